Context: an optimization exercise on an open-source flow, tuned for small area. The choices shown serve that exercise and are no tape-out recipe. RTL that was checked went through simulation tests only; none was proved equivalent to the original. Order is by start time. A run may have started before the one above it ended, and the first run may already hold edits. Not every run is shown, and edits may drop behaviour that the tests do not exercise. For runs 8, 9, 11, 17, 18, 21 to 23, 29, 32, 33, 36, 39 and 40, only the layout was checked, not whether the RTL still works. Power and IR drop assume default switching activity.

File: design/flow/config.mk
export PLATFORM = sky130hd
export DESIGN_NAME = ALU_wrapper
export DESIGN_NICKNAME = ALU_wrapper
export VERILOG_FILES = /design/flow/design.v
export SDC_FILE = /design/flow/constraint.sdc
export NUM_CORES = 4
export LEC_CHECK = 0
export CAP_MARGIN = 20
export CORE_MARGIN = 2
export CORE_UTILIZATION = 40
export SLEW_MARGIN = 20
File: design/flow/constraint.sdc
create_clock -name core_clock -period 6.0 [get_ports {clk}]
set_input_delay 1.2000 -clock core_clock [delete_from_list [all_inputs] [get_ports {clk}]]
set_output_delay 1.2000 -clock core_clock [all_outputs]
set_load 0.01 [all_outputs]
File: design/flow/design.v
module ALU( op, shr, AI, BI, CI, CO, BCD, OUT, V, Z, N, HC);
	input shr;
	input [3:0] op;		 
	input [7:0] AI;
	input [7:0] BI;
	input CI;
	input BCD;		 
	output [7:0] OUT;
	output CO;
	output V;
	output Z;
	output N;
	output HC;
wire [7:0] OUT;
wire CO;
wire V;
wire Z;
wire N;
wire HC;
wire AI7;
wire BI7;
reg [8:0] temp_logic;
reg [7:0] temp_BI;
reg [4:0] temp_l;
reg [4:0] temp_h;
wire [8:0] temp = { temp_h, temp_l[3:0] };
wire adder_CI = (shr | (op[3:2] == 2'b11)) ? 0 : CI;
always @*  begin
	case( op[1:0] )
	    2'b00: temp_logic = {1'b0, AI | BI};
	    2'b01: temp_logic = {1'b0, AI & BI};
	    2'b10: temp_logic = {1'b0, AI ^ BI};
	    2'b11: temp_logic = {1'b0, AI};
	endcase
	if( shr )
	    temp_logic = { AI[0], CI, AI[7:1] };
end
always @* begin
	case( op[3:2] )
	    2'b00: temp_BI = BI;	 
	    2'b01: temp_BI = ~BI;	 
	    2'b10: temp_BI = temp_logic[7:0];	 
	    2'b11: temp_BI = 0;		 
	endcase	
end
wire HC9 = BCD & (temp_l[3:1] >= 3'd5);
wire CO9 = BCD & (temp_h[3:1] >= 3'd5);
wire temp_HC = temp_l[4] | HC9;
always @* begin
/*verilator lint_off WIDTHEXPAND*/
	temp_l = temp_logic[3:0] + temp_BI[3:0] + adder_CI;
	temp_h = temp_logic[8:4] + temp_BI[7:4] + temp_HC;
/*verilator lint_on WIDTHEXPAND*/
end
assign AI7 = AI[7];
assign BI7 = temp_BI[7];
assign OUT = temp[7:0];
assign CO  = temp[8] | CO9;
assign N   = temp[7];
assign HC  = temp_HC;
assign V   = AI7 ^ BI7 ^ CO ^ N;
assign Z   = ~|OUT;
endmodule
module ALU_wrapper( clk, reset, ABCmd_i, LoadA_i, LoadB_i, LoadCmd_i, ACC_o, Done_o);
	input clk;
	input reset;
    input LoadA_i;
    input LoadB_i;
    input LoadCmd_i;
    input [7:0] ABCmd_i;
    output [7:0] ACC_o;
    output Done_o;
    reg [7:0] rA, rB, ACC_o;
    reg Done_o;
    wire [7:0] AI = rA;
    wire [7:0] BI = rB;
    wire [7:0] ACC;
    wire [7:0] rCmd = ABCmd_i;  
    wire [3:0] alu_op = rCmd[3:0];
    wire CI  = rCmd[4];
    wire shr = rCmd[5];
    wire BCD = rCmd[6];
    wire MUL = rCmd[7];
    wire CO, AV, AZ, AN, HC;
    wire [15:0] mult_out;
    parameter sReady   = 3'b001;
    parameter sLoadA   = 3'b010;
    parameter sLoadB   = 3'b011;
    parameter sLoadCmd = 3'b100;
    parameter sOutFlag = 3'b110;
    reg [2:0] state;
    reg LoadA, LoadB, LoadCmd, OutFlag;
    always@(posedge clk or posedge reset)
    begin : FSM_STATE
        if(reset) begin
            state <= sReady;
        end
        else begin
            case(state)
                sReady:
                    if (LoadCmd_i)      state <= sLoadCmd;
                    else if (LoadB_i)   state <= sLoadB;
                    else if (LoadA_i)   state <= sLoadA;
                    else                state <= sReady;
                sLoadA:
                    if (LoadB_i)        state <= sLoadB;
                    else if (LoadCmd_i) state <= sLoadCmd;
                    else                state <= sLoadA;
                sLoadB:
                    if (LoadA_i)        state <= sLoadA;
                    else if (LoadCmd_i) state <= sLoadCmd;
                    else                state <= sLoadB;
                sLoadCmd:
                    if (LoadA_i)        state <= sLoadA;
                    else if (LoadB_i)   state <= sLoadB;
                    else                state <= sOutFlag;
                sOutFlag:
                    if (LoadCmd_i)      state <= sLoadCmd;
                    else if (LoadB_i)   state <= sLoadB;
                    else if (LoadA_i)   state <= sLoadA;
                    else                state <= sReady;
                default:                state <= sReady;
            endcase
        end
    end
    always @*
    begin : FSM_OUT
        LoadA = 0;
        LoadB = 0;
        LoadCmd = 0;
        OutFlag = 0;
        Done_o = 0;
        case(state)
            sLoadA:
                LoadA = 1;
            sLoadB:
                LoadB = 1;
            sLoadCmd:
                LoadCmd = 1;
            sOutFlag: begin
                OutFlag = 1;
                Done_o = 1;
            end
            default: begin
                        LoadA = 0;
                        LoadB = 0;
                        LoadCmd = 0;
                        OutFlag = 0;
                        Done_o = 0;
            end
        endcase
    end
    always @(posedge clk or posedge reset)
    begin : LOAD_REGS
        if (reset) begin
            rA <= 0;
            rB <= 0;
        end
        else begin
            if (LoadA)      rA <= ABCmd_i;
            if (LoadB)      rB <= ABCmd_i;
        end
    end
    ALU u_ALU(
         .op(alu_op),
         .shr(shr),
         .AI(AI),
         .BI(BI),
         .CI(CI),
         .BCD(BCD),
         .CO(CO),
         .OUT(ACC),
         .V(AV),
         .Z(AZ),
         .N(AN),
         .HC(HC) );
    assign mult_out = AI * BI;
    always @(posedge clk or posedge reset)
    begin : EXECUTE
        if (reset) begin
            ACC_o <= 0;
        end
        else begin
            if (LoadCmd) begin
                if (MUL)
                    ACC_o <= mult_out[7:0];
                else
                    ACC_o <= ACC;
            end
            else if (OutFlag) begin
                if (MUL)
                    ACC_o <= mult_out[15:8];
                else
                    ACC_o <= { 3'b000, CO, AV, AZ, AN, HC};
            end
        end
    end
endmodule
File: design/flow/run.sh
#!/bin/bash
# synth_recipe.tcl (not shown) runs the flow's synth.tcl, then flattens the netlist and writes it again
# the make line also repeats each setting of config.mk as NAME=value (left out here)
make -C /OpenROAD-flow-scripts/flow DESIGN_CONFIG=/design/flow/config.mk WORK_HOME=/design/flow/orfs CLKGATE_MAP_FILE= SYNTH_SCRIPT=/design/flow/synth_recipe.tcl finish
==> impl_results.md, run 1 <==
* Status: complete, no violations
* Drt first-iter violations at about 200
* Total Routing Usage GR at between 20% and 30%
* Actual slew at the worst max-slew pin at 697.6 ps
* Worst Path Arrival at 5860 ps
* Pre-antenna DRT Iters at 5
* Critical path type: input pin to register
* Syn Area/Cell at ~8.4 µm²
* CTS buffer count at 3
* Startpoint Class: input pin
* GPL Wtd Cong at 0.8789
* Detailed-route DRC error count at 0
* First-pass GRT wire length at about 19000 µm
* Max cap viols at 0
* Die width at about 110 µm
* Synth area leader: fa_1
* Share of cells above drive strength 1 at 9.290%
* Die height at 108.3 µm
* Synthesized flop and latch total at 27
* RSZ-0062 raised after global routing: false
* Setup Skew at about 9 ps
* Crit Path Max Fanout at 3
* TritonCTS clock tree: built
* Starting Density at 40.50%
* Antenna fix cells at 0
* Post-layout util at 45.55%
* Total Nets Final at around 660
* Cell area after layout at 0.004895 mm²
* Synth cell types at 55
* Most frequent cell after synthesis: inv_1
* Buffers on Ports at 21
* Largest family of logic cells by synthesized area: adder cells
* Post-Synth Simple-Gate Area at 14.35%
* Vias in the first global route at 3808
* Main area contributors after synthesis: fa_1 (18%), ha_1 (17%), dfrtp_1 (15%), inv_1 (7.2%), nand2_1 (5.5%)
* Clock sink count at 27
* Fmax achieved at 177.5 MHz
* Most frequent cells after synthesis: inv_1 (84), nand2_1 (64), ha_1 (58)
* Io pins at 22
* Cell area after synthesis at 0.004352 mm²
* Setup TNS at 0 ps
* Min Tclk post-route at 5632 ps
* Post-detail-place hpwl at ~9600 µm
* Placement-stage worst setup slack at -317.4 ps
* DR vias/cell at between 5 and 6
* Core Footprint at 0.01075 mm²
* Post-synthesis mux area share at 8.568%
* Initial antenna violation count at 0
* Period utilisation layout at 93.87%
* Worst-Skew Late Latency at 290 ps
* FP Rows at 38
* Filler cells at 1113
* Hold Vio Cnt, Final at 0
* XOR/XNOR Fraction of Synth Area at 2.616%
* FFs w/ async S/R, synth at between 90% and 100%
* Final ANT Viol Nets at 0
* Adder-Cell Fraction of Synth Area at 35.08%
* GRT Residual Overflow at 0
* Setup ws final at 367.6 ps
* Wirelength per Cell at between 15 and 20 µm
* Register area share after synthesis at 15.55%
* Clock tree buffer depth at 2
* H-tree depth at 1
* Vias at 3636
* Synthesis Warnings at 2
* Buffer count from post-CTS setup fixing at 0
* Final setup violation count at 0
* Synth Area in Compound Gates at 14.46%
* Clock-pin slew on the worst setup and hold paths at 110 ps
* EDFF count, synth at 0
* Pin count of the biggest net entering global routing at 25
* Die ar. at 0.01173 mm²
* Layout area overhead at 12.48%
* Mapped Cells at 520
* Most frequently used flop master after synthesis: dfrtp_1
* Routed WL at 11440 µm
* Rel. slew slack at 53.49%
* CP Capture Type: register
* Worst min path class: register to register
* Placed instance area at approximately 0.0048 mm²
* CTS root buf: clkbuf_8
* Worst Path Required at approximately 6200 ps
* Final slew viol count at 0
* Post-synth top area share at 18.40%
==> layout by cell type, fill, tap and decap left out, drive strengths merged, types with 2 or more instances in the layout <==
| cell type | instances |
|---|---|
| a211oi | 6 |
| a21boi | 3 |
| a21o | 6 |
| a21oi | 23 |
| a22oi | 2 |
| a31oi | 7 |
| and3 | 2 |
| buf | 20 |
| clkbuf | 3 |
| clkdlybuf4s50 | 20 |
| clkinv | 6 |
| dfrtp | 26 |
| fa | 40 |
| ha | 58 |
| inv | 86 |
| mux2 | 16 |
| mux2i | 5 |
| mux4 | 6 |
| nand2 | 64 |
| nand2b | 5 |
| nand3 | 11 |
| nor2 | 46 |
| nor2b | 3 |
| nor3 | 3 |
| nor3b | 4 |
| o21a | 4 |
| o21ai | 35 |
| o22ai | 3 |
| o31ai | 3 |
| or4 | 2 |
| xnor2 | 11 |
| xor2 | 2 |
==> metrics by stage <==
step	instances	hold WS [ps]
finish	689	520.7
global placement	684	493.7
global route	689	565.9
CTS	689	525.1
floorplan	520	522.9
detailed placement	685	499.4
==> routing by layer <==
layer	part of all wire, %	vias to the layer above	GRT usage, %
li1	-	1785	-
met1	45	1726	30.13
met2	47	108	34.64
met3	6.2	17	3.074
met5	0	-	0
met4	1.6	0	4.579
==> cell type report <==
cell class | instances | area [µm²] | area share, %
clock inverters | 1 | 5.005 | 0.1022
well taps | 140 | 175.2 | 3.579
clock buffers | 3 | 41.29 | 0.8436
flip-flops and latches | 27 | 676.9 | 13.83
multi-input cells | 386 | 3284 | 67.10
repair buffers | 41 | 370.4 | 7.566
inverters | 91 | 341.6 | 6.979
==> final timing paths <==
path,to,slack [ps],cells after the start,start
max in group asynchronous,rA[2],4250,3,reset
min in group asynchronous,ACC_o[0],1240,2,reset
hold reg to reg,ACC_o[0],520,2,ACC_o[0]
setup reg to reg,ACC_o[2],640,18,rA[0]
setup / recovery,ACC_o[2],370,16,ABCmd_i[0]
hold / removal,ACC_o[0],520,2,ACC_o[0]
==> logic make-up (layout without fill, tap and decap cells) <==
logic type | after synthesis | count (layout)
buf+inv | 107 | 136
flops | 27 | 27
xor+xnor | 13 | 13
compound gates | 103 | 103
mux | 27 | 27
simple gates | 145 | 145
fa+ha+maj | 98 | 98
==> worst max-delay path: stages <==
cell,delay (ps)
clkdlybuf4s50_1,480
buf_4,130
mux4_1,530
mux2_2,300
o21ai_1,130
nand2_1,70
ha_1,340
xor2_2,170
nand2_1,100
a311o_1,390
fa_1,420
fa_1,490
or4_1,540
o32ai_1,340
a31oi_1,80
o21ai_1,140
==> state kept, by name, indices dropped and copies added (netlist names) <==
register  flops
rA            8
state         3
rB            8
ACC_o         8
==> repair_timing <==
item,CTS,global route
pin swaps,0,2
gates resized for setup,1,5
cloned,0,0
hold buffers,0,0
setup endpoints to repair,1,5
Power of run 1 is not shown: default switching activity piles up to over one toggle a cycle in this logic, so the estimate is an artifact.
==> run 2, diff against run 1 <==
==> design/flow/design.v (replaced) <==
module FA(a, b, c, s, co);
	input a, b, c;
	output s, co;
	assign s  = a ^ b ^ c;
	assign co = (a & b) | (a & c) | (b & c);
endmodule
module HA(a, b, s, co);
	input a, b;
	output s, co;
	assign s  = a ^ b;
	assign co = a & b;
endmodule
module ALU_wrapper( clk, reset, ABCmd_i, LoadA_i, LoadB_i, LoadCmd_i, ACC_o, Done_o);
	input clk;
	input reset;
	input LoadA_i;
	input LoadB_i;
	input LoadCmd_i;
	input [7:0] ABCmd_i;
	output [7:0] ACC_o;
	output Done_o;
	reg [7:0] rA, rB, ACC_o;
	wire [3:0] op  = ABCmd_i[3:0];
	wire       CI  = ABCmd_i[4];
	wire       shr = ABCmd_i[5];
	wire       BCD = ABCmd_i[6];
	wire       MUL = ABCmd_i[7];
	reg [2:0] state;
	wire RO      = ~state[2] & ~state[1];
	wire LoadA   = ~state[2] &  state[1];
	wire LoadB   =  state[2] & ~state[1];
	wire LoadCmd =  state[2] &  state[1];
	assign Done_o = state[0];
	wire nA = (RO & ~LoadCmd_i & ~LoadB_i & LoadA_i) | (LoadA & ~LoadB_i & ~LoadCmd_i) |
	          (LoadB & LoadA_i) | (LoadCmd & LoadA_i);
	wire nB = (RO & ~LoadCmd_i & LoadB_i) | (LoadA & LoadB_i) |
	          (LoadB & ~LoadA_i & ~LoadCmd_i) | (LoadCmd & ~LoadA_i & LoadB_i);
	wire nC = (RO & LoadCmd_i) | (LoadA & ~LoadB_i & LoadCmd_i) | (LoadB & ~LoadA_i & LoadCmd_i);
	wire nO = LoadCmd & ~LoadA_i & ~LoadB_i;
	always @(posedge clk or posedge reset)
		if (reset)
			state <= 3'b000;
		else
			state <= {nB | nC, nA | nC, nO};
	always @(posedge clk or posedge reset)
		if (reset) begin
			rA <= 0;
			rB <= 0;
		end else begin
			if (LoadA) rA <= ABCmd_i;
			if (LoadB) rB <= ABCmd_i;
		end
	reg  [7:0] lg;
	wire       lg8 = shr & rA[0];
	reg  [7:0] op2;
	wire       cin = CI & ~shr & ~(op[3] & op[2]);
	always @* begin
		case (op[1:0])
		    2'b00: lg = rA | rB;
		    2'b01: lg = rA & rB;
		    2'b10: lg = rA ^ rB;
		    2'b11: lg = rA;
		endcase
		if (shr)
		    lg = {CI, rA[7:1]};
		case (op[3:2])
		    2'b00: op2 = rB;
		    2'b01: op2 = ~rB;
		    2'b10: op2 = lg;
		    2'b11: op2 = 8'd0;
		endcase
	end
	wire [7:0] s;
	wire c1, c2, c3, c4, c5, c6, c7, c8;
	FA u_a0(.a(lg[0]), .b(op2[0]), .c(cin), .s(s[0]), .co(c1));
	FA u_a1(.a(lg[1]), .b(op2[1]), .c(c1),  .s(s[1]), .co(c2));
	FA u_a2(.a(lg[2]), .b(op2[2]), .c(c2),  .s(s[2]), .co(c3));
	FA u_a3(.a(lg[3]), .b(op2[3]), .c(c3),  .s(s[3]), .co(c4));
	wire HC = c4 | (BCD & s[3] & (s[2] | s[1]));
	FA u_a4(.a(lg[4]), .b(op2[4]), .c(HC),  .s(s[4]), .co(c5));
	FA u_a5(.a(lg[5]), .b(op2[5]), .c(c5),  .s(s[5]), .co(c6));
	FA u_a6(.a(lg[6]), .b(op2[6]), .c(c6),  .s(s[6]), .co(c7));
	FA u_a7(.a(lg[7]), .b(op2[7]), .c(c7),  .s(s[7]), .co(c8));
	wire CO = (lg8 ^ c8) | (BCD & s[7] & (s[6] | s[5]));
	wire AN = s[7];
	wire AZ = ~|s;
	wire AV = rA[7] ^ op2[7] ^ CO ^ AN;
	reg mc_hi;
	wire pp0_0 = ~(rA[0] & rB[0]);
	wire pp0_1 = ~(rA[1] & rB[0]);
	wire pp0_2 = ~(rA[2] & rB[0]);
	wire pp0_3 = ~(rA[3] & rB[0]);
	wire pp0_4 = ~(rA[4] & rB[0]);
	wire pp0_5 = ~(rA[5] & rB[0]);
	wire pp0_6 = ~(rA[6] & rB[0]);
	wire pp0_7 = ~(rA[7] & rB[0]);
	wire pp1_0 = ~(rA[0] & rB[1]);
	wire pp1_1 = ~(rA[1] & rB[1]);
	wire pp1_2 = ~(rA[2] & rB[1]);
	wire pp1_3 = ~(rA[3] & rB[1]);
	wire pp1_4 = ~(rA[4] & rB[1]);
	wire pp1_5 = ~(rA[5] & rB[1]);
	wire pp1_6 = ~(rA[6] & rB[1]);
	wire pp1_7 = ~(rA[7] & rB[1]);
	wire pp2_0 = ~(rA[0] & rB[2]);
	wire pp2_1 = ~(rA[1] & rB[2]);
	wire pp2_2 = ~(rA[2] & rB[2]);
	wire pp2_3 = ~(rA[3] & rB[2]);
	wire pp2_4 = ~(rA[4] & rB[2]);
	wire pp2_5 = ~(rA[5] & rB[2]);
	wire pp2_6 = ~(rA[6] & rB[2]);
	wire pp2_7 = ~(rA[7] & rB[2]);
	wire pp3_0 = ~(rA[0] & rB[3]);
	wire pp3_1 = ~(rA[1] & rB[3]);
	wire pp3_2 = ~(rA[2] & rB[3]);
	wire pp3_3 = ~(rA[3] & rB[3]);
	wire pp3_4 = ~(rA[4] & rB[3]);
	wire pp3_5 = ~(rA[5] & rB[3]);
	wire pp3_6 = ~(rA[6] & rB[3]);
	wire pp3_7 = ~(rA[7] & rB[3]);
	wire pp4_0 = ~(rA[0] & rB[4]);
	wire pp4_1 = ~(rA[1] & rB[4]);
	wire pp4_2 = ~(rA[2] & rB[4]);
	wire pp4_3 = ~(rA[3] & rB[4]);
	wire pp4_4 = ~(rA[4] & rB[4]);
	wire pp4_5 = ~(rA[5] & rB[4]);
	wire pp4_6 = ~(rA[6] & rB[4]);
	wire pp4_7 = ~(rA[7] & rB[4]);
	wire pp5_0 = ~(rA[0] & rB[5]);
	wire pp5_1 = ~(rA[1] & rB[5]);
	wire pp5_2 = ~(rA[2] & rB[5]);
	wire pp5_3 = ~(rA[3] & rB[5]);
	wire pp5_4 = ~(rA[4] & rB[5]);
	wire pp5_5 = ~(rA[5] & rB[5]);
	wire pp5_6 = ~(rA[6] & rB[5]);
	wire pp5_7 = ~(rA[7] & rB[5]);
	wire pp6_0 = ~(rA[0] & rB[6]);
	wire pp6_1 = ~(rA[1] & rB[6]);
	wire pp6_2 = ~(rA[2] & rB[6]);
	wire pp6_3 = ~(rA[3] & rB[6]);
	wire pp6_4 = ~(rA[4] & rB[6]);
	wire pp6_5 = ~(rA[5] & rB[6]);
	wire pp6_6 = ~(rA[6] & rB[6]);
	wire pp6_7 = ~(rA[7] & rB[6]);
	wire pp7_0 = ~(rA[0] & rB[7]);
	wire pp7_1 = ~(rA[1] & rB[7]);
	wire pp7_2 = ~(rA[2] & rB[7]);
	wire pp7_3 = ~(rA[3] & rB[7]);
	wire pp7_4 = ~(rA[4] & rB[7]);
	wire pp7_5 = ~(rA[5] & rB[7]);
	wire pp7_6 = ~(rA[6] & rB[7]);
	wire pp7_7 = ~(rA[7] & rB[7]);
	wire ms0, mc0;
	FA u_m0(.a(pp0_6), .b(pp1_5), .c(1'b1), .s(ms0), .co(mc0));
	wire ms1, mc1;
	FA u_m1(.a(pp0_7), .b(pp1_6), .c(pp2_5), .s(ms1), .co(mc1));
	wire ms2, mc2;
	FA u_m2(.a(pp3_4), .b(pp4_3), .c(1'b1), .s(ms2), .co(mc2));
	wire ms3, mc3;
	FA u_m3(.a(pp1_7), .b(pp2_6), .c(pp3_5), .s(ms3), .co(mc3));
	wire ms4, mc4;
	FA u_m4(.a(pp4_4), .b(pp5_3), .c(1'b1), .s(ms4), .co(mc4));
	wire ms5, mc5;
	FA u_m5(.a(pp2_7), .b(pp3_6), .c(pp4_5), .s(ms5), .co(mc5));
	wire ms6, mc6;
	FA u_m6(.a(pp0_4), .b(pp1_3), .c(1'b1), .s(ms6), .co(mc6));
	wire ms7, mc7;
	FA u_m7(.a(pp0_5), .b(pp1_4), .c(pp2_3), .s(ms7), .co(mc7));
	wire ms8, mc8;
	FA u_m8(.a(pp3_2), .b(pp4_1), .c(1'b1), .s(ms8), .co(mc8));
	wire ms9, mc9;
	FA u_m9(.a(ms0), .b(pp2_4), .c(pp3_3), .s(ms9), .co(mc9));
	wire ms10, mc10;
	FA u_m10(.a(pp4_2), .b(pp5_1), .c(pp6_0), .s(ms10), .co(mc10));
	wire ms11, mc11;
	FA u_m11(.a(mc0), .b(ms1), .c(ms2), .s(ms11), .co(mc11));
	wire ms12, mc12;
	FA u_m12(.a(pp5_2), .b(pp6_1), .c(pp7_0), .s(ms12), .co(mc12));
	wire ms13, mc13;
	FA u_m13(.a(mc1), .b(mc2), .c(ms3), .s(ms13), .co(mc13));
	wire ms14, mc14;
	FA u_m14(.a(ms4), .b(pp6_2), .c(pp7_1), .s(ms14), .co(mc14));
	wire ms15, mc15;
	FA u_m15(.a(mc3), .b(mc4), .c(ms5), .s(ms15), .co(mc15));
	wire ms16, mc16;
	FA u_m16(.a(pp5_4), .b(pp6_3), .c(pp7_2), .s(ms16), .co(mc16));
	wire ms17, mc17;
	FA u_m17(.a(mc5), .b(pp3_7), .c(pp4_6), .s(ms17), .co(mc17));
	wire ms18, mc18;
	FA u_m18(.a(pp5_5), .b(pp6_4), .c(pp7_3), .s(ms18), .co(mc18));
	wire ms19, mc19;
	FA u_m19(.a(pp4_7), .b(pp5_6), .c(pp6_5), .s(ms19), .co(mc19));
	wire ms20, mc20;
	FA u_m20(.a(pp0_3), .b(pp1_2), .c(1'b1), .s(ms20), .co(mc20));
	wire ms21, mc21;
	FA u_m21(.a(ms6), .b(pp2_2), .c(pp3_1), .s(ms21), .co(mc21));
	wire ms22, mc22;
	FA u_m22(.a(mc6), .b(ms7), .c(ms8), .s(ms22), .co(mc22));
	wire ms23, mc23;
	FA u_m23(.a(mc7), .b(mc8), .c(ms9), .s(ms23), .co(mc23));
	wire ms24, mc24;
	FA u_m24(.a(mc9), .b(mc10), .c(ms11), .s(ms24), .co(mc24));
	wire ms25, mc25;
	FA u_m25(.a(mc11), .b(mc12), .c(ms13), .s(ms25), .co(mc25));
	wire ms26, mc26;
	FA u_m26(.a(mc13), .b(mc14), .c(ms15), .s(ms26), .co(mc26));
	wire ms27, mc27;
	FA u_m27(.a(mc15), .b(mc16), .c(ms17), .s(ms27), .co(mc27));
	wire ms28, mc28;
	FA u_m28(.a(mc17), .b(mc18), .c(ms19), .s(ms28), .co(mc28));
	wire ms29, mc29;
	FA u_m29(.a(mc19), .b(pp5_7), .c(pp6_6), .s(ms29), .co(mc29));
	wire ms30, mc30;
	FA u_m30(.a(pp0_2), .b(pp1_1), .c(1'b1), .s(ms30), .co(mc30));
	wire ms31, mc31;
	FA u_m31(.a(ms20), .b(pp2_1), .c(pp3_0), .s(ms31), .co(mc31));
	wire ms32, mc32;
	FA u_m32(.a(mc20), .b(ms21), .c(pp4_0), .s(ms32), .co(mc32));
	wire ms33, mc33;
	FA u_m33(.a(mc21), .b(ms22), .c(pp5_0), .s(ms33), .co(mc33));
	wire ms34, mc34;
	FA u_m34(.a(mc22), .b(ms23), .c(ms10), .s(ms34), .co(mc34));
	wire ms35, mc35;
	FA u_m35(.a(mc23), .b(ms24), .c(ms12), .s(ms35), .co(mc35));
	wire ms36, mc36;
	FA u_m36(.a(mc24), .b(ms25), .c(ms14), .s(ms36), .co(mc36));
	wire ms37, mc37;
	FA u_m37(.a(mc25), .b(ms26), .c(ms16), .s(ms37), .co(mc37));
	wire ms38, mc38;
	FA u_m38(.a(mc26), .b(ms27), .c(ms18), .s(ms38), .co(mc38));
	wire ms39, mc39;
	FA u_m39(.a(mc27), .b(ms28), .c(pp7_4), .s(ms39), .co(mc39));
	wire ms40, mc40;
	FA u_m40(.a(mc28), .b(ms29), .c(pp7_5), .s(ms40), .co(mc40));
	wire ms41, mc41;
	FA u_m41(.a(mc29), .b(pp6_7), .c(pp7_6), .s(ms41), .co(mc41));
	wire ms42, mc42;
	FA u_m42(.a(pp0_1), .b(pp1_0), .c(1'b1), .s(ms42), .co(mc42));
	wire ms43, mc43;
	FA u_m43(.a(ms30), .b(pp2_0), .c(mc42), .s(ms43), .co(mc43));
	wire ms44, mc44;
	FA u_m44(.a(mc30), .b(ms31), .c(mc43), .s(ms44), .co(mc44));
	wire ms45, mc45;
	FA u_m45(.a(mc31), .b(ms32), .c(mc44), .s(ms45), .co(mc45));
	wire ms46, mc46;
	FA u_m46(.a(mc32), .b(ms33), .c(mc45), .s(ms46), .co(mc46));
	wire ms47, mc47;
	FA u_m47(.a(mc33), .b(ms34), .c(mc46), .s(ms47), .co(mc47));
	wire ms48, mc48;
	FA u_m48(.a(mc34), .b(ms35), .c(mc47), .s(ms48), .co(mc48));
	wire mc_lo = mc48;
	wire ms49, mc49;
	FA u_m49(.a(mc35), .b(ms36), .c(mc_hi), .s(ms49), .co(mc49));
	wire ms50, mc50;
	FA u_m50(.a(mc36), .b(ms37), .c(mc49), .s(ms50), .co(mc50));
	wire ms51, mc51;
	FA u_m51(.a(mc37), .b(ms38), .c(mc50), .s(ms51), .co(mc51));
	wire ms52, mc52;
	FA u_m52(.a(mc38), .b(ms39), .c(mc51), .s(ms52), .co(mc52));
	wire ms53, mc53;
	FA u_m53(.a(mc39), .b(ms40), .c(mc52), .s(ms53), .co(mc53));
	wire ms54, mc54;
	FA u_m54(.a(mc40), .b(ms41), .c(mc53), .s(ms54), .co(mc54));
	wire ms55, mc55;
	FA u_m55(.a(mc41), .b(pp7_7), .c(mc54), .s(ms55), .co(mc55));
	wire [15:0] mult_out = ~{mc55, ms55, ms54, ms53, ms52, ms51, ms50, ms49, ms48, ms47, ms46, ms45, ms44, ms43, ms42, pp0_0};
	always @(posedge clk)
		mc_hi <= mc_lo;
	always @(posedge clk or posedge reset)
		if (reset)
			ACC_o <= 0;
		else if (LoadCmd)
			ACC_o <= MUL ? mult_out[7:0] : s;
		else if (Done_o)
			ACC_o <= MUL ? mult_out[15:8] : {3'b000, CO, AV, AZ, AN, HC};
endmodule
==> design/flow/flow/run.sh (new file) <==
#!/bin/bash
# Own layout flow: the standard ORFS flow, except that
#  - synthesis maps the design's FA/HA adder modules straight onto the
#    sky130 fa_1/ha_1 cells (flow/my_synth.tcl), and
#  - port buffers are the smallest buffer (buf_1).
# Each tool's output goes to a log file of its own in this folder.
set -euo pipefail
W=$(pwd)
F=$W/flow
# same make call as standard.sh, with our synthesis script
sed "s#SYNTH_SCRIPT=[^ ]*#SYNTH_SCRIPT=$F/my_synth.tcl#" standard.sh > my_standard.sh
grep -q "SYNTH_SCRIPT=$F/my_synth.tcl" my_standard.sh
# my_synth.tcl = synth_recipe.tcl with our own synth wrapper in place of its first line
{ echo "source $F/synth_pre.tcl"; tail -n +2 synth_recipe.tcl; } > $F/my_synth.tcl
export MY_FLOW_DIR=$F
if [[ -f $F/env.sh ]]; then source $F/env.sh; fi
bash my_standard.sh synth > synth.log 2>&1
bash my_standard.sh > layout.log 2>&1
==> design/flow/flow/abc3.script (new file) <==
strash
ifraig
dc2
dch -f
map -a
mfs2
strash
dch -f
map -a
topo
==> design/flow/flow/adder_map.v (new file) <==
module FA(a, b, c, s, co);
	input a, b, c;
	output s, co;
	sky130_fd_sc_hd__fa_1 _TECHMAP_REPLACE_ (.A(a), .B(b), .CIN(c), .SUM(s), .COUT(co));
endmodule

module HA(a, b, s, co);
	input a, b;
	output s, co;
	sky130_fd_sc_hd__ha_1 _TECHMAP_REPLACE_ (.A(a), .B(b), .SUM(s), .COUT(co));
endmodule
==> design/flow/flow/env.sh (new file) <==
export BUFFER_PORTS_ARGS="-buffer_cell sky130_fd_sc_hd__buf_1"
export MY_NO_EXTRACT_FA=1
export MY_ABC_SCRIPT=abc3.script
==> design/flow/flow/synth_pre.tcl (new file) <==
# Replaces the first line of synth_recipe.tcl (which wraps synth in -nofsm -noshare).
# Before the first synth call, the FA/HA adder modules of the design are mapped
# straight onto the platform's full/half adder cells, and ABC is given an
# area-oriented script.
proc synth {args} {
  if { ![info exists ::my_adders_mapped] } {
    set ::my_adders_mapped 1
    yosys proc
    yosys techmap -map $::env(MY_FLOW_DIR)/adder_map.v
    if { [info exists ::env(MY_NO_EXTRACT_FA)] } {
      unset ::env(ADDER_MAP_FILE)
    }
    if { [info exists ::env(MY_ABC_SCRIPT)] } {
      set i [lsearch -exact $::abc_args -script]
      lset ::abc_args [expr {$i + 1}] $::env(MY_FLOW_DIR)/$::env(MY_ABC_SCRIPT)
    }
  }
  yosys synth -nofsm -noshare {*}$args
}
==> design/flow/standard.sh (new file) <==
#!/bin/bash
# synth_recipe.tcl (not shown) runs the flow's synth.tcl, then flattens the netlist and writes it again
# the make line also repeats each setting of config.mk as NAME=value (left out here)
make -C /OpenROAD-flow-scripts/flow DESIGN_CONFIG=/design/flow/config.mk WORK_HOME=/design/flow/orfs CLKGATE_MAP_FILE= SYNTH_SCRIPT=/design/flow/synth_recipe.tcl "${@:-finish}"
removed: design/flow/run.sh
==> impl_results.md, run 2 <==
* Syn Area/Cell at 8.735 µm²
* Synth cell types at 22
* RSZ-0062 raised after global routing: true
* Cells on Worst Hold Path at 2
* Post-detail-place hpwl at 7839 µm
* Hold_buf cts at 0
* Io pins at 22
* Layout area overhead at 21.70%
* Post-synth top area share at 39.97%
* CP Capture Type: register
* Pin count of the biggest net entering global routing at 28
* Total Routing Usage GR at between 20% and 30%
* Critical path type: input pin to register
* Wirelength per Cell at 17.46 µm
* Detailed-route DRC error count at 0
* Startpoint Class: input pin
* First-pass GRT wire length at around 15000 µm
* Routed WL at 9497 µm
* Pre-antenna DRT Iters at 5
* Most common cell after layout, fill and taps aside: nand2_1
* Initial antenna violation count at 0
* GPL Wtd Cong at 0.9439
* Buffers on Ports at 21
* Vias in the first global route at roughly 3k
* Clock sink count at 28
* DR vias/cell at 5.393
* Die width at just over 90 µm
* Period utilisation layout at 98.87%
* Vias at just under 3k
* Post-layout util at between 50% and 60%
* Final ANT Viol Nets at 0
* Crit Path Max Fanout at 4
* Commonest non-fill, non-tap cells in the layout: nand2_1 (111), fa_1 (54), o21ai_0 (48)
* Filler cells at roughly 740
* EDFF count, synth at 0
* Worst Path Required at between 6000 and 7000 ps
* H-tree depth at 1
* Register area share after synthesis at 21.70%
* Clock-pin slew on the worst setup and hold paths at 110 ps
* Status: complete, no violations
* FP Rows at 32
* Max cap viols at 0
* Most frequent cells after synthesis: nand2_1 (112), fa_1 (64), o21ai_0 (52)
* CTS buffer count at 3
* Biggest regs: ACC_o: 8 flops, rA: 8 flops, rB: 8 flops
* Antenna fix cells at 0
* Final slew viol count at 0
* Synthesis Warnings at 1
* TritonCTS clock tree: built
* Final setup violation count at 0
* Most frequently used flop master after synthesis: dfrtp_1
* Setup Skew at 10.92 ps
* Worst-Skew Late Latency at 280 ps
* Actual slew at the worst max-slew pin at 966.5 ps
* Fmax achieved at 168.6 MHz
* Synthesized flop and latch total at 28
* Mapped Cells at 367
* Min Tclk post-route at 5932 ps
* Synth area leader: fa_1
* Die ar. at ~0.0087 mm²
* Rel. slew slack at 35.33%
* Total Nets Final at 520
* Clock tree buffer depth at 2
* FFs w/ async S/R, synth at approximately 96%
* Share of cells above drive strength 1 at roughly 17%
* Placed instance area at 0.003750 mm²
* Die height at 93.52 µm
* Starting Density at 41.48%
* GRT Residual Overflow at 0
* Worst min path class: register to register
* Worst hold margin at 494.6 ps
* Hold Vio Cnt, Final at 0
* Worst Path Arrival at 6150 ps
* CTS root buf: clkbuf_8
* Cell area after layout at 0.003901 mm²
* Drt first-iter violations at 192
* Main area contributors after synthesis: fa_1 (40%), dfrtp_1 (21%), nand2_1 (13%), o21ai_0 (8.1%), clkinv_1 (3.4%)
* R2R cell count at 15
* Core Footprint at a little under 0.008 mm²
* Cell area after synthesis at ~0.0032 mm²
* Most frequent cell after synthesis: nand2_1
run 2: metrics by stage:
stage | worst slack (ps) | TNS (ps) | instances
after detailed placement | -410.6 | -1495 | 536
after global routing | -133.0 | -201.3 | 544
after global placement | -204.4 | -613.5 | 536
after floorplan | 8.622 | 0 | 374
after CTS | 20.53 | 0 | 540
final | 67.54 | 0 | 544
run 2: kinds of logic after synthesis:
kind of cell | after synthesis | share of synthesized area, %
simple gates | 149 | 17.80
compound gates | 94 | 16.47
fa+ha+maj | 64 | 39.97
buf+inv | 29 | 3.396
flops | 28 | 21.70
xor+xnor | 2 | 0.5465
other cells | 1 | 0.1170
run 2: layout make-up:
cell class / instances / area, µm² / share of cell area (%)
Multi-Input combinational cell: 317 / 2506 / 64.24
Tap cell: 102 / 127.6 / 3.271
Inverter: 29 / 111.4 / 2.854
Clock buffer: 4 / 55.05 / 1.411
Sequential cell: 28 / 698.2 / 17.90
Timing Repair Buffer: 64 / 402.9 / 10.33
run 2: final timing paths:
path / slack (ps) / from / endpoint
worst min-delay path: 490 / ACC_o[7] / ACC_o[7]
max in group asynchronous: 4580 / reset / rA[5]
worst max register to register: 250 / rB[1] / ACC_o[6]
worst max-delay path: 70 / ABCmd_i[0] / ACC_o[3]
min in group asynchronous: 970 / reset / rA[1]
worst min register to register: 490 / ACC_o[7] / ACC_o[7]
run 2: worst max-delay path: stages:
cell and delay [ps]:
clkbuf_2 130, nor2_2 120, nand2_1 70, a22oi_2 140
o22ai_2 90, nand2_1 90, o21ai_2 80, fa_2 400
fa_2 350, fa_2 350, fa_1 500, nand2_1 100
o21bai_2 90, fa_2 360, fa_2 340, fa_2 350
fa_2 590, nand3_2 90, nand3_2 120, xor2_2 160
a21oi_1 80, o21ai_1 120, nand2_1 90, a21oi_2 130
run 2: layer usage:
| metal | global-route usage, % | vias to the layer above | part of all wire, % |
|---|---|---|---|
| met5 | 0 | - | 0 |
| met4 | 4.534 | 0 | 2.0 |
| met3 | 2.981 | 12 | 7.0 |
| met2 | 38.07 | 135 | 49 |
| met1 | 32.19 | 1431 | 42 |
| li1 | - | 1356 | - |
run 2: repair_timing:
action,CTS,global route
endpoints found under the setup margin,3,5
setup buffers,0,3
resized for setup,2,23
pin swaps,1,8
Power of run 2 is not shown: the default activity estimate is doubtful for this run.
==> run 3, diff against run 2 <==
==> design/flow/flow/my_synth.tcl (new file) <==
source /design/flow/flow/synth_pre.tcl
source $::env(SCRIPTS_DIR)/synth.tcl
# left out here: clear keep_hierarchy, flatten, clean up, hide names made inside functions, write 1_2_yosys.v
--- a/design/flow/config.mk
+++ b/design/flow/config.mk
@@ -9,3 +9,4 @@
 export CORE_MARGIN = 2
 export CORE_UTILIZATION = 40
+export GPL_TIMING_DRIVEN = 0
 export SLEW_MARGIN = 20
==> impl_results.md, run 3 <==
* Status: complete, no violations
* Total Routing Usage GR at between 20% and 30%
* Detailed-route DRC error count at 0
* Hold Vio Cnt, Final at 0
* Pin count of the biggest net entering global routing at 28
* Placed cell count at 497
* Vias at 2832
* Crit Path Max Fanout at 8
* CTS buffer count at 3
* Most frequent cell after synthesis: nand2_1
* Cell mode on critical path: fa_2
* Cell Chain, Critical Path: clkbuf_4 > clkinv_4 > nand2_8 > a22oi_2 > o22ai_2 > nand2_1 > o21ai_2 > fa_2 > fa_2 > fa_2 > fa_1 > nand2_1 > o21bai_2 > fa_2 > fa_2 > fa_2 > fa_2 > nand3_1 > nand3_2 > xor2_2 > a21oi_1 > o21ai_1 > nand2_1 > a21oi_2
* Synth cell types at 22
* Worst min path class: register to register
* Setup Skew at 3.827 ps
* EDFF count, synth at 0
* CTS root buf: clkbuf_8
* Synthesis Warnings at 1
* Biggest regs: ACC_o: 8 flops, rA: 8 flops, rB: 8 flops
* DR vias/cell at 5.415
* Slowest stage cell, crit path: fa_2
* Total Nets Final at 499
* GPL Wtd Cong at approximately 0.87
* RSZ-0062 raised after global routing: true
* Actual slew at the worst max-slew pin at 1001 ps
* Startpoint Class: input pin
* Pre-antenna DRT Iters at 5
* Worst path buffer plus inverter count at 2
* Crit-path max cell delay at about 580 ps
* Clock sink count at 28
* Filler cells at 737
* FFs w/ async S/R, synth at between 90% and 100%
* Synthesized flop and latch total at 28
* Clock-pin slew on the worst setup and hold paths at 100 ps
* Post-Layout Cell Count at 523
* Worst Path Required at 6220 ps
* Worst-Skew Late Latency at 290 ps
* Share of cells above drive strength 1 at ~15%
* Worst Path Arrival at 6110 ps
* H-tree depth at 1
* FP Rows at 32
* Cell area after layout at between 0.003 and 0.004 mm²
* Antenna fix cells at 0
* Period utilisation layout at 98.15%
* Synth area leader: fa_1
* Starting Density at around two fifths
* CP Capture Type: register
* Multi-input logic area at between 0.002 and 0.003 mm²
* Commonest non-fill, non-tap cells in the layout: nand2_1 (111), fa_1 (54), o21ai_0 (49)
* Vias in the first global route at ~2.8k
* Cell area after synthesis at 0.003206 mm²
* Fmax achieved at 169.8 MHz
* Critical path type: input pin to register
* Syn Area/Cell at 8.735 µm²
* Placed instance area at between 0.003 and 0.004 mm²
* Min Tclk post-route at 5889 ps
* Final setup violation count at 0
* Max cap viols at 0
* Most frequent cells after synthesis: nand2_1 (112), fa_1 (64), o21ai_0 (52)
* Routed WL at between 8000 and 9000 µm
* Initial antenna violation count at 0
* Most common cell after layout, fill and taps aside: nand2_1
* CP delay by family, top: adder cells
* Post-synth top area share at about two fifths
* Die ar. at about 0.0087 mm²
* TritonCTS clock tree: built
* Drt first-iter violations at 138
* Register area at 708.2 µm²
* Rel. slew slack at 33.00%
* First-pass GRT wire length at 14260 µm
* Die width at 93.52 µm
* Die height at 93.52 µm
* Io pins at 22
* Layout area overhead at 18.46%
* Core Footprint at approximately 0.0077 mm²
* Buffers on Ports at 21
* Register area share after synthesis at 21.70%
* Wirelength per Cell at 16.22 µm
* Main area contributors after synthesis: fa_1 (40%), dfrtp_1 (21%), nand2_1 (13%), o21ai_0 (8.1%), clkinv_1 (3.4%)
* GRT Residual Overflow at 0
* Final slew viol count at 0
* Clock tree buffer depth at 2
* Mapped Cells at between 300 and 400
* Most frequently used flop master after synthesis: dfrtp_1
* Final ANT Viol Nets at 0
* Post-detail-place hpwl at between 6000 and 7000 µm
==> run 3: cell counts after synthesis <==
No cell type changed its count.
==> run 3: per-layer routing <==
metal / vias up / global-route usage (%) / share of wire, %
met3: 9 / 2.579 / 5.2
met2: 77 / 35.55 / 50
met4: 0 / 1.838 / 2.0
li1: 1321 / - / -
met5: - / 0 / 0
met1: 1425 / 29.61 / 43
==> run 3: path summary, 6_finish.rpt <==
check | end | slack [ps] | startpoint | cells after the start
min | ACC_o[7] | 490 | ACC_o[7] | 2
max in group asynchronous | rB[0] | 4620 | reset | 2
min reg2reg | ACC_o[7] | 490 | ACC_o[7] | 2
max | ACC_o[3] | 110 | ABCmd_i[1] | 24
min in group asynchronous | rA[5] | 950 | reset | 2
max reg2reg | ACC_o[6] | 160 | rB[1] | 15
==> run 3: timing repair <==
| item | 4_1_cts | 5_1_grt |
|---|---|---|
| gates resized for setup | 24 | 19 |
| pin swaps | 2 | 4 |
| endpoints found under the setup margin | 6 | 4 |
| setup buffers | 2 | 20 |
| hold buffers | 0 | 0 |
==> run 3: final cells by class <==
cell class                      instances  area share (%)
Multi-Input combinational cell        317           66.36
Inverter                               29           3.163
Timing Repair Buffer                   43           6.590
Clock inverter                          1          0.7908
Clock buffer                            3           1.087
Tap cell                              102           3.361
Sequential cell                        28           18.65
==> run 3: logic make-up (layout without fill, tap and decap cells) <==
kind of cell | after synthesis | count (layout) | share of synthesized area, %
AO/OA/AOI/OAI | 94 | 94 | 16.47
XOR/XNOR | 2 | 2 | 0.5465
adder cells (fa/ha/maj) | 64 | 64 | 39.97
AND/OR/NAND/NOR | 149 | 149 | 17.80
flip-flops | 28 | 28 | 21.70
buffers and inverters | 29 | 76 | 3.396
other | 1 | 8 | 0.1170
==> run 3: worst reg2reg max path: stages (launching register included) <==
cell and delay [ps]:
dfrtp_2 470, nand2_1 110, fa_1 560, fa_1 440, fa_1 510, fa_1 440, fa_1 420, fa_1 380
fa_1 390, fa_1 380, fa_1 390, fa_1 410, fa_1 480, nor3_2 190, a21oi_2 60, o21ai_0 160
==> run 3: per-stage QoR <==
stage	setup TNS (ps)	hold slack, ps	util [%]	setup slack, ps
floorplan	0	515.7	-	8.622
global placement	-3497	464.5	44.74	-870.0
detailed placement	-3831	466.3	44.74	-928.3
CTS	0	493.0	46.42	17.26
global route	-144.8	523.7	49.14	-110.9
finish	0	486.6	49.14	110.8
Power of run 3 is not shown: the default activity estimate is doubtful for this run.
==> run 4, diff against run 3 <==
--- a/design/flow/design.v
+++ b/design/flow/design.v
@@ -72,18 +72,30 @@
 	end
 	wire [7:0] s;
-	wire c1, c2, c3, c4, c5, c6, c7, c8;
+	wire c1, c2, c3, c5, c6, c7;
 	FA u_a0(.a(lg[0]), .b(op2[0]), .c(cin), .s(s[0]), .co(c1));
 	FA u_a1(.a(lg[1]), .b(op2[1]), .c(c1),  .s(s[1]), .co(c2));
 	FA u_a2(.a(lg[2]), .b(op2[2]), .c(c2),  .s(s[2]), .co(c3));
-	FA u_a3(.a(lg[3]), .b(op2[3]), .c(c3),  .s(s[3]), .co(c4));
-	wire HC = c4 | (BCD & s[3] & (s[2] | s[1]));
+	wire t3  = lg[3] ^ op2[3];
+	wire g3  = lg[3] & op2[3];
+	assign s[3] = t3 ^ c3;
+	wire s21 = s[2] | s[1];
+	wire HC0 = g3 | (BCD & t3 & s21);
+	wire HC1 = g3 | t3 | (BCD & ~t3 & s21);
+	wire HC  = c3 ? HC1 : HC0;
 	FA u_a4(.a(lg[4]), .b(op2[4]), .c(HC),  .s(s[4]), .co(c5));
 	FA u_a5(.a(lg[5]), .b(op2[5]), .c(c5),  .s(s[5]), .co(c6));
 	FA u_a6(.a(lg[6]), .b(op2[6]), .c(c6),  .s(s[6]), .co(c7));
-	FA u_a7(.a(lg[7]), .b(op2[7]), .c(c7),  .s(s[7]), .co(c8));
-	wire CO = (lg8 ^ c8) | (BCD & s[7] & (s[6] | s[5]));
-	wire AN = s[7];
-	wire AZ = ~|s;
-	wire AV = rA[7] ^ op2[7] ^ CO ^ AN;
+	wire t7  = lg[7] ^ op2[7];
+	wire g7  = lg[7] & op2[7];
+	assign s[7] = t7 ^ c7;
+	wire s65 = s[6] | s[5];
+	wire CO0 = (lg8 ^ g7) | (BCD & t7 & s65);
+	wire CO1 = (lg8 ^ (g7 | t7)) | (BCD & ~t7 & s65);
+	wire CO  = c7 ? CO1 : CO0;
+	wire V0  = rA[7] ^ op2[7] ^ CO0 ^ t7;
+	wire V1  = rA[7] ^ op2[7] ^ CO1 ^ ~t7;
+	wire AV  = c7 ? V1 : V0;
+	wire AN  = s[7];
+	wire AZ  = ~|s;
 	reg mc_hi;
 	wire pp0_0 = ~(rA[0] & rB[0]);
@@ -151,22 +163,22 @@
 	wire pp7_6 = ~(rA[6] & rB[7]);
 	wire pp7_7 = ~(rA[7] & rB[7]);
-	wire ms0, mc0;
-	FA u_m0(.a(pp0_6), .b(pp1_5), .c(1'b1), .s(ms0), .co(mc0));
+	wire ms0 = ~(pp0_6 ^ pp1_5);
+	wire mc0 = pp0_6 | pp1_5;
 	wire ms1, mc1;
 	FA u_m1(.a(pp0_7), .b(pp1_6), .c(pp2_5), .s(ms1), .co(mc1));
-	wire ms2, mc2;
-	FA u_m2(.a(pp3_4), .b(pp4_3), .c(1'b1), .s(ms2), .co(mc2));
+	wire ms2 = ~(pp3_4 ^ pp4_3);
+	wire mc2 = pp3_4 | pp4_3;
 	wire ms3, mc3;
 	FA u_m3(.a(pp1_7), .b(pp2_6), .c(pp3_5), .s(ms3), .co(mc3));
-	wire ms4, mc4;
-	FA u_m4(.a(pp4_4), .b(pp5_3), .c(1'b1), .s(ms4), .co(mc4));
+	wire ms4 = ~(pp4_4 ^ pp5_3);
+	wire mc4 = pp4_4 | pp5_3;
 	wire ms5, mc5;
 	FA u_m5(.a(pp2_7), .b(pp3_6), .c(pp4_5), .s(ms5), .co(mc5));
-	wire ms6, mc6;
-	FA u_m6(.a(pp0_4), .b(pp1_3), .c(1'b1), .s(ms6), .co(mc6));
+	wire ms6 = ~(pp0_4 ^ pp1_3);
+	wire mc6 = pp0_4 | pp1_3;
 	wire ms7, mc7;
 	FA u_m7(.a(pp0_5), .b(pp1_4), .c(pp2_3), .s(ms7), .co(mc7));
-	wire ms8, mc8;
-	FA u_m8(.a(pp3_2), .b(pp4_1), .c(1'b1), .s(ms8), .co(mc8));
+	wire ms8 = ~(pp3_2 ^ pp4_1);
+	wire mc8 = pp3_2 | pp4_1;
 	wire ms9, mc9;
 	FA u_m9(.a(ms0), .b(pp2_4), .c(pp3_3), .s(ms9), .co(mc9));
@@ -191,6 +203,6 @@
 	wire ms19, mc19;
 	FA u_m19(.a(pp4_7), .b(pp5_6), .c(pp6_5), .s(ms19), .co(mc19));
-	wire ms20, mc20;
-	FA u_m20(.a(pp0_3), .b(pp1_2), .c(1'b1), .s(ms20), .co(mc20));
+	wire ms20 = ~(pp0_3 ^ pp1_2);
+	wire mc20 = pp0_3 | pp1_2;
 	wire ms21, mc21;
 	FA u_m21(.a(ms6), .b(pp2_2), .c(pp3_1), .s(ms21), .co(mc21));
@@ -211,6 +223,6 @@
 	wire ms29, mc29;
 	FA u_m29(.a(mc19), .b(pp5_7), .c(pp6_6), .s(ms29), .co(mc29));
-	wire ms30, mc30;
-	FA u_m30(.a(pp0_2), .b(pp1_1), .c(1'b1), .s(ms30), .co(mc30));
+	wire ms30 = ~(pp0_2 ^ pp1_1);
+	wire mc30 = pp0_2 | pp1_1;
 	wire ms31, mc31;
 	FA u_m31(.a(ms20), .b(pp2_1), .c(pp3_0), .s(ms31), .co(mc31));
@@ -235,6 +247,6 @@
 	wire ms41, mc41;
 	FA u_m41(.a(mc29), .b(pp6_7), .c(pp7_6), .s(ms41), .co(mc41));
-	wire ms42, mc42;
-	FA u_m42(.a(pp0_1), .b(pp1_0), .c(1'b1), .s(ms42), .co(mc42));
+	wire ms42 = ~(pp0_1 ^ pp1_0);
+	wire mc42 = pp0_1 | pp1_0;
 	wire ms43, mc43;
 	FA u_m43(.a(ms30), .b(pp2_0), .c(mc42), .s(ms43), .co(mc43));
@@ -256,6 +268,7 @@
 	wire ms51, mc51;
 	FA u_m51(.a(mc37), .b(ms38), .c(mc50), .s(ms51), .co(mc51));
+	wire mc_la = ~((~(mc37 | ms38)) | ((~(mc37 & ms38)) & (~(mc36 | ms37))) | ((~(mc37 & ms38)) & (~(mc36 & ms37)) & (~(mc35 | ms36))) | ((~(mc37 & ms38)) & (~(mc36 & ms37)) & (~(mc35 & ms36)) & ~mc_hi));
 	wire ms52, mc52;
-	FA u_m52(.a(mc38), .b(ms39), .c(mc51), .s(ms52), .co(mc52));
+	FA u_m52(.a(mc38), .b(ms39), .c(mc_la), .s(ms52), .co(mc52));
 	wire ms53, mc53;
 	FA u_m53(.a(mc39), .b(ms40), .c(mc52), .s(ms53), .co(mc53));
==> impl_results.md, run 4 <==
* Status: complete, no violations
* Cell area after synthesis at 0.003199 mm²
* Clock-pin slew on the worst setup and hold paths at 110 ps
* Main area contributors after synthesis: fa_1 (34%), dfrtp_1 (21%), nand2_1 (12%), o21ai_0 (8.1%), nor2_1 (5.3%)
* Filler cells at 781
* Antenna fix cells at 0
* Setup Skew at 13.21 ps
* CTS root buf: clkbuf_8
* Core Footprint at slightly below 0.008 mm²
* Drt first-iter violations at between 150 and 200
* Initial antenna violation count at 0
* Post-Layout Cell Count at 521
* First-pass GRT wire length at 14770 µm
* Total Routing Usage GR at 21.90%
* Min Tclk post-route at between 5000 and 6000 ps
* Max cap viols at 0
* Slowest stage cell, crit path: dfrtp_1
* Worst hold margin at 496.4 ps
* GRT Residual Overflow at 0
* Most common cell after layout, fill and taps aside: nand2_1
* Startpoint Class: register
* Clock sink count at 28
* Crit Path Max Fanout at 11
* Hold Vio Cnt, Final at 0
* Actual slew at the worst max-slew pin at 1046 ps
* Vias in the first global route at between 2k and 3k
* FFs w/ async S/R, synth at between 90% and 100%
* Final slew viol count at 0
* CTS buffer count at 3
* Routed WL at 8876 µm
* Pin count of the biggest net entering global routing at 28
* Register area share after synthesis at 21.74%
* Detailed-route DRC error count at 0
* Starting Density at 41.40%
* Clock tree buffer depth at 2
* Layout area overhead at 10.13%
* Die ar. at 0.008730 mm²
* GPL Wtd Cong at 0.9167
* TritonCTS clock tree: built
* Fmax achieved at around 170 MHz
* Total Nets Final at around 500
* Most frequent cells after synthesis: nand2_1 (104), fa_1 (54), o21ai_0 (52)
* Most frequently used flop master after synthesis: dfrtp_1
* Cell Chain, Critical Path: nand2_1 > fa_1 > fa_1 > fa_1 > fa_1 > maj3_1 > maj3_1 > maj3_1 > fa_1 > fa_1 > fa_1 > fa_1 > nor2_1 > a21oi_1 > o21ai_0
* Worst-Skew Late Latency at 290 ps
* Worst min path class: register to register
* Die height at 93.44 µm
* Final ANT Viol Nets at 0
* Pre-antenna DRT Iters at 5
* Die width at 93.44 µm
* CP Capture Type: register
* Io pins at 22
* Period utilisation layout at 96.36%
* Placed cell count at 515
* Final setup violation count at 0
* Crit-path max cell delay at 610 ps
* Most frequent cell after synthesis: nand2_1
* Post-layout util at 45.60%
* Synthesis Warnings at 1
* Vias at a little under 3k
* Rel. slew slack at 29.98%
* H-tree depth at 1
* Worst Path Required at roughly 6200 ps
* Biggest regs: ACC_o: 8 flops, rA: 8 flops, rB: 8 flops
* Setup TNS at 0 ps
* DR vias/cell at approximately 5.6
* Mapped Cells at 392
* Share of cells above drive strength 1 at 7.399%
* Synth area leader: fa_1
* Commonest non-fill, non-tap cells in the layout: nand2_1 (104), fa_1 (53), o21ai_0 (50)
* Wirelength per Cell at 17.04 µm
* Post-detail-place hpwl at 7076 µm
* Critical path type: register to register
* FP Rows at 32
* Synth cell types at 23
* EDFF count, synth at 0
* Hold_buf cts at 0
* Buffers on Ports at 21
* Worst Path Arrival at 5950 ps
* Synthesized flop and latch total at 28
* Post-synth top area share at 33.79%
* Cell mode on critical path: fa_1
* Syn Area/Cell at 8.162 µm²
[run 4: changes by cell type in the layout (fill, tap and decap cells not counted), sizes merged, moves of 8 or more]
| cell | delta |
|---|---|
| nor2 | +16 |
| nand2 | -8 |
| conb | -8 |
| buf | -17 |
| nand4 | +8 |
| fa | -10 |
[run 4: final timing paths]
kind	endpoint	cells past startpoint	slack, ps	startpoint
min in group asynchronous	state[1]	2	940	reset
setup / recovery	ACC_o[6]	15	220	rA[5]
hold reg to reg	ACC_o[6]	2	500	ACC_o[6]
max in group asynchronous	rA[7]	2	4630	reset
hold / removal	ACC_o[6]	2	500	ACC_o[6]
setup reg to reg	ACC_o[6]	15	220	rA[5]
[run 4: worst max-delay path: cells and delay by family, from the launching register on]
| kind | cells | cell delay [ps] |
|---|---|---|
| DFF | 1 | 610 |
| AOI/OAI and AO/OA | 2 | 200 |
| and+or+nand+nor | 2 | 170 |
| adders and majority gates | 11 | 4670 |
[run 4: final cells by class]
cell class	count	area, µm²	area share, %
well taps	102	127.6	3.622
flip-flops and latches	28	704.4	19.99
repair buffers	23	101.3	2.876
multi-input cells	330	2396	68.00
inverters	34	148.9	4.226
clock buffers	4	45.04	1.278
[run 4: stage by stage]
step           setup slack [ps]  instance area (µm²)
5_1_grt                  -9.008                 3523
2_1_floorplan             284.5                 3199
3_5_place_dp             -665.4                 3406
4_1_cts                   14.11                 3465
6_report                  218.4                 3523
3_3_place_gp             -551.0                 3406
[run 4: logic make-up after synthesis]
group,share of synthesized area [%]
XOR/XNOR,1.095
buffers and inverters,3.989
flip-flops,21.74
AND/OR/NAND/NOR,20.88
adder cells (fa/ha/maj),34.73
AO/OA/AOI/OAI,17.56
[run 4: repair_timing]
| action | CTS | global route |
|---|---|---|
| gates cloned | 0 | 0 |
| setup endpoints to repair | 2 | 4 |
| pin swaps | 0 | 1 |
| buffers inserted | 0 | 2 |
| gates resized for setup | 8 | 20 |
[run 4: routing by layer]
metal / global-route usage, % / up-vias / part of all wire [%]
met1: 30.61 / 1417 / 45
li1: - / 1384 / -
met2: 35.37 / 86 / 47
met5: 0 / - / 0
met4: 5.760 / 0 / 1.3
met3: 3.787 / 10 / 6.9
Power of run 4 is not shown: the default activity estimate is doubtful for this run.
==> run 5, diff against run 4 <==
--- a/design/flow/config.mk
+++ b/design/flow/config.mk
@@ -9,4 +9,3 @@
 export CORE_MARGIN = 2
 export CORE_UTILIZATION = 40
-export GPL_TIMING_DRIVEN = 0
 export SLEW_MARGIN = 20
==> impl_results.md, run 5 <==
* Register area share after synthesis at 21.74%
* Slowest stage cell, crit path: dfrtp_1
* CP endpoint: ACC_o[6]
* Synthesis Warnings at 1
* Crit-path max cell delay at 560 ps
* Actual slew at the worst max-slew pin at 1071 ps
* Wirelength per Cell at 17.51 µm
* Initial antenna violation count at 0
* Source of the critical timing path: rA[5]
* Routed WL at between 9000 and 10000 µm
* Most frequent cell after synthesis: nand2_1
* Die height at between 90 and 100 µm
* Hold_buf cts at 0
* Worst path buffer plus inverter count at 0
* R2R Setup Slk at 330 ps
* Min Tclk post-route at 5674 ps
* Clock sink count at 28
* Main area contributors after synthesis: fa_1 (34%), dfrtp_1 (21%), nand2_1 (12%), o21ai_0 (8.1%), nor2_1 (5.3%)
* Post-synth top area share at around 34%
* CTS root buf: clkbuf_8
* Mapped Cells at 392
* RSZ-0062 raised after global routing: false
* Biggest regs: ACC_o: 8 flops, rA: 8 flops, rB: 8 flops
* Final ANT Viol Nets at 0
* Worst-Skew Late Latency at about 270 ps
* Cell area after synthesis at 0.003199 mm²
* Post-detail-place hpwl at 7936 µm
* Pin count of the biggest net entering global routing at 28
* CP delay by family, top: adder cells
* Max cap viols at 0
* Fmax achieved at between 150 and 200 MHz
* Crit Path Max Fanout at 11
* Synth cell types at 23
* Die ar. at 0.008730 mm²
* GRT Residual Overflow at 0
* Clock tree buffer depth at 2
* FF-to-FF End: ACC_o[6]
* DR vias/cell at approximately 5.6
* Worst min path class: register to register
* EDFF count, synth at 0
* R2R Path Start: rA[5]
* Worst Path Required at 6140 ps
* Antenna fix cells at 0
* Setup Skew at 3.490 ps
* Total Nets Final at approximately 520
* Core Footprint at 0.007727 mm²
* R2R cell count at 15
* Io pins at 22
* Filler cells at 770
* Total Routing Usage GR at 23.51%
* CTS buffer count at 3
* Multi-input logic area at 0.002376 mm²
* Final slew viol count at 0
* Rel. slew slack at 28.33%
* Pre-antenna DRT Iters at 6
* First-pass GRT wire length at 15790 µm
* Worst Path Arrival at 5820 ps
* Critical path type: register to register
* Cell mode on critical path: fa_1
* Most frequently used flop master after synthesis: dfrtp_1
* Most common cell after layout, fill and taps aside: nand2_1
* Status: complete, no violations
* Buffer count from post-CTS setup fixing at 0
* FFs w/ async S/R, synth at about 96%
* Cell Chain, Critical Path: nand2_1 > fa_1 > fa_1 > fa_1 > fa_1 > maj3_1 > maj3_1 > maj3_1 > fa_1 > fa_1 > fa_1 > fa_1 > nor2_1 > a21oi_1 > o21ai_0
* Startpoint Class: register
* Layout area overhead at 15.72%
* FP Rows at 32
* Register area at approximately 700 µm²
* CP Capture Type: register
* Commonest non-fill, non-tap cells in the layout: nand2_1 (104), fa_1 (54), o21ai_0 (50)
* Setup TNS at 0 ps
* Die width at 93.44 µm
* Detailed-route DRC error count at 0
* Starting Density at 41.40%
* Hold Vio Cnt, Final at 0
* Syn Area/Cell at 8.162 µm²
* Final setup violation count at 0
* Buffers on Ports at 21
* Drt first-iter violations at 257
* Clock-pin slew on the worst setup and hold paths at 90 ps
* Worst hold margin at 509.5 ps
* Share of cells above drive strength 1 at 9.131%
* GPL Wtd Cong at approximately 1
* Most frequent cells after synthesis: nand2_1 (104), fa_1 (54), o21ai_0 (52)
* Synthesized flop and latch total at 28
* Crit path depth at 15
* Period utilisation layout at 94.56%
* H-tree depth at 1
* TritonCTS clock tree: built
* Synth area leader: fa_1
* Vias at just over 3k
* Vias in the first global route at 3084
[run 5: changes by cell type in the layout (fill, tap and decap cells not counted), moves of 3 or more]
cell / change
buf_4: +29
dfrtp_1: +6
dfrtp_2: -6
clkinv_1: +5
buf_1: +4
buf_2: -3
clkinvlp_4: -3
[run 5: per-stage QoR]
step | cell area [µm²] | instances | utilization, % | setup slack, ps
2_1_floorplan | 3199 | 392 | - | 284.5
3_3_place_gp | 3646 | 547 | 47.18 | 203.5
3_5_place_dp | 3646 | 547 | 47.18 | 55.71
4_1_cts | 3701 | 551 | 47.90 | 264.5
5_1_grt | 3702 | 551 | 47.91 | 28.52
6_report | 3702 | 551 | 47.91 | 326.1
[run 5: cells by family (layout without fill, tap and decap cells)]
| logic type | Yosys count | count (layout) | share of synthesized area (%) |
|---|---|---|---|
| xor+xnor | 4 | 4 | 1.095 |
| compound gates | 101 | 101 | 17.56 |
| flops | 28 | 28 | 21.74 |
| fa+ha+maj | 57 | 57 | 34.73 |
| buf+inv | 34 | 91 | 3.989 |
| simple gates | 168 | 168 | 20.88 |
[run 5: worst min path at each step]
stage                  start  endpoint  cells past startpoint
floorplan           ACC_o[1]  ACC_o[1]                      2
detailed placement  ACC_o[6]  ACC_o[6]                      2
global placement    ACC_o[1]  ACC_o[1]                      2
global route        ACC_o[1]  ACC_o[1]                      2
CTS                 ACC_o[6]  ACC_o[6]                      2
finish              ACC_o[1]  ACC_o[1]                      2
[run 5: final cells by class]
| cell class | instances | share of cell area [%] |
|---|---|---|
| tap | 102 | 3.447 |
| inverter | 34 | 3.447 |
| multi-input combinational | 330 | 64.18 |
| sequential | 28 | 18.82 |
| timing repair buffer | 53 | 8.618 |
| clock buffer | 4 | 1.487 |
[run 5: worst reg2reg max path, cell delays in order (launching register included)]
cell and delay (ps):
dfrtp_1 560, nand2_1 130, fa_1 520, fa_1 440, fa_1 530, fa_1 440, maj3_1 360, maj3_1 330
maj3_1 340, fa_1 380, fa_1 390, fa_1 390, fa_1 500, nor2_1 50, a21oi_1 100, o21ai_0 80
[run 5: what timing repair did]
item	4_1_cts	5_1_grt
resized for setup	0	3
hold endpoints to repair	0	0
endpoints found under the setup margin	0	2
[run 5: metal layers]
metal	global-route usage (%)	wire length [µm]
met1	33.94	4301
met2	37.65	4314
met3	2.498	731
met4	6.618	302
met5	0	0
Power of run 5 is not shown: the default activity estimate is doubtful for this run.
==> run 6, diff against run 5 <==
--- a/design/flow/config.mk
+++ b/design/flow/config.mk
@@ -9,3 +9,4 @@
 export CORE_MARGIN = 2
 export CORE_UTILIZATION = 40
+export GPL_TIMING_DRIVEN = 0
 export SLEW_MARGIN = 20
removed: design/flow/flow/my_synth.tcl
==> impl_results.md, run 6 <==
* Status: complete, no violations
* Worst Path Required at 6170 ps
* FP Rows at 32
* Cell area after synthesis at 0.003199 mm²
* Most common cell after layout, fill and taps aside: nand2_1
* Worst Path Arrival at roughly 6000 ps
* R2R cell count at 15
* Post-Synth Simple-Gate Area at 20.88%
* Cells on Worst Hold Path at 2
* Critical path type: register to register
* Final ANT Viol Nets at 0
* GRT Residual Overflow at 0
* Buffers on Ports at 21
* Post-synthesis mux area share at 0%
* Register area share after synthesis at 21.74%
* Die width at roughly 93 µm
* CTS buffer count at 3
* Core Footprint at slightly below 0.008 mm²
* EDFF count, synth at 0
* Max cap viols at 0
* Final setup violation count at 0
* Min Tclk post-route at 5782 ps
* Syn Area/Cell at 8.162 µm²
* Drt first-iter violations at 188
* Hold_sp: ACC_o[6]
* Clock sink count at 28
* Fmax achieved at 173.0 MHz
* Synthesis Warnings at 1
* Total Routing Usage GR at 21.90%
* Clock-pin slew on the worst setup and hold paths at 110 ps
* Largest family of logic cells by synthesized area: adder cells
* Total Nets Final at around 490
* DR vias/cell at 5.560
* Biggest regs: ACC_o: 8 flops, rA: 8 flops, rB: 8 flops
* Pre-antenna DRT Iters at 5
* Most frequently used flop master after synthesis: dfrtp_1
* Antenna fix cells at 0
* Detailed-route DRC error count at 0
* Vias at slightly below 3k
* TritonCTS clock tree: built
* Setup Skew at 13.21 ps
* Period utilisation layout at a little over nine tenths
* Final slew viol count at 0
* GPL Wtd Cong at approximately 0.9
* R2R Path Start: rA[5]
* Initial antenna violation count at 0
* Worst min path class: register to register
* Die height at 93.44 µm
* Most frequent cells after synthesis: nand2_1 (104), fa_1 (54), o21ai_0 (52)
* First-pass GRT wire length at 14770 µm
* CTS root buf: clkbuf_8
* Adder-Cell Fraction of Synth Area at 34.73%
* Starting Density at 41.40%
* Worst-Skew Late Latency at 290 ps
* CP Capture Type: register
* Synth cell types at 23
* Post-synth top area share at 33.79%
* H-tree depth at 1
* Synth Area in Compound Gates at 17.56%
* Post-layout util at between 40% and 50%
* Rel. slew slack at 29.98%
* Hold Vio Cnt, Final at 0
* Clock tree buffer depth at 2
* Crit Path Max Fanout at 11
* Setup TNS at 0 ps
* Most frequent cell after synthesis: nand2_1
* R2R Setup Slk at 220 ps
* Actual slew at the worst max-slew pin at 1046 ps
* Hold worst-path end: ACC_o[6]
* Routed WL at 8876 µm
* Wirelength per Cell at 17.04 µm
* Synthesized flop and latch total at 28
* Io pins at 22
* Startpoint Class: register
* Pin count of the biggest net entering global routing at 28
* Cell area after layout at 0.003523 mm²
* Vias in the first global route at 2918
* Share of cells above drive strength 1 at 7.399%
* FF-to-FF End: ACC_o[6]
* Post-detail-place hpwl at 7076 µm
* FFs w/ async S/R, synth at between 90% and 100%
* Commonest non-fill, non-tap cells in the layout: nand2_1 (104), fa_1 (53), o21ai_0 (50)
* XOR/XNOR Fraction of Synth Area at under 10%
* Mapped Cells at 392
* Main area contributors after synthesis: fa_1 (34%), dfrtp_1 (21%), nand2_1 (12%), o21ai_0 (8.1%), nor2_1 (5.3%)
* Die ar. at about 0.0087 mm²
* Layout area overhead at 10.13%
* Placed instance area at approximately 0.0034 mm²
* Synth area leader: fa_1
==> run 6: cell types whose count changed in the layout (fill, tap and decap cells not counted), sizes merged <==
cell / previous run / this run
clkinvlp: 0 / 3
clkinv: 33 / 30
buf: 53 / 23
==> run 6: layout make-up <==
type | instances | area (µm²)
well taps | 102 | 127.6
repair buffers | 23 | 101.3
flip-flops and latches | 28 | 704.4
multi-input cells | 330 | 2396
fillers | 781 | 4204
clock buffers | 4 | 45.04
inverters | 34 | 148.9
==> run 6: logic make-up (layout without fill, tap and decap cells) <==
group / Yosys count / count (layout)
AOI/OAI and AO/OA: 101 / 101
xor gates and xnor gates: 4 / 4
adders and majority gates: 57 / 57
buffers and inverters: 34 / 61
DFF: 28 / 28
and+or+nand+nor: 168 / 168
==> run 6: worst max path at each step <==
stage	start	endpoint	slack, ps	cells after the start
2_1_floorplan	ABCmd_i[5]	ACC_o[3]	280	22
3_3_place_gp	ABCmd_i[0]	ACC_o[3]	-550	23
3_5_place_dp	ABCmd_i[0]	ACC_o[3]	-670	23
4_1_cts	rB[1]	ACC_o[6]	10	16
5_1_grt	ABCmd_i[0]	ACC_o[3]	-9	24
6_report	rA[5]	ACC_o[6]	220	15
==> run 6: routing by layer <==
metal | global-route usage [%] | up-vias | wire length, µm
met5 | 0 | - | 0
met2 | 35.37 | 86 | 4159
met3 | 3.787 | 10 | 612
met4 | 5.760 | 0 | 116
li1 | - | 1384 | -
met1 | 30.61 | 1417 | 3988
==> run 6: through the flow <==
step                      cells  setup slack [ps]  hold slack [ps]
after global placement      515            -551.0            464.8
after global routing        521            -9.008            524.7
after CTS                   519             14.11            502.8
after detailed placement    515            -665.4            476.8
final                       521             218.4            496.4
after floorplan             392             284.5            518.7
==> run 6: what timing repair did <==
item | CTS | global route
endpoints found under the setup margin | 2 | 4
pin swaps | 0 | 1
gates resized for setup | 8 | 20
buffers inserted | 0 | 2
hold buffers | 0 | 0
==> run 6: critical path: stages, from the launching register on <==
cell     delay [ps]
dfrtp_1         610
nand2_1         120
fa_1            470
fa_1            440
fa_1            570
fa_1            480
maj3_1          380
maj3_1          330
maj3_1          350
fa_1            380
fa_1            390
fa_1            380
fa_1            500
nor2_1           50
a21oi_1         120
o21ai_0          80
Power of run 6 is not shown: the default activity estimate is doubtful for this run.
==> run 7, diff against run 6 <==
==> design/flow/flow/my_synth.tcl (new file) <==
source /design/flow/flow/synth_pre.tcl
source $::env(SCRIPTS_DIR)/synth.tcl
# left out here: clear keep_hierarchy, flatten, clean up, hide names made inside functions, write 1_2_yosys.v
--- a/design/flow/config.mk
+++ b/design/flow/config.mk
@@ -9,4 +9,6 @@
 export CORE_MARGIN = 2
 export CORE_UTILIZATION = 40
+export CTS_CLUSTER_DIAMETER = 500
+export CTS_CLUSTER_SIZE = 32
 export GPL_TIMING_DRIVEN = 0
 export SLEW_MARGIN = 20
==> impl_results.md, run 7 <==
* Status: complete, no violations
* Hold Vio Cnt, Final at 0
* Most common cell after layout, fill and taps aside: nand2_1
* Layout area overhead at 10.13%
* Cell area after layout at between 0.003 and 0.004 mm²
* First-pass GRT wire length at 14770 µm
* Die ar. at 0.008730 mm²
* Main area contributors after synthesis: fa_1 (34%), dfrtp_1 (21%), nand2_1 (12%), o21ai_0 (8.1%), nor2_1 (5.3%)
* Worst min path class: register to register
* Buffers on Ports at 21
* Pin count of the biggest net entering global routing at 28
* Final setup violation count at 0
* GPL Wtd Cong at 0.9167
* Placed instance area at about 0.0034 mm²
* Vias at 2897
* Final ANT Viol Nets at 0
* H-tree depth at 1
* Mapped Cells at 392
* Min Tclk post-route at 5782 ps
* Clock-pin slew on the worst setup and hold paths at 110 ps
* Detailed-route DRC error count at 0
* Post-synth top area share at 33.79%
* TritonCTS clock tree: built
* Max cap viols at 0
* Setup Skew at between 10 and 15 ps
* Period utilisation layout at about 96%
* Cell Chain, Critical Path: nand2_1 > fa_1 > fa_1 > fa_1 > fa_1 > maj3_1 > maj3_1 > maj3_1 > fa_1 > fa_1 > fa_1 > fa_1 > nor2_1 > a21oi_1 > o21ai_0
* Crit-path max cell delay at 610 ps
* DR vias/cell at 5.560
* Starting Density at 41.40%
* Filler cells at roughly 780
* GRT Residual Overflow at 0
* Cell mode on critical path: fa_1
* Cell area after synthesis at 0.003199 mm²
* Commonest non-fill, non-tap cells in the layout: nand2_1 (104), fa_1 (53), o21ai_0 (50)
* Post-detail-place hpwl at 7076 µm
* Post-layout util at 45.60%
* Syn Area/Cell at around 8.2 µm²
* CP delay by family, top: adder cells
* Synth cell types at 23
* Final slew viol count at 0
* Total Nets Final at slightly below 500
* Die height at around 93 µm
* Setup TNS at 0 ps
* Register area share after synthesis at 21.74%
* Drt first-iter violations at 188
* Placed cell count at 515
* Worst Path Required at 6170 ps
* CP Capture Type: register
* FP Rows at 32
* Worst path buffer plus inverter count at 0
* Clock tree buffer depth at 2
* Hold_buf cts at 0
* Core Footprint at 0.007727 mm²
* CTS root buf: clkbuf_8
* Synth area leader: fa_1
* Most frequent cells after synthesis: nand2_1 (104), fa_1 (54), o21ai_0 (52)
* Slowest stage cell, crit path: dfrtp_1
* FFs w/ async S/R, synth at 96.43%
* Total Routing Usage GR at about 22%
* EDFF count, synth at 0
* Crit Path Max Fanout at 11
* Most frequently used flop master after synthesis: dfrtp_1
* Worst-Skew Late Latency at just under 300 ps
* Fmax achieved at 173.0 MHz
* Io pins at 22
* Post-Layout Cell Count at 521
* Pre-antenna DRT Iters at 5
* Routed WL at 8876 µm
* Rel. slew slack at roughly 30%
* Biggest regs: ACC_o: 8 flops, rA: 8 flops, rB: 8 flops
* Die width at 93.44 µm
* Antenna fix cells at 0
* Critical path type: register to register
* CTS buffer count at 3
* Most frequent cell after synthesis: nand2_1
* Clock sink count at 28
* Synthesis Warnings at 1
* Initial antenna violation count at 0
* Wirelength per Cell at between 15 and 20 µm
* Startpoint Class: register
* Share of cells above drive strength 1 at 7.399%
* Worst Path Arrival at 5950 ps
* Actual slew at the worst max-slew pin at 1046 ps
* Synthesized flop and latch total at 28
* Vias in the first global route at 2918
==> run 7: cell counts after synthesis <==
Identical to the previous run, type by type.
==> run 7: worst paths after layout <==
check                         start       end  slack, ps  depth (start not counted)
setup / recovery              rA[5]  ACC_o[6]        220                         15
hold / removal             ACC_o[6]  ACC_o[6]        500                          2
setup reg to reg              rA[5]  ACC_o[6]        220                         15
hold reg to reg            ACC_o[6]  ACC_o[6]        500                          2
max in group asynchronous     reset     rA[7]       4630                          2
min in group asynchronous     reset  state[1]        940                          2
==> run 7: layer usage <==
layer	vias to the layer above	GRT usage (%)	routed length [µm]
li1	1384	-	-
met1	1417	30.61	3988
met2	86	35.37	4159
met3	10	3.787	612
met4	0	5.760	116
met5	-	0	0
==> run 7: final cells by class <==
class | instances | area (µm²) | area share (%)
clock buffer | 4 | 45.04 | 1.278
sequential | 28 | 704.4 | 19.99
multi-input combinational | 330 | 2396 | 68.00
timing repair buffer | 23 | 101.3 | 2.876
inverter | 34 | 148.9 | 4.226
tap | 102 | 127.6 | 3.622
==> run 7: logic make-up after synthesis <==
| logic type | Yosys count | synth area share (%) |
|---|---|---|
| XOR/XNOR | 4 | 1.095 |
| adder cells (fa/ha/maj) | 57 | 34.73 |
| AND/OR/NAND/NOR | 168 | 20.88 |
| AO/OA/AOI/OAI | 101 | 17.56 |
| flip-flops | 28 | 21.74 |
| buffers and inverters | 34 | 3.989 |
==> run 7: repair_timing <==
action / CTS / global route
setup endpoints to repair: 2 / 4
pin swaps: 0 / 1
gates resized for setup: 8 / 20
setup buffers: 0 / 2
gates cloned: 0 / 0
==> run 7: worst reg2reg max path, stage by stage (launching register included) <==
cell and delay (ps):
dfrtp_1 610, nand2_1 120, fa_1 470, fa_1 440
fa_1 570, fa_1 480, maj3_1 380, maj3_1 330
maj3_1 350, fa_1 380, fa_1 390, fa_1 390
fa_1 500, nor2_1 50, a21oi_1 120, o21ai_0 90
==> run 7: per-stage QoR <==
step	setup slack [ps]	hold slack, ps
finish	218.4	496.4
global route	-9.008	524.7
CTS	14.11	502.8
detailed placement	-665.4	476.8
global placement	-551.0	464.8
floorplan	284.5	518.7
Power of run 7 is not shown: the default activity estimate is doubtful for this run.
==> run 8, diff against run 7 <==
==> design/flow/design.v (replaced) <==
module FA(a, b, c, s, co);
	input a, b, c;
	output s, co;
	assign s  = a ^ b ^ c;
	assign co = (a & b) | (a & c) | (b & c);
endmodule
module HA(a, b, s, co);
	input a, b;
	output s, co;
	assign s  = a ^ b;
	assign co = a & b;
endmodule
module ALU_wrapper( clk, reset, ABCmd_i, LoadA_i, LoadB_i, LoadCmd_i, ACC_o, Done_o);
	input clk;
	input reset;
	input LoadA_i;
	input LoadB_i;
	input LoadCmd_i;
	input [7:0] ABCmd_i;
	output [7:0] ACC_o;
	output Done_o;
	reg [7:0] rA, rB, ACC_o;
	wire [3:0] op  = ABCmd_i[3:0];
	wire       CI  = ABCmd_i[4];
	wire       shr = ABCmd_i[5];
	wire       BCD = ABCmd_i[6];
	wire       MUL = ABCmd_i[7];
	reg [2:0] state;
	wire RO      = ~state[2] & ~state[1];
	wire LoadA   = ~state[2] &  state[1];
	wire LoadB   =  state[2] & ~state[1];
	wire LoadCmd =  state[2] &  state[1];
	assign Done_o = state[0];
	wire nA = (RO & ~LoadCmd_i & ~LoadB_i & LoadA_i) | (LoadA & ~LoadB_i & ~LoadCmd_i) |
	          (LoadB & LoadA_i) | (LoadCmd & LoadA_i);
	wire nB = (RO & ~LoadCmd_i & LoadB_i) | (LoadA & LoadB_i) |
	          (LoadB & ~LoadA_i & ~LoadCmd_i) | (LoadCmd & ~LoadA_i & LoadB_i);
	wire nC = (RO & LoadCmd_i) | (LoadA & ~LoadB_i & LoadCmd_i) | (LoadB & ~LoadA_i & LoadCmd_i);
	wire nO = LoadCmd & ~LoadA_i & ~LoadB_i;
	always @(posedge clk or posedge reset)
		if (reset)
			state <= 3'b000;
		else
			state <= {nB | nC, nA | nC, nO};
	always @(posedge clk or posedge reset)
		if (reset) begin
			rA <= 0;
			rB <= 0;
		end else begin
			if (LoadA) rA <= ABCmd_i;
			if (LoadB) rB <= ABCmd_i;
		end
	reg  [7:0] lg;
	wire       lg8 = shr & rA[0];
	reg  [7:0] op2;
	wire       cin = CI & ~shr & ~(op[3] & op[2]);
	always @* begin
		case (op[1:0])
		    2'b00: lg = rA | rB;
		    2'b01: lg = rA & rB;
		    2'b10: lg = rA ^ rB;
		    2'b11: lg = rA;
		endcase
		if (shr)
		    lg = {CI, rA[7:1]};
		case (op[3:2])
		    2'b00: op2 = rB;
		    2'b01: op2 = ~rB;
		    2'b10: op2 = lg;
		    2'b11: op2 = 8'd0;
		endcase
	end
	wire pp0_0 = ~(rA[0] & rB[0]);
	wire pp0_1 = ~(rA[1] & rB[0]);
	wire pp0_2 = ~(rA[2] & rB[0]);
	wire pp0_3 = ~(rA[3] & rB[0]);
	wire pp0_4 = ~(rA[4] & rB[0]);
	wire pp0_5 = ~(rA[5] & rB[0]);
	wire pp0_6 = ~(rA[6] & rB[0]);
	wire pp0_7 = ~(rA[7] & rB[0]);
	wire pp1_0 = ~(rA[0] & rB[1]);
	wire pp1_1 = ~(rA[1] & rB[1]);
	wire pp1_2 = ~(rA[2] & rB[1]);
	wire pp1_3 = ~(rA[3] & rB[1]);
	wire pp1_4 = ~(rA[4] & rB[1]);
	wire pp1_5 = ~(rA[5] & rB[1]);
	wire pp1_6 = ~(rA[6] & rB[1]);
	wire pp1_7 = ~(rA[7] & rB[1]);
	wire pp2_0 = ~(rA[0] & rB[2]);
	wire pp2_1 = ~(rA[1] & rB[2]);
	wire pp2_2 = ~(rA[2] & rB[2]);
	wire pp2_3 = ~(rA[3] & rB[2]);
	wire pp2_4 = ~(rA[4] & rB[2]);
	wire pp2_5 = ~(rA[5] & rB[2]);
	wire pp2_6 = ~(rA[6] & rB[2]);
	wire pp2_7 = ~(rA[7] & rB[2]);
	wire pp3_0 = ~(rA[0] & rB[3]);
	wire pp3_1 = ~(rA[1] & rB[3]);
	wire pp3_2 = ~(rA[2] & rB[3]);
	wire pp3_3 = ~(rA[3] & rB[3]);
	wire pp3_4 = ~(rA[4] & rB[3]);
	wire pp3_5 = ~(rA[5] & rB[3]);
	wire pp3_6 = ~(rA[6] & rB[3]);
	wire pp3_7 = ~(rA[7] & rB[3]);
	wire pp4_0 = ~(rA[0] & rB[4]);
	wire pp4_1 = ~(rA[1] & rB[4]);
	wire pp4_2 = ~(rA[2] & rB[4]);
	wire pp4_3 = ~(rA[3] & rB[4]);
	wire pp4_4 = ~(rA[4] & rB[4]);
	wire pp4_5 = ~(rA[5] & rB[4]);
	wire pp4_6 = ~(rA[6] & rB[4]);
	wire pp4_7 = ~(rA[7] & rB[4]);
	wire pp5_0 = ~(rA[0] & rB[5]);
	wire pp5_1 = ~(rA[1] & rB[5]);
	wire pp5_2 = ~(rA[2] & rB[5]);
	wire pp5_3 = ~(rA[3] & rB[5]);
	wire pp5_4 = ~(rA[4] & rB[5]);
	wire pp5_5 = ~(rA[5] & rB[5]);
	wire pp5_6 = ~(rA[6] & rB[5]);
	wire pp5_7 = ~(rA[7] & rB[5]);
	wire pp6_0 = ~(rA[0] & rB[6]);
	wire pp6_1 = ~(rA[1] & rB[6]);
	wire pp6_2 = ~(rA[2] & rB[6]);
	wire pp6_3 = ~(rA[3] & rB[6]);
	wire pp6_4 = ~(rA[4] & rB[6]);
	wire pp6_5 = ~(rA[5] & rB[6]);
	wire pp6_6 = ~(rA[6] & rB[6]);
	wire pp6_7 = ~(rA[7] & rB[6]);
	wire pp7_0 = ~(rA[0] & rB[7]);
	wire pp7_1 = ~(rA[1] & rB[7]);
	wire pp7_2 = ~(rA[2] & rB[7]);
	wire pp7_3 = ~(rA[3] & rB[7]);
	wire pp7_4 = ~(rA[4] & rB[7]);
	wire pp7_5 = ~(rA[5] & rB[7]);
	wire pp7_6 = ~(rA[6] & rB[7]);
	wire pp7_7 = ~(rA[7] & rB[7]);
	wire ms0 = ~(pp0_1 ^ pp1_0);
	wire mc0 = pp0_1 | pp1_0;
	wire ms1, mc1;
	FA u_m1(.a(pp0_2), .b(pp1_1), .c(pp2_0), .s(ms1), .co(mc1));
	wire ms2 = ~(mc0 ^ ms1);
	wire mc2 = mc0 | ms1;
	wire ms3, mc3;
	FA u_m3(.a(pp0_3), .b(pp1_2), .c(pp2_1), .s(ms3), .co(mc3));
	wire ms4, mc4;
	FA u_m4(.a(pp3_0), .b(mc1), .c(ms3), .s(ms4), .co(mc4));
	wire ms5 = ~(mc2 ^ ms4);
	wire mc5 = mc2 | ms4;
	wire ms6, mc6;
	FA u_m6(.a(pp0_4), .b(pp1_3), .c(pp2_2), .s(ms6), .co(mc6));
	wire ms7, mc7;
	FA u_m7(.a(pp3_1), .b(pp4_0), .c(mc3), .s(ms7), .co(mc7));
	wire ms8, mc8;
	FA u_m8(.a(ms6), .b(mc4), .c(ms7), .s(ms8), .co(mc8));
	wire ms9 = ~(mc5 ^ ms8);
	wire mc9 = mc5 | ms8;
	wire ms10, mc10;
	FA u_m10(.a(pp0_5), .b(pp1_4), .c(pp2_3), .s(ms10), .co(mc10));
	wire ms11, mc11;
	FA u_m11(.a(pp3_2), .b(pp4_1), .c(pp5_0), .s(ms11), .co(mc11));
	wire ms12, mc12;
	FA u_m12(.a(mc6), .b(ms10), .c(ms11), .s(ms12), .co(mc12));
	wire ms13, mc13;
	FA u_m13(.a(mc7), .b(ms12), .c(mc8), .s(ms13), .co(mc13));
	wire ms14 = ~(mc9 ^ ms13);
	wire mc14 = mc9 | ms13;
	wire ms15, mc15;
	FA u_m15(.a(pp0_6), .b(pp1_5), .c(pp2_4), .s(ms15), .co(mc15));
	wire ms16, mc16;
	FA u_m16(.a(pp3_3), .b(pp4_2), .c(pp5_1), .s(ms16), .co(mc16));
	wire ms17, mc17;
	FA u_m17(.a(pp6_0), .b(mc10), .c(mc11), .s(ms17), .co(mc17));
	wire ms18, mc18;
	FA u_m18(.a(ms15), .b(ms16), .c(mc12), .s(ms18), .co(mc18));
	wire ms19, mc19;
	FA u_m19(.a(ms17), .b(ms18), .c(mc13), .s(ms19), .co(mc19));
	wire ms20 = ~(mc14 ^ ms19);
	wire mc20 = mc14 | ms19;
	wire ms21, mc21;
	FA u_m21(.a(pp0_7), .b(pp1_6), .c(pp2_5), .s(ms21), .co(mc21));
	wire ms22, mc22;
	FA u_m22(.a(pp3_4), .b(pp4_3), .c(pp5_2), .s(ms22), .co(mc22));
	wire ms23, mc23;
	FA u_m23(.a(pp6_1), .b(pp7_0), .c(mc15), .s(ms23), .co(mc23));
	wire ms24, mc24;
	FA u_m24(.a(mc16), .b(ms21), .c(ms22), .s(ms24), .co(mc24));
	wire ms25, mc25;
	FA u_m25(.a(mc17), .b(ms23), .c(ms24), .s(ms25), .co(mc25));
	wire ms26, mc26;
	FA u_m26(.a(mc18), .b(ms25), .c(mc19), .s(ms26), .co(mc26));
	wire ms27 = ~(mc20 ^ ms26);
	wire mc27 = mc20 | ms26;
	wire ms28, mc28;
	FA u_m28(.a(pp1_7), .b(pp2_6), .c(pp3_5), .s(ms28), .co(mc28));
	wire ms29, mc29;
	FA u_m29(.a(pp4_4), .b(pp5_3), .c(pp6_2), .s(ms29), .co(mc29));
	wire ms30, mc30;
	FA u_m30(.a(pp7_1), .b(mc21), .c(mc22), .s(ms30), .co(mc30));
	wire ms31, mc31;
	FA u_m31(.a(ms28), .b(ms29), .c(mc23), .s(ms31), .co(mc31));
	wire ms32, mc32;
	FA u_m32(.a(mc24), .b(ms30), .c(ms31), .s(ms32), .co(mc32));
	wire ms33, mc33;
	FA u_m33(.a(mc25), .b(ms32), .c(mc26), .s(ms33), .co(mc33));
	wire ms34, mc34;
	FA u_m34(.a(pp2_7), .b(pp3_6), .c(pp4_5), .s(ms34), .co(mc34));
	wire ms35, mc35;
	FA u_m35(.a(pp5_4), .b(pp6_3), .c(pp7_2), .s(ms35), .co(mc35));
	wire ms36, mc36;
	FA u_m36(.a(mc28), .b(mc29), .c(ms34), .s(ms36), .co(mc36));
	wire ms37, mc37;
	FA u_m37(.a(ms35), .b(mc30), .c(ms36), .s(ms37), .co(mc37));
	wire ms38, mc38;
	FA u_m38(.a(mc31), .b(ms37), .c(mc32), .s(ms38), .co(mc38));
	wire ms39, mc39;
	FA u_m39(.a(pp3_7), .b(pp4_6), .c(pp5_5), .s(ms39), .co(mc39));
	wire ms40, mc40;
	FA u_m40(.a(pp6_4), .b(pp7_3), .c(mc34), .s(ms40), .co(mc40));
	wire ms41, mc41;
	FA u_m41(.a(mc35), .b(ms39), .c(mc36), .s(ms41), .co(mc41));
	wire ms42, mc42;
	FA u_m42(.a(ms40), .b(mc37), .c(ms41), .s(ms42), .co(mc42));
	wire ms43, mc43;
	FA u_m43(.a(pp4_7), .b(pp5_6), .c(pp6_5), .s(ms43), .co(mc43));
	wire ms44, mc44;
	FA u_m44(.a(pp7_4), .b(mc39), .c(ms43), .s(ms44), .co(mc44));
	wire ms45, mc45;
	FA u_m45(.a(mc40), .b(ms44), .c(mc41), .s(ms45), .co(mc45));
	wire ms46, mc46;
	FA u_m46(.a(pp5_7), .b(pp6_6), .c(pp7_5), .s(ms46), .co(mc46));
	wire ms47, mc47;
	FA u_m47(.a(mc43), .b(ms46), .c(mc44), .s(ms47), .co(mc47));
	wire ms48, mc48;
	FA u_m48(.a(pp6_7), .b(pp7_6), .c(mc46), .s(ms48), .co(mc48));
	wire [7:0] mlo = ~{ms27, ms20, ms14, ms9, ms5, ms2, ms0, pp0_0};
	wire [7:0] mha = ~{1'b1, pp7_7, ms48, ms47, mc42, ms42, ms38, mc27};
	wire [7:0] mhb = ~{1'b1, mc48, mc47, mc45, ms45, mc38, mc33, ms33};
	wire [7:0] x  = MUL ? mha : lg;
	wire [7:0] y  = MUL ? mhb : op2;
	wire       c0 = ~MUL & cin;
	wire       BCDa = ~MUL & BCD;
	wire [7:0] s;
	wire c1, c2, c5, c6;
	FA u_a0(.a(x[0]), .b(y[0]), .c(c0), .s(s[0]), .co(c1));
	FA u_a1(.a(x[1]), .b(y[1]), .c(c1), .s(s[1]), .co(c2));
	wire c2x;
	FA u_a2(.a(x[2]), .b(y[2]), .c(c2), .s(s[2]), .co(c2x));
	wire [7:0] g = x & y;
	wire [7:0] p = x | y;
	wire c3 = g[2] | (p[2] & g[1]) | (p[2] & p[1] & g[0]) | (p[2] & p[1] & p[0] & c0);
	wire t3  = x[3] ^ y[3];
	assign s[3] = t3 ^ c3;
	wire s21 = s[2] | s[1];
	wire HC0 = g[3] | (BCDa & t3 & s21);
	wire HC1 = g[3] | t3 | (BCDa & ~t3 & s21);
	wire HC  = c3 ? HC1 : HC0;
	FA u_a4(.a(x[4]), .b(y[4]), .c(HC), .s(s[4]), .co(c5));
	FA u_a5(.a(x[5]), .b(y[5]), .c(c5), .s(s[5]), .co(c6));
	wire c6x;
	FA u_a6(.a(x[6]), .b(y[6]), .c(c6), .s(s[6]), .co(c6x));
	wire c7 = g[6] | (p[6] & g[5]) | (p[6] & p[5] & g[4]) | (p[6] & p[5] & p[4] & HC);
	wire t7  = x[7] ^ y[7];
	assign s[7] = t7 ^ c7;
	wire s65 = s[6] | s[5];
	wire CO0 = (lg8 ^ g[7]) | (BCD & t7 & s65);
	wire CO1 = (lg8 ^ (g[7] | t7)) | (BCD & ~t7 & s65);
	wire CO  = c7 ? CO1 : CO0;
	wire V0  = rA[7] ^ op2[7] ^ CO0 ^ t7;
	wire V1  = rA[7] ^ op2[7] ^ CO1 ^ ~t7;
	wire AV  = c7 ? V1 : V0;
	wire AN  = s[7];
	wire AZ  = ~|s;
	wire eL = LoadCmd & MUL;
	wire eS = (LoadCmd & ~MUL) | (Done_o & MUL);
	wire eF = Done_o & ~MUL;
	wire eH = ~LoadCmd & ~Done_o;
	wire [7:0] acc_d = ({8{eL}} & mlo) | ({8{eS}} & s) | ({8{eF}} & {3'b000, CO, AV, AZ, AN, HC}) | ({8{eH}} & ACC_o);
	always @(posedge clk or posedge reset)
		if (reset)
			ACC_o <= 0;
		else
			ACC_o <= acc_d;
endmodule
--- a/design/flow/config.mk
+++ b/design/flow/config.mk
@@ -9,6 +9,4 @@
 export CORE_MARGIN = 2
 export CORE_UTILIZATION = 40
-export CTS_CLUSTER_DIAMETER = 500
-export CTS_CLUSTER_SIZE = 32
 export GPL_TIMING_DRIVEN = 0
 export SLEW_MARGIN = 20
==> impl_results.md, run 8 <==
* Final slew viol count at 0
* Cell area after synthesis at 0.003178 mm²
* Met2 Resource Use GR at 40.64%
* Antenna fix cells at 0
* Fmax achieved at 132.7 MHz
* RSZ-0062 raised after global routing: true
* Commonest non-fill, non-tap cells in the layout: nand2_1 (117), clkinv_1 (45), o21ai_0 (35), fa_1 (35)
* Synthesized flop and latch total at 27
* Layout area overhead at 21.61%
* Synth cell types at 27
* Max cap viols at 0
* Post-synth top area share at just over 30%
* H-tree depth at 1
* Vias at 3174
* Detailed-route DRC error count at 0
* Placed cell count at 528
* Startpoint Class: register
* CTS root buf: clkbuf_8
* Final ANT Viol Nets at 0
* Post-Layout Cell Count at 568
* Crit-path max cell delay at 600 ps
* Routed WL at 9927 µm
* TritonCTS clock tree: built
* Post-detail-place hpwl at ~7000 µm
* Total Routing Usage GR at 24.21%
* Total Nets Final at 528
* Buffers on Ports at 21
* Die width at 93.14 µm
* Hold_buf cts at 0
* Crit Path Max Fanout at 3
* Register area share after synthesis at 21.26%
* Mapped Cells at 405
* Share of cells above drive strength 1 at 19.31%
* Biggest regs: ACC_o: 8 flops, rA: 8 flops, rB: 8 flops
* FF-to-FF End: ACC_o[3]
* GRT Residual Overflow at 0
* Rel. slew slack at around a quarter
* FP Rows at 32
* Final setup violation count at 7
* First-pass GRT wire length at 16350 µm
* Most Used Layer, Global Route: met2
* Most common cell after layout, fill and taps aside: nand2_1
* FFs w/ async S/R, synth at 100.0%
* Source of the critical timing path: rA[3]
* Clock sink count at 27
* CTS buffer count at 3
* R2R cell count at 29
* Setup ws final at -1536 ps
* Met3 usage at 3.304%
* Drt first-iter violations at 262
* Clock tree buffer depth at 2
* Min Tclk post-route at around 7500 ps
* Hold_sp: ACC_o[6]
* Die ar. at 0.008674 mm²
* Worst Path Arrival at 7760 ps
* Setup Skew at 9.614 ps
* Main area contributors after synthesis: fa_1 (30%), dfrtp_1 (21%), nand2_1 (14%), o21ai_0 (6.0%), clkinv_1 (5.6%)
* GPL Wtd Cong at a little under 0.9
* Actual slew at the worst max-slew pin at 1091 ps
* Layout check faults: setup timing
* Worst min path class: register to register
* Vias in the first global route at 3237
* CP Capture Type: register
* Status: finished with violations
* DR vias/cell at 5.588
* R2R Setup Slk at -1540 ps
* Most frequently used flop master after synthesis: dfrtp_1
* Worst Path Required at ~6200 ps
* Synth area leader: fa_1
* Slowest stage cell, crit path: fa_2
* M1 GR Usage at 33.49%
* Die height at slightly above 90 µm
* Wirelength per Cell at 17.48 µm
* Filler cells at 743
* Critical path type: register to register
* Pre-antenna DRT Iters at 4
* Pin count of the biggest net entering global routing at 28
* Worst-Skew Late Latency at 280 ps
* Most frequent cells after synthesis: nand2_1 (121), fa_1 (48), clkinv_1 (47)
* Starting Density at 41.13%
* Io pins at 22
* Clock-pin slew on the worst setup and hold paths at 100 ps
* Initial antenna violation count at 0
* Hold Vio Cnt, Final at 0
* R2R Path Start: rA[3]
* Core Footprint at approximately 0.0077 mm²
* Synthesis Warnings at 1
* Most frequent cell after synthesis: nand2_1
* CP endpoint: ACC_o[3]
* Period utilisation layout at 125.6%
* Cell mode on critical path: fa_2
* Syn Area/Cell at between 7 and 8 µm²
* EDFF count, synth at 0
==> run 8: cell types whose count changed after synthesis, sizes merged, moves of 3 or more <==
cell	delta
a22oi	+15
clkinv	+13
fa	-6
maj3	-3
nand2	+17
nand3	+7
nand4	-7
nor2	-10
o21ai	-14
o22ai	-12
o31ai	+3
==> run 8: what timing repair did <==
| action | CTS | global route |
|---|---|---|
| gates resized for setup | 12 | 17 |
| setup buffers | 27 | 8 |
| endpoints found under the setup margin | 7 | 8 |
| pin swaps | 10 | 7 |
==> run 8: routing by layer <==
metal  vias to the layer above  wire, µm
met5                         -         0
met4                         0       145
met3                        14       502
met2                       107      4855
met1                      1586      4423
li1                       1467         -
==> run 8: logic make-up after synthesis <==
group,synth area share (%)
XOR/XNOR,1.378
flip-flops,21.26
buffers and inverters,5.551
adder cells (fa/ha/maj),30.24
AND/OR/NAND/NOR,21.73
multiplexers,0.6299
AO/OA/AOI/OAI,19.21
==> run 8: worst min path at each step <==
stage          endpoint  cells after the start
3_3_place_gp   ACC_o[7]                      2
5_1_grt        ACC_o[6]                      1
3_5_place_dp   ACC_o[7]                      2
6_report       ACC_o[6]                      1
2_1_floorplan  state[2]                      1
4_1_cts        ACC_o[7]                      2
==> run 8: per-stage QoR <==
stage	setup TNS (ps)	setup WS [ps]	instance area, µm²	hold WS, ps	util (%)
floorplan	-3505	-997.5	3239	521.9	-
finish	-6582	-1536	3865	528.9	50.02
detailed placement	-7825	-1741	3446	508.9	44.59
global placement	-7292	-1655	3446	498.4	44.59
CTS	-5930	-1423	3731	532.8	48.28
global route	-8207	-1762	3865	567.8	50.02
==> run 8: final cells by class <==
class,count,area [µm²],share of cell area (%)
inverter,47,176.4,4.565
tap,102,127.6,3.302
sequential,27,691.9,17.90
clock inverter,1,5.005,0.1295
multi-input combinational,331,2462,63.71
clock buffer,3,41.29,1.068
timing repair buffer,57,360.3,9.323
==> run 8: critical path, delay by kind of cell (launching register included) <==
kind,cells,cell delay [ps]
adders and majority gates,13,5340
AOI/OAI and AO/OA,7,870
and+or+nand+nor,8,730
DFF,1,420
buffers and inverters,1,130
Power of run 8 is not shown: the default activity estimate is doubtful for this run.
==> run 9, diff against run 8 <==
==> design/flow/design.v (replaced) <==
module FA(a, b, c, s, co);
	input a, b, c;
	output s, co;
	assign s  = a ^ b ^ c;
	assign co = (a & b) | (a & c) | (b & c);
endmodule
module HA(a, b, s, co);
	input a, b;
	output s, co;
	assign s  = a ^ b;
	assign co = a & b;
endmodule
module ALU_wrapper( clk, reset, ABCmd_i, LoadA_i, LoadB_i, LoadCmd_i, ACC_o, Done_o);
	input clk;
	input reset;
	input LoadA_i;
	input LoadB_i;
	input LoadCmd_i;
	input [7:0] ABCmd_i;
	output [7:0] ACC_o;
	output Done_o;
	reg [7:0] rA, rB, ACC_o;
	wire [3:0] op  = ABCmd_i[3:0];
	wire       CI  = ABCmd_i[4];
	wire       shr = ABCmd_i[5];
	wire       BCD = ABCmd_i[6];
	wire       MUL = ABCmd_i[7];
	reg [2:0] state;
	wire RO      = ~state[2] & ~state[1];
	wire LoadA   = ~state[2] &  state[1];
	wire LoadB   =  state[2] & ~state[1];
	wire LoadCmd =  state[2] &  state[1];
	assign Done_o = state[0];
	wire nA = (RO & ~LoadCmd_i & ~LoadB_i & LoadA_i) | (LoadA & ~LoadB_i & ~LoadCmd_i) |
	          (LoadB & LoadA_i) | (LoadCmd & LoadA_i);
	wire nB = (RO & ~LoadCmd_i & LoadB_i) | (LoadA & LoadB_i) |
	          (LoadB & ~LoadA_i & ~LoadCmd_i) | (LoadCmd & ~LoadA_i & LoadB_i);
	wire nC = (RO & LoadCmd_i) | (LoadA & ~LoadB_i & LoadCmd_i) | (LoadB & ~LoadA_i & LoadCmd_i);
	wire nO = LoadCmd & ~LoadA_i & ~LoadB_i;
	always @(posedge clk or posedge reset)
		if (reset)
			state <= 3'b000;
		else
			state <= {nB | nC, nA | nC, nO};
	always @(posedge clk or posedge reset)
		if (reset) begin
			rA <= 0;
			rB <= 0;
		end else begin
			if (LoadA) rA <= ABCmd_i;
			if (LoadB) rB <= ABCmd_i;
		end
	reg  [7:0] lg;
	wire       lg8 = shr & rA[0];
	reg  [7:0] op2;
	wire       cin = CI & ~shr & ~(op[3] & op[2]);
	always @* begin
		case (op[1:0])
		    2'b00: lg = rA | rB;
		    2'b01: lg = rA & rB;
		    2'b10: lg = rA ^ rB;
		    2'b11: lg = rA;
		endcase
		if (shr)
		    lg = {CI, rA[7:1]};
		case (op[3:2])
		    2'b00: op2 = rB;
		    2'b01: op2 = ~rB;
		    2'b10: op2 = lg;
		    2'b11: op2 = 8'd0;
		endcase
	end
	wire [7:0] s;
	wire c1, c2, c3, c5, c6, c7;
	FA u_a0(.a(lg[0]), .b(op2[0]), .c(cin), .s(s[0]), .co(c1));
	FA u_a1(.a(lg[1]), .b(op2[1]), .c(c1),  .s(s[1]), .co(c2));
	FA u_a2(.a(lg[2]), .b(op2[2]), .c(c2),  .s(s[2]), .co(c3));
	wire t3  = lg[3] ^ op2[3];
	wire g3  = lg[3] & op2[3];
	assign s[3] = t3 ^ c3;
	wire s21 = s[2] | s[1];
	wire HC0 = g3 | (BCD & t3 & s21);
	wire HC1 = g3 | t3 | (BCD & ~t3 & s21);
	wire HC  = c3 ? HC1 : HC0;
	FA u_a4(.a(lg[4]), .b(op2[4]), .c(HC),  .s(s[4]), .co(c5));
	FA u_a5(.a(lg[5]), .b(op2[5]), .c(c5),  .s(s[5]), .co(c6));
	FA u_a6(.a(lg[6]), .b(op2[6]), .c(c6),  .s(s[6]), .co(c7));
	wire t7  = lg[7] ^ op2[7];
	wire g7  = lg[7] & op2[7];
	assign s[7] = t7 ^ c7;
	wire s65 = s[6] | s[5];
	wire CO0 = (lg8 ^ g7) | (BCD & t7 & s65);
	wire CO1 = (lg8 ^ (g7 | t7)) | (BCD & ~t7 & s65);
	wire CO  = c7 ? CO1 : CO0;
	wire V0  = rA[7] ^ op2[7] ^ CO0 ^ t7;
	wire V1  = rA[7] ^ op2[7] ^ CO1 ^ ~t7;
	wire AV  = c7 ? V1 : V0;
	wire AN  = s[7];
	wire AZ  = ~|s;
	reg mc_hi;
	wire pp0_0 = ~(rA[0] & rB[0]);
	wire pp0_1 = ~(rA[1] & rB[0]);
	wire pp0_2 = ~(rA[2] & rB[0]);
	wire pp0_3 = ~(rA[3] & rB[0]);
	wire pp0_4 = ~(rA[4] & rB[0]);
	wire pp0_5 = ~(rA[5] & rB[0]);
	wire pp0_6 = ~(rA[6] & rB[0]);
	wire pp0_7 = ~(rA[7] & rB[0]);
	wire pp1_0 = ~(rA[0] & rB[1]);
	wire pp1_1 = ~(rA[1] & rB[1]);
	wire pp1_2 = ~(rA[2] & rB[1]);
	wire pp1_3 = ~(rA[3] & rB[1]);
	wire pp1_4 = ~(rA[4] & rB[1]);
	wire pp1_5 = ~(rA[5] & rB[1]);
	wire pp1_6 = ~(rA[6] & rB[1]);
	wire pp1_7 = ~(rA[7] & rB[1]);
	wire pp2_0 = ~(rA[0] & rB[2]);
	wire pp2_1 = ~(rA[1] & rB[2]);
	wire pp2_2 = ~(rA[2] & rB[2]);
	wire pp2_3 = ~(rA[3] & rB[2]);
	wire pp2_4 = ~(rA[4] & rB[2]);
	wire pp2_5 = ~(rA[5] & rB[2]);
	wire pp2_6 = ~(rA[6] & rB[2]);
	wire pp2_7 = ~(rA[7] & rB[2]);
	wire pp3_0 = ~(rA[0] & rB[3]);
	wire pp3_1 = ~(rA[1] & rB[3]);
	wire pp3_2 = ~(rA[2] & rB[3]);
	wire pp3_3 = ~(rA[3] & rB[3]);
	wire pp3_4 = ~(rA[4] & rB[3]);
	wire pp3_5 = ~(rA[5] & rB[3]);
	wire pp3_6 = ~(rA[6] & rB[3]);
	wire pp3_7 = ~(rA[7] & rB[3]);
	wire pp4_0 = ~(rA[0] & rB[4]);
	wire pp4_1 = ~(rA[1] & rB[4]);
	wire pp4_2 = ~(rA[2] & rB[4]);
	wire pp4_3 = ~(rA[3] & rB[4]);
	wire pp4_4 = ~(rA[4] & rB[4]);
	wire pp4_5 = ~(rA[5] & rB[4]);
	wire pp4_6 = ~(rA[6] & rB[4]);
	wire pp4_7 = ~(rA[7] & rB[4]);
	wire pp5_0 = ~(rA[0] & rB[5]);
	wire pp5_1 = ~(rA[1] & rB[5]);
	wire pp5_2 = ~(rA[2] & rB[5]);
	wire pp5_3 = ~(rA[3] & rB[5]);
	wire pp5_4 = ~(rA[4] & rB[5]);
	wire pp5_5 = ~(rA[5] & rB[5]);
	wire pp5_6 = ~(rA[6] & rB[5]);
	wire pp5_7 = ~(rA[7] & rB[5]);
	wire pp6_0 = ~(rA[0] & rB[6]);
	wire pp6_1 = ~(rA[1] & rB[6]);
	wire pp6_2 = ~(rA[2] & rB[6]);
	wire pp6_3 = ~(rA[3] & rB[6]);
	wire pp6_4 = ~(rA[4] & rB[6]);
	wire pp6_5 = ~(rA[5] & rB[6]);
	wire pp6_6 = ~(rA[6] & rB[6]);
	wire pp6_7 = ~(rA[7] & rB[6]);
	wire pp7_0 = ~(rA[0] & rB[7]);
	wire pp7_1 = ~(rA[1] & rB[7]);
	wire pp7_2 = ~(rA[2] & rB[7]);
	wire pp7_3 = ~(rA[3] & rB[7]);
	wire pp7_4 = ~(rA[4] & rB[7]);
	wire pp7_5 = ~(rA[5] & rB[7]);
	wire pp7_6 = ~(rA[6] & rB[7]);
	wire pp7_7 = ~(rA[7] & rB[7]);
	wire ms0 = ~(pp0_6 ^ pp1_5);
	wire mc0 = pp0_6 | pp1_5;
	wire ms1, mc1;
	FA u_m1(.a(pp0_7), .b(pp1_6), .c(pp2_5), .s(ms1), .co(mc1));
	wire ms2 = ~(pp3_4 ^ pp4_3);
	wire mc2 = pp3_4 | pp4_3;
	wire ms3, mc3;
	FA u_m3(.a(pp1_7), .b(pp2_6), .c(pp3_5), .s(ms3), .co(mc3));
	wire ms4 = ~(pp4_4 ^ pp5_3);
	wire mc4 = pp4_4 | pp5_3;
	wire ms5, mc5;
	FA u_m5(.a(pp2_7), .b(pp3_6), .c(pp4_5), .s(ms5), .co(mc5));
	wire ms6 = ~(pp0_4 ^ pp1_3);
	wire mc6 = pp0_4 | pp1_3;
	wire ms7, mc7;
	FA u_m7(.a(pp0_5), .b(pp1_4), .c(pp2_3), .s(ms7), .co(mc7));
	wire ms8 = ~(pp3_2 ^ pp4_1);
	wire mc8 = pp3_2 | pp4_1;
	wire ms9, mc9;
	FA u_m9(.a(ms0), .b(pp2_4), .c(pp3_3), .s(ms9), .co(mc9));
	wire ms10, mc10;
	FA u_m10(.a(pp4_2), .b(pp5_1), .c(pp6_0), .s(ms10), .co(mc10));
	wire ms11, mc11;
	FA u_m11(.a(mc0), .b(ms1), .c(ms2), .s(ms11), .co(mc11));
	wire ms12, mc12;
	FA u_m12(.a(pp5_2), .b(pp6_1), .c(pp7_0), .s(ms12), .co(mc12));
	wire ms13, mc13;
	FA u_m13(.a(mc1), .b(mc2), .c(ms3), .s(ms13), .co(mc13));
	wire ms14, mc14;
	FA u_m14(.a(ms4), .b(pp6_2), .c(pp7_1), .s(ms14), .co(mc14));
	wire ms15, mc15;
	FA u_m15(.a(mc3), .b(mc4), .c(ms5), .s(ms15), .co(mc15));
	wire ms16, mc16;
	FA u_m16(.a(pp5_4), .b(pp6_3), .c(pp7_2), .s(ms16), .co(mc16));
	wire ms17, mc17;
	FA u_m17(.a(mc5), .b(pp3_7), .c(pp4_6), .s(ms17), .co(mc17));
	wire ms18, mc18;
	FA u_m18(.a(pp5_5), .b(pp6_4), .c(pp7_3), .s(ms18), .co(mc18));
	wire ms19, mc19;
	FA u_m19(.a(pp4_7), .b(pp5_6), .c(pp6_5), .s(ms19), .co(mc19));
	wire ms20 = ~(pp0_3 ^ pp1_2);
	wire mc20 = pp0_3 | pp1_2;
	wire ms21, mc21;
	FA u_m21(.a(ms6), .b(pp2_2), .c(pp3_1), .s(ms21), .co(mc21));
	wire ms22, mc22;
	FA u_m22(.a(mc6), .b(ms7), .c(ms8), .s(ms22), .co(mc22));
	wire ms23, mc23;
	FA u_m23(.a(mc7), .b(mc8), .c(ms9), .s(ms23), .co(mc23));
	wire ms24, mc24;
	FA u_m24(.a(mc9), .b(mc10), .c(ms11), .s(ms24), .co(mc24));
	wire ms25, mc25;
	FA u_m25(.a(mc11), .b(mc12), .c(ms13), .s(ms25), .co(mc25));
	wire ms26, mc26;
	FA u_m26(.a(mc13), .b(mc14), .c(ms15), .s(ms26), .co(mc26));
	wire ms27, mc27;
	FA u_m27(.a(mc15), .b(mc16), .c(ms17), .s(ms27), .co(mc27));
	wire ms28, mc28;
	FA u_m28(.a(mc17), .b(mc18), .c(ms19), .s(ms28), .co(mc28));
	wire ms29, mc29;
	FA u_m29(.a(mc19), .b(pp5_7), .c(pp6_6), .s(ms29), .co(mc29));
	wire ms30 = ~(pp0_2 ^ pp1_1);
	wire mc30 = pp0_2 | pp1_1;
	wire ms31, mc31;
	FA u_m31(.a(ms20), .b(pp2_1), .c(pp3_0), .s(ms31), .co(mc31));
	wire ms32, mc32;
	FA u_m32(.a(mc20), .b(ms21), .c(pp4_0), .s(ms32), .co(mc32));
	wire ms33, mc33;
	FA u_m33(.a(mc21), .b(ms22), .c(pp5_0), .s(ms33), .co(mc33));
	wire ms34, mc34;
	FA u_m34(.a(mc22), .b(ms23), .c(ms10), .s(ms34), .co(mc34));
	wire ms35, mc35;
	FA u_m35(.a(mc23), .b(ms24), .c(ms12), .s(ms35), .co(mc35));
	wire ms36, mc36;
	FA u_m36(.a(mc24), .b(ms25), .c(ms14), .s(ms36), .co(mc36));
	wire ms37, mc37;
	FA u_m37(.a(mc25), .b(ms26), .c(ms16), .s(ms37), .co(mc37));
	wire ms38, mc38;
	FA u_m38(.a(mc26), .b(ms27), .c(ms18), .s(ms38), .co(mc38));
	wire ms39, mc39;
	FA u_m39(.a(mc27), .b(ms28), .c(pp7_4), .s(ms39), .co(mc39));
	wire ms40, mc40;
	FA u_m40(.a(mc28), .b(ms29), .c(pp7_5), .s(ms40), .co(mc40));
	wire ms41, mc41;
	FA u_m41(.a(mc29), .b(pp6_7), .c(pp7_6), .s(ms41), .co(mc41));
	wire ms42 = ~(pp0_1 ^ pp1_0);
	wire mc42 = pp0_1 | pp1_0;
	wire ms43, mc43;
	FA u_m43(.a(ms30), .b(pp2_0), .c(mc42), .s(ms43), .co(mc43));
	wire ms44, mc44;
	FA u_m44(.a(mc30), .b(ms31), .c(mc43), .s(ms44), .co(mc44));
	wire ms45, mc45;
	FA u_m45(.a(mc31), .b(ms32), .c(mc44), .s(ms45), .co(mc45));
	wire ms46, mc46;
	FA u_m46(.a(mc32), .b(ms33), .c(mc45), .s(ms46), .co(mc46));
	wire ms47, mc47;
	FA u_m47(.a(mc33), .b(ms34), .c(mc46), .s(ms47), .co(mc47));
	wire ms48, mc48;
	FA u_m48(.a(mc34), .b(ms35), .c(mc47), .s(ms48), .co(mc48));
	wire mc_lo = mc48;
	wire ms49, mc49;
	FA u_m49(.a(mc35), .b(ms36), .c(mc_hi), .s(ms49), .co(mc49));
	wire ms50, mc50;
	FA u_m50(.a(mc36), .b(ms37), .c(mc49), .s(ms50), .co(mc50));
	wire ms51, mc51;
	FA u_m51(.a(mc37), .b(ms38), .c(mc50), .s(ms51), .co(mc51));
	wire mc_la = ~((~(mc37 | ms38)) | ((~(mc37 & ms38)) & (~(mc36 | ms37))) | ((~(mc37 & ms38)) & (~(mc36 & ms37)) & (~(mc35 | ms36))) | ((~(mc37 & ms38)) & (~(mc36 & ms37)) & (~(mc35 & ms36)) & ~mc_hi));
	wire ms52, mc52;
	FA u_m52(.a(mc38), .b(ms39), .c(mc_la), .s(ms52), .co(mc52));
	wire ms53, mc53;
	FA u_m53(.a(mc39), .b(ms40), .c(mc52), .s(ms53), .co(mc53));
	wire ms54, mc54;
	FA u_m54(.a(mc40), .b(ms41), .c(mc53), .s(ms54), .co(mc54));
	wire ms55, mc55;
	FA u_m55(.a(mc41), .b(pp7_7), .c(mc54), .s(ms55), .co(mc55));
	wire [15:0] mult_out = ~{mc55, ms55, ms54, ms53, ms52, ms51, ms50, ms49, ms48, ms47, ms46, ms45, ms44, ms43, ms42, pp0_0};
	always @(posedge clk)
		mc_hi <= mc_lo;
	wire eL = LoadCmd & MUL;
	wire eH8 = Done_o & MUL;
	wire eS = LoadCmd & ~MUL;
	wire eF = Done_o & ~MUL;
	wire eH = ~LoadCmd & ~Done_o;
	wire [7:0] acc_d = ({8{eL}} & mult_out[7:0]) | ({8{eH8}} & mult_out[15:8]) | ({8{eS}} & s) |
	                   ({8{eF}} & {3'b000, CO, AV, AZ, AN, HC}) | ({8{eH}} & ACC_o);
	always @(posedge clk or posedge reset)
		if (reset)
			ACC_o <= 0;
		else
			ACC_o <= acc_d;
endmodule
==> impl_results.md, run 9 <==
* Fmax achieved at 172.5 MHz
* FFs w/ async S/R, synth at 96.43%
* Starting Density at 41.00%
* Cell Chain, Critical Path: buf_6 > nor2_4 > a21oi_1 > nor2_1 > o22ai_2 > a22oi_1 > nand2_1 > fa_2 > fa_2 > fa_2 > nor2_4 > o21bai_4 > fa_2 > fa_2 > fa_2 > o21a_1 > or4_2 > o21ai_2 > a21oi_1 > xnor2_1 > o221ai_1
* R2R Path Start: rB[0]
* Rel. slew slack at 35.59%
* Pin count of the biggest net entering global routing at 28
* Syn Area/Cell at between 8 and 9 µm²
* Hold Vio Cnt, Final at 0
* Biggest regs: ACC_o: 8 flops, rA: 8 flops, rB: 8 flops
* FP Rows at 32
* Most frequently used flop master after synthesis: dfrtp_1
* Critical path type: input pin to register
* Commonest non-fill, non-tap cells in the layout: nand2_1 (105), fa_1 (48), o21ai_0 (38)
* Routed WL at 8699 µm
* Synthesized flop and latch total at 28
* Setup Skew at 6.054 ps
* Main area contributors after synthesis: fa_1 (34%), dfrtp_1 (21%), nand2_1 (13%), o21ai_0 (6.4%), clkinv_1 (4.3%)
* GPL Wtd Cong at 0.8938
* Vias in the first global route at 2702
* Drt first-iter violations at 204
* Total Nets Final at ~470
* Source of the critical timing path: ABCmd_i[0]
* Worst-Skew Late Latency at between 200 and 300 ps
* Initial antenna violation count at 0
* Cell mode on critical path: fa_2
* CTS buffer count at 3
* Total Routing Usage GR at ~21%
* Register area at 696.9 µm²
* Die width at 92.77 µm
* Final slew viol count at 0
* CTS root buf: clkbuf_8
* Status: complete, no violations
* Post-detail-place hpwl at approximately 6800 µm
* Antenna fix cells at 0
* Min Tclk post-route at a little under 6000 ps
* FF-to-FF End: ACC_o[3]
* R2R cell count at 21
* Synth cell types at 25
* Filler cells at 783
* Most frequent cell after synthesis: nand2_1
* Final setup violation count at 0
* First-pass GRT wire length at approximately 14000 µm
* Hold_buf cts at 0
* GRT Residual Overflow at 0
* Setup TNS at 0 ps
* Cells on Worst Hold Path at 1
* Die height at 92.77 µm
* Layout area overhead at 12.23%
* CP Capture Type: register
* Vias at 2838
* Buffers on Ports at 21
* Slowest stage cell, crit path: or4_2
* Core Footprint at 0.007687 mm²
* Startpoint Class: input pin
* Most frequent cells after synthesis: nand2_1 (105), fa_1 (54), o21ai_0 (40)
* Synth area leader: fa_1
* Register area share after synthesis at 22.07%
* Clock-pin slew on the worst setup and hold paths at ~100 ps
* Crit Path Max Fanout at 17
* Mapped Cells at 375
* Synthesis Warnings at 1
* Worst min path class: register to register
* Actual slew at the worst max-slew pin at 962.7 ps
* RSZ-0062 raised after global routing: false
* R2R Setup Slk at 390 ps
* Crit-path max cell delay at 620 ps
* Final ANT Viol Nets at 0
* Wirelength per Cell at 17.12 µm
* Clock sink count at 28
* Worst Path Arrival at 5960 ps
* Die ar. at 0.008605 mm²
* Share of cells above drive strength 1 at between 8 and 9%
* Post-layout util at 46.01%
* Most common cell after layout, fill and taps aside: nand2_1
* Detailed-route DRC error count at 0
* Max cap viols at 0
* Clock tree buffer depth at 2
* Cell area after synthesis at 0.003152 mm²
* Period utilisation layout at 96.64%
* DR vias/cell at 5.587
* EDFF count, synth at 0
* CP endpoint: ACC_o[3]
* Post-synth top area share at approximately 34%
* TritonCTS clock tree: built
* Worst Path Required at 6160 ps
* H-tree depth at 1
* Io pins at 22
* Multi-input logic area at 0.002375 mm²
* Pre-antenna DRT Iters at 5
## run 9: cell types whose count changed in the layout (fill, tap and decap cells not counted), sizes merged, moves of 3 or more
cell,previous run,this run
o2111ai,0,3
nand2,121,105
o22ai,3,14
a22oi,16,12
buf,57,27
fa,48,54
a21oi,22,19
nand4,1,4
o31ai,3,0
o211ai,5,2
clkinv,46,35
nand3,13,7
## run 9: stage by stage
| stage | instance area (µm²) | instances | hold WS [ps] | worst slack (ps) |
|---|---|---|---|---|
| finish | 3537 | 508 | 534.0 | 201.5 |
| global placement | 3358 | 498 | 502.1 | -841.4 |
| floorplan | 3152 | 375 | 521.9 | 33.09 |
| detailed placement | 3358 | 498 | 518.1 | -827.7 |
| global route | 3537 | 508 | 551.9 | 3.734 |
| CTS | 3448 | 503 | 543.9 | 20.14 |
## run 9: per-layer routing
metal  share of wire [%]  vias to the layer above  global-route usage, %
met5                   0                        -                      0
met4                 2.0                        0                  4.167
met3                 4.4                       12                  2.522
met2                  45                       96                  32.91
met1                  49                     1394                  32.77
li1                    -                     1336                      -
## run 9: critical path: cells and delay by family
kind,cells,cell delay (ps)
AOI/OAI and AO/OA,8,890
xor gates and xnor gates,1,180
adders and majority gates,6,2430
buffers and inverters,1,140
and+or+nand+nor,5,1130
## run 9: how the worst min path moves through the flow
stage,to,start,slack [ps]
after floorplan,state[2],state[1],520
after global placement,ACC_o[7],ACC_o[7],500
after detailed placement,ACC_o[2],ACC_o[2],520
after CTS,ACC_o[7],ACC_o[7],540
after global routing,ACC_o[7],ACC_o[7],550
final,ACC_o[7],ACC_o[7],530
## run 9: layout make-up
class,instances,area share [%]
Inverter,36,4.103
Tap cell,102,3.608
Multi-Input combinational cell,311,67.14
Clock buffer,4,1.556
Sequential cell,28,19.70
Timing Repair Buffer,27,3.891
## run 9: logic make-up (layout without fill, tap and decap cells)
kind of cell	after synthesis	count (layout)	share of synthesized area, %
compound gates	100	100	19.13
xor+xnor	4	4	1.112
fa+ha+maj	54	54	34.30
buf+inv	36	67	4.287
flops	28	28	22.07
simple gates	153	153	19.09
## run 9: repair_timing
action | 4_1_cts | 5_1_grt
endpoints found under the setup margin | 2 | 2
pin swaps | 3 | 9
resized for setup | 13 | 16
buffers inserted | 1 | 5
gates cloned | 0 | 0
Power of run 9 is not shown: the default activity estimate is doubtful for this run.
==> run 10, diff against run 9 <==
--- a/design/flow/design.v
+++ b/design/flow/design.v
@@ -280,15 +280,10 @@
 	always @(posedge clk)
 		mc_hi <= mc_lo;
-	wire eL = LoadCmd & MUL;
-	wire eH8 = Done_o & MUL;
-	wire eS = LoadCmd & ~MUL;
-	wire eF = Done_o & ~MUL;
-	wire eH = ~LoadCmd & ~Done_o;
-	wire [7:0] acc_d = ({8{eL}} & mult_out[7:0]) | ({8{eH8}} & mult_out[15:8]) | ({8{eS}} & s) |
-	                   ({8{eF}} & {3'b000, CO, AV, AZ, AN, HC}) | ({8{eH}} & ACC_o);
 	always @(posedge clk or posedge reset)
 		if (reset)
 			ACC_o <= 0;
-		else
-			ACC_o <= acc_d;
+		else if (LoadCmd)
+			ACC_o <= MUL ? mult_out[7:0] : s;
+		else if (Done_o)
+			ACC_o <= MUL ? mult_out[15:8] : {3'b000, CO, AV, AZ, AN, HC};
 endmodule
==> design/flow/flow/env.sh (replaced) <==
export BUFFER_PORTS_ARGS="-buffer_cell sky130_fd_sc_hd__buf_1"
export MY_NO_EXTRACT_FA=1
export MY_ABC_SCRIPT=abc3.script
export RECOVER_POWER=100
==> impl_results.md, run 10 <==
* Status: complete, no violations
* First-pass GRT wire length at 14770 µm
* Cell area after layout at 0.003523 mm²
* R2R Setup Slk at 210 ps
* Final ANT Viol Nets at 0
* Startpoint Class: register
* Placement-stage worst setup slack at -665.4 ps
* R2R Path Start: rA[5]
* Most frequent cells after synthesis: nand2_1 (104), fa_1 (54), o21ai_0 (52)
* Actual slew at the worst max-slew pin at 1054 ps
* CP delay by family, top: adder cells
* Clock tree buffer depth at 2
* Crit Path Max Fanout at 11
* Cell Chain, Critical Path: nand2_1 > fa_1 > fa_1 > fa_1 > fa_1 > maj3_1 > maj3_1 > maj3_1 > fa_1 > fa_1 > fa_1 > fa_1 > nor2_1 > a21oi_1 > o21ai_0
* Biggest regs: ACC_o: 8 flops, rA: 8 flops, rB: 8 flops
* Hold worst-path end: ACC_o[6]
* FFs w/ async S/R, synth at 96.43%
* Min Tclk post-route at between 5000 and 6000 ps
* Clock sink count at 28
* R2R cell count at 15
* Synth cell types at 23
* Total Nets Final at a little under 500
* Post-synth top area share at between 30% and 40%
* Most common cell after layout, fill and taps aside: nand2_1
* Core Footprint at between 0.007 and 0.008 mm²
* Hold Vio Cnt, Final at 0
* EDFF count, synth at 0
* Commonest non-fill, non-tap cells in the layout: nand2_1 (104), fa_1 (53), o21ai_0 (50)
* Share of cells above drive strength 1 at 7.160%
* Period utilisation layout at between 90% and 100%
* Die ar. at 0.008730 mm²
* Hold_sp: ACC_o[6]
* Syn Area/Cell at 8.162 µm²
* Register area share after synthesis at between 20 and 25%
* Critical path type: register to register
* Worst min path class: register to register
* FP Rows at 32
* Drt first-iter violations at 200
* CP Capture Type: register
* Worst path buffer plus inverter count at 0
* Io pins at 22
* Cell mode on critical path: fa_1
* Slowest stage cell, crit path: dfrtp_1
* Wirelength per Cell at 17.10 µm
* Pin count of the biggest net entering global routing at 28
* Initial antenna violation count at 0
* Synthesized flop and latch total at 28
* GPL Wtd Cong at 0.9167
* Antenna fix cells at 0
* Mapped Cells at 392
* Clock-pin slew on the worst setup and hold paths at 110 ps
* Synth area leader: fa_1
* Filler cells at 781
* Fmax achieved at 172.8 MHz
* Routed WL at slightly below 9000 µm
* Final slew viol count at 0
* Vias at 2905
* Total Routing Usage GR at 21.90%
* Pre-antenna DRT Iters at 4
* Rel. slew slack at 29.49%
* Main area contributors after synthesis: fa_1 (34%), dfrtp_1 (21%), nand2_1 (12%), o21ai_0 (8.1%), nor2_1 (5.3%)
* Vias in the first global route at 2918
* Worst Path Required at a little over 6000 ps
* TritonCTS clock tree: built
* Most frequent cell after synthesis: nand2_1
* Die width at 93.44 µm
* Worst Path Arrival at between 5000 and 6000 ps
* Cell area after synthesis at around 0.0032 mm²
* Final setup violation count at 0
* Synthesis Warnings at 1
* Post-detail-place hpwl at 7076 µm
* Starting Density at 41.40%
* Layout area overhead at 10.13%
* Die height at 93.44 µm
* Buffers on Ports at 21
* Most frequently used flop master after synthesis: dfrtp_1
* Crit path depth at 15
* Max cap viols at 0
* Placed instance area at 0.003406 mm²
* Worst-Skew Late Latency at 290 ps
* Setup Skew at about 17 ps
* Cells on Worst Hold Path at 2
* FF-to-FF End: ACC_o[6]
* CTS root buf: clkbuf_8
* GRT Residual Overflow at 0
* Setup ws final at 212.7 ps
* H-tree depth at 1
* CTS buffer count at 3
* Detailed-route DRC error count at 0
* Crit-path max cell delay at 620 ps
* DR vias/cell at approximately 5.6
[run 10: worst max path at each step]
stage               start        to
5_1_grt        ABCmd_i[0]  ACC_o[3]
4_1_cts             rB[1]  ACC_o[6]
6_report            rA[5]  ACC_o[6]
3_3_place_gp   ABCmd_i[0]  ACC_o[3]
3_5_place_dp   ABCmd_i[0]  ACC_o[3]
2_1_floorplan  ABCmd_i[5]  ACC_o[3]
[run 10: metrics by stage]
stage / hold slack [ps] / std cells / utilization [%] / TNS [ps]
after floorplan: 518.7 / 392 / - / 0
after global placement: 464.8 / 515 / 44.07 / -1733
after detailed placement: 476.8 / 515 / 44.07 / -2045
after CTS: 502.8 / 519 / 44.83 / 0
after global routing: 524.7 / 521 / 45.60 / -9.008
final: 497.3 / 521 / 45.60 / 0
[run 10: per-layer routing]
layer | part of all wire, % | GRT usage [%] | routed length, µm
met1 | 45 | 30.61 | 3986
met2 | 47 | 35.37 | 4180
met3 | 7.0 | 3.787 | 626
met4 | 1.3 | 5.760 | 116
met5 | 0 | 0 | 0
[run 10: area by class of cell]
cell class | instances | area (µm²) | share of cell area [%]
Tap cell | 102 | 127.6 | 3.622
Clock buffer | 4 | 45.04 | 1.278
Inverter | 34 | 148.9 | 4.226
Timing Repair Buffer | 23 | 101.3 | 2.876
Sequential cell | 28 | 704.4 | 19.99
Multi-Input combinational cell | 330 | 2396 | 68.00
[run 10: repair_timing]
action,CTS,global route
hold endpoints to repair,0,0
pin swaps,0,1
resized for setup,8,20
hold buffers,0,0
buffers inserted,0,2
setup endpoints to repair,2,4
[run 10: kinds of logic after synthesis]
| group | Yosys count | share of synthesized area [%] |
|---|---|---|
| DFF | 28 | 21.74 |
| and+or+nand+nor | 168 | 20.88 |
| AOI/OAI and AO/OA | 101 | 17.56 |
| xor gates and xnor gates | 4 | 1.095 |
| buffers and inverters | 34 | 3.989 |
| adders and majority gates | 57 | 34.73 |
[run 10: worst reg2reg max path, stage by stage (launching register included)]
cell     delay [ps]
dfrtp_1         620
nand2_1         130
fa_1            470
fa_1            440
fa_1            570
fa_1            480
maj3_1          380
maj3_1          330
maj3_1          350
fa_1            380
fa_1            390
fa_1            390
fa_1            500
nor2_1           50
a21oi_1         120
o21ai_0          90
Power of run 10 is not shown: the default activity estimate is doubtful for this run.
==> run 11, diff against run 10 <==
--- a/design/flow/design.v
+++ b/design/flow/design.v
@@ -55,13 +55,9 @@
 	reg  [7:0] op2;
 	wire       cin = CI & ~shr & ~(op[3] & op[2]);
+	wire [7:0] u  = shr ? {CI, rA[7:1]} : rA;
+	wire [1:0] k  = shr ? 2'b11 : op[1:0];
+	wire       ke = ~(k[1] ^ k[0]);
 	always @* begin
-		case (op[1:0])
-		    2'b00: lg = rA | rB;
-		    2'b01: lg = rA & rB;
-		    2'b10: lg = rA ^ rB;
-		    2'b11: lg = rA;
-		endcase
-		if (shr)
-		    lg = {CI, rA[7:1]};
+		lg  = ({8{~k[0]}} & ~u & rB) | (u & ({8{ke}} | (rB ^ {8{k[1]}})));
 		case (op[3:2])
 		    2'b00: op2 = rB;
@@ -280,10 +276,15 @@
 	always @(posedge clk)
 		mc_hi <= mc_lo;
+	wire eL = LoadCmd & MUL;
+	wire eH8 = Done_o & MUL;
+	wire eS = LoadCmd & ~MUL;
+	wire eF = Done_o & ~MUL;
+	wire eH = ~LoadCmd & ~Done_o;
+	wire [7:0] acc_d = ({8{eL}} & mult_out[7:0]) | ({8{eH8}} & mult_out[15:8]) | ({8{eS}} & s) |
+	                   ({8{eF}} & {3'b000, CO, AV, AZ, AN, HC}) | ({8{eH}} & ACC_o);
 	always @(posedge clk or posedge reset)
 		if (reset)
 			ACC_o <= 0;
-		else if (LoadCmd)
-			ACC_o <= MUL ? mult_out[7:0] : s;
-		else if (Done_o)
-			ACC_o <= MUL ? mult_out[15:8] : {3'b000, CO, AV, AZ, AN, HC};
+		else
+			ACC_o <= acc_d;
 endmodule
==> impl_results.md, run 11 <==
* Share of cells above drive strength 1 at 9.828%
* Min Tclk post-route at just under 6000 ps
* EDFF count, synth at 0
* Setup Skew at 6.689 ps
* Rel. slew slack at between 30 and 40%
* Antenna fix cells at 0
* R2R Path Start: rB[0]
* Worst path buffer plus inverter count at 1
* Final setup violation count at 0
* Die ar. at 0.008553 mm²
* Final slew viol count at 0
* Initial antenna violation count at 0
* Total Nets Final at 475
* Slowest stage cell, crit path: fa_1
* GRT Residual Overflow at 0
* Cell area after synthesis at 0.003132 mm²
* Hold_sp: ACC_o[2]
* Crit-path max cell delay at 530 ps
* Syn Area/Cell at 8.510 µm²
* Vias at 2785
* Top sig layer: met4
* WL met1 at 3881 µm
* Post-detail-place hpwl at roughly 6700 µm
* Placement-stage worst setup slack at -985.6 ps
* Biggest regs: ACC_o: 8 flops, rA: 8 flops, rB: 8 flops
* Commonest non-fill, non-tap cells in the layout: nand2_1 (115), fa_1 (49), o21ai_0 (33)
* First-pass GRT wire length at 14230 µm
* Main area contributors after synthesis: fa_1 (35%), dfrtp_1 (22%), nand2_1 (14%), o21ai_0 (5.9%), clkinv_1 (3.8%)
* Fmax achieved at between 150 and 200 MHz
* CTS buffer count at 3
* Worst Path Required at 6170 ps
* Actual slew at the worst max-slew pin at 1048 ps
* Starting Density at 40.95%
* Period utilisation layout at 98.26%
* Most frequent cell after synthesis: nand2_1
* Synthesis Warnings at 1
* Most frequently used flop master after synthesis: dfrtp_1
* Pre-antenna DRT Iters at 4
* CP delay by family, top: adder cells
* Vias in the first global route at 2691
* FFs w/ async S/R, synth at 96.43%
* Met2 WL at 4085 µm
* Status: complete, no violations
* Worst min path class: register to register
* Core Footprint at 0.007647 mm²
* H-tree depth at 1
* FP Rows at 32
* Layout area overhead at 15.14%
* Synthesized flop and latch total at 28
* Post-layout util at 47.15%
* CP Capture Type: register
* Final ANT Viol Nets at 0
* Synth cell types at 27
* Drt first-iter violations at 192
* Pin count of the biggest net entering global routing at 28
* Worst-Skew Late Latency at 280 ps
* Clock sink count at 28
* Crit Path Max Fanout at 5
* Post-synth top area share at 34.52%
* Setup ws final at 104.6 ps
* Buffers on Ports at 21
* Register area share after synthesis at 22.21%
* Mapped Cells at 368
* TritonCTS clock tree: built
* Io pins at 22
* Die width at 92.49 µm
* Synth area leader: fa_1
* Source of the critical timing path: ABCmd_i[5]
* Cell Chain, Critical Path: buf_16 > nor3b_4 > nand2_1 > nand3_1 > nand2_2 > a22oi_2 > o21ai_2 > fa_2 > fa_2 > fa_2 > or2_4 > nand3_2 > o21ai_2 > fa_2 > fa_2 > fa_1 > nor2_2 > nor2_2 > o21ai_1 > o211ai_1 > o21ai_1 > xor2_1 > a221o_2
* Worst Path Arrival at 6060 ps
* CTS root buf: clkbuf_8
* Max cap viols at 0
* DR WL met3 at 555 µm
* RSZ-0062 raised after global routing: true
* Hold Vio Cnt, Final at 0
* DR vias/cell at 5.472
* Die height at 92.49 µm
* Critical path type: input pin to register
* Clock tree buffer depth at 2
* Wirelength per Cell at 16.84 µm
* Detailed-route DRC error count at 0
* Routed WL at between 8000 and 9000 µm
* Cell mode on critical path: fa_2
* Clock-pin slew on the worst setup and hold paths at 90 ps
* GPL Wtd Cong at 0.9471
* Total Routing Usage GR at between 20% and 30%
* Most frequent cells after synthesis: nand2_1 (117), fa_1 (54), o21ai_0 (37)
* Startpoint Class: input pin
* Most common cell after layout, fill and taps aside: nand2_1
run 11: cell type report:
type	count	area [µm²]
Timing Repair Buffer	35	232.7
Fill cell	756	4041
Sequential cell	28	695.7
Inverter	32	127.6
Multi-Input combinational cell	308	2377
Clock buffer	4	45.04
Tap cell	102	127.6
run 11: final timing paths:
path                       endpoint  cells after the start  slack, ps
max in group asynchronous     rB[7]                      2       4240
hold / removal             ACC_o[2]                      2        550
setup / recovery           ACC_o[3]                     23        100
setup reg to reg           ACC_o[3]                     22        510
hold reg to reg            ACC_o[2]                      2        550
min in group asynchronous  ACC_o[2]                      2       1140
run 11: timing repair:
item	CTS	global route
gates resized for setup	12	22
hold buffers	0	0
setup endpoints to repair	5	1
setup buffers	3	10
cloned	0	1
pin swaps	2	19
run 11: tightest hold or removal path, stage by stage (launching register included):
cell and delay, ps:
dfrtp_1 370, a221oi_1 80, o41ai_1 70
run 11: stage by stage:
step	area (µm²)	hold WS [ps]	setup TNS, ps	cells
after floorplan	3151	521.9	0	368
after global placement	3357	514.7	-3204	491
after detailed placement	3357	529.3	-3127	491
after CTS	3447	558.5	0	498
after global routing	3606	598.7	-57.96	509
final	3606	549.4	0	509
run 11: per-layer routing:
layer  up-vias  GRT usage (%)
li1       1329              -
met1      1361          29.45
met2        91          36.50
met4         0          3.358
met3         4          3.255
met5         -              0
run 11: cell families after synthesis:
kind of cell / count (synthesis) / share of synthesized area (%)
compound gates: 80 / 16.10
xor+xnor: 5 / 1.398
fa+ha+maj: 54 / 34.52
buf+inv: 32 / 3.836
flops: 28 / 22.21
simple gates: 169 / 21.93
Power of run 11 is not shown: the default activity estimate is doubtful for this run.
==> run 12, diff against run 11 <==
--- a/design/flow/design.v
+++ b/design/flow/design.v
@@ -55,9 +55,13 @@
 	reg  [7:0] op2;
 	wire       cin = CI & ~shr & ~(op[3] & op[2]);
-	wire [7:0] u  = shr ? {CI, rA[7:1]} : rA;
-	wire [1:0] k  = shr ? 2'b11 : op[1:0];
-	wire       ke = ~(k[1] ^ k[0]);
 	always @* begin
-		lg  = ({8{~k[0]}} & ~u & rB) | (u & ({8{ke}} | (rB ^ {8{k[1]}})));
+		case (op[1:0])
+		    2'b00: lg = rA | rB;
+		    2'b01: lg = rA & rB;
+		    2'b10: lg = rA ^ rB;
+		    2'b11: lg = rA;
+		endcase
+		if (shr)
+		    lg = {CI, rA[7:1]};
 		case (op[3:2])
 		    2'b00: op2 = rB;
@@ -276,15 +280,10 @@
 	always @(posedge clk)
 		mc_hi <= mc_lo;
-	wire eL = LoadCmd & MUL;
-	wire eH8 = Done_o & MUL;
-	wire eS = LoadCmd & ~MUL;
-	wire eF = Done_o & ~MUL;
-	wire eH = ~LoadCmd & ~Done_o;
-	wire [7:0] acc_d = ({8{eL}} & mult_out[7:0]) | ({8{eH8}} & mult_out[15:8]) | ({8{eS}} & s) |
-	                   ({8{eF}} & {3'b000, CO, AV, AZ, AN, HC}) | ({8{eH}} & ACC_o);
 	always @(posedge clk or posedge reset)
 		if (reset)
 			ACC_o <= 0;
-		else
-			ACC_o <= acc_d;
+		else if (LoadCmd)
+			ACC_o <= MUL ? mult_out[7:0] : s;
+		else if (Done_o)
+			ACC_o <= MUL ? mult_out[15:8] : {3'b000, CO, AV, AZ, AN, HC};
 endmodule
==> design/flow/flow/env.sh (replaced) <==
export BUFFER_PORTS_ARGS="-buffer_cell sky130_fd_sc_hd__buf_1"
export MY_NO_EXTRACT_FA=1
export MY_ABC_SCRIPT=abc3.script
--- a/design/flow/config.mk
+++ b/design/flow/config.mk
@@ -8,5 +8,5 @@
 export CAP_MARGIN = 20
 export CORE_MARGIN = 2
-export CORE_UTILIZATION = 40
+export CORE_UTILIZATION = 55
 export GPL_TIMING_DRIVEN = 0
 export SLEW_MARGIN = 20
==> impl_results.md, run 12 <==
* Status: complete, no violations
* Pin count of the biggest net entering global routing at 28
* R2R Setup Slk at 270 ps
* Die height at 80.27 µm
* Fmax achieved at 174.5 MHz
* GRT Residual Overflow at 0
* FFs w/ async S/R, synth at 96.43%
* Worst min path class: register to register
* FP Rows at 27
* Total Nets Final at 500
* Pre-antenna DRT Iters at 5
* Most frequent cells after synthesis: nand2_1 (104), fa_1 (54), o21ai_0 (52)
* CP delay by family, top: adder cells
* Slowest stage cell, crit path: fa_1
* Commonest non-fill, non-tap cells in the layout: nand2_1 (104), fa_1 (53), o21ai_0 (48)
* Cell area after synthesis at 0.003199 mm²
* Worst Path Required at between 6000 and 7000 ps
* Total Routing Usage GR at 29.86%
* Crit Path Max Fanout at 11
* Drt first-iter violations at 225
* Final setup violation count at 0
* Synthesized flop and latch total at 28
* Final slew viol count at 0
* Register area share after synthesis at roughly 22%
* Post-detail-place hpwl at 6689 µm
* RSZ-0062 raised after global routing: false
* FF-to-FF End: ACC_o[6]
* Filler cells at 502
* Rel. slew slack at 27.52%
* Hold Vio Cnt, Final at 0
* Clock-pin slew on the worst setup and hold paths at 110 ps
* Max cap viols at 0
* Post-Layout Cell Count at about 500
* Io pins at 22
* CTS buffer count at 3
* Cell Chain, Critical Path: clkinvlp_4 > o22ai_1 > nand2_1 > fa_1 > fa_1 > fa_1 > maj3_1 > maj3_1 > maj3_1 > fa_1 > fa_1 > fa_1 > fa_1 > nor2_1 > a21oi_1 > o21ai_1
* Synth cell types at 23
* Core Footprint at about 0.0056 mm²
* EDFF count, synth at 0
* Synth area leader: fa_1
* Starting Density at 57.40%
* Initial antenna violation count at 0
* Actual slew at the worst max-slew pin at 1083 ps
* Hold worst-path end: ACC_o[1]
* Final ANT Viol Nets at 0
* R2R Path Start: rA[3]
* Placed cell count at 485
* Period utilisation layout at a little over nine tenths
* Main area contributors after synthesis: fa_1 (34%), dfrtp_1 (21%), nand2_1 (12%), o21ai_0 (8.1%), nor2_1 (5.3%)
* Most frequently used flop master after synthesis: dfrtp_1
* Worst path buffer plus inverter count at 1
* Worst Path Arrival at 5900 ps
* First-pass GRT wire length at 14410 µm
* TritonCTS clock tree: built
* Syn Area/Cell at 8.162 µm²
* Worst hold margin at 494.4 ps
* Most frequent cell after synthesis: nand2_1
* Antenna fix cells at 0
* Clock sink count at 28
* Mapped Cells at roughly 400
* Die width at 80.27 µm
* Min Tclk post-route at approximately 5700 ps
* Cells on Worst Hold Path at 2
* Layout area overhead at 12.63%
* Most common cell after layout, fill and taps aside: nand2_1
* Critical path type: register to register
* Startpoint Class: register
* Hold_buf cts at 0
* Synthesis Warnings at 1
* Crit-path max cell delay at 570 ps
* R2R cell count at 16
* Wirelength per Cell at 17.51 µm
* Clock tree buffer depth at 2
* Setup Skew at 11.96 ps
* Share of cells above drive strength 1 at between 10% and 20%
* Buffers on Ports at 21
* Die ar. at 0.006443 mm²
* DR vias/cell at just under 6
* CP Capture Type: register
* Biggest regs: ACC_o: 8 flops, rA: 8 flops, rB: 8 flops
* Cell mode on critical path: fa_1
* GPL Wtd Cong at 0.9453
* Vias at ~3.0k
* CTS root buf: clkbuf_8
* Post-synth top area share at roughly 34%
* H-tree depth at 1
* Worst-Skew Late Latency at ~290 ps
* Routed WL at 8827 µm
* Hold_sp: ACC_o[1]
* Vias in the first global route at around 2.8k
* Detailed-route DRC error count at 0
==> run 12: worst reg2reg max path, cell delays in order, from the launching register on <==
cell and delay, ps:
dfrtp_2 550, clkinvlp_4 230, o22ai_1 230, nand2_1 90
fa_1 410, fa_1 570, fa_1 470, maj3_1 390
maj3_1 350, maj3_1 360, fa_1 410, fa_1 410
fa_1 400, fa_1 500, nor2_1 40, a21oi_1 130
o21ai_1 70
==> run 12: cell type report <==
type	count	area, µm²	area share [%]
Multi-Input combinational cell	330	2392	66.39
Inverter	34	156.4	4.340
Timing Repair Buffer	36	201.4	5.590
Sequential cell	28	708.2	19.65
Clock buffer	4	55.05	1.528
Tap cell	72	90.09	2.500
==> run 12: stage by stage <==
step                setup slack [ps]  util (%)  area (µm²)  TNS (ps)
global route                   6.765     64.65        3603         0
floorplan                      284.5         -        3199         0
finish                         269.6     64.65        3603         0
global placement              -489.8     60.43        3368     -1333
CTS                            27.84     61.62        3435         0
detailed placement            -603.3     60.43        3368     -1762
==> run 12: kinds of logic (layout without fill, tap and decap cells) <==
kind of cell | after synthesis | in the layout | share of synthesized area [%]
buffers and inverters | 34 | 74 | 3.989
XOR/XNOR | 4 | 4 | 1.095
AND/OR/NAND/NOR | 168 | 168 | 20.88
AO/OA/AOI/OAI | 101 | 101 | 17.56
adder cells (fa/ha/maj) | 57 | 57 | 34.73
flip-flops | 28 | 28 | 21.74
==> run 12: worst max-delay path by stage <==
stage	start	end	slack (ps)	depth (start not counted)
2_1_floorplan	ABCmd_i[5]	ACC_o[3]	280	22
3_3_place_gp	ABCmd_i[0]	ACC_o[3]	-490	23
4_1_cts	rB[0]	ACC_o[6]	30	16
5_1_grt	ABCmd_i[1]	ACC_o[3]	7	23
3_5_place_dp	ABCmd_i[0]	ACC_o[3]	-600	23
6_report	rA[3]	ACC_o[6]	270	16
==> run 12: repair_timing <==
action,4_1_cts,5_1_grt
setup endpoints to repair,3,5
gates resized for setup,8,29
cloned,0,0
setup buffers,0,15
==> run 12: per-layer routing <==
| metal | vias to the layer above | global-route usage [%] | part of all wire, % |
|---|---|---|---|
| li1 | 1405 | - | - |
| met1 | 1426 | 46.38 | 44 |
| met2 | 127 | 46.67 | 47 |
| met3 | 12 | 3.258 | 7.2 |
| met4 | 0 | 3.898 | 0.97 |
| met5 | - | 0 | 0 |
Power of run 12 is not shown: the default activity estimate is doubtful for this run.
==> run 13, diff against run 12 <==
==> design/flow/flow/abc10.script (new file) <==
&get -n
&st
&dch -f
&nf -R 1000
&put
topo
==> design/flow/flow/env.sh (replaced) <==
export BUFFER_PORTS_ARGS="-buffer_cell sky130_fd_sc_hd__buf_1"
export MY_NO_EXTRACT_FA=1
export MY_ABC_SCRIPT=abc10.script
--- a/design/flow/config.mk
+++ b/design/flow/config.mk
@@ -8,5 +8,5 @@
 export CAP_MARGIN = 20
 export CORE_MARGIN = 2
-export CORE_UTILIZATION = 55
+export CORE_UTILIZATION = 40
 export GPL_TIMING_DRIVEN = 0
 export SLEW_MARGIN = 20
removed: design/flow/flow/abc3.script
==> impl_results.md, run 13 <==
* Status: complete, no violations
* Min Tclk post-route at 5898 ps
* Filler cells at between 700 and 800
* Vias in the first global route at around 2.7k
* FP Rows at 32
* H-tree depth at 1
* Register area share after synthesis at 21.54%
* TritonCTS clock tree: built
* Wirelength per Cell at 17.12 µm
* Worst Path Arrival at 6110 ps
* Routed WL at 8318 µm
* Critical path type: input pin to register
* FFs w/ async S/R, synth at 96.43%
* DR vias/cell at 5.640
* Clock sink count at 28
* Most frequent cells after synthesis: nand2_1 (95), fa_1 (54), nor2_1 (28)
* GPL Wtd Cong at 0.8522
* Setup Skew at between 9 and 10 ps
* Clock-pin slew on the worst setup and hold paths at 110 ps
* Hold Vio Cnt, Final at 0
* Final setup violation count at 0
* Biggest regs: ACC_o: 8 flops, rA: 8 flops, rB: 8 flops
* Commonest non-fill, non-tap cells in the layout: nand2_1 (94), fa_1 (50), nor2_1 (28)
* Post-detail-place hpwl at 6310 µm
* Worst min path class: register to register
* Actual slew at the worst max-slew pin at 943.1 ps
* RSZ-0062 raised after global routing: true
* Placed cell count at 474
* Main area contributors after synthesis: fa_1 (33%), dfrtp_1 (21%), nand2_1 (11%), a21oi_1 (4.2%), mux2_1 (4.2%)
* Post-synth top area share at 33.48%
* Mapped Cells at 351
* Worst-Skew Late Latency at 280 ps
* CTS buffer count at 3
* Io pins at 22
* Drt first-iter violations at 126
* Die height at 93.85 µm
* Vias at 2741
* EDFF count, synth at 0
* Most frequent cell after synthesis: nand2_1
* Antenna fix cells at 0
* Fmax achieved at about 170 MHz
* Synth area leader: fa_1
* Die ar. at between 0.008 and 0.009 mm²
* Layout area overhead at 12.79%
* Initial antenna violation count at 0
* Share of cells above drive strength 1 at 7.292%
* Clock tree buffer depth at 2
* Most common cell after layout, fill and taps aside: nand2_1
* Cell Chain, Critical Path: buf_12 > nand2b_4 > a22oi_2 > o31ai_4 > a221o_1 > fa_2 > fa_2 > fa_1 > o21ai_2 > nor2_1 > nor3_1 > a31oi_1 > fa_2 > fa_2 > fa_1 > or2_1 > nand2_1 > o211ai_1 > o211a_1 > nor2_1 > xnor2_1 > o21ai_1 > a31oi_1
* Period utilisation layout at 98.30%
* Crit-path max cell delay at approximately 530 ps
* CTS root buf: clkbuf_8
* Final slew viol count at 0
* Post-layout util at 46.89%
* Startpoint Class: input pin
* Syn Area/Cell at just over 9 µm²
* Max cap viols at 0
* Cell area after synthesis at 0.003229 mm²
* Synthesized flop and latch total at 28
* Pre-antenna DRT Iters at 5
* Final ANT Viol Nets at 0
* First-pass GRT wire length at 14140 µm
* Starting Density at 41.58%
* Crit Path Max Fanout at 6
* Detailed-route DRC error count at 0
* Cell mode on critical path: fa_2
* CP Capture Type: register
* Core Footprint at between 0.007 and 0.008 mm²
* Total Nets Final at ~450
* Pin count of the biggest net entering global routing at 28
* Rel. slew slack at 36.99%
* Synthesis Warnings at 1
* GRT Residual Overflow at 0
* Die width at 93.85 µm
* Buffers on Ports at 21
* Slowest stage cell, crit path: fa_1
* Post-Layout Cell Count at 486
* Most frequently used flop master after synthesis: dfrtp_1
* Worst Path Required at 6220 ps
* Synth cell types at 32
* Total Routing Usage GR at 20.67%
## run 13: cell count changes after synthesis, sizes merged, moves of 6 or more
cell / change
o21ai: -34
a221o: +6
nand3: -6
a22o: +7
o22ai: -14
a22oi: +9
nor2: -17
mux2: +12
nand2: -9
a21oi: +7
o31ai: +7
clkinv: -27
## run 13: final timing paths
path,start,endpoint,slack (ps),cells after the start
max,ABCmd_i[1],ACC_o[3],100,23
min,ACC_o[1],ACC_o[1],500,2
max reg2reg,rB[0],ACC_o[3],370,22
min reg2reg,ACC_o[1],ACC_o[1],500,2
max in group asynchronous,reset,rA[4],4680,2
min in group asynchronous,reset,state[1],940,2
## run 13: cell families after synthesis
family	after synthesis	synth area share (%)
adders and majority gates	54	33.48
muxes	12	4.184
buffers and inverters	7	0.8138
DFF	28	21.54
and+or+nand+nor	152	19.68
xor gates and xnor gates	6	1.627
AOI/OAI and AO/OA	92	18.68
## run 13: final cells by class
class	instances	area, µm²	share of cell area, %
clock buffer	3	41.29	1.134
clock inverter	1	30.03	0.8245
inverter	7	31.28	0.8588
multi-input combinational	316	2555	70.15
sequential	28	695.7	19.10
tap	102	127.6	3.504
timing repair buffer	29	161.4	4.431
## run 13: per-stage QoR
step	TNS (ps)	setup WS, ps	area (µm²)	hold slack (ps)
floorplan	0	1.554	3233	516.2
global placement	-2627	-774.4	3440	464.0
detailed placement	-3140	-853.6	3440	475.4
CTS	0	5.938	3595	502.5
global route	-392.7	-211.1	3642	541.3
finish	0	102.1	3642	498.5
## run 13: worst max-delay path: cells and delay by family
| kind | cells | cell delay (ps) |
|---|---|---|
| compound gates | 9 | 1570 |
| simple gates | 6 | 630 |
| xor+xnor | 1 | 160 |
| fa+ha+maj | 6 | 2440 |
| buf+inv | 1 | 110 |
## run 13: per-layer routing
metal  up-vias  global-route usage, %  share of wire [%]
li1       1307                      -                  -
met1      1338                  30.99                 45
met2        86                  32.08                 46
met3        10                  2.648                7.1
met4         0                  4.589                1.8
met5         -                      0                  0
## run 13: what timing repair did
item,in CTS,in global routing
pin swaps,5,4
gates resized for setup,14,11
hold buffers,0,0
setup endpoints to repair,4,3
setup buffers,6,2
Power of run 13 is left out: the tool's default activity adds up to more than one toggle a clock period on the data nets, which glitch-free logic cannot reach.
==> run 14, diff against run 13 <==
==> design/flow/flow/abc3.script (new file) <==
strash
ifraig
dc2
dch -f
map -a
mfs2
strash
dch -f
map -a
topo
==> design/flow/flow/env.sh (replaced) <==
export BUFFER_PORTS_ARGS="-buffer_cell sky130_fd_sc_hd__buf_1"
export MY_NO_EXTRACT_FA=1
export MY_ABC_SCRIPT=abc3.script
--- a/design/flow/config.mk
+++ b/design/flow/config.mk
@@ -6,7 +6,7 @@
 export NUM_CORES = 4
 export LEC_CHECK = 0
-export CAP_MARGIN = 20
+export CAP_MARGIN = 0
 export CORE_MARGIN = 2
 export CORE_UTILIZATION = 40
 export GPL_TIMING_DRIVEN = 0
-export SLEW_MARGIN = 20
+export SLEW_MARGIN = 0
removed: design/flow/flow/abc10.script
==> impl_results.md, run 14 <==
* Vias in the first global route at 2918
* Final ANT Viol Nets at 0
* Total Nets Final at approximately 490
* TritonCTS clock tree: built
* Routed WL at 8876 µm
* Commonest non-fill, non-tap cells in the layout: nand2_1 (104), fa_1 (53), o21ai_0 (50)
* Pin count of the biggest net entering global routing at 28
* Most frequent cell after synthesis: nand2_1
* Startpoint Class: register
* Post-synth top area share at 33.79%
* Cell area after synthesis at 0.003199 mm²
* Clock sink count at 28
* Register area at 704.4 µm²
* Post-detail-place hpwl at just over 7000 µm
* Source of the critical timing path: rA[5]
* Filler cells at 781
* Die width at 93.44 µm
* Critical path type: register to register
* Status: complete, no violations
* Layout area overhead at 10.13%
* Hold_buf cts at 0
* Min Tclk post-route at between 5000 and 6000 ps
* Starting Density at roughly 41%
* CTS buffer count at 3
* Cells on Worst Hold Path at 2
* Clock-pin slew on the worst setup and hold paths at between 100 and 150 ps
* R2R Setup Slk at between 200 and 250 ps
* Final setup violation count at 0
* Wirelength per Cell at 17.04 µm
* DR vias/cell at 5.560
* Io pins at 22
* Hold_sp: ACC_o[6]
* FFs w/ async S/R, synth at 96.43%
* Worst min path class: register to register
* CTS root buf: clkbuf_8
* Final slew viol count at 0
* Rel. slew slack at 29.98%
* Synthesized flop and latch total at 28
* Fmax achieved at 173.0 MHz
* FF-to-FF End: ACC_o[6]
* Most frequently used flop master after synthesis: dfrtp_1
* Vias at roughly 2.9k
* GPL Wtd Cong at 0.9167
* Drt first-iter violations at 188
* Main area contributors after synthesis: fa_1 (34%), dfrtp_1 (21%), nand2_1 (12%), o21ai_0 (8.1%), nor2_1 (5.3%)
* R2R Path Start: rA[5]
* Mapped Cells at a little under 400
* Synth area leader: fa_1
* Die ar. at 0.008730 mm²
* Max cap viols at 0
* Register area share after synthesis at 21.74%
* Worst Path Required at 6170 ps
* Buffers on Ports at 21
* Setup Skew at 13.21 ps
* Detailed-route DRC error count at 0
* Synth cell types at 23
* Initial antenna violation count at 0
* Total Routing Usage GR at 21.90%
* Biggest regs: ACC_o: 8 flops, rA: 8 flops, rB: 8 flops
* Die height at 93.44 µm
* CP Capture Type: register
* Pre-antenna DRT Iters at 5
* FP Rows at 32
* First-pass GRT wire length at 14770 µm
* EDFF count, synth at 0
* Most frequent cells after synthesis: nand2_1 (104), fa_1 (54), o21ai_0 (52)
* CP endpoint: ACC_o[6]
* Synthesis Warnings at 1
* Worst Path Arrival at 5950 ps
* R2R cell count at 15
* Worst-Skew Late Latency at 290 ps
* Crit Path Max Fanout at 11
* Most common cell after layout, fill and taps aside: nand2_1
* Syn Area/Cell at a little over 8 µm²
* Setup TNS at 0 ps
* Period utilisation layout at 96.36%
* Share of cells above drive strength 1 at around 7%
* Core Footprint at 0.007727 mm²
* Actual slew at the worst max-slew pin at 1046 ps
* GRT Residual Overflow at 0
* Hold Vio Cnt, Final at 0
* Antenna fix cells at 0
* Clock tree buffer depth at 2
* H-tree depth at 1
* Multi-input logic area at 0.002396 mm²
run 14: kinds of logic after synthesis:
| kind of cell | share of synthesized area (%) |
|---|---|
| buf+inv | 3.989 |
| flops | 21.74 |
| fa+ha+maj | 34.73 |
| xor+xnor | 1.095 |
| simple gates | 20.88 |
| compound gates | 17.56 |
run 14: repair_timing:
| item | CTS | global route |
|---|---|---|
| gates resized for setup | 8 | 20 |
| endpoints found under the hold margin | 0 | 0 |
| setup endpoints to repair | 2 | 4 |
| pin swaps | 0 | 1 |
| gates cloned | 0 | 0 |
| buffers inserted | 0 | 2 |
run 14: through the flow:
step,utilization (%),instance area [µm²],cells,hold slack [ps],worst slack (ps)
after detailed placement,44.07,3406,515,476.8,-665.4
after CTS,44.83,3465,519,502.8,14.11
final,45.60,3523,521,496.4,218.4
after floorplan,-,3199,392,518.7,284.5
after global routing,45.60,3523,521,524.7,-9.008
after global placement,44.07,3406,515,464.8,-551.0
run 14: per-layer routing:
metal  vias to the layer above  track usage [%]  wire length (µm)
met5                         -                0                 0
met4                         0            5.760               116
met3                        10            3.787               612
met2                        86            35.37              4159
met1                      1417            30.61              3987
li1                       1384                -                 -
run 14: layout make-up:
class,instances,share of cell area [%]
inverters,34,4.226
well taps,102,3.622
repair buffers,23,2.876
multi-input cells,330,68.00
clock buffers,4,1.278
flip-flops and latches,28,19.99
run 14: worst min path at each step:
stage / to
2_1_floorplan: ACC_o[1]
3_3_place_gp: ACC_o[6]
3_5_place_dp: ACC_o[6]
4_1_cts: ACC_o[6]
5_1_grt: ACC_o[6]
6_report: ACC_o[6]
run 14: critical path, cell delays in order (launching register included):
cell and delay (ps):
dfrtp_1 610, nand2_1 120, fa_1 470, fa_1 440, fa_1 570, fa_1 480
maj3_1 380, maj3_1 330, maj3_1 350, fa_1 380, fa_1 390, fa_1 380
fa_1 500, nor2_1 50, a21oi_1 120, o21ai_0 80
Power of run 14 is not shown: the default activity estimate is doubtful for this run.
==> run 15, diff against run 14 <==
==> design/flow/flow/env.sh (replaced) <==
export BUFFER_PORTS_ARGS="-buffer_cell sky130_fd_sc_hd__buf_1"
export MY_NO_EXTRACT_FA=1
export MY_ABC_SCRIPT=abc3.script
export SETUP_MOVE_SEQUENCE="unbuffer,sizeup,swap"
--- a/design/flow/config.mk
+++ b/design/flow/config.mk
@@ -6,7 +6,7 @@
 export NUM_CORES = 4
 export LEC_CHECK = 0
-export CAP_MARGIN = 0
+export CAP_MARGIN = 20
 export CORE_MARGIN = 2
 export CORE_UTILIZATION = 40
 export GPL_TIMING_DRIVEN = 0
-export SLEW_MARGIN = 0
+export SLEW_MARGIN = 20
==> impl_results.md, run 15 <==
* Status: complete, no violations
* Share of cells above drive strength 1 at 7.194%
* Most frequently used flop master after synthesis: dfrtp_1
* Io pins at 22
* Pre-antenna DRT Iters at 4
* Vias at 2886
* Filler cells at around 780
* Routed WL at 8848 µm
* Rel. slew slack at between 20% and 30%
* Worst hold margin at 495.5 ps
* Worst min path class: register to register
* Period utilisation layout at 96.61%
* Startpoint Class: register
* Crit Path Max Fanout at 10
* Synth cell types at 23
* RSZ-0062 raised after global routing: false
* Worst Path Required at 6160 ps
* Hold Vio Cnt, Final at 0
* Antenna fix cells at 0
* Register area share after synthesis at 21.74%
* FFs w/ async S/R, synth at between 90% and 100%
* Critical path type: register to register
* Starting Density at 41.40%
* First-pass GRT wire length at roughly 15000 µm
* Most frequent cells after synthesis: nand2_1 (104), fa_1 (54), o21ai_0 (52)
* Die width at 93.44 µm
* Most common cell after layout, fill and taps aside: nand2_1
* GPL Wtd Cong at 0.9167
* Clock tree buffer depth at 2
* Post-synth top area share at 33.79%
* Die height at 93.44 µm
* Core Footprint at 0.007727 mm²
* Total Routing Usage GR at between 20% and 30%
* Clock sink count at 28
* TritonCTS clock tree: built
* Drt first-iter violations at 198
* Biggest regs: ACC_o: 8 flops, rA: 8 flops, rB: 8 flops
* Synthesis Warnings at 1
* Vias in the first global route at about 2.9k
* EDFF count, synth at 0
* Fmax achieved at 172.5 MHz
* Clock-pin slew on the worst setup and hold paths at 100 ps
* Actual slew at the worst max-slew pin at 1047 ps
* Min Tclk post-route at 5797 ps
* CTS root buf: clkbuf_8
* Syn Area/Cell at just over 8 µm²
* Final setup violation count at 0
* Detailed-route DRC error count at 0
* Synth area leader: fa_1
* Most frequent cell after synthesis: nand2_1
* FP Rows at 32
* Buffers on Ports at 21
* Hold_buf cts at 0
* Initial antenna violation count at 0
* H-tree depth at 1
* Total Nets Final at slightly below 500
* Die ar. at a little under 0.009 mm²
* Synthesized flop and latch total at 28
* Worst Path Arrival at between 5000 and 6000 ps
* Mapped Cells at 392
* Wirelength per Cell at 17.05 µm
* Final ANT Viol Nets at 0
* DR vias/cell at 5.561
* R2R Setup Slk at 200 ps
* CTS buffer count at 3
* CP Capture Type: register
* Worst-Skew Late Latency at between 200 and 300 ps
* Main area contributors after synthesis: fa_1 (34%), dfrtp_1 (21%), nand2_1 (12%), o21ai_0 (8.1%), nor2_1 (5.3%)
* Final slew viol count at 0
* Setup Skew at 8.789 ps
* Pin count of the biggest net entering global routing at 28
* Layout area overhead at 9.816%
* Cell area after synthesis at about 0.0032 mm²
* GRT Residual Overflow at 0
* Post-layout util at 45.47%
* Max cap viols at 0
* Post-detail-place hpwl at 7076 µm
* Commonest non-fill, non-tap cells in the layout: nand2_1 (104), fa_1 (53), o21ai_0 (49)
run 15: worst paths after layout:
kind,from,to,cells past startpoint
max,rB[2],ACC_o[6],15
min reg2reg,ACC_o[6],ACC_o[6],2
min,ACC_o[6],ACC_o[6],2
max reg2reg,rB[2],ACC_o[6],15
max in group asynchronous,reset,rA[7],2
min in group asynchronous,reset,state[1],2
run 15: timing repair:
item | in CTS | in global routing
setup buffers | 0 | 0
endpoints found under the setup margin | 2 | 4
pin swaps | 0 | 2
resized for setup | 8 | 23
cloned | 0 | 0
run 15: kinds of logic after synthesis:
| group | synth area share (%) |
|---|---|
| simple gates | 20.88 |
| compound gates | 17.56 |
| fa+ha+maj | 34.73 |
| buf+inv | 3.989 |
| flops | 21.74 |
| xor+xnor | 1.095 |
run 15: per-layer routing:
metal	global-route usage (%)	part of all wire, %	vias to the layer above
met1	30.61	44	1392
met5	0	0	-
met3	3.787	8.1	13
li1	-	-	1373
met2	35.37	46	108
met4	5.760	1.8	0
run 15: cell type report:
cell class / count / area, µm² / area share (%)
repair buffers: 21 / 88.84 / 2.528
flip-flops and latches: 28 / 704.4 / 20.05
well taps: 102 / 127.6 / 3.632
inverters: 34 / 148.9 / 4.238
multi-input cells: 330 / 2399 / 68.27
clock buffers: 4 / 45.04 / 1.282
run 15: metrics by stage:
step / TNS (ps) / cell area [µm²] / worst slack [ps] / std cells
floorplan: 0 / 3199 / 284.5 / 392
global placement: -1733 / 3406 / -551.0 / 515
detailed placement: -2045 / 3406 / -665.4 / 515
CTS: 0 / 3465 / 14.11 / 519
global route: 0 / 3513 / 1.285 / 519
finish: 0 / 3513 / 203.1 / 519
run 15: critical path, cell delays in order (launching register included):
cell	delay, ps
dfrtp_1	610
nand2_1	140
fa_1	480
fa_1	510
fa_1	430
fa_1	540
maj3_1	380
maj3_1	330
maj3_1	350
fa_1	380
fa_1	390
fa_1	380
fa_1	500
nor2_1	50
a21oi_1	120
o21ai_0	80
Power of run 15 is not shown: the default activity estimate is doubtful for this run.
==> run 16, diff against run 15 <==
removed: design/flow/flow/my_synth.tcl
==> impl_results.md, run 16 <==
* GPL Wtd Cong at 0.9167
* Io pins at 22
* Register area share after synthesis at 21.74%
* TritonCTS clock tree: built
* Worst path buffer plus inverter count at 0
* Worst hold margin at 495.5 ps
* Synth cell types at 23
* Post-detail-place hpwl at just over 7000 µm
* Die ar. at 0.008730 mm²
* DR vias/cell at 5.561
* Antenna fix cells at 0
* Detailed-route DRC error count at 0
* Wirelength per Cell at approximately 17 µm
* Critical path type: register to register
* Core Footprint at 0.007727 mm²
* Setup Skew at 8.789 ps
* FFs w/ async S/R, synth at 96.43%
* Cell Chain, Critical Path: nand2_1 > fa_1 > fa_1 > fa_1 > fa_1 > maj3_1 > maj3_1 > maj3_1 > fa_1 > fa_1 > fa_1 > fa_1 > nor2_1 > a21oi_1 > o21ai_0
* Period utilisation layout at 96.61%
* Most common cell after layout, fill and taps aside: nand2_1
* Crit-path max cell delay at 610 ps
* Initial antenna violation count at 0
* Buffers on Ports at 21
* Die height at 93.44 µm
* Multi-input logic area at 0.002399 mm²
* Rel. slew slack at 29.95%
* CTS buffer count at 3
* RSZ-0062 raised after global routing: false
* Worst-Skew Late Latency at roughly 290 ps
* CP Capture Type: register
* Starting Density at between 40% and 50%
* Synthesis Warnings at 1
* Most frequent cells after synthesis: nand2_1 (104), fa_1 (54), o21ai_0 (52)
* Final setup violation count at 0
* Source of the critical timing path: rB[2]
* Final ANT Viol Nets at 0
* Routed WL at between 8000 and 9000 µm
* Main area contributors after synthesis: fa_1 (34%), dfrtp_1 (21%), nand2_1 (12%), o21ai_0 (8.1%), nor2_1 (5.3%)
* Post-synth top area share at 33.79%
* Most Used Layer, Global Route: met2
* R2R Path Start: rB[2]
* Vias in the first global route at 2918
* Synthesized flop and latch total at 28
* Cell mode on critical path: fa_1
* Final slew viol count at 0
* H-tree depth at 1
* Fmax achieved at about 170 MHz
* Status: complete, no violations
* Share of cells above drive strength 1 at 7.194%
* Worst min path class: register to register
* First-pass GRT wire length at 14770 µm
* Most frequent cell after synthesis: nand2_1
* Most frequently used flop master after synthesis: dfrtp_1
* Total Routing Usage GR at 21.90%
* Max cap viols at 0
* Met3 usage at ~3.8%
* Mapped Cells at 392
* Min Tclk post-route at between 5000 and 6000 ps
* Worst Path Arrival at 5960 ps
* Die width at 93.44 µm
* Met2 Resource Use GR at 35.37%
* Pre-antenna DRT Iters at 4
* CP delay by family, top: adder cells
* Commonest non-fill, non-tap cells in the layout: nand2_1 (104), fa_1 (53), o21ai_0 (49)
* CTS root buf: clkbuf_8
* Cell area after layout at 0.003513 mm²
* M1 GR Usage at 30.61%
* FP Rows at 32
* Hold_sp: ACC_o[6]
* Buffer count from post-CTS setup fixing at 0
* Cell area after synthesis at between 0.003 and 0.004 mm²
* Biggest regs: ACC_o: 8 flops, rA: 8 flops, rB: 8 flops
* Drt first-iter violations at 198
* EDFF count, synth at 0
* Clock-pin slew on the worst setup and hold paths at roughly 100 ps
* Synth area leader: fa_1
* Register area at just over 700 µm²
* Pin count of the biggest net entering global routing at 28
* GRT Residual Overflow at 0
* Slowest stage cell, crit path: dfrtp_1
* Clock tree buffer depth at 2
* Total Nets Final at 485
* Syn Area/Cell at 8.162 µm²
* Hold Vio Cnt, Final at 0
* Actual slew at the worst max-slew pin at 1047 ps
* Startpoint Class: register
* Worst Path Required at 6160 ps
* Post-layout util at 45.47%
* Layout area overhead at 9.816%
* Filler cells at 784
* Vias at 2886
* Crit Path Max Fanout at 10
* Clock sink count at 28
* Placed instance area at 0.003406 mm²
run 16: cell counts in the layout (fill, tap and decap cells not counted):
Identical to the previous run, type by type.
run 16: final cells by class:
cell class                 instances  area share [%]
multi-input combinational        330           68.27
sequential                        28           20.05
inverter                          34           4.238
tap                              102           3.632
timing repair buffer              21           2.528
clock buffer                       4           1.282
run 16: worst paths after layout:
kind                       endpoint  slack, ps  cells past startpoint
max                        ACC_o[6]        200                     15
min                        ACC_o[6]        500                      2
max reg2reg                ACC_o[6]        200                     15
min reg2reg                ACC_o[6]        500                      2
max in group asynchronous     rA[7]       4650                      2
min in group asynchronous  state[1]        930                      2
run 16: what timing repair did:
action	4_1_cts	5_1_grt
pin swaps	0	2
cloned	0	0
hold buffers	0	0
setup endpoints to repair	2	4
resized for setup	8	23
run 16: metrics by stage:
step                std cells  setup slack, ps  setup TNS (ps)
finish                    519            203.1               0
global route              519            1.285               0
CTS                       519            14.11               0
detailed placement        515           -665.4           -2045
global placement          515           -551.0           -1733
floorplan                 392            284.5               0
run 16: metal layers:
layer / wire length [µm] / part of all wire, %
met1: 3914 / 44
met2: 4057 / 46
met3: 719 / 8.1
met4: 157 / 1.8
met5: 0 / 0
run 16: worst min-delay path, cell delays in order (launching register included):
cell	delay, ps
dfrtp_1	360
nand2_1	50
o21ai_0	60
run 16: kinds of logic after synthesis:
logic type                 Yosys count  share of synthesized area [%]
and+or+nand+nor                    168                          20.88
DFF                                 28                          21.74
buffers and inverters               34                          3.989
AOI/OAI and AO/OA                  101                          17.56
adders and majority gates           57                          34.73
xor gates and xnor gates             4                          1.095
Power of run 16 is not shown: the default activity estimate is doubtful for this run.
==> run 17, diff against run 16 <==
--- a/design/flow/design.v
+++ b/design/flow/design.v
@@ -26,10 +26,6 @@
 	wire       BCD = ABCmd_i[6];
 	wire       MUL = ABCmd_i[7];
-	reg [2:0] state;
-	wire RO      = ~state[2] & ~state[1];
-	wire LoadA   = ~state[2] &  state[1];
-	wire LoadB   =  state[2] & ~state[1];
-	wire LoadCmd =  state[2] &  state[1];
-	assign Done_o = state[0];
+	reg LoadA, LoadB, LoadCmd, Done_o;
+	wire RO = ~LoadA & ~LoadB & ~LoadCmd;
 	wire nA = (RO & ~LoadCmd_i & ~LoadB_i & LoadA_i) | (LoadA & ~LoadB_i & ~LoadCmd_i) |
 	          (LoadB & LoadA_i) | (LoadCmd & LoadA_i);
@@ -40,7 +36,7 @@
 	always @(posedge clk or posedge reset)
 		if (reset)
-			state <= 3'b000;
+			{LoadA, LoadB, LoadCmd, Done_o} <= 4'b0000;
 		else
-			state <= {nB | nC, nA | nC, nO};
+			{LoadA, LoadB, LoadCmd, Done_o} <= {nA, nB, nC, nO};
 	always @(posedge clk or posedge reset)
 		if (reset) begin
==> design/flow/flow/my_synth.tcl (new file) <==
source /design/flow/flow/synth_pre.tcl
source $::env(SCRIPTS_DIR)/synth.tcl
# left out here: clear keep_hierarchy, flatten, clean up, hide names made inside functions, write 1_2_yosys.v
==> impl_results.md, run 17 <==
* Status: complete, no violations
* Fmax achieved at between 150 and 200 MHz
* CP delay by family, top: adder cells
* Synth area leader: fa_1
* Die width at 93.70 µm
* Worst min path class: register to register
* Detailed-route DRC error count at 0
* Period utilisation layout at 96.23%
* CP Capture Type: register
* DR vias/cell at around 5.7
* M1 GR Usage at 33.79%
* Min Tclk post-route at ~5800 ps
* GPL Wtd Cong at 0.9550
* Pre-antenna DRT Iters at 5
* Setup Skew at 8.948 ps
* Rel. slew slack at 48.23%
* Share of cells above drive strength 1 at 7.488%
* Clock tree buffer depth at 2
* FP Rows at 32
* Critical path type: input pin to register
* Pin count of the biggest net entering global routing at 29
* Die ar. at 0.008779 mm²
* PwrDens at 501.5 mW/mm²
* Slowest stage cell, crit path: fa_1
* Final slew viol count at 0
* Total Nets Final at 480
* GRT Residual Overflow at 0
* Mapped Cells at 385
* Cells on Worst Hold Path at 2
* First-pass GRT wire length at around 15000 µm
* Most frequent cell after synthesis: nand2_1
* Antenna fix cells at 0
* Worst Path Arrival at between 5000 and 6000 ps
* Hold worst-path end: ACC_o[5]
* Buffer count from post-CTS setup fixing at 0
* Total Routing Usage GR at 21.82%
* EDFF count, synth at 0
* Vias at 2921
* Layout area overhead at 10.96%
* Routed WL at 9134 µm
* Cell area after layout at 0.003571 mm²
* Met3 usage at 3.692%
* Cell mode on critical path: fa_1
* Starting Density at slightly above 40%
* Wirelength per Cell at 17.70 µm
* Register area share after synthesis at approximately 22%
* Most frequent cells after synthesis: nand2_1 (101), fa_1 (54), o21ai_0 (44)
* Synthesized flop and latch total at 29
* Worst Path Required at 6170 ps
* Synth cell types at 25
* Filler cells at approximately 780
* Pwr Total at about 1.8 mW
* Final ANT Viol Nets at 0
* R2R Path Start: rA[7]
* Worst VDD drop at 0.0001626 V
* Most Used Layer, Global Route: met1
* Biggest regs: ACC_o: 8 flops, rA: 8 flops, rB: 8 flops
* Drt first-iter violations at 326
* R2R Setup Slk at 260 ps
* Initial antenna violation count at 0
* Io pins at 22
* Hold_buf cts at 0
* Core Footprint at 0.007767 mm²
* Met2 Resource Use GR at between 30% and 40%
* Clock-pin slew on the worst setup and hold paths at 70 ps
* Syn Area/Cell at 8.359 µm²
* Crit Path Max Fanout at 10
* Buffers on Ports at 21
* R2R cell count at 15
* Most common cell after layout, fill and taps aside: nand2_1
* Worst-Skew Late Latency at roughly 290 ps
* Cell Chain, Critical Path: clkbuf_2 > inv_4 > a21oi_1 > nor2_1 > o22ai_1 > a22oi_1 > nand2_1 > fa_1 > fa_1 > fa_2 > o221ai_1 > nand3_1 > fa_1 > fa_1 > fa_1 > o21ai_2 > nand3_1 > o21ai_0 > o22ai_1 > xor2_1 > o21ai_0 > a31oi_1
* Final setup violation count at 0
* Die height at 93.70 µm
* CTS buffer count at 5
* Actual slew at the worst max-slew pin at a little under 800 ps
* Cell area after synthesis at 0.003218 mm²
* Post-detail-place hpwl at roughly 6900 µm
* Post-synth top area share at 33.59%
* Register area at 734.5 µm²
* Hold_sp: ACC_o[5]
* Clock sink count at 29
* Synthesis Warnings at 1
* Startpoint Class: input pin
* CTS root buf: clkbuf_8
* TritonCTS clock tree: built
* Most frequently used flop master after synthesis: dfrtp_1
* Multi-input logic area at 0.002392 mm²
* Pleak at 1.180 nW
* Worst path buffer plus inverter count at 2
* FFs w/ async S/R, synth at 96.55%
* FF-to-FF End: ACC_o[6]
* H-tree depth at 2
* Commonest non-fill, non-tap cells in the layout: nand2_1 (99), fa_1 (51), o21ai_0 (42)
* Vias in the first global route at 2705
* Max cap viols at 0
* Main area contributors after synthesis: fa_1 (34%), dfrtp_1 (22%), nand2_1 (12%), o21ai_0 (6.8%), a21oi_1 (4.2%)
* Crit-path max cell delay at approximately 520 ps
* Placed instance area at roughly 0.0034 mm²
* Hold Vio Cnt, Final at 0
## run 17: changes by cell type in the layout (fill, tap and decap cells not counted), sizes merged, moves of 4 or more
| cell | before | now |
|---|---|---|
| clkbuf | 5 | 10 |
| nand3 | 6 | 10 |
| nor2 | 45 | 31 |
| a22oi | 1 | 8 |
| nand4 | 8 | 3 |
| o21ai | 52 | 44 |
| a21oi | 20 | 27 |
## run 17: power by group
part	switching [mW]	total, mW	internal, mW	leakage [nW]
clock	0.0771	0.171	0.0935	0.0455
sequential	0.153	0.415	0.262	0.340
combinational	0.692	1.20	0.513	0.794
## run 17: final cells by class
type | count | share of cell area [%]
inverters | 35 | 3.994
well taps | 102 | 3.574
multi-input cells | 321 | 66.99
repair buffers | 21 | 2.348
flip-flops and latches | 29 | 20.57
clock buffers | 8 | 2.523
## run 17: routing by layer
layer,wire [µm],up-vias
li1,-,1369
met1,4318,1418
met2,3963,118
met3,652,16
met4,199,0
met5,0,-
## run 17: what timing repair did
| action | CTS | global route |
|---|---|---|
| hold endpoints to repair | 0 | 0 |
| gates resized for setup | 5 | 26 |
| endpoints found under the setup margin | 2 | 4 |
| pin swaps | 0 | 2 |
## run 17: kinds of logic after synthesis
kind of cell | share of synthesized area (%)
AND/OR/NAND/NOR | 18.55
AO/OA/AOI/OAI | 19.09
adder cells (fa/ha/maj) | 34.53
buffers and inverters | 4.083
flip-flops | 22.39
XOR/XNOR | 1.361
## run 17: how the worst max path moves through the flow
stage | from | to | slack (ps) | cells past startpoint
finish | ABCmd_i[1] | ACC_o[3] | 230 | 22
detailed placement | ABCmd_i[0] | ACC_o[3] | -460 | 20
CTS | ABCmd_i[1] | ACC_o[3] | 50 | 21
floorplan | ABCmd_i[5] | ACC_o[3] | 350 | 20
global route | ABCmd_i[1] | ACC_o[3] | -7 | 22
global placement | ABCmd_i[0] | ACC_o[3] | -390 | 21
## run 17: worst min-delay path, delay by kind of cell (launching register included)
family | cells | cell delay, ps
compound gates | 1 | 70
flops | 1 | 350
simple gates | 1 | 50
## run 17: metrics by stage
stage | hold slack (ps) | utilization, % | setup slack, ps | setup TNS [ps] | std cells
5_1_grt | 543.4 | 45.97 | -7.363 | -7.363 | 516
2_1_floorplan | 518.7 | - | 346.9 | 0 | 385
4_1_cts | 499.7 | 45.34 | 48.57 | 0 | 516
3_5_place_dp | 483.5 | 44.09 | -458.7 | -919.6 | 508
6_report | 506.8 | 45.97 | 226.3 | 0 | 516
3_3_place_gp | 465.6 | 44.09 | -393.4 | -591.7 | 508
==> run 18, diff against run 17 <==
--- a/design/flow/design.v
+++ b/design/flow/design.v
@@ -26,6 +26,10 @@
 	wire       BCD = ABCmd_i[6];
 	wire       MUL = ABCmd_i[7];
-	reg LoadA, LoadB, LoadCmd, Done_o;
-	wire RO = ~LoadA & ~LoadB & ~LoadCmd;
+	reg [2:0] state;
+	wire RO      = ~state[2] & ~state[1];
+	wire LoadCmd =  state[2] &  state[1];
+	wire LoadA   =  state[2] & ~state[1];
+	wire LoadB   = ~state[2] &  state[1];
+	assign Done_o = state[0];
 	wire nA = (RO & ~LoadCmd_i & ~LoadB_i & LoadA_i) | (LoadA & ~LoadB_i & ~LoadCmd_i) |
 	          (LoadB & LoadA_i) | (LoadCmd & LoadA_i);
@@ -36,7 +40,7 @@
 	always @(posedge clk or posedge reset)
 		if (reset)
-			{LoadA, LoadB, LoadCmd, Done_o} <= 4'b0000;
+			state <= 3'b000;
 		else
-			{LoadA, LoadB, LoadCmd, Done_o} <= {nA, nB, nC, nO};
+			state <= {nA | nC, nB | nC, nO};
 	always @(posedge clk or posedge reset)
 		if (reset) begin
==> impl_results.md, run 18 <==
* Multi-input logic area at 0.002406 mm²
* DR WL met3 at 511 µm
* WL met1 at approximately 4400 µm
* Hold Vio Cnt, Final at 0
* Total Routing Usage GR at between 20% and 30%
* Buffer count from post-CTS setup fixing at 0
* XOR/XNOR Fraction of Synth Area at 1.365%
* Mapped Cells at 395
* First-pass GRT wire length at 15100 µm
* Worst min path class: register to register
* Layout area overhead at 11.08%
* Die width at 93.56 µm
* GRT Residual Overflow at 0
* FFs w/ async S/R, synth at roughly 96%
* Synth Area in Compound Gates at 17.59%
* Die height at between 90 and 100 µm
* Rel. slew slack at between 50% and 60%
* Final ANT Viol Nets at 0
* Antenna fix cells at 0
* Final setup violation count at 0
* Post-synthesis mux area share at 0%
* Status: complete, no violations
* FP Rows at 32
* Drt first-iter violations at 233
* Source of the critical timing path: rA[7]
* Cell mode on critical path: fa_1
* Final slew viol count at 0
* Startpoint Class: register
* Worst-Skew Late Latency at 280 ps
* Max cap viols at 0
* Io pins at 22
* Crit-path max cell delay at 600 ps
* Min Tclk post-route at 5838 ps
* Met2 WL at 3938 µm
* R2R cell count at 15
* CP Capture Type: register
* Pin count of the biggest net entering global routing at 28
* Vias at around 3.0k
* Crit Path Max Fanout at 12
* Die ar. at 0.008753 mm²
* Period utilisation layout at 97.30%
* FF-to-FF End: ACC_o[6]
* Most frequently used flop master after synthesis: dfrtp_1
* Pre-antenna DRT Iters at 5
* CTS root buf: clkbuf_8
* Synth cell types at 22
* CTS buffer count at 3
* Main area contributors after synthesis: fa_1 (34%), dfrtp_1 (21%), nand2_1 (12%), o21ai_0 (8.0%), nor2_1 (5.0%)
* CP endpoint: ACC_o[6]
* Clock-pin slew on the worst setup and hold paths at 100 ps
* R2R Setup Slk at ~160 ps
* Post-Synth Simple-Gate Area at roughly a fifth
* Vias in the first global route at 2917
* Routed WL at slightly above 9000 µm
* Setup ws final at 161.8 ps
* Starting Density at between 40 and 50%
* Post-synth top area share at 33.70%
* Cell area after synthesis at 0.003208 mm²
* Most frequent cells after synthesis: nand2_1 (101), fa_1 (54), o21ai_0 (51)
* Actual slew at the worst max-slew pin at a little under 700 ps
* TritonCTS clock tree: built
* Fmax achieved at between 150 and 200 MHz
* Critical path type: register to register
* Register area at 708.2 µm²
* Initial antenna violation count at 0
* Commonest non-fill, non-tap cells in the layout: nand2_1 (100), fa_1 (49), o21ai_0 (48)
* Wirelength per Cell at roughly 17 µm
* H-tree depth at 1
* Cell Chain, Critical Path: nand2_1 > fa_2 > fa_2 > fa_2 > fa_1 > maj3_1 > maj3_1 > maj3_1 > fa_1 > fa_1 > fa_1 > fa_1 > nor3_1 > a21oi_1 > o21ai_1
* Worst Path Required at between 6000 and 7000 ps
* Worst hold margin at 494.0 ps
* Setup Skew at 2.783 ps
* EDFF count, synth at 0
* Top sig layer: met4
* Buffers on Ports at 21
* DR vias/cell at 5.674
* Core Footprint at about 0.0078 mm²
* Adder-Cell Fraction of Synth Area at 34.63%
* GPL Wtd Cong at 0.9537
* Detailed-route DRC error count at 0
* Most frequent cell after synthesis: nand2_1
* Hold_buf cts at 0
* Slowest stage cell, crit path: dfrtp_2
* Filler cells at around 790
* Clock tree buffer depth at 2
* Synthesis Warnings at 1
* Post-detail-place hpwl at 6968 µm
* Cells on Worst Hold Path at 2
* Setup TNS at 0 ps
* Worst Path Arrival at 6050 ps
* Synth area leader: fa_1
* Largest family of logic cells by synthesized area: adder cells
* Most common cell after layout, fill and taps aside: nand2_1
* Share of cells above drive strength 1 at between 8 and 9%
* Biggest regs: ACC_o: 8 flops, rA: 8 flops, rB: 8 flops
* Clock sink count at 28
* Total Nets Final at 488
* Synthesized flop and latch total at 28
* RSZ-0062 raised after global routing: false
* R2R Path Start: rA[7]
* Syn Area/Cell at 8.122 µm²
* Placement-stage worst setup slack at -567.4 ps
* Register area share after synthesis at 21.68%
-- run 18: cell count changes after synthesis, moves of 3 or more --
cell	previous run	this run
clkinv_1	35	38
a21oi_1	27	24
nand4_1	3	8
nor2_1	31	43
o21ai_0	44	51
a22oi_1	8	2
-- run 18: metal layers --
metal	GRT usage, %	up-vias
li1	-	1381
met1	33.42	1450
met2	34.41	116
met3	2.740	15
met4	5.435	0
met5	0	-
-- run 18: area by class of cell --
class	instances	share of cell area, %
Inverter	38	4.600
Sequential cell	28	19.87
Tap cell	102	3.581
Clock inverter	1	0.8427
Timing Repair Buffer	21	2.423
Multi-Input combinational cell	329	67.52
Clock buffer	3	1.159
-- run 18: through the flow --
step | area [µm²] | std cells | util (%)
floorplan | 3208 | 395 | -
global placement | 3415 | 518 | 43.96
detailed placement | 3415 | 518 | 43.96
CTS | 3498 | 522 | 45.04
global route | 3563 | 522 | 45.88
finish | 3563 | 522 | 45.88
-- run 18: how the worst min path moves through the flow --
stage | from | endpoint
final | ACC_o[5] | ACC_o[5]
after global routing | ACC_o[6] | ACC_o[6]
after CTS | ACC_o[5] | ACC_o[5]
after detailed placement | ACC_o[5] | ACC_o[5]
after global placement | ACC_o[1] | ACC_o[1]
after floorplan | state[1] | state[1]
-- run 18: what timing repair did --
action | 4_1_cts | 5_1_grt
pin swaps | 0 | 2
gates resized for setup | 8 | 29
cloned | 0 | 0
setup endpoints to repair | 2 | 2
-- run 18: logic make-up (layout without fill, tap and decap cells) --
family,after synthesis,after routing
buffers and inverters,38,63
adder cells (fa/ha/maj),57,57
AND/OR/NAND/NOR,164,164
flip-flops,28,28
AO/OA/AOI/OAI,103,103
XOR/XNOR,5,5
-- run 18: critical path: cells and delay by family, from the launching register on --
kind	cells	cell delay [ps]
AOI/OAI and AO/OA	2	210
adders and majority gates	11	4640
DFF	1	600
and+or+nand+nor	2	320
Power of run 18 is not shown: the default activity estimate is doubtful for this run.
==> run 19, diff against run 18 <==
--- a/design/flow/design.v
+++ b/design/flow/design.v
@@ -27,9 +27,9 @@
 	wire       MUL = ABCmd_i[7];
 	reg [2:0] state;
-	wire RO      = ~state[2] & ~state[1];
+	wire RO      = ~state[1];
+	wire LoadA   = ~state[2] &  state[1] & ~state[0];
+	wire LoadB   =  state[0];
 	wire LoadCmd =  state[2] &  state[1];
-	wire LoadA   =  state[2] & ~state[1];
-	wire LoadB   = ~state[2] &  state[1];
-	assign Done_o = state[0];
+	assign Done_o = state[2] & ~state[1];
 	wire nA = (RO & ~LoadCmd_i & ~LoadB_i & LoadA_i) | (LoadA & ~LoadB_i & ~LoadCmd_i) |
 	          (LoadB & LoadA_i) | (LoadCmd & LoadA_i);
@@ -42,5 +42,5 @@
 			state <= 3'b000;
 		else
-			state <= {nA | nC, nB | nC, nO};
+			state <= {nC | nO, nA | nB | nC, nB};
 	always @(posedge clk or posedge reset)
 		if (reset) begin
==> impl_results.md, run 19 <==
* Placed instance area at 0.003398 mm²
* Most frequently used flop master after synthesis: dfrtp_1
* Largest family of logic cells by synthesized area: adder cells
* Final setup violation count at 0
* Actual slew at the worst max-slew pin at around 600 ps
* Worst min path class: register to register
* Cell area after layout at 0.003481 mm²
* Starting Density at slightly above 40%
* Main area contributors after synthesis: fa_1 (34%), dfrtp_1 (21%), nand2_1 (11%), o21ai_0 (7.9%), a21oi_1 (4.9%)
* Critical path type: register to register
* Rel. slew slack at ~60%
* Cell area after synthesis at 0.003179 mm²
* DR vias/cell at 5.627
* Routed WL at 8783 µm
* Biggest regs: ACC_o: 8 flops, rA: 8 flops, rB: 8 flops
* Mapped Cells at 384
* Die width at slightly above 90 µm
* Most frequent cells after synthesis: nand2_1 (94), fa_1 (54), o21ai_0 (50)
* Pin count of the biggest net entering global routing at 28
* Synth Area in Compound Gates at 19.01%
* First-pass GRT wire length at 14660 µm
* Filler cells at 773
* Status: complete, no violations
* Period utilisation layout at 96.46%
* CTS buffer count at 3
* GPL Wtd Cong at 0.9301
* Buffers on Ports at 21
* Initial antenna violation count at 0
* Min Tclk post-route at 5788 ps
* EDFF count, synth at 0
* Worst Path Arrival at 5950 ps
* GRT Residual Overflow at 0
* Antenna fix cells at 0
* H-tree depth at 1
* Post-detail-place hpwl at slightly below 7000 µm
* XOR/XNOR Fraction of Synth Area at 1.377%
* Most common cell after layout, fill and taps aside: nand2_1
* Wirelength per Cell at about 17 µm
* Die ar. at 0.008677 mm²
* Adder-Cell Fraction of Synth Area at between 30% and 40%
* Total Nets Final at about 480
* Vias at 2881
* Buffer count from post-CTS setup fixing at 0
* Synthesized flop and latch total at 28
* Syn Area/Cell at 8.279 µm²
* Synthesis Warnings at 1
* Commonest non-fill, non-tap cells in the layout: nand2_1 (94), fa_1 (53), o21ai_0 (50)
* FP Rows at 32
* Worst-Skew Late Latency at 280 ps
* CTS root buf: clkbuf_8
* Crit Path Max Fanout at 11
* Fmax achieved at 172.8 MHz
* Worst Path Required at 6170 ps
* Hold_buf cts at 0
* Clock sink count at 28
* Max cap viols at 0
* Drt first-iter violations at 228
* Startpoint Class: register
* Post-Synth Simple-Gate Area at between 10% and 20%
* Core Footprint at 0.007727 mm²
* Final slew viol count at 0
* Post-synth top area share at about a third
* Final ANT Viol Nets at 0
* Worst hold margin at 518.1 ps
* CP Capture Type: register
* Hold Vio Cnt, Final at 0
* Setup Skew at ~6.6 ps
* Share of cells above drive strength 1 at between 4 and 5%
* Register area share after synthesis at 21.88%
* Synth area leader: fa_1
* Clock-pin slew on the worst setup and hold paths at 100 ps
* Vias in the first global route at approximately 2.8k
* Layout area overhead at 9.485%
* Total Routing Usage GR at approximately 22%
* Synth cell types at 25
* Io pins at 22
* Die height at 93.15 µm
* Detailed-route DRC error count at 0
* Pre-antenna DRT Iters at 5
* TritonCTS clock tree: built
* FFs w/ async S/R, synth at 96.43%
* Clock tree buffer depth at 2
* Most frequent cell after synthesis: nand2_1
* RSZ-0062 raised after global routing: false
* Post-synthesis mux area share at 0%
[run 19: changes by cell type in the layout (fill, tap and decap cells not counted), sizes merged, moves of 3 or more]
| cell | delta |
|---|---|
| a21oi | +7 |
| nand2 | -7 |
| nand3 | -4 |
| nor2 | -4 |
| clkinv | -3 |
[run 19: layout make-up]
cell class / instances / area (µm²) / area share, %
multi-input cells: 320 / 2361 / 67.83
flip-flops and latches: 28 / 696.9 / 20.02
repair buffers: 22 / 92.59 / 2.660
well taps: 102 / 127.6 / 3.666
clock buffers: 4 / 55.05 / 1.582
inverters: 36 / 147.6 / 4.242
[run 19: cells by family (layout without fill, tap and decap cells)]
logic type      after synthesis  count (layout)
fa+ha+maj                    57              57
compound gates              109             109
flops                        28              28
xor+xnor                      5               5
simple gates                149             149
buf+inv                      36              62
[run 19: critical path, cell delays in order, from the launching register on]
cell and delay (ps):
dfrtp_1 620, clkinv_1 320, o22ai_1 310, nand2_1 100, fa_1 410, fa_1 580
fa_1 480, maj3_1 380, maj3_1 340, maj3_1 350, fa_1 390, fa_1 390
fa_1 390, fa_1 500, o211ai_1 100
[run 19: repair_timing]
action	CTS	global route
resized for setup	4	13
endpoints found under the setup margin	2	3
pin swaps	0	0
[run 19: worst paths after layout]
check,from,endpoint,slack (ps),cells past startpoint
setup / recovery,rA[3],ACC_o[6],210,14
hold / removal,ACC_o[5],ACC_o[5],520,2
setup reg to reg,rA[3],ACC_o[6],210,14
hold reg to reg,ACC_o[5],ACC_o[5],520,2
max in group asynchronous,reset,rB[1],4630,2
min in group asynchronous,reset,rA[0],950,2
[run 19: stage by stage]
stage / cells / utilization, % / setup TNS, ps / setup slack (ps)
2_1_floorplan: 384 / - / 0 / 304.7
3_3_place_gp: 507 / 43.81 / -718.4 / -427.0
3_5_place_dp: 508 / 43.98 / -967.1 / -507.8
4_1_cts: 512 / 44.75 / 0 / 63.35
5_1_grt: 512 / 45.05 / 0 / 0.7510
6_report: 512 / 45.05 / 0 / 212.3
[run 19: metal layers]
metal  GRT usage, %  vias up  wire (µm)
met3          4.271        8        545
met2          33.03      104       3903
met4          3.186        0         74
li1               -     1348          -
met1          32.95     1421       4261
met5              0        -          0
Power of run 19 is not shown: the default activity estimate is doubtful for this run.
==> run 20, diff against run 19 <==
removed: design/flow/flow/my_synth.tcl
==> impl_results.md, run 20 <==
* Status: complete, no violations
* Routed WL at 8783 µm
* Most frequently used flop master after synthesis: dfrtp_1
* Clock tree buffer depth at 2
* Final ANT Viol Nets at 0
* Post-detail-place hpwl at 6945 µm
* Rel. slew slack at 59.84%
* Post-synth top area share at 34.00%
* Final setup violation count at 0
* CTS root buf: clkbuf_8
* Cell area after synthesis at ~0.0032 mm²
* CP endpoint: ACC_o[6]
* Antenna fix cells at 0
* Synthesis Warnings at 1
* Worst Path Required at 6170 ps
* Period utilisation layout at 96.46%
* Most frequent cells after synthesis: nand2_1 (94), fa_1 (54), o21ai_0 (50)
* Die ar. at around 0.0087 mm²
* Hold Vio Cnt, Final at 0
* Placed cell count at a little over 500
* Vias at 2881
* FF-to-FF End: ACC_o[6]
* Cell area after layout at 0.003481 mm²
* Total Nets Final at 478
* Worst-Skew Late Latency at 280 ps
* DR vias/cell at 5.627
* Synth cell types at 25
* Worst Path Arrival at 5950 ps
* Clock sink count at 28
* R2R Setup Slk at 210 ps
* First-pass GRT wire length at roughly 15000 µm
* Cell Chain, Critical Path: clkinv_1 > o22ai_1 > nand2_1 > fa_1 > fa_1 > fa_1 > maj3_1 > maj3_1 > maj3_1 > fa_1 > fa_1 > fa_1 > fa_1 > o211ai_1
* Synthesized flop and latch total at 28
* Buffers on Ports at 21
* GPL Wtd Cong at 0.9301
* Setup Skew at 6.647 ps
* Critical path type: register to register
* Most frequent cell after synthesis: nand2_1
* Most common cell after layout, fill and taps aside: nand2_1
* Post-Layout Cell Count at 512
* Core Footprint at about 0.0077 mm²
* Final slew viol count at 0
* Pre-antenna DRT Iters at 5
* FFs w/ async S/R, synth at between 90% and 100%
* Source of the critical timing path: rA[3]
* Pin count of the biggest net entering global routing at 28
* Crit-path max cell delay at 620 ps
* Main area contributors after synthesis: fa_1 (34%), dfrtp_1 (21%), nand2_1 (11%), o21ai_0 (7.9%), a21oi_1 (4.9%)
* EDFF count, synth at 0
* CP delay by family, top: adder cells
* CP Capture Type: register
* Vias in the first global route at 2800
* Placed instance area at 0.003398 mm²
* CTS buffer count at 3
* Startpoint Class: register
* Actual slew at the worst max-slew pin at ~600 ps
* Commonest non-fill, non-tap cells in the layout: nand2_1 (94), fa_1 (53), o21ai_0 (50)
* Synth area leader: fa_1
* Crit path depth at 14
* Share of cells above drive strength 1 at 4.878%
* Hold_buf cts at 0
* Cell mode on critical path: fa_1
* Max cap viols at 0
* Slowest stage cell, crit path: dfrtp_1
* Worst min path class: register to register
* Syn Area/Cell at around 8.3 µm²
* Wirelength per Cell at between 15 and 20 µm
* Starting Density at around two fifths
* H-tree depth at 1
* RSZ-0062 raised after global routing: false
* Crit Path Max Fanout at 11
* Drt first-iter violations at about 230
* Total Routing Usage GR at 21.71%
* Mapped Cells at 384
* Filler cells at 773
* GRT Residual Overflow at 0
* TritonCTS clock tree: built
* Detailed-route DRC error count at 0
* Layout area overhead at 9.485%
* Min Tclk post-route at 5788 ps
* Io pins at 22
* Die height at 93.15 µm
* Biggest regs: ACC_o: 8 flops, rA: 8 flops, rB: 8 flops
* Worst path buffer plus inverter count at 1
* R2R Path Start: rA[3]
* Register area share after synthesis at 21.88%
* FP Rows at 32
* Clock-pin slew on the worst setup and hold paths at 100 ps
* Initial antenna violation count at 0
* R2R cell count at 14
* Fmax achieved at 172.8 MHz
* Die width at about 93 µm
-- run 20: cell counts after synthesis --
Identical to the previous run, type by type.
-- run 20: metal layers --
| metal | part of all wire (%) | global-route usage [%] | up-vias |
|---|---|---|---|
| met3 | 6.2 | 4.271 | 8 |
| met1 | 49 | 32.95 | 1421 |
| met5 | 0 | 0 | - |
| met2 | 44 | 33.03 | 104 |
| li1 | - | - | 1348 |
| met4 | 0.84 | 3.186 | 0 |
-- run 20: layout make-up --
cell class                      instances  area [µm²]  area share, %
Multi-Input combinational cell        320        2361          67.83
Sequential cell                        28       696.9          20.02
Inverter                               36       147.6          4.242
Tap cell                              102       127.6          3.666
Timing Repair Buffer                   22       92.59          2.660
Clock buffer                            4       55.05          1.582
-- run 20: timing repair --
item                       in CTS  in global routing
gates cloned                    0                  0
gates resized for setup         4                 13
buffers inserted                0                  0
setup endpoints to repair       2                  3
pin swaps                       0                  0
-- run 20: worst min path at each step --
stage,to,start,slack (ps),cells after the start
2_1_floorplan,ACC_o[5],ACC_o[5],540,2
3_3_place_gp,ACC_o[5],ACC_o[5],500,2
3_5_place_dp,ACC_o[5],ACC_o[5],500,2
4_1_cts,ACC_o[5],ACC_o[5],520,2
5_1_grt,ACC_o[2],ACC_o[2],550,2
6_report,ACC_o[5],ACC_o[5],520,2
-- run 20: worst register-to-register path: cells and delay by family, from the launching register on --
family | cells | cell delay, ps
compound gates | 2 | 420
fa+ha+maj | 10 | 4210
buf+inv | 1 | 320
flops | 1 | 620
simple gates | 1 | 100
-- run 20: kinds of logic (layout without fill, tap and decap cells) --
logic type,Yosys count,count (layout),synth area share [%]
buffers and inverters,36,62,4.250
flip-flops,28,28,21.88
XOR/XNOR,5,5,1.377
AO/OA/AOI/OAI,109,109,19.01
AND/OR/NAND/NOR,149,149,18.54
adder cells (fa/ha/maj),57,57,34.95
-- run 20: per-stage QoR --
step | setup WS, ps | util [%] | TNS (ps) | hold WS (ps)
after CTS | 63.35 | 44.75 | 0 | 523.2
final | 212.3 | 45.05 | 0 | 518.1
after global placement | -427.0 | 43.81 | -718.4 | 496.2
after detailed placement | -507.8 | 43.98 | -967.1 | 497.0
after floorplan | 304.7 | - | 0 | 536.5
after global routing | 0.7510 | 45.05 | 0 | 546.8
Power of run 20 is not shown: the default activity estimate is doubtful for this run.
==> run 21, diff against run 20 <==
--- a/design/flow/design.v
+++ b/design/flow/design.v
@@ -27,9 +27,9 @@
 	wire       MUL = ABCmd_i[7];
 	reg [2:0] state;
-	wire RO      = ~state[1];
-	wire LoadA   = ~state[2] &  state[1] & ~state[0];
-	wire LoadB   =  state[0];
-	wire LoadCmd =  state[2] &  state[1];
-	assign Done_o = state[2] & ~state[1];
+	wire RO      = ~state[2] & ~state[1];
+	wire LoadA   =  state[1] & ~state[0];
+	wire LoadB   =  state[1] &  state[0];
+	wire LoadCmd =  state[2];
+	assign Done_o = ~state[1] & state[0];
 	wire nA = (RO & ~LoadCmd_i & ~LoadB_i & LoadA_i) | (LoadA & ~LoadB_i & ~LoadCmd_i) |
 	          (LoadB & LoadA_i) | (LoadCmd & LoadA_i);
@@ -42,5 +42,5 @@
 			state <= 3'b000;
 		else
-			state <= {nC | nO, nA | nB | nC, nB};
+			state <= {nC, nA | nB, nB | nO};
 	always @(posedge clk or posedge reset)
 		if (reset) begin
==> design/flow/flow/my_synth.tcl (new file) <==
source /design/flow/flow/synth_pre.tcl
source $::env(SCRIPTS_DIR)/synth.tcl
# left out here: clear keep_hierarchy, flatten, clean up, hide names made inside functions, write 1_2_yosys.v
==> impl_results.md, run 21 <==
* Status: complete, no violations
* Most frequently used flop master after synthesis: dfrtp_1
* Clock tree buffer depth at 2
* WL met1 at 4342 µm
* Final setup violation count at 0
* RSZ-0062 raised after global routing: false
* Detailed-route DRC error count at 0
* Synthesized flop and latch total at 28
* Cell Chain, Critical Path: buf_4 > nor2_4 > nor2_1 > nor2_1 > o22ai_2 > nand2_1 > o21ai_1 > fa_2 > fa_2 > fa_1 > o21ai_1 > o211ai_1 > fa_2 > fa_2 > fa_2 > o21a_1 > clkinv_1 > o21ai_2 > clkinv_1 > o21ai_1 > a21boi_1 > o21ai_1 > a31oi_1
* Starting Density at 41.62%
* Mapped Cells at approximately 400
* GPL Wtd Cong at 0.9396
* Final ANT Viol Nets at 0
* Hold_buf cts at 0
* Biggest regs: ACC_o: 8 flops, rA: 8 flops, rB: 8 flops
* Most common cell after layout, fill and taps aside: nand2_1
* H-tree depth at 1
* Pre-antenna DRT Iters at 5
* Slowest stage cell, crit path: fa_2
* FP Rows at 32
* DR vias/cell at 5.682
* Worst min path class: register to register
* Vias at roughly 3.0k
* Total Routing Usage GR at 21.90%
* Pin count of the biggest net entering global routing at 28
* Synth area leader: fa_1
* Register area share after synthesis at 21.52%
* First-pass GRT wire length at 14940 µm
* Critical path type: input pin to register
* EDFF count, synth at 0
* Register area at between 600 and 700 µm²
* Commonest non-fill, non-tap cells in the layout: nand2_1 (94), o21ai_0 (55), nor2_1 (49), fa_1 (49), clkinv_1 (32)
* CP delay by family, top: adder cells
* Total Nets Final at 495
* Final slew viol count at 0
* Most frequent cell after synthesis: nand2_1
* GRT Residual Overflow at 0
* Worst path buffer plus inverter count at 3
* Crit Path Max Fanout at 10
* Buffers on Ports at 21
* TritonCTS clock tree: built
* Crit-path max cell delay at 620 ps
* Die width at about 94 µm
* Worst hold margin at approximately 500 ps
* Worst-Skew Late Latency at between 200 and 300 ps
* DR WL met3 at 531 µm
* Multi-input logic area at approximately 0.0024 mm²
* Clock sink count at 28
* Layout area overhead at 10.18%
* Drt first-iter violations at 240
* CP Capture Type: register
* Fmax achieved at 175.5 MHz
* Routed WL at roughly 9000 µm
* Met2 WL at between 3000 and 4000 µm
* Rel. slew slack at 47.02%
* Share of cells above drive strength 1 at 5.152%
* Die height at between 90 and 100 µm
* Die ar. at about 0.0088 mm²
* Max cap viols at 0
* Actual slew at the worst max-slew pin at 793.9 ps
* Worst Path Arrival at 5870 ps
* Min Tclk post-route at 5699 ps
* Cell area after synthesis at 0.003233 mm²
* Syn Area/Cell at 8.043 µm²
* Period utilisation layout at between 90% and 100%
* Antenna fix cells at 0
* Core Footprint at 0.007767 mm²
* Synthesis Warnings at 1
* Post-detail-place hpwl at 7035 µm
* Top sig layer: met4
* Initial antenna violation count at 0
* Cell mode on critical path: fa_2
* Worst Path Required at 6170 ps
* Io pins at 22
* Wirelength per Cell at 17.06 µm
* Clock-pin slew on the worst setup and hold paths at approximately 100 ps
* FFs w/ async S/R, synth at a little over nine tenths
* Most frequent cells after synthesis: nand2_1 (94), o21ai_0 (60), fa_1 (54)
* CTS buffer count at 3
* Filler cells at between 700 and 800
* Vias in the first global route at 2876
* Synth cell types at 22
* CTS root buf: clkbuf_8
* Hold Vio Cnt, Final at 0
* Startpoint Class: input pin
* Setup Skew at 6.359 ps
* Main area contributors after synthesis: fa_1 (33%), dfrtp_1 (21%), nand2_1 (11%), o21ai_0 (9.3%), nor2_1 (6.0%)
* Post-synth top area share at between 30% and 40%
[run 21: changes by cell type after synthesis, moves of 2 or more]
cell,before,now
o21a_1,0,2
nand4_1,7,9
o21ai_0,50,60
o22ai_1,13,16
o2111ai_1,2,0
maj3_1,3,0
nor2_1,39,52
nor3_1,4,8
a31oi_1,2,7
a21oi_1,31,17
[run 21: metal layers]
metal  GRT usage, %  vias to the layer above
li1               -                     1408
met1          33.14                     1447
met2          33.15                      128
met3          2.729                       23
met4          5.918                        0
met5              0                        -
[run 21: logic make-up (layout without fill, tap and decap cells)]
kind of cell               Yosys count  in the layout  share of synthesized area (%)
adders and majority gates           54             54                          33.44
and+or+nand+nor                    170            170                          21.09
AOI/OAI and AO/OA                  110            110                          18.69
buffers and inverters               36             61                          4.180
DFF                                 28             28                          21.52
xor gates and xnor gates             4              4                          1.083
[run 21: worst min-delay path, delay by kind of cell, from the launching register on]
family | cells | cell delay (ps)
DFF | 1 | 360
and+or+nand+nor | 1 | 50
AOI/OAI and AO/OA | 1 | 60
[run 21: stage by stage]
step / area (µm²) / util (%) / worst slack [ps] / instances / setup TNS [ps]
3_3_place_gp: 3440 / 44.28 / -891.7 / 525 / -2851
6_report: 3562 / 45.86 / 301.3 / 529 / 0
3_5_place_dp: 3442 / 44.31 / -963.8 / 525 / -3152
5_1_grt: 3562 / 45.86 / 10.67 / 529 / 0
2_1_floorplan: 3233 / - / 219.8 / 402 / 0
4_1_cts: 3528 / 45.43 / 8.445 / 529 / 0
[run 21: area by class of cell]
class / instances / share of cell area [%]
clock buffer: 3 / 1.159
clock inverter: 1 / 0.8430
inverter: 36 / 3.899
multi-input combinational: 338 / 68.42
sequential: 28 / 19.53
tap: 102 / 3.583
timing repair buffer: 21 / 2.564
[run 21: final timing paths]
path / start / to / slack, ps / depth (start not counted)
min in group asynchronous: reset / ACC_o[5] / 960 / 2
max in group asynchronous: reset / rA[2] / 4640 / 2
hold / removal: ACC_o[1] / ACC_o[1] / 500 / 2
hold reg to reg: ACC_o[1] / ACC_o[1] / 500 / 2
setup / recovery: ABCmd_i[1] / ACC_o[3] / 300 / 23
setup reg to reg: rB[0] / ACC_o[3] / 490 / 23
[run 21: repair_timing]
action / in CTS / in global routing
resized for setup: 8 / 18
pin swaps: 1 / 7
setup endpoints to repair: 5 / 2
buffers inserted: 0 / 0
Power of run 21 is not shown: the default activity estimate is doubtful for this run.
==> run 22, diff against run 21 <==
--- a/design/flow/design.v
+++ b/design/flow/design.v
@@ -27,9 +27,9 @@
 	wire       MUL = ABCmd_i[7];
 	reg [2:0] state;
-	wire RO      = ~state[2] & ~state[1];
-	wire LoadA   =  state[1] & ~state[0];
+	wire RO      = ~state[1] & ~state[0];
+	wire LoadA   = ~state[1] &  state[0];
 	wire LoadB   =  state[1] &  state[0];
-	wire LoadCmd =  state[2];
-	assign Done_o = ~state[1] & state[0];
+	wire LoadCmd =  state[2] &  state[1];
+	assign Done_o = state[2] & ~state[1];
 	wire nA = (RO & ~LoadCmd_i & ~LoadB_i & LoadA_i) | (LoadA & ~LoadB_i & ~LoadCmd_i) |
 	          (LoadB & LoadA_i) | (LoadCmd & LoadA_i);
@@ -42,5 +42,5 @@
 			state <= 3'b000;
 		else
-			state <= {nC, nA | nB, nB | nO};
+			state <= {nC | nO, nB | nC, nA | nB};
 	always @(posedge clk or posedge reset)
 		if (reset) begin
==> impl_results.md, run 22 <==
* Filler cells at 812
* Register area at 699.4 µm²
* Commonest non-fill, non-tap cells in the layout: nand2_1 (100), o21ai_0 (53), fa_1 (53)
* Hold_sp: ACC_o[5]
* CP Capture Type: register
* Worst min path class: register to register
* Drt first-iter violations at approximately 220
* Share of cells above drive strength 1 at under 10%
* R2R Path Start: rA[6]
* Total Routing Usage GR at 21.98%
* Die ar. at 0.008775 mm²
* Core Footprint at around 0.0078 mm²
* Crit Path Max Fanout at 11
* Setup Skew at 8.115 ps
* RSZ-0062 raised after global routing: false
* Final slew viol count at 0
* Initial antenna violation count at 0
* Cell Chain, Critical Path: nand2_1 > fa_1 > fa_1 > fa_1 > fa_1 > maj3_1 > maj3_1 > maj3_1 > fa_1 > fa_1 > fa_1 > fa_1 > o211ai_1
* FF-to-FF End: ACC_o[6]
* Multi-input logic area at roughly 0.0024 mm²
* Worst path buffer plus inverter count at 0
* Rel. slew slack at about 47%
* Period utilisation layout at between 90% and 100%
* Detailed-route DRC error count at 0
* Max cap viols at 0
* FFs w/ async S/R, synth at 96.43%
* Io pins at 22
* Synth cell types at 23
* Register area share after synthesis at between 20% and 30%
* GRT Residual Overflow at 0
* EDFF count, synth at 0
* Clock-pin slew on the worst setup and hold paths at 110 ps
* Post-layout util at between 40 and 50%
* Crit path depth at 13
* Vias at 2900
* Starting Density at 41.41%
* Worst hold margin at 517.0 ps
* Slowest stage cell, crit path: dfrtp_1
* Antenna fix cells at 0
* Synthesis Warnings at 1
* Most frequent cells after synthesis: nand2_1 (100), fa_1 (54), o21ai_0 (54)
* Final ANT Viol Nets at 0
* Status: complete, no violations
* Worst Path Required at just over 6000 ps
* Min Tclk post-route at 5718 ps
* Synth area leader: fa_1
* Critical path type: register to register
* R2R Setup Slk at 280 ps
* Post-synth top area share at 33.61%
* Most common cell after layout, fill and taps aside: nand2_1
* Cells on Worst Hold Path at 2
* CTS buffer count at 3
* H-tree depth at 1
* Hold_buf cts at 0
* Die width at roughly 94 µm
* Most frequently used flop master after synthesis: dfrtp_1
* Die height at approximately 94 µm
* Worst Path Arrival at slightly below 6000 ps
* Syn Area/Cell at 8.144 µm²
* Crit-path max cell delay at 660 ps
* CP delay by family, top: adder cells
* First-pass GRT wire length at 14950 µm
* Pre-antenna DRT Iters at 4
* Routed WL at 8873 µm
* Startpoint Class: register
* Mapped Cells at 395
* GPL Wtd Cong at 0.9923
* Actual slew at the worst max-slew pin at 790.9 ps
* Biggest regs: ACC_o: 8 flops, rA: 8 flops, rB: 8 flops
* DR vias/cell at 5.545
* Wirelength per Cell at 16.97 µm
* Post-detail-place hpwl at ~7000 µm
* Vias in the first global route at 2933
* Most frequent cell after synthesis: nand2_1
* Cell mode on critical path: fa_1
* FP Rows at 32
* Post-cts resize count at 5
* Hold Vio Cnt, Final at 0
* Worst-Skew Late Latency at approximately 290 ps
* Cell area after synthesis at 0.003217 mm²
* Final setup violation count at 0
* Synthesized flop and latch total at 28
* R2R cell count at 13
* Layout area overhead at 10.23%
* TritonCTS clock tree: built
* Buffer count from post-CTS setup fixing at 0
* Fmax achieved at 174.9 MHz
* Main area contributors after synthesis: fa_1 (34%), dfrtp_1 (21%), nand2_1 (12%), o21ai_0 (8.4%), nor2_1 (5.4%)
* Pin count of the biggest net entering global routing at 28
* Total Nets Final at 489
* Clock tree buffer depth at 2
* Buffers on Ports at 21
* CTS root buf: clkbuf_8
* Hold worst-path end: ACC_o[5]
* Clock sink count at 28
[run 22: stage by stage]
| stage | std cells | cell area [µm²] | worst slack [ps] | setup TNS, ps |
|---|---|---|---|---|
| after floorplan | 395 | 3217 | 311.2 | 0 |
| after global placement | 518 | 3423 | -517.9 | -736.9 |
| after detailed placement | 518 | 3426 | -616.6 | -963.0 |
| after CTS | 522 | 3503 | 23.76 | 0 |
| after global routing | 523 | 3546 | 19.85 | 0 |
| final | 523 | 3546 | 282.0 | 0 |
[run 22: worst register-to-register path: cells and delay by family, from the launching register on]
kind                     cells  cell delay (ps)
AO/OA/AOI/OAI                1               90
adder cells (fa/ha/maj)     11             4720
flip-flops                   1              660
AND/OR/NAND/NOR              1              140
[run 22: cell type report]
class | instances | share of cell area [%]
clock buffer | 3 | 1.164
sequential | 28 | 19.72
tap | 102 | 3.599
timing repair buffer | 22 | 2.682
multi-input combinational | 329 | 67.43
inverter | 38 | 4.552
clock inverter | 1 | 0.8469
[run 22: metal layers]
metal	vias up	wire (µm)	track usage (%)
li1	1386	-	-
met1	1415	4147	31.58
met2	91	4110	35.37
met3	8	504	3.371
met4	0	111	5.072
met5	-	0	0
[run 22: cell families (layout without fill, tap and decap cells)]
group / count (synthesis) / after routing / share of synthesized area (%)
flops: 28 / 28 / 21.63
xor+xnor: 4 / 4 / 1.089
buf+inv: 38 / 64 / 4.434
fa+ha+maj: 57 / 57 / 34.54
compound gates: 110 / 110 / 19.14
simple gates: 158 / 158 / 19.18
[run 22: how the worst max path moves through the flow]
stage                     from  endpoint  slack, ps
floorplan           ABCmd_i[5]  ACC_o[3]        310
global placement    ABCmd_i[0]  ACC_o[3]       -520
detailed placement  ABCmd_i[0]  ACC_o[3]       -620
CTS                 ABCmd_i[0]  ACC_o[3]         20
global route        ABCmd_i[0]  ACC_o[3]         20
finish                   rA[6]  ACC_o[6]        280
Power of run 22 is not shown: the default activity estimate is doubtful for this run.
==> run 23, diff against run 22 <==
--- a/design/flow/design.v
+++ b/design/flow/design.v
@@ -27,7 +27,7 @@
 	wire       MUL = ABCmd_i[7];
 	reg [2:0] state;
-	wire RO      = ~state[1] & ~state[0];
-	wire LoadA   = ~state[1] &  state[0];
-	wire LoadB   =  state[1] &  state[0];
+	wire RO      = ~state[1];
+	wire LoadA   = ~state[2] &  state[1] & ~state[0];
+	wire LoadB   =  state[0];
 	wire LoadCmd =  state[2] &  state[1];
 	assign Done_o = state[2] & ~state[1];
@@ -42,5 +42,5 @@
 			state <= 3'b000;
 		else
-			state <= {nC | nO, nB | nC, nA | nB};
+			state <= {nC | nO, nA | nB | nC, nB};
 	always @(posedge clk or posedge reset)
 		if (reset) begin
@@ -55,13 +55,9 @@
 	reg  [7:0] op2;
 	wire       cin = CI & ~shr & ~(op[3] & op[2]);
+	wire [7:0] u  = shr ? {CI, rA[7:1]} : rA;
+	wire [1:0] k  = shr ? 2'b11 : op[1:0];
+	wire       ke = ~(k[1] ^ k[0]);
 	always @* begin
-		case (op[1:0])
-		    2'b00: lg = rA | rB;
-		    2'b01: lg = rA & rB;
-		    2'b10: lg = rA ^ rB;
-		    2'b11: lg = rA;
-		endcase
-		if (shr)
-		    lg = {CI, rA[7:1]};
+		lg  = ({8{~k[0]}} & ~u & rB) | (u & ({8{ke}} | (rB ^ {8{k[1]}})));
 		case (op[3:2])
 		    2'b00: op2 = rB;
==> impl_results.md, run 23 <==
* Most frequent cells after synthesis: nand2_1 (117), o21ai_0 (61), fa_1 (54)
* Hold worst-path end: ACC_o[6]
* Register area share after synthesis at 21.65%
* Die width at approximately 94 µm
* Post-Layout Cell Count at 525
* Vias at 2930
* Io pins at 22
* Source of the critical timing path: ABCmd_i[1]
* Slowest stage cell, crit path: fa_2
* Antenna fix cells at 0
* Crit Path Max Fanout at 8
* Pre-antenna DRT Iters at 5
* Hold_sp: ACC_o[6]
* Register area at about 700 µm²
* Main area contributors after synthesis: fa_1 (34%), dfrtp_1 (21%), nand2_1 (14%), o21ai_0 (9.5%), clkinv_1 (4.4%)
* Total Routing Usage GR at roughly 22%
* Final setup violation count at 0
* CP Capture Type: register
* Buffers on Ports at 21
* Critical path type: input pin to register
* Min Tclk post-route at 5704 ps
* Hold Vio Cnt, Final at 0
* Cells on Worst Hold Path at 2
* Total Nets Final at 491
* XOR/XNOR Fraction of Synth Area at 1.090%
* Multi-input logic area at 0.002436 mm²
* Pin count of the biggest net entering global routing at 28
* Post-synth top area share at 33.64%
* Placed cell count at approximately 520
* CTS root buf: clkbuf_8
* Status: complete, no violations
* Most frequently used flop master after synthesis: dfrtp_1
* GRT Residual Overflow at 0
* Filler cells at 822
* Routed WL at ~9000 µm
* EDFF count, synth at 0
* Clock-pin slew on the worst setup and hold paths at 110 ps
* Worst Path Required at 6170 ps
* Synth area leader: fa_1
* Period utilisation layout at 95.07%
* Most frequent cell after synthesis: nand2_1
* Clock sink count at 28
* FP Rows at 32
* FF-to-FF End: ACC_o[6]
* Commonest non-fill, non-tap cells in the layout: nand2_1 (115), o21ai_0 (57), fa_1 (49)
* Die height at 93.63 µm
* Worst Path Arrival at just under 6000 ps
* Syn Area/Cell at 8.093 µm²
* DR vias/cell at 5.581
* Post-detail-place hpwl at 7101 µm
* First-pass GRT wire length at 14940 µm
* Buffer count from post-CTS setup fixing at 0
* Drt first-iter violations at 208
* Most common cell after layout, fill and taps aside: nand2_1
* Clock tree buffer depth at 2
* Post-synthesis mux area share at 0%
* Core Footprint at 0.007767 mm²
* Share of cells above drive strength 1 at 6.856%
* Starting Density at around 41%
* Rel. slew slack at 50.61%
* Adder-Cell Fraction of Synth Area at 33.64%
* Final ANT Viol Nets at 0
* GPL Wtd Cong at 0.8652
* Wirelength per Cell at 17.24 µm
* Post-Synth Simple-Gate Area at 20.60%
* Final slew viol count at 0
* Crit-path max cell delay at 570 ps
* CTS buffer count at 3
* Hold_buf cts at 0
* Actual slew at the worst max-slew pin at 740.8 ps
* FFs w/ async S/R, synth at 96.43%
* Cell area after synthesis at 0.003213 mm²
* Mapped Cells at 397
* Worst-Skew Late Latency at 290 ps
* R2R Setup Slk at 750 ps
* Biggest regs: ACC_o: 8 flops, rA: 8 flops, rB: 8 flops
* Die ar. at 0.008766 mm²
* R2R Path Start: rB[1]
* Layout area overhead at 10.63%
* H-tree depth at 1
* Setup Skew at between 15 and 20 ps
* Synthesis Warnings at 1
* Worst min path class: register to register
* R2R cell count at 15
* Synthesized flop and latch total at 28
* Initial antenna violation count at 0
* Fmax achieved at 175.3 MHz
* Largest family of logic cells by synthesized area: adder cells
* Synth cell types at 20
* TritonCTS clock tree: built
* Synth Area in Compound Gates at between 15 and 20%
* Vias in the first global route at 2841
* Cell mode on critical path: fa_2
* RSZ-0062 raised after global routing: false
* Max cap viols at 0
* Detailed-route DRC error count at 0
* Startpoint Class: input pin
[run 23: logic make-up (layout without fill, tap and decap cells)]
logic type,Yosys count,after routing
flip-flops,28,28
buffers and inverters,38,64
AO/OA/AOI/OAI,108,108
adder cells (fa/ha/maj),54,54
AND/OR/NAND/NOR,165,165
XOR/XNOR,4,4
[run 23: metrics by stage]
step | area, µm² | hold WS, ps | utilization (%) | setup slack, ps | setup TNS (ps)
floorplan | 3213 | 531.9 | - | 85.81 | 0
global placement | 3420 | 485.1 | 44.02 | -1108 | -3678
detailed placement | 3432 | 486.3 | 44.18 | -1163 | -3940
CTS | 3535 | 517.3 | 45.51 | 19.03 | 0
global route | 3555 | 528.6 | 45.76 | 34.71 | 0
finish | 3555 | 513.6 | 45.76 | 296.1 | 0
[run 23: cell type report]
cell class / instances / share of cell area (%)
well taps: 102 / 3.590
multi-input cells: 331 / 68.53
inverters: 38 / 4.083
flip-flops and latches: 28 / 19.57
repair buffers: 22 / 2.675
clock buffers: 4 / 1.549
[run 23: how the worst max path moves through the flow]
| stage | endpoint | slack [ps] | depth (start not counted) |
|---|---|---|---|
| finish | ACC_o[3] | 300 | 25 |
| global route | ACC_o[3] | 30 | 25 |
| CTS | ACC_o[3] | 20 | 25 |
| detailed placement | ACC_o[3] | -1160 | 25 |
| global placement | ACC_o[3] | -1110 | 25 |
| floorplan | ACC_o[3] | 90 | 24 |
[run 23: repair_timing]
item	CTS	global route
resized for setup	21	9
pin swaps	5	8
setup endpoints to repair	6	2
endpoints found under the hold margin	0	0
[run 23: worst max-delay path: cells and delay by family]
| family | cells | cell delay (ps) |
|---|---|---|
| fa+ha+maj | 6 | 2470 |
| simple gates | 7 | 810 |
| buf+inv | 3 | 310 |
| compound gates | 8 | 930 |
| xor+xnor | 1 | 160 |
[run 23: per-layer routing]
| layer | wire length (µm) | global-route usage (%) | vias to the layer above |
|---|---|---|---|
| met4 | 174 | 4.469 | 0 |
| li1 | - | - | 1393 |
| met3 | 536 | 2.659 | 11 |
| met2 | 4187 | 35.43 | 92 |
| met1 | 4151 | 32.39 | 1434 |
| met5 | 0 | 0 | - |
Power of run 23 is not shown: the default activity estimate is doubtful for this run.
==> run 24, diff against run 23 <==
--- a/design/flow/design.v
+++ b/design/flow/design.v
@@ -55,9 +55,13 @@
 	reg  [7:0] op2;
 	wire       cin = CI & ~shr & ~(op[3] & op[2]);
-	wire [7:0] u  = shr ? {CI, rA[7:1]} : rA;
-	wire [1:0] k  = shr ? 2'b11 : op[1:0];
-	wire       ke = ~(k[1] ^ k[0]);
 	always @* begin
-		lg  = ({8{~k[0]}} & ~u & rB) | (u & ({8{ke}} | (rB ^ {8{k[1]}})));
+		case (op[1:0])
+		    2'b00: lg = rA | rB;
+		    2'b01: lg = rA & rB;
+		    2'b10: lg = rA ^ rB;
+		    2'b11: lg = rA;
+		endcase
+		if (shr)
+		    lg = {CI, rA[7:1]};
 		case (op[3:2])
 		    2'b00: op2 = rB;
--- a/design/flow/flow/env.sh
+++ b/design/flow/flow/env.sh
@@ -3,2 +3,3 @@
 export MY_ABC_SCRIPT=abc3.script
 export SETUP_MOVE_SEQUENCE="unbuffer,sizeup,swap"
+export CTS_ARGS="-sink_clustering_enable -sink_clustering_size 30 -sink_clustering_max_diameter 300 -repair_clock_nets -dont_use_dummy_load -root_buf sky130_fd_sc_hd__clkbuf_8 -buf_list sky130_fd_sc_hd__clkbuf_8"
==> impl_results.md, run 24 <==
* Status: complete, no violations
* Crit Path Max Fanout at 10
* Fmax achieved at 172.7 MHz
* Placed instance area at 0.003398 mm²
* Final slew viol count at 0
* CP delay by family, top: adder cells
* Worst path buffer plus inverter count at 1
* Crit-path max cell delay at 630 ps
* Detailed-route DRC error count at 0
* M1 GR Usage at 33.11%
* FP Rows at 32
* R2R Setup Slk at 210 ps
* Buffers on Ports at 21
* Actual slew at the worst max-slew pin at about 610 ps
* Hold Vio Cnt, Final at 0
* Clock tree buffer depth at 2
* CP Capture Type: register
* Hold_sp: ACC_o[5]
* Placed cell count at 508
* Main area contributors after synthesis: fa_1 (34%), dfrtp_1 (21%), nand2_1 (11%), o21ai_0 (7.9%), a21oi_1 (4.9%)
* Layout area overhead at 9.130%
* Die width at 93.15 µm
* Cells on Worst Hold Path at 2
* Total Nets Final at 478
* Cell area after layout at 0.003470 mm²
* FF-to-FF End: ACC_o[6]
* Pre-antenna DRT Iters at 4
* Syn Area/Cell at 8.279 µm²
* Most frequently used flop master after synthesis: dfrtp_1
* Crit path depth at 14
* Worst Path Required at 6160 ps
* Cell mode on critical path: fa_1
* Placement-stage worst setup slack at -507.8 ps
* RSZ-0062 raised after global routing: false
* R2R cell count at 14
* Synthesis Warnings at 1
* Final ANT Viol Nets at 0
* Vias at 2876
* Cell Chain, Critical Path: clkinv_1 > o22ai_1 > nand2_1 > fa_1 > fa_1 > fa_1 > maj3_1 > maj3_1 > maj3_1 > fa_1 > fa_1 > fa_1 > fa_1 > o211ai_1
* Synthesized flop and latch total at 28
* Mapped Cells at roughly 380
* Critical path type: register to register
* CTS root buf: clkbuf_8
* Vias in the first global route at between 2k and 3k
* Share of cells above drive strength 1 at around 4.9%
* Clock sink count at 28
* Most Used Layer, Global Route: met1
* Buffer count from post-CTS setup fixing at 0
* Max cap viols at 0
* Die height at 93.15 µm
* Biggest regs: ACC_o: 8 flops, rA: 8 flops, rB: 8 flops
* Final setup violation count at 0
* GPL Wtd Cong at just over 0.9
* DR vias/cell at 5.628
* GRT Residual Overflow at 0
* Register area share after synthesis at 21.88%
* EDFF count, synth at 0
* Pin count of the biggest net entering global routing at 28
* Die ar. at 0.008677 mm²
* Worst-Skew Late Latency at 280 ps
* Drt first-iter violations at approximately 240
* Post-synth top area share at between 30% and 40%
* Synth area leader: fa_1
* Worst min path class: register to register
* R2R Path Start: rB[4]
* CTS buffer count at 3
* Post-Layout Cell Count at 511
* Min Tclk post-route at 5789 ps
* Total Routing Usage GR at 21.71%
* Initial antenna violation count at 0
* Post-detail-place hpwl at 6945 µm
* Setup ws final at approximately 210 ps
* Clock-pin slew on the worst setup and hold paths at 100 ps
* Setup Skew at approximately 11 ps
* Worst Path Arrival at 5950 ps
* Rel. slew slack at 59.44%
* Routed WL at 8775 µm
* Core Footprint at slightly below 0.008 mm²
* H-tree depth at 1
* Startpoint Class: register
* Most frequent cells after synthesis: nand2_1 (94), fa_1 (54), o21ai_0 (50)
* Commonest non-fill, non-tap cells in the layout: nand2_1 (94), fa_1 (53), o21ai_0 (50)
* Met3 usage at 4.271%
* FFs w/ async S/R, synth at 96.43%
* Worst hold margin at 518.0 ps
* Antenna fix cells at 0
* Wirelength per Cell at 17.17 µm
* Starting Density at approximately two fifths
* TritonCTS clock tree: built
* Slowest stage cell, crit path: dfrtp_1
* Hold worst-path end: ACC_o[5]
* Most frequent cell after synthesis: nand2_1
* First-pass GRT wire length at 14650 µm
* Io pins at 22
* Period utilisation layout at 96.48%
* Synth cell types at 25
* Cell area after synthesis at 0.003179 mm²
* Met2 Resource Use GR at 32.85%
* Most common cell after layout, fill and taps aside: nand2_1
[run 24: tightest hold or removal path, stage by stage, from the launching register on]
cell and delay (ps):
dfrtp_1 360, nand2_1 60, o211ai_1 70
[run 24: per-stage QoR]
step,TNS (ps),util (%)
global route,0,44.90
detailed placement,-967.1,43.98
global placement,-718.4,43.81
floorplan,0,-
finish,0,44.90
CTS,0,44.58
[run 24: metal layers]
| metal | up-vias | wire (µm) |
|---|---|---|
| li1 | 1350 | - |
| met1 | 1401 | 4252 |
| met2 | 113 | 3876 |
| met3 | 12 | 556 |
| met4 | 0 | 89 |
| met5 | - | 0 |
[run 24: kinds of logic after synthesis]
logic type	share of synthesized area (%)
xor gates and xnor gates	1.377
and+or+nand+nor	18.54
AOI/OAI and AO/OA	19.01
DFF	21.88
buffers and inverters	4.250
adders and majority gates	34.95
[run 24: timing repair]
action,4_1_cts,5_1_grt
pin swaps,0,0
gates cloned,0,0
endpoints found under the setup margin,2,3
resized for setup,4,14
hold buffers,0,0
[run 24: final cells by class]
cell class / count / area [µm²]
Clock buffer: 3 / 41.29
Fill cell: 774 / 4258
Inverter: 36 / 147.6
Tap cell: 102 / 127.6
Multi-Input combinational cell: 320 / 2364
Sequential cell: 28 / 696.9
Timing Repair Buffer: 22 / 92.59
[run 24: worst max-delay path by stage]
stage	startpoint	endpoint	slack, ps
final	rB[4]	ACC_o[6]	210
after global routing	ABCmd_i[1]	ACC_o[3]	5
after CTS	ABCmd_i[1]	ACC_o[3]	60
after detailed placement	ABCmd_i[0]	ACC_o[3]	-510
after global placement	ABCmd_i[0]	ACC_o[3]	-430
after floorplan	ABCmd_i[5]	ACC_o[3]	300
Power of run 24 is not shown: the default activity estimate is doubtful for this run.
==> run 25, diff against run 24 <==
==> design/flow/flow/env.sh (replaced) <==
export BUFFER_PORTS_ARGS="-buffer_cell sky130_fd_sc_hd__buf_1"
export MY_NO_EXTRACT_FA=1
export MY_ABC_SCRIPT=abc3.script
export SETUP_MOVE_SEQUENCE="unbuffer,sizeup,swap"
export CTS_ARGS="-sink_clustering_enable -repair_clock_nets -dont_use_dummy_load"
==> impl_results.md, run 25 <==
* Status: complete, no violations
* Cell area after synthesis at roughly 0.0032 mm²
* Rel. slew slack at 59.44%
* Setup Skew at roughly 11 ps
* Total Nets Final at 478
* Cell area after layout at around 0.0035 mm²
* Main area contributors after synthesis: fa_1 (34%), dfrtp_1 (21%), nand2_1 (11%), o21ai_0 (7.9%), a21oi_1 (4.9%)
* Starting Density at 41.14%
* Antenna fix cells at 0
* First-pass GRT wire length at 14650 µm
* Max cap viols at 0
* Critical path type: register to register
* Biggest regs: ACC_o: 8 flops, rA: 8 flops, rB: 8 flops
* Cell Chain, Critical Path: clkinv_1 > o22ai_1 > nand2_1 > fa_1 > fa_1 > fa_1 > maj3_1 > maj3_1 > maj3_1 > fa_1 > fa_1 > fa_1 > fa_1 > o211ai_1
* Pin count of the biggest net entering global routing at 28
* Most common cell after layout, fill and taps aside: nand2_1
* Buffers on Ports at 21
* Synthesis Warnings at 1
* Mapped Cells at 384
* Detailed-route DRC error count at 0
* Register area share after synthesis at between 20% and 30%
* FFs w/ async S/R, synth at 96.43%
* Placed instance area at 0.003398 mm²
* Layout area overhead at 9.130%
* Share of cells above drive strength 1 at a little under 5%
* Synth Area in Compound Gates at 19.01%
* Worst-Skew Late Latency at 280 ps
* Synth cell types at 25
* Most frequent cell after synthesis: nand2_1
* XOR/XNOR Fraction of Synth Area at between 1 and 1.5%
* Commonest non-fill, non-tap cells in the layout: nand2_1 (94), fa_1 (53), o21ai_0 (50)
* FP Rows at 32
* Crit Path Max Fanout at 10
* Total Routing Usage GR at between 20 and 25%
* Synth area leader: fa_1
* DR vias/cell at 5.628
* CTS root buf: clkbuf_8
* Slowest stage cell, crit path: dfrtp_1
* Filler cells at 774
* CP Capture Type: register
* Largest family of logic cells by synthesized area: adder cells
* Clock tree buffer depth at 2
* Vias in the first global route at 2792
* Most frequently used flop master after synthesis: dfrtp_1
* Cell mode on critical path: fa_1
* CTS buffer count at 3
* Die height at roughly 93 µm
* Final ANT Viol Nets at 0
* Worst Path Required at ~6200 ps
* Post-Synth Simple-Gate Area at around 19%
* Routed WL at 8775 µm
* Wirelength per Cell at 17.17 µm
* Worst min path class: register to register
* TritonCTS clock tree: built
* GRT Residual Overflow at 0
* EDFF count, synth at 0
* Post-synthesis mux area share at 0%
* Worst Path Arrival at a little under 6000 ps
* Clock sink count at 28
* RSZ-0062 raised after global routing: false
* R2R Setup Slk at ~210 ps
* Final setup violation count at 0
* Io pins at 22
* Synthesized flop and latch total at 28
* Actual slew at the worst max-slew pin at approximately 610 ps
* Crit-path max cell delay at between 600 and 700 ps
* Fmax achieved at 172.7 MHz
* Pre-antenna DRT Iters at 4
* Die width at 93.15 µm
* Startpoint Class: register
* Min Tclk post-route at 5789 ps
* Drt first-iter violations at 244
* Placement-stage worst setup slack at -507.8 ps
* Most frequent cells after synthesis: nand2_1 (94), fa_1 (54), o21ai_0 (50)
* Clock-pin slew on the worst setup and hold paths at 100 ps
* GPL Wtd Cong at 0.9301
* Worst hold margin at about 520 ps
* H-tree depth at 1
* Vias at 2876
* Setup ws final at 211.1 ps
* Die ar. at 0.008677 mm²
* Post-synth top area share at 34.00%
* Period utilisation layout at 96.48%
* Post-detail-place hpwl at 6945 µm
* Core Footprint at 0.007727 mm²
* Hold Vio Cnt, Final at 0
* Initial antenna violation count at 0
* Final slew viol count at 0
* Adder-Cell Fraction of Synth Area at 34.95%
* Syn Area/Cell at 8.279 µm²
==> run 25: worst paths after layout <==
path	startpoint	endpoint	cells after the start
max	rB[4]	ACC_o[6]	14
min	ACC_o[5]	ACC_o[5]	2
max reg2reg	rB[4]	ACC_o[6]	14
min reg2reg	ACC_o[5]	ACC_o[5]	2
max in group asynchronous	reset	rB[1]	2
min in group asynchronous	reset	rA[0]	2
==> run 25: cells by family after synthesis <==
logic type,after synthesis
AO/OA/AOI/OAI,109
buffers and inverters,36
XOR/XNOR,5
flip-flops,28
adder cells (fa/ha/maj),57
AND/OR/NAND/NOR,149
==> run 25: stage by stage <==
| step | util, % | setup TNS, ps | std cells |
|---|---|---|---|
| CTS | 44.58 | 0 | 511 |
| detailed placement | 43.98 | -967.1 | 508 |
| global placement | 43.81 | -718.4 | 507 |
| floorplan | - | 0 | 384 |
| finish | 44.90 | 0 | 511 |
| global route | 44.90 | 0 | 511 |
==> run 25: worst max-delay path: cells and delay by family (launching register included) <==
kind | cells | cell delay [ps]
AND/OR/NAND/NOR | 1 | 100
buffers and inverters | 1 | 330
adder cells (fa/ha/maj) | 10 | 4210
flip-flops | 1 | 630
AO/OA/AOI/OAI | 2 | 410
==> run 25: per-layer routing <==
layer | vias up | wire, µm | GRT usage (%)
li1 | 1350 | - | -
met1 | 1401 | 4252 | 33.11
met2 | 113 | 3876 | 32.85
met3 | 12 | 556 | 4.271
met4 | 0 | 89 | 3.186
met5 | - | 0 | 0
==> run 25: cell type report <==
cell class	count	area [µm²]	share of cell area [%]
timing repair buffer	22	92.59	2.669
sequential	28	696.9	20.09
multi-input combinational	320	2364	68.12
tap	102	127.6	3.678
inverter	36	147.6	4.255
clock buffer	3	41.29	1.190
==> run 25: repair_timing <==
item,in CTS,in global routing
hold buffers,0,0
buffers inserted,0,0
cloned,0,0
resized for setup,4,14
endpoints found under the setup margin,2,3
Power of run 25 is not shown: the default activity estimate is doubtful for this run.
==> run 26, diff against run 25 <==
==> design/flow/flow/env.sh (replaced) <==
export BUFFER_PORTS_ARGS="-buffer_cell sky130_fd_sc_hd__buf_1"
export MY_NO_EXTRACT_FA=1
export MY_ABC_SCRIPT=abc3.script
export SETUP_MOVE_SEQUENCE="unbuffer,sizeup,swap"
export CTS_ARGS="-sink_clustering_enable -repair_clock_nets -dont_use_dummy_load -sink_buffer_max_cap_derate 0.6 -buf_list sky130_fd_sc_hd__clkbuf_8 -root_buf sky130_fd_sc_hd__clkbuf_8 -sink_clustering_buffer sky130_fd_sc_hd__clkbuf_8"
==> impl_results.md, run 26 <==
* Core Footprint at 0.007727 mm²
* RSZ-0062 raised after global routing: false
* Min Tclk post-route at 5789 ps
* Die height at 93.15 µm
* Vias in the first global route at 2792
* CTS buffer count at 3
* Final slew viol count at 0
* Crit-path max cell delay at 630 ps
* Routed WL at just under 9000 µm
* Io pins at 22
* Most frequently used flop master after synthesis: dfrtp_1
* Cell mode on critical path: fa_1
* EDFF count, synth at 0
* Buffers on Ports at 21
* Actual slew at the worst max-slew pin at 608.4 ps
* Detailed-route DRC error count at 0
* Synthesis Warnings at 1
* Setup Skew at between 10 and 15 ps
* Multi-input logic area at 0.002364 mm²
* Worst path buffer plus inverter count at 1
* Main area contributors after synthesis: fa_1 (34%), dfrtp_1 (21%), nand2_1 (11%), o21ai_0 (7.9%), a21oi_1 (4.9%)
* Most common cell after layout, fill and taps aside: nand2_1
* Initial antenna violation count at 0
* GRT Residual Overflow at 0
* Antenna fix cells at 0
* Die width at slightly above 90 µm
* Critical path type: register to register
* Status: complete, no violations
* Pin count of the biggest net entering global routing at 28
* Most frequent cell after synthesis: nand2_1
* Share of cells above drive strength 1 at 4.890%
* Die ar. at 0.008677 mm²
* DR vias/cell at 5.628
* Cell area after synthesis at 0.003179 mm²
* FFs w/ async S/R, synth at between 90% and 100%
* Layout area overhead at 9.130%
* CP delay by family, top: adder cells
* Commonest non-fill, non-tap cells in the layout: nand2_1 (94), fa_1 (53), o21ai_0 (50)
* Register area share after synthesis at approximately 22%
* Syn Area/Cell at 8.279 µm²
* GPL Wtd Cong at about 0.93
* WL met1 at roughly 4300 µm
* Post-synth top area share at 34.00%
* Pre-antenna DRT Iters at 4
* FP Rows at 32
* CTS root buf: clkbuf_8
* Post-layout util at 44.90%
* Met2 WL at 3876 µm
* Starting Density at 41.14%
* Most frequent cells after synthesis: nand2_1 (94), fa_1 (54), o21ai_0 (50)
* Total Nets Final at roughly 480
* Period utilisation layout at 96.48%
* Mapped Cells at ~380
* CP Capture Type: register
* DR WL met3 at 556 µm
* Worst Path Arrival at 5950 ps
* Biggest regs: ACC_o: 8 flops, rA: 8 flops, rB: 8 flops
* Total Routing Usage GR at 21.71%
* Clock sink count at 28
* Hold Vio Cnt, Final at 0
* Top sig layer: met4
* Worst hold margin at 518.0 ps
* Vias at around 2.9k
* Final setup violation count at 0
* Synthesized flop and latch total at 28
* Startpoint Class: register
* Max cap viols at 0
* Synth cell types at 25
* Post-detail-place hpwl at 6945 µm
* Fmax achieved at 172.7 MHz
* Drt first-iter violations at 244
* Wirelength per Cell at 17.17 µm
* Register area at about 700 µm²
* Rel. slew slack at 59.44%
* Crit Path Max Fanout at 10
* Filler cells at a little under 800
* TritonCTS clock tree: built
* Synth area leader: fa_1
* Slowest stage cell, crit path: dfrtp_1
* First-pass GRT wire length at roughly 15000 µm
* Worst-Skew Late Latency at 280 ps
* Cell Chain, Critical Path: clkinv_1 > o22ai_1 > nand2_1 > fa_1 > fa_1 > fa_1 > maj3_1 > maj3_1 > maj3_1 > fa_1 > fa_1 > fa_1 > fa_1 > o211ai_1
* Final ANT Viol Nets at 0
* Worst Path Required at between 6000 and 7000 ps
* Clock-pin slew on the worst setup and hold paths at 100 ps
* H-tree depth at 1
* Clock tree buffer depth at 2
* Worst min path class: register to register
[run 26: worst min-delay path, cell delays in order, from the launching register on]
cell and delay [ps]:
dfrtp_1 360, nand2_1 60, o211ai_1 70
[run 26: cells by family after synthesis]
group / share of synthesized area [%]
buf+inv: 4.250
compound gates: 19.01
xor+xnor: 1.377
fa+ha+maj: 34.95
simple gates: 18.54
flops: 21.88
[run 26: per-stage QoR]
step / setup slack, ps / TNS (ps) / instances / cell area (µm²)
global route: 4.819 / 0 / 511 / 3470
finish: 211.1 / 0 / 511 / 3470
global placement: -427.0 / -718.4 / 507 / 3386
detailed placement: -507.8 / -967.1 / 508 / 3398
CTS: 63.34 / 0 / 511 / 3445
floorplan: 304.7 / 0 / 384 / 3179
[run 26: final cells by class]
cell class,instances,share of cell area [%]
clock buffers,3,1.190
inverters,36,4.255
multi-input cells,320,68.12
flip-flops and latches,28,20.09
well taps,102,3.678
repair buffers,22,2.669
[run 26: repair_timing]
action / CTS / global route
hold buffers: 0 / 0
setup endpoints to repair: 2 / 3
resized for setup: 4 / 14
buffers inserted: 0 / 0
cloned: 0 / 0
[run 26: path summary, 6_finish.rpt]
| path | slack [ps] | depth (start not counted) | startpoint | end |
|---|---|---|---|---|
| worst max-delay path | 210 | 14 | rB[4] | ACC_o[6] |
| worst min-delay path | 520 | 2 | ACC_o[5] | ACC_o[5] |
| worst max register to register | 210 | 14 | rB[4] | ACC_o[6] |
| worst min register to register | 520 | 2 | ACC_o[5] | ACC_o[5] |
| max in group asynchronous | 4630 | 2 | reset | rB[1] |
| min in group asynchronous | 940 | 2 | reset | rA[0] |
[run 26: metal layers]
metal  vias to the layer above  GRT usage [%]
met2                       113          32.85
met1                      1401          33.11
met4                         0          3.186
met5                         -              0
li1                       1350              -
met3                        12          4.271
Power of run 26 is not shown: the default activity estimate is doubtful for this run.
==> run 27, diff against run 26 <==
==> design/flow/flow/env.sh (replaced) <==
export BUFFER_PORTS_ARGS="-buffer_cell sky130_fd_sc_hd__buf_1"
export MY_NO_EXTRACT_FA=1
export MY_ABC_SCRIPT=abc3.script
export SETUP_MOVE_SEQUENCE="unbuffer,sizeup,swap"
export CTS_ARGS="-sink_clustering_enable -repair_clock_nets -dont_use_dummy_load -sink_buffer_max_cap_derate 0.3 -buf_list sky130_fd_sc_hd__clkbuf_8 -root_buf sky130_fd_sc_hd__clkbuf_8 -sink_clustering_buffer sky130_fd_sc_hd__clkbuf_8"
==> impl_results.md, run 27 <==
* Most frequent cell after synthesis: nand2_1
* R2R Path Start: rB[4]
* Initial antenna violation count at 0
* Final setup violation count at 0
* Main area contributors after synthesis: fa_1 (34%), dfrtp_1 (21%), nand2_1 (11%), o21ai_0 (7.9%), a21oi_1 (4.9%)
* Starting Density at 41.14%
* Cell area after synthesis at 0.003179 mm²
* DR vias/cell at 5.628
* EDFF count, synth at 0
* Biggest regs: ACC_o: 8 flops, rA: 8 flops, rB: 8 flops
* Status: complete, no violations
* Final slew viol count at 0
* Mapped Cells at roughly 380
* FFs w/ async S/R, synth at between 90% and 100%
* RSZ-0062 raised after global routing: false
* FP Rows at 32
* Buffer count from post-CTS setup fixing at 0
* Register area share after synthesis at approximately 22%
* Die width at ~93 µm
* Pre-antenna DRT Iters at 4
* XOR/XNOR Fraction of Synth Area at 1.377%
* Hold Vio Cnt, Final at 0
* Period utilisation layout at between 90 and 100%
* Worst min path class: register to register
* R2R cell count at 14
* Synthesized flop and latch total at 28
* Filler cells at slightly below 800
* Vias at 2876
* Post-layout util at 44.90%
* Detailed-route DRC error count at 0
* Syn Area/Cell at 8.279 µm²
* Io pins at 22
* Final ANT Viol Nets at 0
* Most common cell after layout, fill and taps aside: nand2_1
* CTS root buf: clkbuf_8
* Adder-Cell Fraction of Synth Area at 34.95%
* Antenna fix cells at 0
* First-pass GRT wire length at ~15000 µm
* GRT Residual Overflow at 0
* Fmax achieved at 172.7 MHz
* Hold worst-path end: ACC_o[5]
* Rel. slew slack at 59.44%
* Post-Synth Simple-Gate Area at 18.54%
* Wirelength per Cell at 17.17 µm
* Clock-pin slew on the worst setup and hold paths at 100 ps
* Synth Area in Compound Gates at 19.01%
* Share of cells above drive strength 1 at 4.890%
* Cell mode on critical path: fa_1
* Hold_buf cts at 0
* Die ar. at 0.008677 mm²
* Synth cell types at 25
* Total Nets Final at 478
* Most frequently used flop master after synthesis: dfrtp_1
* Most Used Layer, Global Route: met1
* Cell Chain, Critical Path: clkinv_1 > o22ai_1 > nand2_1 > fa_1 > fa_1 > fa_1 > maj3_1 > maj3_1 > maj3_1 > fa_1 > fa_1 > fa_1 > fa_1 > o211ai_1
* Buffers on Ports at 21
* Met3 usage at 4.271%
* Die height at around 93 µm
* Met2 Resource Use GR at 32.85%
* Total Routing Usage GR at around 22%
* Crit Path Max Fanout at 10
* GPL Wtd Cong at approximately 0.93
* Worst Path Required at around 6200 ps
* Worst path buffer plus inverter count at 1
* Synthesis Warnings at 1
* CP delay by family, top: adder cells
* Core Footprint at 0.007727 mm²
* Synth area leader: fa_1
* CP Capture Type: register
* Post-detail-place hpwl at around 6900 µm
* Worst-Skew Late Latency at 280 ps
* Clock tree buffer depth at 2
* FF-to-FF End: ACC_o[6]
* R2R Setup Slk at roughly 210 ps
* H-tree depth at 1
* CTS buffer count at 3
* TritonCTS clock tree: built
* Most frequent cells after synthesis: nand2_1 (94), fa_1 (54), o21ai_0 (50)
* Slowest stage cell, crit path: dfrtp_1
* Startpoint Class: register
* Routed WL at 8775 µm
* Layout area overhead at 9.130%
* M1 GR Usage at 33.11%
* Drt first-iter violations at 244
* Crit-path max cell delay at 630 ps
* Post-synth top area share at 34.00%
* Worst Path Arrival at 5950 ps
* Commonest non-fill, non-tap cells in the layout: nand2_1 (94), fa_1 (53), o21ai_0 (50)
* Min Tclk post-route at roughly 5800 ps
* Actual slew at the worst max-slew pin at 608.4 ps
* Cells on Worst Hold Path at 2
* Hold_sp: ACC_o[5]
* Post-synthesis mux area share at 0%
* Setup Skew at 11.19 ps
* Pin count of the biggest net entering global routing at 28
* Vias in the first global route at 2792
* Largest family of logic cells by synthesized area: adder cells
* Clock sink count at 28
* Critical path type: register to register
* Max cap viols at 0
[run 27: kinds of logic (layout without fill, tap and decap cells)]
kind of cell             count (synthesis)  in the layout
AO/OA/AOI/OAI                          109            109
XOR/XNOR                                 5              5
adder cells (fa/ha/maj)                 57             57
buffers and inverters                   36             61
flip-flops                              28             28
AND/OR/NAND/NOR                        149            149
[run 27: per-stage QoR]
step                      setup slack (ps)  TNS [ps]  cells  hold WS (ps)  cell area, µm²
after detailed placement            -507.8    -967.1    508         497.0            3398
after global routing                 4.819         0    511         546.8            3470
after global placement              -427.0    -718.4    507         496.2            3386
after floorplan                      304.7         0    384         536.5            3179
after CTS                            63.34         0    511         523.2            3445
final                                211.1         0    511         518.0            3470
[run 27: per-layer routing]
layer,routed length (µm),vias up
li1,-,1350
met3,556,12
met5,0,-
met4,89,0
met1,4252,1401
met2,3876,113
[run 27: worst max path at each step]
stage / startpoint / cells past startpoint / to / slack, ps
6_report: rB[4] / 14 / ACC_o[6] / 210
3_5_place_dp: ABCmd_i[0] / 23 / ACC_o[3] / -510
5_1_grt: ABCmd_i[1] / 24 / ACC_o[3] / 5
4_1_cts: ABCmd_i[1] / 23 / ACC_o[3] / 60
3_3_place_gp: ABCmd_i[0] / 23 / ACC_o[3] / -430
2_1_floorplan: ABCmd_i[5] / 22 / ACC_o[3] / 300
[run 27: final cells by class]
| cell class | instances | area (µm²) | share of cell area, % |
|---|---|---|---|
| timing repair buffer | 22 | 92.59 | 2.669 |
| tap | 102 | 127.6 | 3.678 |
| sequential | 28 | 696.9 | 20.09 |
| inverter | 36 | 147.6 | 4.255 |
| multi-input combinational | 320 | 2364 | 68.12 |
| clock buffer | 3 | 41.29 | 1.190 |
[run 27: worst register-to-register path, delay by kind of cell (launching register included)]
| kind | cells | cell delay [ps] |
|---|---|---|
| AO/OA/AOI/OAI | 2 | 410 |
| buffers and inverters | 1 | 330 |
| adder cells (fa/ha/maj) | 10 | 4210 |
| AND/OR/NAND/NOR | 1 | 100 |
| flip-flops | 1 | 630 |
[run 27: what timing repair did]
item / in CTS / in global routing
gates resized for setup: 4 / 14
setup endpoints to repair: 2 / 3
hold endpoints to repair: 0 / 0
Power of run 27 is not shown: the default activity estimate is doubtful for this run.
==> run 28, diff against run 27 <==
==> design/flow/flow/env.sh (replaced) <==
export BUFFER_PORTS_ARGS="-buffer_cell sky130_fd_sc_hd__buf_1"
export MY_NO_EXTRACT_FA=1
export MY_ABC_SCRIPT=abc3.script
export SETUP_MOVE_SEQUENCE="unbuffer,sizeup,swap"
export CTS_ARGS="-sink_clustering_enable -repair_clock_nets -dont_use_dummy_load"
removed: design/flow/flow/my_synth.tcl
==> impl_results.md, run 28 <==
* Vias at 2876
* Actual slew at the worst max-slew pin at ~600 ps
* Final setup violation count at 0
* TritonCTS clock tree: built
* Final slew viol count at 0
* EDFF count, synth at 0
* Post-cts resize count at 4
* Core Footprint at 0.007727 mm²
* Routed WL at 8775 µm
* Worst min path class: register to register
* Cell area after layout at 0.003470 mm²
* Antenna fix cells at 0
* Synth area leader: fa_1
* Worst Path Required at 6160 ps
* Post-Layout Cell Count at 511
* Worst Path Arrival at 5950 ps
* Setup Skew at 11.19 ps
* Biggest regs: ACC_o: 8 flops, rA: 8 flops, rB: 8 flops
* Post-detail-place hpwl at 6945 µm
* FFs w/ async S/R, synth at 96.43%
* Clock-pin slew on the worst setup and hold paths at 100 ps
* Register area share after synthesis at 21.88%
* Total Routing Usage GR at ~22%
* Slowest stage cell, crit path: dfrtp_1
* Placed instance area at 0.003398 mm²
* Pre-antenna DRT Iters at 4
* H-tree depth at 1
* Crit-path max cell delay at 630 ps
* Hold_buf cts at 0
* Filler cells at 774
* Crit Path Max Fanout at 10
* GRT Residual Overflow at 0
* Synthesized flop and latch total at 28
* Die ar. at ~0.0087 mm²
* Vias in the first global route at 2792
* Buffer count from post-CTS setup fixing at 0
* Critical path type: register to register
* Starting Density at 41.14%
* Cell Chain, Critical Path: clkinv_1 > o22ai_1 > nand2_1 > fa_1 > fa_1 > fa_1 > maj3_1 > maj3_1 > maj3_1 > fa_1 > fa_1 > fa_1 > fa_1 > o211ai_1
* Syn Area/Cell at roughly 8.3 µm²
* Synthesis Warnings at 1
* Placement-stage worst setup slack at -507.8 ps
* CP Capture Type: register
* Period utilisation layout at 96.48%
* Most frequently used flop master after synthesis: dfrtp_1
* Post-synth top area share at 34.00%
* Rel. slew slack at 59.44%
* Most common cell after layout, fill and taps aside: nand2_1
* Share of cells above drive strength 1 at approximately 4.9%
* First-pass GRT wire length at 14650 µm
* Detailed-route DRC error count at 0
* Mapped Cells at approximately 380
* Startpoint Class: register
* CP delay by family, top: adder cells
* Placed cell count at 508
* RSZ-0062 raised after global routing: false
* Total Nets Final at 478
* Cell mode on critical path: fa_1
* Buffers on Ports at 21
* DR vias/cell at 5.628
* Setup ws final at between 200 and 250 ps
* Clock sink count at 28
* Initial antenna violation count at 0
* Max cap viols at 0
* Drt first-iter violations at 244
* Synth cell types at 25
* Min Tclk post-route at between 5000 and 6000 ps
* Cell area after synthesis at 0.003179 mm²
* Wirelength per Cell at 17.17 µm
* Worst path buffer plus inverter count at 1
* Pin count of the biggest net entering global routing at 28
* CTS buffer count at 3
* Final ANT Viol Nets at 0
* Most frequent cells after synthesis: nand2_1 (94), fa_1 (54), o21ai_0 (50)
* Die width at 93.15 µm
* Hold Vio Cnt, Final at 0
* Status: complete, no violations
* Commonest non-fill, non-tap cells in the layout: nand2_1 (94), fa_1 (53), o21ai_0 (50)
* FP Rows at 32
* Layout area overhead at 9.130%
* Main area contributors after synthesis: fa_1 (34%), dfrtp_1 (21%), nand2_1 (11%), o21ai_0 (7.9%), a21oi_1 (4.9%)
* Clock tree buffer depth at 2
* Worst-Skew Late Latency at 280 ps
* Die height at 93.15 µm
* GPL Wtd Cong at about 0.93
* CTS root buf: clkbuf_8
* Most frequent cell after synthesis: nand2_1
* Fmax achieved at 172.7 MHz
* Io pins at 22
[run 28: stage by stage]
stage / util [%] / TNS [ps] / hold WS (ps)
6_report: 44.90 / 0 / 518.0
5_1_grt: 44.90 / 0 / 546.8
4_1_cts: 44.58 / 0 / 523.2
3_5_place_dp: 43.98 / -967.1 / 497.0
3_3_place_gp: 43.81 / -718.4 / 496.2
2_1_floorplan: - / 0 / 536.5
[run 28: final timing paths]
| check | depth (start not counted) | start | end | slack [ps] |
|---|---|---|---|---|
| worst max-delay path | 14 | rB[4] | ACC_o[6] | 210 |
| worst min-delay path | 2 | ACC_o[5] | ACC_o[5] | 520 |
| worst max register to register | 14 | rB[4] | ACC_o[6] | 210 |
| worst min register to register | 2 | ACC_o[5] | ACC_o[5] | 520 |
| max in group asynchronous | 2 | reset | rB[1] | 4630 |
| min in group asynchronous | 2 | reset | rA[0] | 940 |
[run 28: worst reg2reg max path: stages, from the launching register on]
cell and delay (ps):
dfrtp_1 630, clkinv_1 330, o22ai_1 310, nand2_1 100, fa_1 410, fa_1 580
fa_1 480, maj3_1 380, maj3_1 340, maj3_1 350, fa_1 390, fa_1 390
fa_1 390, fa_1 500, o211ai_1 100
[run 28: logic make-up (layout without fill, tap and decap cells)]
group / count (synthesis) / after routing / synth area share, %
xor+xnor: 5 / 5 / 1.377
simple gates: 149 / 149 / 18.54
buf+inv: 36 / 61 / 4.250
flops: 28 / 28 / 21.88
fa+ha+maj: 57 / 57 / 34.95
compound gates: 109 / 109 / 19.01
[run 28: cell type report]
type	instances	area [µm²]	area share [%]
Timing Repair Buffer	22	92.59	2.669
Inverter	36	147.6	4.255
Tap cell	102	127.6	3.678
Clock buffer	3	41.29	1.190
Sequential cell	28	696.9	20.09
Multi-Input combinational cell	320	2364	68.12
[run 28: per-layer routing]
metal  vias to the layer above  track usage [%]  wire length, µm
li1                       1350                -                -
met1                      1401            33.11             4252
met2                       113            32.85             3876
met3                        12            4.271              556
met4                         0            3.186               89
met5                         -                0                0
Power of run 28 is not shown: the default activity estimate is doubtful for this run.
==> run 29, diff against run 28 <==
--- a/design/flow/design.v
+++ b/design/flow/design.v
@@ -71,31 +71,4 @@
 		endcase
 	end
-	wire [7:0] s;
-	wire c1, c2, c3, c5, c6, c7;
-	FA u_a0(.a(lg[0]), .b(op2[0]), .c(cin), .s(s[0]), .co(c1));
-	FA u_a1(.a(lg[1]), .b(op2[1]), .c(c1),  .s(s[1]), .co(c2));
-	FA u_a2(.a(lg[2]), .b(op2[2]), .c(c2),  .s(s[2]), .co(c3));
-	wire t3  = lg[3] ^ op2[3];
-	wire g3  = lg[3] & op2[3];
-	assign s[3] = t3 ^ c3;
-	wire s21 = s[2] | s[1];
-	wire HC0 = g3 | (BCD & t3 & s21);
-	wire HC1 = g3 | t3 | (BCD & ~t3 & s21);
-	wire HC  = c3 ? HC1 : HC0;
-	FA u_a4(.a(lg[4]), .b(op2[4]), .c(HC),  .s(s[4]), .co(c5));
-	FA u_a5(.a(lg[5]), .b(op2[5]), .c(c5),  .s(s[5]), .co(c6));
-	FA u_a6(.a(lg[6]), .b(op2[6]), .c(c6),  .s(s[6]), .co(c7));
-	wire t7  = lg[7] ^ op2[7];
-	wire g7  = lg[7] & op2[7];
-	assign s[7] = t7 ^ c7;
-	wire s65 = s[6] | s[5];
-	wire CO0 = (lg8 ^ g7) | (BCD & t7 & s65);
-	wire CO1 = (lg8 ^ (g7 | t7)) | (BCD & ~t7 & s65);
-	wire CO  = c7 ? CO1 : CO0;
-	wire V0  = rA[7] ^ op2[7] ^ CO0 ^ t7;
-	wire V1  = rA[7] ^ op2[7] ^ CO1 ^ ~t7;
-	wire AV  = c7 ? V1 : V0;
-	wire AN  = s[7];
-	wire AZ  = ~|s;
 	reg mc_hi;
 	wire pp0_0 = ~(rA[0] & rB[0]);
@@ -262,28 +235,47 @@
 	FA u_m48(.a(mc34), .b(ms35), .c(mc47), .s(ms48), .co(mc48));
 	wire mc_lo = mc48;
-	wire ms49, mc49;
-	FA u_m49(.a(mc35), .b(ms36), .c(mc_hi), .s(ms49), .co(mc49));
-	wire ms50, mc50;
-	FA u_m50(.a(mc36), .b(ms37), .c(mc49), .s(ms50), .co(mc50));
-	wire ms51, mc51;
-	FA u_m51(.a(mc37), .b(ms38), .c(mc50), .s(ms51), .co(mc51));
-	wire mc_la = ~((~(mc37 | ms38)) | ((~(mc37 & ms38)) & (~(mc36 | ms37))) | ((~(mc37 & ms38)) & (~(mc36 & ms37)) & (~(mc35 | ms36))) | ((~(mc37 & ms38)) & (~(mc36 & ms37)) & (~(mc35 & ms36)) & ~mc_hi));
-	wire ms52, mc52;
-	FA u_m52(.a(mc38), .b(ms39), .c(mc_la), .s(ms52), .co(mc52));
-	wire ms53, mc53;
-	FA u_m53(.a(mc39), .b(ms40), .c(mc52), .s(ms53), .co(mc53));
-	wire ms54, mc54;
-	FA u_m54(.a(mc40), .b(ms41), .c(mc53), .s(ms54), .co(mc54));
-	wire ms55, mc55;
-	FA u_m55(.a(mc41), .b(pp7_7), .c(mc54), .s(ms55), .co(mc55));
-	wire [15:0] mult_out = ~{mc55, ms55, ms54, ms53, ms52, ms51, ms50, ms49, ms48, ms47, ms46, ms45, ms44, ms43, ms42, pp0_0};
+	wire [7:0] mlo = ~{ms48, ms47, ms46, ms45, ms44, ms43, ms42, pp0_0};
+	wire [7:0] mha = ~{1'b1, mc41, mc40, mc39, mc38, mc37, mc36, mc35};
+	wire [7:0] mhb = ~{1'b1, pp7_7, ms41, ms40, ms39, ms38, ms37, ms36};
 	always @(posedge clk)
 		mc_hi <= mc_lo;
+	wire [7:0] x = MUL ? mha : lg;
+	wire [7:0] y = MUL ? mhb : op2;
+	wire c0   = MUL ? ~mc_hi : cin;
+	wire BCDa = BCD & ~MUL;
+	wire [7:0] s;
+	wire c1, c2, c2x, c5, c6, c7;
+	wire [7:0] g = x & y;
+	wire [7:0] p = x | y;
+	FA u_a0(.a(x[0]), .b(y[0]), .c(c0), .s(s[0]), .co(c1));
+	FA u_a1(.a(x[1]), .b(y[1]), .c(c1), .s(s[1]), .co(c2));
+	FA u_a2(.a(x[2]), .b(y[2]), .c(c2), .s(s[2]), .co(c2x));
+	wire c3 = g[2] | (p[2] & g[1]) | (p[2] & p[1] & g[0]) | (p[2] & p[1] & p[0] & c0);
+	wire t3  = x[3] ^ y[3];
+	assign s[3] = t3 ^ c3;
+	wire s21 = s[2] | s[1];
+	wire HC0 = g[3] | (BCDa & t3 & s21);
+	wire HC1 = g[3] | t3 | (BCDa & ~t3 & s21);
+	wire HC  = c3 ? HC1 : HC0;
+	FA u_a4(.a(x[4]), .b(y[4]), .c(HC), .s(s[4]), .co(c5));
+	FA u_a5(.a(x[5]), .b(y[5]), .c(c5), .s(s[5]), .co(c6));
+	FA u_a6(.a(x[6]), .b(y[6]), .c(c6), .s(s[6]), .co(c7));
+	wire t7  = x[7] ^ y[7];
+	assign s[7] = t7 ^ c7;
+	wire s65 = s[6] | s[5];
+	wire CO0 = (lg8 ^ g[7]) | (BCD & t7 & s65);
+	wire CO1 = (lg8 ^ (g[7] | t7)) | (BCD & ~t7 & s65);
+	wire CO  = c7 ? CO1 : CO0;
+	wire V0  = rA[7] ^ op2[7] ^ CO0 ^ t7;
+	wire V1  = rA[7] ^ op2[7] ^ CO1 ^ ~t7;
+	wire AV  = c7 ? V1 : V0;
+	wire AN  = s[7];
+	wire AZ  = ~|s;
 	always @(posedge clk or posedge reset)
 		if (reset)
 			ACC_o <= 0;
 		else if (LoadCmd)
-			ACC_o <= MUL ? mult_out[7:0] : s;
+			ACC_o <= MUL ? mlo : s;
 		else if (Done_o)
-			ACC_o <= MUL ? mult_out[15:8] : {3'b000, CO, AV, AZ, AN, HC};
+			ACC_o <= MUL ? s : {3'b000, CO, AV, AZ, AN, HC};
 endmodule
==> design/flow/flow/my_synth.tcl (new file) <==
source /design/flow/flow/synth_pre.tcl
source $::env(SCRIPTS_DIR)/synth.tcl
# left out here: clear keep_hierarchy, flatten, clean up, hide names made inside functions, write 1_2_yosys.v
==> impl_results.md, run 29 <==
* Status: finished with violations
* Layout check faults: setup timing
* Buffer count from post-CTS setup fixing at 0
* Buffers on Ports at 21
* Pre-antenna DRT Iters at 5
* Vias in the first global route at 2905
* Die height at 92.64 µm
* Crit Path Max Fanout at 11
* Post-detail-place hpwl at 7045 µm
* Final setup violation count at 6
* Mapped Cells at 395
* Most frequent cell after synthesis: nand2_1
* Crit-path max cell delay at 610 ps
* Worst-Skew Late Latency at 280 ps
* Period utilisation layout at 111.8%
* CTS buffer count at 3
* Wirelength per Cell at 17.67 µm
* Rel. slew slack at 59.85%
* CP Capture Type: register
* RSZ-0062 raised after global routing: true
* Starting Density at between 40% and 50%
* FFs w/ async S/R, synth at 96.43%
* Hold_buf cts at 0
* Startpoint Class: register
* Die ar. at 0.008582 mm²
* Synth area leader: fa_1
* Most frequently used flop master after synthesis: dfrtp_1
* Worst Path Required at 6170 ps
* Clock-pin slew on the worst setup and hold paths at roughly 110 ps
* Clock sink count at 28
* Vias at 2961
* GRT Residual Overflow at 0
* CTS root buf: clkbuf_8
* EDFF count, synth at 0
* Most frequent cells after synthesis: nand2_1 (109), o21ai_0 (51), fa_1 (47)
* Syn Area/Cell at 7.957 µm²
* Setup Skew at 17.45 ps
* FP Rows at 32
* TritonCTS clock tree: built
* Placed cell count at ~520
* Io pins at 22
* Final ANT Viol Nets at 0
* Fmax achieved at 149.1 MHz
* GPL Wtd Cong at between 0.9 and 1
* First-pass GRT wire length at 15470 µm
* Layout area overhead at 11.82%
* Actual slew at the worst max-slew pin at roughly 600 ps
* Routed WL at 9223 µm
* CP delay by family, top: adder cells
* Worst Path Arrival at 6880 ps
* Biggest regs: ACC_o: 8 flops, rA: 8 flops, rB: 8 flops
* Core Footprint at 0.007687 mm²
* Main area contributors after synthesis: fa_1 (30%), dfrtp_1 (21%), nand2_1 (13%), o21ai_0 (8.1%), clkinv_1 (5.3%)
* Slowest stage cell, crit path: fa_2
* Synthesis Warnings at 1
* Pin count of the biggest net entering global routing at 28
* DR vias/cell at 5.672
* Critical path type: register to register
* Worst hold margin at 496.2 ps
* Drt first-iter violations at just under 200
* Most common cell after layout, fill and taps aside: nand2_1
* H-tree depth at 1
* Total Nets Final at approximately 480
* Cell area after synthesis at 0.003143 mm²
* Setup ws final at -708.0 ps
* Max cap viols at 0
* Worst path buffer plus inverter count at 1
* Post-Layout Cell Count at approximately 520
* Clock tree buffer depth at 2
* Final slew viol count at 0
* Commonest non-fill, non-tap cells in the layout: nand2_1 (104), o21ai_0 (45), clkinv_1 (38), fa_1 (38), nor2_1 (27)
* Min Tclk post-route at roughly 6700 ps
* Synthesized flop and latch total at 28
* Initial antenna violation count at 0
* Synth cell types at 24
* Cell mode on critical path: fa_2
* Hold Vio Cnt, Final at 0
* Detailed-route DRC error count at 0
* Worst min path class: register to register
* Post-synth top area share at roughly 30%
* Total Routing Usage GR at 22.94%
* Register area share after synthesis at 22.13%
* Antenna fix cells at 0
* Share of cells above drive strength 1 at 11.19%
* Die width at about 93 µm
## run 29: changes by cell type after synthesis, moves of 5 or more
cell,before,now
a21oi_1,31,11
nand2_1,94,109
a22oi_1,3,15
nor2_1,39,30
clkinv_1,36,44
fa_1,54,47
nand3_1,4,9
o211ai_1,2,7
## run 29: worst register-to-register path, stage by stage (launching register included)
cell      delay [ps]
dfrtp_2          540
nand2_2          100
fa_2             580
fa_2             450
fa_2             390
fa_1             560
a22oi_2          110
fa_2             400
fa_2             370
fa_2             460
nor2_2           110
nor3_2            50
o21ai_1          130
and3_4           210
inv_4             30
fa_2             330
fa_2             350
fa_2             610
nor2_4            50
nor2_4            80
nand2_1           60
o211ai_1         120
o21ai_2           90
o21ai_1          130
a21oi_1           60
a21oi_1          110
o211ai_1         100
## run 29: layout make-up
class | instances | area, µm²
fillers | 809 | 4173
multi-input cells | 323 | 2374
inverters | 44 | 176.4
well taps | 102 | 127.6
repair buffers | 22 | 87.58
flip-flops and latches | 28 | 708.2
clock buffers | 3 | 41.29
## run 29: worst paths after layout
| kind | cells past startpoint | endpoint | slack (ps) | start |
|---|---|---|---|---|
| hold reg to reg | 2 | ACC_o[5] | 500 | ACC_o[5] |
| setup reg to reg | 26 | ACC_o[3] | -710 | rB[2] |
| min in group asynchronous | 2 | state[0] | 950 | reset |
| setup / recovery | 26 | ACC_o[3] | -710 | rB[2] |
| hold / removal | 2 | ACC_o[5] | 500 | ACC_o[5] |
| max in group asynchronous | 2 | rB[1] | 4600 | reset |
## run 29: cells by family after synthesis
logic type | after synthesis | synth area share (%)
adders and majority gates | 48 | 30.25
buffers and inverters | 44 | 5.255
AOI/OAI and AO/OA | 107 | 20.06
and+or+nand+nor | 164 | 21.18
DFF | 28 | 22.13
xor gates and xnor gates | 4 | 1.115
## run 29: metrics by stage
step                      worst slack, ps  cell area, µm²  setup TNS (ps)  util (%)
after detailed placement            -1560            3403           -7622     44.27
after global placement              -1515            3391           -7331     44.11
final                              -708.0            3515           -1982     45.72
after global routing                -1033            3515           -3569     45.72
after floorplan                    -392.1            3184          -555.7         -
after CTS                          -845.0            3478           -2715     45.25
## run 29: what timing repair did
action                                  in CTS  in global routing
pin swaps                                   20                  3
gates resized for setup                     16                 10
endpoints found under the setup margin       7                  7
gates cloned                                 0                  0
## run 29: routing by layer
metal | GRT usage [%] | wire [µm] | vias to the layer above
met4 | 5.025 | 225 | 0
met3 | 4.150 | 651 | 18
li1 | - | - | 1402
met2 | 36.31 | 4258 | 115
met1 | 33.14 | 4087 | 1426
met5 | 0 | 0 | -
Power of run 29 is not shown: the default activity estimate is doubtful for this run.
==> run 30, diff against run 29 <==
--- a/design/flow/design.v
+++ b/design/flow/design.v
@@ -71,4 +71,31 @@
 		endcase
 	end
+	wire [7:0] s;
+	wire c1, c2, c3, c5, c6, c7;
+	FA u_a0(.a(lg[0]), .b(op2[0]), .c(cin), .s(s[0]), .co(c1));
+	FA u_a1(.a(lg[1]), .b(op2[1]), .c(c1),  .s(s[1]), .co(c2));
+	FA u_a2(.a(lg[2]), .b(op2[2]), .c(c2),  .s(s[2]), .co(c3));
+	wire t3  = lg[3] ^ op2[3];
+	wire g3  = lg[3] & op2[3];
+	assign s[3] = t3 ^ c3;
+	wire s21 = s[2] | s[1];
+	wire HC0 = g3 | (BCD & t3 & s21);
+	wire HC1 = g3 | t3 | (BCD & ~t3 & s21);
+	wire HC  = c3 ? HC1 : HC0;
+	FA u_a4(.a(lg[4]), .b(op2[4]), .c(HC),  .s(s[4]), .co(c5));
+	FA u_a5(.a(lg[5]), .b(op2[5]), .c(c5),  .s(s[5]), .co(c6));
+	FA u_a6(.a(lg[6]), .b(op2[6]), .c(c6),  .s(s[6]), .co(c7));
+	wire t7  = lg[7] ^ op2[7];
+	wire g7  = lg[7] & op2[7];
+	assign s[7] = t7 ^ c7;
+	wire s65 = s[6] | s[5];
+	wire CO0 = (lg8 ^ g7) | (BCD & t7 & s65);
+	wire CO1 = (lg8 ^ (g7 | t7)) | (BCD & ~t7 & s65);
+	wire CO  = c7 ? CO1 : CO0;
+	wire V0  = rA[7] ^ op2[7] ^ CO0 ^ t7;
+	wire V1  = rA[7] ^ op2[7] ^ CO1 ^ ~t7;
+	wire AV  = c7 ? V1 : V0;
+	wire AN  = s[7];
+	wire AZ  = ~|s;
 	reg mc_hi;
 	wire pp0_0 = ~(rA[0] & rB[0]);
@@ -235,47 +262,33 @@
 	FA u_m48(.a(mc34), .b(ms35), .c(mc47), .s(ms48), .co(mc48));
 	wire mc_lo = mc48;
-	wire [7:0] mlo = ~{ms48, ms47, ms46, ms45, ms44, ms43, ms42, pp0_0};
-	wire [7:0] mha = ~{1'b1, mc41, mc40, mc39, mc38, mc37, mc36, mc35};
-	wire [7:0] mhb = ~{1'b1, pp7_7, ms41, ms40, ms39, ms38, ms37, ms36};
+	wire ms49, mc49;
+	FA u_m49(.a(mc35), .b(ms36), .c(mc_hi), .s(ms49), .co(mc49));
+	wire ms50, mc50;
+	FA u_m50(.a(mc36), .b(ms37), .c(mc49), .s(ms50), .co(mc50));
+	wire ms51, mc51;
+	FA u_m51(.a(mc37), .b(ms38), .c(mc50), .s(ms51), .co(mc51));
+	wire mc_la = ~((~(mc37 | ms38)) | ((~(mc37 & ms38)) & (~(mc36 | ms37))) | ((~(mc37 & ms38)) & (~(mc36 & ms37)) & (~(mc35 | ms36))) | ((~(mc37 & ms38)) & (~(mc36 & ms37)) & (~(mc35 & ms36)) & ~mc_hi));
+	wire ms52, mc52;
+	FA u_m52(.a(mc38), .b(ms39), .c(mc_la), .s(ms52), .co(mc52));
+	wire ms53, mc53;
+	FA u_m53(.a(mc39), .b(ms40), .c(mc52), .s(ms53), .co(mc53));
+	wire ms54, mc54;
+	FA u_m54(.a(mc40), .b(ms41), .c(mc53), .s(ms54), .co(mc54));
+	wire ms55, mc55;
+	FA u_m55(.a(mc41), .b(pp7_7), .c(mc54), .s(ms55), .co(mc55));
+	wire [15:0] mult_out = ~{mc55, ms55, ms54, ms53, ms52, ms51, ms50, ms49, ms48, ms47, ms46, ms45, ms44, ms43, ms42, pp0_0};
 	always @(posedge clk)
 		mc_hi <= mc_lo;
-	wire [7:0] x = MUL ? mha : lg;
-	wire [7:0] y = MUL ? mhb : op2;
-	wire c0   = MUL ? ~mc_hi : cin;
-	wire BCDa = BCD & ~MUL;
-	wire [7:0] s;
-	wire c1, c2, c2x, c5, c6, c7;
-	wire [7:0] g = x & y;
-	wire [7:0] p = x | y;
-	FA u_a0(.a(x[0]), .b(y[0]), .c(c0), .s(s[0]), .co(c1));
-	FA u_a1(.a(x[1]), .b(y[1]), .c(c1), .s(s[1]), .co(c2));
-	FA u_a2(.a(x[2]), .b(y[2]), .c(c2), .s(s[2]), .co(c2x));
-	wire c3 = g[2] | (p[2] & g[1]) | (p[2] & p[1] & g[0]) | (p[2] & p[1] & p[0] & c0);
-	wire t3  = x[3] ^ y[3];
-	assign s[3] = t3 ^ c3;
-	wire s21 = s[2] | s[1];
-	wire HC0 = g[3] | (BCDa & t3 & s21);
-	wire HC1 = g[3] | t3 | (BCDa & ~t3 & s21);
-	wire HC  = c3 ? HC1 : HC0;
-	FA u_a4(.a(x[4]), .b(y[4]), .c(HC), .s(s[4]), .co(c5));
-	FA u_a5(.a(x[5]), .b(y[5]), .c(c5), .s(s[5]), .co(c6));
-	FA u_a6(.a(x[6]), .b(y[6]), .c(c6), .s(s[6]), .co(c7));
-	wire t7  = x[7] ^ y[7];
-	assign s[7] = t7 ^ c7;
-	wire s65 = s[6] | s[5];
-	wire CO0 = (lg8 ^ g[7]) | (BCD & t7 & s65);
-	wire CO1 = (lg8 ^ (g[7] | t7)) | (BCD & ~t7 & s65);
-	wire CO  = c7 ? CO1 : CO0;
-	wire V0  = rA[7] ^ op2[7] ^ CO0 ^ t7;
-	wire V1  = rA[7] ^ op2[7] ^ CO1 ^ ~t7;
-	wire AV  = c7 ? V1 : V0;
-	wire AN  = s[7];
-	wire AZ  = ~|s;
+	wire eL = LoadCmd & MUL;
+	wire eH8 = Done_o & MUL;
+	wire eS = LoadCmd & ~MUL;
+	wire eF = Done_o & ~MUL;
+	wire eH = ~LoadCmd & ~Done_o;
+	wire [7:0] acc_d = ({8{eL}} & mult_out[7:0]) | ({8{eH8}} & mult_out[15:8]) | ({8{eS}} & s) |
+	                   ({8{eF}} & {3'b000, CO, AV, AZ, AN, HC}) | ({8{eH}} & ACC_o);
 	always @(posedge clk or posedge reset)
 		if (reset)
 			ACC_o <= 0;
-		else if (LoadCmd)
-			ACC_o <= MUL ? mlo : s;
-		else if (Done_o)
-			ACC_o <= MUL ? s : {3'b000, CO, AV, AZ, AN, HC};
+		else
+			ACC_o <= acc_d;
 endmodule
==> impl_results.md, run 30 <==
* Min Tclk post-route at ~5700 ps
* Vias in the first global route at between 2k and 3k
* Worst-Skew Late Latency at 280 ps
* Synth cell types at 23
* Post-detail-place hpwl at 6958 µm
* Antenna fix cells at 0
* Startpoint Class: input pin
* Buffer count from post-CTS setup fixing at 0
* Setup Skew at 4.070 ps
* Worst hold margin at ~550 ps
* Source of the critical timing path: ABCmd_i[0]
* Synthesis Warnings at 1
* Cell area after synthesis at 0.003120 mm²
* Die ar. at 0.008524 mm²
* R2R Setup Slk at 390 ps
* Most frequent cells after synthesis: nand2_1 (101), fa_1 (54), o21ai_0 (40)
* FFs w/ async S/R, synth at 96.43%
* Die height at 92.33 µm
* Worst Path Arrival at 5890 ps
* Crit Path Max Fanout at 17
* EDFF count, synth at 0
* First-pass GRT wire length at roughly 14000 µm
* CTS buffer count at 3
* Critical path type: input pin to register
* Main area contributors after synthesis: fa_1 (35%), dfrtp_1 (22%), nand2_1 (12%), o21ai_0 (6.4%), nor2_1 (4.0%)
* Syn Area/Cell at 8.526 µm²
* Io pins at 22
* RSZ-0062 raised after global routing: false
* GRT Residual Overflow at 0
* Buffers on Ports at 21
* Max cap viols at 0
* Biggest regs: ACC_o: 8 flops, rA: 8 flops, rB: 8 flops
* FF-to-FF End: ACC_o[3]
* Filler cells at 795
* CTS root buf: clkbuf_8
* FP Rows at 32
* Status: complete, no violations
* Post-synth top area share at 34.64%
* Wirelength per Cell at 17.67 µm
* Pin count of the biggest net entering global routing at 28
* Pre-antenna DRT Iters at 4
* TritonCTS clock tree: built
* Final setup violation count at 0
* Core Footprint at 0.007647 mm²
* Routed WL at 8710 µm
* Clock tree buffer depth at 2
* Total Routing Usage GR at 21.09%
* Rel. slew slack at 56.39%
* Fmax achieved at 174.3 MHz
* Synth area leader: fa_1
* Most common cell after layout, fill and taps aside: nand2_1
* Detailed-route DRC error count at 0
* Synthesized flop and latch total at 28
* Clock-pin slew on the worst setup and hold paths at 100 ps
* Clock sink count at 28
* Starting Density at 40.80%
* Worst Path Required at 6150 ps
* Commonest non-fill, non-tap cells in the layout: nand2_1 (101), fa_1 (53), o21ai_0 (40)
* Worst min path class: register to register
* GPL Wtd Cong at 0.9371
* CP endpoint: ACC_o[3]
* Share of cells above drive strength 1 at 3.836%
* H-tree depth at 1
* Initial antenna violation count at 0
* Most frequently used flop master after synthesis: dfrtp_1
* Final slew viol count at 0
* Most frequent cell after synthesis: nand2_1
* R2R cell count at 22
* Period utilisation layout at 95.60%
* Drt first-iter violations at about 150
* R2R Path Start: rB[0]
* Die width at 92.33 µm
* Layout area overhead at 9.062%
* DR vias/cell at 5.629
* CP Capture Type: register
* Hold_buf cts at 0
* Mapped Cells at ~370
* Total Nets Final at 460
* Final ANT Viol Nets at 0
* Cells on Worst Hold Path at 2
* Register area share after synthesis at 22.29%
* Actual slew at the worst max-slew pin at 650.7 ps
* Vias at 2775
* Hold Vio Cnt, Final at 0
run 30: cell types whose count changed after synthesis, moves of 2 or more:
| cell | before | now |
|---|---|---|
| nand4_1 | 11 | 5 |
| o211ai_1 | 7 | 1 |
| o21ai_0 | 51 | 40 |
| nor2_1 | 30 | 33 |
| a31oi_1 | 2 | 0 |
| a22oi_1 | 15 | 13 |
| a21oi_1 | 11 | 17 |
| o221ai_1 | 1 | 4 |
| fa_1 | 47 | 54 |
| nand3_1 | 9 | 6 |
| clkinv_1 | 44 | 32 |
| o2111ai_1 | 0 | 2 |
| nand2_1 | 109 | 101 |
run 30: critical path: stages:
cell and delay, ps:
clkbuf_4 200, nor2_2 140, a21oi_1 50, nor2_1 90, o22ai_1 120, a22oi_1 160
nand2_1 100, fa_1 420, fa_1 400, fa_2 470, nor2_2 150, o311ai_1 160
fa_1 410, fa_1 400, fa_1 540, nor2_1 70, nor2_1 130, nor2_1 50
o211ai_1 200, o21ai_0 140, xor2_1 150, o221ai_1 110
run 30: cells by family after synthesis:
| group | count (synthesis) | synth area share, % |
|---|---|---|
| xor+xnor | 5 | 1.403 |
| simple gates | 147 | 18.48 |
| compound gates | 100 | 19.33 |
| fa+ha+maj | 54 | 34.64 |
| buf+inv | 32 | 3.849 |
| flops | 28 | 22.29 |
run 30: worst min-delay path by stage:
stage	from	slack, ps	to
5_1_grt	ACC_o[2]	590	ACC_o[2]
2_1_floorplan	ACC_o[2]	550	ACC_o[2]
4_1_cts	ACC_o[2]	550	ACC_o[2]
3_5_place_dp	ACC_o[2]	520	ACC_o[2]
6_report	ACC_o[3]	550	ACC_o[3]
3_3_place_gp	ACC_o[4]	520	ACC_o[4]
run 30: stage by stage:
step | utilization (%) | cell area [µm²] | instances | TNS [ps] | setup slack (ps)
final | 44.50 | 3403 | 493 | 0 | 263.9
after CTS | 44.26 | 3385 | 493 | 0 | 39.50
after floorplan | - | 3120 | 366 | 0 | 351.5
after global placement | 43.50 | 3327 | 489 | -772.3 | -474.0
after detailed placement | 43.67 | 3339 | 490 | -1042 | -533.0
after global routing | 44.50 | 3403 | 493 | 0 | 12.02
run 30: final cells by class:
class / count / area, µm² / area share, %
Clock buffer: 3 / 41.29 / 1.213
Inverter: 32 / 127.6 / 3.750
Sequential cell: 28 / 695.7 / 20.44
Multi-Input combinational cell: 306 / 2317 / 68.09
Tap cell: 102 / 127.6 / 3.750
Timing Repair Buffer: 22 / 93.84 / 2.757
run 30: metal layers:
layer,share of wire [%],global-route usage (%),vias up
li1,-,-,1312
met1,46,30.43,1353
met2,47,34.31,100
met3,5.6,3.092,10
met4,1.0,3.856,0
met5,0,0,-
run 30: repair_timing:
item | in CTS | in global routing
gates cloned | 0 | 0
gates resized for setup | 3 | 12
endpoints found under the setup margin | 1 | 2
Power of run 30 is not shown: the default activity estimate is doubtful for this run.
==> run 31, diff against run 30 <==
removed: design/flow/flow/my_synth.tcl
==> impl_results.md, run 31 <==
* Synthesized flop and latch total at 28
* Crit Path Max Fanout at 17
* Hold Vio Cnt, Final at 0
* Placed cell count at between 400 and 500
* Source of the critical timing path: ABCmd_i[0]
* Worst Path Required at approximately 6200 ps
* RSZ-0062 raised after global routing: false
* Clock-pin slew on the worst setup and hold paths at roughly 100 ps
* DR vias/cell at 5.629
* Hold_buf cts at 0
* Layout area overhead at 9.062%
* Min Tclk post-route at about 5700 ps
* Synth area leader: fa_1
* Worst Path Arrival at about 5900 ps
* Cell area after synthesis at 0.003120 mm²
* Rel. slew slack at 56.39%
* Hold_sp: ACC_o[3]
* First-pass GRT wire length at between 10000 and 15000 µm
* Status: complete, no violations
* Buffer count from post-CTS setup fixing at 0
* Multi-input logic area at 0.002317 mm²
* Hold worst-path end: ACC_o[3]
* Startpoint Class: input pin
* Final slew viol count at 0
* Most common cell after layout, fill and taps aside: nand2_1
* Most frequent cells after synthesis: nand2_1 (101), fa_1 (54), o21ai_0 (40)
* Final ANT Viol Nets at 0
* Buffers on Ports at 21
* Post-detail-place hpwl at about 7000 µm
* Main area contributors after synthesis: fa_1 (35%), dfrtp_1 (22%), nand2_1 (12%), o21ai_0 (6.4%), nor2_1 (4.0%)
* Die height at 92.33 µm
* Post-Layout Cell Count at between 400 and 500
* Clock sink count at 28
* FFs w/ async S/R, synth at 96.43%
* Pre-antenna DRT Iters at 4
* Detailed-route DRC error count at 0
* Drt first-iter violations at 154
* CP Capture Type: register
* Commonest non-fill, non-tap cells in the layout: nand2_1 (101), fa_1 (53), o21ai_0 (40)
* FP Rows at 32
* TritonCTS clock tree: built
* Final setup violation count at 0
* Period utilisation layout at 95.60%
* Syn Area/Cell at roughly 8.5 µm²
* CTS root buf: clkbuf_8
* Fmax achieved at around 170 MHz
* Placed instance area at between 0.003 and 0.004 mm²
* R2R Path Start: rB[0]
* Pin count of the biggest net entering global routing at 28
* Max cap viols at 0
* Setup Skew at 4.070 ps
* Total Routing Usage GR at 21.09%
* R2R Setup Slk at 390 ps
* CTS buffer count at 3
* GRT Residual Overflow at 0
* Share of cells above drive strength 1 at 3.836%
* Io pins at 22
* Worst-Skew Late Latency at 280 ps
* Critical path type: input pin to register
* Cells on Worst Hold Path at 2
* Synthesis Warnings at 1
* Core Footprint at 0.007647 mm²
* Starting Density at 40.80%
* Initial antenna violation count at 0
* Worst min path class: register to register
* GPL Wtd Cong at 0.9371
* Vias at 2775
* Synth cell types at 23
* FF-to-FF End: ACC_o[3]
* Biggest regs: ACC_o: 8 flops, rA: 8 flops, rB: 8 flops
* Routed WL at 8710 µm
* Register area at just under 700 µm²
* Post-synth top area share at 34.64%
* Vias in the first global route at between 2k and 3k
* Worst hold margin at 548.5 ps
* R2R cell count at 22
* Die width at 92.33 µm
* Actual slew at the worst max-slew pin at 650.7 ps
* Most frequent cell after synthesis: nand2_1
* Register area share after synthesis at approximately 22%
* Total Nets Final at 460
* Clock tree buffer depth at 2
* H-tree depth at 1
* Die ar. at 0.008524 mm²
* Setup TNS at 0 ps
* Filler cells at around 800
* Mapped Cells at 366
* Wirelength per Cell at 17.67 µm
* Most frequently used flop master after synthesis: dfrtp_1
* Antenna fix cells at 0
* EDFF count, synth at 0
* Cell area after layout at about 0.0034 mm²
[run 31: cell counts in the layout (fill, tap and decap cells not counted)]
Identical to the previous run, type by type.
[run 31: layer usage]
layer	part of all wire [%]	track usage, %	vias up
li1	-	-	1312
met3	5.6	3.092	10
met1	46	30.43	1353
met2	47	34.31	100
met5	0	0	-
met4	1.0	3.856	0
[run 31: through the flow]
| step | setup slack, ps | utilization, % |
|---|---|---|
| after floorplan | 351.5 | - |
| after global placement | -474.0 | 43.50 |
| after detailed placement | -533.0 | 43.67 |
| after CTS | 39.50 | 44.26 |
| after global routing | 12.02 | 44.50 |
| final | 263.9 | 44.50 |
[run 31: logic make-up (layout without fill, tap and decap cells)]
group / after synthesis / after routing / synth area share (%)
simple gates: 147 / 147 / 18.48
compound gates: 100 / 100 / 19.33
xor+xnor: 5 / 5 / 1.403
buf+inv: 32 / 57 / 3.849
fa+ha+maj: 54 / 54 / 34.64
flops: 28 / 28 / 22.29
[run 31: worst max-delay path, stage by stage]
cell	delay, ps
clkbuf_4	200
nor2_2	140
a21oi_1	50
nor2_1	90
o22ai_1	120
a22oi_1	160
nand2_1	100
fa_1	420
fa_1	400
fa_2	470
nor2_2	150
o311ai_1	160
fa_1	410
fa_1	400
fa_1	540
nor2_1	70
nor2_1	130
nor2_1	50
o211ai_1	200
o21ai_0	140
xor2_1	150
o221ai_1	110
[run 31: worst max-delay path by stage]
stage	cells past startpoint	slack, ps	endpoint
2_1_floorplan	20	350	ACC_o[3]
3_3_place_gp	21	-470	ACC_o[3]
3_5_place_dp	21	-530	ACC_o[3]
4_1_cts	22	40	ACC_o[3]
5_1_grt	21	10	ACC_o[3]
6_report	22	260	ACC_o[3]
[run 31: what timing repair did]
item	in CTS	in global routing
gates resized for setup	3	12
endpoints found under the hold margin	0	0
endpoints found under the setup margin	1	2
pin swaps	0	0
[run 31: area by class of cell]
type	count	area share, %
multi-input cells	306	68.09
repair buffers	22	2.757
clock buffers	3	1.213
flip-flops and latches	28	20.44
well taps	102	3.750
inverters	32	3.750
Power of run 31 is not shown: the default activity estimate is doubtful for this run.
==> run 32, diff against run 31 <==
--- a/design/flow/design.v
+++ b/design/flow/design.v
@@ -268,7 +268,6 @@
 	wire ms51, mc51;
 	FA u_m51(.a(mc37), .b(ms38), .c(mc50), .s(ms51), .co(mc51));
-	wire mc_la = ~((~(mc37 | ms38)) | ((~(mc37 & ms38)) & (~(mc36 | ms37))) | ((~(mc37 & ms38)) & (~(mc36 & ms37)) & (~(mc35 | ms36))) | ((~(mc37 & ms38)) & (~(mc36 & ms37)) & (~(mc35 & ms36)) & ~mc_hi));
 	wire ms52, mc52;
-	FA u_m52(.a(mc38), .b(ms39), .c(mc_la), .s(ms52), .co(mc52));
+	FA u_m52(.a(mc38), .b(ms39), .c(mc51), .s(ms52), .co(mc52));
 	wire ms53, mc53;
 	FA u_m53(.a(mc39), .b(ms40), .c(mc52), .s(ms53), .co(mc53));
==> design/flow/flow/my_synth.tcl (new file) <==
source /design/flow/flow/synth_pre.tcl
source $::env(SCRIPTS_DIR)/synth.tcl
# left out here: clear keep_hierarchy, flatten, clean up, hide names made inside functions, write 1_2_yosys.v
==> impl_results.md, run 32 <==
* Status: complete, no violations
* Register area at between 700 and 800 µm²
* Clock-pin slew on the worst setup and hold paths at roughly 100 ps
* Vias in the first global route at around 3k
* Clock tree buffer depth at 2
* CP Capture Type: register
* Final setup violation count at 0
* Pre-antenna DRT Iters at 5
* Mapped Cells at 370
* Layout area overhead at 9.727%
* Die ar. at 0.008505 mm²
* Total Routing Usage GR at 22.54%
* Buffer count from post-CTS setup fixing at 0
* GPL Wtd Cong at 0.9909
* Total Nets Final at 464
* Final slew viol count at 0
* Initial antenna violation count at 0
* Io pins at 22
* FP Rows at 32
* CTS buffer count at 3
* Share of cells above drive strength 1 at 7.089%
* DR vias/cell at 5.704
* Worst Path Required at 6160 ps
* Pin count of the biggest net entering global routing at 28
* Actual slew at the worst max-slew pin at approximately 600 ps
* Hold Vio Cnt, Final at 0
* Hold_buf cts at 0
* First-pass GRT wire length at 15030 µm
* TritonCTS clock tree: built
* Biggest regs: ACC_o: 8 flops, rA: 8 flops, rB: 8 flops
* Most frequent cells after synthesis: nand2_1 (101), fa_1 (54), o21ai_0 (42)
* Buffers on Ports at 21
* Multi-input logic area at 0.002305 mm²
* Slowest stage cell, crit path: fa_2
* Most common cell after layout, fill and taps aside: nand2_1
* Antenna fix cells at 0
* Cell area after synthesis at a little over 0.003 mm²
* Crit-path max cell delay at 570 ps
* Detailed-route DRC error count at 0
* Max cap viols at 0
* Worst min path class: register to register
* EDFF count, synth at 0
* Worst Path Arrival at 5970 ps
* Rel. slew slack at 60.14%
* Setup Skew at 7.886 ps
* Main area contributors after synthesis: fa_1 (35%), dfrtp_1 (22%), nand2_1 (12%), o21ai_0 (6.8%), nor2_1 (4.5%)
* Vias at 2835
* Routed WL at 8838 µm
* Most frequently used flop master after synthesis: dfrtp_1
* Fmax achieved at 172.1 MHz
* Synth cell types at 23
* H-tree depth at 1
* Cell mode on critical path: fa_1
* Worst-Skew Late Latency at 280 ps
* Register area share after synthesis at 22.35%
* Clock sink count at 28
* Filler cells at slightly below 800
* Die width at 92.22 µm
* CTS root buf: clkbuf_8
* Synth area leader: fa_1
* Die height at just over 90 µm
* Min Tclk post-route at about 5800 ps
* Crit Path Max Fanout at 11
* Critical path type: register to register
* Cell Chain, Critical Path: nand2_2 > fa_1 > fa_2 > fa_1 > fa_1 > fa_1 > fa_1 > fa_1 > fa_1 > fa_1 > fa_1 > fa_1 > o221ai_1
* Period utilisation layout at 96.83%
* Post-synth top area share at roughly a third
* Startpoint Class: register
* Placed cell count at 494
* Most frequent cell after synthesis: nand2_1
* Synthesized flop and latch total at 28
* Wirelength per Cell at 17.78 µm
* Post-Layout Cell Count at 497
* Post-detail-place hpwl at 7081 µm
* Syn Area/Cell at between 8 and 9 µm²
* RSZ-0062 raised after global routing: false
* GRT Residual Overflow at 0
* FFs w/ async S/R, synth at 96.43%
* Starting Density at 40.71%
* Synthesis Warnings at 1
* Commonest non-fill, non-tap cells in the layout: nand2_1 (100), fa_1 (53), o21ai_0 (41)
* Final ANT Viol Nets at 0
* Core Footprint at between 0.007 and 0.008 mm²
* Drt first-iter violations at 200
## run 32: changes by cell type after synthesis, sizes merged, moves of 2 or more
cell	before	now
a22oi	13	6
nor2	33	37
nand4	5	8
clkinv	32	34
o21ai	40	42
xor2	5	3
## run 32: worst max-delay path, delay by kind of cell, from the launching register on
| family | cells | cell delay, ps |
|---|---|---|
| AOI/OAI and AO/OA | 1 | 120 |
| adders and majority gates | 11 | 4900 |
| DFF | 1 | 550 |
| and+or+nand+nor | 1 | 100 |
## run 32: area by class of cell
class                   count  share of cell area, %
clock buffers               3                  1.209
inverters                  34                  4.139
multi-input cells         308                  67.47
flip-flops and latches     28                  20.73
well taps                 102                  3.736
repair buffers             22                  2.711
## run 32: path summary, 6_finish.rpt
kind / slack, ps / cells past startpoint / end / startpoint
min in group asynchronous: 940 / 2 / rB[7] / reset
worst min register to register: 550 / 2 / ACC_o[2] / ACC_o[2]
max in group asynchronous: 4650 / 2 / rA[4] / reset
worst min-delay path: 550 / 2 / ACC_o[2] / ACC_o[2]
worst max register to register: 190 / 13 / ACC_o[6] / rB[0]
worst max-delay path: 190 / 13 / ACC_o[6] / rB[0]
## run 32: logic make-up after synthesis
kind of cell | after synthesis | share of synthesized area, %
and+or+nand+nor | 154 | 19.57
adders and majority gates | 54 | 34.73
xor gates and xnor gates | 4 | 1.126
buffers and inverters | 34 | 4.100
DFF | 28 | 22.35
AOI/OAI and AO/OA | 96 | 18.13
## run 32: routing by layer
layer	vias to the layer above	routed length [µm]	track usage (%)	part of all wire, %
met5	-	0	0	0
met4	0	201	6.841	2.3
met3	13	427	2.876	4.8
met2	90	3991	35.48	45
met1	1412	4217	32.67	48
li1	1320	-	-	-
## run 32: through the flow
stage          TNS [ps]  hold slack [ps]  cell area [µm²]  utilization (%)  setup WS (ps)
2_1_floorplan         0            554.6             3113                -          460.0
3_3_place_gp     -426.9            518.2             3319            43.41         -284.7
3_5_place_dp     -624.1            529.7             3332            43.57         -386.0
4_1_cts               0            553.1             3376            44.14          7.798
5_1_grt               0            607.5             3416            44.67          7.150
6_report              0            545.9             3416            44.67          190.5
## run 32: what timing repair did
| item | 4_1_cts | 5_1_grt |
|---|---|---|
| gates resized for setup | 2 | 22 |
| pin swaps | 0 | 1 |
| endpoints found under the setup margin | 1 | 4 |
Power of run 32 is not shown: the default activity estimate is doubtful for this run.
==> run 33, diff against run 32 <==
--- a/design/flow/design.v
+++ b/design/flow/design.v
@@ -55,13 +55,9 @@
 	reg  [7:0] op2;
 	wire       cin = CI & ~shr & ~(op[3] & op[2]);
+	wire [7:0] u  = shr ? {CI, rA[7:1]} : rA;
+	wire [1:0] k  = shr ? 2'b11 : op[1:0];
+	wire       ke = ~(k[1] ^ k[0]);
 	always @* begin
-		case (op[1:0])
-		    2'b00: lg = rA | rB;
-		    2'b01: lg = rA & rB;
-		    2'b10: lg = rA ^ rB;
-		    2'b11: lg = rA;
-		endcase
-		if (shr)
-		    lg = {CI, rA[7:1]};
+		lg  = ({8{~k[0]}} & ~u & rB) | (u & ({8{ke}} | (rB ^ {8{k[1]}})));
 		case (op[3:2])
 		    2'b00: op2 = rB;
@@ -268,6 +264,7 @@
 	wire ms51, mc51;
 	FA u_m51(.a(mc37), .b(ms38), .c(mc50), .s(ms51), .co(mc51));
+	wire mc_la = ~((~(mc37 | ms38)) | ((~(mc37 & ms38)) & (~(mc36 | ms37))) | ((~(mc37 & ms38)) & (~(mc36 & ms37)) & (~(mc35 | ms36))) | ((~(mc37 & ms38)) & (~(mc36 & ms37)) & (~(mc35 & ms36)) & ~mc_hi));
 	wire ms52, mc52;
-	FA u_m52(.a(mc38), .b(ms39), .c(mc51), .s(ms52), .co(mc52));
+	FA u_m52(.a(mc38), .b(ms39), .c(mc_la), .s(ms52), .co(mc52));
 	wire ms53, mc53;
 	FA u_m53(.a(mc39), .b(ms40), .c(mc52), .s(ms53), .co(mc53));
==> impl_results.md, run 33 <==
* Wirelength per Cell at 17.81 µm
* Synthesized flop and latch total at 28
* Hold_buf cts at 0
* TritonCTS clock tree: built
* Buffer count from post-CTS setup fixing at 0
* Io pins at 22
* Most frequent cell after synthesis: nand2_1
* Vias in the first global route at 2889
* Mapped Cells at between 300 and 400
* FP Rows at 32
* Synthesis Warnings at 1
* Initial antenna violation count at 0
* Pin count of the biggest net entering global routing at 28
* Source of the critical timing path: ABCmd_i[5]
* GRT Residual Overflow at 0
* Hold_sp: ACC_o[3]
* Clock-pin slew on the worst setup and hold paths at 100 ps
* Total Nets Final at 472
* Synth area leader: fa_1
* Hold Vio Cnt, Final at 0
* Antenna fix cells at 0
* Starting Density at 41.08%
* Period utilisation layout at 97.49%
* First-pass GRT wire length at 14770 µm
* Clock sink count at 28
* Die height at between 90 and 100 µm
* Synth cell types at 25
* Pre-antenna DRT Iters at 5
* Worst Path Required at 6230 ps
* Critical path type: input pin to register
* R2R Setup Slk at 480 ps
* Crit Path Max Fanout at 23
* Layout area overhead at 12.00%
* Fmax achieved at between 150 and 200 MHz
* Biggest regs: ACC_o: 8 flops, rA: 8 flops, rB: 8 flops
* EDFF count, synth at 0
* Commonest non-fill, non-tap cells in the layout: nand2_1 (107), o21ai_0 (53), fa_1 (49)
* Die width at around 93 µm
* Post-detail-place hpwl at 6976 µm
* FFs w/ async S/R, synth at 96.43%
* Actual slew at the worst max-slew pin at 583.9 ps
* Worst min path class: register to register
* Detailed-route DRC error count at 0
* Status: complete, no violations
* Die ar. at 0.008622 mm²
* CTS root buf: clkbuf_8
* Worst Path Arrival at between 6000 and 7000 ps
* Final slew viol count at 0
* CTS buffer count at 3
* Post-Layout Cell Count at around 510
* H-tree depth at 1
* Total Routing Usage GR at 21.83%
* Routed WL at 8996 µm
* Min Tclk post-route at 5850 ps
* RSZ-0062 raised after global routing: true
* Drt first-iter violations at roughly 270
* Register area share after synthesis at 22.03%
* Worst-Skew Late Latency at 280 ps
* Clock tree buffer depth at 2
* Most frequently used flop master after synthesis: dfrtp_1
* Cell area after synthesis at 0.003158 mm²
* Rel. slew slack at between 60 and 70%
* GPL Wtd Cong at 0.9713
* Post-synth top area share at between 30% and 40%
* Setup Skew at 10.96 ps
* Vias at about 2.9k
* Most frequent cells after synthesis: nand2_1 (107), o21ai_0 (58), fa_1 (54)
* Share of cells above drive strength 1 at 7.692%
* Buffers on Ports at 21
* Startpoint Class: input pin
* Placed cell count at about 500
* Syn Area/Cell at 8.355 µm²
* R2R Path Start: rB[0]
* Main area contributors after synthesis: fa_1 (34%), dfrtp_1 (21%), nand2_1 (13%), o21ai_0 (9.2%), clkinv_1 (4.2%)
* DR vias/cell at 5.762
* Final setup violation count at 0
* CP Capture Type: register
* Max cap viols at 0
* Most common cell after layout, fill and taps aside: nand2_1
* Filler cells at 794
* Final ANT Viol Nets at 0
* Core Footprint at 0.007687 mm²
* Worst hold margin at ~500 ps
==> run 33: cell types whose count changed after synthesis, sizes merged, moves of 2 or more <==
cell / before / now
o21ai: 42 / 58
a21oi: 18 / 9
o32ai: 0 / 2
nand2: 101 / 107
nor2: 37 / 23
o22ai: 16 / 14
nand3: 5 / 9
nor3: 2 / 9
==> run 33: worst paths after layout <==
check,depth (start not counted),to
hold / removal,2,ACC_o[3]
hold reg to reg,2,ACC_o[3]
setup / recovery,26,ACC_o[3]
min in group asynchronous,2,rB[7]
max in group asynchronous,2,rA[6]
setup reg to reg,22,ACC_o[3]
==> run 33: cell families (layout without fill, tap and decap cells) <==
kind of cell | Yosys count | count (layout) | share of synthesized area (%)
AO/OA/AOI/OAI | 102 | 102 | 18.86
flip-flops | 28 | 28 | 22.03
XOR/XNOR | 3 | 3 | 0.8322
adder cells (fa/ha/maj) | 54 | 54 | 34.23
AND/OR/NAND/NOR | 156 | 156 | 19.89
buffers and inverters | 35 | 60 | 4.160
==> run 33: layout make-up <==
cell class	count	area, µm²	area share [%]
multi-input combinational	315	2432	68.77
sequential	28	695.7	19.67
inverter	35	136.4	3.856
tap	102	127.6	3.608
timing repair buffer	22	103.9	2.936
clock buffer	3	41.29	1.167
==> run 33: routing by layer <==
layer  up-vias  share of wire, %  track usage [%]
met5         -                 0                0
li1       1346                 -                -
met4         0               1.8            5.025
met2       102                46            34.00
met1      1447                47            32.12
met3        15               5.2            3.499
==> run 33: repair_timing <==
item                                    in CTS  in global routing
endpoints found under the setup margin       6                  3
pin swaps                                    3                 19
resized for setup                           17                 25
==> run 33: through the flow <==
stage / setup WS [ps] / TNS (ps) / area (µm²) / util [%]
after floorplan: 28.28 / 0 / 3158 / -
after global placement: -1100 / -4487 / 3364 / 43.77
after detailed placement: -1195 / -4991 / 3377 / 43.93
after CTS: 36.12 / 0 / 3450 / 44.87
after global routing: -118.1 / -118.1 / 3537 / 46.01
final: 150.4 / 0 / 3537 / 46.01
==> run 33: critical path: stages <==
cell      delay [ps]
buf_12           130
nor2_4           220
inv_4             80
nor2_4           130
inv_4             60
o21ai_4          160
o32ai_4          130
nand2_1          110
o21ai_2           70
fa_2             350
fa_2             380
fa_2             470
o21ai_2          130
o211ai_1         170
fa_2             400
fa_2             370
fa_1             570
nor2_2            60
nor2_2           120
nand2_1           80
nand3_2           70
o21ai_2           70
o21a_1           230
a21oi_2          150
o21ai_2           70
nand3_1           90
Power of run 33 is not shown: the default activity estimate is doubtful for this run.
==> run 34, diff against run 33 <==
--- a/design/flow/design.v
+++ b/design/flow/design.v
@@ -55,9 +55,13 @@
 	reg  [7:0] op2;
 	wire       cin = CI & ~shr & ~(op[3] & op[2]);
-	wire [7:0] u  = shr ? {CI, rA[7:1]} : rA;
-	wire [1:0] k  = shr ? 2'b11 : op[1:0];
-	wire       ke = ~(k[1] ^ k[0]);
 	always @* begin
-		lg  = ({8{~k[0]}} & ~u & rB) | (u & ({8{ke}} | (rB ^ {8{k[1]}})));
+		case (op[1:0])
+		    2'b00: lg = rA | rB;
+		    2'b01: lg = rA & rB;
+		    2'b10: lg = rA ^ rB;
+		    2'b11: lg = rA;
+		endcase
+		if (shr)
+		    lg = {CI, rA[7:1]};
 		case (op[3:2])
 		    2'b00: op2 = rB;
--- a/design/flow/config.mk
+++ b/design/flow/config.mk
@@ -8,5 +8,5 @@
 export CAP_MARGIN = 20
 export CORE_MARGIN = 2
-export CORE_UTILIZATION = 40
+export CORE_UTILIZATION = 35
 export GPL_TIMING_DRIVEN = 0
 export SLEW_MARGIN = 20
==> impl_results.md, run 34 <==
* Post-detail-place hpwl at between 6000 and 7000 µm
* CP Capture Type: register
* Biggest regs: ACC_o: 8 flops, rA: 8 flops, rB: 8 flops
* DR vias/cell at between 5 and 6
* Initial antenna violation count at 0
* Slowest stage cell, crit path: fa_1
* CP delay by family, top: adder cells
* Register area at 695.7 µm²
* Crit-path max cell delay at 570 ps
* Final slew viol count at 0
* FF-to-FF End: ACC_o[3]
* Vias at between 2k and 3k
* CTS buffer count at 3
* Cell mode on critical path: nor2_1
* Clock sink count at 28
* CTS root buf: clkbuf_8
* Worst path buffer plus inverter count at 2
* Startpoint Class: input pin
* Commonest non-fill, non-tap cells in the layout: nand2_1 (101), fa_1 (51), o21ai_0 (39)
* Wirelength per Cell at 17.34 µm
* Pin count of the biggest net entering global routing at 28
* Setup Skew at 11.64 ps
* FP Rows at 34
* Most frequent cells after synthesis: nand2_1 (101), fa_1 (54), o21ai_0 (40)
* Critical path type: input pin to register
* Actual slew at the worst max-slew pin at 657.0 ps
* EDFF count, synth at 0
* Status: complete, no violations
* R2R cell count at 22
* Starting Density at 35.96%
* Worst-Skew Late Latency at 280 ps
* Pre-antenna DRT Iters at 5
* Fmax achieved at 175.6 MHz
* FFs w/ async S/R, synth at a little under 100%
* Main area contributors after synthesis: fa_1 (35%), dfrtp_1 (22%), nand2_1 (12%), o21ai_0 (6.4%), nor2_1 (4.0%)
* Cells on Worst Hold Path at 2
* Post-Layout Cell Count at around 500
* Share of cells above drive strength 1 at 4.348%
* First-pass GRT wire length at 14150 µm
* Die ar. at 0.009687 mm²
* Total Nets Final at 460
* Die width at 98.42 µm
* Total Routing Usage GR at 18.09%
* Final setup violation count at 0
* R2R Setup Slk at about 500 ps
* Synthesis Warnings at 1
* Min Tclk post-route at 5694 ps
* GRT Residual Overflow at 0
* TritonCTS clock tree: built
* Final ANT Viol Nets at 0
* Cell Chain, Critical Path: buf_2 > clkinvlp_4 > a21oi_1 > nor2_1 > o22ai_1 > a22oi_1 > nand2_1 > fa_1 > fa_2 > fa_2 > nor2_4 > o311ai_2 > fa_1 > fa_2 > fa_1 > nor2_1 > nor2_1 > nor2_1 > o211ai_1 > o21ai_1 > xor2_1 > o221ai_1
* Hold_buf cts at 0
* Core Footprint at 0.008678 mm²
* Max cap viols at 0
* Buffers on Ports at 21
* Worst min path class: register to register
* Layout area overhead at 9.984%
* Hold_sp: ACC_o[2]
* Filler cells at 887
* RSZ-0062 raised after global routing: false
* Drt first-iter violations at around 220
* Vias in the first global route at between 2k and 3k
* Placement-stage worst setup slack at -549.9 ps
* Clock-pin slew on the worst setup and hold paths at around 100 ps
* Synthesized flop and latch total at 28
* R2R Path Start: rB[0]
* Hold Vio Cnt, Final at 0
* Multi-input logic area at between 0.002 and 0.0025 mm²
* Hold worst-path end: ACC_o[2]
* Rel. slew slack at 55.96%
* Cell area after synthesis at 0.003120 mm²
* Routed WL at approximately 8700 µm
* Antenna fix cells at 0
* Register area share after synthesis at 22.29%
* Most frequent cell after synthesis: nand2_1
* Worst Path Arrival at 5850 ps
* Most frequently used flop master after synthesis: dfrtp_1
* Syn Area/Cell at approximately 8.5 µm²
* Detailed-route DRC error count at 0
* GPL Wtd Cong at 0.8858
* Die height at 98.42 µm
* Most common cell after layout, fill and taps aside: nand2_1
* Synth cell types at 23
* Setup ws final at 305.6 ps
* Clock tree buffer depth at 2
* Placed cell count at 496
* Mapped Cells at 366
* Post-synth top area share at 34.64%
* Period utilisation layout at 94.91%
* Io pins at 22
* Worst Path Required at 6150 ps
* Synth area leader: fa_1
* Crit Path Max Fanout at 9
* H-tree depth at 1
run 34: cell count changes after synthesis, moves of 2 or more:
cell	before	now
nand2_1	107	101
a22oi_1	6	13
o21ai_0	58	40
a21oi_1	9	17
nor2_1	23	33
nand3_1	9	6
clkinv_1	35	32
nand4_1	7	5
nor3_1	9	1
xor2_1	2	5
o22ai_1	14	16
o32ai_1	2	0
run 34: area by class of cell:
| class | count | area share (%) |
|---|---|---|
| Inverter | 32 | 3.682 |
| Multi-Input combinational cell | 306 | 68.25 |
| Clock buffer | 3 | 1.203 |
| Sequential cell | 28 | 20.27 |
| Tap cell | 108 | 3.937 |
| Timing Repair Buffer | 22 | 2.661 |
run 34: worst reg2reg max path, cell delays in order (launching register included):
cell and delay [ps]:
dfrtp_1 610, clkinv_1 330, nor2_2 180, a21oi_1 60, nor2_1 90, o22ai_1 110, a22oi_1 180, nand2_1 100
fa_1 410, fa_2 360, fa_2 500, nor2_4 140, o311ai_2 130, fa_1 400, fa_2 360, fa_1 570
nor2_1 80, nor2_1 120, nor2_1 60, o211ai_1 220, o21ai_1 110, xor2_1 150, o221ai_1 120
run 34: worst max path at each step:
stage                           from       end  slack [ps]  cells after the start
after floorplan           ABCmd_i[5]  ACC_o[3]         350                     20
after global placement    ABCmd_i[0]  ACC_o[3]        -500                     21
after detailed placement  ABCmd_i[0]  ACC_o[3]        -550                     21
after CTS                 ABCmd_i[1]  ACC_o[3]          30                     22
after global routing      ABCmd_i[5]  ACC_o[3]          40                     21
final                     ABCmd_i[1]  ACC_o[3]         310                     22
run 34: what timing repair did:
action                                  4_1_cts  5_1_grt
pin swaps                                     0        3
setup buffers                                 0        0
gates resized for setup                       2       15
endpoints found under the setup margin        1        3
run 34: kinds of logic after synthesis:
kind of cell / share of synthesized area [%]
AO/OA/AOI/OAI: 19.33
XOR/XNOR: 1.403
adder cells (fa/ha/maj): 34.64
buffers and inverters: 3.849
flip-flops: 22.29
AND/OR/NAND/NOR: 18.48
run 34: layer usage:
metal	wire length, µm	share of wire (%)	vias to the layer above	track usage, %
met4	206	2.4	0	5.269
met5	0	0	-	0
li1	-	-	1306	-
met3	395	4.6	16	1.986
met2	3962	46	97	28.31
met1	4087	47	1356	26.74
run 34: through the flow:
step           util [%]  TNS, ps  hold slack (ps)  area [µm²]
2_1_floorplan         -        0            551.0        3120
3_3_place_gp      38.42   -849.3            514.5        3334
3_5_place_dp      38.57    -1115            512.5        3347
4_1_cts           39.07        0            536.7        3391
5_1_grt           39.55        0            570.7        3432
6_report          39.55        0            536.0        3432
Power of run 34 is not shown: the default activity estimate is doubtful for this run.
==> run 35, diff against run 34 <==
--- a/design/flow/config.mk
+++ b/design/flow/config.mk
@@ -8,5 +8,5 @@
 export CAP_MARGIN = 20
 export CORE_MARGIN = 2
-export CORE_UTILIZATION = 35
+export CORE_UTILIZATION = 45
 export GPL_TIMING_DRIVEN = 0
 export SLEW_MARGIN = 20
==> impl_results.md, run 35 <==
* Status: complete, no violations
* Share of cells above drive strength 1 at 4.348%
* RSZ-0062 raised after global routing: false
* Detailed-route DRC error count at 0
* Commonest non-fill, non-tap cells in the layout: nand2_1 (101), fa_1 (52), o21ai_0 (39)
* Mapped Cells at 366
* GPL Wtd Cong at slightly below 0.9
* Cell area after synthesis at 0.003120 mm²
* GRT Residual Overflow at 0
* Final slew viol count at 0
* Hold Vio Cnt, Final at 0
* Startpoint Class: input pin
* Cells on Worst Hold Path at 2
* Total Routing Usage GR at 24.33%
* Io pins at 22
* R2R cell count at 22
* Crit-path max cell delay at roughly 550 ps
* Slowest stage cell, crit path: fa_1
* Max cap viols at 0
* Buffers on Ports at 21
* FP Rows at 30
* Hold_sp: ACC_o[4]
* Buffer count from post-CTS setup fixing at 0
* Cell Chain, Critical Path: buf_2 > clkinv_2 > a21oi_1 > nor2_1 > o22ai_1 > a22oi_1 > nand2_1 > fa_1 > fa_1 > fa_2 > nor2_2 > o311ai_1 > fa_2 > fa_1 > fa_1 > nor2_1 > nor2_1 > nor2_1 > o211ai_1 > o21ai_1 > xor2_1 > o221ai_1
* Most frequently used flop master after synthesis: dfrtp_1
* Wirelength per Cell at roughly 18 µm
* FFs w/ async S/R, synth at between 90% and 100%
* CP delay by family, top: adder cells
* Most frequent cells after synthesis: nand2_1 (101), fa_1 (54), o21ai_0 (40)
* Drt first-iter violations at 215
* Critical path type: input pin to register
* Rel. slew slack at between 50% and 60%
* H-tree depth at 1
* Final ANT Viol Nets at 0
* Post-synth top area share at 34.64%
* Worst Path Required at 6150 ps
* Final setup violation count at 0
* Cell area after layout at approximately 0.0034 mm²
* Setup TNS at 0 ps
* FF-to-FF End: ACC_o[3]
* Core Footprint at 0.006756 mm²
* CTS root buf: clkbuf_8
* Pin count of the biggest net entering global routing at 28
* EDFF count, synth at 0
* Antenna fix cells at 0
* Synth area leader: fa_1
* Register area share after synthesis at roughly 22%
* Worst-Skew Late Latency at 280 ps
* Worst path buffer plus inverter count at 2
* Worst min path class: register to register
* Pre-antenna DRT Iters at 5
* Hold worst-path end: ACC_o[4]
* Layout area overhead at 8.621%
* Hold_buf cts at 0
* Fmax achieved at 175.6 MHz
* Setup Skew at 9.376 ps
* Placed instance area at roughly 0.0033 mm²
* Vias at 2784
* Routed WL at 8519 µm
* Initial antenna violation count at 0
* CP Capture Type: register
* Synthesized flop and latch total at 28
* R2R Path Start: rB[0]
* Most common cell after layout, fill and taps aside: nand2_1
* Post-layout util at roughly 50%
* Period utilisation layout at 94.90%
* Synth cell types at 23
* Worst hold margin at 536.9 ps
* TritonCTS clock tree: built
* Die width at 87.28 µm
* Vias in the first global route at about 2.8k
* Die ar. at 0.007617 mm²
* Die height at ~87 µm
* Actual slew at the worst max-slew pin at about 660 ps
* Main area contributors after synthesis: fa_1 (35%), dfrtp_1 (22%), nand2_1 (12%), o21ai_0 (6.4%), nor2_1 (4.0%)
* Clock tree buffer depth at 2
* Post-detail-place hpwl at 6868 µm
* Most frequent cell after synthesis: nand2_1
* Clock sink count at 28
* Clock-pin slew on the worst setup and hold paths at approximately 100 ps
* Synthesis Warnings at 1
* DR vias/cell at 5.911
* Crit Path Max Fanout at 9
* Syn Area/Cell at 8.526 µm²
* First-pass GRT wire length at approximately 14000 µm
* Biggest regs: ACC_o: 8 flops, rA: 8 flops, rB: 8 flops
* CTS buffer count at 3
* Starting Density at between 40% and 50%
* Min Tclk post-route at 5694 ps
* Worst Path Arrival at 5850 ps
* Total Nets Final at 460
* R2R Setup Slk at 430 ps
==> run 35: how the worst max path moves through the flow <==
| stage | slack, ps | startpoint | cells past startpoint | to |
|---|---|---|---|---|
| final | 310 | ABCmd_i[1] | 22 | ACC_o[3] |
| after global routing | 10 | ABCmd_i[0] | 22 | ACC_o[3] |
| after CTS | 30 | ABCmd_i[5] | 21 | ACC_o[3] |
| after detailed placement | -590 | ABCmd_i[0] | 21 | ACC_o[3] |
| after global placement | -500 | ABCmd_i[0] | 21 | ACC_o[3] |
| after floorplan | 350 | ABCmd_i[5] | 20 | ACC_o[3] |
==> run 35: final cells by class <==
type	count	area [µm²]
multi-input cells	306	2332
inverters	32	126.4
fillers	665	3367
flip-flops and latches	28	695.7
repair buffers	22	93.84
clock buffers	3	41.29
well taps	80	100.1
==> run 35: timing repair <==
item,CTS,global route
resized for setup,5,11
pin swaps,0,2
setup endpoints to repair,1,2
==> run 35: logic make-up after synthesis <==
family	synth area share, %
AOI/OAI and AO/OA	19.33
xor gates and xnor gates	1.403
adders and majority gates	34.64
buffers and inverters	3.849
DFF	22.29
and+or+nand+nor	18.48
==> run 35: through the flow <==
step / worst slack (ps) / std cells
after CTS: 31.89 / 471
after detailed placement: -594.4 / 468
after global placement: -503.1 / 467
after global routing: 11.14 / 471
after floorplan: 351.5 / 366
final: 305.9 / 471
==> run 35: routing by layer <==
layer	track usage, %	part of all wire, %	vias to the layer above
met5	0	0	-
met4	4.336	1.7	0
met3	4.076	7.6	12
met2	37.88	44	134
met1	36.34	47	1333
li1	-	-	1305
==> run 35: tightest hold or removal path, cell delays in order, from the launching register on <==
cell and delay, ps:
dfrtp_1 360, a221oi_1 80, nand2_1 70
Power of run 35 is not shown: the default activity estimate is doubtful for this run.
==> run 36, diff against run 35 <==
--- a/design/flow/design.v
+++ b/design/flow/design.v
@@ -72,30 +72,18 @@
 	end
 	wire [7:0] s;
-	wire c1, c2, c3, c5, c6, c7;
+	wire c1, c2, c3, c4, c5, c6, c7, c8;
 	FA u_a0(.a(lg[0]), .b(op2[0]), .c(cin), .s(s[0]), .co(c1));
 	FA u_a1(.a(lg[1]), .b(op2[1]), .c(c1),  .s(s[1]), .co(c2));
 	FA u_a2(.a(lg[2]), .b(op2[2]), .c(c2),  .s(s[2]), .co(c3));
-	wire t3  = lg[3] ^ op2[3];
-	wire g3  = lg[3] & op2[3];
-	assign s[3] = t3 ^ c3;
-	wire s21 = s[2] | s[1];
-	wire HC0 = g3 | (BCD & t3 & s21);
-	wire HC1 = g3 | t3 | (BCD & ~t3 & s21);
-	wire HC  = c3 ? HC1 : HC0;
+	FA u_a3(.a(lg[3]), .b(op2[3]), .c(c3),  .s(s[3]), .co(c4));
+	wire HC = c4 | (BCD & s[3] & (s[2] | s[1]));
 	FA u_a4(.a(lg[4]), .b(op2[4]), .c(HC),  .s(s[4]), .co(c5));
 	FA u_a5(.a(lg[5]), .b(op2[5]), .c(c5),  .s(s[5]), .co(c6));
 	FA u_a6(.a(lg[6]), .b(op2[6]), .c(c6),  .s(s[6]), .co(c7));
-	wire t7  = lg[7] ^ op2[7];
-	wire g7  = lg[7] & op2[7];
-	assign s[7] = t7 ^ c7;
-	wire s65 = s[6] | s[5];
-	wire CO0 = (lg8 ^ g7) | (BCD & t7 & s65);
-	wire CO1 = (lg8 ^ (g7 | t7)) | (BCD & ~t7 & s65);
-	wire CO  = c7 ? CO1 : CO0;
-	wire V0  = rA[7] ^ op2[7] ^ CO0 ^ t7;
-	wire V1  = rA[7] ^ op2[7] ^ CO1 ^ ~t7;
-	wire AV  = c7 ? V1 : V0;
-	wire AN  = s[7];
-	wire AZ  = ~|s;
+	FA u_a7(.a(lg[7]), .b(op2[7]), .c(c7),  .s(s[7]), .co(c8));
+	wire CO = (lg8 ^ c8) | (BCD & s[7] & (s[6] | s[5]));
+	wire AN = s[7];
+	wire AZ = ~|s;
+	wire AV = rA[7] ^ op2[7] ^ CO ^ AN;
 	reg mc_hi;
 	wire pp0_0 = ~(rA[0] & rB[0]);
--- a/design/flow/config.mk
+++ b/design/flow/config.mk
@@ -8,5 +8,5 @@
 export CAP_MARGIN = 20
 export CORE_MARGIN = 2
-export CORE_UTILIZATION = 45
+export CORE_UTILIZATION = 40
 export GPL_TIMING_DRIVEN = 0
 export SLEW_MARGIN = 20
==> impl_results.md, run 36 <==
* Status: finished with violations
* Layout check faults: setup timing
* Setup Skew at 11.92 ps
* Cell Chain, Critical Path: buf_12 > clkinv_4 > or2_4 > a21oi_2 > o22ai_2 > nand2_1 > o211ai_1 > fa_2 > fa_2 > fa_2 > fa_2 > nand2_2 > o21bai_2 > fa_2 > fa_2 > fa_2 > fa_2 > nand2_1 > o211ai_1 > xor2_1 > xor2_1 > o221ai_1
* Register area at 696.9 µm²
* Worst-Skew Late Latency at 280 ps
* Pin count of the biggest net entering global routing at 28
* Hold_buf cts at 0
* FP Rows at 32
* Total Routing Usage GR at between 20% and 30%
* Multi-input logic area at 0.002327 mm²
* GRT Residual Overflow at 0
* Total Nets Final at 447
* Mapped Cells at 351
* Filler cells at ~770
* Final ANT Viol Nets at 0
* TritonCTS clock tree: built
* Cell mode on critical path: fa_2
* Clock sink count at 28
* Biggest regs: ACC_o: 8 flops, rA: 8 flops, rB: 8 flops
* Wirelength per Cell at 17.65 µm
* Worst hold margin at about 530 ps
* Most frequent cells after synthesis: nand2_1 (92), fa_1 (56), clkinv_1 (35)
* Most common cell after layout, fill and taps aside: nand2_1
* Clock-pin slew on the worst setup and hold paths at 100 ps
* Die height at 92.15 µm
* Worst min path class: register to register
* Vias at approximately 2.7k
* Crit-path max cell delay at 640 ps
* Starting Density at 40.86%
* Synth cell types at 24
* Crit Path Max Fanout at 11
* Clock tree buffer depth at 2
* Syn Area/Cell at between 8 and 9 µm²
* Initial antenna violation count at 0
* Rel. slew slack at 61.26%
* H-tree depth at 1
* Buffers on Ports at 21
* Min Tclk post-route at 6151 ps
* Worst Path Required at between 6000 and 7000 ps
* Io pins at 22
* Core Footprint at about 0.0076 mm²
* Slowest stage cell, crit path: fa_2
* Max cap viols at 0
* Pre-antenna DRT Iters at 5
* FFs w/ async S/R, synth at 96.43%
* Synthesis Warnings at 1
* Startpoint Class: input pin
* Detailed-route DRC error count at 0
* EDFF count, synth at 0
* Cell area after synthesis at between 0.003 and 0.004 mm²
* First-pass GRT wire length at 13990 µm
* Final setup violation count at 1
* Most frequently used flop master after synthesis: dfrtp_1
* Worst Path Arrival at 6300 ps
* Synth area leader: fa_1
* Register area share after synthesis at 22.38%
* DR vias/cell at roughly 5.7
* Post-synth top area share at 36.07%
* Fmax achieved at around 160 MHz
* Post-detail-place hpwl at 6763 µm
* Setup ws final at -150.7 ps
* CTS buffer count at 3
* GPL Wtd Cong at 0.8490
* Actual slew at the worst max-slew pin at ~580 ps
* RSZ-0062 raised after global routing: true
* Die ar. at 0.008491 mm²
* Antenna fix cells at 0
* CTS root buf: clkbuf_8
* Hold Vio Cnt, Final at 0
* Drt first-iter violations at 196
* Period utilisation layout at 102.5%
* Placement-stage worst setup slack at -967.1 ps
* Final slew viol count at 0
* Layout area overhead at 10.99%
* Routed WL at 8439 µm
* CP Capture Type: register
* Critical path type: input pin to register
* Most frequent cell after synthesis: nand2_1
* Die width at ~90 µm
* Vias in the first global route at 2679
* Synthesized flop and latch total at 28
* Main area contributors after synthesis: fa_1 (36%), dfrtp_1 (22%), nand2_1 (11%), o21ai_0 (4.8%), clkinv_1 (4.2%)
* Share of cells above drive strength 1 at 7.713%
* Commonest non-fill, non-tap cells in the layout: nand2_1 (90), fa_1 (48), clkinv_1 (31)
[run 36: cell families after synthesis]
| logic type | Yosys count | synth area share [%] |
|---|---|---|
| fa+ha+maj | 59 | 37.04 |
| compound gates | 88 | 17.35 |
| simple gates | 138 | 18.16 |
| xor+xnor | 3 | 0.8456 |
| flops | 28 | 22.38 |
| buf+inv | 35 | 4.227 |
[run 36: per-stage QoR]
step	instance area, µm²	setup TNS [ps]	cells	utilization (%)
CTS	3440	-184.5	478	45.21
floorplan	3137	-128.3	351	-
global route	3450	-636.6	478	45.35
detailed placement	3356	-2857	475	44.11
finish	3450	-150.7	478	45.35
global placement	3343	-2579	474	43.95
[run 36: worst paths after layout]
path	startpoint	endpoint	slack [ps]	cells past startpoint
setup / recovery	ABCmd_i[0]	ACC_o[3]	-150	22
hold / removal	ACC_o[3]	ACC_o[3]	530	2
setup reg to reg	rA[7]	ACC_o[6]	50	13
hold reg to reg	ACC_o[3]	ACC_o[3]	530	2
max in group asynchronous	reset	rB[0]	4640	2
min in group asynchronous	reset	ACC_o[5]	940	2
[run 36: critical path, delay by kind of cell]
kind,cells,cell delay [ps]
adders and majority gates,8,3250
xor gates and xnor gates,2,360
AOI/OAI and AO/OA,6,810
and+or+nand+nor,4,530
buffers and inverters,2,150
[run 36: area by class of cell]
type / instances / share of cell area, %
clock buffers: 3 / 1.197
inverters: 35 / 4.207
multi-input cells: 288 / 67.46
flip-flops and latches: 28 / 20.20
well taps: 102 / 3.700
repair buffers: 22 / 3.228
[run 36: per-layer routing]
layer  GRT usage, %  up-vias  wire length, µm  share of wire, %
met5              0        -                0                 0
met1          31.25     1379             4095                49
met2          32.97       80             3801                45
met3          2.794       10              409               4.8
li1               -     1258                -                 -
met4          4.726        0              133               1.6
[run 36: repair_timing]
item / CTS / global route
resized for setup: 15 / 4
endpoints found under the setup margin: 4 / 5
setup buffers: 0 / 0
gates cloned: 0 / 0
pin swaps: 7 / 5
Power of run 36 is not shown: the default activity estimate is doubtful for this run.
==> run 37, diff against run 36 <==
--- a/design/flow/design.v
+++ b/design/flow/design.v
@@ -72,18 +72,30 @@
 	end
 	wire [7:0] s;
-	wire c1, c2, c3, c4, c5, c6, c7, c8;
+	wire c1, c2, c3, c5, c6, c7;
 	FA u_a0(.a(lg[0]), .b(op2[0]), .c(cin), .s(s[0]), .co(c1));
 	FA u_a1(.a(lg[1]), .b(op2[1]), .c(c1),  .s(s[1]), .co(c2));
 	FA u_a2(.a(lg[2]), .b(op2[2]), .c(c2),  .s(s[2]), .co(c3));
-	FA u_a3(.a(lg[3]), .b(op2[3]), .c(c3),  .s(s[3]), .co(c4));
-	wire HC = c4 | (BCD & s[3] & (s[2] | s[1]));
+	wire t3  = lg[3] ^ op2[3];
+	wire g3  = lg[3] & op2[3];
+	assign s[3] = t3 ^ c3;
+	wire s21 = s[2] | s[1];
+	wire HC0 = g3 | (BCD & t3 & s21);
+	wire HC1 = g3 | t3 | (BCD & ~t3 & s21);
+	wire HC  = c3 ? HC1 : HC0;
 	FA u_a4(.a(lg[4]), .b(op2[4]), .c(HC),  .s(s[4]), .co(c5));
 	FA u_a5(.a(lg[5]), .b(op2[5]), .c(c5),  .s(s[5]), .co(c6));
 	FA u_a6(.a(lg[6]), .b(op2[6]), .c(c6),  .s(s[6]), .co(c7));
-	FA u_a7(.a(lg[7]), .b(op2[7]), .c(c7),  .s(s[7]), .co(c8));
-	wire CO = (lg8 ^ c8) | (BCD & s[7] & (s[6] | s[5]));
-	wire AN = s[7];
-	wire AZ = ~|s;
-	wire AV = rA[7] ^ op2[7] ^ CO ^ AN;
+	wire t7  = lg[7] ^ op2[7];
+	wire g7  = lg[7] & op2[7];
+	assign s[7] = t7 ^ c7;
+	wire s65 = s[6] | s[5];
+	wire CO0 = (lg8 ^ g7) | (BCD & t7 & s65);
+	wire CO1 = (lg8 ^ (g7 | t7)) | (BCD & ~t7 & s65);
+	wire CO  = c7 ? CO1 : CO0;
+	wire V0  = rA[7] ^ op2[7] ^ CO0 ^ t7;
+	wire V1  = rA[7] ^ op2[7] ^ CO1 ^ ~t7;
+	wire AV  = c7 ? V1 : V0;
+	wire AN  = s[7];
+	wire AZ  = ~|s;
 	reg mc_hi;
 	wire pp0_0 = ~(rA[0] & rB[0]);
==> design/flow/flow/env.sh (replaced) <==
export BUFFER_PORTS_ARGS="-buffer_cell sky130_fd_sc_hd__buf_1"
export MY_NO_EXTRACT_FA=1
export MY_ABC_SCRIPT=abc3.script
export SETUP_MOVE_SEQUENCE="sizeup,swap"
export CTS_ARGS="-sink_clustering_enable -repair_clock_nets -dont_use_dummy_load"
==> impl_results.md, run 37 <==
* Share of cells above drive strength 1 at 3.836%
* GPL Wtd Cong at between 0.9 and 1
* Detailed-route DRC error count at 0
* Critical path type: input pin to register
* Buffers on Ports at 21
* Synthesized flop and latch total at 28
* Syn Area/Cell at 8.526 µm²
* Clock-pin slew on the worst setup and hold paths at 100 ps
* Max cap viols at 0
* Startpoint Class: input pin
* Die height at ~92 µm
* Cell area after synthesis at 0.003120 mm²
* EDFF count, synth at 0
* Wirelength per Cell at about 18 µm
* RSZ-0062 raised after global routing: false
* DR vias/cell at 5.629
* Worst Path Arrival at around 6000 ps
* Routed WL at 8710 µm
* FFs w/ async S/R, synth at 96.43%
* Most frequently used flop master after synthesis: dfrtp_1
* H-tree depth at 1
* GRT Residual Overflow at 0
* CTS buffer count at 3
* Hold_sp: ACC_o[3]
* Crit Path Max Fanout at 17
* Rel. slew slack at 56.39%
* Worst Path Required at 6150 ps
* Vias at 2775
* Clock sink count at 28
* CP Capture Type: register
* Starting Density at between 40 and 50%
* Hold_buf cts at 0
* R2R Setup Slk at roughly 400 ps
* Core Footprint at around 0.0076 mm²
* Post-detail-place hpwl at ~7000 µm
* Setup Skew at 4.070 ps
* Buffer count from post-CTS setup fixing at 0
* R2R cell count at 22
* Clock tree buffer depth at 2
* Min Tclk post-route at 5736 ps
* Biggest regs: ACC_o: 8 flops, rA: 8 flops, rB: 8 flops
* Die width at 92.33 µm
* FP Rows at 32
* First-pass GRT wire length at 14110 µm
* CTS root buf: clkbuf_8
* Final setup violation count at 0
* TritonCTS clock tree: built
* Io pins at 22
* Cells on Worst Hold Path at 2
* Filler cells at 795
* Status: complete, no violations
* Synthesis Warnings at 1
* Layout area overhead at 9.062%
* Mapped Cells at ~370
* Most common cell after layout, fill and taps aside: nand2_1
* Post-synth top area share at 34.64%
* Pin count of the biggest net entering global routing at 28
* Total Routing Usage GR at between 20% and 30%
* Drt first-iter violations at 154
* Register area share after synthesis at 22.29%
* Source of the critical timing path: ABCmd_i[0]
* R2R Path Start: rB[0]
* Synth area leader: fa_1
* FF-to-FF End: ACC_o[3]
* Final slew viol count at 0
* Main area contributors after synthesis: fa_1 (35%), dfrtp_1 (22%), nand2_1 (12%), o21ai_0 (6.4%), nor2_1 (4.0%)
* Period utilisation layout at roughly 96%
* Total Nets Final at 460
* Vias in the first global route at 2732
* Worst min path class: register to register
* Worst-Skew Late Latency at 280 ps
* Actual slew at the worst max-slew pin at 650.7 ps
* Commonest non-fill, non-tap cells in the layout: nand2_1 (101), fa_1 (53), o21ai_0 (40)
* Most frequent cell after synthesis: nand2_1
* Hold Vio Cnt, Final at 0
* Pre-antenna DRT Iters at 4
* Final ANT Viol Nets at 0
* Fmax achieved at 174.3 MHz
* Initial antenna violation count at 0
* Worst hold margin at about 550 ps
* Antenna fix cells at 0
* Hold worst-path end: ACC_o[3]
* Most frequent cells after synthesis: nand2_1 (101), fa_1 (54), o21ai_0 (40)
* Synth cell types at 23
* Die ar. at 0.008524 mm²
run 37: changes by cell type in the layout (fill, tap and decap cells not counted), moves of 3 or more:
cell,delta
nand4_1,-3
nand3_1,-6
a22oi_1,+7
fa_1,+5
o21ai_0,+10
maj3_1,-3
nor2_1,+10
o211ai_1,-10
o22ai_1,+3
fa_2,-7
xor2_1,+3
nand2_1,+11
run 37: through the flow:
stage	area, µm²	instances	setup TNS [ps]	util (%)	setup WS [ps]
floorplan	3120	366	0	-	351.5
global placement	3327	489	-772.3	43.50	-474.0
detailed placement	3339	490	-1042	43.67	-533.0
CTS	3385	493	0	44.26	39.50
global route	3403	493	0	44.50	12.02
finish	3403	493	0	44.50	263.9
run 37: final cells by class:
| type | count | area (µm²) | area share (%) |
|---|---|---|---|
| inverters | 32 | 127.6 | 3.750 |
| clock buffers | 3 | 41.29 | 1.213 |
| repair buffers | 22 | 93.84 | 2.757 |
| well taps | 102 | 127.6 | 3.750 |
| multi-input cells | 306 | 2317 | 68.09 |
| flip-flops and latches | 28 | 695.7 | 20.44 |
run 37: logic make-up after synthesis:
| logic type | share of synthesized area, % |
|---|---|
| compound gates | 19.33 |
| fa+ha+maj | 34.64 |
| buf+inv | 3.849 |
| flops | 22.29 |
| xor+xnor | 1.403 |
| simple gates | 18.48 |
run 37: what timing repair did:
item / in CTS / in global routing
endpoints found under the hold margin: 0 / 0
setup endpoints to repair: 1 / 2
pin swaps: 0 / 0
resized for setup: 3 / 12
run 37: metal layers:
metal	up-vias	GRT usage, %	share of wire (%)
li1	1312	-	-
met1	1353	30.43	46
met2	100	34.31	47
met3	10	3.092	5.6
met4	0	3.856	1.0
met5	-	0	0
run 37: worst max-delay path by stage:
stage / end / slack, ps / cells past startpoint
after floorplan: ACC_o[3] / 350 / 20
after global placement: ACC_o[3] / -470 / 21
after detailed placement: ACC_o[3] / -530 / 21
after CTS: ACC_o[3] / 40 / 22
after global routing: ACC_o[3] / 10 / 21
final: ACC_o[3] / 260 / 22
run 37: critical path: stages:
cell	delay, ps
clkbuf_4	200
nor2_2	140
a21oi_1	50
nor2_1	90
o22ai_1	120
a22oi_1	160
nand2_1	100
fa_1	420
fa_1	400
fa_2	470
nor2_2	150
o311ai_1	160
fa_1	410
fa_1	400
fa_1	540
nor2_1	70
nor2_1	130
nor2_1	50
o211ai_1	200
o21ai_0	140
xor2_1	150
o221ai_1	110
Power of run 37 is not shown: the default activity estimate is doubtful for this run.
==> run 38, diff against run 37 <==
==> design/flow/flow/env.sh (replaced) <==
export BUFFER_PORTS_ARGS="-buffer_cell sky130_fd_sc_hd__buf_1"
export MY_NO_EXTRACT_FA=1
export MY_ABC_SCRIPT=abc3.script
export CTS_ARGS="-sink_clustering_enable -repair_clock_nets -dont_use_dummy_load"
==> impl_results.md, run 38 <==
* Worst Path Arrival at 5890 ps
* Final setup violation count at 0
* Worst Path Required at ~6000 ps
* Fmax achieved at 174.3 MHz
* Post-Layout Cell Count at between 400 and 500
* R2R cell count at 22
* Min Tclk post-route at 5736 ps
* Pre-antenna DRT Iters at 4
* CTS buffer count at 3
* Total Nets Final at 460
* Pin count of the biggest net entering global routing at 28
* CP Capture Type: register
* Clock tree buffer depth at 2
* Synth cell types at 23
* R2R Setup Slk at 390 ps
* Share of cells above drive strength 1 at 3.836%
* Main area contributors after synthesis: fa_1 (35%), dfrtp_1 (22%), nand2_1 (12%), o21ai_0 (6.4%), nor2_1 (4.0%)
* Post-layout util at 44.50%
* Post-detail-place hpwl at 6958 µm
* Biggest regs: ACC_o: 8 flops, rA: 8 flops, rB: 8 flops
* Register area at 695.7 µm²
* Die width at around 92 µm
* Detailed-route DRC error count at 0
* Commonest non-fill, non-tap cells in the layout: nand2_1 (101), fa_1 (53), o21ai_0 (40)
* Initial antenna violation count at 0
* Vias in the first global route at 2732
* GRT Residual Overflow at 0
* GPL Wtd Cong at around 0.94
* Mapped Cells at 366
* TritonCTS clock tree: built
* Actual slew at the worst max-slew pin at 650.7 ps
* Routed WL at 8710 µm
* Post-synth top area share at 34.64%
* Max cap viols at 0
* Crit-path max cell delay at approximately 540 ps
* Startpoint Class: input pin
* Most frequently used flop master after synthesis: dfrtp_1
* Buffers on Ports at 21
* Cells on Worst Hold Path at 2
* Die ar. at ~0.0085 mm²
* Hold worst-path end: ACC_o[3]
* Setup Skew at 4.070 ps
* Buffer count from post-CTS setup fixing at 0
* Core Footprint at between 0.007 and 0.008 mm²
* Cell area after synthesis at 0.003120 mm²
* Die height at approximately 92 µm
* Synthesized flop and latch total at 28
* RSZ-0062 raised after global routing: false
* Wirelength per Cell at 17.67 µm
* Placed cell count at 490
* FFs w/ async S/R, synth at 96.43%
* Register area share after synthesis at 22.29%
* Most common cell after layout, fill and taps aside: nand2_1
* Synthesis Warnings at 1
* Clock-pin slew on the worst setup and hold paths at 100 ps
* Io pins at 22
* Synth area leader: fa_1
* Total Routing Usage GR at between 20% and 30%
* Multi-input logic area at ~0.0023 mm²
* FP Rows at 32
* Period utilisation layout at 95.60%
* DR vias/cell at 5.629
* Clock sink count at 28
* Slowest stage cell, crit path: fa_1
* Starting Density at between 40% and 50%
* FF-to-FF End: ACC_o[3]
* Drt first-iter violations at 154
* Final slew viol count at 0
* Vias at approximately 2.8k
* Most frequent cells after synthesis: nand2_1 (101), fa_1 (54), o21ai_0 (40)
* CTS root buf: clkbuf_8
* Cell Chain, Critical Path: clkbuf_4 > nor2_2 > a21oi_1 > nor2_1 > o22ai_1 > a22oi_1 > nand2_1 > fa_1 > fa_1 > fa_2 > nor2_2 > o311ai_1 > fa_1 > fa_1 > fa_1 > nor2_1 > nor2_1 > nor2_1 > o211ai_1 > o21ai_0 > xor2_1 > o221ai_1
* Status: complete, no violations
* Filler cells at around 800
* Worst-Skew Late Latency at 280 ps
* Syn Area/Cell at about 8.5 µm²
* Hold_sp: ACC_o[3]
* EDFF count, synth at 0
* Antenna fix cells at 0
* Hold Vio Cnt, Final at 0
* Cell mode on critical path: fa_1
* First-pass GRT wire length at 14110 µm
* Worst min path class: register to register
* Layout area overhead at 9.062%
* Crit Path Max Fanout at 17
* Most frequent cell after synthesis: nand2_1
* Rel. slew slack at 56.39%
* Critical path type: input pin to register
* R2R Path Start: rB[0]
* Final ANT Viol Nets at 0
* H-tree depth at 1
[run 38: cell type report]
cell class / instances / share of cell area (%)
Multi-Input combinational cell: 306 / 68.09
Sequential cell: 28 / 20.44
Inverter: 32 / 3.750
Tap cell: 102 / 3.750
Timing Repair Buffer: 22 / 2.757
Clock buffer: 3 / 1.213
[run 38: per-stage QoR]
| step | setup slack [ps] | hold slack [ps] | setup TNS [ps] | instance area (µm²) |
|---|---|---|---|---|
| floorplan | 351.5 | 551.0 | 0 | 3120 |
| global placement | -474.0 | 521.9 | -772.3 | 3327 |
| detailed placement | -533.0 | 519.7 | -1042 | 3339 |
| CTS | 39.50 | 549.2 | 0 | 3385 |
| global route | 12.02 | 586.7 | 0 | 3403 |
| finish | 263.9 | 548.5 | 0 | 3403 |
[run 38: repair_timing]
action                                  4_1_cts  5_1_grt
hold buffers                                  0        0
endpoints found under the setup margin        1        2
resized for setup                             3       12
pin swaps                                     0        0
[run 38: cell families after synthesis]
kind of cell	Yosys count	share of synthesized area, %
AOI/OAI and AO/OA	100	19.33
xor gates and xnor gates	5	1.403
adders and majority gates	54	34.64
buffers and inverters	32	3.849
DFF	28	22.29
and+or+nand+nor	147	18.48
[run 38: critical path, delay by kind of cell]
kind | cells | cell delay (ps)
AOI/OAI and AO/OA | 7 | 940
xor gates and xnor gates | 1 | 150
adders and majority gates | 6 | 2640
buffers and inverters | 1 | 200
and+or+nand+nor | 7 | 730
[run 38: per-layer routing]
layer / share of wire [%] / routed length (µm) / global-route usage, %
met1: 46 / 4040 / 30.43
met2: 47 / 4091 / 34.31
met3: 5.6 / 487 / 3.092
met4: 1.0 / 90 / 3.856
met5: 0 / 0 / 0
[run 38: how the worst max path moves through the flow]
| stage | cells past startpoint | endpoint | slack (ps) | from |
|---|---|---|---|---|
| detailed placement | 21 | ACC_o[3] | -530 | ABCmd_i[0] |
| global route | 21 | ACC_o[3] | 10 | ABCmd_i[0] |
| CTS | 22 | ACC_o[3] | 40 | ABCmd_i[1] |
| global placement | 21 | ACC_o[3] | -470 | ABCmd_i[0] |
| floorplan | 20 | ACC_o[3] | 350 | ABCmd_i[5] |
| finish | 22 | ACC_o[3] | 260 | ABCmd_i[0] |
Power of run 38 is not shown: the default activity estimate is doubtful for this run.
==> run 39, diff against run 38 <==
--- a/design/flow/design.v
+++ b/design/flow/design.v
@@ -27,7 +27,7 @@
 	wire       MUL = ABCmd_i[7];
 	reg [2:0] state;
-	wire RO      = ~state[1];
-	wire LoadA   = ~state[2] &  state[1] & ~state[0];
-	wire LoadB   =  state[0];
+	wire RO      = ~state[1] & ~state[0];
+	wire LoadA   = ~state[1] &  state[0];
+	wire LoadB   =  state[1] &  state[0];
 	wire LoadCmd =  state[2] &  state[1];
 	assign Done_o = state[2] & ~state[1];
@@ -42,5 +42,5 @@
 			state <= 3'b000;
 		else
-			state <= {nC | nO, nA | nB | nC, nB};
+			state <= {nC | nO, nB | nC, nA | nB};
 	always @(posedge clk or posedge reset)
 		if (reset) begin
==> design/flow/flow/env.sh (replaced) <==
export BUFFER_PORTS_ARGS="-buffer_cell sky130_fd_sc_hd__buf_1"
export MY_NO_EXTRACT_FA=1
export MY_ABC_SCRIPT=abc3.script
export SETUP_MOVE_SEQUENCE="unbuffer,sizeup,swap"
export CTS_ARGS="-sink_clustering_enable -repair_clock_nets -dont_use_dummy_load"
==> impl_results.md, run 39 <==
* Status: complete, no violations
* Setup ws final at just over 300 ps
* CP Capture Type: register
* Filler cells at about 800
* Buffer count from post-CTS setup fixing at 0
* Placed instance area at 0.003371 mm²
* Total Nets Final at 470
* H-tree depth at 1
* Rel. slew slack at a little over half
* Fmax achieved at 175.5 MHz
* Mapped Cells at roughly 380
* Min Tclk post-route at between 5000 and 6000 ps
* Pin count of the biggest net entering global routing at 28
* Syn Area/Cell at 8.393 µm²
* Final slew viol count at 0
* Synth area leader: fa_1
* Worst path buffer plus inverter count at 3
* Max cap viols at 0
* Io pins at 22
* Drt first-iter violations at 201
* Antenna fix cells at 0
* Hold_buf cts at 0
* Most frequent cell after synthesis: nand2_1
* Most frequently used flop master after synthesis: dfrtp_1
* RSZ-0062 raised after global routing: false
* Crit-path max cell delay at 560 ps
* Final ANT Viol Nets at 0
* GRT Residual Overflow at 0
* Startpoint Class: input pin
* CP delay by family, top: adder cells
* Vias at around 2.9k
* Pre-antenna DRT Iters at 4
* Cell area after layout at roughly 0.0035 mm²
* Die width at approximately 93 µm
* FP Rows at 32
* Final setup violation count at 0
* Die height at 92.94 µm
* Post-detail-place hpwl at 6981 µm
* Starting Density at 41.16%
* Worst min path class: register to register
* Total Routing Usage GR at 22.44%
* Detailed-route DRC error count at 0
* Placement-stage worst setup slack at -904.6 ps
* Clock tree buffer depth at 2
* Vias in the first global route at 2921
* Register area share after synthesis at 21.98%
* First-pass GRT wire length at 15190 µm
* Worst Path Required at a little over 6000 ps
* Commonest non-fill, non-tap cells in the layout: nand2_1 (106), fa_1 (49), o21ai_0 (36)
* Cell mode on critical path: fa_2
* Post-synth top area share at between 30% and 40%
* Core Footprint at 0.007687 mm²
* FFs w/ async S/R, synth at roughly 96%
* Slowest stage cell, crit path: fa_1
* Layout area overhead at 11.19%
* Most frequent cells after synthesis: nand2_1 (106), fa_1 (54), o21ai_0 (41)
* Synthesis Warnings at 1
* Synth cell types at 23
* Die ar. at around 0.0086 mm²
* Main area contributors after synthesis: fa_1 (34%), dfrtp_1 (21%), nand2_1 (13%), o21ai_0 (6.5%), clkinv_1 (4.2%)
* Biggest regs: ACC_o: 8 flops, rA: 8 flops, rB: 8 flops
* Routed WL at 8946 µm
* Clock sink count at 28
* GPL Wtd Cong at 0.8787
* Crit Path Max Fanout at 17
* Critical path type: input pin to register
* EDFF count, synth at 0
* Worst-Skew Late Latency at 290 ps
* Worst Path Arrival at a little under 6000 ps
* CTS root buf: clkbuf_8
* Clock-pin slew on the worst setup and hold paths at 100 ps
* CTS buffer count at 3
* Actual slew at the worst max-slew pin at 680.0 ps
* Cell area after synthesis at 0.003164 mm²
* Most common cell after layout, fill and taps aside: nand2_1
* Setup Skew at 8.127 ps
* Buffers on Ports at 21
* Period utilisation layout at between 90% and 100%
* DR vias/cell at 5.732
* Wirelength per Cell at 17.79 µm
* Synthesized flop and latch total at 28
* Initial antenna violation count at 0
* TritonCTS clock tree: built
* Hold Vio Cnt, Final at 0
* Share of cells above drive strength 1 at 7.980%
## run 39: cell types whose count changed after synthesis, sizes merged, moves of 2 or more
cell | previous run | this run
nand2 | 101 | 106
clkinv | 32 | 35
o211ai | 1 | 4
xnor2 | 0 | 3
xor2 | 5 | 2
nand3 | 6 | 8
## run 39: cell type report
class	instances	area, µm²	area share [%]
inverters	35	143.9	4.090
flip-flops and latches	28	696.9	19.81
clock buffers	3	41.29	1.174
repair buffers	21	103.9	2.952
multi-input cells	314	2405	68.35
well taps	102	127.6	3.627
## run 39: worst register-to-register path, cell delays in order, from the launching register on
cell,delay (ps)
dfrtp_2,550
clkinv_1,320
nor2_4,190
a21oi_1,50
nor2_1,120
o22ai_2,120
a22oi_2,150
nand2_1,100
fa_2,410
fa_2,380
fa_2,500
nor2_4,140
nor2_2,60
o21ai_2,110
nand3_2,110
fa_2,390
fa_2,370
fa_1,560
nor2_2,60
nor2_1,120
inv_2,50
o21ai_2,130
clkinv_1,90
o21ai_2,120
xnor2_1,80
a22oi_1,160
nand2_1,70
## run 39: stage by stage
stage                     util, %  cells  setup TNS (ps)  hold WS (ps)
after detailed placement    43.85    500           -2255         484.9
final                       45.77    503               0         504.3
after global placement      43.85    500           -2050         479.1
after floorplan                 -    377               0         532.2
after CTS                   44.68    503               0         508.8
after global routing        45.77    503               0         540.2
## run 39: path summary, 6_finish.rpt
check / to / slack (ps) / from / cells after the start
max in group asynchronous: rB[0] / 4640 / reset / 2
max reg2reg: ACC_o[3] / 380 / rB[0] / 26
min: ACC_o[3] / 500 / ACC_o[3] / 2
min reg2reg: ACC_o[3] / 500 / ACC_o[3] / 2
min in group asynchronous: rB[2] / 940 / reset / 2
max: ACC_o[3] / 300 / ABCmd_i[0] / 26
## run 39: layer usage
metal	track usage (%)	wire [µm]
met3	2.604	327
met2	34.90	4036
met4	4.779	182
met1	33.88	4400
met5	0	0
## run 39: logic make-up after synthesis
family	count (synthesis)	share of synthesized area (%)
buffers and inverters	35	4.152
flip-flops	28	21.99
AO/OA/AOI/OAI	101	19.14
XOR/XNOR	5	1.384
adder cells (fa/ha/maj)	54	34.16
AND/OR/NAND/NOR	154	19.18
## run 39: what timing repair did
action	in CTS	in global routing
pin swaps	2	16
cloned	0	0
resized for setup	12	31
endpoints found under the setup margin	2	3
Power of run 39 is not shown: the default activity estimate is doubtful for this run.
==> run 40, diff against run 39 <==
--- a/design/flow/design.v
+++ b/design/flow/design.v
@@ -27,9 +27,9 @@
 	wire       MUL = ABCmd_i[7];
 	reg [2:0] state;
-	wire RO      = ~state[1] & ~state[0];
-	wire LoadA   = ~state[1] &  state[0];
-	wire LoadB   =  state[1] &  state[0];
+	wire RO      = ~state[2] & ~state[1];
+	wire LoadA   = ~state[2] &  state[1];
+	wire LoadB   =  state[2] & ~state[1];
 	wire LoadCmd =  state[2] &  state[1];
-	assign Done_o = state[2] & ~state[1];
+	assign Done_o = state[0];
 	wire nA = (RO & ~LoadCmd_i & ~LoadB_i & LoadA_i) | (LoadA & ~LoadB_i & ~LoadCmd_i) |
 	          (LoadB & LoadA_i) | (LoadCmd & LoadA_i);
@@ -42,5 +42,5 @@
 			state <= 3'b000;
 		else
-			state <= {nC | nO, nB | nC, nA | nB};
+			state <= {nB | nC, nA | nC, nO};
 	always @(posedge clk or posedge reset)
 		if (reset) begin
==> impl_results.md, run 40 <==
* Status: complete, no violations
* Post-synth top area share at 34.30%
* Main area contributors after synthesis: fa_1 (34%), dfrtp_1 (21%), nand2_1 (13%), o21ai_0 (6.4%), clkinv_1 (4.3%)
* EDFF count, synth at 0
* Setup ws final at 276.6 ps
* TritonCTS clock tree: built
* Pre-antenna DRT Iters at 4
* Syn Area/Cell at approximately 8.4 µm²
* Cell area after synthesis at roughly 0.0032 mm²
* Total Routing Usage GR at 21.31%
* Slowest stage cell, crit path: or4_4
* Post-Layout Cell Count at about 500
* Worst Path Arrival at 5880 ps
* Die ar. at 0.008605 mm²
* Worst-Skew Late Latency at about 280 ps
* GPL Wtd Cong at 0.8938
* Max cap viols at 0
* FP Rows at 32
* Clock tree buffer depth at 2
* Synth area leader: fa_1
* Cell Chain, Critical Path: buf_6 > nor2_4 > a21oi_1 > nor2_1 > o22ai_2 > a22oi_1 > nand2_1 > fa_2 > fa_2 > fa_2 > clkinv_1 > a21oi_1 > o21bai_4 > fa_2 > fa_2 > fa_2 > o21a_1 > or4_4 > o21ai_2 > a21oi_2 > xnor2_1 > o221ai_1
* Hold Vio Cnt, Final at 0
* Final slew viol count at 0
* Critical path type: input pin to register
* Placement-stage worst setup slack at -827.7 ps
* Routed WL at 8652 µm
* Final ANT Viol Nets at 0
* Initial antenna violation count at 0
* Post-layout util at 45.38%
* Vias at 2804
* Final setup violation count at 0
* Most frequent cells after synthesis: nand2_1 (105), fa_1 (54), o21ai_0 (40)
* Period utilisation layout at 95.39%
* Worst hold margin at 535.2 ps
* Most common cell after layout, fill and taps aside: nand2_1
* Worst min path class: register to register
* Mapped Cells at 375
* Wirelength per Cell at 17.27 µm
* Share of cells above drive strength 1 at 6.516%
* Drt first-iter violations at 215
* Startpoint Class: input pin
* FFs w/ async S/R, synth at between 90% and 100%
* Starting Density at slightly above 40%
* Clock-pin slew on the worst setup and hold paths at roughly 100 ps
* Actual slew at the worst max-slew pin at 1015 ps
* R2R Setup Slk at 410 ps
* Synth cell types at 25
* Layout area overhead at 10.68%
* Worst Path Required at 6150 ps
* Register area share after synthesis at 22.07%
* Most frequent cell after synthesis: nand2_1
* Worst path buffer plus inverter count at 2
* Placed cell count at 498
* H-tree depth at 1
* Clock sink count at 28
* CTS root buf: clkbuf_8
* Synthesis Warnings at 1
* Die height at 92.77 µm
* Cell mode on critical path: fa_2
* RSZ-0062 raised after global routing: false
* CTS buffer count at 3
* Total Nets Final at 468
* Setup Skew at 11.31 ps
* Fmax achieved at 174.7 MHz
* Die width at 92.77 µm
* Buffers on Ports at 21
* Rel. slew slack at around 32%
* Crit Path Max Fanout at 17
* CP Capture Type: register
* Crit-path max cell delay at 480 ps
* GRT Residual Overflow at 0
* Vias in the first global route at 2699
* Io pins at 22
* Min Tclk post-route at about 5700 ps
* Biggest regs: ACC_o: 8 flops, rA: 8 flops, rB: 8 flops
* Core Footprint at roughly 0.0077 mm²
* Commonest non-fill, non-tap cells in the layout: nand2_1 (105), fa_1 (48), o21ai_0 (37)
* Synthesized flop and latch total at 28
* Post-detail-place hpwl at 6822 µm
* Hold_buf cts at 0
* Detailed-route DRC error count at 0
* CP delay by family, top: adder cells
* Antenna fix cells at 0
* Pin count of the biggest net entering global routing at 28
* DR vias/cell at 5.597
* Most frequently used flop master after synthesis: dfrtp_1
* First-pass GRT wire length at 14340 µm
-- run 40: changes by cell type after synthesis, sizes merged, moves of 2 or more --
cell / previous run / this run
a21oi: 17 / 19
o211ai: 4 / 2
xnor2: 3 / 1
a221oi: 2 / 0
nand4: 6 / 4
o311ai: 0 / 2
a32oi: 2 / 0
nor3: 1 / 3
-- run 40: final timing paths --
path                            start  depth (start not counted)        to
min reg2reg                  ACC_o[7]                          1  ACC_o[7]
max reg2reg                     rB[0]                         22  ACC_o[3]
max                        ABCmd_i[0]                         22  ACC_o[3]
min in group asynchronous       reset                          2  ACC_o[7]
max in group asynchronous       reset                          2     rB[0]
min                          ACC_o[7]                          1  ACC_o[7]
-- run 40: what timing repair did --
item,CTS,global route
setup endpoints to repair,2,1
pin swaps,4,14
buffers inserted,0,0
gates resized for setup,15,19
-- run 40: per-stage QoR --
step                      TNS [ps]  cell area [µm²]
final                            0             3488
after global routing             0             3488
after CTS                        0             3430
after detailed placement     -1444             3358
after global placement       -1445             3358
after floorplan                  0             3152
-- run 40: cell families (layout without fill, tap and decap cells) --
group / Yosys count / in the layout / synth area share [%]
simple gates: 153 / 153 / 19.09
compound gates: 100 / 100 / 19.13
flops: 28 / 28 / 22.07
fa+ha+maj: 54 / 54 / 34.30
xor+xnor: 4 / 4 / 1.112
buf+inv: 36 / 60 / 4.287
-- run 40: final cells by class --
type	instances	area, µm²
Multi-Input combinational cell	311	2379
Timing Repair Buffer	21	96.34
Inverter	36	147.6
Clock buffer	3	41.29
Fill cell	786	4199
Tap cell	102	127.6
Sequential cell	28	696.9
-- run 40: metal layers --
metal,GRT usage (%),wire length (µm)
met3,2.441,353
met2,33.45,3933
met1,32.56,4268
met5,0,0
met4,3.064,97
Power of run 40 is not shown: the default activity estimate is doubtful for this run.

-- afterwards: timing with drivers on the ports --
Ports are ideal in the flow. The routed layouts listed here were re-timed in OpenROAD. Step 1, drivers: a clkbuf_16 drives clk and a buf_2 each remaining input, both assumed. Step 2 times the ports against the registers' clock, not the clock port: input delays grow and output delays shrink by t, the midpoint of the rising clock arrivals with the driver on. Slacks: ideal / step 1 / step 2; pairs: ideal / step 1.
run	t, ns	setup slack, ns	clock arrival spread, ns	slew at the worst register clock pin (ns)	pins driven straight from the clock port
run 1	0.315	0.368 / 0.372 / 0.058	0.009 / 0.009	0.11 / 0.11	1
run 2	0.304	0.068 / 0.073 / -0.232	0.011 / 0.011	0.11 / 0.11	1
run 3	0.311	0.111 / 0.116 / -0.195	0.004 / 0.003	0.10 / 0.10	1
run 4	0.317	0.218 / 0.218 / -0.059	0.013 / 0.013	0.11 / 0.11	1
run 5	0.299	0.326 / 0.326 / 0.096	0.004 / 0.003	0.09 / 0.09	1
run 6	0.317	0.218 / 0.218 / -0.059	0.013 / 0.013	0.11 / 0.11	1
run 7	0.317	0.218 / 0.218 / -0.059	0.013 / 0.013	0.11 / 0.11	1
run 8	0.307	-1.536 / -1.536 / -1.536	0.009 / 0.010	0.10 / 0.10	1
run 9	0.309	0.201 / 0.202 / -0.107	0.006 / 0.006	0.10 / 0.10	1
run 10	0.318	0.213 / 0.213 / -0.056	0.017 / 0.016	0.11 / 0.11	1
run 11	0.307	0.105 / 0.047 / -0.260	0.007 / 0.006	0.10 / 0.10	1
run 12	0.312	0.270 / 0.270 / -0.028	0.012 / 0.012	0.11 / 0.11	1
run 13	0.310	0.102 / 0.086 / -0.225	0.009 / 0.009	0.11 / 0.11	1
run 14	0.317	0.218 / 0.218 / -0.059	0.013 / 0.013	0.11 / 0.11	1
run 15	0.316	0.203 / 0.203 / -0.086	0.008 / 0.009	0.10 / 0.10	1
run 16	0.316	0.203 / 0.203 / -0.086	0.008 / 0.009	0.10 / 0.10	1
run 17	0.310	0.226 / 0.234 / -0.076	0.009 / 0.009	0.07 / 0.07	1
run 18	0.307	0.162 / 0.162 / 0.036	0.003 / 0.003	0.10 / 0.10	1
run 19	0.309	0.212 / 0.212 / -0.067	0.006 / 0.007	0.10 / 0.10	1
run 20	0.309	0.212 / 0.212 / -0.067	0.006 / 0.007	0.10 / 0.10	1
run 21	0.307	0.301 / 0.292 / -0.016	0.006 / 0.007	0.10 / 0.10	1
run 22	0.314	0.282 / 0.282 / -0.012	0.008 / 0.008	0.11 / 0.11	1
run 23	0.310	0.296 / 0.294 / -0.016	0.017 / 0.018	0.11 / 0.11	1
run 24	0.306	0.211 / 0.211 / -0.051	0.011 / 0.011	0.10 / 0.10	1
run 25	0.306	0.211 / 0.211 / -0.051	0.011 / 0.011	0.10 / 0.10	1
run 26	0.306	0.211 / 0.211 / -0.051	0.011 / 0.011	0.10 / 0.10	1
run 27	0.306	0.211 / 0.211 / -0.051	0.011 / 0.011	0.10 / 0.10	1
run 28	0.306	0.211 / 0.211 / -0.051	0.011 / 0.011	0.10 / 0.10	1
run 29	0.303	-0.708 / -0.708 / -0.708	0.018 / 0.017	0.11 / 0.11	1
run 30	0.300	0.264 / 0.264 / -0.036	0.004 / 0.005	0.10 / 0.10	1
run 31	0.300	0.264 / 0.264 / -0.036	0.004 / 0.005	0.10 / 0.10	1
run 32	0.303	0.190 / 0.190 / -0.035	0.008 / 0.008	0.10 / 0.10	1
run 33	0.305	0.150 / 0.133 / -0.172	0.011 / 0.012	0.10 / 0.10	1
run 34	0.300	0.306 / 0.311 / 0.011	0.011 / 0.011	0.10 / 0.10	1
run 35	0.302	0.306 / 0.316 / 0.014	0.010 / 0.009	0.10 / 0.10	1
run 36	0.303	-0.151 / -0.184 / -0.487	0.012 / 0.012	0.10 / 0.10	1
run 37	0.300	0.264 / 0.264 / -0.036	0.004 / 0.005	0.10 / 0.10	1
run 38	0.300	0.264 / 0.264 / -0.036	0.004 / 0.005	0.10 / 0.10	1
run 39	0.311	0.303 / 0.289 / -0.022	0.008 / 0.008	0.11 / 0.11	1
run 40	0.306	0.277 / 0.277 / -0.030	0.011 / 0.011	0.10 / 0.10	1
With both steps, setup timing fails in 32 of these runs, where it was met with ideal ports. For run 11, which loses most, drivers alone change the setup slack by -0.058 ns; drivers and shift together by -0.365 ns.
